Context: an optimization exercise on an open-source flow, tuned for small area, a short achievable clock period and few clock cycles. The choices shown serve that exercise and are no tape-out recipe.
At most, simulation tests tie the RTL to the original design; equivalence was not proved.
Runs are listed by start time; runs that overlapped did not see each other's results, and the first one shown may already differ from the original design.
Not every run is shown, and edits may drop behaviour that the tests do not exercise.
Function not checked in runs 2 to 5, 8, 13, 17 to 21, 30, 31 and 39: the RTL went through the layout flow alone.
Power and IR drop assume default switching activity.

$ cat config.mk
export PLATFORM = sky130hd
export DESIGN_NAME = DATAPATH
export DESIGN_NICKNAME = DATAPATH
export VERILOG_FILES = /design/flow/design.v
export SDC_FILE = /design/flow/constraint.sdc
export NUM_CORES = 4
export LEC_CHECK = 0
export CAP_MARGIN = 20
export CORE_MARGIN = 2
export CORE_UTILIZATION = 40
export SLEW_MARGIN = 20
$ cat design.v
`timescale 1ns / 1ps
module ADDER16BIT(data_out,
                  data0,
                  data1);
parameter n=16;    
output[n:0] data_out;
input[n-1:0] data0,
            data1;
assign data_out={1'b0,data0}+{1'b0,data1};                        
endmodule
`timescale 1ns / 1ps
module MUX17BIT2_1(data_out,
                   data0,
                   data1,
                   sel);
parameter n=16;   
output[n:0] data_out;
input[n:0] data0,        
            data1;
input sel;
assign  data_out=sel?data1:data0;                   
endmodule
`timescale 1ns / 1ps
module PIPO16BITS(data_out,
                  clk,
                  data_in,
                  load,
                  rst);
parameter n=16;          
output reg[n-1:0] data_out;
input[n-1:0] data_in;
input load,
      clk,
      rst;
always @(posedge clk)
 begin
  if(rst)
   data_out<=16'b0;
  else if(load)
   data_out<=data_in;
  else
   data_out<=data_out; 
 end                              
endmodule
`timescale 1ns / 1ps
module PISO16BITS(data_out,
                 clk,
                 data_in,
                 shift_in,
                 load,
                 shift,
                 rst);
parameter m=16;          
output reg[m-1:0] data_out;
input[m-1:0] data_in;
input load,
      shift,
      shift_in,
      clk,
      rst;
always @(posedge clk)
 begin
  if(rst)
   data_out<=16'b0;
  else if(load)
   data_out<=data_in;
  else if(shift)
   data_out<={shift_in,data_out[15:1]}; 
  else
   data_out<=data_out;
 end                              
endmodule
`timescale 1ns / 1ps
`timescale 1ns / 1ps
module RPIPO16BITS(data_out,
                   clk,
                   data_in,
                   Rrst,
                   load,
                   rst);
parameter n=16;          
output reg[n-1:0] data_out;
input[n-1:0] data_in;
input load,
      Rrst,
      clk,
      rst;
always @(posedge clk)
 begin
  if(rst)
   data_out<=16'b0;
  else if(Rrst)
   data_out<=16'b0;
  else if(load)
   data_out<=data_in;
  else
   data_out<=data_out;
 end                              
endmodule
`timescale 1ns / 1ps
module COUNTER16(count16done,  
                 count16set,   
                 count16reset,
                 rst,
                 clk);
output  count16done;  
input count16set,
      count16reset,
      rst,
      clk;
reg[4:0] count;
assign count16done=count[4];
always @(posedge clk)
begin
 if(rst)
  count<=5'b00001;
 else if(count16reset) 
  count<=5'b00001;
 else if(count16set)
  count<=count+1;
 else
  count<=count;
end               
endmodule
`timescale 1ns / 1ps
module CONTROLLER(load,
                  loadAC,
                  rstAC,
                  shift,
                  count16set,
                  count16reset,
                  clk,
                  start,
                  rst,
                  count16done);
output reg load,
           loadAC,
           rstAC,
           shift,
           count16set,
           count16reset;
input clk,
      rst,
      start,
      count16done;
parameter S0=2'b00,S1=2'b01,S2=2'b10,S3=2'b11;  
reg[1:0] ps,ns;
always @(posedge clk)
begin
 if(rst)
  ps<=S0;
 else
  ps<=ns;
end    
always @(*)
begin
case(ps)
S0: begin
     rstAC=1'b1;
     loadAC=1'b0;
     load=1'b0;
     shift=1'b0;
     count16set=1'b0;
     count16reset=1'b1;  
     if(start)
      ns=S1;
     else
      ns=S0;
    end
S1: begin
     rstAC=1'b1;
     loadAC=1'b0;
     load=1'b1;
     shift=1'b0;
     count16set=1'b0;
     count16reset=1'b1; 
     ns=S2;
    end 
S2: begin
     rstAC=1'b0;
     loadAC=1'b1;
     load=1'b0;
     shift=1'b1;
     count16set=1'b1;
     count16reset=1'b0; 
     if(count16done)
      ns=S3;
     else
      ns=S2; 
    end   
S3: begin
     rstAC=1'b0;
     loadAC=1'b0;
     load=1'b0;
     shift=1'b0;
     count16set=1'b0;
     count16reset=1'b1;
     if(start)
      ns=S1;
     else
      ns=S3;
    end 
default: begin
          rstAC=1'b1;
          loadAC=1'b0;
          load=1'b0;
          shift=1'b0;
          count16set=1'b0;
          count16reset=1'b1;
          ns=S0;
         end 
endcase                       
end                             
endmodule
`timescale 1ns / 1ps
module DATAPATH(Product,
                done,
                clk,
                multiplicand,
                multiplier,
                start,
                rst);
parameter n=16,     
          m=16 ;   
output[m+n-1:0] Product;
output reg done;
input[n:0] multiplicand;
input[m:0] multiplier;
input clk,
      start,
      rst;
wire cr_load,
     cr_loadAC,
     cr_rstAC,
     cr_shift,
     cr_count16set,
     cr_count16reset,
     cr_clk,
     cr_start,
     cr_rst,
     cr_count16done; 
wire ct_counter16done,
     ct_count16set,
     ct_count16reset,
     ct_rst,
     ct_clk;
wire[n-1:0] md_data_out,
            md_data_in;
wire md_clk,
     md_load,
     md_rst;   
wire[n:0] add_data_out;
wire[n-1:0] add_data0,
            add_data1;  
wire[n:0] mux_data_out,
          mux_data0,
          mux_data1;   
wire[n-1:0] ac_data_out,
          ac_data_in;  
wire ac_clk,
     ac_rstAC,
     ac_loadAC,
     ac_rst;    
wire[m-1:0] mr_data_out,
            mr_data_in;
wire mr_clk,
     mr_shift_in,
     mr_load,
     mr_shift,
     mr_rst;                          
CONTROLLER controller(.load(cr_load),
                  .loadAC(cr_loadAC),
                  .rstAC(cr_rstAC),
                  .shift(cr_shift),
                  .count16set(cr_count16set),
                  .count16reset(cr_count16reset),
                  .clk(cr_clk),
                  .start(cr_start),
                  .rst(cr_rst),
                  .count16done(cr_count16done)); 
assign cr_clk=clk;
assign cr_rst=rst;
assign cr_start=start;
assign cr_count16done=ct_count16done;
COUNTER16 ct(.count16done(ct_count16done),  
                 .count16set(ct_count16set),   
                 .count16reset(ct_count16reset),
                 .rst(ct_rst),
                 .clk(ct_clk));
assign ct_count16set=cr_count16set;
assign ct_count16reset=cr_count16reset;
assign ct_rst=rst;
assign ct_clk=clk;
PIPO16BITS md(.data_out(md_data_out),
                  .clk(md_clk),
                  .data_in(md_data_in),
                  .load(md_load),
                  .rst(md_rst));  
assign md_clk=clk;                    
assign md_data_in=multiplicand;
assign md_load=cr_load;
assign md_rst=rst;
ADDER16BIT adder(.data_out(add_data_out),
                  .data0(add_data0),
                  .data1(add_data1));
assign add_data0=md_data_out;
assign add_data1=ac_data_out;
MUX17BIT2_1 mux(.data_out(mux_data_out),
                   .data0(mux_data0),
                   .data1(mux_data1),
                   .sel(mux_sel));
assign mux_data0={1'b0,ac_data_out};
assign mux_data1=add_data_out;
assign mux_sel=mr_data_out[0]; 
RPIPO16BITS ac(.data_out(ac_data_out),
                   .clk(ac_clk),
                   .data_in(ac_data_in),
                   .Rrst(ac_rstAC),
                   .load(ac_loadAC),
                   .rst(ac_rst)); 
assign ac_clk=clk;
assign ac_data_in=mux_data_out[n:1];
assign ac_rstAC=cr_rstAC;
assign ac_loadAC=cr_loadAC;
assign ac_rst=rst;
PISO16BITS mr(.data_out(mr_data_out),
                 .clk(mr_clk),
                 .data_in(mr_data_in),
                 .shift_in(mr_shift_in),
                 .load(mr_load),
                 .shift(mr_shift),
                 .rst(mr_rst));  
assign mr_clk=clk;
assign mr_data_in=multiplier;
assign mr_shift_in=mux_data_out[0];
assign mr_load=cr_load;
assign mr_shift=cr_shift;
assign mr_rst=rst;   
assign Product={ac_data_out,mr_data_out};
always @(posedge clk)
if(rst)
 done<=1'b0;
else
 done<=ct_count16done & cr_count16set;  
endmodule
$ cat constraint.sdc
create_clock -name core_clock -period 4.0 [get_ports {clk}]
set_input_delay 0.8000 -clock core_clock [delete_from_list [all_inputs] [get_ports {clk}]]
set_output_delay 0.8000 -clock core_clock [all_outputs]
set_load 0.01 [all_outputs]
$ cat run.sh
#!/bin/bash
# synth_recipe.tcl (not shown) runs the flow's synth.tcl, then flattens the netlist and writes it again
# the make line also repeats each setting of config.mk as NAME=value (left out here)
make -C /OpenROAD-flow-scripts/flow DESIGN_CONFIG=/design/flow/config.mk WORK_HOME=/design/flow/orfs CLKGATE_MAP_FILE= SYNTH_SCRIPT=/design/flow/synth_recipe.tcl finish
==> metrics.csv, run 1 <==
stage;metric;value;unit
clock_tree;root buf cell;clkbuf_8;
sta;Slew HR;28.2;%
critical_path;Worst EP arrival;2.53;ns
floorplan;Initial Util;41.2;%
global_route;initial antenna violation count;0;
clock_tree;Post-CTS Repair Setup Buffers;0;
critical_path;Max stage delay on crit path;0.45;ns
critical_path;worst-path cell with the longest stage delay;fa_1;
pwr;Peak VDD IR;0.195;mV
route;drt first pass iters;5;
critical_path;Worst path most repeated cell;nor3_2;
pwr;Comb pwr share;34.8;%
sta;Post-Route Setup TNS;0;ns
critical_path;maximum fanout along the worst path;4;
clock_tree;later-pin clock latency in the skew report;0.31;ns
floorplan;die width;92.9;um
route;Routed Antenna Nets;0;
global_route;largest net degree at the start of global routing;35;
floorplan;die area;8640;sq um
pwr;Reg power frac;45.1;%
sta;Slew Limit Fails;0;
yosys;post-synthesis instance total;350;
pwr;Internal;1000;uW
clock_tree;TritonCTS clock tree;yes;
clock_tree;H-tree Lvls;2;
yosys;Synth area leaders;dfxtp_1 35%, mux2i_1 13%, ha_1 8.7%;
layout;Area Growth Syn to Fin;25.3;%
yosys;Post-Syn Area;3160;sq um
pwr;Power Density;378;nW/um^2
yosys;Synth area leader;dfxtp_1;
placement;DP Wirelength;5.16;mm
layout;post-route cell area;3960;sq um
placement;dpl cells;503;
placement;routability cong.;0.853;
yosys;ys flop type;dfxtp_1;
critical_path;CP Cell Sequence;ha_1 > fa_1 > a211oi_2 > nor3_2 > nor3_2 > o221ai_2 > a41oi_1 > nor2_1;
hold_path;worst min path class;flop to flop;
sta;period utilization;58.4;%
placement;Placed Area;3880;sq um
clock_tree;clock buffer depth;2;
clock_tree;Num CTS Buffers;5;
floorplan;# IOs;70;
route;DRT Wirelength;7.15;mm
run_status;status;timing/DRC/antenna clean;
layout;proportion of layout cells with a drive suffix above 1;6.13;%
clock_tree;clock slew at reported path FFs;0.10;ns
critical_path;Setup crit end kind;flop;
pwr;Clk pwr share;20.1;%
layout;Final nets;468;
route;WL/cell;14.0;um
layout;Layout Cells excl Fill;510;
route;DRT iter0 DRCs;98;
route;DR DRC count;0;
sta;minimum clock period;2.33;ns
global_route;first-pass GRT wire length;11.8;mm
floorplan;height of the die;92.9;um
critical_path;crit start category;flop;
sta;Max Clk Rate;428;MHz
critical_path;worst path required time;4.20;ns
pwr;Net Sw Frac;33.0;%
pwr;P_sw;494;uW
yosys;post-synthesis sequential area ratio;35.4;%
global_route;vias in the first global route;2488;
route;DR vias/cell;5.15;
floorplan;core area;7690;sq um
pwr;LEAKAGE;0.00144;uW
yosys;synth warn;8;
yosys;synth unique cells;48;
run;maxcap violations;0;
yosys;Post-synth EDFFs;0;
global_route;GRT Util Overall;17.0;%
clock_tree;post-CTS sizing;0;
route;vias post-DR;2628;
placement;I/O Buffers;67;
yosys;synthesized flop and latch total;56;
sta;final setup violating endpoints;0;
clock_tree;Sink Count;56;
yosys;post-synth top area share;35.4;%
sta;Worst Tran Pin Value;1.08;ns
critical_path;Crit Path Class;flop to flop;
yosys;Post-synth ARST share;0;%
layout;# diodes;0;
sta;Final Hold Viols;0;
sta;RSZ-0062 raised after global routing;false;
yosys;Avg Cell Area, Syn;9.04;sq um
floorplan;Row Count;32;
global_route;total gr overflow;0;
sta;skew final;0.00780;ns
clock_tree;hold_buf cts;0;
[final timing paths]
path              slack (ns)                      endpoint                        start  cells past startpoint
hold / removal          0.48               done$_SDFF_PP0_     ct.count[4]$_SDFFE_PP0N_                      2
setup reg to reg        1.67  ac.data_out[15]$_SDFFE_PP0N_  ac.data_out[0]$_SDFFE_PP0N_                      8
setup / recovery        1.67  ac.data_out[15]$_SDFFE_PP0N_  ac.data_out[0]$_SDFFE_PP0N_                      8
hold reg to reg         0.48               done$_SDFF_PP0_     ct.count[4]$_SDFFE_PP0N_                      2
[per-stage QoR]
stage	setup slack, ns	total power, uW	utilization (%)	hold slack, ns
global route	1.50	1590	51.6	0.519
detailed placement	1.40	1210	50.5	0.473
floorplan	1.88	1030	-	0.445
CTS	1.65	1520	51.6	0.487
finish	1.67	1500	51.6	0.482
global placement	1.41	1200	50.5	0.467
[sequential cells by signal (all words and copies together) (netlist names)]
register	count
md.data_out	16
done	1
controller.ps	2
mr.data_out	16
ct.count	5
ac.data_out	16
[power groups by stage]
stage / registers, uW / logic [uW] / clock network, uW
2_1_floorplan: 698 / 335 / 0
4_1_cts: 675 / 528 / 312
6_report: 675 / 521 / 301
5_1_grt: 686 / 574 / 332
3_3_place_gp: 686 / 518 / 0
3_5_place_dp: 687 / 526 / 0
[kinds of logic after synthesis]
group | after synthesis | synth area share, %
AO/OA/AOI/OAI | 91 | 18.9
XOR/XNOR | 16 | 4.43
adder cells (fa/ha/maj) | 23 | 9.33
buffers and inverters | 29 | 4.63
flip-flops | 56 | 35.4
multiplexers | 43 | 13.6
AND/OR/NAND/NOR | 92 | 13.7
[cell type report]
type,instances,area [sq um]
Tap cell,102,128
Sequential cell,56,1120
Fill cell,766,3720
Multi-Input combinational cell,265,1900
Timing Repair Buffer,71,701
Clock inverter,2,12.5
Inverter,9,33.8
Clock buffer,5,68.8
[cell usage after synthesis (2+ instances only)]
library cell / instances
a31oi_1: 3
nand4_1: 3
ha_1: 22
nand2_1: 15
inv_1: 9
o21ai_0: 15
and3_4: 2
a21o_1: 6
xnor2_1: 10
o22ai_1: 2
nor2b_1: 2
clkbuf_1: 11
nor2_1: 53
a21oi_1: 28
xor2_1: 6
mux2i_1: 42
o21bai_1: 2
a211oi_2: 3
and2_1: 2
o21ai_1: 2
dfxtp_1: 56
buf_2: 3
nor3_2: 2
buf_6: 4
a41oi_1: 2
a211oi_1: 21
nand2b_1: 3
[cells in the final DEF, fill, tap and decap left out, drive strengths merged, types with 2 or more instances in the layout]
cell type      synthesis  final
nor2b                  2      2
nor2                  53     53
nand3                  2      2
and3                   3      3
mux2i                 42     42
clkdlybuf4s50          0     67
dfxtp                 56     56
a21o                   6      6
and2                   2      2
buf                    9      4
ha                    22     22
xnor2                 10     10
nor3                   3      3
o21bai                 2      2
nand2b                 3      3
o21ai                 17     17
a21oi                 28     28
clkbuf                11      5
a31oi                  3      3
xor2                   6      6
a41oi                  2      2
inv                    9      9
o22ai                  2      2
a211oi                24     24
nand4                  3      3
nand2                 15     15
[routing by layer]
| metal | up-vias | part of all wire, % | GRT usage, % | wire [um] |
|---|---|---|---|---|
| li1 | 1371 | - | - | - |
| met1 | 1207 | 50 | 23.4 | 3590 |
| met2 | 44 | 45 | 26.8 | 3210 |
| met3 | 6 | 3.3 | 3.42 | 238 |
| met4 | 0 | 1.5 | 5.27 | 107 |
| met5 | - | 0 | 0 | 0 |
[worst max-delay path, delay by kind of cell (launching register included)]
| family | cells | cell delay, ns |
|---|---|---|
| AO/OA/AOI/OAI | 3 | 0.74 |
| adder cells (fa/ha/maj) | 2 | 0.68 |
| AND/OR/NAND/NOR | 3 | 0.46 |
| flip-flops | 1 | 0.35 |
Testbench counts, summed over its fixed seeds: cycles 43,200.
==> run 2: changes to the inputs <==
==> design.v (replaced) <==
`timescale 1ns / 1ps
module DATAPATH(Product,
                done,
                clk,
                multiplicand,
                multiplier,
                start,
                rst);
output reg [31:0] Product;
output reg done;
input [16:0] multiplicand;
input [16:0] multiplier;
input clk,
      start,
      rst;
always @(posedge clk)
 if (start)
  Product <= multiplicand[15:0] * multiplier[15:0];
always @(posedge clk)
 if (rst)
  done <= 1'b0;
 else
  done <= start;
endmodule
==> run 2 against run 1 <==
Compared with the run above: now fails the layout checks on setup timing; core utilization increased by 8.7 points; wire length grew to 3.7 times the previous value; non-clock buffer count up 265; sequential share of layout area is 21 points lower; cell area rose to 3.6 times the previous value; first-iteration DRC count rose to 3.5 times the previous value; synthesized area rose to 3.1 times the previous value; cell count grew to 3.3 times the previous value; worst setup slack got worse by 3.6 ns; largest cell class unchanged.
==> metrics.csv, run 2 <==
stage;metric;value;unit;change
critical_path;CP Cell Sequence;buf_8 > buf_8 > buf_6 > and2_4 > fa_1 > fa_1 > fa_1 > fa_1 > fa_1 > inv_2 > fa_1 > inv_2 > ha_4 > a21o_1 > a21oi_2 > o21ai_2 > o21ai_2 > nand3_2 > a311oi_2 > xnor2_1;;was ha_1 > fa_1 > a211oi_2 > nor3_2 > nor3_2 > o221ai_2 > a41oi_1 > nor2_1
global_route;first-pass GRT wire length;43.3;mm;was 11.8 mm
yosys;multiplexer area fraction after synthesis;0.104;%;was 13.6%
route;DRT iter0 DRCs;341;;was 98
route;DR vias/cell;4.85;;was 5.15
yosys;post-synth top area share;40.2;%;was 35.4%
clock_tree;clock buffer depth;2;;unchanged
hold_path;hold_sp;rst;;was ct.count[4]$_SDFFE_PP0N_
yosys;post-synthesis sequential area ratio;10.2;%;was 35.4%
layout;area of the multi-input gates;8690;sq um;was 1900 sq um
sta;period utilization;147;%;was 58.4%
yosys;largest family of logic cells by synthesized area;adder cells;;was compound AO/OA/AOI/OAI gates
layout;proportion of layout cells with a drive suffix above 1;41.0;%;was 6.13%
layout;Area Growth Syn to Fin;47.4;%;was 25.3%
placement;DP Wirelength;20.2;mm;was 5.16 mm
route;DRT Wirelength;26.6;mm;was 7.15 mm
run;maxcap violations;0;;unchanged
clock_tree;TritonCTS clock tree;yes;;unchanged
run_status;violated checks;setup timing;;
layout;commonest non-fill, non-tap cell in the layout;inv_1;;was clkdlybuf4s50_1
sta;Post-Route Setup TNS;-39.73;ns;was 0 ns
clock_tree;root buf cell;clkbuf_16;;was clkbuf_8
sta;Slew HR;71.6;%;was 28.2%
floorplan;die area;25400;sq um;was 8640 sq um
layout;fillers;2014;;was 766
yosys;Avg Cell Area, Syn;9.31;sq um;was 9.04 sq um
yosys;Post-Synth XOR/XNOR Area;2.36;%;was 4.43%
yosys;post-synthesis instance total;1037;;was 350
yosys;Synth area leader;fa_1;;was dfxtp_1
layout;Final nets;1677;;was 468
route;WL/cell;16.0;um;was 14.0 um
floorplan;die width;159;um;was 92.9 um
floorplan;# IOs;70;;unchanged
global_route;vias in the first global route;8872;;was 2488
layout;Largest regs;Product: 32 flops, done: 1 flops;;was ac.data_out: 16 flops, md.data_out: 16 flops, mr.data_out: 16 flops
sta;PnR worst setup slack;-1.90;ns;was 1.67 ns
critical_path;Max stage delay on crit path;0.58;ns;was 0.45 ns
hold_path;Hold Crit Depth;2;;unchanged
critical_path;Setup crit end kind;flop;;unchanged
critical_path;worst path required time;4.03;ns;was 4.20 ns
global_route;total gr overflow;0;;unchanged
layout;Largest Register;Product;;
floorplan;height of the die;159;um;was 92.9 um
sta;minimum clock period;5.90;ns;was 2.33 ns
yosys;synth warn;1;;was 8
sta;Worst Tran Pin Value;0.427;ns;was 1.08 ns
layout;# diodes;0;;unchanged
route;vias post-DR;8067;;was 2628
critical_path;crit start category;input port;;was flop
route;DR DRC count;0;;unchanged
yosys;ys flop type;edfxtp_1;;was dfxtp_1
yosys;Post-synth ARST share;0;%;unchanged
sta;Slew Limit Fails;0;;unchanged
yosys;synth unique cells;51;;was 48
route;Routed Antenna Nets;0;;unchanged
sta;Max Clk Rate;170;MHz;was 428 MHz
route;drt first pass iters;5;;unchanged
layout;commonest cells after routing, fill and taps aside;184 x inv_1, 175 x buf_4, 168 x fa_1, 108 x nand2_1, 80 x buf_6;;was 67 x clkdlybuf4s50_1, 56 x dfxtp_1, 53 x nor2_1, 42 x mux2i_1, 28 x a21oi_1
layout;FF+latch area;981;sq um;was 1120 sq um
critical_path;Worst EP arrival;5.93;ns;was 2.53 ns
global_route;initial antenna violation count;0;;unchanged
run_status;status;finished with violations;;was timing/DRC/antenna clean
yosys;Post-Syn Area;9650;sq um;was 3160 sq um
critical_path;Worst path most repeated cell;fa_1;;was nor3_2
clock_tree;Sink Count;33;;was 56
sta;Final Hold Viols;0;;unchanged
placement;I/O Buffers;67;;unchanged
global_route;largest net degree at the start of global routing;34;;was 35
yosys;Synth area leaders;fa_1 40%, ha_1 13%, edfxtp_1 10%;;was dfxtp_1 35%, mux2i_1 13%, ha_1 8.7%
yosys;post-synthesis compound-gate area fraction;6.69;%;was 18.9%
clock_tree;H-tree Lvls;2;;unchanged
critical_path;Top delay family on crit path;adder cells;;was compound AO/OA/AOI/OAI gates
yosys;top-count cell post-synth;inv_1;;was dfxtp_1
clock_tree;clock slew at reported path FFs;0.06;ns;was 0.10 ns
critical_path;maximum fanout along the worst path;6;;was 4
critical_path;Crit Path Class;input port to flop;;was flop to flop
yosys;post-synthesis adder-cell area fraction;53.7;%;was 9.33%
sta;RSZ-0062 raised after global routing;true;;was false
placement;pre-CTS WS;-2.77;ns;was 1.40 ns
hold_path;worst min path class;input port to flop;;was flop to flop
clock_tree;Num CTS Buffers;5;;unchanged
critical_path;crit path buf inv count;5;;was 0
yosys;simple logic cell fraction of the synthesized area;16.5;%;was 13.7%
yosys;Post-synth EDFFs;32;;was 0
layout;Largest register FFs;32;;
hold_path;hold endpoint;done$_SDFF_PP0_;;unchanged
global_route;GRT Util Overall;21.3;%;was 17.0%
placement;routability cong.;0.849;;was 0.853
yosys;Synth top cells by count;230 x inv_1, 194 x fa_1, 146 x nand2_1;;was 56 x dfxtp_1, 53 x nor2_1, 42 x mux2i_1
floorplan;core area;23600;sq um;was 7690 sq um
floorplan;Row Count;56;;was 32
yosys;synthesized flop and latch total;33;;was 56
sta;final setup violating endpoints;26;;was 0
critical_path;worst-path cell with the longest stage delay;fa_1;;unchanged
floorplan;Initial Util;40.9;%;was 41.2%
[run 2: cell types whose count changed in the layout (fill, tap and decap cells not counted), moves of 41 or more]
cell     delta
fa_1      +167
buf_6      +80
nor2_1     -45
nand2_1    +93
and2_4     +47
inv_2      +46
dfxtp_1    -55
inv_1     +175
mux2i_1    -41
buf_4     +171
and2_1     +76
ha_1       +54
[run 2: worst max-delay path by stage]
stage               depth (start not counted)        startpoint  slack [ns]                    end
global placement                           19    multiplier[10]       -2.73  Product[30]$_DFFE_PP_
detailed placement                         19    multiplier[10]       -2.77  Product[30]$_DFFE_PP_
finish                                     20   multiplicand[6]       -1.90  Product[30]$_DFFE_PP_
CTS                                        21     multiplier[4]       -1.91  Product[31]$_DFFE_PP_
global route                               20   multiplicand[6]       -2.07  Product[30]$_DFFE_PP_
floorplan                                  21  multiplicand[14]       -1.78  Product[31]$_DFFE_PP_
[run 2: repair_timing]
item	CTS	global route
pin swaps	129	132
gates resized for setup	309	143
endpoints found under the setup margin	27	27
hold buffers	0	0
gates cloned	5	0
buffers inserted	78	35
[run 2: kinds of logic after synthesis]
family / after synthesis
and+or+nand+nor: 319
adders and majority gates: 298
buffers and inverters: 268
AOI/OAI and AO/OA: 92
DFF: 33
xor gates and xnor gates: 26
muxes: 1
[run 2: layout make-up]
| class | count | area share (%) |
|---|---|---|
| clock buffer | 5 | 0.879 |
| clock inverter | 3 | 0.290 |
| inverter | 230 | 6.07 |
| multi-input combinational | 736 | 61.0 |
| sequential | 33 | 6.89 |
| tap | 319 | 2.80 |
| timing repair buffer | 336 | 22.0 |
[run 2: per-layer routing]
layer / global-route usage [%] / routed length [um]
met5: 0 / 0
met3: 2.42 / 1070
met2: 38.5 / 14100
met4: 5.37 / 498
met1: 27.2 / 10900
[run 2: stage by stage]
stage	cell area [sq um]	util (%)	std cells	hold WS (ns)
floorplan	10100	-	1037	0.872
global placement	12200	51.8	1555	1.32
detailed placement	12200	51.8	1555	1.34
CTS	13700	57.8	1643	1.03
global route	14200	60.3	1662	1.04
finish	14200	60.3	1662	1.03
Power of run 2 is left out: the tool's default activity adds up to more than one toggle a clock period on the data nets, which glitch-free logic cannot reach.
==> run 3: changes to the inputs <==
==> design.v (replaced) <==
`timescale 1ns / 1ps
module DATAPATH(Product, done, clk, multiplicand, multiplier, start, rst);
output [31:0] Product;
output reg done;
input [16:0] multiplicand;
input [16:0] multiplier;
input clk, start, rst;
wire one1 = multiplier[0] ^ 1'b0;
wire two2 = (multiplier[1] & ~multiplier[0] & ~1'b0) | (~multiplier[1] & multiplier[0] & 1'b0);
wire pp3 = ((one1 & multiplicand[0])) ^ multiplier[1];
wire pp4 = ((one1 & multiplicand[1]) | (two2 & multiplicand[0])) ^ multiplier[1];
wire pp5 = ((one1 & multiplicand[2]) | (two2 & multiplicand[1])) ^ multiplier[1];
wire pp6 = ((one1 & multiplicand[3]) | (two2 & multiplicand[2])) ^ multiplier[1];
wire pp7 = ((one1 & multiplicand[4]) | (two2 & multiplicand[3])) ^ multiplier[1];
wire pp8 = ((one1 & multiplicand[5]) | (two2 & multiplicand[4])) ^ multiplier[1];
wire pp9 = ((one1 & multiplicand[6]) | (two2 & multiplicand[5])) ^ multiplier[1];
wire pp10 = ((one1 & multiplicand[7]) | (two2 & multiplicand[6])) ^ multiplier[1];
wire pp11 = ((one1 & multiplicand[8]) | (two2 & multiplicand[7])) ^ multiplier[1];
wire pp12 = ((one1 & multiplicand[9]) | (two2 & multiplicand[8])) ^ multiplier[1];
wire pp13 = ((one1 & multiplicand[10]) | (two2 & multiplicand[9])) ^ multiplier[1];
wire pp14 = ((one1 & multiplicand[11]) | (two2 & multiplicand[10])) ^ multiplier[1];
wire pp15 = ((one1 & multiplicand[12]) | (two2 & multiplicand[11])) ^ multiplier[1];
wire pp16 = ((one1 & multiplicand[13]) | (two2 & multiplicand[12])) ^ multiplier[1];
wire pp17 = ((one1 & multiplicand[14]) | (two2 & multiplicand[13])) ^ multiplier[1];
wire pp18 = ((one1 & multiplicand[15]) | (two2 & multiplicand[14])) ^ multiplier[1];
wire pp19 = ((two2 & multiplicand[15])) ^ multiplier[1];
wire sn20 = ~multiplier[1];
wire one21 = multiplier[2] ^ multiplier[1];
wire two22 = (multiplier[3] & ~multiplier[2] & ~multiplier[1]) | (~multiplier[3] & multiplier[2] & multiplier[1]);
wire pp23 = ((one21 & multiplicand[0])) ^ multiplier[3];
wire pp24 = ((one21 & multiplicand[1]) | (two22 & multiplicand[0])) ^ multiplier[3];
wire pp25 = ((one21 & multiplicand[2]) | (two22 & multiplicand[1])) ^ multiplier[3];
wire pp26 = ((one21 & multiplicand[3]) | (two22 & multiplicand[2])) ^ multiplier[3];
wire pp27 = ((one21 & multiplicand[4]) | (two22 & multiplicand[3])) ^ multiplier[3];
wire pp28 = ((one21 & multiplicand[5]) | (two22 & multiplicand[4])) ^ multiplier[3];
wire pp29 = ((one21 & multiplicand[6]) | (two22 & multiplicand[5])) ^ multiplier[3];
wire pp30 = ((one21 & multiplicand[7]) | (two22 & multiplicand[6])) ^ multiplier[3];
wire pp31 = ((one21 & multiplicand[8]) | (two22 & multiplicand[7])) ^ multiplier[3];
wire pp32 = ((one21 & multiplicand[9]) | (two22 & multiplicand[8])) ^ multiplier[3];
wire pp33 = ((one21 & multiplicand[10]) | (two22 & multiplicand[9])) ^ multiplier[3];
wire pp34 = ((one21 & multiplicand[11]) | (two22 & multiplicand[10])) ^ multiplier[3];
wire pp35 = ((one21 & multiplicand[12]) | (two22 & multiplicand[11])) ^ multiplier[3];
wire pp36 = ((one21 & multiplicand[13]) | (two22 & multiplicand[12])) ^ multiplier[3];
wire pp37 = ((one21 & multiplicand[14]) | (two22 & multiplicand[13])) ^ multiplier[3];
wire pp38 = ((one21 & multiplicand[15]) | (two22 & multiplicand[14])) ^ multiplier[3];
wire pp39 = ((two22 & multiplicand[15])) ^ multiplier[3];
wire sn40 = ~multiplier[3];
wire one41 = multiplier[4] ^ multiplier[3];
wire two42 = (multiplier[5] & ~multiplier[4] & ~multiplier[3]) | (~multiplier[5] & multiplier[4] & multiplier[3]);
wire pp43 = ((one41 & multiplicand[0])) ^ multiplier[5];
wire pp44 = ((one41 & multiplicand[1]) | (two42 & multiplicand[0])) ^ multiplier[5];
wire pp45 = ((one41 & multiplicand[2]) | (two42 & multiplicand[1])) ^ multiplier[5];
wire pp46 = ((one41 & multiplicand[3]) | (two42 & multiplicand[2])) ^ multiplier[5];
wire pp47 = ((one41 & multiplicand[4]) | (two42 & multiplicand[3])) ^ multiplier[5];
wire pp48 = ((one41 & multiplicand[5]) | (two42 & multiplicand[4])) ^ multiplier[5];
wire pp49 = ((one41 & multiplicand[6]) | (two42 & multiplicand[5])) ^ multiplier[5];
wire pp50 = ((one41 & multiplicand[7]) | (two42 & multiplicand[6])) ^ multiplier[5];
wire pp51 = ((one41 & multiplicand[8]) | (two42 & multiplicand[7])) ^ multiplier[5];
wire pp52 = ((one41 & multiplicand[9]) | (two42 & multiplicand[8])) ^ multiplier[5];
wire pp53 = ((one41 & multiplicand[10]) | (two42 & multiplicand[9])) ^ multiplier[5];
wire pp54 = ((one41 & multiplicand[11]) | (two42 & multiplicand[10])) ^ multiplier[5];
wire pp55 = ((one41 & multiplicand[12]) | (two42 & multiplicand[11])) ^ multiplier[5];
wire pp56 = ((one41 & multiplicand[13]) | (two42 & multiplicand[12])) ^ multiplier[5];
wire pp57 = ((one41 & multiplicand[14]) | (two42 & multiplicand[13])) ^ multiplier[5];
wire pp58 = ((one41 & multiplicand[15]) | (two42 & multiplicand[14])) ^ multiplier[5];
wire pp59 = ((two42 & multiplicand[15])) ^ multiplier[5];
wire sn60 = ~multiplier[5];
wire one61 = multiplier[6] ^ multiplier[5];
wire two62 = (multiplier[7] & ~multiplier[6] & ~multiplier[5]) | (~multiplier[7] & multiplier[6] & multiplier[5]);
wire pp63 = ((one61 & multiplicand[0])) ^ multiplier[7];
wire pp64 = ((one61 & multiplicand[1]) | (two62 & multiplicand[0])) ^ multiplier[7];
wire pp65 = ((one61 & multiplicand[2]) | (two62 & multiplicand[1])) ^ multiplier[7];
wire pp66 = ((one61 & multiplicand[3]) | (two62 & multiplicand[2])) ^ multiplier[7];
wire pp67 = ((one61 & multiplicand[4]) | (two62 & multiplicand[3])) ^ multiplier[7];
wire pp68 = ((one61 & multiplicand[5]) | (two62 & multiplicand[4])) ^ multiplier[7];
wire pp69 = ((one61 & multiplicand[6]) | (two62 & multiplicand[5])) ^ multiplier[7];
wire pp70 = ((one61 & multiplicand[7]) | (two62 & multiplicand[6])) ^ multiplier[7];
wire pp71 = ((one61 & multiplicand[8]) | (two62 & multiplicand[7])) ^ multiplier[7];
wire pp72 = ((one61 & multiplicand[9]) | (two62 & multiplicand[8])) ^ multiplier[7];
wire pp73 = ((one61 & multiplicand[10]) | (two62 & multiplicand[9])) ^ multiplier[7];
wire pp74 = ((one61 & multiplicand[11]) | (two62 & multiplicand[10])) ^ multiplier[7];
wire pp75 = ((one61 & multiplicand[12]) | (two62 & multiplicand[11])) ^ multiplier[7];
wire pp76 = ((one61 & multiplicand[13]) | (two62 & multiplicand[12])) ^ multiplier[7];
wire pp77 = ((one61 & multiplicand[14]) | (two62 & multiplicand[13])) ^ multiplier[7];
wire pp78 = ((one61 & multiplicand[15]) | (two62 & multiplicand[14])) ^ multiplier[7];
wire pp79 = ((two62 & multiplicand[15])) ^ multiplier[7];
wire sn80 = ~multiplier[7];
wire one81 = multiplier[8] ^ multiplier[7];
wire two82 = (multiplier[9] & ~multiplier[8] & ~multiplier[7]) | (~multiplier[9] & multiplier[8] & multiplier[7]);
wire pp83 = ((one81 & multiplicand[0])) ^ multiplier[9];
wire pp84 = ((one81 & multiplicand[1]) | (two82 & multiplicand[0])) ^ multiplier[9];
wire pp85 = ((one81 & multiplicand[2]) | (two82 & multiplicand[1])) ^ multiplier[9];
wire pp86 = ((one81 & multiplicand[3]) | (two82 & multiplicand[2])) ^ multiplier[9];
wire pp87 = ((one81 & multiplicand[4]) | (two82 & multiplicand[3])) ^ multiplier[9];
wire pp88 = ((one81 & multiplicand[5]) | (two82 & multiplicand[4])) ^ multiplier[9];
wire pp89 = ((one81 & multiplicand[6]) | (two82 & multiplicand[5])) ^ multiplier[9];
wire pp90 = ((one81 & multiplicand[7]) | (two82 & multiplicand[6])) ^ multiplier[9];
wire pp91 = ((one81 & multiplicand[8]) | (two82 & multiplicand[7])) ^ multiplier[9];
wire pp92 = ((one81 & multiplicand[9]) | (two82 & multiplicand[8])) ^ multiplier[9];
wire pp93 = ((one81 & multiplicand[10]) | (two82 & multiplicand[9])) ^ multiplier[9];
wire pp94 = ((one81 & multiplicand[11]) | (two82 & multiplicand[10])) ^ multiplier[9];
wire pp95 = ((one81 & multiplicand[12]) | (two82 & multiplicand[11])) ^ multiplier[9];
wire pp96 = ((one81 & multiplicand[13]) | (two82 & multiplicand[12])) ^ multiplier[9];
wire pp97 = ((one81 & multiplicand[14]) | (two82 & multiplicand[13])) ^ multiplier[9];
wire pp98 = ((one81 & multiplicand[15]) | (two82 & multiplicand[14])) ^ multiplier[9];
wire pp99 = ((two82 & multiplicand[15])) ^ multiplier[9];
wire sn100 = ~multiplier[9];
wire one101 = multiplier[10] ^ multiplier[9];
wire two102 = (multiplier[11] & ~multiplier[10] & ~multiplier[9]) | (~multiplier[11] & multiplier[10] & multiplier[9]);
wire pp103 = ((one101 & multiplicand[0])) ^ multiplier[11];
wire pp104 = ((one101 & multiplicand[1]) | (two102 & multiplicand[0])) ^ multiplier[11];
wire pp105 = ((one101 & multiplicand[2]) | (two102 & multiplicand[1])) ^ multiplier[11];
wire pp106 = ((one101 & multiplicand[3]) | (two102 & multiplicand[2])) ^ multiplier[11];
wire pp107 = ((one101 & multiplicand[4]) | (two102 & multiplicand[3])) ^ multiplier[11];
wire pp108 = ((one101 & multiplicand[5]) | (two102 & multiplicand[4])) ^ multiplier[11];
wire pp109 = ((one101 & multiplicand[6]) | (two102 & multiplicand[5])) ^ multiplier[11];
wire pp110 = ((one101 & multiplicand[7]) | (two102 & multiplicand[6])) ^ multiplier[11];
wire pp111 = ((one101 & multiplicand[8]) | (two102 & multiplicand[7])) ^ multiplier[11];
wire pp112 = ((one101 & multiplicand[9]) | (two102 & multiplicand[8])) ^ multiplier[11];
wire pp113 = ((one101 & multiplicand[10]) | (two102 & multiplicand[9])) ^ multiplier[11];
wire pp114 = ((one101 & multiplicand[11]) | (two102 & multiplicand[10])) ^ multiplier[11];
wire pp115 = ((one101 & multiplicand[12]) | (two102 & multiplicand[11])) ^ multiplier[11];
wire pp116 = ((one101 & multiplicand[13]) | (two102 & multiplicand[12])) ^ multiplier[11];
wire pp117 = ((one101 & multiplicand[14]) | (two102 & multiplicand[13])) ^ multiplier[11];
wire pp118 = ((one101 & multiplicand[15]) | (two102 & multiplicand[14])) ^ multiplier[11];
wire pp119 = ((two102 & multiplicand[15])) ^ multiplier[11];
wire sn120 = ~multiplier[11];
wire one121 = multiplier[12] ^ multiplier[11];
wire two122 = (multiplier[13] & ~multiplier[12] & ~multiplier[11]) | (~multiplier[13] & multiplier[12] & multiplier[11]);
wire pp123 = ((one121 & multiplicand[0])) ^ multiplier[13];
wire pp124 = ((one121 & multiplicand[1]) | (two122 & multiplicand[0])) ^ multiplier[13];
wire pp125 = ((one121 & multiplicand[2]) | (two122 & multiplicand[1])) ^ multiplier[13];
wire pp126 = ((one121 & multiplicand[3]) | (two122 & multiplicand[2])) ^ multiplier[13];
wire pp127 = ((one121 & multiplicand[4]) | (two122 & multiplicand[3])) ^ multiplier[13];
wire pp128 = ((one121 & multiplicand[5]) | (two122 & multiplicand[4])) ^ multiplier[13];
wire pp129 = ((one121 & multiplicand[6]) | (two122 & multiplicand[5])) ^ multiplier[13];
wire pp130 = ((one121 & multiplicand[7]) | (two122 & multiplicand[6])) ^ multiplier[13];
wire pp131 = ((one121 & multiplicand[8]) | (two122 & multiplicand[7])) ^ multiplier[13];
wire pp132 = ((one121 & multiplicand[9]) | (two122 & multiplicand[8])) ^ multiplier[13];
wire pp133 = ((one121 & multiplicand[10]) | (two122 & multiplicand[9])) ^ multiplier[13];
wire pp134 = ((one121 & multiplicand[11]) | (two122 & multiplicand[10])) ^ multiplier[13];
wire pp135 = ((one121 & multiplicand[12]) | (two122 & multiplicand[11])) ^ multiplier[13];
wire pp136 = ((one121 & multiplicand[13]) | (two122 & multiplicand[12])) ^ multiplier[13];
wire pp137 = ((one121 & multiplicand[14]) | (two122 & multiplicand[13])) ^ multiplier[13];
wire pp138 = ((one121 & multiplicand[15]) | (two122 & multiplicand[14])) ^ multiplier[13];
wire pp139 = ((two122 & multiplicand[15])) ^ multiplier[13];
wire sn140 = ~multiplier[13];
wire one141 = multiplier[14] ^ multiplier[13];
wire two142 = (multiplier[15] & ~multiplier[14] & ~multiplier[13]) | (~multiplier[15] & multiplier[14] & multiplier[13]);
wire pp143 = ((one141 & multiplicand[0])) ^ multiplier[15];
wire pp144 = ((one141 & multiplicand[1]) | (two142 & multiplicand[0])) ^ multiplier[15];
wire pp145 = ((one141 & multiplicand[2]) | (two142 & multiplicand[1])) ^ multiplier[15];
wire pp146 = ((one141 & multiplicand[3]) | (two142 & multiplicand[2])) ^ multiplier[15];
wire pp147 = ((one141 & multiplicand[4]) | (two142 & multiplicand[3])) ^ multiplier[15];
wire pp148 = ((one141 & multiplicand[5]) | (two142 & multiplicand[4])) ^ multiplier[15];
wire pp149 = ((one141 & multiplicand[6]) | (two142 & multiplicand[5])) ^ multiplier[15];
wire pp150 = ((one141 & multiplicand[7]) | (two142 & multiplicand[6])) ^ multiplier[15];
wire pp151 = ((one141 & multiplicand[8]) | (two142 & multiplicand[7])) ^ multiplier[15];
wire pp152 = ((one141 & multiplicand[9]) | (two142 & multiplicand[8])) ^ multiplier[15];
wire pp153 = ((one141 & multiplicand[10]) | (two142 & multiplicand[9])) ^ multiplier[15];
wire pp154 = ((one141 & multiplicand[11]) | (two142 & multiplicand[10])) ^ multiplier[15];
wire pp155 = ((one141 & multiplicand[12]) | (two142 & multiplicand[11])) ^ multiplier[15];
wire pp156 = ((one141 & multiplicand[13]) | (two142 & multiplicand[12])) ^ multiplier[15];
wire pp157 = ((one141 & multiplicand[14]) | (two142 & multiplicand[13])) ^ multiplier[15];
wire pp158 = ((one141 & multiplicand[15]) | (two142 & multiplicand[14])) ^ multiplier[15];
wire pp159 = ((two142 & multiplicand[15])) ^ multiplier[15];
wire sn160 = ~multiplier[15];
wire pp161 = multiplicand[0] & multiplier[15];
wire pp162 = multiplicand[1] & multiplier[15];
wire pp163 = multiplicand[2] & multiplier[15];
wire pp164 = multiplicand[3] & multiplier[15];
wire pp165 = multiplicand[4] & multiplier[15];
wire pp166 = multiplicand[5] & multiplier[15];
wire pp167 = multiplicand[6] & multiplier[15];
wire pp168 = multiplicand[7] & multiplier[15];
wire pp169 = multiplicand[8] & multiplier[15];
wire pp170 = multiplicand[9] & multiplier[15];
wire pp171 = multiplicand[10] & multiplier[15];
wire pp172 = multiplicand[11] & multiplier[15];
wire pp173 = multiplicand[12] & multiplier[15];
wire pp174 = multiplicand[13] & multiplier[15];
wire pp175 = multiplicand[14] & multiplier[15];
wire pp176 = multiplicand[15] & multiplier[15];
wire s177 = multiplier[3] ^ pp5 ^ pp23;
wire c178 = (multiplier[3] & pp5) | (multiplier[3] & pp23) | (pp5 & pp23);
wire s179 = pp6 ^ pp24;
wire c180 = pp6 & pp24;
wire s181 = multiplier[5] ^ pp7 ^ pp25;
wire c182 = (multiplier[5] & pp7) | (multiplier[5] & pp25) | (pp7 & pp25);
wire s183 = pp43 ^ c180;
wire c184 = pp43 & c180;
wire s185 = pp8 ^ pp26 ^ pp44;
wire c186 = (pp8 & pp26) | (pp8 & pp44) | (pp26 & pp44);
wire s187 = c182 ^ c184;
wire c188 = c182 & c184;
wire s189 = multiplier[7] ^ pp9 ^ pp27;
wire c190 = (multiplier[7] & pp9) | (multiplier[7] & pp27) | (pp9 & pp27);
wire s191 = pp45 ^ pp63 ^ c186;
wire c192 = (pp45 & pp63) | (pp45 & c186) | (pp63 & c186);
wire s193 = s189 ^ c188;
wire c194 = s189 & c188;
wire s195 = pp10 ^ pp28 ^ pp46;
wire c196 = (pp10 & pp28) | (pp10 & pp46) | (pp28 & pp46);
wire s197 = pp64 ^ c190 ^ s195;
wire c198 = (pp64 & c190) | (pp64 & s195) | (c190 & s195);
wire s199 = c192 ^ c194;
wire c200 = c192 & c194;
wire s201 = multiplier[9] ^ pp11 ^ pp29;
wire c202 = (multiplier[9] & pp11) | (multiplier[9] & pp29) | (pp11 & pp29);
wire s203 = pp47 ^ pp65 ^ pp83;
wire c204 = (pp47 & pp65) | (pp47 & pp83) | (pp65 & pp83);
wire s205 = c196 ^ s201 ^ s203;
wire c206 = (c196 & s201) | (c196 & s203) | (s201 & s203);
wire s207 = c198 ^ s205;
wire c208 = c198 & s205;
wire s209 = pp12 ^ pp30 ^ pp48;
wire c210 = (pp12 & pp30) | (pp12 & pp48) | (pp30 & pp48);
wire s211 = pp66 ^ pp84 ^ c202;
wire c212 = (pp66 & pp84) | (pp66 & c202) | (pp84 & c202);
wire s213 = c204 ^ s209 ^ c206;
wire c214 = (c204 & s209) | (c204 & c206) | (s209 & c206);
wire s215 = s211 ^ c208;
wire c216 = s211 & c208;
wire s217 = multiplier[11] ^ pp13 ^ pp31;
wire c218 = (multiplier[11] & pp13) | (multiplier[11] & pp31) | (pp13 & pp31);
wire s219 = pp49 ^ pp67 ^ pp85;
wire c220 = (pp49 & pp67) | (pp49 & pp85) | (pp67 & pp85);
wire s221 = pp103 ^ c210 ^ s217;
wire c222 = (pp103 & c210) | (pp103 & s217) | (c210 & s217);
wire s223 = s219 ^ c212 ^ s221;
wire c224 = (s219 & c212) | (s219 & s221) | (c212 & s221);
wire s225 = c214 ^ c216;
wire c226 = c214 & c216;
wire s227 = pp14 ^ pp32 ^ pp50;
wire c228 = (pp14 & pp32) | (pp14 & pp50) | (pp32 & pp50);
wire s229 = pp68 ^ pp86 ^ pp104;
wire c230 = (pp68 & pp86) | (pp68 & pp104) | (pp86 & pp104);
wire s231 = c218 ^ c220 ^ s227;
wire c232 = (c218 & c220) | (c218 & s227) | (c220 & s227);
wire s233 = s229 ^ c222 ^ s231;
wire c234 = (s229 & c222) | (s229 & s231) | (c222 & s231);
wire s235 = c224 ^ s233;
wire c236 = c224 & s233;
wire s237 = multiplier[13] ^ pp15 ^ pp33;
wire c238 = (multiplier[13] & pp15) | (multiplier[13] & pp33) | (pp15 & pp33);
wire s239 = pp51 ^ pp69 ^ pp87;
wire c240 = (pp51 & pp69) | (pp51 & pp87) | (pp69 & pp87);
wire s241 = pp105 ^ pp123 ^ c228;
wire c242 = (pp105 & pp123) | (pp105 & c228) | (pp123 & c228);
wire s243 = c230 ^ s237 ^ s239;
wire c244 = (c230 & s237) | (c230 & s239) | (s237 & s239);
wire s245 = c232 ^ s241 ^ s243;
wire c246 = (c232 & s241) | (c232 & s243) | (s241 & s243);
wire s247 = c234 ^ s245;
wire c248 = c234 & s245;
wire s249 = pp16 ^ pp34 ^ pp52;
wire c250 = (pp16 & pp34) | (pp16 & pp52) | (pp34 & pp52);
wire s251 = pp70 ^ pp88 ^ pp106;
wire c252 = (pp70 & pp88) | (pp70 & pp106) | (pp88 & pp106);
wire s253 = pp124 ^ c238 ^ c240;
wire c254 = (pp124 & c238) | (pp124 & c240) | (c238 & c240);
wire s255 = s249 ^ s251 ^ c242;
wire c256 = (s249 & s251) | (s249 & c242) | (s251 & c242);
wire s257 = c244 ^ s253 ^ s255;
wire c258 = (c244 & s253) | (c244 & s255) | (s253 & s255);
wire s259 = c246 ^ c248;
wire c260 = c246 & c248;
wire s261 = multiplier[15] ^ pp17 ^ pp35;
wire c262 = (multiplier[15] & pp17) | (multiplier[15] & pp35) | (pp17 & pp35);
wire s263 = pp53 ^ pp71 ^ pp89;
wire c264 = (pp53 & pp71) | (pp53 & pp89) | (pp71 & pp89);
wire s265 = pp107 ^ pp125 ^ pp143;
wire c266 = (pp107 & pp125) | (pp107 & pp143) | (pp125 & pp143);
wire s267 = c250 ^ c252 ^ s261;
wire c268 = (c250 & c252) | (c250 & s261) | (c252 & s261);
wire s269 = s263 ^ s265 ^ c254;
wire c270 = (s263 & s265) | (s263 & c254) | (s265 & c254);
wire s271 = s267 ^ c256 ^ s269;
wire c272 = (s267 & c256) | (s267 & s269) | (c256 & s269);
wire s273 = c258 ^ s271;
wire c274 = c258 & s271;
wire s275 = pp18 ^ pp36 ^ pp54;
wire c276 = (pp18 & pp36) | (pp18 & pp54) | (pp36 & pp54);
wire s277 = pp72 ^ pp90 ^ pp108;
wire c278 = (pp72 & pp90) | (pp72 & pp108) | (pp90 & pp108);
wire s279 = pp126 ^ pp144 ^ c262;
wire c280 = (pp126 & pp144) | (pp126 & c262) | (pp144 & c262);
wire s281 = c264 ^ c266 ^ s275;
wire c282 = (c264 & c266) | (c264 & s275) | (c266 & s275);
wire s283 = s277 ^ c268 ^ s279;
wire c284 = (s277 & c268) | (s277 & s279) | (c268 & s279);
wire s285 = s281 ^ c270 ^ s283;
wire c286 = (s281 & c270) | (s281 & s283) | (c270 & s283);
wire s287 = c272 ^ s285;
wire c288 = c272 & s285;
wire s289 = pp161 ^ pp19 ^ pp37;
wire c290 = (pp161 & pp19) | (pp161 & pp37) | (pp19 & pp37);
wire s291 = pp55 ^ pp73 ^ pp91;
wire c292 = (pp55 & pp73) | (pp55 & pp91) | (pp73 & pp91);
wire s293 = pp109 ^ pp127 ^ pp145;
wire c294 = (pp109 & pp127) | (pp109 & pp145) | (pp127 & pp145);
wire s295 = c276 ^ c278 ^ s289;
wire c296 = (c276 & c278) | (c276 & s289) | (c278 & s289);
wire s297 = s291 ^ s293 ^ c280;
wire c298 = (s291 & s293) | (s291 & c280) | (s293 & c280);
wire s299 = c282 ^ s295 ^ s297;
wire c300 = (c282 & s295) | (c282 & s297) | (s295 & s297);
wire s301 = c284 ^ s299 ^ c286;
wire c302 = (c284 & s299) | (c284 & c286) | (s299 & c286);
wire s303 = 1'b1 ^ sn20 ^ pp162;
wire c304 = (1'b1 & sn20) | (1'b1 & pp162) | (sn20 & pp162);
wire s305 = pp38 ^ pp56 ^ pp74;
wire c306 = (pp38 & pp56) | (pp38 & pp74) | (pp56 & pp74);
wire s307 = pp92 ^ pp110 ^ pp128;
wire c308 = (pp92 & pp110) | (pp92 & pp128) | (pp110 & pp128);
wire s309 = pp146 ^ s303 ^ c290;
wire c310 = (pp146 & s303) | (pp146 & c290) | (s303 & c290);
wire s311 = c292 ^ c294 ^ s305;
wire c312 = (c292 & c294) | (c292 & s305) | (c294 & s305);
wire s313 = s307 ^ c296 ^ s309;
wire c314 = (s307 & c296) | (s307 & s309) | (c296 & s309);
wire s315 = s311 ^ c298 ^ s313;
wire c316 = (s311 & c298) | (s311 & s313) | (c298 & s313);
wire s317 = c300 ^ s315;
wire c318 = c300 & s315;
wire s319 = 1'b1 ^ pp163 ^ pp39;
wire c320 = (1'b1 & pp163) | (1'b1 & pp39) | (pp163 & pp39);
wire s321 = pp57 ^ pp75 ^ pp93;
wire c322 = (pp57 & pp75) | (pp57 & pp93) | (pp75 & pp93);
wire s323 = pp111 ^ pp129 ^ pp147;
wire c324 = (pp111 & pp129) | (pp111 & pp147) | (pp129 & pp147);
wire s325 = c304 ^ c306 ^ c308;
wire c326 = (c304 & c306) | (c304 & c308) | (c306 & c308);
wire s327 = s319 ^ s321 ^ s323;
wire c328 = (s319 & s321) | (s319 & s323) | (s321 & s323);
wire s329 = c310 ^ c312 ^ s325;
wire c330 = (c310 & c312) | (c310 & s325) | (c312 & s325);
wire s331 = s327 ^ c314 ^ s329;
wire c332 = (s327 & c314) | (s327 & s329) | (c314 & s329);
wire s333 = c316 ^ s331;
wire c334 = c316 & s331;
wire s335 = sn40 ^ pp164 ^ pp58;
wire c336 = (sn40 & pp164) | (sn40 & pp58) | (pp164 & pp58);
wire s337 = pp76 ^ pp94 ^ pp112;
wire c338 = (pp76 & pp94) | (pp76 & pp112) | (pp94 & pp112);
wire s339 = pp130 ^ pp148 ^ c320;
wire c340 = (pp130 & pp148) | (pp130 & c320) | (pp148 & c320);
wire s341 = c322 ^ c324 ^ s335;
wire c342 = (c322 & c324) | (c322 & s335) | (c324 & s335);
wire s343 = s337 ^ c326 ^ c328;
wire c344 = (s337 & c326) | (s337 & c328) | (c326 & c328);
wire s345 = s339 ^ s341 ^ c330;
wire c346 = (s339 & s341) | (s339 & c330) | (s341 & c330);
wire s347 = s343 ^ c332 ^ s345;
wire c348 = (s343 & c332) | (s343 & s345) | (c332 & s345);
wire s349 = 1'b1 ^ pp165 ^ pp59;
wire c350 = (1'b1 & pp165) | (1'b1 & pp59) | (pp165 & pp59);
wire s351 = pp77 ^ pp95 ^ pp113;
wire c352 = (pp77 & pp95) | (pp77 & pp113) | (pp95 & pp113);
wire s353 = pp131 ^ pp149 ^ c336;
wire c354 = (pp131 & pp149) | (pp131 & c336) | (pp149 & c336);
wire s355 = c338 ^ s349 ^ s351;
wire c356 = (c338 & s349) | (c338 & s351) | (s349 & s351);
wire s357 = c340 ^ c342 ^ s353;
wire c358 = (c340 & c342) | (c340 & s353) | (c342 & s353);
wire s359 = s355 ^ c344 ^ s357;
wire c360 = (s355 & c344) | (s355 & s357) | (c344 & s357);
wire s361 = c346 ^ s359;
wire c362 = c346 & s359;
wire s363 = sn60 ^ pp166 ^ pp78;
wire c364 = (sn60 & pp166) | (sn60 & pp78) | (pp166 & pp78);
wire s365 = pp96 ^ pp114 ^ pp132;
wire c366 = (pp96 & pp114) | (pp96 & pp132) | (pp114 & pp132);
wire s367 = pp150 ^ c350 ^ c352;
wire c368 = (pp150 & c350) | (pp150 & c352) | (c350 & c352);
wire s369 = s363 ^ s365 ^ c354;
wire c370 = (s363 & s365) | (s363 & c354) | (s365 & c354);
wire s371 = c356 ^ s367 ^ s369;
wire c372 = (c356 & s367) | (c356 & s369) | (s367 & s369);
wire s373 = c358 ^ s371 ^ c360;
wire c374 = (c358 & s371) | (c358 & c360) | (s371 & c360);
wire s375 = 1'b1 ^ pp167 ^ pp79;
wire c376 = (1'b1 & pp167) | (1'b1 & pp79) | (pp167 & pp79);
wire s377 = pp97 ^ pp115 ^ pp133;
wire c378 = (pp97 & pp115) | (pp97 & pp133) | (pp115 & pp133);
wire s379 = pp151 ^ c364 ^ c366;
wire c380 = (pp151 & c364) | (pp151 & c366) | (c364 & c366);
wire s381 = s375 ^ s377 ^ c368;
wire c382 = (s375 & s377) | (s375 & c368) | (s377 & c368);
wire s383 = s379 ^ c370 ^ s381;
wire c384 = (s379 & c370) | (s379 & s381) | (c370 & s381);
wire s385 = c372 ^ s383;
wire c386 = c372 & s383;
wire s387 = sn80 ^ pp168 ^ pp98;
wire c388 = (sn80 & pp168) | (sn80 & pp98) | (pp168 & pp98);
wire s389 = pp116 ^ pp134 ^ pp152;
wire c390 = (pp116 & pp134) | (pp116 & pp152) | (pp134 & pp152);
wire s391 = c376 ^ c378 ^ s387;
wire c392 = (c376 & c378) | (c376 & s387) | (c378 & s387);
wire s393 = s389 ^ c380 ^ s391;
wire c394 = (s389 & c380) | (s389 & s391) | (c380 & s391);
wire s395 = c382 ^ s393 ^ c384;
wire c396 = (c382 & s393) | (c382 & c384) | (s393 & c384);
wire s397 = 1'b1 ^ pp169 ^ pp99;
wire c398 = (1'b1 & pp169) | (1'b1 & pp99) | (pp169 & pp99);
wire s399 = pp117 ^ pp135 ^ pp153;
wire c400 = (pp117 & pp135) | (pp117 & pp153) | (pp135 & pp153);
wire s401 = c388 ^ c390 ^ s397;
wire c402 = (c388 & c390) | (c388 & s397) | (c390 & s397);
wire s403 = s399 ^ c392 ^ s401;
wire c404 = (s399 & c392) | (s399 & s401) | (c392 & s401);
wire s405 = c394 ^ s403;
wire c406 = c394 & s403;
wire s407 = sn100 ^ pp170 ^ pp118;
wire c408 = (sn100 & pp170) | (sn100 & pp118) | (pp170 & pp118);
wire s409 = pp136 ^ pp154 ^ c398;
wire c410 = (pp136 & pp154) | (pp136 & c398) | (pp154 & c398);
wire s411 = c400 ^ s407 ^ c402;
wire c412 = (c400 & s407) | (c400 & c402) | (s407 & c402);
wire s413 = s409 ^ c404 ^ s411;
wire c414 = (s409 & c404) | (s409 & s411) | (c404 & s411);
wire s415 = 1'b1 ^ pp171 ^ pp119;
wire c416 = (1'b1 & pp171) | (1'b1 & pp119) | (pp171 & pp119);
wire s417 = pp137 ^ pp155 ^ c408;
wire c418 = (pp137 & pp155) | (pp137 & c408) | (pp155 & c408);
wire s419 = s415 ^ c410 ^ s417;
wire c420 = (s415 & c410) | (s415 & s417) | (c410 & s417);
wire s421 = c412 ^ s419;
wire c422 = c412 & s419;
wire s423 = sn120 ^ pp172 ^ pp138;
wire c424 = (sn120 & pp172) | (sn120 & pp138) | (pp172 & pp138);
wire s425 = pp156 ^ c416 ^ s423;
wire c426 = (pp156 & c416) | (pp156 & s423) | (c416 & s423);
wire s427 = c418 ^ s425 ^ c420;
wire c428 = (c418 & s425) | (c418 & c420) | (s425 & c420);
wire s429 = 1'b1 ^ pp173 ^ pp139;
wire c430 = (1'b1 & pp173) | (1'b1 & pp139) | (pp173 & pp139);
wire s431 = pp157 ^ c424 ^ s429;
wire c432 = (pp157 & c424) | (pp157 & s429) | (c424 & s429);
wire s433 = c426 ^ s431;
wire c434 = c426 & s431;
wire s435 = sn140 ^ pp174 ^ pp158;
wire c436 = (sn140 & pp174) | (sn140 & pp158) | (pp174 & pp158);
wire s437 = c430 ^ s435 ^ c432;
wire c438 = (c430 & s435) | (c430 & c432) | (s435 & c432);
wire s439 = 1'b1 ^ pp175 ^ pp159;
wire c440 = (1'b1 & pp175) | (1'b1 & pp159) | (pp175 & pp159);
wire s441 = c436 ^ s439;
wire c442 = c436 & s439;
wire s443 = sn160 ^ pp176 ^ c440;
wire [31:0] row_s = {c442, s441, c434, s433, c422, s421, c406, s405, c386, s385, c362, s361, c334, c318, s317, c288, c274, c260, s257, c236, c226, s223, s213, c200, s197, s191, s185, s181, s179, s177, pp4, multiplier[1]};
wire [31:0] row_c = {s443, c438, s437, c428, s427, c414, s413, c396, s395, c374, s373, c348, s347, s333, c302, s301, s287, s273, s259, s247, s235, s225, s215, s207, s199, s193, s187, s183, c178, 1'b0, 1'b0, pp3};
reg [31:0] acc_s, acc_c;
always @(posedge clk)
 if (start) begin
  acc_s <= row_s;
  acc_c <= row_c;
 end
assign Product = acc_s + acc_c;
always @(posedge clk)
 if (rst)
  done <= 1'b0;
 else
  done <= start;
endmodule
==> run 3 against run 2 <==
Compared with the run above: worst hold slack got worse by 0.032 ns; critical path type unchanged; the run now finishes clean; non-clock buffer count increased by 1; highest routed layer unchanged; fmax increased by 50%; via count increased by 43%; first-iteration DRC count increased to 3.6 times the previous value; global-route usage increased by 1.5 points.
==> metrics.csv, run 3 <==
stage;metric;value;unit;change
placement;Placed Area;14000;sq um;was 12200 sq um
pwr;Power Density;558;nW/um^2;
layout;Largest register FFs;32;;unchanged
pwr;Clk pwr share;9.3;%;
critical_path;Crit Path Class;input port to flop;;unchanged
global_route;GRT Util Overall;22.8;%;was 21.3%
route;Routed Antenna Nets;0;;unchanged
hold_path;worst min path class;input port to flop;;unchanged
clock_tree;Sink Count;63;;was 33
floorplan;die area;29800;sq um;was 25400 sq um
layout;commonest cells after routing, fill and taps aside;231 x buf_4, 148 x a21oi_1, 132 x nand2_1, 128 x nor2_1, 110 x inv_1;;was 184 x inv_1, 175 x buf_4, 168 x fa_1, 108 x nand2_1, 80 x buf_6
critical_path;maximum fanout along the worst path;5;;was 6
clock_tree;H-tree Lvls;3;;was 2
floorplan;height of the die;173;um;was 159 um
layout;Final nets;1863;;was 1677
route;DRT iter0 DRCs;1232;;was 341
floorplan;die width;173;um;was 159 um
yosys;Post-synth EDFFs;62;;was 32
sta;period utilization;98.2;%;was 147%
pwr;Net Sw Frac;43.2;%;
global_route;vias in the first global route;10595;;was 8872
yosys;synthesized flop and latch total;63;;was 33
layout;# diodes;0;;unchanged
yosys;synth warn;1;;unchanged
clock_tree;Num CTS Buffers;9;;was 5
floorplan;core area;27900;sq um;was 23600 sq um
layout;Largest regs;acc_s: 32 flops, acc_c: 30 flops, done: 1 flops;;was Product: 32 flops, done: 1 flops
global_route;total gr overflow;0;;unchanged
layout;commonest non-fill, non-tap cell in the layout;buf_4;;was inv_1
clock_tree;hold_buf cts;0;;unchanged
layout;Area Growth Syn to Fin;31.2;%;was 47.4%
clock_tree;clock slew at reported path FFs;0.05;ns;was 0.06 ns
sta;Slew Limit Fails;0;;unchanged
pwr;LEAKAGE;0.00628;uW;
floorplan;Initial Util;40.8;%;was 40.9%
clock_tree;root buf cell;clkbuf_16;;unchanged
yosys;Post-synth ARST share;0;%;unchanged
yosys;multiplexer area fraction after synthesis;0.0880;%;was 0.104%
yosys;post-synthesis adder-cell area fraction;27.2;%;was 53.7%
layout;Largest Register;acc_s;;was Product
sta;Slew HR;49.2;%;was 71.6%
route;DR vias/cell;5.65;;was 4.85
floorplan;Row Count;61;;was 56
run_status;status;timing/DRC/antenna clean;;was finished with violations
critical_path;Worst EP arrival;4.00;ns;was 5.93 ns
yosys;Post-Synth XOR/XNOR Area;4.62;%;was 2.36%
pwr;Internal;4730;uW;
global_route;first-pass GRT wire length;55.9;mm;was 43.3 mm
route;DR DRC count;0;;unchanged
yosys;post-synth top area share;18.1;%;was 40.2%
yosys;synth unique cells;64;;was 51
sta;Max Clk Rate;254;MHz;was 170 MHz
pwr;P_sw;3600;uW;
sta;Worst Tran Pin Value;0.762;ns;was 0.427 ns
clock_tree;clock buffer depth;2;;unchanged
floorplan;# IOs;70;;unchanged
route;DRT Wirelength;35.4;mm;was 26.6 mm
layout;Layout Cells excl Fill;2047;;was 1662
placement;I/O Buffers;67;;unchanged
yosys;Avg Cell Area, Syn;7.74;sq um;was 9.31 sq um
placement;DP Wirelength;27.9;mm;was 20.2 mm
yosys;largest family of logic cells by synthesized area;compound AO/OA/AOI/OAI gates;;was adder cells
yosys;post-synthesis compound-gate area fraction;28.0;%;was 6.69%
yosys;simple logic cell fraction of the synthesized area;14.2;%;was 16.5%
placement;dpl cells;2015;;was 1555
layout;post-route cell area;14900;sq um;was 14200 sq um
yosys;Synth top cells by count;151 x a21oi_1, 134 x nand2_1, 133 x nor2_1;;was 230 x inv_1, 194 x fa_1, 146 x nand2_1
sta;minimum clock period;3.93;ns;was 5.90 ns
yosys;top-count cell post-synth;a21oi_1;;was inv_1
global_route;initial antenna violation count;0;;unchanged
critical_path;Setup crit end kind;flop;;unchanged
sta;worst hold slack;1.00;ns;was 1.03 ns
route;vias post-DR;11557;;was 8067
layout;proportion of layout cells with a drive suffix above 1;24.8;%;was 41.0%
yosys;Synth area leader;fa_1;;unchanged
run;maxcap violations;0;;unchanged
critical_path;crit start category;input port;;unchanged
placement;routability cong.;0.933;;was 0.849
route;WL/cell;17.3;um;was 16.0 um
pwr;Reg power frac;15.4;%;
critical_path;worst path required time;4.07;ns;was 4.03 ns
route;drt first pass iters;6;;was 5
sta;Final Hold Viols;0;;unchanged
sta;final setup violating endpoints;0;;was 26
global_route;largest net degree at the start of global routing;64;;was 34
yosys;post-synthesis sequential area ratio;16.5;%;was 10.2%
yosys;ys flop type;edfxtp_1;;unchanged
clock_tree;TritonCTS clock tree;yes;;unchanged
pwr;Peak VDD IR;0.294;mV;
yosys;post-synthesis instance total;1470;;was 1037
yosys;Post-Syn Area;11400;sq um;was 9650 sq um
yosys;Synth area leaders;fa_1 18%, edfxtp_1 16%, a21oi_1 6.6%;;was fa_1 40%, ha_1 13%, edfxtp_1 10%
pwr;Comb pwr share;75.3;%;
run 3: area by class of cell:
type	instances	area, sq um
flip-flops and latches	63	1880
clock inverters	4	53.8
clock buffers	12	256
multi-input cells	1124	8860
repair inverters	1	7.51
repair buffers	337	2900
fillers	2616	12900
inverters	128	485
well taps	378	473
run 3: power by group through the flow:
stage / registers, uW / logic (uW) / clock network, uW
2_1_floorplan: 1260 / 3780 / 0
3_3_place_gp: 1280 / 5960 / 0
3_5_place_dp: 1280 / 6070 / 0
4_1_cts: 1270 / 6150 / 792
5_1_grt: 1310 / 6920 / 824
6_report: 1280 / 6260 / 778
run 3: path summary, 6_finish.rpt:
check	start	depth (start not counted)	slack, ns	endpoint
hold / removal	rst	2	1.00	done$_SDFF_PP0_
setup / recovery	multiplicand[13]	14	0.07	acc_s[17]$_DFFE_PP_
run 3: kinds of logic after synthesis:
kind of cell / Yosys count
xor gates and xnor gates: 60
buffers and inverters: 283
AOI/OAI and AO/OA: 501
and+or+nand+nor: 371
adders and majority gates: 191
muxes: 1
DFF: 63
run 3: per-stage QoR:
stage                     TNS (ns)  setup WS [ns]  total power, uW  util, %
after floorplan             -0.513         -0.145             5040        -
after global placement      -15.48         -0.625             7240     50.3
after detailed placement    -16.65         -0.634             7360     50.3
after CTS                 -0.00211       -0.00211             8220     52.4
after global routing       -0.0297        -0.0161             9050     53.5
final                            0         0.0705             8320     53.5
run 3: per-layer routing:
layer	track usage [%]	vias to the layer above	wire length, um
li1	-	5557	-
met1	33.7	5504	16700
met2	36.3	429	15600
met3	1.32	67	2220
met4	6.20	0	954
met5	0	-	0
run 3: worst max-delay path, cell delays in order:
cell and delay, ns:
dlygate4sd2_1 0.28, buf_4 0.19, buf_4 0.16, o22ai_1 0.15
nor2_1 0.07, nor2_1 0.12, a221oi_2 0.07, fa_2 0.41
fa_1 0.43, inv_1 0.08, fa_1 0.43, fa_1 0.49
inv_1 0.05, ha_1 0.26
run 3: what timing repair did:
action                                  in CTS  in global routing
endpoints found under the hold margin        0                  0
resized for setup                           99                 88
gates cloned                                 2                  2
pin swaps                                   33                 29
setup buffers                                8                  4
endpoints found under the setup margin      33                 29
==> run 4: changes to the inputs <==
--- a/config.mk
+++ b/config.mk
@@ -9,3 +9,4 @@
 export CORE_MARGIN = 2
-export CORE_UTILIZATION = 40
+export CORE_UTILIZATION = 60
+export GPL_TIMING_DRIVEN = 0
 export SLEW_MARGIN = 20
==> run 4 against run 3 <==
Compared with the run above: now fails the layout checks on setup timing; via count increased by 6.5%; fmax decreased by 3.1%; clock power decreased by 13%; cell count decreased by 12%; synthesized area unchanged; cell area decreased by 6.2%; die area decreased by 33%; combinational power increased by 4.0%; core utilization increased by 21 points; sequential share of layout area increased by 0.84 points; non-clock buffer count decreased by 100; critical path depth decreased by 2; critical path type unchanged.
==> metrics.csv, run 4 <==
stage;metric;value;unit;change
yosys;synthesized flop and latch total;63;;unchanged
pwr;Net Sw Frac;45.6;%;was 43.2%
route;Routed Antenna Nets;0;;unchanged
sta;minimum clock period;4.06;ns;was 3.93 ns
run;maxcap violations;0;;unchanged
yosys;multiplexer area fraction after synthesis;0.0880;%;unchanged
critical_path;crit start category;input port;;unchanged
placement;pre-CTS WS;-1.77;ns;was -0.634 ns
placement;Placed Area;12400;sq um;was 14000 sq um
layout;Final nets;1763;;was 1863
hold_path;worst min path class;input port to flop;;unchanged
floorplan;# IOs;70;;unchanged
clock_tree;H-tree Lvls;3;;unchanged
layout;Largest register FFs;32;;unchanged
layout;Area Growth Syn to Fin;23.0;%;was 31.2%
floorplan;height of the die;142;um;was 173 um
floorplan;die area;20100;sq um;was 29800 sq um
clock_tree;Num CTS Buffers;9;;unchanged
yosys;post-synthesis adder-cell area fraction;27.2;%;unchanged
pwr;Comb pwr share;76.7;%;was 75.3%
yosys;post-synth top area share;18.1;%;unchanged
yosys;Post-synth EDFFs;62;;unchanged
critical_path;Worst EP arrival;4.12;ns;was 4.00 ns
route;vias post-DR;12304;;was 11557
layout;proportion of layout cells with a drive suffix above 1;20.4;%;was 24.8%
yosys;largest family of logic cells by synthesized area;compound AO/OA/AOI/OAI gates;;unchanged
yosys;Synth area leaders;fa_1 18%, edfxtp_1 16%, a21oi_1 6.6%;;unchanged
pwr;P_sw;3870;uW;was 3600 uW
global_route;largest net degree at the start of global routing;64;;unchanged
critical_path;Crit Path Class;input port to flop;;unchanged
pwr;Power Density;607;nW/um^2;was 558 nW/um^2
sta;Max Clk Rate;246;MHz;was 254 MHz
sta;Final Hold Viols;0;;unchanged
layout;fillers;1408;;was 2616
sta;worst hold slack;0.773;ns;was 1.00 ns
sta;period utilization;101;%;was 98.2%
yosys;Post-Synth XOR/XNOR Area;4.62;%;unchanged
pwr;Clk pwr share;8.0;%;was 9.3%
placement;I/O Buffers;59;;was 67
pwr;Peak VDD IR;0.323;mV;was 0.294 mV
placement;routability cong.;1.10;;was 0.933
global_route;GRT Util Overall;44.1;%;was 22.8%
yosys;synth warn;1;;unchanged
run_status;violated checks;setup timing;;
route;DR DRC count;0;;unchanged
yosys;ys flop type;edfxtp_1;;unchanged
clock_tree;Sink Count;63;;unchanged
pwr;LEAKAGE;0.00575;uW;was 0.00628 uW
route;DRT Wirelength;44.6;mm;was 35.4 mm
global_route;initial antenna violation count;0;;unchanged
clock_tree;clock slew at reported path FFs;0.05;ns;about the same
yosys;Post-Syn Area;11400;sq um;unchanged
floorplan;Row Count;50;;was 61
sta;Slew Limit Fails;0;;unchanged
yosys;post-synthesis instance total;1470;;unchanged
yosys;post-synthesis compound-gate area fraction;28.0;%;unchanged
sta;Slew HR;50.9;%;was 49.2%
pwr;Reg power frac;15.3;%;was 15.4%
global_route;total gr overflow;0;;unchanged
layout;Largest Register;acc_s;;unchanged
critical_path;Setup crit end kind;flop;;unchanged
sta;RSZ-0062 raised after global routing;true;;
route;drt first pass iters;8;;was 6
route;WL/cell;24.8;um;was 17.3 um
pwr;Internal;4620;uW;was 4730 uW
yosys;Synth area leader;fa_1;;unchanged
critical_path;maximum fanout along the worst path;10;;was 5
layout;Largest regs;acc_s: 32 flops, acc_c: 30 flops, done: 1 flops;;unchanged
critical_path;worst path required time;4.06;ns;was 4.07 ns
placement;dpl cells;1763;;was 2015
route;DR vias/cell;6.83;;was 5.65
run_status;status;finished with violations;;was timing/DRC/antenna clean
layout;post-route cell area;14000;sq um;was 14900 sq um
yosys;synth unique cells;64;;unchanged
layout;Layout Cells excl Fill;1802;;was 2047
clock_tree;clock buffer depth;2;;unchanged
yosys;simple logic cell fraction of the synthesized area;14.2;%;unchanged
floorplan;Initial Util;61.0;%;was 40.8%
yosys;post-synthesis sequential area ratio;16.5;%;unchanged
yosys;Synth top cells by count;151 x a21oi_1, 134 x nand2_1, 133 x nor2_1;;unchanged
clock_tree;root buf cell;clkbuf_16;;unchanged
layout;commonest cells after routing, fill and taps aside;146 x a21oi_1, 131 x nand2_1, 127 x nor2_1, 112 x inv_1, 84 x fa_1;;was 231 x buf_4, 148 x a21oi_1, 132 x nand2_1, 128 x nor2_1, 110 x inv_1
route;DRT iter0 DRCs;1877;;was 1232
placement;DP Wirelength;32.1;mm;was 27.9 mm
layout;# diodes;0;;unchanged
clock_tree;TritonCTS clock tree;yes;;unchanged
sta;PnR worst setup slack;-0.0571;ns;was 0.0705 ns
layout;commonest non-fill, non-tap cell in the layout;a21oi_1;;was buf_4
global_route;first-pass GRT wire length;67.2;mm;was 55.9 mm
pwr;Total Power;8490;uW;was 8320 uW
yosys;Post-synth ARST share;0;%;unchanged
floorplan;core area;18600;sq um;was 27900 sq um
sta;Worst Tran Pin Value;0.737;ns;was 0.762 ns
yosys;Avg Cell Area, Syn;7.74;sq um;unchanged
global_route;vias in the first global route;11521;;was 10595
yosys;top-count cell post-synth;a21oi_1;;unchanged
floorplan;die width;142;um;was 173 um
sta;final setup violating endpoints;2;;was 0
[run 4: cell counts after synthesis]
Identical to the previous run, type by type.
[run 4: final cells by class]
| type | instances | area, sq um | share of cell area [%] |
|---|---|---|---|
| inverter | 128 | 500 | 3.58 |
| clock inverter | 6 | 38.8 | 0.277 |
| sequential | 63 | 1880 | 13.5 |
| multi-input combinational | 1125 | 8930 | 63.8 |
| clock buffer | 9 | 225 | 1.61 |
| tap | 234 | 293 | 2.09 |
| timing repair buffer | 87 | 756 | 5.40 |
| buffer | 150 | 1360 | 9.73 |
[run 4: timing repair]
item,4_1_cts,5_1_grt
cloned,1,1
gates resized for setup,338,175
buffers inserted,21,6
hold buffers,0,0
pin swaps,21,27
endpoints found under the setup margin,48,34
[run 4: logic make-up (layout without fill, tap and decap cells)]
group                    count (synthesis)  after routing
flip-flops                              63             63
adder cells (fa/ha/maj)                191            191
XOR/XNOR                                60             60
AO/OA/AOI/OAI                          501            501
AND/OR/NAND/NOR                        371            372
multiplexers                             1              1
buffers and inverters                  283            380
[run 4: worst paths after layout]
path	cells past startpoint	from	end
min	2	multiplier[1]	acc_s[0]$_DFFE_PP_
max	12	multiplier[7]	acc_c[19]$_DFFE_PP_
[run 4: metrics by stage]
stage	TNS, ns	utilization [%]
floorplan	-0.513	-
global placement	-49.92	66.5
detailed placement	-51.12	66.5
CTS	-0.0836	72.9
global route	-0.135	75.0
finish	-0.0668	75.0
[run 4: critical path, stage by stage]
cell and delay, ns:
buf_4 0.19, clkbuf_4 0.28, buf_4 0.24, o211ai_1 0.10, o21ai_0 0.10, o21ai_2 0.14, fa_2 0.42, fa_1 0.47
fa_2 0.38, fa_1 0.49, inv_1 0.05, fa_1 0.44
[run 4: power groups by stage]
stage / clock network (uW) / logic [uW] / registers [uW]
2_1_floorplan: 0 / 3780 / 1260
3_3_place_gp: 0 / 5670 / 1280
3_5_place_dp: 0 / 5900 / 1290
4_1_cts: 686 / 6240 / 1290
5_1_grt: 710 / 7100 / 1320
6_report: 676 / 6510 / 1300
[run 4: metal layers]
metal	GRT usage, %	vias up	wire, um
li1	-	5369	-
met1	58.0	5690	16300
met2	69.5	982	19300
met3	9.15	263	5710
met4	22.5	0	3310
met5	0	-	0
==> run 5: too many edits to list; what changed since run 4 <==
design.v: 465 -> 478 lines; modules unchanged: 0
  DATAPATH: edited, 464 -> 465 lines, shown in part
  FA3: new, 6 lines
  HA2: new, 6 lines
==> module DATAPATH as of run 5, first 15 of 465 lines <==
module DATAPATH(Product, done, clk, multiplicand, multiplier, start, rst);
output [31:0] Product;
output reg done;
input [16:0] multiplicand;
input [16:0] multiplier;
input clk, start, rst;
wire one1 = multiplier[0] ^ 1'b0;
wire two2 = (multiplier[1] & ~multiplier[0] & ~1'b0) | (~multiplier[1] & multiplier[0] & 1'b0);
wire pp3 = ((one1 & multiplicand[0])) ^ multiplier[1];
wire pp4 = ((one1 & multiplicand[1]) | (two2 & multiplicand[0])) ^ multiplier[1];
wire pp5 = ((one1 & multiplicand[2]) | (two2 & multiplicand[1])) ^ multiplier[1];
wire pp6 = ((one1 & multiplicand[3]) | (two2 & multiplicand[2])) ^ multiplier[1];
wire pp7 = ((one1 & multiplicand[4]) | (two2 & multiplicand[3])) ^ multiplier[1];
wire pp8 = ((one1 & multiplicand[5]) | (two2 & multiplicand[4])) ^ multiplier[1];
wire pp9 = ((one1 & multiplicand[6]) | (two2 & multiplicand[5])) ^ multiplier[1];
==> module FA3 as of run 5 <==
module FA3(a, b, c, s, co);
input a, b, c;
output s, co;
assign s = a ^ b ^ c;
assign co = (a & b) | (a & c) | (b & c);
endmodule
==> module HA2 as of run 5 <==
module HA2(a, b, s, co);
input a, b;
output s, co;
assign s = a ^ b;
assign co = a & b;
endmodule
--- a/config.mk
+++ b/config.mk
@@ -7,2 +7,3 @@
 export LEC_CHECK = 0
+export ABC_AREA = 1
 export CAP_MARGIN = 20
@@ -10,3 +11,4 @@
 export CORE_UTILIZATION = 60
-export GPL_TIMING_DRIVEN = 0
 export SLEW_MARGIN = 20
+export SYNTH_HIERARCHICAL = 1
+export SYNTH_MINIMUM_KEEP_SIZE = 0
==> run 5 against run 4 <==
Compared with the run above: now clean on timing, DRC and antenna; global-route usage down 15 points; cell area down 14%; synthesized cell count down 25%; via count down 35%; worst hold slack better by 0.22 ns; non-clock buffer count down 49; sequential share of layout area up 2.2 points; flip-flop and latch count unchanged; total power down 2.1%; count of clock-buffer cells in the layout up 1.
==> metrics.csv, run 5 <==
stage;metric;value;unit;change
route;WL/cell;17.0;um;was 24.8 um
yosys;post-synthesis instance total;1103;;was 1470
critical_path;Max stage delay on crit path;0.55;ns;was 0.49 ns
global_route;first-pass GRT wire length;39.8;mm;was 67.2 mm
yosys;ys flop type;edfxtp_1;;unchanged
floorplan;Initial Util;61.6;%;was 61.0%
sta;Slew Limit Fails;0;;unchanged
placement;DP Wirelength;20.4;mm;was 32.1 mm
critical_path;Worst EP arrival;4.00;ns;was 4.12 ns
route;DRT iter0 DRCs;530;;was 1877
route;DR vias/cell;5.41;;was 6.83
run;maxcap violations;0;;unchanged
global_route;GR Util met2;46.8;%;was 69.5%
critical_path;CP Cell Sequence;clkdlybuf4s50_1 > inv_2 > o22ai_2 > xor2_2 > fa_2 > fa_1 > fa_2 > fa_2 > fa_1;;was buf_4 > clkbuf_4 > buf_4 > o211ai_1 > o21ai_0 > o21ai_2 > fa_2 > fa_1 > fa_2 > fa_1 > inv_1 > fa_1
global_route;GRT Util Overall;29.0;%;was 44.1%
yosys;synth unique cells;33;;was 64
global_route;total gr overflow;0;;unchanged
pwr;P_sw;3770;uW;was 3870 uW
critical_path;Setup crit end kind;flop;;unchanged
clock_tree;H-tree Lvls;3;;unchanged
yosys;synthesized flop and latch total;63;;unchanged
sta;Worst Tran Pin Value;0.889;ns;was 0.737 ns
layout;Largest regs;acc_s: 32 flops, acc_c: 30 flops, done: 1 flops;;unchanged
yosys;Post-synth EDFFs;62;;unchanged
pwr;Net Sw Frac;45.4;%;was 45.6%
run_status;status;timing/DRC/antenna clean;;was finished with violations
critical_path;maximum fanout along the worst path;7;;was 10
hold_path;worst min path class;input port to flop;;unchanged
pwr;Clk pwr share;8.9;%;was 8.0%
sta;period utilization;98.4;%;was 101%
layout;fillers;1283;;was 1408
clock_tree;root buf cell;clkbuf_16;;unchanged
clock_tree;Sink Count;63;;unchanged
critical_path;crit start category;input port;;unchanged
hold_path;hold endpoint;acc_c[0]$_DFFE_PP_;;was acc_s[0]$_DFFE_PP_
route;DRT Wirelength;25.0;mm;was 44.6 mm
critical_path;Worst path most repeated cell;fa_2;;was fa_1
yosys;Post-Syn Area;9860;sq um;was 11400 sq um
layout;Final Util;75.2;%;was 75.0%
pwr;Power Density;691;nW/um^2;was 607 nW/um^2
floorplan;# IOs;70;;unchanged
route;drt first pass iters;5;;was 8
pwr;Internal;4540;uW;was 4620 uW
global_route;gr busiest metal;met2;;unchanged
sta;minimum clock period;3.94;ns;was 4.06 ns
sta;Slew HR;40.7;%;was 50.9%
layout;commonest cells after routing, fill and taps aside;247 x nand2_1, 146 x inv_1, 137 x xor2_1, 106 x buf_4;;was 146 x a21oi_1, 131 x nand2_1, 127 x nor2_1, 112 x inv_1, 84 x fa_1
clock_tree;TritonCTS clock tree;yes;;unchanged
floorplan;Row Count;46;;was 50
critical_path;Crit Path Class;input port to flop;;unchanged
layout;Area Growth Syn to Fin;22.0;%;was 23.0%
yosys;post-synth top area share;21.3;%;was 18.1%
floorplan;core area;16000;sq um;was 18600 sq um
yosys;Avg Cell Area, Syn;8.94;sq um;was 7.74 sq um
yosys;top-count cell post-synth;nand2_1;;was a21oi_1
critical_path;worst path required time;4.07;ns;was 4.06 ns
pwr;Reg power frac;16.3;%;was 15.3%
yosys;Synth top cells by count;251 x nand2_1, 156 x inv_1, 144 x xor2_1;;was 151 x a21oi_1, 134 x nand2_1, 133 x nor2_1
sta;Final Hold Viols;0;;unchanged
layout;proportion of layout cells with a drive suffix above 1;24.6;%;was 20.4%
floorplan;height of the die;132;um;was 142 um
hold_path;hold_sp;multiplier[0];;was multiplier[1]
global_route;vias in the first global route;7785;;was 11521
route;vias post-DR;7961;;was 12304
global_route;grt met3 use;3.19;%;was 9.15%
yosys;Synth area leaders;fa_1 21%, edfxtp_1 19%, xor2_1 13%;;was fa_1 18%, edfxtp_1 16%, a21oi_1 6.6%
critical_path;worst-path cell with the longest stage delay;fa_1;;unchanged
layout;Final nets;1452;;was 1763
placement;routability cong.;0.930;;was 1.10
clock_tree;clock slew at reported path FFs;0.05;ns;about the same
layout;Largest Register;acc_s;;unchanged
yosys;Synth area leader;fa_1;;unchanged
clock_tree;clock buffer depth;2;;unchanged
floorplan;die width;132;um;was 142 um
placement;dpl cells;1440;;was 1763
clock_tree;hold_buf cts;0;;unchanged
floorplan;die area;17500;sq um;was 20100 sq um
yosys;post-synthesis sequential area ratio;19.1;%;was 16.5%
yosys;Post-synth ARST share;0;%;unchanged
layout;Largest register FFs;32;;unchanged
global_route;initial antenna violation count;0;;unchanged
layout;commonest non-fill, non-tap cell in the layout;nand2_1;;was a21oi_1
layout;# diodes;0;;unchanged
sta;final setup violating endpoints;0;;was 2
layout;Layout Cells excl Fill;1472;;was 1802
placement;I/O Buffers;67;;was 59
route;DR DRC count;0;;unchanged
route;Routed Antenna Nets;0;;unchanged
yosys;synth warn;7;;was 1
pwr;Peak VDD IR;0.609;mV;was 0.323 mV
pwr;LEAKAGE;0.00569;uW;was 0.00575 uW
hold_path;Hold Crit Depth;3;;was 2
sta;RSZ-0062 raised after global routing;true;;unchanged
clock_tree;Num CTS Buffers;9;;unchanged
sta;Max Clk Rate;254;MHz;was 246 MHz
pwr;Comb pwr share;74.8;%;was 76.7%
pwr;Total Power;8310;uW;was 8490 uW
global_route;met1 Usage GRT;41.5;%;was 58.0%
global_route;largest net degree at the start of global routing;44;;was 64
-- run 5: how the worst max path moves through the flow --
stage	startpoint	to	slack [ns]	cells past startpoint
after detailed placement	multiplier[3]	acc_c[16]$_DFFE_PP_	-0.72	12
after floorplan	multiplier[13]	acc_c[19]$_DFFE_PP_	0.001	10
after CTS	multiplicand[7]	acc_c[14]$_DFFE_PP_	-0.03	10
after global placement	multiplier[3]	acc_c[16]$_DFFE_PP_	-0.68	12
after global routing	multiplier[4]	acc_c[19]$_DFFE_PP_	-0.04	11
final	multiplicand[10]	acc_c[19]$_DFFE_PP_	0.06	9
-- run 5: repair_timing --
item                       in CTS  in global routing
gates resized for setup        46                 70
setup endpoints to repair      26                 17
buffers inserted                8                  8
pin swaps                      17                 21
-- run 5: cells by family after synthesis --
kind of cell | count (synthesis) | synth area share (%)
flops | 63 | 19.1
fa+ha+maj | 164 | 28.8
compound gates | 161 | 14.9
simple gates | 356 | 14.7
xor+xnor | 145 | 12.9
buf+inv | 214 | 9.58
-- run 5: stage by stage --
step	worst slack [ns]	hold slack, ns	cell area [sq um]	setup TNS, ns
3_5_place_dp	-0.718	1.35	11300	-16.82
3_3_place_gp	-0.678	1.32	11300	-15.32
4_1_cts	-0.0279	1.00	11800	-0.0597
5_1_grt	-0.0411	1.00	12000	-0.0504
6_report	0.0641	0.994	12000	0
2_1_floorplan	0.00132	0.871	9860	0
-- run 5: routing by layer --
| metal | up-vias | part of all wire, % |
|---|---|---|
| met3 | 31 | 5.8 |
| met5 | - | 0 |
| met4 | 0 | 1.7 |
| li1 | 3853 | - |
| met2 | 263 | 47 |
| met1 | 3814 | 46 |
-- run 5: worst max-delay path: cells and delay by family --
family | cells | cell delay, ns
AO/OA/AOI/OAI | 1 | 0.13
buffers and inverters | 2 | 0.69
XOR/XNOR | 1 | 0.16
adder cells (fa/ha/maj) | 5 | 2.23
-- run 5: area by class of cell --
class	count	area, sq um	share of cell area (%)
Multi-Input combinational cell	826	7290	60.6
Sequential cell	63	1880	15.6
Timing Repair Buffer	188	1670	13.9
Inverter	163	627	5.21
Tap cell	216	270	2.25
Clock buffer	10	229	1.90
Clock inverter	6	61.3	0.510
-- run 5: power by group through the flow --
stage / sequential [uW] / clock [uW] / combinational, uW
2_1_floorplan: 1330 / 0 / 3870
3_3_place_gp: 1360 / 0 / 5870
3_5_place_dp: 1360 / 0 / 6070
4_1_cts: 1360 / 756 / 6160
5_1_grt: 1380 / 780 / 7050
6_report: 1350 / 743 / 6220
-- run 5: per-module statistics from Yosys, one instance, submodules excluded --
| module | flops+latches | cell area [sq um] |
|---|---|---|
| DATAPATH | 63 | 7490 |
| FA3 | 0 | 20.0 |
| HA2 | 0 | 12.5 |
==> run 6: changes to the inputs <==
--- a/design.v
+++ b/design.v
@@ -184,271 +184,283 @@
 wire s177, c178;
-FA3 u_s177 (.a(multiplier[3]), .b(pp5), .c(pp23), .s(s177), .co(c178));
+HA2 u_s177 (.a(multiplier[11]), .b(pp13), .s(s177), .co(c178));
 wire s179, c180;
-HA2 u_s179 (.a(pp6), .b(pp24), .s(s179), .co(c180));
+HA2 u_s179 (.a(pp14), .b(pp32), .s(s179), .co(c180));
 wire s181, c182;
-FA3 u_s181 (.a(multiplier[5]), .b(pp7), .c(pp25), .s(s181), .co(c182));
+FA3 u_s181 (.a(multiplier[13]), .b(pp15), .c(pp33), .s(s181), .co(c182));
 wire s183, c184;
-HA2 u_s183 (.a(pp43), .b(c180), .s(s183), .co(c184));
+FA3 u_s183 (.a(pp16), .b(pp34), .c(pp52), .s(s183), .co(c184));
 wire s185, c186;
-FA3 u_s185 (.a(pp8), .b(pp26), .c(pp44), .s(s185), .co(c186));
+FA3 u_s185 (.a(multiplier[15]), .b(pp17), .c(pp35), .s(s185), .co(c186));
 wire s187, c188;
-HA2 u_s187 (.a(c182), .b(c184), .s(s187), .co(c188));
+HA2 u_s187 (.a(pp53), .b(pp71), .s(s187), .co(c188));
 wire s189, c190;
-FA3 u_s189 (.a(multiplier[7]), .b(pp9), .c(pp27), .s(s189), .co(c190));
+FA3 u_s189 (.a(pp18), .b(pp36), .c(pp54), .s(s189), .co(c190));
 wire s191, c192;
-FA3 u_s191 (.a(pp45), .b(pp63), .c(c186), .s(s191), .co(c192));
+HA2 u_s191 (.a(pp72), .b(pp90), .s(s191), .co(c192));
 wire s193, c194;
-HA2 u_s193 (.a(s189), .b(c188), .s(s193), .co(c194));
+FA3 u_s193 (.a(pp161), .b(pp19), .c(pp37), .s(s193), .co(c194));
 wire s195, c196;
-FA3 u_s195 (.a(pp10), .b(pp28), .c(pp46), .s(s195), .co(c196));
+FA3 u_s195 (.a(pp55), .b(pp73), .c(pp91), .s(s195), .co(c196));
 wire s197, c198;
-FA3 u_s197 (.a(pp64), .b(c190), .c(s195), .s(s197), .co(c198));
+FA3 u_s197 (.a(multiplier[1]), .b(pp162), .c(pp38), .s(s197), .co(c198));
 wire s199, c200;
-HA2 u_s199 (.a(c192), .b(c194), .s(s199), .co(c200));
+FA3 u_s199 (.a(pp56), .b(pp74), .c(pp92), .s(s199), .co(c200));
 wire s201, c202;
-FA3 u_s201 (.a(multiplier[9]), .b(pp11), .c(pp29), .s(s201), .co(c202));
+FA3 u_s201 (.a(multiplier[1]), .b(pp163), .c(pp39), .s(s201), .co(c202));
 wire s203, c204;
-FA3 u_s203 (.a(pp47), .b(pp65), .c(pp83), .s(s203), .co(c204));
+FA3 u_s203 (.a(pp57), .b(pp75), .c(pp93), .s(s203), .co(c204));
 wire s205, c206;
-FA3 u_s205 (.a(c196), .b(s201), .c(s203), .s(s205), .co(c206));
+FA3 u_s205 (.a(sn20), .b(sn40), .c(pp164), .s(s205), .co(c206));
 wire s207, c208;
-HA2 u_s207 (.a(c198), .b(s205), .s(s207), .co(c208));
-wire s209, c210;
-FA3 u_s209 (.a(pp12), .b(pp30), .c(pp48), .s(s209), .co(c210));
+FA3 u_s207 (.a(pp58), .b(pp76), .c(pp94), .s(s207), .co(c208));
+wire s209 = ~(pp165 ^ pp59);
+wire c210 = pp165 | pp59;
 wire s211, c212;
-FA3 u_s211 (.a(pp66), .b(pp84), .c(c202), .s(s211), .co(c212));
+HA2 u_s211 (.a(pp77), .b(pp95), .s(s211), .co(c212));
 wire s213, c214;
-FA3 u_s213 (.a(c204), .b(s209), .c(c206), .s(s213), .co(c214));
-wire s215, c216;
-HA2 u_s215 (.a(s211), .b(c208), .s(s215), .co(c216));
+FA3 u_s213 (.a(sn60), .b(pp166), .c(pp78), .s(s213), .co(c214));
+wire s215 = ~(pp167 ^ pp79);
+wire c216 = pp167 | pp79;
 wire s217, c218;
-FA3 u_s217 (.a(multiplier[11]), .b(pp13), .c(pp31), .s(s217), .co(c218));
+HA2 u_s217 (.a(sn80), .b(pp168), .s(s217), .co(c218));
 wire s219, c220;
-FA3 u_s219 (.a(pp49), .b(pp67), .c(pp85), .s(s219), .co(c220));
+HA2 u_s219 (.a(1'b1), .b(pp169), .s(s219), .co(c220));
 wire s221, c222;
-FA3 u_s221 (.a(pp103), .b(c210), .c(s217), .s(s221), .co(c222));
+HA2 u_s221 (.a(multiplier[7]), .b(pp9), .s(s221), .co(c222));
 wire s223, c224;
-FA3 u_s223 (.a(s219), .b(c212), .c(s221), .s(s223), .co(c224));
+HA2 u_s223 (.a(pp10), .b(pp28), .s(s223), .co(c224));
 wire s225, c226;
-HA2 u_s225 (.a(c214), .b(c216), .s(s225), .co(c226));
+FA3 u_s225 (.a(multiplier[9]), .b(pp11), .c(pp29), .s(s225), .co(c226));
 wire s227, c228;
-FA3 u_s227 (.a(pp14), .b(pp32), .c(pp50), .s(s227), .co(c228));
+FA3 u_s227 (.a(pp12), .b(pp30), .c(pp48), .s(s227), .co(c228));
 wire s229, c230;
-FA3 u_s229 (.a(pp68), .b(pp86), .c(pp104), .s(s229), .co(c230));
+FA3 u_s229 (.a(pp31), .b(pp49), .c(pp67), .s(s229), .co(c230));
 wire s231, c232;
-FA3 u_s231 (.a(c218), .b(c220), .c(s227), .s(s231), .co(c232));
+FA3 u_s231 (.a(pp50), .b(pp68), .c(pp86), .s(s231), .co(c232));
 wire s233, c234;
-FA3 u_s233 (.a(s229), .b(c222), .c(s231), .s(s233), .co(c234));
+FA3 u_s233 (.a(pp51), .b(pp69), .c(pp87), .s(s233), .co(c234));
 wire s235, c236;
-HA2 u_s235 (.a(c224), .b(s233), .s(s235), .co(c236));
+HA2 u_s235 (.a(pp105), .b(pp123), .s(s235), .co(c236));
 wire s237, c238;
-FA3 u_s237 (.a(multiplier[13]), .b(pp15), .c(pp33), .s(s237), .co(c238));
+FA3 u_s237 (.a(pp70), .b(pp88), .c(pp106), .s(s237), .co(c238));
 wire s239, c240;
-FA3 u_s239 (.a(pp51), .b(pp69), .c(pp87), .s(s239), .co(c240));
+HA2 u_s239 (.a(pp124), .b(c182), .s(s239), .co(c240));
 wire s241, c242;
-FA3 u_s241 (.a(pp105), .b(pp123), .c(c228), .s(s241), .co(c242));
+FA3 u_s241 (.a(pp89), .b(pp107), .c(pp125), .s(s241), .co(c242));
 wire s243, c244;
-FA3 u_s243 (.a(c230), .b(s237), .c(s239), .s(s243), .co(c244));
+FA3 u_s243 (.a(pp143), .b(s187), .c(c184), .s(s243), .co(c244));
 wire s245, c246;
-FA3 u_s245 (.a(c232), .b(s241), .c(s243), .s(s245), .co(c246));
+FA3 u_s245 (.a(pp108), .b(pp126), .c(pp144), .s(s245), .co(c246));
 wire s247, c248;
-HA2 u_s247 (.a(c234), .b(s245), .s(s247), .co(c248));
+FA3 u_s247 (.a(c188), .b(s191), .c(c186), .s(s247), .co(c248));
 wire s249, c250;
-FA3 u_s249 (.a(pp16), .b(pp34), .c(pp52), .s(s249), .co(c250));
+FA3 u_s249 (.a(pp109), .b(pp127), .c(pp145), .s(s249), .co(c250));
 wire s251, c252;
-FA3 u_s251 (.a(pp70), .b(pp88), .c(pp106), .s(s251), .co(c252));
+FA3 u_s251 (.a(c192), .b(c190), .c(s193), .s(s251), .co(c252));
 wire s253, c254;
-FA3 u_s253 (.a(pp124), .b(c238), .c(c240), .s(s253), .co(c254));
+FA3 u_s253 (.a(pp110), .b(pp128), .c(pp146), .s(s253), .co(c254));
 wire s255, c256;
-FA3 u_s255 (.a(s249), .b(s251), .c(c242), .s(s255), .co(c256));
+FA3 u_s255 (.a(c194), .b(c196), .c(s197), .s(s255), .co(c256));
 wire s257, c258;
-FA3 u_s257 (.a(c244), .b(s253), .c(s255), .s(s257), .co(c258));
+FA3 u_s257 (.a(pp111), .b(pp129), .c(pp147), .s(s257), .co(c258));
 wire s259, c260;
-HA2 u_s259 (.a(c246), .b(c248), .s(s259), .co(c260));
+FA3 u_s259 (.a(c198), .b(c200), .c(s201), .s(s259), .co(c260));
 wire s261, c262;
-FA3 u_s261 (.a(multiplier[15]), .b(pp17), .c(pp35), .s(s261), .co(c262));
+FA3 u_s261 (.a(pp112), .b(pp130), .c(pp148), .s(s261), .co(c262));
 wire s263, c264;
-FA3 u_s263 (.a(pp53), .b(pp71), .c(pp89), .s(s263), .co(c264));
+FA3 u_s263 (.a(s205), .b(c202), .c(c204), .s(s263), .co(c264));
 wire s265, c266;
-FA3 u_s265 (.a(pp107), .b(pp125), .c(pp143), .s(s265), .co(c266));
+FA3 u_s265 (.a(pp113), .b(pp131), .c(pp149), .s(s265), .co(c266));
 wire s267, c268;
-FA3 u_s267 (.a(c250), .b(c252), .c(s261), .s(s267), .co(c268));
+FA3 u_s267 (.a(c206), .b(s211), .c(c208), .s(s267), .co(c268));
 wire s269, c270;
-FA3 u_s269 (.a(s263), .b(s265), .c(c254), .s(s269), .co(c270));
+FA3 u_s269 (.a(pp96), .b(pp114), .c(pp132), .s(s269), .co(c270));
 wire s271, c272;
-FA3 u_s271 (.a(s267), .b(c256), .c(s269), .s(s271), .co(c272));
+FA3 u_s271 (.a(pp150), .b(c212), .c(c210), .s(s271), .co(c272));
 wire s273, c274;
-HA2 u_s273 (.a(c258), .b(s271), .s(s273), .co(c274));
+FA3 u_s273 (.a(pp97), .b(pp115), .c(pp133), .s(s273), .co(c274));
 wire s275, c276;
-FA3 u_s275 (.a(pp18), .b(pp36), .c(pp54), .s(s275), .co(c276));
+HA2 u_s275 (.a(pp151), .b(c214), .s(s275), .co(c276));
 wire s277, c278;
-FA3 u_s277 (.a(pp72), .b(pp90), .c(pp108), .s(s277), .co(c278));
+FA3 u_s277 (.a(s217), .b(pp98), .c(pp116), .s(s277), .co(c278));
 wire s279, c280;
-FA3 u_s279 (.a(pp126), .b(pp144), .c(c262), .s(s279), .co(c280));
+HA2 u_s279 (.a(pp134), .b(pp152), .s(s279), .co(c280));
 wire s281, c282;
-FA3 u_s281 (.a(c264), .b(c266), .c(s275), .s(s281), .co(c282));
+FA3 u_s281 (.a(c218), .b(s219), .c(pp99), .s(s281), .co(c282));
 wire s283, c284;
-FA3 u_s283 (.a(s277), .b(c268), .c(s279), .s(s283), .co(c284));
+HA2 u_s283 (.a(pp117), .b(pp135), .s(s283), .co(c284));
 wire s285, c286;
-FA3 u_s285 (.a(s281), .b(c270), .c(s283), .s(s285), .co(c286));
+FA3 u_s285 (.a(sn100), .b(pp170), .c(c220), .s(s285), .co(c286));
 wire s287, c288;
-HA2 u_s287 (.a(c272), .b(s285), .s(s287), .co(c288));
-wire s289, c290;
-FA3 u_s289 (.a(pp161), .b(pp19), .c(pp37), .s(s289), .co(c290));
+HA2 u_s287 (.a(pp118), .b(pp136), .s(s287), .co(c288));
+wire s289 = ~(pp171 ^ pp119);
+wire c290 = pp171 | pp119;
 wire s291, c292;
-FA3 u_s291 (.a(pp55), .b(pp73), .c(pp91), .s(s291), .co(c292));
+HA2 u_s291 (.a(sn120), .b(pp172), .s(s291), .co(c292));
 wire s293, c294;
-FA3 u_s293 (.a(pp109), .b(pp127), .c(pp145), .s(s293), .co(c294));
+HA2 u_s293 (.a(1'b1), .b(pp173), .s(s293), .co(c294));
 wire s295, c296;
-FA3 u_s295 (.a(c276), .b(c278), .c(s289), .s(s295), .co(c296));
+HA2 u_s295 (.a(multiplier[5]), .b(pp7), .s(s295), .co(c296));
 wire s297, c298;
-FA3 u_s297 (.a(s291), .b(s293), .c(c280), .s(s297), .co(c298));
+HA2 u_s297 (.a(pp8), .b(pp26), .s(s297), .co(c298));
 wire s299, c300;
-FA3 u_s299 (.a(c282), .b(s295), .c(s297), .s(s299), .co(c300));
+FA3 u_s299 (.a(pp27), .b(pp45), .c(pp63), .s(s299), .co(c300));
 wire s301, c302;
-FA3 u_s301 (.a(c284), .b(s299), .c(c286), .s(s301), .co(c302));
-wire s303 = ~(sn20 ^ pp162);
-wire c304 = sn20 | pp162;
+FA3 u_s301 (.a(pp46), .b(pp64), .c(c222), .s(s301), .co(c302));
+wire s303, c304;
+FA3 u_s303 (.a(pp47), .b(pp65), .c(pp83), .s(s303), .co(c304));
 wire s305, c306;
-FA3 u_s305 (.a(pp38), .b(pp56), .c(pp74), .s(s305), .co(c306));
+FA3 u_s305 (.a(pp66), .b(pp84), .c(c226), .s(s305), .co(c306));
 wire s307, c308;
-FA3 u_s307 (.a(pp92), .b(pp110), .c(pp128), .s(s307), .co(c308));
+FA3 u_s307 (.a(pp85), .b(pp103), .c(s177), .s(s307), .co(c308));
 wire s309, c310;
-FA3 u_s309 (.a(pp146), .b(s303), .c(c290), .s(s309), .co(c310));
+FA3 u_s309 (.a(pp104), .b(c178), .c(s179), .s(s309), .co(c310));
 wire s311, c312;
-FA3 u_s311 (.a(c292), .b(c294), .c(s305), .s(s311), .co(c312));
+FA3 u_s311 (.a(c180), .b(s235), .c(c232), .s(s311), .co(c312));
 wire s313, c314;
-FA3 u_s313 (.a(s307), .b(c296), .c(s309), .s(s313), .co(c314));
+FA3 u_s313 (.a(c236), .b(c234), .c(s237), .s(s313), .co(c314));
 wire s315, c316;
-FA3 u_s315 (.a(s311), .b(c298), .c(s313), .s(s315), .co(c316));
+FA3 u_s315 (.a(c238), .b(s241), .c(s185), .s(s315), .co(c316));
 wire s317, c318;
-HA2 u_s317 (.a(c300), .b(s315), .s(s317), .co(c318));
-wire s319 = ~(pp163 ^ pp39);
-wire c320 = pp163 | pp39;
+FA3 u_s317 (.a(c242), .b(s245), .c(s189), .s(s317), .co(c318));
+wire s319, c320;
+FA3 u_s319 (.a(c246), .b(s249), .c(s195), .s(s319), .co(c320));
 wire s321, c322;
-FA3 u_s321 (.a(pp57), .b(pp75), .c(pp93), .s(s321), .co(c322));
+FA3 u_s321 (.a(c250), .b(s253), .c(s199), .s(s321), .co(c322));
 wire s323, c324;
-FA3 u_s323 (.a(pp111), .b(pp129), .c(pp147), .s(s323), .co(c324));
+FA3 u_s323 (.a(c254), .b(s257), .c(s203), .s(s323), .co(c324));
 wire s325, c326;
-FA3 u_s325 (.a(c304), .b(c306), .c(c308), .s(s325), .co(c326));
+FA3 u_s325 (.a(c258), .b(s261), .c(s207), .s(s325), .co(c326));
 wire s327, c328;
-FA3 u_s327 (.a(s319), .b(s321), .c(s323), .s(s327), .co(c328));
+FA3 u_s327 (.a(c262), .b(s265), .c(s209), .s(s327), .co(c328));
 wire s329, c330;
-FA3 u_s329 (.a(c310), .b(c312), .c(s325), .s(s329), .co(c330));
+FA3 u_s329 (.a(c266), .b(s269), .c(s213), .s(s329), .co(c330));
 wire s331, c332;
-FA3 u_s331 (.a(s327), .b(c314), .c(s329), .s(s331), .co(c332));
+FA3 u_s331 (.a(c270), .b(s273), .c(s215), .s(s331), .co(c332));
 wire s333, c334;
-HA2 u_s333 (.a(c316), .b(s331), .s(s333), .co(c334));
+FA3 u_s333 (.a(s279), .b(c216), .c(c274), .s(s333), .co(c334));
 wire s335, c336;
-FA3 u_s335 (.a(sn40), .b(pp164), .c(pp58), .s(s335), .co(c336));
+FA3 u_s335 (.a(pp153), .b(c280), .c(s283), .s(s335), .co(c336));
 wire s337, c338;
-FA3 u_s337 (.a(pp76), .b(pp94), .c(pp112), .s(s337), .co(c338));
+FA3 u_s337 (.a(pp154), .b(c284), .c(s287), .s(s337), .co(c338));
 wire s339, c340;
-FA3 u_s339 (.a(pp130), .b(pp148), .c(c320), .s(s339), .co(c340));
+FA3 u_s339 (.a(pp137), .b(pp155), .c(c288), .s(s339), .co(c340));
 wire s341, c342;
-FA3 u_s341 (.a(c322), .b(c324), .c(s335), .s(s341), .co(c342));
+FA3 u_s341 (.a(s291), .b(pp138), .c(pp156), .s(s341), .co(c342));
 wire s343, c344;
-FA3 u_s343 (.a(s337), .b(c326), .c(c328), .s(s343), .co(c344));
+FA3 u_s343 (.a(c292), .b(s293), .c(pp139), .s(s343), .co(c344));
 wire s345, c346;
-FA3 u_s345 (.a(s339), .b(s341), .c(c330), .s(s345), .co(c346));
+FA3 u_s345 (.a(sn140), .b(pp174), .c(c294), .s(s345), .co(c346));
 wire s347, c348;
-FA3 u_s347 (.a(s343), .b(c332), .c(s345), .s(s347), .co(c348));
-wire s349 = ~(pp165 ^ pp59);
-wire c350 = pp165 | pp59;
+HA2 u_s347 (.a(1'b1), .b(pp175), .s(s347), .co(c348));
+wire s349, c350;
+HA2 u_s349 (.a(multiplier[3]), .b(pp5), .s(s349), .co(c350));
 wire s351, c352;
-FA3 u_s351 (.a(pp77), .b(pp95), .c(pp113), .s(s351), .co(c352));
+HA2 u_s351 (.a(pp6), .b(pp24), .s(s351), .co(c352));
 wire s353, c354;
-FA3 u_s353 (.a(pp131), .b(pp149), .c(c336), .s(s353), .co(c354));
+FA3 u_s353 (.a(pp25), .b(pp43), .c(s295), .s(s353), .co(c354));
 wire s355, c356;
-FA3 u_s355 (.a(c338), .b(s349), .c(s351), .s(s355), .co(c356));
+FA3 u_s355 (.a(pp44), .b(c296), .c(s297), .s(s355), .co(c356));
 wire s357, c358;
-FA3 u_s357 (.a(c340), .b(c342), .c(s353), .s(s357), .co(c358));
+FA3 u_s357 (.a(c298), .b(s221), .c(s299), .s(s357), .co(c358));
 wire s359, c360;
-FA3 u_s359 (.a(s355), .b(c344), .c(s357), .s(s359), .co(c360));
+FA3 u_s359 (.a(s223), .b(c300), .c(s301), .s(s359), .co(c360));
 wire s361, c362;
-HA2 u_s361 (.a(c346), .b(s359), .s(s361), .co(c362));
+FA3 u_s361 (.a(c224), .b(s303), .c(s225), .s(s361), .co(c362));
 wire s363, c364;
-FA3 u_s363 (.a(sn60), .b(pp166), .c(pp78), .s(s363), .co(c364));
+FA3 u_s363 (.a(c304), .b(s227), .c(s305), .s(s363), .co(c364));
 wire s365, c366;
-FA3 u_s365 (.a(pp96), .b(pp114), .c(pp132), .s(s365), .co(c366));
+FA3 u_s365 (.a(c228), .b(s229), .c(s307), .s(s365), .co(c366));
 wire s367, c368;
-FA3 u_s367 (.a(pp150), .b(c350), .c(c352), .s(s367), .co(c368));
+FA3 u_s367 (.a(c230), .b(s231), .c(c308), .s(s367), .co(c368));
 wire s369, c370;
-FA3 u_s369 (.a(s363), .b(s365), .c(c354), .s(s369), .co(c370));
+FA3 u_s369 (.a(s233), .b(s181), .c(c310), .s(s369), .co(c370));
 wire s371, c372;
-FA3 u_s371 (.a(c356), .b(s367), .c(s369), .s(s371), .co(c372));
+FA3 u_s371 (.a(s183), .b(s239), .c(c312), .s(s371), .co(c372));
 wire s373, c374;
-FA3 u_s373 (.a(c358), .b(s371), .c(c360), .s(s373), .co(c374));
-wire s375 = ~(pp167 ^ pp79);
-wire c376 = pp167 | pp79;
+FA3 u_s373 (.a(c240), .b(c314), .c(s243), .s(s373), .co(c374));
+wire s375, c376;
+FA3 u_s375 (.a(c244), .b(c316), .c(s247), .s(s375), .co(c376));
 wire s377, c378;
-FA3 u_s377 (.a(pp97), .b(pp115), .c(pp133), .s(s377), .co(c378));
+FA3 u_s377 (.a(c248), .b(c318), .c(s319), .s(s377), .co(c378));
 wire s379, c380;
-FA3 u_s379 (.a(pp151), .b(c364), .c(c366), .s(s379), .co(c380));
+FA3 u_s379 (.a(c252), .b(c320), .c(s321), .s(s379), .co(c380));
 wire s381, c382;
-FA3 u_s381 (.a(s375), .b(s377), .c(c368), .s(s381), .co(c382));
+FA3 u_s381 (.a(c256), .b(c322), .c(s323), .s(s381), .co(c382));
 wire s383, c384;
-FA3 u_s383 (.a(s379), .b(c370), .c(s381), .s(s383), .co(c384));
+FA3 u_s383 (.a(c260), .b(c324), .c(s263), .s(s383), .co(c384));
 wire s385, c386;
-HA2 u_s385 (.a(c372), .b(s383), .s(s385), .co(c386));
+FA3 u_s385 (.a(c264), .b(c326), .c(s267), .s(s385), .co(c386));
 wire s387, c388;
-FA3 u_s387 (.a(sn80), .b(pp168), .c(pp98), .s(s387), .co(c388));
+FA3 u_s387 (.a(c268), .b(c328), .c(s271), .s(s387), .co(c388));
 wire s389, c390;
-FA3 u_s389 (.a(pp116), .b(pp134), .c(pp152), .s(s389), .co(c390));
+FA3 u_s389 (.a(s275), .b(c272), .c(c330), .s(s389), .co(c390));
 wire s391, c392;
-FA3 u_s391 (.a(c376), .b(c378), .c(s387), .s(s391), .co(c392));
+FA3 u_s391 (.a(s277), .b(c276), .c(c332), .s(s391), .co(c392));
 wire s393, c394;
-FA3 u_s393 (.a(s389), .b(c380), .c(s391), .s(s393), .co(c394));
+FA3 u_s393 (.a(c278), .b(s281), .c(s335), .s(s393), .co(c394));
 wire s395, c396;
-FA3 u_s395 (.a(c382), .b(s393), .c(c384), .s(s395), .co(c396));
-wire s397 = ~(pp169 ^ pp99);
-wire c398 = pp169 | pp99;
+FA3 u_s395 (.a(s285), .b(c282), .c(c336), .s(s395), .co(c396));
+wire s397, c398;
+FA3 u_s397 (.a(c286), .b(s289), .c(c338), .s(s397), .co(c398));
 wire s399, c400;
-FA3 u_s399 (.a(pp117), .b(pp135), .c(pp153), .s(s399), .co(c400));
+FA3 u_s399 (.a(c290), .b(s341), .c(c340), .s(s399), .co(c400));
 wire s401, c402;
-FA3 u_s401 (.a(c388), .b(c390), .c(s397), .s(s401), .co(c402));
+FA3 u_s401 (.a(pp157), .b(c342), .c(s343), .s(s401), .co(c402));
 wire s403, c404;
-FA3 u_s403 (.a(s399), .b(c392), .c(s401), .s(s403), .co(c404));
+FA3 u_s403 (.a(pp158), .b(s345), .c(c344), .s(s403), .co(c404));
 wire s405, c406;
-HA2 u_s405 (.a(c394), .b(s403), .s(s405), .co(c406));
+FA3 u_s405 (.a(s347), .b(pp159), .c(c346), .s(s405), .co(c406));
 wire s407, c408;
-FA3 u_s407 (.a(sn100), .b(pp170), .c(pp118), .s(s407), .co(c408));
+FA3 u_s407 (.a(sn160), .b(pp176), .c(c348), .s(s407), .co(c408));
 wire s409, c410;
-FA3 u_s409 (.a(pp136), .b(pp154), .c(c398), .s(s409), .co(c410));
+HA2 u_s409 (.a(c302), .b(s361), .s(s409), .co(c410));
 wire s411, c412;
-FA3 u_s411 (.a(c400), .b(s407), .c(c402), .s(s411), .co(c412));
+HA2 u_s411 (.a(c362), .b(c410), .s(s411), .co(c412));
 wire s413, c414;
-FA3 u_s413 (.a(s409), .b(c404), .c(s411), .s(s413), .co(c414));
-wire s415 = ~(pp171 ^ pp119);
-wire c416 = pp171 | pp119;
+FA3 u_s413 (.a(c306), .b(s365), .c(c364), .s(s413), .co(c414));
+wire s415, c416;
+FA3 u_s415 (.a(s309), .b(s367), .c(c366), .s(s415), .co(c416));
 wire s417, c418;
-FA3 u_s417 (.a(pp137), .b(pp155), .c(c408), .s(s417), .co(c418));
+FA3 u_s417 (.a(s311), .b(c368), .c(s369), .s(s417), .co(c418));
 wire s419, c420;
-FA3 u_s419 (.a(s415), .b(c410), .c(s417), .s(s419), .co(c420));
+FA3 u_s419 (.a(s313), .b(c370), .c(s371), .s(s419), .co(c420));
 wire s421, c422;
-HA2 u_s421 (.a(c412), .b(s419), .s(s421), .co(c422));
+FA3 u_s421 (.a(s315), .b(c372), .c(s373), .s(s421), .co(c422));
 wire s423, c424;
-FA3 u_s423 (.a(sn120), .b(pp172), .c(pp138), .s(s423), .co(c424));
+FA3 u_s423 (.a(s317), .b(c374), .c(s375), .s(s423), .co(c424));
 wire s425, c426;
-FA3 u_s425 (.a(pp156), .b(c416), .c(s423), .s(s425), .co(c426));
+FA3 u_s425 (.a(s251), .b(c376), .c(s377), .s(s425), .co(c426));
 wire s427, c428;
-FA3 u_s427 (.a(c418), .b(s425), .c(c420), .s(s427), .co(c428));
-wire s429 = ~(pp173 ^ pp139);
-wire c430 = pp173 | pp139;
+FA3 u_s427 (.a(s255), .b(c378), .c(s379), .s(s427), .co(c428));
+wire s429, c430;
+FA3 u_s429 (.a(s259), .b(c380), .c(s381), .s(s429), .co(c430));
 wire s431, c432;
-FA3 u_s431 (.a(pp157), .b(c424), .c(s429), .s(s431), .co(c432));
+FA3 u_s431 (.a(s325), .b(c382), .c(s383), .s(s431), .co(c432));
 wire s433, c434;
-HA2 u_s433 (.a(c426), .b(s431), .s(s433), .co(c434));
+FA3 u_s433 (.a(s327), .b(c384), .c(s385), .s(s433), .co(c434));
 wire s435, c436;
-FA3 u_s435 (.a(sn140), .b(pp174), .c(pp158), .s(s435), .co(c436));
+FA3 u_s435 (.a(s329), .b(c386), .c(s387), .s(s435), .co(c436));
 wire s437, c438;
-FA3 u_s437 (.a(c430), .b(s435), .c(c432), .s(s437), .co(c438));
-wire s439 = ~(pp175 ^ pp159);
-wire c440 = pp175 | pp159;
+FA3 u_s437 (.a(s331), .b(c388), .c(s389), .s(s437), .co(c438));
+wire s439, c440;
+FA3 u_s439 (.a(s333), .b(c390), .c(s391), .s(s439), .co(c440));
 wire s441, c442;
-HA2 u_s441 (.a(c436), .b(s439), .s(s441), .co(c442));
+FA3 u_s441 (.a(c334), .b(s393), .c(c392), .s(s441), .co(c442));
 wire s443, c444;
-FA3 u_s443 (.a(sn160), .b(pp176), .c(c440), .s(s443), .co(c444));
-wire [31:0] row_s = {c442, s441, c434, s433, c422, s421, c406, s405, c386, s385, c362, s361, c334, c318, s317, c288, c274, c260, s257, c236, c226, s223, s213, c200, s197, s191, s185, s181, s179, s177, pp4, multiplier[1]};
-wire [31:0] row_c = {s443, c438, s437, c428, s427, c414, s413, c396, s395, c374, s373, c348, s347, s333, c302, s301, s287, s273, s259, s247, s235, s225, s215, s207, s199, s193, s187, s183, c178, 1'b0, 1'b0, pp3};
+FA3 u_s443 (.a(s337), .b(s395), .c(c394), .s(s443), .co(c444));
+wire s445, c446;
+FA3 u_s445 (.a(s339), .b(c396), .c(s397), .s(s445), .co(c446));
+wire s447, c448;
+HA2 u_s447 (.a(c398), .b(s399), .s(s447), .co(c448));
+wire s449, c450;
+HA2 u_s449 (.a(s401), .b(c400), .s(s449), .co(c450));
+wire s451, c452;
+HA2 u_s451 (.a(c402), .b(s403), .s(s451), .co(c452));
+wire s453, c454;
+HA2 u_s453 (.a(s405), .b(c404), .s(s453), .co(c454));
+wire s455, c456;
+HA2 u_s455 (.a(s407), .b(c406), .s(s455), .co(c456));
+wire [31:0] row_s = {s455, s453, s451, s449, s447, c444, s443, s441, c438, c436, c434, c432, c430, c428, c426, c424, c422, c420, c418, c416, s415, c412, s363, c360, c358, c356, c354, c352, c350, pp23, pp4, multiplier[1]};
+wire [31:0] row_c = {c454, c452, c450, c448, c446, s445, c442, c440, s439, s437, s435, s433, s431, s429, s427, s425, s423, s421, s419, s417, c414, s413, s411, s409, s359, s357, s355, s353, s351, s349, 1'b0, pp3};
 reg [31:0] acc_s, acc_c;
==> run 6 against run 5 <==
Compared with the run above: still clean; clock power is about 20% higher; via count grew 3.8%; flip-flop and latch count is 1 higher; first-iteration DRC count down 11%; sequential share of layout area is 0.19 points lower; total power increased by 3.9%; critical path depth rose by 1; synthesized area grew 1.6%; worst setup slack lost 0.012 ns; critical path type unchanged; critical endpoint is now acc_c[18]$_DFFE_PP_; largest power group unchanged.
==> metrics.csv, run 6 <==
stage;metric;value;unit;change
yosys;Synth area leader;fa_1;;unchanged
yosys;Avg Cell Area, Syn;8.92;sq um;was 8.94 sq um
yosys;Synth area leaders;fa_1 22%, edfxtp_1 19%, xor2_1 13%;;was fa_1 21%, edfxtp_1 19%, xor2_1 13%
yosys;post-synthesis sequential area ratio;19.1;%;about the same
layout;Largest regs;acc_s: 32 flops, acc_c: 31 flops, done: 1 flops;;was acc_s: 32 flops, acc_c: 30 flops, done: 1 flops
run;maxcap violations;0;;unchanged
critical_path;CP Cell Sequence;clkdlybuf4s50_1 > nand2_1 > nor2_2 > a21oi_4 > o22ai_1 > xor2_1 > fa_1 > fa_1 > fa_1 > fa_1;;was clkdlybuf4s50_1 > inv_2 > o22ai_2 > xor2_2 > fa_2 > fa_1 > fa_2 > fa_2 > fa_1
placement;DP Wirelength;20.8;mm;was 20.4 mm
yosys;Post-synth EDFFs;63;;was 62
sta;RSZ-0062 raised after global routing;true;;unchanged
floorplan;core area;16500;sq um;was 16000 sq um
critical_path;worst path required time;4.04;ns;was 4.07 ns
yosys;post-synth top area share;21.6;%;was 21.3%
placement;dpl cells;1480;;was 1440
placement;I/O Buffers;67;;unchanged
floorplan;height of the die;133;um;was 132 um
layout;# diodes;0;;unchanged
clock_tree;Sink Count;64;;was 63
route;DRT iter0 DRCs;472;;was 530
route;WL/cell;17.4;um;was 17.0 um
pwr;Power Density;698;nW/um^2;was 691 nW/um^2
route;DR DRC count;0;;unchanged
layout;Area Growth Syn to Fin;23.5;%;was 22.0%
layout;proportion of layout cells with a drive suffix above 1;21.7;%;was 24.6%
layout;commonest non-fill, non-tap cell in the layout;nand2_1;;unchanged
critical_path;Max stage delay on crit path;0.58;ns;was 0.55 ns
clock_tree;clock slew at reported path FFs;0.05;ns;about the same
floorplan;Row Count;47;;was 46
global_route;total gr overflow;0;;unchanged
yosys;top-count cell post-synth;nand2_1;;unchanged
yosys;Synth top cells by count;264 x nand2_1, 155 x inv_1, 143 x xor2_1;;was 251 x nand2_1, 156 x inv_1, 144 x xor2_1
critical_path;crit start category;input port;;unchanged
floorplan;Initial Util;60.8;%;was 61.6%
placement;routability cong.;0.933;;was 0.930
clock_tree;hold_buf cts;0;;unchanged
layout;commonest cells after routing, fill and taps aside;259 x nand2_1, 151 x inv_1, 136 x xor2_1, 120 x buf_4, 103 x fa_1;;was 247 x nand2_1, 146 x inv_1, 137 x xor2_1, 106 x buf_4
critical_path;maximum fanout along the worst path;6;;was 7
layout;fillers;1264;;was 1283
pwr;LEAKAGE;0.00600;uW;was 0.00569 uW
route;DR vias/cell;5.46;;was 5.41
floorplan;# IOs;70;;unchanged
yosys;post-synthesis instance total;1123;;was 1103
clock_tree;TritonCTS clock tree;yes;;unchanged
sta;minimum clock period;3.95;ns;was 3.94 ns
route;drt first pass iters;5;;unchanged
clock_tree;root buf cell;clkbuf_16;;unchanged
sta;final setup violating endpoints;0;;unchanged
layout;Largest Register;acc_s;;unchanged
clock_tree;Num CTS Buffers;9;;unchanged
global_route;GRT Util Overall;30.3;%;was 29.0%
yosys;synth warn;7;;unchanged
global_route;largest net degree at the start of global routing;30;;was 44
clock_tree;H-tree Lvls;3;;unchanged
route;DRT Wirelength;26.4;mm;was 25.0 mm
critical_path;Setup crit end kind;flop;;unchanged
yosys;synth unique cells;32;;was 33
yosys;Post-Syn Area;10000;sq um;was 9860 sq um
critical_path;crit path buf inv count;1;;was 2
layout;Layout Cells excl Fill;1513;;was 1472
floorplan;die width;133;um;was 132 um
global_route;first-pass GRT wire length;41.8;mm;was 39.8 mm
global_route;initial antenna violation count;0;;unchanged
sta;Worst Tran Pin Value;0.597;ns;was 0.889 ns
pwr;Peak VDD IR;0.655;mV;was 0.609 mV
yosys;Post-synth ARST share;0;%;unchanged
critical_path;Worst path most repeated cell;fa_1;;was fa_2
sta;Max Clk Rate;253;MHz;was 254 MHz
route;Routed Antenna Nets;0;;unchanged
critical_path;Worst EP arrival;3.99;ns;was 4.00 ns
sta;Slew HR;60.2;%;was 40.7%
layout;Final Util;75.1;%;was 75.2%
yosys;synthesized flop and latch total;64;;was 63
sta;Final Hold Viols;0;;unchanged
global_route;vias in the first global route;8266;;was 7785
layout;Final nets;1496;;was 1452
sta;period utilization;98.7;%;was 98.4%
hold_path;worst min path class;input port to flop;;unchanged
critical_path;Crit Path Class;input port to flop;;unchanged
critical_path;Top delay family on crit path;adder cells;;unchanged
clock_tree;clock buffer depth;2;;unchanged
run_status;status;timing/DRC/antenna clean;;unchanged
layout;Largest register FFs;32;;unchanged
critical_path;worst-path cell with the longest stage delay;fa_1;;unchanged
yosys;ys flop type;edfxtp_1;;unchanged
sta;Slew Limit Fails;0;;unchanged
route;vias post-DR;8266;;was 7961
floorplan;die area;17700;sq um;was 17500 sq um
==> run 6: final timing paths <==
kind	from	end	cells after the start
max	multiplier[2]	acc_c[18]$_DFFE_PP_	10
min	rst	done$_SDFF_PP0_	2
==> run 6: through the flow <==
stage               hold slack, ns  worst slack [ns]  instance area, sq um  total power, uW  TNS [ns]
CTS                           1.00           0.00965                 12000             8550         0
global route                  1.03           -0.0332                 12400             9420   -0.0654
floorplan                    0.871             0.258                 10000             5190         0
detailed placement            1.34            -0.426                 11600             7560     -9.84
finish                        1.01            0.0526                 12400             8640         0
global placement              1.32            -0.396                 11600             7380     -8.37
==> run 6: area by class of cell <==
type | instances | area (sq um) | area share [%]
clock inverter | 5 | 104 | 0.839
clock buffer | 11 | 243 | 1.96
inverter | 162 | 623 | 5.04
tap | 220 | 275 | 2.23
timing repair buffer | 203 | 1850 | 15.0
sequential | 64 | 1910 | 15.5
multi-input combinational | 848 | 7360 | 59.5
==> run 6: cell families (layout without fill, tap and decap cells) <==
logic type | Yosys count | count (layout) | share of synthesized area [%]
xor+xnor | 144 | 144 | 12.6
simple gates | 372 | 372 | 15.0
flops | 64 | 64 | 19.1
buf+inv | 213 | 381 | 9.33
compound gates | 158 | 158 | 14.4
fa+ha+maj | 171 | 171 | 29.5
other cells | 1 | 3 | 0.0374
==> run 6: report_power, final <==
part | switching [uW] | total (uW) | leakage [uW] | internal (uW)
Clock | 268 | 892 | 0.000170 | 625
Combinational | 3560 | 6410 | 0.00521 | 2850
Sequential | 92.4 | 1340 | 0.000623 | 1250
Total | 3920 | 8640 | 0.00600 | 4720
==> run 6: layer usage <==
metal | vias up | part of all wire [%] | global-route usage [%]
met5 | - | 0 | 0
met4 | 0 | 3.3 | 12.6
met3 | 59 | 5.2 | 4.07
met2 | 277 | 49 | 50.6
met1 | 3983 | 43 | 40.1
li1 | 3947 | - | -
==> run 6: Yosys stat by module, one instance, submodules excluded <==
module / copies in the design / cells inside / area [sq um] / flip-flops and latches
FA3: 108 / 1 / 20.0 / 0
HA2: 29 / 1 / 12.5 / 0
DATAPATH: 1 / 986 / 7490 / 64
==> run 6: timing repair <==
item | in CTS | in global routing
pin swaps | 1 | 22
endpoints found under the setup margin | 10 | 24
buffers inserted | 0 | 17
resized for setup | 4 | 57
Testbench counts for the RTL of run 6, summed over its fixed seeds: cycles 2,400.
==> run 7: changes to the inputs <==
==> flow/run.sh (new file) <==
#!/bin/bash
# Standard layout, with plain buffers (instead of delay buffers) on the ports.
set -euo pipefail
export BUFFER_PORTS_ARGS="-buffer_cell sky130_fd_sc_hd__buf_2"
bash standard.sh > standard.log 2>&1
==> standard.sh (new file) <==
#!/bin/bash
# synth_recipe.tcl (not shown) runs the flow's synth.tcl, then flattens the netlist and writes it again
# the make line also repeats each setting of config.mk as NAME=value (left out here)
make -C /OpenROAD-flow-scripts/flow DESIGN_CONFIG=/design/flow/config.mk WORK_HOME=/design/flow/orfs CLKGATE_MAP_FILE= SYNTH_SCRIPT=/design/flow/synth_recipe.tcl "${@:-finish}"
removed: run.sh
==> run 7 against run 6 <==
Compared with the run above: cell area shrank 9.3%; die area is the same; worst setup slack gained 0.15 ns; wire length shrank 6.1%; global-route usage shrank 1.3 points; combinational power shrank 12%; critical path depth grew 1; synthesized area is the same; sequential power is essentially flat; cell count shrank 4.6%; critical path type unchanged; largest power group unchanged.
==> metrics.csv, run 7 <==
stage;metric;value;unit;change
pwr;LEAKAGE;0.00553;uW;was 0.00600 uW
pwr;Total Power;7670;uW;was 8640 uW
route;DR DRC count;0;;unchanged
pwr;Clk pwr share;9.1;%;was 10.3%
sta;Slew HR;50.1;%;was 60.2%
yosys;Post-synth ARST share;0;%;unchanged
yosys;Post-Syn Area;10000;sq um;unchanged
pwr;Internal;3920;uW;was 4720 uW
yosys;synth unique cells;32;;unchanged
clock_tree;clock buffer depth;2;;unchanged
layout;Area Growth Syn to Fin;12.1;%;was 23.5%
route;DRT iter0 DRCs;520;;was 472
sta;RSZ-0062 raised after global routing;false;;was true
global_route;initial antenna violation count;0;;unchanged
yosys;Synth area leader;fa_1;;unchanged
placement;routability cong.;0.882;;was 0.933
hold_path;worst min path class;input port to flop;;unchanged
sta;minimum clock period;3.80;ns;was 3.95 ns
route;drt first pass iters;5;;unchanged
layout;Layout Cells excl Fill;1443;;was 1513
yosys;post-synth top area share;21.6;%;unchanged
layout;commonest cells after routing, fill and taps aside;264 x nand2_1, 155 x inv_1, 143 x xor2_1, 108 x fa_1, 70 x o22ai_2;;was 259 x nand2_1, 151 x inv_1, 136 x xor2_1, 120 x buf_4, 103 x fa_1
critical_path;worst-path cell with the longest stage delay;fa_1;;unchanged
placement;dpl cells;1427;;was 1480
critical_path;Top delay family on crit path;adder cells;;unchanged
yosys;largest family of logic cells by synthesized area;adder cells;;unchanged
clock_tree;root buf cell;clkbuf_16;;unchanged
yosys;ys flop type;edfxtp_1;;unchanged
layout;# diodes;0;;unchanged
yosys;post-synthesis instance total;1123;;unchanged
global_route;vias in the first global route;7588;;was 8266
critical_path;Max stage delay on crit path;0.57;ns;was 0.58 ns
route;vias post-DR;7879;;was 8266
pwr;Peak VDD IR;0.607;mV;was 0.655 mV
run;maxcap violations;0;;unchanged
layout;Largest Register;acc_s;;unchanged
yosys;simple logic cell fraction of the synthesized area;15.0;%;unchanged
pwr;Net Sw Frac;48.9;%;was 45.3%
layout;Largest regs;acc_s: 32 flops, acc_c: 31 flops, done: 1 flops;;unchanged
global_route;total gr overflow;0;;unchanged
yosys;multiplexer area fraction after synthesis;0;%;unchanged
critical_path;worst path required time;4.06;ns;was 4.04 ns
global_route;largest net degree at the start of global routing;36;;was 30
floorplan;core area;16500;sq um;unchanged
critical_path;crit start category;input port;;unchanged
sta;Worst Tran Pin Value;0.749;ns;was 0.597 ns
pwr;Reg power frac;17.4;%;was 15.5%
layout;Largest register FFs;32;;unchanged
critical_path;Worst EP arrival;3.85;ns;was 3.99 ns
critical_path;crit path buf inv count;3;;was 1
yosys;Post-Synth XOR/XNOR Area;12.6;%;unchanged
run_status;status;timing/DRC/antenna clean;;unchanged
pwr;Power Density;683;nW/um^2;was 698 nW/um^2
pwr;P_sw;3750;uW;was 3920 uW
yosys;Avg Cell Area, Syn;8.92;sq um;unchanged
clock_tree;Num CTS Buffers;9;;unchanged
sta;final setup violating endpoints;0;;unchanged
route;WL/cell;17.2;um;was 17.4 um
yosys;synthesized flop and latch total;64;;unchanged
clock_tree;TritonCTS clock tree;yes;;unchanged
floorplan;die width;133;um;unchanged
yosys;post-synthesis sequential area ratio;19.1;%;unchanged
critical_path;CP Cell Sequence;buf_2 > buf_4 > nor2_2 > a21oi_4 > buf_12 > o22ai_2 > xor2_1 > fa_1 > fa_1 > fa_1 > fa_1;;was clkdlybuf4s50_1 > nand2_1 > nor2_2 > a21oi_4 > o22ai_1 > xor2_1 > fa_1 > fa_1 > fa_1 > fa_1
critical_path;Crit Path Class;input port to flop;;unchanged
global_route;first-pass GRT wire length;40.4;mm;was 41.8 mm
floorplan;# IOs;70;;unchanged
yosys;post-synthesis compound-gate area fraction;14.4;%;unchanged
sta;Slew Limit Fails;0;;unchanged
floorplan;Row Count;47;;unchanged
layout;Final nets;1426;;was 1496
sta;period utilization;94.9;%;was 98.7%
yosys;Synth area leaders;fa_1 22%, edfxtp_1 19%, xor2_1 13%;;unchanged
clock_tree;Sink Count;64;;unchanged
yosys;post-synthesis adder-cell area fraction;29.5;%;unchanged
yosys;top-count cell post-synth;nand2_1;;unchanged
placement;I/O Buffers;67;;unchanged
critical_path;Setup crit end kind;flop;;unchanged
sta;Max Clk Rate;263;MHz;was 253 MHz
critical_path;maximum fanout along the worst path;17;;was 6
clock_tree;Post-CTS Repair Setup Buffers;0;;unchanged
critical_path;Worst path most repeated cell;fa_1;;unchanged
layout;proportion of layout cells with a drive suffix above 1;20.4;%;was 21.7%
floorplan;height of the die;133;um;unchanged
clock_tree;clock slew at reported path FFs;0.05;ns;about the same
yosys;Synth top cells by count;264 x nand2_1, 155 x inv_1, 143 x xor2_1;;unchanged
route;DR vias/cell;5.46;;about the same
route;DRT Wirelength;24.8;mm;was 26.4 mm
yosys;synth warn;7;;unchanged
yosys;Post-synth EDFFs;63;;unchanged
clock_tree;H-tree Lvls;3;;unchanged
floorplan;die area;17700;sq um;unchanged
layout;commonest non-fill, non-tap cell in the layout;nand2_1;;unchanged
route;Routed Antenna Nets;0;;unchanged
layout;fillers;1370;;was 1264
placement;DP Wirelength;19.9;mm;was 20.8 mm
pwr;Comb pwr share;73.4;%;was 74.2%
sta;Final Hold Viols;0;;unchanged
layout;FF+latch area;1910;sq um;unchanged
global_route;GRT Util Overall;29.0;%;was 30.3%
floorplan;Initial Util;60.8;%;unchanged
layout;area of the multi-input gates;7180;sq um;was 7360 sq um
run 7: path summary, 6_finish.rpt:
kind	start	end	slack [ns]	cells past startpoint
hold / removal	rst	done$_SDFF_PP0_	0.62	2
setup / recovery	multiplier[11]	acc_c[16]$_DFFE_PP_	0.20	11
run 7: cells by family (layout without fill, tap and decap cells):
family          after synthesis  in the layout
buf+inv                     213            311
fa+ha+maj                   171            171
xor+xnor                    144            144
simple gates                372            372
flops                        64             64
compound gates              158            158
other cells                   1              3
run 7: per-stage QoR:
step | TNS (ns) | setup WS, ns | utilization, % | hold WS, ns | area, sq um
finish | 0 | 0.204 | 68.2 | 0.624 | 11200
global route | 0 | 0.117 | 68.2 | 0.627 | 11200
CTS | 0 | 0.0793 | 68.1 | 0.616 | 11200
detailed placement | -3.69 | -0.246 | 66.4 | 0.960 | 10900
global placement | -2.66 | -0.187 | 66.4 | 0.955 | 10900
floorplan | 0 | 0.258 | - | 0.871 | 10000
run 7: per-module statistics from Yosys (local to each module, per instance):
module | times used | cell area [sq um] | cells inside | flip-flops and latches
FA3 | 108 | 20.0 | 1 | 0
DATAPATH | 1 | 7490 | 986 | 64
HA2 | 29 | 12.5 | 1 | 0
run 7: power groups by stage:
stage / Sequential (uW) / Combinational (uW) / Clock, uW
floorplan: 1310 / 3870 / 0
global placement: 1340 / 5450 / 0
detailed placement: 1350 / 5590 / 0
CTS: 1340 / 5620 / 715
global route: 1370 / 6410 / 741
finish: 1340 / 5630 / 701
run 7: final cells by class:
class                           count  area share (%)
Clock inverter                      5           0.301
Clock buffer                       11            2.16
Sequential cell                    64            17.0
Timing Repair Buffer              133            8.63
Tap cell                          220            2.45
Multi-Input combinational cell    848            64.0
Inverter                          162            5.42
run 7: timing repair:
action                                 CTS  global route
hold buffers                             0             0
endpoints found under the hold margin    0             0
gates resized for setup                  0             1
setup endpoints to repair                0             4
run 7: metal layers:
layer  share of wire (%)  GRT usage (%)
met3                 6.1           4.03
met4                 1.3           5.79
met5                   0              0
met2                  45           46.0
met1                  48           43.0
==> run 8: changes to the inputs <==
==> design.v: back to that of run 5 <==
==> run 8 against run 7 <==
Compared with the run above: still clean; count of clock-buffer cells in the layout rose by 1; flip-flop and latch count fell by 1; synthesized cell count fell by 1.8%; non-clock buffer count rose by 33; cell area rose by 0.97%; critical endpoint is now acc_c[19]$_DFFE_PP_.
==> metrics.csv, run 8 <==
stage;metric;value;unit;change
clock_tree;Num CTS Buffers;9;;unchanged
critical_path;crit start category;input port;;unchanged
pwr;Power Density;682;nW/um^2;was 683 nW/um^2
global_route;GRT Util Overall;28.2;%;was 29.0%
clock_tree;clock slew at reported path FFs;0.05;ns;about the same
critical_path;worst path required time;4.06;ns;about the same
layout;Final Util;70.8;%;was 68.2%
layout;post-route cell area;11300;sq um;was 11200 sq um
sta;Max Clk Rate;255;MHz;was 263 MHz
critical_path;crit path buf inv count;2;;was 3
yosys;ys flop type;edfxtp_1;;unchanged
pwr;Total Power;7730;uW;was 7670 uW
sta;Slew HR;61.2;%;was 50.1%
layout;FF+latch area;1880;sq um;was 1910 sq um
route;DRT iter0 DRCs;581;;was 520
yosys;post-synth top area share;21.3;%;was 21.6%
sta;RSZ-0062 raised after global routing;true;;was false
floorplan;height of the die;132;um;was 133 um
floorplan;die width;132;um;was 133 um
sta;period utilization;97.9;%;was 94.9%
yosys;Post-Synth XOR/XNOR Area;12.9;%;was 12.6%
yosys;largest family of logic cells by synthesized area;adder cells;;unchanged
layout;area of the multi-input gates;7060;sq um;was 7180 sq um
route;DR DRC count;0;;unchanged
layout;Largest regs;acc_s: 32 flops, acc_c: 30 flops, done: 1 flops;;was acc_s: 32 flops, acc_c: 31 flops, done: 1 flops
yosys;synthesized flop and latch total;63;;was 64
route;DRT Wirelength;23.8;mm;was 24.8 mm
placement;DP Wirelength;19.9;mm;about the same
critical_path;Top delay family on crit path;adder cells;;unchanged
yosys;Synth area leader;fa_1;;unchanged
sta;Final Hold Viols;0;;unchanged
hold_path;Hold Crit Depth;2;;unchanged
clock_tree;TritonCTS clock tree;yes;;unchanged
layout;commonest cells after routing, fill and taps aside;251 x nand2_1, 156 x inv_1, 144 x xor2_1, 99 x fa_1, 88 x buf_4;;was 264 x nand2_1, 155 x inv_1, 143 x xor2_1, 108 x fa_1, 70 x o22ai_2
sta;Slew Limit Fails;0;;unchanged
floorplan;core area;16000;sq um;was 16500 sq um
placement;pre-CTS WS;-0.276;ns;was -0.246 ns
route;drt first pass iters;5;;unchanged
floorplan;Initial Util;61.6;%;was 60.8%
floorplan;Row Count;46;;was 47
critical_path;Worst path most repeated cell;fa_1;;unchanged
global_route;total gr overflow;0;;unchanged
placement;I/O Buffers;67;;unchanged
layout;Area Growth Syn to Fin;14.9;%;was 12.1%
route;DR vias/cell;5.39;;was 5.46
route;vias post-DR;7809;;was 7879
global_route;initial antenna violation count;0;;unchanged
layout;Largest Register;acc_s;;unchanged
global_route;first-pass GRT wire length;39.1;mm;was 40.4 mm
sta;Worst Tran Pin Value;0.583;ns;was 0.749 ns
global_route;vias in the first global route;7569;;was 7588
yosys;Post-synth ARST share;0;%;unchanged
yosys;Synth top cells by count;251 x nand2_1, 156 x inv_1, 144 x xor2_1;;was 264 x nand2_1, 155 x inv_1, 143 x xor2_1
yosys;Post-Syn Area;9860;sq um;was 10000 sq um
yosys;post-synthesis adder-cell area fraction;28.8;%;was 29.5%
floorplan;# IOs;70;;unchanged
sta;final setup violating endpoints;0;;unchanged
yosys;synth warn;7;;unchanged
route;Routed Antenna Nets;0;;unchanged
yosys;post-synthesis instance total;1103;;was 1123
hold_path;worst min path class;input port to flop;;unchanged
floorplan;die area;17500;sq um;was 17700 sq um
sta;minimum clock period;3.91;ns;was 3.80 ns
yosys;Synth area leaders;fa_1 21%, edfxtp_1 19%, xor2_1 13%;;was fa_1 22%, edfxtp_1 19%, xor2_1 13%
sta;PnR worst setup slack;0.0850;ns;was 0.204 ns
placement;Placed Area;11000;sq um;was 10900 sq um
critical_path;Worst EP arrival;3.97;ns;was 3.85 ns
clock_tree;clock buffer depth;2;;unchanged
critical_path;Setup crit end kind;flop;;unchanged
layout;# diodes;0;;unchanged
yosys;multiplexer area fraction after synthesis;0;%;unchanged
layout;Final nets;1430;;was 1426
run_status;status;timing/DRC/antenna clean;;unchanged
layout;Largest register FFs;32;;unchanged
hold_path;hold endpoint;done$_SDFF_PP0_;;unchanged
sta;worst hold slack;0.624;ns;about the same
yosys;post-synthesis compound-gate area fraction;14.9;%;was 14.4%
route;WL/cell;16.4;um;was 17.2 um
critical_path;Max stage delay on crit path;0.52;ns;was 0.57 ns
yosys;top-count cell post-synth;nand2_1;;unchanged
critical_path;Crit Path Class;input port to flop;;unchanged
layout;commonest non-fill, non-tap cell in the layout;nand2_1;;unchanged
placement;routability cong.;0.947;;was 0.882
clock_tree;hold_buf cts;0;;unchanged
critical_path;worst-path cell with the longest stage delay;fa_1;;unchanged
pwr;LEAKAGE;0.00554;uW;was 0.00553 uW
yosys;post-synthesis sequential area ratio;19.1;%;about the same
clock_tree;Sink Count;63;;was 64
global_route;largest net degree at the start of global routing;37;;was 36
yosys;simple logic cell fraction of the synthesized area;14.7;%;was 15.0%
yosys;Avg Cell Area, Syn;8.94;sq um;was 8.92 sq um
critical_path;CP Cell Sequence;buf_2 > buf_4 > nor2_2 > a21oi_4 > o22ai_1 > xor2_1 > fa_2 > fa_2 > fa_1 > fa_1 > fa_1;;was buf_2 > buf_4 > nor2_2 > a21oi_4 > buf_12 > o22ai_2 > xor2_1 > fa_1 > fa_1 > fa_1 > fa_1
yosys;synth unique cells;33;;was 32
layout;proportion of layout cells with a drive suffix above 1;23.8;%;was 20.4%
yosys;Post-synth EDFFs;62;;was 63
pwr;Peak VDD IR;0.626;mV;was 0.607 mV
run;maxcap violations;0;;unchanged
clock_tree;root buf cell;clkbuf_16;;unchanged
layout;fillers;1353;;was 1370
hold_path;hold_sp;rst;;unchanged
clock_tree;H-tree Lvls;3;;unchanged
critical_path;maximum fanout along the worst path;6;;was 17
run 8: cell types whose count changed after synthesis, sizes merged:
cell | before | now
a21oi | 27 | 28
and2 | 0 | 1
conb | 1 | 0
edfxtp | 63 | 62
fa | 108 | 105
ha | 63 | 59
inv | 161 | 162
nand2 | 272 | 260
nand3 | 28 | 24
nor2 | 62 | 63
nor3 | 4 | 1
nor4 | 0 | 1
o21ai | 8 | 10
xor2 | 143 | 144
run 8: per-module statistics from Yosys (local to each module, per instance):
module | flops+latches | area [sq um]
DATAPATH | 63 | 7490
FA3 | 0 | 20.0
HA2 | 0 | 12.5
run 8: worst max-delay path by stage:
stage                                      to            from  slack [ns]  cells past startpoint
after floorplan           acc_c[19]$_DFFE_PP_  multiplier[13]       0.001                     10
after global placement    acc_c[16]$_DFFE_PP_   multiplier[3]       -0.25                     12
after detailed placement  acc_c[19]$_DFFE_PP_   multiplier[3]       -0.28                     11
after CTS                 acc_c[19]$_DFFE_PP_   multiplier[3]        0.07                     11
after global routing      acc_c[19]$_DFFE_PP_   multiplier[3]       -0.02                     11
final                     acc_c[19]$_DFFE_PP_   multiplier[3]        0.09                     11
run 8: layout make-up:
cell class	count	area share [%]
inverters	163	5.40
clock buffers	12	2.26
clock inverters	4	0.475
multi-input cells	826	62.3
well taps	216	2.38
repair buffers	166	10.6
flip-flops and latches	63	16.6
run 8: cells by family after synthesis:
logic type,Yosys count
AND/OR/NAND/NOR,356
buffers and inverters,214
XOR/XNOR,145
adder cells (fa/ha/maj),164
AO/OA/AOI/OAI,161
flip-flops,63
run 8: metrics by stage:
stage | TNS (ns) | instances
floorplan | 0 | 1103
global placement | -2.66 | 1434
detailed placement | -2.97 | 1434
CTS | 0 | 1450
global route | -0.0211 | 1450
finish | 0 | 1450
run 8: metal layers:
layer  up-vias  global-route usage (%)  wire length, um
met1      3698                    41.0            11100
met5         -                       0                0
li1       3818                       -                -
met3        29                    3.54             1380
met2       264                    45.1            10900
met4         0                    7.23              438
run 8: power breakdown:
| part | switching (uW) | internal, uW | leakage, uW |
|---|---|---|---|
| Sequential | 88.9 | 1260 | 0.000613 |
| Clock | 259 | 516 | 0.000145 |
| Combinational | 3340 | 2270 | 0.00478 |
| Total | 3680 | 4050 | 0.00554 |
run 8: what timing repair did:
| action | 4_1_cts | 5_1_grt |
|---|---|---|
| buffers inserted | 0 | 0 |
| setup endpoints to repair | 0 | 5 |
| gates resized for setup | 0 | 10 |
==> run 9: too many edits to list; what changed since run 8 <==
design.v: 478 -> 707 lines; modules unchanged: 2
  DATAPATH: edited, 465 -> 684 lines, shown in part
  BSEL: new, 5 lines
  AO21: new, 5 lines
==> module DATAPATH, changes in run 9, first 24 of 643 lines <==
@@ -183,271 +183,283 @@
 wire s177, c178;
-FA3 u_s177 (.a(multiplier[3]), .b(pp5), .c(pp23), .s(s177), .co(c178));
+HA2 u_s177 (.a(multiplier[11]), .b(pp13), .s(s177), .co(c178));
 wire s179, c180;
-HA2 u_s179 (.a(pp6), .b(pp24), .s(s179), .co(c180));
+HA2 u_s179 (.a(pp14), .b(pp32), .s(s179), .co(c180));
 wire s181, c182;
-FA3 u_s181 (.a(multiplier[5]), .b(pp7), .c(pp25), .s(s181), .co(c182));
+FA3 u_s181 (.a(multiplier[13]), .b(pp15), .c(pp33), .s(s181), .co(c182));
 wire s183, c184;
-HA2 u_s183 (.a(pp43), .b(c180), .s(s183), .co(c184));
+FA3 u_s183 (.a(pp16), .b(pp34), .c(pp52), .s(s183), .co(c184));
 wire s185, c186;
-FA3 u_s185 (.a(pp8), .b(pp26), .c(pp44), .s(s185), .co(c186));
+FA3 u_s185 (.a(multiplier[15]), .b(pp17), .c(pp35), .s(s185), .co(c186));
 wire s187, c188;
-HA2 u_s187 (.a(c182), .b(c184), .s(s187), .co(c188));
+HA2 u_s187 (.a(pp53), .b(pp71), .s(s187), .co(c188));
 wire s189, c190;
-FA3 u_s189 (.a(multiplier[7]), .b(pp9), .c(pp27), .s(s189), .co(c190));
+FA3 u_s189 (.a(pp18), .b(pp36), .c(pp54), .s(s189), .co(c190));
 wire s191, c192;
-FA3 u_s191 (.a(pp45), .b(pp63), .c(c186), .s(s191), .co(c192));
==> module BSEL as of run 9 <==
module BSEL(one, two, neg, a0, a1, pp);
input one, two, neg, a0, a1;
output pp;
assign pp = ((one & a0) | (two & a1)) ^ neg;
endmodule
==> module AO21 as of run 9 <==
module AO21(a, b, c, y);
input a, b, c;
output y;
assign y = (a & b) | c;
endmodule
==> run 9 against run 8 <==
Compared with the run above: flip-flop and latch count is 1 higher; worst hold slack lost 0.015 ns; clock power is 5.9% lower; worst setup slack improved by 0.12 ns; sequential power about the same; global-route usage is 0.38 points lower; first-iteration DRC count is 3.1% lower; via count is 19% lower; die area is 11% lower; highest routed layer unchanged.
==> metrics.csv, run 9 <==
stage;metric;value;unit;change
pwr;Comb pwr share;67.2;%;was 72.5%
pwr;Clk pwr share;11.6;%;was 10.0%
critical_path;Worst EP arrival;3.88;ns;was 3.97 ns
yosys;post-synthesis sequential area ratio;21.9;%;was 19.1%
clock_tree;H-tree Lvls;3;;unchanged
critical_path;crit start category;input port;;unchanged
yosys;top-count cell post-synth;xor2_1;;was nand2_1
placement;routability cong.;0.935;;was 0.947
route;DR DRC count;0;;unchanged
critical_path;worst path required time;4.08;ns;was 4.06 ns
critical_path;Setup crit end kind;flop;;unchanged
global_route;initial antenna violation count;0;;unchanged
layout;Area Growth Syn to Fin;9.05;%;was 14.9%
yosys;post-synth top area share;24.8;%;was 21.3%
yosys;largest family of logic cells by synthesized area;adder cells;;unchanged
clock_tree;clock slew at reported path FFs;0.06;ns;was 0.05 ns
yosys;Post-Syn Area;8730;sq um;was 9860 sq um
sta;period utilization;95.0;%;was 97.9%
yosys;synthesized flop and latch total;64;;was 63
yosys;post-synthesis instance total;838;;was 1103
sta;Final Hold Viols;0;;unchanged
layout;# diodes;0;;unchanged
floorplan;Initial Util;60.8;%;was 61.6%
yosys;Post-synth EDFFs;63;;was 62
yosys;simple logic cell fraction of the synthesized area;6.62;%;was 14.7%
yosys;synth warn;7;;unchanged
sta;RSZ-0062 raised after global routing;false;;was true
clock_tree;root buf cell;clkbuf_16;;unchanged
clock_tree;clock buffer depth;2;;unchanged
global_route;first-pass GRT wire length;34.0;mm;was 39.1 mm
sta;Slew Limit Fails;0;;unchanged
hold_path;worst min path class;input port to flop;;unchanged
pwr;Power Density;657;nW/um^2;was 682 nW/um^2
global_route;gr busiest metal;met2;;unchanged
yosys;synth unique cells;36;;was 33
global_route;GRT Util Overall;27.8;%;was 28.2%
clock_tree;TritonCTS clock tree;yes;;unchanged
global_route;grt met3 use;4.42;%;was 3.54%
clock_tree;Num CTS Buffers;9;;unchanged
sta;minimum clock period;3.80;ns;was 3.91 ns
clock_tree;Sink Count;64;;was 63
layout;commonest cells after routing, fill and taps aside;129 x xor2_1, 116 x o22ai_1, 108 x fa_1, 79 x ha_1, 70 x nand2_1;;was 251 x nand2_1, 156 x inv_1, 144 x xor2_1, 99 x fa_1, 88 x buf_4
clock_tree;hold_buf cts;0;;unchanged
yosys;Synth area leaders;fa_1 25%, edfxtp_1 22%, xor2_1 13%;;was fa_1 21%, edfxtp_1 19%, xor2_1 13%
clock_tree;post-CTS sizing;0;;unchanged
sta;Worst Tran Pin Value;0.632;ns;was 0.583 ns
route;DRT Wirelength;20.6;mm;was 23.8 mm
yosys;Avg Cell Area, Syn;10.4;sq um;was 8.94 sq um
layout;Final Util;66.3;%;was 70.8%
route;DRT iter0 DRCs;563;;was 581
layout;Largest register FFs;32;;unchanged
pwr;Total Power;6260;uW;was 7730 uW
sta;final setup violating endpoints;0;;unchanged
global_route;vias in the first global route;6725;;was 7569
yosys;multiplexer area fraction after synthesis;0;%;unchanged
route;WL/cell;19.0;um;was 16.4 um
layout;Largest Register;acc_s;;unchanged
sta;Post-Route Setup TNS;0;ns;unchanged
route;vias post-DR;6287;;was 7809
floorplan;core area;14400;sq um;was 16000 sq um
pwr;Reg power frac;21.2;%;was 17.4%
route;drt first pass iters;6;;was 5
floorplan;height of the die;125;um;was 132 um
yosys;Post-synth ARST share;0;%;unchanged
layout;commonest non-fill, non-tap cell in the layout;xor2_1;;was nand2_1
run_status;status;timing/DRC/antenna clean;;unchanged
layout;proportion of layout cells with a drive suffix above 1;19.7;%;was 23.8%
global_route;total gr overflow;0;;unchanged
critical_path;maximum fanout along the worst path;13;;was 6
run;maxcap violations;0;;unchanged
sta;Max Clk Rate;263;MHz;was 255 MHz
yosys;post-synthesis compound-gate area fraction;11.6;%;was 14.9%
floorplan;die width;125;um;was 132 um
yosys;Synth top cells by count;129 x xor2_1, 116 x o22ai_1, 108 x fa_1;;was 251 x nand2_1, 156 x inv_1, 144 x xor2_1
pwr;P_sw;2710;uW;was 3680 uW
yosys;ys flop type;edfxtp_1;;unchanged
yosys;post-synthesis adder-cell area fraction;36.1;%;was 28.8%
pwr;Internal;3550;uW;was 4050 uW
pwr;Peak VDD IR;0.497;mV;was 0.626 mV
layout;Largest regs;acc_s: 32 flops, acc_c: 31 flops, done: 1 flops;;was acc_s: 32 flops, acc_c: 30 flops, done: 1 flops
route;Routed Antenna Nets;0;;unchanged
pwr;Net Sw Frac;43.3;%;was 47.7%
global_route;met1 Usage GRT;36.9;%;was 41.0%
sta;Slew HR;57.8;%;was 61.2%
layout;Final nets;1119;;was 1430
clock_tree;Post-CTS Repair Setup Buffers;0;;unchanged
global_route;largest net degree at the start of global routing;40;;was 37
floorplan;# IOs;70;;unchanged
pwr;LEAKAGE;0.00434;uW;was 0.00554 uW
floorplan;Row Count;44;;was 46
route;DR vias/cell;5.80;;was 5.39
global_route;GR Util met2;47.0;%;was 45.1%
placement;DP Wirelength;16.4;mm;was 19.9 mm
yosys;Post-Synth XOR/XNOR Area;14.3;%;was 12.9%
placement;I/O Buffers;67;;unchanged
yosys;Synth area leader;fa_1;;unchanged
floorplan;die area;15500;sq um;was 17500 sq um
critical_path;Crit Path Class;input port to flop;;unchanged
run 9: cell types whose count changed after synthesis, sizes merged, moves of 15 or more:
cell   before  now
ha         59   79
buf        48   70
nand2     260   77
xor2      144  129
inv       162   73
nor2       63   40
run 9: cells by family after synthesis:
group / count (synthesis)
AOI/OAI and AO/OA: 154
xor gates and xnor gates: 143
adders and majority gates: 187
buffers and inverters: 158
DFF: 64
other: 1
and+or+nand+nor: 131
run 9: modules after synthesis, one instance, submodules excluded:
module / cells / area [sq um]
FA3: 1 / 20.0
HA2: 1 / 12.5
DATAPATH: 670 / 5820
run 9: per-layer routing:
metal / vias to the layer above / share of wire (%) / wire length, um
li1: 2920 / - / -
met1: 3116 / 43 / 8820
met2: 206 / 49 / 10200
met3: 45 / 5.1 / 1040
met4: 0 / 2.6 / 541
met5: - / 0 / 0
run 9: power groups by stage:
stage	Sequential, uW	Combinational [uW]	Clock [uW]
6_report	1330	4200	729
5_1_grt	1360	4810	767
4_1_cts	1330	4260	742
3_5_place_dp	1340	4230	0
3_3_place_gp	1330	4090	0
2_1_floorplan	1310	3650	0
run 9: final timing paths:
kind,start,to,cells after the start
hold / removal,rst,done$_SDFF_PP0_,2
setup / recovery,multiplier[9],acc_c[17]$_DFFE_PP_,11
run 9: area by class of cell:
class / count / area [sq um]
multi-input cells: 618 / 6000
clock buffers: 9 / 225
fillers: 1141 / 4840
well taps: 184 / 230
clock inverters: 7 / 47.5
repair buffers: 127 / 823
flip-flops and latches: 64 / 1910
inverters: 75 / 282
run 9: worst max-delay path: stages:
cell and delay (ns):
buf_2 0.13, nor2_1 0.15, nand2_1 0.08, o21ai_1 0.07
inv_1 0.22, o22ai_1 0.23, xor2_1 0.31, fa_1 0.49
fa_1 0.49, fa_1 0.51, fa_1 0.40
run 9: stage by stage:
stage	hold WS, ns	cell area, sq um	worst slack [ns]	cells
floorplan	0.871	8740	0.222	840
global placement	0.957	9250	-0.00909	1068
detailed placement	0.964	9250	-0.0629	1068
CTS	0.602	9520	0.225	1084
global route	0.608	9520	0.0134	1084
finish	0.608	9520	0.201	1084
Testbench counts for the RTL of run 9, summed over its fixed seeds: cycles 2,400.
==> run 10: changes to the inputs <==
--- a/config.mk
+++ b/config.mk
@@ -10,3 +10,3 @@
 export CORE_MARGIN = 2
-export CORE_UTILIZATION = 60
+export CORE_UTILIZATION = 70
 export SLEW_MARGIN = 20
==> run 10 against run 9 <==
Compared with the run above: fmax decreased by 0.25%; still clean on timing, DRC and antenna; die area decreased by 14%; wire length is 4.2% higher; via count up 0.86%; global-route usage increased by 5.9 points; largest power group unchanged.
==> metrics.csv, run 10 <==
stage;metric;value;unit;change
yosys;Synth area leader;fa_1;;unchanged
floorplan;die width;116;um;was 125 um
yosys;top-count cell post-synth;xor2_1;;unchanged
pwr;Power Density;678;nW/um^2;was 657 nW/um^2
layout;Largest regs;acc_s: 32 flops, acc_c: 31 flops, done: 1 flops;;unchanged
layout;commonest cells after routing, fill and taps aside;129 x xor2_1, 116 x o22ai_1, 108 x fa_1, 79 x ha_1, 70 x nand2_1;;unchanged
placement;I/O Buffers;67;;unchanged
floorplan;Initial Util;72.1;%;was 60.8%
sta;Slew Limit Fails;0;;unchanged
clock_tree;Post-CTS Repair Setup Buffers;0;;unchanged
floorplan;# IOs;70;;unchanged
route;DR DRC count;0;;unchanged
yosys;ys flop type;edfxtp_1;;unchanged
run_status;status;timing/DRC/antenna clean;;unchanged
sta;period utilization;95.2;%;was 95.0%
critical_path;worst path required time;4.08;ns;about the same
sta;Final Hold Viols;0;;unchanged
global_route;GRT Util Overall;33.7;%;was 27.8%
clock_tree;clock slew at reported path FFs;0.05;ns;was 0.06 ns
hold_path;worst min path class;input port to flop;;unchanged
clock_tree;TritonCTS clock tree;yes;;unchanged
floorplan;Row Count;40;;was 44
critical_path;Top delay family on crit path;adder cells;;unchanged
clock_tree;clock buffer depth;2;;unchanged
global_route;largest net degree at the start of global routing;34;;was 40
route;drt first pass iters;5;;was 6
critical_path;worst-path cell with the longest stage delay;fa_1;;unchanged
floorplan;height of the die;116;um;was 125 um
sta;Worst Tran Pin Value;0.713;ns;was 0.632 ns
route;Routed Antenna Nets;0;;unchanged
yosys;Avg Cell Area, Syn;10.4;sq um;unchanged
yosys;synth warn;7;;unchanged
layout;Largest register FFs;32;;unchanged
pwr;Peak VDD IR;0.490;mV;was 0.497 mV
layout;# diodes;0;;unchanged
global_route;vias in the first global route;6648;;was 6725
route;DR vias/cell;5.95;;was 5.80
layout;Layout Cells excl Fill;1066;;was 1084
clock_tree;H-tree Lvls;3;;unchanged
critical_path;maximum fanout along the worst path;13;;unchanged
global_route;total gr overflow;0;;unchanged
critical_path;crit start category;input port;;unchanged
layout;commonest non-fill, non-tap cell in the layout;xor2_1;;unchanged
yosys;Post-synth ARST share;0;%;unchanged
floorplan;die area;13400;sq um;was 15500 sq um
yosys;synth unique cells;36;;unchanged
yosys;post-synthesis sequential area ratio;21.9;%;unchanged
yosys;Synth top cells by count;129 x xor2_1, 116 x o22ai_1, 108 x fa_1;;unchanged
sta;RSZ-0062 raised after global routing;false;;unchanged
clock_tree;Sink Count;64;;unchanged
pwr;LEAKAGE;0.00438;uW;was 0.00434 uW
route;WL/cell;20.1;um;was 19.0 um
critical_path;CP Cell Sequence;buf_2 > nor2_1 > nand2_1 > o21ai_1 > inv_1 > buf_4 > o22ai_1 > xor2_1 > fa_1 > fa_1 > fa_1 > fa_1;;was buf_2 > nor2_1 > nand2_1 > o21ai_1 > inv_1 > o22ai_1 > xor2_1 > fa_1 > fa_1 > fa_1 > fa_1
placement;dpl cells;1050;;was 1068
clock_tree;Num CTS Buffers;9;;unchanged
layout;Final nets;1117;;was 1119
layout;Area Growth Syn to Fin;9.68;%;was 9.05%
route;DRT iter0 DRCs;570;;was 563
placement;DP Wirelength;16.7;mm;was 16.4 mm
sta;final setup violating endpoints;0;;unchanged
clock_tree;root buf cell;clkbuf_16;;unchanged
layout;fillers;832;;was 1141
critical_path;Setup crit end kind;flop;;unchanged
sta;minimum clock period;3.81;ns;was 3.80 ns
layout;proportion of layout cells with a drive suffix above 1;19.4;%;was 19.7%
critical_path;Worst path most repeated cell;fa_1;;unchanged
sta;Max Clk Rate;263;MHz;about the same
critical_path;Worst EP arrival;3.89;ns;was 3.88 ns
yosys;Synth area leaders;fa_1 25%, edfxtp_1 22%, xor2_1 13%;;unchanged
run;maxcap violations;0;;unchanged
critical_path;Crit Path Class;input port to flop;;unchanged
global_route;first-pass GRT wire length;34.0;mm;about the same
route;DRT Wirelength;21.5;mm;was 20.6 mm
yosys;synthesized flop and latch total;64;;unchanged
sta;Slew HR;52.4;%;was 57.8%
yosys;Post-synth EDFFs;63;;unchanged
clock_tree;hold_buf cts;0;;unchanged
floorplan;core area;12100;sq um;was 14400 sq um
global_route;initial antenna violation count;0;;unchanged
route;vias post-DR;6341;;was 6287
placement;Placed Area;9270;sq um;was 9250 sq um
yosys;Post-Syn Area;8730;sq um;unchanged
critical_path;crit path buf inv count;3;;was 2
clock_tree;post-CTS sizing;0;;unchanged
yosys;post-synth top area share;24.8;%;unchanged
critical_path;Max stage delay on crit path;0.54;ns;was 0.51 ns
layout;Largest Register;acc_s;;unchanged
yosys;post-synthesis instance total;838;;unchanged
placement;routability cong.;0.969;;was 0.935
layout;post-route cell area;9580;sq um;was 9520 sq um
## run 10: cell type report
cell class	count	area [sq um]	share of cell area (%)
sequential	64	1910	20.0
inverter	75	282	2.94
clock inverter	6	83.8	0.875
tap	168	210	2.19
multi-input combinational	618	6000	62.7
timing repair buffer	125	858	8.96
clock buffer	10	229	2.39
## run 10: final timing paths
kind / from / end / slack [ns] / depth (start not counted)
worst max-delay path: multiplier[9] / acc_c[14]$_DFFE_PP_ / 0.19 / 12
worst min-delay path: rst / done$_SDFF_PP0_ / 0.61 / 2
## run 10: cell families after synthesis
kind of cell             after synthesis  share of synthesized area (%)
flip-flops                            64                           21.9
AO/OA/AOI/OAI                        154                           11.6
adder cells (fa/ha/maj)              187                           36.1
other                                  1                         0.0429
XOR/XNOR                             143                           14.3
buffers and inverters                158                           9.44
AND/OR/NAND/NOR                      131                           6.62
## run 10: where the power goes
part | switching, uW | internal, uW | total, uW
combinational | 2400 | 1920 | 4320
sequential | 92.0 | 1240 | 1340
clock | 297 | 542 | 839
## run 10: per-stage QoR
step                      util, %  worst slack, ns  hold slack [ns]   TNS, ns  total power [uW]
after floorplan                 -            0.222            0.871         0              4960
after global placement       76.5         -0.00303            0.957  -0.00303              5340
after detailed placement     76.5          -0.0758            0.961    -0.417              5660
after CTS                    79.1            0.241            0.606         0              6530
after global routing         79.1           0.0654            0.605         0              7120
final                        79.1            0.191            0.609         0              6500
## run 10: metal layers
metal	GRT usage, %	vias up	wire, um
met5	0	-	0
met2	57.8	274	10700
met1	43.8	3111	8780
li1	-	2918	-
met4	12.0	0	516
met3	5.54	38	1480
## run 10: Yosys stat by module (local to each module, per instance)
| module | cell area (sq um) | flip-flops and latches | cells inside | times used |
|---|---|---|---|---|
| HA2 | 12.5 | 0 | 1 | 60 |
| DATAPATH | 5820 | 64 | 670 | 1 |
| FA3 | 20.0 | 0 | 1 | 108 |
==> run 11: changes to the inputs <==
--- a/config.mk
+++ b/config.mk
@@ -10,3 +10,4 @@
 export CORE_MARGIN = 2
-export CORE_UTILIZATION = 70
+export CORE_UTILIZATION = 60
+export SETUP_SLACK_MARGIN = 0.3
 export SLEW_MARGIN = 20
==> run 11 against run 10 <==
Compared with the run above: die area is 16% higher; flip-flop and latch count stayed put; worst setup slack better by 0.11 ns; highest routed layer unchanged; still clean; non-clock buffer count is 8 higher; combinational power hardly changed; largest power group unchanged.
==> metrics.csv, run 11 <==
stage;metric;value;unit;change
run_status;status;timing/DRC/antenna clean;;unchanged
sta;Max Clk Rate;271;MHz;was 263 MHz
critical_path;Worst EP arrival;3.78;ns;was 3.89 ns
global_route;first-pass GRT wire length;34.9;mm;was 34.0 mm
layout;area of the multi-input gates;6230;sq um;was 6000 sq um
floorplan;Row Count;44;;was 40
layout;FF+latch area;1910;sq um;unchanged
critical_path;Crit Path Class;input port to flop;;unchanged
layout;Largest regs;acc_s: 32 flops, acc_c: 31 flops, done: 1 flops;;unchanged
yosys;Avg Cell Area, Syn;10.4;sq um;unchanged
run;maxcap violations;0;;unchanged
hold_path;worst min path class;input port to flop;;unchanged
yosys;Post-synth ARST share;0;%;unchanged
sta;RSZ-0062 raised after global routing;true;;was false
yosys;post-synth top area share;24.8;%;unchanged
route;WL/cell;19.8;um;was 20.1 um
floorplan;Initial Util;60.8;%;was 72.1%
yosys;Synth area leaders;fa_1 25%, edfxtp_1 22%, xor2_1 13%;;unchanged
layout;Area Growth Syn to Fin;13.5;%;was 9.68%
sta;Final Hold Viols;0;;unchanged
layout;Largest Register;acc_s;;unchanged
pwr;Internal;3690;uW;was 3710 uW
clock_tree;H-tree Lvls;3;;unchanged
pwr;Power Density;653;nW/um^2;was 678 nW/um^2
sta;final setup violating endpoints;0;;unchanged
layout;Largest register FFs;32;;unchanged
floorplan;core area;14400;sq um;was 12100 sq um
layout;post-route cell area;9910;sq um;was 9580 sq um
layout;Final Util;69.0;%;was 79.1%
clock_tree;clock slew at reported path FFs;0.06;ns;was 0.05 ns
critical_path;Setup crit end kind;flop;;unchanged
clock_tree;TritonCTS clock tree;yes;;unchanged
pwr;Total Power;6470;uW;was 6500 uW
clock_tree;root buf cell;clkbuf_16;;unchanged
pwr;Peak VDD IR;0.527;mV;was 0.490 mV
sta;Slew HR;46.4;%;was 52.4%
placement;dpl cells;1068;;was 1050
route;vias post-DR;6365;;was 6341
route;DR vias/cell;5.83;;was 5.95
placement;DP Wirelength;16.9;mm;was 16.7 mm
yosys;synth warn;7;;unchanged
yosys;synth unique cells;36;;unchanged
route;DRT Wirelength;21.6;mm;was 21.5 mm
yosys;post-synthesis instance total;838;;unchanged
pwr;Clk pwr share;12.2;%;was 12.9%
sta;period utilization;92.4;%;was 95.2%
pwr;P_sw;2780;uW;was 2790 uW
sta;minimum clock period;3.69;ns;was 3.81 ns
floorplan;die width;125;um;was 116 um
global_route;total gr overflow;0;;unchanged
yosys;post-synthesis sequential area ratio;21.9;%;unchanged
critical_path;crit start category;input port;;unchanged
global_route;largest net degree at the start of global routing;34;;unchanged
clock_tree;Sink Count;64;;unchanged
yosys;Synth top cells by count;129 x xor2_1, 116 x o22ai_1, 108 x fa_1;;unchanged
yosys;Post-synth EDFFs;63;;unchanged
clock_tree;Num CTS Buffers;9;;unchanged
route;DRT iter0 DRCs;457;;was 570
yosys;Synth area leader;fa_1;;unchanged
layout;Final nets;1126;;was 1117
floorplan;height of the die;125;um;was 116 um
critical_path;worst path required time;4.08;ns;about the same
pwr;LEAKAGE;0.00446;uW;was 0.00438 uW
sta;Worst Tran Pin Value;0.804;ns;was 0.713 ns
pwr;Net Sw Frac;43.0;%;was 42.9%
sta;Post-Route Setup TNS;0;ns;unchanged
layout;commonest non-fill, non-tap cell in the layout;xor2_1;;unchanged
floorplan;# IOs;70;;unchanged
route;drt first pass iters;5;;unchanged
route;DR DRC count;0;;unchanged
layout;# diodes;0;;unchanged
sta;Slew Limit Fails;0;;unchanged
pwr;Reg power frac;20.6;%;about the same
layout;fillers;1128;;was 832
yosys;synthesized flop and latch total;64;;unchanged
clock_tree;clock buffer depth;2;;unchanged
placement;routability cong.;0.939;;was 0.969
yosys;ys flop type;edfxtp_1;;unchanged
layout;proportion of layout cells with a drive suffix above 1;24.7;%;was 19.4%
placement;Placed Area;9330;sq um;was 9270 sq um
route;Routed Antenna Nets;0;;unchanged
global_route;GRT Util Overall;28.8;%;was 33.7%
floorplan;die area;15500;sq um;was 13400 sq um
global_route;initial antenna violation count;0;;unchanged
global_route;vias in the first global route;6877;;was 6648
pwr;Comb pwr share;67.2;%;was 66.5%
placement;I/O Buffers;67;;unchanged
critical_path;maximum fanout along the worst path;10;;was 13
layout;commonest cells after routing, fill and taps aside;125 x xor2_1, 105 x fa_1, 103 x o22ai_1, 79 x ha_1, 65 x inv_1;;was 129 x xor2_1, 116 x o22ai_1, 108 x fa_1, 79 x ha_1, 70 x nand2_1
layout;Layout Cells excl Fill;1091;;was 1066
yosys;top-count cell post-synth;xor2_1;;unchanged
yosys;Post-Syn Area;8730;sq um;unchanged
-- run 11: changes by cell type in the layout (fill, tap and decap cells not counted), moves of 6 or more --
| cell | change |
|---|---|
| buf_4 | +10 |
| o22ai_1 | -13 |
| nor2_1 | -7 |
| nand2_1 | -7 |
| o22ai_2 | +11 |
| nor2_4 | +6 |
-- run 11: kinds of logic after synthesis --
| group | count (synthesis) | share of synthesized area [%] |
|---|---|---|
| fa+ha+maj | 187 | 36.1 |
| compound gates | 154 | 11.6 |
| buf+inv | 158 | 9.44 |
| simple gates | 131 | 6.62 |
| other cells | 1 | 0.0429 |
| xor+xnor | 143 | 14.3 |
| flops | 64 | 21.9 |
-- run 11: worst paths after layout --
| path | start | end | slack, ns | cells past startpoint |
|---|---|---|---|---|
| setup / recovery | multiplier[7] | acc_c[17]$_DFFE_PP_ | 0.31 | 11 |
| hold / removal | rst | done$_SDFF_PP0_ | 0.60 | 2 |
-- run 11: what timing repair did --
action | CTS | global route
setup endpoints to repair | 4 | 20
buffers inserted | 0 | 6
pin swaps | 0 | 17
hold buffers | 0 | 0
gates cloned | 0 | 1
gates resized for setup | 3 | 53
-- run 11: modules after synthesis, one instance, submodules excluded --
| module | cells inside | copies in the design | cell area [sq um] | flops+latches |
|---|---|---|---|---|
| DATAPATH | 670 | 1 | 5820 | 64 |
| FA3 | 1 | 108 | 20.0 | 0 |
| HA2 | 1 | 60 | 12.5 | 0 |
-- run 11: per-layer routing --
layer | GRT usage (%) | part of all wire, % | up-vias
met4 | 10.9 | 2.7 | 0
met2 | 48.0 | 50 | 210
met5 | 0 | 0 | -
li1 | - | - | 2933
met1 | 38.8 | 43 | 3186
met3 | 3.69 | 4.9 | 36
-- run 11: worst max-delay path, stage by stage --
cell,delay [ns]
clkbuf_4,0.17
nand2_2,0.11
inv_1,0.07
nor2_4,0.13
inv_4,0.09
o22ai_1,0.23
xor2_1,0.27
fa_1,0.49
fa_1,0.48
fa_1,0.51
fa_1,0.41
-- run 11: through the flow --
step / hold slack (ns) / setup slack, ns
after global routing: 0.600 / 0.224
after CTS: 0.593 / 0.301
after detailed placement: 0.961 / -0.0944
after floorplan: 0.871 / 0.285
after global placement: 0.956 / -0.00441
final: 0.602 / 0.306
-- run 11: final cells by class --
| class | instances | area share (%) |
|---|---|---|
| inverter | 75 | 3.08 |
| sequential | 64 | 19.3 |
| multi-input combinational | 618 | 62.9 |
| timing repair inverter | 1 | 0.0757 |
| clock inverter | 7 | 0.720 |
| tap | 184 | 2.32 |
| timing repair buffer | 133 | 9.34 |
| clock buffer | 9 | 2.27 |
-- run 11: power by group through the flow --
stage               Clock (uW)  Combinational, uW  Sequential (uW)
finish                     792               4350             1330
global route               836               4970             1360
CTS                        808               4300             1340
detailed placement           0               4280             1350
global placement             0               4080             1330
floorplan                    0               3650             1310
--- run 12: outline of the changes from run 11 ---
design.v: 707 -> 691 lines; modules unchanged: 4
  DATAPATH: edited, 684 -> 668 lines, not shown
--- a/config.mk
+++ b/config.mk
@@ -11,3 +11,2 @@
 export CORE_UTILIZATION = 60
-export SETUP_SLACK_MARGIN = 0.3
 export SLEW_MARGIN = 20
==> run 12 against run 11 <==
Compared with the run above: flip-flop and latch count unchanged; combinational power fell by 6.2%; count of clock-buffer cells in the layout is 3 higher; total power down 5.4%; synthesized area fell by 1.0%; first-iteration DRC count is 14% lower; clock power shrank 9.1%; non-clock buffer count shrank 12; via count shrank 3.0%; critical endpoint unchanged; largest power group unchanged; highest routed layer unchanged.
==> metrics.csv, run 12 <==
stage;metric;value;unit;change
global_route;total gr overflow;0;;unchanged
yosys;Avg Cell Area, Syn;10.4;sq um;about the same
critical_path;crit start category;input port;;unchanged
sta;final setup violating endpoints;0;;unchanged
sta;RSZ-0062 raised after global routing;false;;was true
pwr;Comb pwr share;66.8;%;was 67.2%
yosys;post-synthesis adder-cell area fraction;35.4;%;was 36.1%
critical_path;Worst path most repeated cell;fa_1;;unchanged
yosys;Post-Syn Area;8640;sq um;was 8730 sq um
sta;worst hold slack;0.607;ns;was 0.602 ns
pwr;LEAKAGE;0.00426;uW;was 0.00446 uW
critical_path;Worst EP arrival;3.86;ns;was 3.78 ns
sta;Slew Limit Fails;0;;unchanged
layout;Final Util;67.1;%;was 69.0%
pwr;Power Density;652;nW/um^2;was 653 nW/um^2
placement;I/O Buffers;67;;unchanged
run;maxcap violations;0;;unchanged
layout;commonest cells after routing, fill and taps aside;129 x xor2_1, 116 x o22ai_1, 109 x fa_1, 70 x nand2_1, 70 x ha_1;;was 125 x xor2_1, 105 x fa_1, 103 x o22ai_1, 79 x ha_1, 65 x inv_1
yosys;synth warn;7;;unchanged
hold_path;worst min path class;input port to flop;;unchanged
global_route;grt met3 use;5.22;%;was 3.69%
global_route;GR Util met2;45.2;%;was 48.0%
critical_path;maximum fanout along the worst path;9;;was 10
yosys;largest family of logic cells by synthesized area;adder cells;;unchanged
yosys;Post-Synth XOR/XNOR Area;14.5;%;was 14.3%
sta;minimum clock period;3.78;ns;was 3.69 ns
layout;Largest register FFs;32;;unchanged
sta;Worst Tran Pin Value;0.977;ns;was 0.804 ns
route;vias post-DR;6175;;was 6365
layout;commonest non-fill, non-tap cell in the layout;xor2_1;;unchanged
placement;DP Wirelength;16.1;mm;was 16.9 mm
route;DRT iter0 DRCs;395;;was 457
yosys;multiplexer area fraction after synthesis;0;%;unchanged
layout;Largest Register;acc_s;;unchanged
sta;Max Clk Rate;264;MHz;was 271 MHz
yosys;Post-synth ARST share;0;%;unchanged
run_status;status;timing/DRC/antenna clean;;unchanged
placement;routability cong.;0.951;;was 0.939
route;WL/cell;19.0;um;was 19.8 um
clock_tree;post-CTS sizing;0;;was 3
pwr;Clk pwr share;11.8;%;was 12.2%
floorplan;core area;14000;sq um;was 14400 sq um
yosys;Post-synth EDFFs;63;;unchanged
layout;proportion of layout cells with a drive suffix above 1;19.2;%;was 24.7%
layout;Area Growth Syn to Fin;8.58;%;was 13.5%
global_route;GRT Util Overall;28.6;%;was 28.8%
pwr;P_sw;2630;uW;was 2780 uW
floorplan;height of the die;124;um;was 125 um
yosys;simple logic cell fraction of the synthesized area;6.69;%;was 6.62%
route;DR vias/cell;5.79;;was 5.83
critical_path;Setup crit end kind;flop;;unchanged
critical_path;worst-path cell with the longest stage delay;fa_1;;unchanged
critical_path;worst path required time;4.08;ns;about the same
yosys;top-count cell post-synth;xor2_1;;unchanged
critical_path;Crit Path Class;input port to flop;;unchanged
yosys;post-synthesis sequential area ratio;22.1;%;was 21.9%
global_route;vias in the first global route;6168;;was 6877
floorplan;# IOs;70;;unchanged
route;Routed Antenna Nets;0;;unchanged
floorplan;die area;15400;sq um;was 15500 sq um
pwr;Reg power frac;21.4;%;was 20.6%
clock_tree;Post-CTS Repair Setup Buffers;0;;unchanged
yosys;ys flop type;edfxtp_1;;unchanged
clock_tree;Sink Count;64;;unchanged
critical_path;Max stage delay on crit path;0.54;ns;was 0.51 ns
yosys;post-synth top area share;25.2;%;was 24.8%
route;DRT Wirelength;20.3;mm;was 21.6 mm
yosys;Synth area leader;fa_1;;unchanged
yosys;post-synthesis compound-gate area fraction;11.7;%;was 11.6%
floorplan;Initial Util;61.8;%;was 60.8%
layout;Layout Cells excl Fill;1066;;was 1091
placement;dpl cells;1050;;was 1068
route;DR DRC count;0;;unchanged
layout;post-route cell area;9390;sq um;was 9910 sq um
clock_tree;hold_buf cts;0;;unchanged
clock_tree;TritonCTS clock tree;yes;;unchanged
yosys;synthesized flop and latch total;64;;unchanged
yosys;Synth area leaders;fa_1 25%, edfxtp_1 22%, xor2_1 13%;;unchanged
layout;Final nets;1097;;was 1126
clock_tree;clock buffer depth;2;;unchanged
pwr;Peak VDD IR;0.359;mV;was 0.527 mV
global_route;first-pass GRT wire length;33.0;mm;was 34.9 mm
layout;area of the multi-input gates;5920;sq um;was 6230 sq um
pwr;Internal;3490;uW;was 3690 uW
pwr;Net Sw Frac;43.0;%;about the same
global_route;gr busiest metal;met2;;unchanged
placement;Placed Area;9110;sq um;was 9330 sq um
sta;Final Hold Viols;0;;unchanged
sta;Post-Route Setup TNS;0;ns;unchanged
sta;Slew HR;34.9;%;was 46.4%
global_route;met1 Usage GRT;41.2;%;was 38.8%
layout;FF+latch area;1910;sq um;unchanged
global_route;largest net degree at the start of global routing;45;;was 34
yosys;synth unique cells;36;;unchanged
clock_tree;clock slew at reported path FFs;0.05;ns;was 0.06 ns
clock_tree;root buf cell;clkbuf_16;;unchanged
layout;# diodes;0;;unchanged
clock_tree;H-tree Lvls;3;;unchanged
layout;Largest regs;acc_s: 32 flops, acc_c: 31 flops, done: 1 flops;;unchanged
global_route;initial antenna violation count;0;;unchanged
critical_path;CP Cell Sequence;buf_2 > nor2_1 > inv_1 > nand2_1 > o22ai_1 > xor2_1 > fa_1 > fa_1 > fa_1 > fa_1;;was clkbuf_4 > nand2_2 > inv_1 > nor2_4 > inv_4 > o22ai_1 > xor2_1 > fa_1 > fa_1 > fa_1 > fa_1
sta;period utilization;94.5;%;was 92.4%
route;drt first pass iters;7;;was 5
layout;fillers;1101;;was 1128
clock_tree;Num CTS Buffers;9;;unchanged
yosys;post-synthesis instance total;830;;was 838
floorplan;Row Count;43;;was 44
yosys;Synth top cells by count;129 x xor2_1, 116 x o22ai_1, 109 x fa_1;;was 129 x xor2_1, 116 x o22ai_1, 108 x fa_1
floorplan;die width;124;um;was 125 um
-- run 12: cell types whose count changed after synthesis, sizes merged --
cell | before | now
fa | 108 | 109
ha | 79 | 70
-- run 12: cells by family after synthesis --
group | Yosys count
AO/OA/AOI/OAI | 154
XOR/XNOR | 143
adder cells (fa/ha/maj) | 179
buffers and inverters | 158
flip-flops | 64
other | 1
AND/OR/NAND/NOR | 131
-- run 12: stage by stage --
stage | power [uW] | setup slack, ns
2_1_floorplan | 4830 | 0.288
3_3_place_gp | 5230 | -0.187
3_5_place_dp | 5440 | -0.271
4_1_cts | 6200 | 0.112
5_1_grt | 6830 | 0.0326
6_report | 6120 | 0.219
-- run 12: path summary, 6_finish.rpt --
| check | startpoint | endpoint | slack, ns | depth (start not counted) |
|---|---|---|---|---|
| worst max-delay path | multiplier[3] | acc_c[17]$_DFFE_PP_ | 0.22 | 10 |
| worst min-delay path | rst | done$_SDFF_PP0_ | 0.61 | 2 |
-- run 12: power by group through the flow --
stage	Combinational (uW)	Sequential (uW)	Clock, uW
6_report	4080	1310	720
4_1_cts	4140	1320	736
3_5_place_dp	4110	1330	0
3_3_place_gp	3910	1320	0
5_1_grt	4730	1340	763
2_1_floorplan	3540	1290	0
-- run 12: final cells by class --
type	instances	share of cell area [%]
multi-input combinational	610	63.1
sequential	64	20.4
timing repair buffer	121	8.29
inverter	75	3.00
clock buffer	12	2.63
tap	180	2.40
clock inverter	4	0.240
-- run 12: per-module statistics from Yosys (local to each module, per instance) --
module	copies in the design	cells	flops+latches	area (sq um)
DATAPATH	1	670	64	5820
FA3	109	1	0	20.0
HA2	51	1	0	12.5
-- run 12: worst max-delay path: cells and delay by family --
| family | cells | cell delay [ns] |
|---|---|---|
| AOI/OAI and AO/OA | 1 | 0.14 |
| buffers and inverters | 2 | 0.22 |
| xor gates and xnor gates | 1 | 0.30 |
| and+or+nand+nor | 2 | 0.54 |
| adders and majority gates | 4 | 1.85 |
-- run 12: metal layers --
metal / wire (um) / share of wire, % / vias to the layer above
met5: 0 / 0 / -
met4: 315 / 1.6 / 0
met3: 1350 / 6.7 / 37
met2: 9410 / 46 / 247
met1: 9190 / 45 / 3017
li1: - / - / 2874
Testbench counts for the RTL of run 12, summed over its fixed seeds: cycles 2,400.
==> run 13: changes to the inputs <==
--- a/design.v
+++ b/design.v
@@ -387,134 +387,132 @@
 HA2 u_s379 (.a(1'b1), .b(pp175), .s(s379), .co(c380));
+reg [91:0] acc_r;
+always @(posedge clk)
+ if (start)
+  acc_r <= {c380, pp176, sn160, c378, pp159, s379, c376, pp158, s377, c374, c324, s375, c372, s323, s373, c370, s319, s371, c368, c314, s369, c366, s313, s367, c364, s309, s365, c362, s305, s363, c360, s301, s361, c358, s297, s359, c356, s293, s357, c354, s289, s355, c352, s285, s353, c350, s281, s351, c348, s277, s349, c346, s273, s347, c344, s269, s345, c342, s265, s343, c340, s261, s341, c338, s257, s339, c336, s251, s337, c334, s247, s335, c332, s245, s333, c330, s243, s331, c328, pp44, s329, pp43, pp25, s327, pp24, pp6, pp23, pp5, multiplier[3], pp4, pp3, multiplier[1]};
 wire s381, c382;
-HA2 u_s381 (.a(multiplier[3]), .b(pp5), .s(s381), .co(c382));
+HA2 u_s381 (.a(acc_r[3]), .b(acc_r[4]), .s(s381), .co(c382));
 wire s383, c384;
-HA2 u_s383 (.a(pp6), .b(pp24), .s(s383), .co(c384));
+HA2 u_s383 (.a(acc_r[6]), .b(acc_r[7]), .s(s383), .co(c384));
 wire s385, c386;
-FA3 u_s385 (.a(pp25), .b(pp43), .c(s327), .s(s385), .co(c386));
+FA3 u_s385 (.a(acc_r[8]), .b(acc_r[9]), .c(acc_r[10]), .s(s385), .co(c386));
 wire s387, c388;
-FA3 u_s387 (.a(pp44), .b(c328), .c(s329), .s(s387), .co(c388));
+FA3 u_s387 (.a(acc_r[11]), .b(acc_r[12]), .c(acc_r[13]), .s(s387), .co(c388));
 wire s389, c390;
-FA3 u_s389 (.a(c330), .b(s243), .c(s331), .s(s389), .co(c390));
+FA3 u_s389 (.a(acc_r[14]), .b(acc_r[15]), .c(acc_r[16]), .s(s389), .co(c390));
 wire s391, c392;
-FA3 u_s391 (.a(s245), .b(c332), .c(s333), .s(s391), .co(c392));
+FA3 u_s391 (.a(acc_r[17]), .b(acc_r[18]), .c(acc_r[19]), .s(s391), .co(c392));
 wire s393, c394;
-FA3 u_s393 (.a(s247), .b(c334), .c(s335), .s(s393), .co(c394));
+FA3 u_s393 (.a(acc_r[20]), .b(acc_r[21]), .c(acc_r[22]), .s(s393), .co(c394));
 wire s395, c396;
-FA3 u_s395 (.a(s251), .b(c336), .c(s337), .s(s395), .co(c396));
+FA3 u_s395 (.a(acc_r[23]), .b(acc_r[24]), .c(acc_r[25]), .s(s395), .co(c396));
 wire s397, c398;
-FA3 u_s397 (.a(s257), .b(c338), .c(s339), .s(s397), .co(c398));
+FA3 u_s397 (.a(acc_r[26]), .b(acc_r[27]), .c(acc_r[28]), .s(s397), .co(c398));
 wire s399, c400;
-FA3 u_s399 (.a(s261), .b(c340), .c(s341), .s(s399), .co(c400));
+FA3 u_s399 (.a(acc_r[29]), .b(acc_r[30]), .c(acc_r[31]), .s(s399), .co(c400));
 wire s401, c402;
-FA3 u_s401 (.a(s265), .b(c342), .c(s343), .s(s401), .co(c402));
+FA3 u_s401 (.a(acc_r[32]), .b(acc_r[33]), .c(acc_r[34]), .s(s401), .co(c402));
 wire s403, c404;
-FA3 u_s403 (.a(s269), .b(c344), .c(s345), .s(s403), .co(c404));
+FA3 u_s403 (.a(acc_r[35]), .b(acc_r[36]), .c(acc_r[37]), .s(s403), .co(c404));
 wire s405, c406;
-FA3 u_s405 (.a(s273), .b(c346), .c(s347), .s(s405), .co(c406));
+FA3 u_s405 (.a(acc_r[38]), .b(acc_r[39]), .c(acc_r[40]), .s(s405), .co(c406));
 wire s407, c408;
-FA3 u_s407 (.a(s277), .b(c348), .c(s349), .s(s407), .co(c408));
+FA3 u_s407 (.a(acc_r[41]), .b(acc_r[42]), .c(acc_r[43]), .s(s407), .co(c408));
 wire s409, c410;
-FA3 u_s409 (.a(s281), .b(c350), .c(s351), .s(s409), .co(c410));
+FA3 u_s409 (.a(acc_r[44]), .b(acc_r[45]), .c(acc_r[46]), .s(s409), .co(c410));
 wire s411, c412;
-FA3 u_s411 (.a(s285), .b(c352), .c(s353), .s(s411), .co(c412));
+FA3 u_s411 (.a(acc_r[47]), .b(acc_r[48]), .c(acc_r[49]), .s(s411), .co(c412));
 wire s413, c414;
-FA3 u_s413 (.a(s289), .b(c354), .c(s355), .s(s413), .co(c414));
+FA3 u_s413 (.a(acc_r[50]), .b(acc_r[51]), .c(acc_r[52]), .s(s413), .co(c414));
 wire s415, c416;
-FA3 u_s415 (.a(s293), .b(c356), .c(s357), .s(s415), .co(c416));
+FA3 u_s415 (.a(acc_r[53]), .b(acc_r[54]), .c(acc_r[55]), .s(s415), .co(c416));
 wire s417, c418;
-FA3 u_s417 (.a(s297), .b(c358), .c(s359), .s(s417), .co(c418));
+FA3 u_s417 (.a(acc_r[56]), .b(acc_r[57]), .c(acc_r[58]), .s(s417), .co(c418));
 wire s419, c420;
-FA3 u_s419 (.a(s301), .b(c360), .c(s361), .s(s419), .co(c420));
+FA3 u_s419 (.a(acc_r[59]), .b(acc_r[60]), .c(acc_r[61]), .s(s419), .co(c420));
 wire s421, c422;
-FA3 u_s421 (.a(s305), .b(c362), .c(s363), .s(s421), .co(c422));
+FA3 u_s421 (.a(acc_r[62]), .b(acc_r[63]), .c(acc_r[64]), .s(s421), .co(c422));
 wire s423, c424;
-FA3 u_s423 (.a(s309), .b(c364), .c(s365), .s(s423), .co(c424));
+FA3 u_s423 (.a(acc_r[65]), .b(acc_r[66]), .c(acc_r[67]), .s(s423), .co(c424));
 wire s425, c426;
-FA3 u_s425 (.a(s313), .b(c366), .c(s367), .s(s425), .co(c426));
+FA3 u_s425 (.a(acc_r[68]), .b(acc_r[69]), .c(acc_r[70]), .s(s425), .co(c426));
 wire s427, c428;
-FA3 u_s427 (.a(c314), .b(s369), .c(c368), .s(s427), .co(c428));
+FA3 u_s427 (.a(acc_r[71]), .b(acc_r[72]), .c(acc_r[73]), .s(s427), .co(c428));
 wire s429, c430;
-FA3 u_s429 (.a(s319), .b(c370), .c(s371), .s(s429), .co(c430));
+FA3 u_s429 (.a(acc_r[74]), .b(acc_r[75]), .c(acc_r[76]), .s(s429), .co(c430));
 wire s431, c432;
-FA3 u_s431 (.a(s323), .b(c372), .c(s373), .s(s431), .co(c432));
+FA3 u_s431 (.a(acc_r[77]), .b(acc_r[78]), .c(acc_r[79]), .s(s431), .co(c432));
 wire s433, c434;
-FA3 u_s433 (.a(c324), .b(s375), .c(c374), .s(s433), .co(c434));
+FA3 u_s433 (.a(acc_r[80]), .b(acc_r[81]), .c(acc_r[82]), .s(s433), .co(c434));
 wire s435, c436;
-FA3 u_s435 (.a(pp158), .b(s377), .c(c376), .s(s435), .co(c436));
+FA3 u_s435 (.a(acc_r[83]), .b(acc_r[84]), .c(acc_r[85]), .s(s435), .co(c436));
 wire s437, c438;
-FA3 u_s437 (.a(s379), .b(pp159), .c(c378), .s(s437), .co(c438));
+FA3 u_s437 (.a(acc_r[86]), .b(acc_r[87]), .c(acc_r[88]), .s(s437), .co(c438));
 wire s439, c440;
-FA3 u_s439 (.a(sn160), .b(pp176), .c(c380), .s(s439), .co(c440));
-wire [31:0] row_s = {s439, s437, s435, s433, c430, s429, s427, c424, c422, c420, c418, c416, c414, c412, c410, c408, c406, c404, c402, c400, c398, c396, c394, c392, c390, c388, c386, c384, c382, pp23, pp4, multiplier[1]};
-wire [31:0] row_c = {c438, c436, c434, c432, s431, c428, c426, s425, s423, s421, s419, s417, s415, s413, s411, s409, s407, s405, s403, s401, s399, s397, s395, s393, s391, s389, s387, s385, s383, s381, 1'b0, pp3};
-reg [31:0] acc_s, acc_c;
-always @(posedge clk)
- if (start) begin
-  acc_s <= row_s;
-  acc_c <= row_c;
- end
+FA3 u_s439 (.a(acc_r[89]), .b(acc_r[90]), .c(acc_r[91]), .s(s439), .co(c440));
+wire [31:0] acc_s = {c438, c436, c434, c432, c430, c428, c426, c424, c422, c420, c418, c416, c414, c412, c410, c408, c406, c404, c402, c400, c398, c396, c394, c392, c390, c388, c386, c384, c382, acc_r[5], acc_r[2], acc_r[0]};
+wire [31:0] acc_c = {s439, s437, s435, s433, s431, s429, s427, s425, s423, s421, s419, s417, s415, s413, s411, s409, s407, s405, s403, s401, s399, s397, s395, s393, s391, s389, s387, s385, s383, s381, 1'b0, acc_r[1]};
 wire g441, p442;
-HA2 u_g441 (.a(acc_s[0]), .b(acc_c[0]), .s(p442), .co(g441));
+HA2 u_g441 (.a(acc_r[0]), .b(acc_r[1]), .s(p442), .co(g441));
 wire g443, p444;
-HA2 u_g443 (.a(acc_s[2]), .b(acc_c[2]), .s(p444), .co(g443));
+HA2 u_g443 (.a(acc_r[5]), .b(s381), .s(p444), .co(g443));
 wire g445, p446;
-HA2 u_g445 (.a(acc_s[3]), .b(acc_c[3]), .s(p446), .co(g445));
+HA2 u_g445 (.a(c382), .b(s383), .s(p446), .co(g445));
 wire g447, p448;
-HA2 u_g447 (.a(acc_s[4]), .b(acc_c[4]), .s(p448), .co(g447));
+HA2 u_g447 (.a(c384), .b(s385), .s(p448), .co(g447));
 wire g449, p450;
-HA2 u_g449 (.a(acc_s[5]), .b(acc_c[5]), .s(p450), .co(g449));
+HA2 u_g449 (.a(c386), .b(s387), .s(p450), .co(g449));
 wire g451, p452;
-HA2 u_g451 (.a(acc_s[6]), .b(acc_c[6]), .s(p452), .co(g451));
+HA2 u_g451 (.a(c388), .b(s389), .s(p452), .co(g451));
 wire g453, p454;
-HA2 u_g453 (.a(acc_s[7]), .b(acc_c[7]), .s(p454), .co(g453));
+HA2 u_g453 (.a(c390), .b(s391), .s(p454), .co(g453));
 wire g455, p456;
-HA2 u_g455 (.a(acc_s[8]), .b(acc_c[8]), .s(p456), .co(g455));
+HA2 u_g455 (.a(c392), .b(s393), .s(p456), .co(g455));
 wire g457, p458;
-HA2 u_g457 (.a(acc_s[9]), .b(acc_c[9]), .s(p458), .co(g457));
+HA2 u_g457 (.a(c394), .b(s395), .s(p458), .co(g457));
 wire g459, p460;
-HA2 u_g459 (.a(acc_s[10]), .b(acc_c[10]), .s(p460), .co(g459));
+HA2 u_g459 (.a(c396), .b(s397), .s(p460), .co(g459));
 wire g461, p462;
-HA2 u_g461 (.a(acc_s[11]), .b(acc_c[11]), .s(p462), .co(g461));
+HA2 u_g461 (.a(c398), .b(s399), .s(p462), .co(g461));
 wire g463, p464;
-HA2 u_g463 (.a(acc_s[12]), .b(acc_c[12]), .s(p464), .co(g463));
+HA2 u_g463 (.a(c400), .b(s401), .s(p464), .co(g463));
 wire g465, p466;
-HA2 u_g465 (.a(acc_s[13]), .b(acc_c[13]), .s(p466), .co(g465));
+HA2 u_g465 (.a(c402), .b(s403), .s(p466), .co(g465));
 wire g467, p468;
-HA2 u_g467 (.a(acc_s[14]), .b(acc_c[14]), .s(p468), .co(g467));
+HA2 u_g467 (.a(c404), .b(s405), .s(p468), .co(g467));
 wire g469, p470;
-HA2 u_g469 (.a(acc_s[15]), .b(acc_c[15]), .s(p470), .co(g469));
+HA2 u_g469 (.a(c406), .b(s407), .s(p470), .co(g469));
 wire g471, p472;
-HA2 u_g471 (.a(acc_s[16]), .b(acc_c[16]), .s(p472), .co(g471));
+HA2 u_g471 (.a(c408), .b(s409), .s(p472), .co(g471));
 wire g473, p474;
-HA2 u_g473 (.a(acc_s[17]), .b(acc_c[17]), .s(p474), .co(g473));
+HA2 u_g473 (.a(c410), .b(s411), .s(p474), .co(g473));
 wire g475, p476;
-HA2 u_g475 (.a(acc_s[18]), .b(acc_c[18]), .s(p476), .co(g475));
+HA2 u_g475 (.a(c412), .b(s413), .s(p476), .co(g475));
 wire g477, p478;
-HA2 u_g477 (.a(acc_s[19]), .b(acc_c[19]), .s(p478), .co(g477));
+HA2 u_g477 (.a(c414), .b(s415), .s(p478), .co(g477));
 wire g479, p480;
-HA2 u_g479 (.a(acc_s[20]), .b(acc_c[20]), .s(p480), .co(g479));
+HA2 u_g479 (.a(c416), .b(s417), .s(p480), .co(g479));
 wire g481, p482;
-HA2 u_g481 (.a(acc_s[21]), .b(acc_c[21]), .s(p482), .co(g481));
+HA2 u_g481 (.a(c418), .b(s419), .s(p482), .co(g481));
 wire g483, p484;
-HA2 u_g483 (.a(acc_s[22]), .b(acc_c[22]), .s(p484), .co(g483));
+HA2 u_g483 (.a(c420), .b(s421), .s(p484), .co(g483));
 wire g485, p486;
-HA2 u_g485 (.a(acc_s[23]), .b(acc_c[23]), .s(p486), .co(g485));
+HA2 u_g485 (.a(c422), .b(s423), .s(p486), .co(g485));
 wire g487, p488;
-HA2 u_g487 (.a(acc_s[24]), .b(acc_c[24]), .s(p488), .co(g487));
+HA2 u_g487 (.a(c424), .b(s425), .s(p488), .co(g487));
 wire g489, p490;
-HA2 u_g489 (.a(acc_s[25]), .b(acc_c[25]), .s(p490), .co(g489));
+HA2 u_g489 (.a(c426), .b(s427), .s(p490), .co(g489));
 wire g491, p492;
-HA2 u_g491 (.a(acc_s[26]), .b(acc_c[26]), .s(p492), .co(g491));
+HA2 u_g491 (.a(c428), .b(s429), .s(p492), .co(g491));
 wire g493, p494;
-HA2 u_g493 (.a(acc_s[27]), .b(acc_c[27]), .s(p494), .co(g493));
+HA2 u_g493 (.a(c430), .b(s431), .s(p494), .co(g493));
 wire g495, p496;
-HA2 u_g495 (.a(acc_s[28]), .b(acc_c[28]), .s(p496), .co(g495));
+HA2 u_g495 (.a(c432), .b(s433), .s(p496), .co(g495));
 wire g497, p498;
-HA2 u_g497 (.a(acc_s[29]), .b(acc_c[29]), .s(p498), .co(g497));
+HA2 u_g497 (.a(c434), .b(s435), .s(p498), .co(g497));
 wire g499, p500;
-HA2 u_g499 (.a(acc_s[30]), .b(acc_c[30]), .s(p500), .co(g499));
+HA2 u_g499 (.a(c436), .b(s437), .s(p500), .co(g499));
 wire g501, p502;
-HA2 u_g501 (.a(acc_s[31]), .b(acc_c[31]), .s(p502), .co(g501));
-wire q503 = acc_s[1] & g441;
-wire q504 = acc_s[1] & p442;
+HA2 u_g501 (.a(c438), .b(s439), .s(p502), .co(g501));
+wire q503 = acc_r[2] & g441;
+wire q504 = acc_r[2] & p442;
 wire q505 = (p446 & g443) | g445;
@@ -631,3 +629,3 @@
 wire q616 = p500 & q586;
-wire q617 = acc_s[1] ^ g441;
+wire q617 = acc_r[2] ^ g441;
 wire q618 = p444 ^ q503;
==> run 13 against run 12 <==
Compared with the run above: now fails the layout checks on setup timing; clock power up 27%; largest power group unchanged; largest cell class unchanged; flip-flop and latch count up 29; wire length up 4.9%; cell count up 4.2%; total power up 31%; critical path type is now flop to output pin.
==> metrics.csv, run 13 <==
stage;metric;value;unit;change
run_status;status;finished with violations;;was timing/DRC/antenna clean
run_status;violated checks;setup timing;;
floorplan;Initial Util;60.6;%;was 61.8%
clock_tree;H-tree Lvls;3;;unchanged
yosys;Post-synth ARST share;0;%;unchanged
layout;# diodes;0;;unchanged
yosys;Synth top cells by count;129 x xor2_1, 116 x o22ai_1, 109 x fa_1;;unchanged
yosys;Post-Syn Area;9510;sq um;was 8640 sq um
sta;Final Hold Viols;0;;unchanged
run;maxcap violations;0;;unchanged
layout;Layout Cells excl Fill;1111;;was 1066
clock_tree;root buf cell;clkbuf_16;;unchanged
clock_tree;clock buffer depth;2;;unchanged
global_route;vias in the first global route;6452;;was 6168
yosys;synthesized flop and latch total;93;;was 64
critical_path;crit start category;flop;;was input port
critical_path;worst path required time;3.20;ns;was 4.08 ns
route;Routed Antenna Nets;0;;unchanged
global_route;initial antenna violation count;1;;was 0
placement;DP Wirelength;16.3;mm;was 16.1 mm
pwr;P_sw;3490;uW;was 2630 uW
pwr;LEAKAGE;0.00446;uW;was 0.00426 uW
sta;minimum clock period;4.02;ns;was 3.78 ns
clock_tree;clock slew at reported path FFs;0.07;ns;was 0.05 ns
pwr;Comb pwr share;67.9;%;was 66.8%
layout;Final Util;65.3;%;was 67.1%
layout;Area Growth Syn to Fin;7.89;%;was 8.58%
sta;Post-Route Setup TNS;-0.0184;ns;was 0 ns
yosys;post-synthesis compound-gate area fraction;10.6;%;was 11.7%
hold_path;hold endpoint;done$_SDFF_PP0_;;unchanged
placement;I/O Buffers;67;;unchanged
sta;final setup violating endpoints;1;;was 0
yosys;Post-Synth XOR/XNOR Area;13.2;%;was 14.5%
critical_path;Worst EP arrival;3.22;ns;was 3.86 ns
yosys;post-synthesis instance total;859;;was 830
critical_path;Crit Path Class;flop to output pin;;was input port to flop
yosys;post-synth top area share;29.0;%;was 25.2%
global_route;total gr overflow;0;;unchanged
layout;Largest regs;acc_r: 92 flops, done: 1 flops;;was acc_s: 32 flops, acc_c: 31 flops, done: 1 flops
clock_tree;Num CTS Buffers;9;;unchanged
clock_tree;Sink Count;93;;was 64
route;WL/cell;19.1;um;was 19.0 um
layout;Largest register FFs;92;;was 32
pwr;Reg power frac;20.7;%;was 21.4%
hold_path;worst min path class;input port to flop;;unchanged
layout;commonest cells after routing, fill and taps aside;129 x xor2_1, 116 x o22ai_1, 108 x fa_1, 92 x edfxtp_1, 68 x inv_1;;was 129 x xor2_1, 116 x o22ai_1, 109 x fa_1, 70 x nand2_1, 70 x ha_1
layout;proportion of layout cells with a drive suffix above 1;18.8;%;was 19.2%
yosys;synth warn;7;;unchanged
yosys;Synth area leaders;edfxtp_1 29%, fa_1 23%, xor2_1 12%;;was fa_1 25%, edfxtp_1 22%, xor2_1 13%
yosys;synth unique cells;36;;unchanged
yosys;multiplexer area fraction after synthesis;0;%;unchanged
critical_path;Setup crit end kind;output pin;;was flop
layout;commonest non-fill, non-tap cell in the layout;xor2_1;;unchanged
yosys;Synth area leader;edfxtp_1;;was fa_1
sta;PnR worst setup slack;-0.0184;ns;was 0.219 ns
critical_path;maximum fanout along the worst path;4;;was 9
layout;fillers;1269;;was 1101
sta;period utilization;100;%;was 94.5%
pwr;Clk pwr share;11.4;%;was 11.8%
sta;Max Clk Rate;249;MHz;was 264 MHz
pwr;Internal;4500;uW;was 3490 uW
floorplan;height of the die;130;um;was 124 um
yosys;Avg Cell Area, Syn;11.1;sq um;was 10.4 sq um
sta;RSZ-0062 raised after global routing;true;;was false
pwr;Peak VDD IR;0.885;mV;was 0.359 mV
global_route;GRT Util Overall;26.6;%;was 28.6%
sta;Worst Tran Pin Value;0.825;ns;was 0.977 ns
placement;routability cong.;0.912;;was 0.951
floorplan;die width;130;um;was 124 um
sta;Slew HR;45.0;%;was 34.9%
route;vias post-DR;6407;;was 6175
floorplan;die area;16900;sq um;was 15400 sq um
floorplan;# IOs;70;;unchanged
route;DR vias/cell;5.77;;was 5.79
pwr;Power Density;778;nW/um^2;was 652 nW/um^2
route;drt first pass iters;5;;was 7
sta;Slew Limit Fails;0;;unchanged
yosys;top-count cell post-synth;xor2_1;;unchanged
global_route;first-pass GRT wire length;33.8;mm;was 33.0 mm
route;DRT iter0 DRCs;574;;was 395
hold_path;Hold Crit Depth;2;;unchanged
layout;Largest Register;acc_r;;was acc_s
layout;Final nets;1106;;was 1097
route;DRT Wirelength;21.3;mm;was 20.3 mm
yosys;largest family of logic cells by synthesized area;adder cells;;unchanged
clock_tree;hold_buf cts;0;;unchanged
floorplan;core area;15700;sq um;was 14000 sq um
clock_tree;TritonCTS clock tree;yes;;unchanged
global_route;largest net degree at the start of global routing;94;;was 45
yosys;ys flop type;edfxtp_1;;unchanged
floorplan;Row Count;46;;was 43
yosys;post-synthesis adder-cell area fraction;32.1;%;was 35.4%
route;DR DRC count;0;;unchanged
hold_path;hold_sp;rst;;unchanged
yosys;Post-synth EDFFs;92;;was 63
placement;dpl cells;1089;;was 1050
pwr;Net Sw Frac;43.7;%;was 43.0%
yosys;simple logic cell fraction of the synthesized area;6.08;%;was 6.69%
yosys;post-synthesis sequential area ratio;29.2;%;was 22.1%
run 13: metrics by stage:
stage	area [sq um]	hold slack [ns]	setup slack (ns)	total power (uW)
floorplan	9520	0.871	0.681	6260
global placement	9790	0.957	0.202	6640
detailed placement	9790	0.958	0.151	6810
CTS	10200	0.579	0.00912	7890
global route	10300	0.580	-0.176	8750
finish	10300	0.590	-0.0184	7990
run 13: area by class of cell:
cell class	instances	area [sq um]	share of cell area, %
clock buffer	9	225	2.19
clock inverter	7	90.1	0.878
timing repair buffer	101	597	5.81
sequential	93	2780	27.1
multi-input combinational	610	6020	58.6
inverter	75	282	2.74
tap	216	270	2.63
run 13: per-module statistics from Yosys, one instance, submodules excluded:
module / cell area (sq um) / cells inside
HA2: 12.5 / 1
FA3: 20.0 / 1
DATAPATH: 6690 / 699
run 13: power groups by stage:
stage | sequential (uW) | combinational [uW] | clock, uW
floorplan | 1650 | 4610 | 0
global placement | 1670 | 4970 | 0
detailed placement | 1690 | 5120 | 0
CTS | 1670 | 5300 | 930
global route | 1700 | 6090 | 966
finish | 1660 | 5420 | 911
run 13: cells by family after synthesis:
family	after synthesis
other cells	1
fa+ha+maj	179
flops	93
compound gates	154
buf+inv	158
xor+xnor	143
simple gates	131
run 13: what timing repair did:
action                                  CTS  global route
cloned                                    0             0
setup buffers                             2             4
gates resized for setup                  10            11
pin swaps                                 5            12
endpoints found under the setup margin    6             8
run 13: worst max-delay path: stages, from the launching register on:
cell and delay, ns:
edfxtp_1 0.41, fa_2 0.62, ha_4 0.22, nand2_2 0.08, inv_2 0.05, a21oi_4 0.21, nand2_2 0.10, nand2_2 0.08
nand2_4 0.08, nand2_4 0.07, nand2_4 0.08, nand2_2 0.07, nand2_2 0.06, nand2_1 0.07, nand2_1 0.08, ha_2 0.19
nor2_2 0.12, xnor2_1 0.12, buf_2 0.15
run 13: worst max-delay path by stage:
stage,startpoint,slack [ns],endpoint,cells after the start
after floorplan,acc_r[11]$_DFFE_PP_,0.68,Product[31],18
after global placement,acc_r[11]$_DFFE_PP_,0.20,Product[31],18
after detailed placement,acc_r[17]$_DFFE_PP_,0.15,Product[31],18
after CTS,acc_r[19]$_DFFE_PP_,0.009,Product[31],18
after global routing,acc_r[16]$_DFFE_PP_,-0.18,Product[31],18
final,acc_r[17]$_DFFE_PP_,-0.02,Product[31],18
run 13: layer usage:
metal	track usage, %	wire [um]	up-vias
met5	0	7	-
met1	38.3	9350	3132
met4	8.79	503	2
met2	40.0	9720	268
li1	-	-	2957
met3	6.31	1680	48
==> run 14: changes to the inputs <==
==> design.v: back to that of run 9 <==
--- a/config.mk
+++ b/config.mk
@@ -7,3 +7,3 @@
 export LEC_CHECK = 0
-export ABC_AREA = 1
+export ABC_AREA = 0
 export CAP_MARGIN = 20
==> run 14 against run 13 <==
Compared with the run above: the run now finishes clean; wire length up 43%; flip-flop and latch count down 29; cell area up 20%; core utilization up 4.0 points; highest routed layer is now met4; largest cell class unchanged; critical endpoint is now acc_c[20]$_DFFE_PP_; critical path depth down 8; sequential share of layout area down 12 points.
==> metrics.csv, run 14 <==
stage;metric;value;unit;change
run_status;status;timing/DRC/antenna clean;;was finished with violations
clock_tree;Post-CTS Repair Setup Buffers;0;;was 2
layout;Largest regs;acc_s: 32 flops, acc_c: 31 flops, done: 1 flops;;was acc_r: 92 flops, done: 1 flops
global_route;total gr overflow;0;;unchanged
clock_tree;clock slew at reported path FFs;0.05;ns;was 0.07 ns
yosys;post-synthesis sequential area ratio;17.7;%;was 29.2%
global_route;GRT Util Overall;31.6;%;was 26.6%
critical_path;maximum fanout along the worst path;10;;was 4
pwr;Total Power;6510;uW;was 7990 uW
placement;routability cong.;0.994;;was 0.912
critical_path;Worst EP arrival;3.98;ns;was 3.22 ns
sta;Slew Limit Fails;0;;unchanged
pwr;Peak VDD IR;0.718;mV;was 0.885 mV
clock_tree;H-tree Lvls;3;;unchanged
yosys;Post-Syn Area;10800;sq um;was 9510 sq um
hold_path;hold_sp;rst;;unchanged
clock_tree;Num CTS Buffers;9;;unchanged
yosys;Post-synth ARST share;0;%;unchanged
pwr;LEAKAGE;0.00515;uW;was 0.00446 uW
route;WL/cell;19.0;um;was 19.1 um
yosys;synth unique cells;51;;was 36
clock_tree;Sink Count;64;;was 93
floorplan;core area;17800;sq um;was 15700 sq um
layout;Area Growth Syn to Fin;14.3;%;was 7.89%
sta;Max Clk Rate;256;MHz;was 249 MHz
yosys;post-synth top area share;20.0;%;was 29.0%
placement;Placed Area;12000;sq um;was 9790 sq um
global_route;initial antenna violation count;0;;was 1
critical_path;Setup crit end kind;flop;;was output pin
critical_path;Crit Path Class;input port to flop;;was flop to output pin
sta;minimum clock period;3.91;ns;was 4.02 ns
global_route;first-pass GRT wire length;48.1;mm;was 33.8 mm
clock_tree;root buf cell;clkbuf_16;;unchanged
placement;dpl cells;1583;;was 1089
placement;I/O Buffers;67;;unchanged
route;Routed Antenna Nets;0;;unchanged
layout;Final nets;1589;;was 1106
layout;# diodes;0;;unchanged
sta;Final Hold Viols;0;;unchanged
yosys;Avg Cell Area, Syn;8.43;sq um;was 11.1 sq um
route;drt first pass iters;7;;was 5
global_route;largest net degree at the start of global routing;66;;was 94
sta;period utilization;97.8;%;was 100%
sta;PnR worst setup slack;0.0890;ns;was -0.0184 ns
critical_path;crit start category;input port;;was flop
floorplan;Row Count;49;;was 46
placement;pre-CTS WS;-0.330;ns;was 0.151 ns
layout;commonest non-fill, non-tap cell in the layout;nand2_1;;was xor2_1
yosys;Synth area leader;fa_1;;was edfxtp_1
floorplan;die width;138;um;was 130 um
floorplan;# IOs;70;;unchanged
sta;Worst Tran Pin Value;0.937;ns;was 0.825 ns
clock_tree;hold_buf cts;0;;unchanged
sta;Slew HR;37.5;%;was 45.0%
yosys;ys flop type;edfxtp_1;;unchanged
route;DRT Wirelength;30.4;mm;was 21.3 mm
sta;final setup violating endpoints;0;;was 1
yosys;post-synthesis instance total;1280;;was 859
yosys;Synth area leaders;fa_1 20%, edfxtp_1 18%, ha_1 9.2%;;was edfxtp_1 29%, fa_1 23%, xor2_1 12%
placement;DP Wirelength;23.9;mm;was 16.3 mm
route;DRT iter0 DRCs;899;;was 574
yosys;Post-synth EDFFs;63;;was 92
floorplan;Initial Util;60.7;%;was 60.6%
run;maxcap violations;0;;unchanged
critical_path;worst path required time;4.07;ns;was 3.20 ns
layout;commonest cells after routing, fill and taps aside;198 x nand2_1, 172 x buf_4, 157 x a21oi_1, 108 x fa_1, 105 x nor2_1;;was 129 x xor2_1, 116 x o22ai_1, 108 x fa_1, 92 x edfxtp_1, 68 x inv_1
floorplan;die area;19100;sq um;was 16900 sq um
clock_tree;post-CTS sizing;0;;was 10
layout;Largest Register;acc_s;;was acc_r
yosys;synth warn;7;;unchanged
floorplan;height of the die;138;um;was 130 um
layout;proportion of layout cells with a drive suffix above 1;20.5;%;was 18.8%
route;DR DRC count;0;;unchanged
layout;Layout Cells excl Fill;1599;;was 1111
sta;worst hold slack;0.623;ns;was 0.590 ns
yosys;Synth top cells by count;198 x nand2_1, 157 x a21oi_1, 108 x fa_1;;was 129 x xor2_1, 116 x o22ai_1, 109 x fa_1
global_route;vias in the first global route;8741;;was 6452
sta;RSZ-0062 raised after global routing;false;;was true
yosys;synthesized flop and latch total;64;;was 93
layout;post-route cell area;12300;sq um;was 10300 sq um
route;vias post-DR;9639;;was 6407
pwr;Power Density;528;nW/um^2;was 778 nW/um^2
critical_path;Critical path origin;multiplier[5];;was acc_r[17]$_DFFE_PP_
route;DR vias/cell;6.03;;was 5.77
clock_tree;clock buffer depth;2;;unchanged
layout;Largest register FFs;32;;was 92
hold_path;worst min path class;input port to flop;;unchanged
clock_tree;TritonCTS clock tree;yes;;unchanged
yosys;top-count cell post-synth;nand2_1;;was xor2_1
run 14: critical path, cell delays in order:
cell and delay [ns]:
buf_2 0.12, buf_4 0.15, xor2_1 0.16, and2_1 0.30, a221oi_1 0.39, buf_4 0.18, fa_1 0.44, fa_1 0.40
fa_1 0.59, fa_1 0.43
run 14: stage by stage:
step	setup TNS (ns)	utilization (%)
4_1_cts	0	69.2
5_1_grt	0	69.3
3_5_place_dp	-4.69	67.4
2_1_floorplan	0	-
3_3_place_gp	-3.44	67.4
6_report	0	69.3
run 14: kinds of logic after synthesis:
group	count (synthesis)	synth area share, %
and+or+nand+nor	392	15.6
AOI/OAI and AO/OA	362	21.8
adders and majority gates	226	32.8
buffers and inverters	193	8.50
DFF	64	17.7
xor gates and xnor gates	30	2.44
muxes	12	1.11
other	1	0.0348
run 14: layout make-up:
type | instances | area [sq um]
timing repair buffer | 245 | 1750
tap | 229 | 287
multi-input combinational | 1025 | 7990
sequential | 64 | 1910
fill | 1477 | 5450
inverter | 20 | 75.1
clock inverter | 5 | 80.1
clock buffer | 11 | 243
run 14: worst paths after layout:
path                             endpoint  slack [ns]  cells past startpoint
worst min-delay path      done$_SDFF_PP0_        0.62                      2
worst max-delay path  acc_c[20]$_DFFE_PP_        0.09                     10
run 14: layer usage:
metal / part of all wire [%] / vias up / track usage [%]
met5: 0 / - / 0
met4: 1.7 / 0 / 6.77
met3: 8.6 / 40 / 3.81
met2: 43 / 416 / 47.6
met1: 46 / 4547 / 49.5
li1: - / 4636 / -
run 14: report_power, final:
group	leakage, uW	total, uW	switching [uW]	internal, uW
combinational	0.00437	4410	2420	1990
clock	0.000152	835	274	561
sequential	0.000623	1270	85.6	1180
total	0.00515	6510	2780	3730
run 14: per-module statistics from Yosys, one instance, submodules excluded:
module	cell area (sq um)	cells inside
DATAPATH	7880	1112
HA2	12.5	1
FA3	20.0	1
Testbench counts for the RTL of run 14, summed over its fixed seeds: cycles 2,400.
==> run 15: changes to the inputs <==
==> design.v: back to that of run 12 <==
--- a/config.mk
+++ b/config.mk
@@ -7,7 +7,7 @@
 export LEC_CHECK = 0
-export ABC_AREA = 0
-export CAP_MARGIN = 20
+export ABC_AREA = 1
+export CAP_MARGIN = 0
 export CORE_MARGIN = 2
 export CORE_UTILIZATION = 60
-export SLEW_MARGIN = 20
+export SLEW_MARGIN = 0
 export SYNTH_HIERARCHICAL = 1
==> run 15 against run 14 <==
Compared with the run above: sequential power increased by 3%; core utilization decreased by 2.2 points; cell count decreased by 33%; global-route usage decreased by 3.0 points; synthesized cell count decreased by 35%; first-iteration DRC count decreased by 56%; non-clock buffer count decreased by 124; critical path depth unchanged; wire length decreased by 33%; cell area decreased by 24%; critical path type unchanged.
==> metrics.csv, run 15 <==
stage;metric;value;unit;change
clock_tree;TritonCTS clock tree;yes;;unchanged
hold_path;hold_sp;rst;;unchanged
placement;Placed Area;9110;sq um;was 12000 sq um
sta;Post-Route Setup TNS;0;ns;unchanged
hold_path;Hold Crit Depth;2;;unchanged
pwr;Clk pwr share;11.8;%;was 12.8%
global_route;first-pass GRT wire length;33.0;mm;was 48.1 mm
critical_path;Critical path origin;multiplier[3];;was multiplier[5]
sta;final setup violating endpoints;0;;unchanged
pwr;P_sw;2630;uW;was 2780 uW
yosys;top-count cell post-synth;xor2_1;;was nand2_1
critical_path;maximum fanout along the worst path;9;;was 10
sta;RSZ-0062 raised after global routing;false;;unchanged
clock_tree;hold_buf cts;0;;unchanged
route;WL/cell;19.0;um;about the same
route;M1 wire length;9.19;mm;was 14.1 mm
placement;DP Wirelength;16.1;mm;was 23.9 mm
layout;Largest Register;acc_s;;unchanged
route;DR vias/cell;5.79;;was 6.03
layout;Largest regs;acc_s: 32 flops, acc_c: 31 flops, done: 1 flops;;unchanged
floorplan;Initial Util;61.8;%;was 60.7%
yosys;synth unique cells;36;;was 51
floorplan;die area;15400;sq um;was 19100 sq um
yosys;post-synth top area share;25.2;%;was 20.0%
critical_path;Crit Path Class;input port to flop;;unchanged
route;vias post-DR;6175;;was 9639
global_route;initial antenna violation count;0;;unchanged
pwr;Internal;3490;uW;was 3730 uW
placement;routability cong.;0.951;;was 0.994
layout;commonest non-fill, non-tap cell in the layout;xor2_1;;was nand2_1
yosys;post-synthesis instance total;830;;was 1280
clock_tree;Num CTS Buffers;9;;unchanged
route;DR DRC count;0;;unchanged
global_route;largest net degree at the start of global routing;45;;was 66
yosys;Avg Cell Area, Syn;10.4;sq um;was 8.43 sq um
hold_path;hold endpoint;done$_SDFF_PP0_;;unchanged
route;Routed Antenna Nets;0;;unchanged
pwr;Comb pwr share;66.8;%;was 67.7%
global_route;total gr overflow;0;;unchanged
sta;Max Clk Rate;264;MHz;was 256 MHz
clock_tree;H-tree Lvls;3;;unchanged
hold_path;worst min path class;input port to flop;;unchanged
layout;# diodes;0;;unchanged
yosys;synth warn;7;;unchanged
layout;proportion of layout cells with a drive suffix above 1;19.2;%;was 20.5%
layout;Largest register FFs;32;;unchanged
sta;minimum clock period;3.78;ns;was 3.91 ns
pwr;Power Density;652;nW/um^2;was 528 nW/um^2
layout;post-route cell area;9390;sq um;was 12300 sq um
yosys;synthesized flop and latch total;64;;unchanged
placement;dpl cells;1050;;was 1583
route;Top Metal Used;met4;;unchanged
placement;I/O Buffers;67;;unchanged
critical_path;Setup crit end kind;flop;;unchanged
floorplan;height of the die;124;um;was 138 um
clock_tree;clock slew at reported path FFs;0.05;ns;about the same
clock_tree;root buf cell;clkbuf_16;;unchanged
route;DRT iter0 DRCs;395;;was 899
clock_tree;clock buffer depth;2;;unchanged
critical_path;crit start category;input port;;unchanged
yosys;Post-Syn Area;8640;sq um;was 10800 sq um
sta;period utilization;94.5;%;was 97.8%
yosys;Post-synth EDFFs;63;;unchanged
floorplan;Row Count;43;;was 49
yosys;ys flop type;edfxtp_1;;unchanged
yosys;Synth top cells by count;129 x xor2_1, 116 x o22ai_1, 109 x fa_1;;was 198 x nand2_1, 157 x a21oi_1, 108 x fa_1
layout;Area Growth Syn to Fin;8.58;%;was 14.3%
global_route;GRT Util Overall;28.6;%;was 31.6%
clock_tree;post-CTS sizing;0;;unchanged
route;DRT Wirelength;20.3;mm;was 30.4 mm
sta;Worst Tran Pin Value;0.977;ns;was 0.937 ns
layout;fillers;1101;;was 1477
pwr;Reg power frac;21.4;%;was 19.5%
run_status;status;timing/DRC/antenna clean;;unchanged
clock_tree;Post-CTS Repair Setup Buffers;0;;unchanged
route;drt first pass iters;7;;unchanged
pwr;LEAKAGE;0.00426;uW;was 0.00515 uW
pwr;Net Sw Frac;43.0;%;was 42.7%
critical_path;worst path required time;4.08;ns;was 4.07 ns
layout;Final nets;1097;;was 1589
floorplan;die width;124;um;was 138 um
route;met2 routed WL;9.41;mm;was 13.2 mm
sta;Final Hold Viols;0;;unchanged
floorplan;# IOs;70;;unchanged
layout;Layout Cells excl Fill;1066;;was 1599
critical_path;Worst EP arrival;3.86;ns;was 3.98 ns
sta;Slew Limit Fails;0;;unchanged
sta;Slew HR;34.9;%;was 37.5%
layout;commonest cells after routing, fill and taps aside;129 x xor2_1, 116 x o22ai_1, 109 x fa_1, 70 x nand2_1, 70 x ha_1;;was 198 x nand2_1, 172 x buf_4, 157 x a21oi_1, 108 x fa_1, 105 x nor2_1
run;maxcap violations;0;;unchanged
yosys;Synth area leaders;fa_1 25%, edfxtp_1 22%, xor2_1 13%;;was fa_1 20%, edfxtp_1 18%, ha_1 9.2%
floorplan;core area;14000;sq um;was 17800 sq um
yosys;Synth area leader;fa_1;;unchanged
clock_tree;Sink Count;64;;unchanged
yosys;post-synthesis sequential area ratio;22.1;%;was 17.7%
global_route;vias in the first global route;6168;;was 8741
route;DR WL met3;1.35;mm;was 2.63 mm
pwr;Peak VDD IR;0.359;mV;was 0.718 mV
yosys;Post-synth ARST share;0;%;unchanged
## run 15: changes by cell type in the layout (fill, tap and decap cells not counted), sizes merged, moves of 43 or more
cell    change
a21oi     -140
buf       -124
xor2      +122
nand2     -121
o22ai      +75
nor2       -68
a221oi     -67
inv        +54
nor2b      -43
## run 15: metal layers
layer  track usage (%)  up-vias
li1                  -     2874
met1              41.2     3017
met2              45.2      247
met3              5.22       37
met4              6.95        0
met5                 0        -
## run 15: cells by family (layout without fill, tap and decap cells)
logic type                 after synthesis  after routing  synth area share [%]
buffers and inverters                  158            212                  9.57
other                                    1              3                0.0434
xor gates and xnor gates               143            143                  14.5
DFF                                     64             64                  22.1
adders and majority gates              179            179                  35.4
AOI/OAI and AO/OA                      154            154                  11.7
and+or+nand+nor                        131            131                  6.69
## run 15: stage by stage
stage               hold WS, ns  total power (uW)  util (%)  setup slack [ns]
floorplan                 0.871              4830         -             0.288
global placement          0.956              5230      65.1            -0.187
detailed placement        0.960              5440      65.1            -0.271
CTS                       0.601              6200      67.0             0.112
global route              0.607              6830      67.1            0.0326
finish                    0.607              6120      67.1             0.219
## run 15: Yosys stat by module, one instance, submodules excluded
module | flops+latches | cells
DATAPATH | 64 | 670
FA3 | 0 | 1
HA2 | 0 | 1
## run 15: power groups by stage
stage / clock network, uW / registers (uW) / logic, uW
floorplan: 0 / 1290 / 3540
global placement: 0 / 1320 / 3910
detailed placement: 0 / 1330 / 4110
CTS: 736 / 1320 / 4140
global route: 763 / 1340 / 4730
finish: 720 / 1310 / 4080
## run 15: worst max-delay path by stage
stage                               end  cells past startpoint
floorplan           acc_c[17]$_DFFE_PP_                     11
global placement    acc_c[20]$_DFFE_PP_                     10
detailed placement  acc_c[17]$_DFFE_PP_                     10
CTS                 acc_c[17]$_DFFE_PP_                     10
global route        acc_c[17]$_DFFE_PP_                     10
finish              acc_c[17]$_DFFE_PP_                     10
## run 15: area by class of cell
cell class	count	area, sq um	share of cell area (%)
Timing Repair Buffer	121	778	8.29
Clock inverter	4	22.5	0.240
Clock buffer	12	246	2.63
Inverter	75	282	3.00
Sequential cell	64	1910	20.4
Tap cell	180	225	2.40
Multi-Input combinational cell	610	5920	63.1
## run 15: worst max-delay path: stages
cell	delay, ns
buf_2	0.13
nor2_1	0.25
inv_1	0.09
nand2_1	0.29
o22ai_1	0.14
xor2_1	0.30
fa_1	0.47
fa_1	0.43
fa_1	0.54
fa_1	0.41
Testbench counts for the RTL of run 15, summed over its fixed seeds: cycles 2,400.
==> run 16: changes to the inputs <==
--- a/config.mk
+++ b/config.mk
@@ -8,7 +8,8 @@
 export ABC_AREA = 1
-export CAP_MARGIN = 0
+export CAP_MARGIN = 20
 export CORE_MARGIN = 2
 export CORE_UTILIZATION = 60
-export SLEW_MARGIN = 0
+export SLEW_MARGIN = 20
 export SYNTH_HIERARCHICAL = 1
 export SYNTH_MINIMUM_KEEP_SIZE = 0
+export TNS_END_PERCENT = 0
==> run 16 against run 15 <==
Compared with the run above: still clean on timing, DRC and antenna; die area stayed put; non-clock buffer count stayed put; total power stayed put; highest routed layer unchanged.
==> metrics.csv, run 16 <==
stage;metric;value;unit;change
critical_path;Worst EP arrival;3.86;ns;about the same
sta;Slew Limit Fails;0;;unchanged
yosys;synth warn;7;;unchanged
layout;post-route cell area;9390;sq um;unchanged
floorplan;height of the die;124;um;unchanged
placement;pre-CTS WS;-0.271;ns;unchanged
global_route;first-pass GRT wire length;33.0;mm;unchanged
global_route;gr busiest metal;met2;;unchanged
critical_path;maximum fanout along the worst path;9;;unchanged
yosys;Post-synth EDFFs;63;;unchanged
global_route;total gr overflow;0;;unchanged
global_route;largest net degree at the start of global routing;45;;unchanged
sta;PnR worst setup slack;0.219;ns;unchanged
sta;Max Clk Rate;264;MHz;unchanged
hold_path;worst min path class;input port to flop;;unchanged
clock_tree;Sink Count;64;;unchanged
critical_path;Worst path most repeated cell;fa_1;;unchanged
sta;final setup violating endpoints;0;;unchanged
critical_path;worst-path cell with the longest stage delay;fa_1;;unchanged
pwr;Reg power frac;21.4;%;about the same
floorplan;die area;15400;sq um;unchanged
clock_tree;hold_buf cts;0;;unchanged
placement;DP Wirelength;16.1;mm;unchanged
route;WL/cell;19.0;um;unchanged
yosys;Post-Syn Area;8640;sq um;unchanged
floorplan;# IOs;70;;unchanged
route;DRT iter0 DRCs;395;;unchanged
critical_path;Setup crit end kind;flop;;unchanged
yosys;ys flop type;edfxtp_1;;unchanged
global_route;grt met3 use;5.22;%;unchanged
clock_tree;Num CTS Buffers;9;;unchanged
global_route;initial antenna violation count;0;;unchanged
placement;I/O Buffers;67;;unchanged
layout;proportion of layout cells with a drive suffix above 1;19.2;%;unchanged
route;DR vias/cell;5.79;;unchanged
sta;RSZ-0062 raised after global routing;false;;unchanged
layout;commonest non-fill, non-tap cell in the layout;xor2_1;;unchanged
placement;dpl cells;1050;;unchanged
global_route;GR Util met2;45.2;%;unchanged
layout;Largest regs;acc_s: 32 flops, acc_c: 31 flops, done: 1 flops;;unchanged
floorplan;Row Count;43;;unchanged
route;DR DRC count;0;;unchanged
critical_path;worst path required time;4.08;ns;about the same
critical_path;crit start category;input port;;unchanged
critical_path;Max stage delay on crit path;0.54;ns;about the same
yosys;post-synthesis sequential area ratio;22.1;%;unchanged
yosys;synth unique cells;36;;unchanged
yosys;top-count cell post-synth;xor2_1;;unchanged
pwr;P_sw;2630;uW;unchanged
critical_path;CP Cell Sequence;buf_2 > nor2_1 > inv_1 > nand2_1 > o22ai_1 > xor2_1 > fa_1 > fa_1 > fa_1 > fa_1;;unchanged
pwr;Internal;3490;uW;unchanged
clock_tree;H-tree Lvls;3;;unchanged
route;vias post-DR;6175;;unchanged
pwr;Net Sw Frac;43.0;%;unchanged
floorplan;Initial Util;61.8;%;unchanged
layout;fillers;1101;;unchanged
clock_tree;TritonCTS clock tree;yes;;unchanged
layout;commonest cells after routing, fill and taps aside;129 x xor2_1, 116 x o22ai_1, 109 x fa_1, 70 x nand2_1, 70 x ha_1;;unchanged
yosys;Synth top cells by count;129 x xor2_1, 116 x o22ai_1, 109 x fa_1;;unchanged
critical_path;Crit Path Class;input port to flop;;unchanged
placement;routability cong.;0.951;;unchanged
clock_tree;clock buffer depth;2;;unchanged
sta;worst hold slack;0.607;ns;unchanged
run_status;status;timing/DRC/antenna clean;;unchanged
floorplan;core area;14000;sq um;unchanged
critical_path;crit path buf inv count;2;;unchanged
route;DRT Wirelength;20.3;mm;unchanged
pwr;Comb pwr share;66.8;%;about the same
global_route;GRT Util Overall;28.6;%;unchanged
sta;period utilization;94.5;%;unchanged
sta;Final Hold Viols;0;;unchanged
pwr;Peak VDD IR;0.359;mV;unchanged
layout;Area Growth Syn to Fin;8.58;%;unchanged
layout;Largest Register;acc_s;;unchanged
pwr;LEAKAGE;0.00426;uW;unchanged
clock_tree;clock slew at reported path FFs;0.05;ns;about the same
sta;Worst Tran Pin Value;0.977;ns;unchanged
yosys;Avg Cell Area, Syn;10.4;sq um;unchanged
critical_path;Top delay family on crit path;adder cells;;unchanged
pwr;Power Density;652;nW/um^2;unchanged
route;drt first pass iters;7;;unchanged
yosys;post-synth top area share;25.2;%;unchanged
pwr;Total Power;6120;uW;unchanged
layout;Largest register FFs;32;;unchanged
sta;Slew HR;34.9;%;unchanged
yosys;synthesized flop and latch total;64;;unchanged
clock_tree;root buf cell;clkbuf_16;;unchanged
layout;Final nets;1097;;unchanged
placement;Placed Area;9110;sq um;unchanged
layout;Layout Cells excl Fill;1066;;unchanged
yosys;Synth area leader;fa_1;;unchanged
yosys;post-synthesis instance total;830;;unchanged
floorplan;die width;124;um;unchanged
global_route;met1 Usage GRT;41.2;%;unchanged
pwr;Clk pwr share;11.8;%;about the same
global_route;vias in the first global route;6168;;unchanged
yosys;Synth area leaders;fa_1 25%, edfxtp_1 22%, xor2_1 13%;;unchanged
route;Routed Antenna Nets;0;;unchanged
sta;minimum clock period;3.78;ns;unchanged
yosys;Post-synth ARST share;0;%;unchanged
run;maxcap violations;0;;unchanged
layout;# diodes;0;;unchanged
-- run 16: worst paths after layout --
check	cells after the start	to	startpoint	slack, ns
hold / removal	2	done$_SDFF_PP0_	rst	0.61
setup / recovery	10	acc_c[17]$_DFFE_PP_	multiplier[3]	0.22
-- run 16: Yosys stat by module, one instance, submodules excluded --
module / area [sq um] / copies in the design / flip-flops and latches
DATAPATH: 5820 / 1 / 64
FA3: 20.0 / 109 / 0
HA2: 12.5 / 51 / 0
-- run 16: final cells by class --
cell class / instances / area (sq um) / area share [%]
Multi-Input combinational cell: 610 / 5920 / 63.1
Sequential cell: 64 / 1910 / 20.4
Timing Repair Buffer: 121 / 778 / 8.29
Inverter: 75 / 282 / 3.00
Clock buffer: 12 / 246 / 2.63
Tap cell: 180 / 225 / 2.40
Clock inverter: 4 / 22.5 / 0.240
-- run 16: repair_timing --
item                       CTS  global route
buffers inserted             0             0
setup endpoints to repair    0             6
resized for setup            0             1
-- run 16: logic make-up (layout without fill, tap and decap cells) --
kind of cell               after synthesis  after routing  synth area share (%)
adders and majority gates              179            179                  35.4
buffers and inverters                  158            212                  9.57
AOI/OAI and AO/OA                      154            154                  11.7
xor gates and xnor gates               143            143                  14.5
and+or+nand+nor                        131            131                  6.69
DFF                                     64             64                  22.1
other                                    1              3                0.0434
-- run 16: stage by stage --
step                TNS, ns  util (%)
floorplan                 0         -
global placement      -1.79      65.1
detailed placement    -3.19      65.1
CTS                       0      67.0
global route              0      67.1
finish                    0      67.1
-- run 16: power groups by stage --
stage | Combinational [uW] | Sequential, uW | Clock (uW)
after floorplan | 3540 | 1290 | 0
after global placement | 3910 | 1320 | 0
after detailed placement | 4110 | 1330 | 0
after CTS | 4140 | 1320 | 736
after global routing | 4730 | 1340 | 763
final | 4080 | 1310 | 720
-- run 16: layer usage --
metal / wire (um) / part of all wire, % / up-vias
li1: - / - / 2874
met1: 9190 / 45 / 3017
met2: 9410 / 46 / 247
met3: 1350 / 6.7 / 37
met4: 315 / 1.6 / 0
met5: 0 / 0 / -
==> run 17: changes to the inputs <==
--- a/design.v
+++ b/design.v
@@ -447,4 +447,17 @@
 FA3 u_s439 (.a(sn160), .b(pp176), .c(c380), .s(s439), .co(c440));
-wire [31:0] row_s = {s439, s437, s435, s433, c430, s429, s427, c424, c422, c420, c418, c416, c414, c412, c410, c408, c406, c404, c402, c400, c398, c396, c394, c392, c390, c388, c386, c384, c382, pp23, pp4, multiplier[1]};
-wire [31:0] row_c = {c438, c436, c434, c432, s431, c428, c426, s425, s423, s421, s419, s417, s415, s413, s411, s409, s407, s405, s403, s401, s399, s397, s395, s393, s391, s389, s387, s385, s383, s381, 1'b0, pp3};
+wire s441, c442;
+HA2 u_s441 (.a(multiplier[1]), .b(pp3), .s(s441), .co(c442));
+wire s443, c444;
+HA2 u_s443 (.a(pp4), .b(c442), .s(s443), .co(c444));
+wire s445, c446;
+FA3 u_s445 (.a(pp23), .b(s381), .c(c444), .s(s445), .co(c446));
+wire s447, c448;
+FA3 u_s447 (.a(c382), .b(s383), .c(c446), .s(s447), .co(c448));
+wire s449, c450;
+FA3 u_s449 (.a(c384), .b(s385), .c(c448), .s(s449), .co(c450));
+wire s451, c452;
+HA2 u_s451 (.a(s437), .b(c436), .s(s451), .co(c452));
+wire s453 = s439 ^ c438 ^ c452;
+wire [31:0] row_s = {s453, s451, s435, s433, c430, s429, s427, c424, c422, c420, c418, c416, c414, c412, c410, c408, c406, c404, c402, c400, c398, c396, c394, c392, c390, c388, c386, 1'b0, 1'b0, 1'b0, 1'b0, 1'b0};
+wire [31:0] row_c = {1'b0, 1'b0, c434, c432, s431, c428, c426, s425, s423, s421, s419, s417, s415, s413, s411, s409, s407, s405, s403, s401, s399, s397, s395, s393, s391, s389, s387, 1'b0, 1'b0, 1'b0, 1'b0, 1'b0};
 reg [31:0] acc_s, acc_c;
@@ -455,210 +468,159 @@
  end
-wire g441, p442;
-HA2 u_g441 (.a(acc_s[0]), .b(acc_c[0]), .s(p442), .co(g441));
-wire g443, p444;
-HA2 u_g443 (.a(acc_s[2]), .b(acc_c[2]), .s(p444), .co(g443));
-wire g445, p446;
-HA2 u_g445 (.a(acc_s[3]), .b(acc_c[3]), .s(p446), .co(g445));
-wire g447, p448;
-HA2 u_g447 (.a(acc_s[4]), .b(acc_c[4]), .s(p448), .co(g447));
-wire g449, p450;
-HA2 u_g449 (.a(acc_s[5]), .b(acc_c[5]), .s(p450), .co(g449));
-wire g451, p452;
-HA2 u_g451 (.a(acc_s[6]), .b(acc_c[6]), .s(p452), .co(g451));
-wire g453, p454;
-HA2 u_g453 (.a(acc_s[7]), .b(acc_c[7]), .s(p454), .co(g453));
-wire g455, p456;
-HA2 u_g455 (.a(acc_s[8]), .b(acc_c[8]), .s(p456), .co(g455));
-wire g457, p458;
-HA2 u_g457 (.a(acc_s[9]), .b(acc_c[9]), .s(p458), .co(g457));
-wire g459, p460;
-HA2 u_g459 (.a(acc_s[10]), .b(acc_c[10]), .s(p460), .co(g459));
-wire g461, p462;
-HA2 u_g461 (.a(acc_s[11]), .b(acc_c[11]), .s(p462), .co(g461));
-wire g463, p464;
-HA2 u_g463 (.a(acc_s[12]), .b(acc_c[12]), .s(p464), .co(g463));
-wire g465, p466;
-HA2 u_g465 (.a(acc_s[13]), .b(acc_c[13]), .s(p466), .co(g465));
-wire g467, p468;
-HA2 u_g467 (.a(acc_s[14]), .b(acc_c[14]), .s(p468), .co(g467));
-wire g469, p470;
-HA2 u_g469 (.a(acc_s[15]), .b(acc_c[15]), .s(p470), .co(g469));
-wire g471, p472;
-HA2 u_g471 (.a(acc_s[16]), .b(acc_c[16]), .s(p472), .co(g471));
-wire g473, p474;
-HA2 u_g473 (.a(acc_s[17]), .b(acc_c[17]), .s(p474), .co(g473));
-wire g475, p476;
-HA2 u_g475 (.a(acc_s[18]), .b(acc_c[18]), .s(p476), .co(g475));
-wire g477, p478;
-HA2 u_g477 (.a(acc_s[19]), .b(acc_c[19]), .s(p478), .co(g477));
-wire g479, p480;
-HA2 u_g479 (.a(acc_s[20]), .b(acc_c[20]), .s(p480), .co(g479));
-wire g481, p482;
-HA2 u_g481 (.a(acc_s[21]), .b(acc_c[21]), .s(p482), .co(g481));
-wire g483, p484;
-HA2 u_g483 (.a(acc_s[22]), .b(acc_c[22]), .s(p484), .co(g483));
-wire g485, p486;
-HA2 u_g485 (.a(acc_s[23]), .b(acc_c[23]), .s(p486), .co(g485));
-wire g487, p488;
-HA2 u_g487 (.a(acc_s[24]), .b(acc_c[24]), .s(p488), .co(g487));
-wire g489, p490;
-HA2 u_g489 (.a(acc_s[25]), .b(acc_c[25]), .s(p490), .co(g489));
-wire g491, p492;
-HA2 u_g491 (.a(acc_s[26]), .b(acc_c[26]), .s(p492), .co(g491));
-wire g493, p494;
-HA2 u_g493 (.a(acc_s[27]), .b(acc_c[27]), .s(p494), .co(g493));
-wire g495, p496;
-HA2 u_g495 (.a(acc_s[28]), .b(acc_c[28]), .s(p496), .co(g495));
-wire g497, p498;
-HA2 u_g497 (.a(acc_s[29]), .b(acc_c[29]), .s(p498), .co(g497));
-wire g499, p500;
-HA2 u_g499 (.a(acc_s[30]), .b(acc_c[30]), .s(p500), .co(g499));
-wire g501, p502;
-HA2 u_g501 (.a(acc_s[31]), .b(acc_c[31]), .s(p502), .co(g501));
-wire q503 = acc_s[1] & g441;
-wire q504 = acc_s[1] & p442;
-wire q505 = (p446 & g443) | g445;
-wire q506 = p446 & p444;
-wire q507 = (p450 & g447) | g449;
-wire q508 = p450 & p448;
-wire q509 = (p454 & g451) | g453;
-wire q510 = p454 & p452;
-wire q511 = (p458 & g455) | g457;
-wire q512 = p458 & p456;
-wire q513 = (p462 & g459) | g461;
-wire q514 = p462 & p460;
-wire q515 = (p466 & g463) | g465;
-wire q516 = p466 & p464;
-wire q517 = (p470 & g467) | g469;
-wire q518 = p470 & p468;
-wire q519 = (p474 & g471) | g473;
-wire q520 = p474 & p472;
-wire q521 = (p478 & g475) | g477;
-wire q522 = p478 & p476;
-wire q523 = (p482 & g479) | g481;
-wire q524 = p482 & p480;
-wire q525 = (p486 & g483) | g485;
-wire q526 = p486 & p484;
-wire q527 = (p490 & g487) | g489;
-wire q528 = p490 & p488;
-wire q529 = (p494 & g491) | g493;
-wire q530 = p494 & p492;
-wire q531 = (p498 & g495) | g497;
-wire q532 = p498 & p496;
-wire q533 = (p502 & g499) | g501;
-wire q534 = p502 & p500;
-wire q535 = (q506 & q503) | q505;
-wire q536 = q506 & q504;
-wire q537 = (q510 & q507) | q509;
-wire q538 = q510 & q508;
-wire q539 = (q514 & q511) | q513;
-wire q540 = q514 & q512;
-wire q541 = (q518 & q515) | q517;
-wire q542 = q518 & q516;
-wire q543 = (q522 & q519) | q521;
-wire q544 = q522 & q520;
-wire q545 = (q526 & q523) | q525;
-wire q546 = q526 & q524;
-wire q547 = (q530 & q527) | q529;
-wire q548 = q530 & q528;
-wire q549 = (q534 & q531) | q533;
-wire q550 = q534 & q532;
-wire q551 = (q538 & q535) | q537;
-wire q552 = q538 & q536;
-wire q553 = (q542 & q539) | q541;
-wire q554 = q542 & q540;
-wire q555 = (q546 & q543) | q545;
-wire q556 = q546 & q544;
-wire q557 = (q550 & q547) | q549;
-wire q558 = q550 & q548;
-wire q559 = (q554 & q551) | q553;
-wire q560 = q554 & q552;
-wire q561 = (q558 & q555) | q557;
-wire q562 = q558 & q556;
-wire q563 = (q562 & q559) | q561;
-wire q564 = q562 & q560;
-wire q565 = (q556 & q559) | q555;
-wire q566 = q556 & q560;
-wire q567 = (q540 & q551) | q539;
-wire q568 = q540 & q552;
-wire q569 = (q544 & q559) | q543;
-wire q570 = q544 & q560;
-wire q571 = (q548 & q565) | q547;
-wire q572 = q548 & q566;
-wire q573 = (q508 & q535) | q507;
-wire q574 = q508 & q536;
-wire q575 = (q512 & q551) | q511;
-wire q576 = q512 & q552;
-wire q577 = (q516 & q567) | q515;
-wire q578 = q516 & q568;
-wire q579 = (q520 & q559) | q519;
-wire q580 = q520 & q560;
-wire q581 = (q524 & q569) | q523;
-wire q582 = q524 & q570;
-wire q583 = (q528 & q565) | q527;
-wire q584 = q528 & q566;
-wire q585 = (q532 & q571) | q531;
-wire q586 = q532 & q572;
-wire q587 = (p444 & q503) | g443;
-wire q588 = p444 & q504;
-wire q589 = (p448 & q535) | g447;
-wire q590 = p448 & q536;
-wire q591 = (p452 & q573) | g451;
-wire q592 = p452 & q574;
-wire q593 = (p456 & q551) | g455;
-wire q594 = p456 & q552;
-wire q595 = (p460 & q575) | g459;
-wire q596 = p460 & q576;
-wire q597 = (p464 & q567) | g463;
-wire q598 = p464 & q568;
-wire q599 = (p468 & q577) | g467;
-wire q600 = p468 & q578;
-wire q601 = (p472 & q559) | g471;
-wire q602 = p472 & q560;
-wire q603 = (p476 & q579) | g475;
-wire q604 = p476 & q580;
-wire q605 = (p480 & q569) | g479;
-wire q606 = p480 & q570;
-wire q607 = (p484 & q581) | g483;
-wire q608 = p484 & q582;
-wire q609 = (p488 & q565) | g487;
-wire q610 = p488 & q566;
-wire q611 = (p492 & q583) | g491;
-wire q612 = p492 & q584;
-wire q613 = (p496 & q571) | g495;
-wire q614 = p496 & q572;
-wire q615 = (p500 & q585) | g499;
-wire q616 = p500 & q586;
-wire q617 = acc_s[1] ^ g441;
-wire q618 = p444 ^ q503;
-wire q619 = p446 ^ q587;
-wire q620 = p448 ^ q535;
-wire q621 = p450 ^ q589;
-wire q622 = p452 ^ q573;
-wire q623 = p454 ^ q591;
-wire q624 = p456 ^ q551;
-wire q625 = p458 ^ q593;
-wire q626 = p460 ^ q575;
-wire q627 = p462 ^ q595;
-wire q628 = p464 ^ q567;
-wire q629 = p466 ^ q597;
-wire q630 = p468 ^ q577;
-wire q631 = p470 ^ q599;
-wire q632 = p472 ^ q559;
-wire q633 = p474 ^ q601;
-wire q634 = p476 ^ q579;
-wire q635 = p478 ^ q603;
-wire q636 = p480 ^ q569;
-wire q637 = p482 ^ q605;
-wire q638 = p484 ^ q581;
-wire q639 = p486 ^ q607;
-wire q640 = p488 ^ q565;
-wire q641 = p490 ^ q609;
-wire q642 = p492 ^ q583;
-wire q643 = p494 ^ q611;
-wire q644 = p496 ^ q571;
-wire q645 = p498 ^ q613;
-wire q646 = p500 ^ q585;
-wire q647 = p502 ^ q615;
-assign Product = {q647, q646, q645, q644, q643, q642, q641, q640, q639, q638, q637, q636, q635, q634, q633, q632, q631, q630, q629, q628, q627, q626, q625, q624, q623, q622, q621, q620, q619, q618, q617, p442};
+reg [4:0] lo_r;
+reg cin_r;
+always @(posedge clk)
+ if (start) begin
+  lo_r <= {s449, s447, s445, s443, s441};
+  cin_r <= c450;
+ end
+wire g454, p455;
+HA2 u_g454 (.a(acc_s[5]), .b(acc_c[5]), .s(p455), .co(g454));
+wire g456, p457;
+HA2 u_g456 (.a(acc_s[6]), .b(acc_c[6]), .s(p457), .co(g456));
+wire g458, p459;
+HA2 u_g458 (.a(acc_s[7]), .b(acc_c[7]), .s(p459), .co(g458));
+wire g460, p461;
+HA2 u_g460 (.a(acc_s[8]), .b(acc_c[8]), .s(p461), .co(g460));
+wire g462, p463;
+HA2 u_g462 (.a(acc_s[9]), .b(acc_c[9]), .s(p463), .co(g462));
+wire g464, p465;
+HA2 u_g464 (.a(acc_s[10]), .b(acc_c[10]), .s(p465), .co(g464));
+wire g466, p467;
+HA2 u_g466 (.a(acc_s[11]), .b(acc_c[11]), .s(p467), .co(g466));
+wire g468, p469;
+HA2 u_g468 (.a(acc_s[12]), .b(acc_c[12]), .s(p469), .co(g468));
+wire g470, p471;
+HA2 u_g470 (.a(acc_s[13]), .b(acc_c[13]), .s(p471), .co(g470));
+wire g472, p473;
+HA2 u_g472 (.a(acc_s[14]), .b(acc_c[14]), .s(p473), .co(g472));
+wire g474, p475;
+HA2 u_g474 (.a(acc_s[15]), .b(acc_c[15]), .s(p475), .co(g474));
+wire g476, p477;
+HA2 u_g476 (.a(acc_s[16]), .b(acc_c[16]), .s(p477), .co(g476));
+wire g478, p479;
+HA2 u_g478 (.a(acc_s[17]), .b(acc_c[17]), .s(p479), .co(g478));
+wire g480, p481;
+HA2 u_g480 (.a(acc_s[18]), .b(acc_c[18]), .s(p481), .co(g480));
+wire g482, p483;
+HA2 u_g482 (.a(acc_s[19]), .b(acc_c[19]), .s(p483), .co(g482));
+wire g484, p485;
+HA2 u_g484 (.a(acc_s[20]), .b(acc_c[20]), .s(p485), .co(g484));
+wire g486, p487;
+HA2 u_g486 (.a(acc_s[21]), .b(acc_c[21]), .s(p487), .co(g486));
+wire g488, p489;
+HA2 u_g488 (.a(acc_s[22]), .b(acc_c[22]), .s(p489), .co(g488));
+wire g490, p491;
+HA2 u_g490 (.a(acc_s[23]), .b(acc_c[23]), .s(p491), .co(g490));
+wire g492, p493;
+HA2 u_g492 (.a(acc_s[24]), .b(acc_c[24]), .s(p493), .co(g492));
+wire g494, p495;
+HA2 u_g494 (.a(acc_s[25]), .b(acc_c[25]), .s(p495), .co(g494));
+wire g496, p497;
+HA2 u_g496 (.a(acc_s[26]), .b(acc_c[26]), .s(p497), .co(g496));
+wire g498, p499;
+HA2 u_g498 (.a(acc_s[27]), .b(acc_c[27]), .s(p499), .co(g498));
+wire g500, p501;
+HA2 u_g500 (.a(acc_s[28]), .b(acc_c[28]), .s(p501), .co(g500));
+wire g502, p503;
+HA2 u_g502 (.a(acc_s[29]), .b(acc_c[29]), .s(p503), .co(g502));
+wire q504 = (p455 & cin_r) | g454;
+wire q505 = (p459 & g456) | g458;
+wire q506 = p459 & p457;
+wire q507 = (p463 & g460) | g462;
+wire q508 = p463 & p461;
+wire q509 = (p467 & g464) | g466;
+wire q510 = p467 & p465;
+wire q511 = (p471 & g468) | g470;
+wire q512 = p471 & p469;
+wire q513 = (p475 & g472) | g474;
+wire q514 = p475 & p473;
+wire q515 = (p479 & g476) | g478;
+wire q516 = p479 & p477;
+wire q517 = (p483 & g480) | g482;
+wire q518 = p483 & p481;
+wire q519 = (p487 & g484) | g486;
+wire q520 = p487 & p485;
+wire q521 = (p491 & g488) | g490;
+wire q522 = p491 & p489;
+wire q523 = (p495 & g492) | g494;
+wire q524 = p495 & p493;
+wire q525 = (p499 & g496) | g498;
+wire q526 = p499 & p497;
+wire q527 = (p503 & g500) | g502;
+wire q528 = p503 & p501;
+wire q529 = acc_s[31] & acc_s[30];
+wire q530 = (q506 & q504) | q505;
+wire q531 = (q510 & q507) | q509;
+wire q532 = q510 & q508;
+wire q533 = (q514 & q511) | q513;
+wire q534 = q514 & q512;
+wire q535 = (q518 & q515) | q517;
+wire q536 = q518 & q516;
+wire q537 = (q522 & q519) | q521;
+wire q538 = q522 & q520;
+wire q539 = (q526 & q523) | q525;
+wire q540 = q526 & q524;
+wire q541 = q529 & q527;
+wire q542 = q529 & q528;
+wire q543 = (q534 & q531) | q533;
+wire q544 = q534 & q532;
+wire q545 = (q538 & q535) | q537;
+wire q546 = q538 & q536;
+wire q547 = (q542 & q539) | q541;
+wire q548 = q542 & q540;
+wire q549 = (q544 & q530) | q543;
+wire q550 = (q548 & q545) | q547;
+wire q551 = q548 & q546;
+wire q552 = (q551 & q549) | q550;
+wire q553 = (q546 & q549) | q545;
+wire q554 = (q532 & q530) | q531;
+wire q555 = (q536 & q549) | q535;
+wire q556 = (q540 & q553) | q539;
+wire q557 = (q508 & q530) | q507;
+wire q558 = (q512 & q554) | q511;
+wire q559 = (q516 & q549) | q515;
+wire q560 = (q520 & q555) | q519;
+wire q561 = (q524 & q553) | q523;
+wire q562 = (q528 & q556) | q527;
+wire q563 = (p457 & q504) | g456;
+wire q564 = (p461 & q530) | g460;
+wire q565 = (p465 & q557) | g464;
+wire q566 = (p469 & q554) | g468;
+wire q567 = (p473 & q558) | g472;
+wire q568 = (p477 & q549) | g476;
+wire q569 = (p481 & q559) | g480;
+wire q570 = (p485 & q555) | g484;
+wire q571 = (p489 & q560) | g488;
+wire q572 = (p493 & q553) | g492;
+wire q573 = (p497 & q561) | g496;
+wire q574 = (p501 & q556) | g500;
+wire q575 = acc_s[30] & q562;
+wire q576 = p455 ^ cin_r;
+wire q577 = p457 ^ q504;
+wire q578 = p459 ^ q563;
+wire q579 = p461 ^ q530;
+wire q580 = p463 ^ q564;
+wire q581 = p465 ^ q557;
+wire q582 = p467 ^ q565;
+wire q583 = p469 ^ q554;
+wire q584 = p471 ^ q566;
+wire q585 = p473 ^ q558;
+wire q586 = p475 ^ q567;
+wire q587 = p477 ^ q549;
+wire q588 = p479 ^ q568;
+wire q589 = p481 ^ q559;
+wire q590 = p483 ^ q569;
+wire q591 = p485 ^ q555;
+wire q592 = p487 ^ q570;
+wire q593 = p489 ^ q560;
+wire q594 = p491 ^ q571;
+wire q595 = p493 ^ q553;
+wire q596 = p495 ^ q572;
+wire q597 = p497 ^ q561;
+wire q598 = p499 ^ q573;
+wire q599 = p501 ^ q556;
+wire q600 = p503 ^ q574;
+wire q601 = acc_s[30] ^ q562;
+wire q602 = acc_s[31] ^ q575;
+assign Product = {q602, q601, q600, q599, q598, q597, q596, q595, q594, q593, q592, q591, q590, q589, q588, q587, q586, q585, q584, q583, q582, q581, q580, q579, q578, q577, q576, lo_r[4], lo_r[3], lo_r[2], lo_r[1], lo_r[0]};
 always @(posedge clk)
--- a/config.mk
+++ b/config.mk
@@ -14,2 +14 @@
 export SYNTH_MINIMUM_KEEP_SIZE = 0
-export TNS_END_PERCENT = 0
==> run 17 against run 16 <==
Compared with the run above: worst setup slack worse by 0.017 ns; non-clock buffer count grew 4; cell count decreased by 0.75%; flip-flop and latch count is 5 lower; clock power grew 5.7%; cell area decreased by 0.91%; still clean on timing, DRC and antenna; die area is 2.7% lower; fmax fell by 0.44%; worst hold slack better by 0.010 ns; count of clock-buffer cells in the layout is 1 lower; synthesized cell count is 2.0% lower.
==> metrics.csv, run 17 <==
stage;metric;value;unit;change
pwr;Power Density;652;nW/um^2;about the same
yosys;Post-Syn Area;8400;sq um;was 8640 sq um
critical_path;Crit Path Class;input port to flop;;unchanged
layout;Area Growth Syn to Fin;10.7;%;was 8.58%
global_route;largest net degree at the start of global routing;38;;was 45
yosys;post-synth top area share;26.7;%;was 25.2%
layout;Final Util;67.5;%;was 67.1%
sta;Worst Tran Pin Value;0.863;ns;was 0.977 ns
layout;Final nets;1087;;was 1097
layout;commonest cells after routing, fill and taps aside;130 x xor2_1, 112 x fa_1, 109 x o22ai_1, 82 x nand2_1, 68 x inv_1;;was 129 x xor2_1, 116 x o22ai_1, 109 x fa_1, 70 x nand2_1, 70 x ha_1
floorplan;die width;122;um;was 124 um
placement;I/O Buffers;67;;unchanged
sta;final setup violating endpoints;0;;unchanged
layout;Largest Register;acc_s;;unchanged
clock_tree;post-CTS sizing;0;;unchanged
yosys;Post-synth EDFFs;58;;was 63
floorplan;Row Count;43;;unchanged
yosys;synthesized flop and latch total;59;;was 64
critical_path;Setup crit end kind;flop;;unchanged
floorplan;# IOs;70;;unchanged
global_route;GRT Util Overall;29.0;%;was 28.6%
yosys;Avg Cell Area, Syn;10.3;sq um;was 10.4 sq um
clock_tree;TritonCTS clock tree;yes;;unchanged
clock_tree;H-tree Lvls;3;;unchanged
sta;Slew HR;42.4;%;was 34.9%
route;DR vias/cell;5.66;;was 5.79
route;DRT Wirelength;20.0;mm;was 20.3 mm
yosys;top-count cell post-synth;xor2_1;;unchanged
sta;RSZ-0062 raised after global routing;false;;unchanged
critical_path;worst path required time;4.08;ns;about the same
route;WL/cell;18.9;um;was 19.0 um
global_route;GR Util met2;47.3;%;was 45.2%
placement;routability cong.;0.964;;was 0.951
global_route;vias in the first global route;6173;;was 6168
clock_tree;clock slew at reported path FFs;0.05;ns;about the same
critical_path;crit start category;input port;;unchanged
floorplan;core area;13800;sq um;was 14000 sq um
critical_path;Worst EP arrival;3.88;ns;was 3.86 ns
run_status;status;timing/DRC/antenna clean;;unchanged
clock_tree;hold_buf cts;0;;unchanged
sta;worst hold slack;0.617;ns;was 0.607 ns
yosys;Synth top cells by count;130 x xor2_1, 112 x fa_1, 109 x o22ai_1;;was 129 x xor2_1, 116 x o22ai_1, 109 x fa_1
route;vias post-DR;5991;;was 6175
yosys;ys flop type;edfxtp_1;;unchanged
floorplan;height of the die;122;um;was 124 um
clock_tree;Post-CTS Repair Setup Buffers;0;;unchanged
layout;commonest non-fill, non-tap cell in the layout;xor2_1;;unchanged
sta;period utilization;94.9;%;was 94.5%
yosys;post-synthesis sequential area ratio;21.0;%;was 22.1%
yosys;post-synthesis instance total;813;;was 830
global_route;first-pass GRT wire length;32.5;mm;was 33.0 mm
yosys;Synth area leader;fa_1;;unchanged
route;DRT iter0 DRCs;364;;was 395
layout;Largest regs;acc_s: 27 flops, acc_c: 25 flops, lo_r: 5 flops;;was acc_s: 32 flops, acc_c: 31 flops, done: 1 flops
sta;Slew Limit Fails;0;;unchanged
route;DR DRC count;0;;unchanged
route;drt first pass iters;5;;was 7
global_route;gr busiest metal;met2;;unchanged
placement;DP Wirelength;16.0;mm;was 16.1 mm
run;maxcap violations;0;;unchanged
hold_path;worst min path class;input port to flop;;unchanged
clock_tree;Sink Count;59;;was 64
clock_tree;root buf cell;clkbuf_16;;unchanged
clock_tree;Num CTS Buffers;9;;unchanged
sta;minimum clock period;3.80;ns;was 3.78 ns
layout;# diodes;0;;unchanged
yosys;synth warn;7;;unchanged
layout;proportion of layout cells with a drive suffix above 1;20.2;%;was 19.2%
floorplan;Initial Util;61.0;%;was 61.8%
layout;Largest register FFs;27;;was 32
global_route;initial antenna violation count;0;;unchanged
clock_tree;clock buffer depth;2;;unchanged
yosys;Post-synth ARST share;0;%;unchanged
global_route;total gr overflow;0;;unchanged
yosys;synth unique cells;33;;was 36
floorplan;die area;15000;sq um;was 15400 sq um
pwr;LEAKAGE;0.00426;uW;about the same
global_route;grt met3 use;4.41;%;was 5.22%
global_route;met1 Usage GRT;40.4;%;was 41.2%
route;Routed Antenna Nets;0;;unchanged
sta;Max Clk Rate;263;MHz;was 264 MHz
critical_path;maximum fanout along the worst path;14;;was 9
sta;Final Hold Viols;0;;unchanged
yosys;Synth area leaders;fa_1 27%, edfxtp_1 21%, xor2_1 14%;;was fa_1 25%, edfxtp_1 22%, xor2_1 13%
pwr;Peak VDD IR;0.423;mV;was 0.359 mV
==> run 17: cell types whose count changed in the layout (fill, tap and decap cells not counted), moves of 5 or more <==
cell | previous run | this run
edfxtp_1 | 63 | 58
ha_1 | 70 | 65
nand2_1 | 70 | 82
nand2_2 | 7 | 2
nor2_1 | 31 | 22
nor2_2 | 5 | 11
o22ai_1 | 116 | 109
o22ai_2 | 4 | 11
==> run 17: routing by layer <==
| metal | wire [um] | vias up |
|---|---|---|
| li1 | - | 2830 |
| met1 | 9160 | 2951 |
| met2 | 9480 | 188 |
| met3 | 1050 | 22 |
| met4 | 313 | 0 |
| met5 | 0 | - |
==> run 17: cell type report <==
class,instances,area (sq um)
multi-input combinational,603,5900
fill,1107,4470
sequential,59,1760
timing repair buffer,125,846
inverter,75,282
clock buffer,11,233
tap,180,225
clock inverter,5,53.8
==> run 17: report_power, final <==
part | leakage [uW] | internal [uW] | total [uW] | switching (uW)
logic | 0.00355 | 1810 | 4040 | 2230
clock network | 0.000133 | 478 | 761 | 283
registers | 0.000575 | 1180 | 1260 | 87.6
total | 0.00426 | 3460 | 6060 | 2600
==> run 17: worst paths after layout <==
check / from / cells after the start / end / slack (ns)
max: multiplier[11] / 10 / acc_c[20]$_DFFE_PP_ / 0.20
min: rst / 2 / done$_SDFF_PP0_ / 0.62
==> run 17: kinds of logic after synthesis <==
family          count (synthesis)  synth area share, %
compound gates                149                 12.0
xor+xnor                      143                 14.9
fa+ha+maj                     177                 36.4
buf+inv                       153                 9.08
flops                          59                 21.0
other cells                     1               0.0446
simple gates                  131                 6.60
==> run 17: per-stage QoR <==
stage               instance area, sq um  cells  total power [uW]  setup TNS [ns]  worst slack [ns]
floorplan                           8410    815              4710               0             0.150
global placement                    9000   1042              5150           -1.43            -0.126
detailed placement                  9000   1042              5320           -2.68            -0.195
finish                              9300   1058              6060               0             0.202
CTS                                 9290   1058              6120               0             0.154
global route                        9300   1058              6690               0          0.000648
==> run 17: critical path, cell delays in order <==
cell,delay (ns)
buf_2,0.14
nand2_1,0.10
nor2_2,0.05
a21oi_2,0.53
o22ai_1,0.19
xor2_1,0.26
fa_1,0.47
fa_1,0.40
fa_1,0.53
fa_1,0.40
==> run 17: modules after synthesis (local to each module, per instance) <==
module | cells inside | copies in the design | cell area, sq um
FA3 | 1 | 112 | 20.0
DATAPATH | 653 | 1 | 5560
HA2 | 1 | 48 | 12.5
==> run 18: changes to the inputs <==
--- a/config.mk
+++ b/config.mk
@@ -11,2 +11,4 @@
 export CORE_UTILIZATION = 60
+export CTS_BUF_LIST = sky130_fd_sc_hd__clkbuf_4 sky130_fd_sc_hd__clkbuf_8
+export CTS_CLUSTER_SIZE = 30
 export SLEW_MARGIN = 20
==> run 18 against run 17 <==
Compared with the run above: sequential share of layout area grew 0.21 points; highest routed layer unchanged; cell count unchanged; flip-flop and latch count is the same; largest power group unchanged; still clean; via count is 0.30% lower; critical path type unchanged; die area stayed put; worst setup slack worse by 0.047 ns.
==> metrics.csv, run 18 <==
stage;metric;value;unit;change
clock_tree;Post-CTS Repair Setup Buffers;0;;unchanged
placement;pre-CTS WS;-0.195;ns;unchanged
layout;Largest register FFs;27;;unchanged
route;Routed Antenna Nets;0;;unchanged
pwr;Internal;3270;uW;was 3460 uW
yosys;Synth area leaders;fa_1 27%, edfxtp_1 21%, xor2_1 14%;;unchanged
sta;minimum clock period;3.85;ns;was 3.80 ns
yosys;post-synthesis adder-cell area fraction;36.4;%;unchanged
floorplan;Row Count;43;;unchanged
yosys;Avg Cell Area, Syn;10.3;sq um;unchanged
floorplan;die area;15000;sq um;unchanged
layout;area of the multi-input gates;5890;sq um;was 5900 sq um
global_route;initial antenna violation count;0;;unchanged
yosys;post-synth top area share;26.7;%;unchanged
yosys;synthesized flop and latch total;59;;unchanged
layout;proportion of layout cells with a drive suffix above 1;20.5;%;was 20.2%
yosys;post-synthesis compound-gate area fraction;12.0;%;unchanged
pwr;Net Sw Frac;44.0;%;was 42.9%
yosys;Post-Syn Area;8400;sq um;unchanged
pwr;LEAKAGE;0.00422;uW;was 0.00426 uW
clock_tree;clock buffer depth;2;;unchanged
global_route;GRT Util Overall;28.9;%;was 29.0%
route;vias post-DR;5973;;was 5991
layout;Final nets;1087;;unchanged
sta;RSZ-0062 raised after global routing;false;;unchanged
clock_tree;root buf cell;clkbuf_8;;was clkbuf_16
global_route;first-pass GRT wire length;32.3;mm;was 32.5 mm
route;drt first pass iters;5;;unchanged
critical_path;Crit Path Class;input port to flop;;unchanged
layout;Final Util;66.8;%;was 67.5%
route;DR vias/cell;5.65;;was 5.66
critical_path;Critical path origin;multiplier[9];;was multiplier[11]
floorplan;height of the die;122;um;unchanged
critical_path;Worst EP arrival;3.96;ns;was 3.88 ns
critical_path;CP Cell Sequence;buf_2 > or2_1 > nor2_2 > a21oi_2 > o22ai_1 > xor2_1 > fa_1 > fa_1 > fa_1 > fa_1;;was buf_2 > nand2_1 > nor2_2 > a21oi_2 > o22ai_1 > xor2_1 > fa_1 > fa_1 > fa_1 > fa_1
yosys;synth warn;7;;unchanged
yosys;top-count cell post-synth;xor2_1;;unchanged
layout;Layout Cells excl Fill;1058;;unchanged
sta;period utilization;96.1;%;was 94.9%
yosys;Synth top cells by count;130 x xor2_1, 112 x fa_1, 109 x o22ai_1;;unchanged
placement;I/O Buffers;67;;unchanged
route;DRT Wirelength;19.9;mm;was 20.0 mm
critical_path;maximum fanout along the worst path;15;;was 14
sta;worst hold slack;0.578;ns;was 0.617 ns
layout;# diodes;0;;unchanged
clock_tree;clock slew at reported path FFs;0.07;ns;was 0.05 ns
pwr;Comb pwr share;68.8;%;was 66.6%
floorplan;# IOs;70;;unchanged
pwr;Total Power;5850;uW;was 6060 uW
pwr;Power Density;636;nW/um^2;was 652 nW/um^2
sta;final setup violating endpoints;0;;unchanged
critical_path;Critical Path End;acc_c[21]$_DFFE_PP_;;was acc_c[20]$_DFFE_PP_
sta;Slew Limit Fails;0;;unchanged
clock_tree;H-tree Lvls;3;;unchanged
critical_path;Max stage delay on crit path;0.58;ns;was 0.53 ns
floorplan;die width;122;um;unchanged
yosys;Post-Synth XOR/XNOR Area;14.9;%;unchanged
global_route;largest net degree at the start of global routing;38;;unchanged
placement;routability cong.;0.964;;unchanged
layout;FF+latch area;1760;sq um;unchanged
sta;Max Clk Rate;260;MHz;was 263 MHz
layout;Largest regs;acc_s: 27 flops, acc_c: 25 flops, lo_r: 5 flops;;unchanged
layout;commonest cells after routing, fill and taps aside;130 x xor2_1, 112 x fa_1, 109 x o22ai_1, 82 x nand2_1, 68 x inv_1;;unchanged
pwr;Clk pwr share;9.6;%;was 12.6%
sta;Worst Tran Pin Value;0.857;ns;was 0.863 ns
run;maxcap violations;0;;unchanged
pwr;Reg power frac;21.6;%;was 20.9%
yosys;ys flop type;edfxtp_1;;unchanged
clock_tree;TritonCTS clock tree;yes;;unchanged
yosys;simple logic cell fraction of the synthesized area;6.60;%;unchanged
critical_path;worst-path cell with the longest stage delay;a21oi_2;;unchanged
yosys;Post-synth EDFFs;58;;unchanged
sta;Slew HR;42.9;%;was 42.4%
yosys;largest family of logic cells by synthesized area;adder cells;;unchanged
yosys;Post-synth ARST share;0;%;unchanged
layout;Largest Register;acc_s;;unchanged
placement;DP Wirelength;16.0;mm;unchanged
critical_path;worst path required time;4.12;ns;was 4.08 ns
floorplan;core area;13800;sq um;unchanged
sta;Final Hold Viols;0;;unchanged
clock_tree;Num CTS Buffers;9;;unchanged
global_route;total gr overflow;0;;unchanged
sta;PnR worst setup slack;0.155;ns;was 0.202 ns
pwr;Peak VDD IR;0.424;mV;was 0.423 mV
floorplan;Initial Util;61.0;%;unchanged
yosys;Synth area leader;fa_1;;unchanged
global_route;vias in the first global route;6158;;was 6173
yosys;post-synthesis instance total;813;;unchanged
layout;commonest non-fill, non-tap cell in the layout;xor2_1;;unchanged
layout;Area Growth Syn to Fin;9.46;%;was 10.7%
yosys;post-synthesis sequential area ratio;21.0;%;unchanged
route;WL/cell;18.8;um;was 18.9 um
clock_tree;Sink Count;59;;unchanged
yosys;multiplexer area fraction after synthesis;0;%;unchanged
critical_path;Worst path most repeated cell;fa_1;;unchanged
critical_path;crit start category;input port;;unchanged
pwr;P_sw;2570;uW;was 2600 uW
route;DRT iter0 DRCs;420;;was 364
route;DR DRC count;0;;unchanged
critical_path;Setup crit end kind;flop;;unchanged
layout;fillers;1121;;was 1107
yosys;synth unique cells;33;;unchanged
run_status;status;timing/DRC/antenna clean;;unchanged
hold_path;worst min path class;input port to flop;;unchanged
placement;dpl cells;1042;;unchanged
## run 18: worst min path at each step
stage          start              end  depth (start not counted)
6_report         rst  done$_SDFF_PP0_                          2
3_3_place_gp     rst  done$_SDFF_PP0_                          2
5_1_grt          rst  done$_SDFF_PP0_                          2
3_5_place_dp     rst  done$_SDFF_PP0_                          2
4_1_cts          rst  done$_SDFF_PP0_                          2
2_1_floorplan    rst  done$_SDFF_PP0_                          1
## run 18: stage by stage
stage                     instance area (sq um)  setup TNS, ns
after floorplan                            8410              0
after global placement                     9000          -1.43
after detailed placement                   9000          -2.68
after CTS                                  9190              0
after global routing                       9200              0
final                                      9200              0
## run 18: power groups by stage
stage / clock network, uW / registers, uW / logic [uW]
floorplan: 0 / 1250 / 3450
global placement: 0 / 1270 / 3880
detailed placement: 0 / 1280 / 4040
CTS: 573 / 1270 / 4070
global route: 595 / 1290 / 4610
finish: 560 / 1260 / 4020
## run 18: modules after synthesis, one instance, submodules excluded
module	times used	cell area (sq um)	cells inside
DATAPATH	1	5560	653
HA2	48	12.5	1
FA3	112	20.0	1
## run 18: layer usage
| layer | GRT usage, % | routed length (um) | vias up |
|---|---|---|---|
| li1 | - | - | 2824 |
| met4 | 8.41 | 312 | 0 |
| met2 | 46.4 | 9360 | 185 |
| met1 | 40.5 | 9070 | 2940 |
| met3 | 5.30 | 1160 | 24 |
| met5 | 0 | 0 | - |
## run 18: critical path, delay by kind of cell
kind	cells	cell delay, ns
xor+xnor	1	0.21
buf+inv	1	0.13
fa+ha+maj	4	1.86
compound gates	2	0.77
simple gates	2	0.19
## run 18: logic make-up after synthesis
kind of cell | after synthesis
flip-flops | 59
adder cells (fa/ha/maj) | 177
AO/OA/AOI/OAI | 149
buffers and inverters | 153
other | 1
XOR/XNOR | 143
AND/OR/NAND/NOR | 131
## run 18: area by class of cell
class / instances / area share [%]
clock buffers: 11 / 1.51
repair buffers: 125 / 9.20
clock inverters: 5 / 0.585
well taps: 180 / 2.45
inverters: 75 / 3.06
multi-input cells: 603 / 64.0
flip-flops and latches: 59 / 19.2
## run 18: timing repair
action | CTS | global route
hold buffers | 0 | 0
resized for setup | 0 | 1
endpoints found under the setup margin | 0 | 2
==> run 19: changes to the inputs <==
--- a/config.mk
+++ b/config.mk
@@ -10,3 +10,3 @@
 export CORE_MARGIN = 2
-export CORE_UTILIZATION = 60
+export CORE_UTILIZATION = 50
 export CTS_BUF_LIST = sky130_fd_sc_hd__clkbuf_4 sky130_fd_sc_hd__clkbuf_8
==> run 19 against run 18 <==
Compared with the run above: global-route usage decreased by 5.3 points; core utilization decreased by 11 points; clock power decreased by 4%; sequential power about the same; cell count increased by 4.1%; non-clock buffer count increased by 3; still clean on timing, DRC and antenna; total power decreased by 0.30%; synthesized area unchanged; cell area increased by 0.22%.
==> metrics.csv, run 19 <==
stage;metric;value;unit;change
floorplan;die area;17900;sq um;was 15000 sq um
route;WL/cell;18.2;um;was 18.8 um
pwr;LEAKAGE;0.00421;uW;was 0.00422 uW
critical_path;Worst path most repeated cell;fa_1;;unchanged
yosys;post-synthesis instance total;813;;unchanged
floorplan;Row Count;47;;was 43
hold_path;worst min path class;input port to flop;;unchanged
global_route;first-pass GRT wire length;32.9;mm;was 32.3 mm
critical_path;Crit Path Class;input port to flop;;unchanged
layout;Largest regs;acc_s: 27 flops, acc_c: 25 flops, lo_r: 5 flops;;unchanged
layout;Largest Register;acc_s;;unchanged
yosys;Synth area leader;fa_1;;unchanged
floorplan;die width;134;um;was 122 um
yosys;ys flop type;edfxtp_1;;unchanged
yosys;Avg Cell Area, Syn;10.3;sq um;unchanged
sta;final setup violating endpoints;0;;unchanged
layout;fillers;1437;;was 1121
floorplan;Initial Util;50.8;%;was 61.0%
placement;dpl cells;1085;;was 1042
global_route;GRT Util Overall;23.6;%;was 28.9%
route;Routed Antenna Nets;0;;unchanged
yosys;Post-Syn Area;8400;sq um;unchanged
sta;RSZ-0062 raised after global routing;false;;unchanged
layout;Area Growth Syn to Fin;9.69;%;was 9.46%
route;DR vias/cell;5.47;;was 5.65
yosys;top-count cell post-synth;xor2_1;;unchanged
clock_tree;H-tree Lvls;3;;unchanged
route;DR DRC count;0;;unchanged
global_route;met1 Usage GRT;32.6;%;was 40.5%
clock_tree;clock slew at reported path FFs;0.07;ns;about the same
layout;# diodes;0;;unchanged
critical_path;worst-path cell with the longest stage delay;fa_1;;was a21oi_2
critical_path;worst path required time;4.10;ns;was 4.12 ns
sta;Slew Limit Fails;0;;unchanged
critical_path;crit start category;input port;;unchanged
placement;DP Wirelength;16.1;mm;was 16.0 mm
sta;Max Clk Rate;261;MHz;was 260 MHz
global_route;GR Util met2;38.6;%;was 46.4%
critical_path;Top delay family on crit path;adder cells;;unchanged
yosys;synth unique cells;33;;unchanged
run;maxcap violations;0;;unchanged
placement;routability cong.;0.931;;was 0.964
critical_path;Worst EP arrival;3.94;ns;was 3.96 ns
yosys;Post-synth EDFFs;58;;unchanged
critical_path;Max stage delay on crit path;0.54;ns;was 0.58 ns
yosys;synth warn;7;;unchanged
pwr;Power Density;632;nW/um^2;was 636 nW/um^2
yosys;Post-synth ARST share;0;%;unchanged
clock_tree;TritonCTS clock tree;yes;;unchanged
sta;Final Hold Viols;0;;unchanged
yosys;post-synthesis sequential area ratio;21.0;%;unchanged
route;vias post-DR;6018;;was 5973
sta;Post-Route Setup TNS;0;ns;unchanged
floorplan;height of the die;134;um;was 122 um
layout;Largest register FFs;27;;unchanged
critical_path;Setup crit end kind;flop;;unchanged
global_route;gr busiest metal;met2;;unchanged
route;DRT Wirelength;20.0;mm;was 19.9 mm
global_route;total gr overflow;0;;unchanged
global_route;initial antenna violation count;0;;unchanged
route;DRT iter0 DRCs;409;;was 420
sta;period utilization;95.9;%;was 96.1%
placement;I/O Buffers;67;;unchanged
yosys;Synth area leaders;fa_1 27%, edfxtp_1 21%, xor2_1 14%;;unchanged
layout;proportion of layout cells with a drive suffix above 1;20.5;%;about the same
critical_path;maximum fanout along the worst path;10;;was 15
yosys;post-synth top area share;26.7;%;unchanged
layout;commonest cells after routing, fill and taps aside;130 x xor2_1, 112 x fa_1, 109 x o22ai_1, 82 x nand2_1, 68 x inv_1;;unchanged
critical_path;crit path buf inv count;3;;was 1
global_route;grt met3 use;3.73;%;was 5.30%
global_route;largest net degree at the start of global routing;36;;was 38
layout;Layout Cells excl Fill;1101;;was 1058
run_status;status;timing/DRC/antenna clean;;unchanged
clock_tree;root buf cell;clkbuf_8;;unchanged
sta;Slew HR;43.1;%;was 42.9%
floorplan;# IOs;70;;unchanged
route;drt first pass iters;5;;unchanged
sta;minimum clock period;3.84;ns;was 3.85 ns
sta;worst hold slack;0.583;ns;was 0.578 ns
layout;Final nets;1090;;was 1087
clock_tree;clock buffer depth;2;;unchanged
yosys;synthesized flop and latch total;59;;unchanged
critical_path;CP Cell Sequence;buf_2 > nand2_1 > nor2_2 > a21oi_2 > buf_4 > buf_4 > o22ai_1 > xor2_1 > ha_1 > fa_1 > fa_1 > fa_1;;was buf_2 > or2_1 > nor2_2 > a21oi_2 > o22ai_1 > xor2_1 > fa_1 > fa_1 > fa_1 > fa_1
floorplan;core area;16500;sq um;was 13800 sq um
pwr;Peak VDD IR;0.348;mV;was 0.424 mV
clock_tree;Sink Count;59;;unchanged
sta;Worst Tran Pin Value;0.853;ns;was 0.857 ns
yosys;Synth top cells by count;130 x xor2_1, 112 x fa_1, 109 x o22ai_1;;unchanged
layout;commonest non-fill, non-tap cell in the layout;xor2_1;;unchanged
global_route;vias in the first global route;6348;;was 6158
clock_tree;Num CTS Buffers;9;;unchanged
run 19: cell counts after synthesis:
No cell type changed its count.
run 19: repair_timing:
action | CTS | global route
hold buffers | 0 | 0
setup buffers | 0 | 0
resized for setup | 0 | 2
setup endpoints to repair | 0 | 7
run 19: final cells by class:
type | count | area, sq um | share of cell area, %
clock buffers | 9 | 124 | 1.34
clock inverters | 7 | 58.8 | 0.638
multi-input cells | 603 | 5900 | 64.0
flip-flops and latches | 59 | 1760 | 19.1
repair buffers | 128 | 818 | 8.88
inverters | 75 | 282 | 3.05
well taps | 220 | 275 | 2.99
run 19: logic make-up after synthesis:
logic type | count (synthesis) | share of synthesized area (%)
adders and majority gates | 177 | 36.4
xor gates and xnor gates | 143 | 14.9
buffers and inverters | 153 | 9.08
AOI/OAI and AO/OA | 149 | 12.0
DFF | 59 | 21.0
other | 1 | 0.0446
and+or+nand+nor | 131 | 6.60
run 19: per-layer routing:
metal  part of all wire (%)  up-vias
met4                    1.7        0
met5                      0        -
li1                       -     2828
met1                     45     2989
met3                    5.7       18
met2                     47      183
run 19: modules after synthesis, one instance, submodules excluded:
module | flops+latches | copies in the design | cells | cell area (sq um)
FA3 | 0 | 112 | 1 | 20.0
DATAPATH | 59 | 1 | 653 | 5560
HA2 | 0 | 48 | 1 | 12.5
run 19: report_power, final:
part           total, uW  internal (uW)  leakage (uW)  switching, uW
Clock                540            279     0.0000915            262
Sequential          1250           1170      0.000575           79.7
Combinational       4040           1790       0.00355           2240
run 19: final timing paths:
path / from / to / slack (ns) / cells past startpoint
setup / recovery: multiplier[11] / acc_c[14]$_DFFE_PP_ / 0.16 / 12
hold / removal: rst / done$_SDFF_PP0_ / 0.58 / 2
run 19: through the flow:
step                utilization, %  setup WS (ns)  area [sq um]  power, uW
CTS                           55.7         0.0963          9200       5900
finish                        55.8          0.163          9220       5830
detailed placement            54.6         -0.289          9020       5320
global placement              54.6         -0.197          9020       5180
global route                  55.8        0.00466          9220       6500
floorplan                        -          0.150          8410       4710
==> run 20: changes to the inputs <==
--- a/flow/run.sh
+++ b/flow/run.sh
@@ -4,2 +4,3 @@
 export BUFFER_PORTS_ARGS="-buffer_cell sky130_fd_sc_hd__buf_2"
+export RECOVER_POWER=100
 bash standard.sh > standard.log 2>&1
--- a/config.mk
+++ b/config.mk
@@ -10,3 +10,3 @@
 export CORE_MARGIN = 2
-export CORE_UTILIZATION = 50
+export CORE_UTILIZATION = 60
 export CTS_BUF_LIST = sky130_fd_sc_hd__clkbuf_4 sky130_fd_sc_hd__clkbuf_8
==> run 20 against run 19 <==
Compared with the run above: now fails the layout checks on capacitance limit, slew limit; count of clock-buffer cells in the layout is 2 higher; non-clock buffer count is 3 lower; core utilization is 11 points higher; cell count is 3.9% lower; clock power is 3.9% higher; synthesized area stayed put; synthesized cell count stayed put; flip-flop and latch count stayed put; die area is 16% lower; sequential share of layout area is 0.18 points higher; worst setup slack worse by 0.0010 ns; fmax hardly changed; critical endpoint is now acc_c[21]$_DFFE_PP_.
==> metrics.csv, run 20 <==
stage;metric;value;unit;change
clock_tree;clock slew at reported path FFs;0.07;ns;about the same
layout;commonest non-fill, non-tap cell in the layout;xor2_1;;unchanged
yosys;Post-synth ARST share;0;%;unchanged
floorplan;die area;15000;sq um;was 17900 sq um
yosys;post-synth top area share;26.7;%;unchanged
pwr;P_sw;2590;uW;was 2580 uW
pwr;Net Sw Frac;45.1;%;was 44.3%
clock_tree;Num CTS Buffers;9;;unchanged
hold_path;hold endpoint;done$_SDFF_PP0_;;unchanged
run_status;violated checks;capacitance limit, slew limit;;
global_route;largest net degree at the start of global routing;38;;was 36
sta;Slew Limit Fails;38;;was 0
pwr;Comb pwr share;68.2;%;was 69.2%
yosys;Synth area leader;fa_1;;unchanged
yosys;Avg Cell Area, Syn;10.3;sq um;unchanged
pwr;Clk pwr share;9.8;%;was 9.3%
hold_path;worst min path class;input port to flop;;unchanged
global_route;vias in the first global route;6158;;was 6348
clock_tree;Post-CTS Repair Setup Buffers;0;;unchanged
floorplan;Row Count;43;;was 47
yosys;Post-synth EDFFs;58;;unchanged
critical_path;crit start category;input port;;unchanged
layout;Largest register FFs;27;;unchanged
yosys;post-synthesis sequential area ratio;21.0;%;unchanged
critical_path;Crit Path Class;input port to flop;;unchanged
sta;Worst Tran Pin Value;2.05;ns;was 0.853 ns
floorplan;# IOs;70;;unchanged
pwr;Reg power frac;22.0;%;was 21.5%
global_route;GRT Util Overall;28.9;%;was 23.6%
yosys;post-synthesis instance total;813;;unchanged
floorplan;Initial Util;61.0;%;was 50.8%
clock_tree;TritonCTS clock tree;yes;;unchanged
pwr;LEAKAGE;0.00411;uW;was 0.00421 uW
route;drt first pass iters;5;;unchanged
yosys;top-count cell post-synth;xor2_1;;unchanged
global_route;first-pass GRT wire length;32.3;mm;was 32.9 mm
route;WL/cell;18.8;um;was 18.2 um
placement;I/O Buffers;67;;unchanged
run;maxcap violations;1;;was 0
layout;Final nets;1087;;was 1090
layout;commonest cells after routing, fill and taps aside;130 x xor2_1, 112 x fa_1, 109 x o22ai_1, 82 x nand2_1, 69 x inv_1;;was 130 x xor2_1, 112 x fa_1, 109 x o22ai_1, 82 x nand2_1, 68 x inv_1
clock_tree;H-tree Lvls;3;;unchanged
floorplan;die width;122;um;was 134 um
run_status;status;finished with violations;;was timing/DRC/antenna clean
yosys;synth unique cells;33;;unchanged
layout;Area Growth Syn to Fin;8.67;%;was 9.69%
clock_tree;clock buffer depth;2;;unchanged
floorplan;height of the die;122;um;was 134 um
critical_path;Worst EP arrival;3.96;ns;was 3.94 ns
route;DR DRC count;0;;unchanged
sta;RSZ-0062 raised after global routing;false;;unchanged
global_route;initial antenna violation count;0;;unchanged
sta;final setup violating endpoints;0;;unchanged
sta;Final Hold Viols;0;;unchanged
placement;Placed Area;9000;sq um;was 9020 sq um
placement;routability cong.;0.964;;was 0.931
critical_path;Setup crit end kind;flop;;unchanged
placement;DP Wirelength;16.0;mm;was 16.1 mm
layout;proportion of layout cells with a drive suffix above 1;15.7;%;was 20.5%
floorplan;core area;13800;sq um;was 16500 sq um
clock_tree;root buf cell;clkbuf_8;;unchanged
route;DR vias/cell;5.68;;was 5.47
pwr;Internal;3150;uW;was 3250 uW
pwr;Total Power;5740;uW;was 5830 uW
route;DRT iter0 DRCs;398;;was 409
route;vias post-DR;6008;;was 6018
layout;Largest Register;acc_s;;unchanged
sta;Max Clk Rate;261;MHz;about the same
yosys;ys flop type;edfxtp_1;;unchanged
layout;post-route cell area;9130;sq um;was 9220 sq um
layout;# diodes;0;;unchanged
yosys;Post-Syn Area;8400;sq um;unchanged
critical_path;maximum fanout along the worst path;15;;was 10
route;DRT Wirelength;19.9;mm;was 20.0 mm
layout;Largest regs;acc_s: 27 flops, acc_c: 25 flops, lo_r: 5 flops;;unchanged
clock_tree;Sink Count;59;;unchanged
yosys;synth warn;7;;unchanged
yosys;Synth top cells by count;130 x xor2_1, 112 x fa_1, 109 x o22ai_1;;unchanged
global_route;total gr overflow;0;;unchanged
route;Routed Antenna Nets;0;;unchanged
yosys;Synth area leaders;fa_1 27%, edfxtp_1 21%, xor2_1 14%;;unchanged
pwr;Power Density;628;nW/um^2;was 632 nW/um^2
pwr;Peak VDD IR;0.407;mV;was 0.348 mV
hold_path;Hold Crit Depth;2;;unchanged
yosys;synthesized flop and latch total;59;;unchanged
sta;period utilization;95.9;%;about the same
sta;minimum clock period;3.84;ns;about the same
hold_path;hold_sp;rst;;unchanged
critical_path;worst path required time;4.12;ns;was 4.10 ns
sta;Slew HR;-36.8;%;was 43.1%
-- run 20: power by group through the flow --
stage | Clock (uW) | Sequential [uW] | Combinational (uW)
after global routing | 595 | 1290 | 4470
final | 561 | 1260 | 3910
after global placement | 0 | 1270 | 3880
after floorplan | 0 | 1250 | 3450
after CTS | 573 | 1270 | 4070
after detailed placement | 0 | 1280 | 4040
-- run 20: how the worst max path moves through the flow --
stage | start | endpoint | cells after the start
6_report | multiplier[9] | acc_c[21]$_DFFE_PP_ | 10
3_3_place_gp | multiplier[9] | acc_c[21]$_DFFE_PP_ | 9
4_1_cts | acc_s[5]$_DFFE_PP_ | Product[31] | 17
3_5_place_dp | multiplier[9] | acc_c[16]$_DFFE_PP_ | 9
5_1_grt | multiplier[9] | acc_c[17]$_DFFE_PP_ | 10
2_1_floorplan | multiplier[5] | acc_c[17]$_DFFE_PP_ | 11
-- run 20: cell families after synthesis --
| group | after synthesis | synth area share, % |
|---|---|---|
| other cells | 1 | 0.0446 |
| fa+ha+maj | 177 | 36.4 |
| xor+xnor | 143 | 14.9 |
| simple gates | 131 | 6.60 |
| compound gates | 149 | 12.0 |
| buf+inv | 153 | 9.08 |
| flops | 59 | 21.0 |
-- run 20: cell type report --
cell class / instances / area [sq um]
multi-input combinational: 603 / 5880
fill: 1150 / 4640
sequential: 59 / 1760
timing repair buffer: 125 / 785
inverter: 75 / 282
tap: 180 / 225
clock buffer: 11 / 139
clock inverter: 5 / 53.8
-- run 20: layer usage --
layer / share of wire, % / vias up / global-route usage (%)
met5: 0 / - / 0
met3: 5.7 / 30 / 5.30
li1: - / 2823 / -
met4: 1.6 / 0 / 8.41
met2: 47 / 185 / 46.4
met1: 46 / 2970 / 40.5
-- run 20: repair_timing --
| action | CTS | global route |
|---|---|---|
| hold buffers | 0 | 0 |
| resized for setup | 0 | 1 |
| setup endpoints to repair | 0 | 2 |
-- run 20: per-stage QoR --
step	hold WS [ns]	TNS, ns	worst slack (ns)	std cells	util, %
global placement	0.956	-1.43	-0.126	1042	65.3
CTS	0.567	0	0.152	1058	66.7
floorplan	0.871	0	0.150	815	-
detailed placement	0.974	-2.68	-0.195	1042	65.3
global route	0.574	0	0.0203	1058	66.3
finish	0.580	0	0.162	1058	66.3
-- run 20: worst max-delay path, stage by stage --
cell and delay, ns:
buf_2 0.12, or2_1 0.13, nor2_1 0.06, a21oi_2 0.58
o22ai_1 0.19, xor2_1 0.21, fa_1 0.46, fa_1 0.46
fa_1 0.53, fa_1 0.41
-- run 20: Yosys stat by module, one instance, submodules excluded --
module / copies in the design / cells inside / flops+latches / area [sq um]
HA2: 48 / 1 / 0 / 12.5
DATAPATH: 1 / 653 / 59 / 5560
FA3: 112 / 1 / 0 / 20.0
==> run 21: changes to the inputs <==
--- a/flow/run.sh
+++ b/flow/run.sh
@@ -4,3 +4,3 @@
 export BUFFER_PORTS_ARGS="-buffer_cell sky130_fd_sc_hd__buf_2"
-export RECOVER_POWER=100
+export MATCH_CELL_FOOTPRINT=0
 bash standard.sh > standard.log 2>&1
==> run 21 against run 20 <==
Compared with the run above: the run now finishes clean; synthesized cell count unchanged; worst hold slack got worse by 0.0017 ns; die area unchanged; total power increased by 1.9%; synthesized area unchanged; cell count unchanged; sequential share of layout area decreased by 0.14 points; largest cell class unchanged; largest power group unchanged; highest routed layer unchanged.
==> metrics.csv, run 21 <==
stage;metric;value;unit;change
global_route;total gr overflow;0;;unchanged
pwr;P_sw;2570;uW;was 2590 uW
floorplan;Row Count;43;;unchanged
clock_tree;post-CTS sizing;0;;unchanged
yosys;synth unique cells;33;;unchanged
layout;proportion of layout cells with a drive suffix above 1;20.5;%;was 15.7%
global_route;GRT Util Overall;28.9;%;unchanged
layout;Largest regs;acc_s: 27 flops, acc_c: 25 flops, lo_r: 5 flops;;unchanged
pwr;Comb pwr share;68.8;%;was 68.2%
yosys;top-count cell post-synth;xor2_1;;unchanged
layout;fillers;1121;;was 1150
yosys;post-synthesis instance total;813;;unchanged
critical_path;worst path required time;4.12;ns;about the same
route;Routed Antenna Nets;0;;unchanged
run;maxcap violations;0;;was 1
layout;Area Growth Syn to Fin;9.46;%;was 8.67%
clock_tree;Num CTS Buffers;9;;unchanged
clock_tree;root buf cell;clkbuf_8;;unchanged
clock_tree;clock buffer depth;2;;unchanged
route;WL/cell;18.8;um;about the same
yosys;Avg Cell Area, Syn;10.3;sq um;unchanged
route;DRT Wirelength;19.9;mm;about the same
clock_tree;Post-CTS Repair Setup Buffers;0;;unchanged
critical_path;crit start category;input port;;unchanged
placement;I/O Buffers;67;;unchanged
route;DR DRC count;0;;unchanged
pwr;Reg power frac;21.6;%;was 22.0%
layout;Final nets;1087;;unchanged
pwr;Total Power;5850;uW;was 5740 uW
critical_path;Worst EP arrival;3.96;ns;about the same
global_route;initial antenna violation count;0;;unchanged
yosys;Synth area leaders;fa_1 27%, edfxtp_1 21%, xor2_1 14%;;unchanged
clock_tree;hold_buf cts;0;;unchanged
critical_path;Max stage delay on crit path;0.58;ns;about the same
route;vias post-DR;5973;;was 6008
clock_tree;TritonCTS clock tree;yes;;unchanged
sta;Max Clk Rate;260;MHz;was 261 MHz
global_route;vias in the first global route;6158;;unchanged
clock_tree;Sink Count;59;;unchanged
critical_path;Setup crit end kind;flop;;unchanged
yosys;Post-Syn Area;8400;sq um;unchanged
run_status;status;timing/DRC/antenna clean;;was finished with violations
layout;Largest register FFs;27;;unchanged
pwr;Power Density;636;nW/um^2;was 628 nW/um^2
yosys;synth warn;7;;unchanged
yosys;Post-synth ARST share;0;%;unchanged
layout;# diodes;0;;unchanged
pwr;Clk pwr share;9.6;%;was 9.8%
yosys;Synth top cells by count;130 x xor2_1, 112 x fa_1, 109 x o22ai_1;;unchanged
critical_path;worst-path cell with the longest stage delay;a21oi_2;;unchanged
layout;post-route cell area;9200;sq um;was 9130 sq um
floorplan;# IOs;70;;unchanged
sta;RSZ-0062 raised after global routing;false;;unchanged
critical_path;crit path buf inv count;1;;unchanged
layout;Largest Register;acc_s;;unchanged
sta;Worst Tran Pin Value;0.857;ns;was 2.05 ns
floorplan;core area;13800;sq um;unchanged
pwr;Internal;3270;uW;was 3150 uW
yosys;post-synthesis sequential area ratio;21.0;%;unchanged
yosys;ys flop type;edfxtp_1;;unchanged
route;DRT iter0 DRCs;420;;was 398
sta;worst hold slack;0.578;ns;was 0.580 ns
sta;Final Hold Viols;0;;unchanged
sta;Slew Limit Fails;0;;was 38
global_route;largest net degree at the start of global routing;38;;unchanged
placement;Placed Area;9000;sq um;unchanged
hold_path;worst min path class;input port to flop;;unchanged
floorplan;Initial Util;61.0;%;unchanged
layout;commonest cells after routing, fill and taps aside;130 x xor2_1, 112 x fa_1, 109 x o22ai_1, 82 x nand2_1, 68 x inv_1;;was 130 x xor2_1, 112 x fa_1, 109 x o22ai_1, 82 x nand2_1, 69 x inv_1
floorplan;die width;122;um;unchanged
critical_path;CP Cell Sequence;buf_2 > or2_1 > nor2_2 > a21oi_2 > o22ai_1 > xor2_1 > fa_1 > fa_1 > fa_1 > fa_1;;was buf_2 > or2_1 > nor2_1 > a21oi_2 > o22ai_1 > xor2_1 > fa_1 > fa_1 > fa_1 > fa_1
critical_path;maximum fanout along the worst path;15;;unchanged
clock_tree;clock slew at reported path FFs;0.07;ns;about the same
critical_path;Crit Path Class;input port to flop;;unchanged
yosys;synthesized flop and latch total;59;;unchanged
pwr;Net Sw Frac;44.0;%;was 45.1%
pwr;Peak VDD IR;0.424;mV;was 0.407 mV
yosys;Synth area leader;fa_1;;unchanged
critical_path;Top delay family on crit path;adder cells;;unchanged
sta;minimum clock period;3.85;ns;was 3.84 ns
global_route;first-pass GRT wire length;32.3;mm;unchanged
yosys;Post-synth EDFFs;58;;unchanged
sta;period utilization;96.1;%;was 95.9%
layout;commonest non-fill, non-tap cell in the layout;xor2_1;;unchanged
pwr;LEAKAGE;0.00422;uW;was 0.00411 uW
sta;PnR worst setup slack;0.155;ns;was 0.162 ns
sta;Slew HR;42.9;%;was -36.8%
placement;pre-CTS WS;-0.195;ns;unchanged
critical_path;Worst path most repeated cell;fa_1;;unchanged
clock_tree;H-tree Lvls;3;;unchanged
sta;final setup violating endpoints;0;;unchanged
floorplan;die area;15000;sq um;unchanged
placement;routability cong.;0.964;;unchanged
route;drt first pass iters;5;;unchanged
yosys;post-synth top area share;26.7;%;unchanged
placement;DP Wirelength;16.0;mm;unchanged
sta;Post-Route Setup TNS;0;ns;unchanged
floorplan;height of the die;122;um;unchanged
route;DR vias/cell;5.65;;was 5.68
## run 21: cell counts after synthesis
No cell type changed its count.
## run 21: through the flow
stage,util [%],cells
4_1_cts,66.7,1058
6_report,66.8,1058
5_1_grt,66.8,1058
3_5_place_dp,65.3,1042
2_1_floorplan,-,815
3_3_place_gp,65.3,1042
## run 21: Yosys stat by module (local to each module, per instance)
module	flip-flops and latches	copies in the design	cells
FA3	0	112	1
DATAPATH	59	1	653
HA2	0	48	1
## run 21: cells by family after synthesis
| group | synth area share, % |
|---|---|
| xor+xnor | 14.9 |
| other cells | 0.0446 |
| simple gates | 6.60 |
| flops | 21.0 |
| fa+ha+maj | 36.4 |
| buf+inv | 9.08 |
| compound gates | 12.0 |
## run 21: layout make-up
cell class                 instances  area (sq um)  area share (%)
sequential                        59          1760            19.2
multi-input combinational        603          5890            64.0
clock inverter                     5          53.8           0.585
tap                              180           225            2.45
inverter                          75           282            3.06
clock buffer                      11           139            1.51
timing repair buffer             125           846            9.20
## run 21: path summary, 6_finish.rpt
kind                     startpoint                   to  cells after the start  slack [ns]
worst max-delay path  multiplier[9]  acc_c[21]$_DFFE_PP_                     10        0.15
worst min-delay path            rst      done$_SDFF_PP0_                      2        0.58
## run 21: power by group through the flow
stage / clock (uW) / sequential (uW) / combinational [uW]
after detailed placement: 0 / 1280 / 4040
after global routing: 595 / 1290 / 4610
after floorplan: 0 / 1250 / 3450
after global placement: 0 / 1270 / 3880
final: 560 / 1260 / 4020
after CTS: 573 / 1270 / 4070
## run 21: layer usage
metal,GRT usage [%],share of wire (%)
met5,0,0
met4,8.41,1.6
met3,5.30,5.8
met2,46.4,47
met1,40.5,46
==> run 22: changes to the inputs <==
==> design.v: back to that of run 12 <==
--- a/flow/run.sh
+++ b/flow/run.sh
@@ -4,3 +4,2 @@
 export BUFFER_PORTS_ARGS="-buffer_cell sky130_fd_sc_hd__buf_2"
-export MATCH_CELL_FOOTPRINT=0
 bash standard.sh > standard.log 2>&1
==> run 22 against run 21 <==
Compared with the run above: core utilization down 0.35 points; sequential share of layout area up 1.4 points; combinational power up 1%; die area up 2.8%; cell area up 1.0%; count of clock-buffer cells in the layout up 1; fmax up 2.0%; via count up 2.3%; critical path type unchanged; largest cell class unchanged; largest power group unchanged.
==> metrics.csv, run 22 <==
stage;metric;value;unit;change
run_status;status;timing/DRC/antenna clean;;unchanged
sta;Post-Route Setup TNS;0;ns;unchanged
critical_path;worst-path cell with the longest stage delay;fa_1;;was a21oi_2
critical_path;Setup crit end kind;flop;;unchanged
sta;minimum clock period;3.77;ns;was 3.85 ns
sta;Final Hold Viols;0;;unchanged
route;Routed Antenna Nets;0;;unchanged
pwr;Peak VDD IR;0.359;mV;was 0.424 mV
sta;final setup violating endpoints;0;;unchanged
pwr;Comb pwr share;69.0;%;was 68.8%
pwr;Net Sw Frac;44.0;%;about the same
sta;Slew HR;35.1;%;was 42.9%
critical_path;Worst EP arrival;3.88;ns;was 3.96 ns
critical_path;Crit Path Class;input port to flop;;unchanged
clock_tree;Sink Count;64;;was 59
yosys;Synth area leaders;fa_1 25%, edfxtp_1 22%, xor2_1 13%;;was fa_1 27%, edfxtp_1 21%, xor2_1 14%
yosys;Avg Cell Area, Syn;10.4;sq um;was 10.3 sq um
layout;Largest register FFs;32;;was 27
yosys;Post-synth ARST share;0;%;unchanged
yosys;Synth area leader;fa_1;;unchanged
sta;Max Clk Rate;265;MHz;was 260 MHz
critical_path;CP Cell Sequence;buf_2 > nor2_1 > inv_1 > nand2_1 > o22ai_1 > xor2_1 > fa_1 > fa_1 > fa_1 > fa_1;;was buf_2 > or2_1 > nor2_2 > a21oi_2 > o22ai_1 > xor2_1 > fa_1 > fa_1 > fa_1 > fa_1
clock_tree;H-tree Lvls;3;;unchanged
global_route;largest net degree at the start of global routing;45;;was 38
pwr;Reg power frac;22.2;%;was 21.6%
floorplan;die width;124;um;was 122 um
yosys;ys flop type;edfxtp_1;;unchanged
clock_tree;clock slew at reported path FFs;0.07;ns;about the same
layout;Largest regs;acc_s: 32 flops, acc_c: 31 flops, done: 1 flops;;was acc_s: 27 flops, acc_c: 25 flops, lo_r: 5 flops
global_route;initial antenna violation count;0;;unchanged
layout;Largest Register;acc_s;;unchanged
clock_tree;Num CTS Buffers;9;;unchanged
layout;Area Growth Syn to Fin;7.50;%;was 9.46%
layout;commonest non-fill, non-tap cell in the layout;xor2_1;;unchanged
pwr;Total Power;5900;uW;was 5850 uW
layout;# diodes;0;;unchanged
yosys;post-synthesis instance total;830;;was 813
hold_path;worst min path class;input port to flop;;unchanged
route;DR vias/cell;5.73;;was 5.65
yosys;synthesized flop and latch total;64;;was 59
global_route;vias in the first global route;6201;;was 6158
layout;commonest cells after routing, fill and taps aside;129 x xor2_1, 116 x o22ai_1, 109 x fa_1, 70 x nand2_1, 70 x ha_1;;was 130 x xor2_1, 112 x fa_1, 109 x o22ai_1, 82 x nand2_1, 68 x inv_1
placement;dpl cells;1050;;was 1042
global_route;total gr overflow;0;;unchanged
route;WL/cell;18.9;um;was 18.8 um
sta;PnR worst setup slack;0.231;ns;was 0.155 ns
clock_tree;TritonCTS clock tree;yes;;unchanged
pwr;LEAKAGE;0.00422;uW;about the same
placement;pre-CTS WS;-0.271;ns;was -0.195 ns
global_route;GRT Util Overall;28.5;%;was 28.9%
route;drt first pass iters;5;;unchanged
clock_tree;root buf cell;clkbuf_8;;unchanged
yosys;Post-synth EDFFs;63;;was 58
critical_path;Worst path most repeated cell;fa_1;;unchanged
layout;Final nets;1097;;was 1087
critical_path;crit start category;input port;;unchanged
floorplan;Initial Util;61.8;%;was 61.0%
sta;Worst Tran Pin Value;0.973;ns;was 0.857 ns
yosys;Post-Syn Area;8640;sq um;was 8400 sq um
critical_path;maximum fanout along the worst path;9;;was 15
placement;routability cong.;0.951;;was 0.964
route;DRT Wirelength;20.1;mm;was 19.9 mm
floorplan;height of the die;124;um;was 122 um
placement;DP Wirelength;16.1;mm;was 16.0 mm
critical_path;Max stage delay on crit path;0.54;ns;was 0.58 ns
route;DRT iter0 DRCs;387;;was 420
yosys;post-synth top area share;25.2;%;was 26.7%
yosys;Synth top cells by count;129 x xor2_1, 116 x o22ai_1, 109 x fa_1;;was 130 x xor2_1, 112 x fa_1, 109 x o22ai_1
clock_tree;hold_buf cts;0;;unchanged
yosys;top-count cell post-synth;xor2_1;;unchanged
route;vias post-DR;6109;;was 5973
pwr;Power Density;635;nW/um^2;was 636 nW/um^2
sta;period utilization;94.2;%;was 96.1%
pwr;Clk pwr share;8.7;%;was 9.6%
layout;Layout Cells excl Fill;1066;;was 1058
floorplan;core area;14000;sq um;was 13800 sq um
floorplan;# IOs;70;;unchanged
critical_path;worst path required time;4.11;ns;was 4.12 ns
floorplan;Row Count;43;;unchanged
sta;RSZ-0062 raised after global routing;false;;unchanged
critical_path;crit path buf inv count;2;;was 1
layout;proportion of layout cells with a drive suffix above 1;19.4;%;was 20.5%
global_route;first-pass GRT wire length;32.8;mm;was 32.3 mm
critical_path;Top delay family on crit path;adder cells;;unchanged
hold_path;Hold Crit Depth;2;;unchanged
route;DR DRC count;0;;unchanged
yosys;post-synthesis sequential area ratio;22.1;%;was 21.0%
placement;I/O Buffers;67;;unchanged
run;maxcap violations;0;;unchanged
pwr;P_sw;2600;uW;was 2570 uW
clock_tree;clock buffer depth;2;;unchanged
critical_path;Crit path depth;10;;unchanged
pwr;Internal;3300;uW;was 3270 uW
yosys;synth unique cells;36;;was 33
floorplan;die area;15400;sq um;was 15000 sq um
yosys;synth warn;7;;unchanged
sta;Slew Limit Fails;0;;unchanged
==> run 22: cell types whose count changed after synthesis, moves of 6 or more <==
cell	before	now
nor2_2	11	5
o22ai_1	109	116
nor2_1	22	31
buf_6	2	8
o22ai_2	11	4
nand2_1	82	70
==> run 22: path summary, 6_finish.rpt <==
check     startpoint                  end  slack (ns)
max    multiplier[3]  acc_c[17]$_DFFE_PP_        0.23
min              rst      done$_SDFF_PP0_        0.57
==> run 22: layer usage <==
| layer | GRT usage, % | vias up | wire length [um] |
|---|---|---|---|
| li1 | - | 2883 | - |
| met1 | 40.4 | 2988 | 9200 |
| met2 | 44.9 | 205 | 9380 |
| met3 | 5.68 | 33 | 1170 |
| met4 | 8.01 | 0 | 360 |
| met5 | 0 | - | 0 |
==> run 22: layout make-up <==
type,instances,area (sq um)
multi-input cells,610,5920
fillers,1124,4700
flip-flops and latches,64,1910
repair buffers,121,778
inverters,75,282
well taps,180,225
clock buffers,12,153
clock inverters,4,22.5
==> run 22: per-stage QoR <==
stage               area [sq um]  util (%)  hold WS [ns]
floorplan                   8650         -         0.871
global placement            9110      65.1         0.956
detailed placement          9110      65.1         0.960
CTS                         9280      66.4         0.553
global route                9290      66.4         0.560
finish                      9290      66.4         0.573
==> run 22: power groups by stage <==
stage	Combinational [uW]	Clock, uW	Sequential [uW]
floorplan	3540	0	1290
global placement	3910	0	1320
detailed placement	4110	0	1330
CTS	4130	536	1310
global route	4710	561	1340
finish	4070	516	1310
==> run 22: kinds of logic (layout without fill, tap and decap cells) <==
family                   count (synthesis)  count (layout)  share of synthesized area, %
flip-flops                              64              64                          22.1
XOR/XNOR                               143             143                          14.5
other                                    1               3                        0.0434
AO/OA/AOI/OAI                          154             154                          11.7
adder cells (fa/ha/maj)                179             179                          35.4
AND/OR/NAND/NOR                        131             131                          6.69
buffers and inverters                  158             212                          9.57
==> run 22: per-module statistics from Yosys (local to each module, per instance) <==
module	area (sq um)	times used	cells	flops+latches
FA3	20.0	109	1	0
DATAPATH	5820	1	670	64
HA2	12.5	51	1	0
==> run 22: what timing repair did <==
action                     4_1_cts  5_1_grt
gates resized for setup          0        1
setup endpoints to repair        0        2
buffers inserted                 0        0
Testbench counts for the RTL of run 22, summed over its fixed seeds: cycles 2,400.
==> run 23: changes to the inputs <==
--- a/config.mk
+++ b/config.mk
@@ -10,3 +10,3 @@
 export CORE_MARGIN = 2
-export CORE_UTILIZATION = 60
+export CORE_UTILIZATION = 50
 export CTS_BUF_LIST = sky130_fd_sc_hd__clkbuf_4 sky130_fd_sc_hd__clkbuf_8
==> run 23 against run 22 <==
Compared with the run above: synthesized area is the same; die area grew 19%; critical path depth grew 7; cell area grew 0.88%; sequential power is essentially flat; fmax grew 2.7%; wire length grew 2.0%; critical endpoint is now Product[31]; highest routed layer unchanged.
==> metrics.csv, run 23 <==
stage;metric;value;unit;change
sta;Max Clk Rate;273;MHz;was 265 MHz
floorplan;# IOs;70;;unchanged
critical_path;crit path buf inv count;1;;was 2
yosys;Synth top cells by count;129 x xor2_1, 116 x o22ai_1, 109 x fa_1;;unchanged
critical_path;Crit Path Class;flop to output pin;;was input port to flop
yosys;Post-synth EDFFs;63;;unchanged
floorplan;height of the die;135;um;was 124 um
sta;minimum clock period;3.67;ns;was 3.77 ns
floorplan;Initial Util;50.5;%;was 61.8%
sta;Slew HR;52.7;%;was 35.1%
critical_path;CP Cell Sequence;ha_1 > nand2_1 > nand2_1 > a21oi_2 > nand2_2 > nand2_1 > nand2_2 > nand2_2 > nand2_2 > nand2_2 > nand2_2 > nand2_1 > nand2_1 > ha_1 > nor2_1 > xnor2_1 > buf_2;;was buf_2 > nor2_1 > inv_1 > nand2_1 > o22ai_1 > xor2_1 > fa_1 > fa_1 > fa_1 > fa_1
clock_tree;TritonCTS clock tree;yes;;unchanged
yosys;synth unique cells;36;;unchanged
run;maxcap violations;0;;unchanged
route;DRT iter0 DRCs;349;;was 387
layout;Final nets;1103;;was 1097
layout;commonest non-fill, non-tap cell in the layout;xor2_1;;unchanged
global_route;initial antenna violation count;0;;unchanged
pwr;LEAKAGE;0.00424;uW;was 0.00422 uW
hold_path;worst min path class;input port to flop;;unchanged
yosys;Avg Cell Area, Syn;10.4;sq um;unchanged
critical_path;Worst EP arrival;2.87;ns;was 3.88 ns
floorplan;core area;17100;sq um;was 14000 sq um
placement;Placed Area;9200;sq um;was 9110 sq um
sta;final setup violating endpoints;0;;unchanged
sta;RSZ-0062 raised after global routing;false;;unchanged
global_route;first-pass GRT wire length;33.3;mm;was 32.8 mm
sta;Slew Limit Fails;0;;unchanged
critical_path;worst path required time;3.20;ns;was 4.11 ns
floorplan;die area;18400;sq um;was 15400 sq um
floorplan;die width;135;um;was 124 um
placement;routability cong.;0.940;;was 0.951
yosys;synthesized flop and latch total;64;;unchanged
global_route;largest net degree at the start of global routing;35;;was 45
sta;period utilization;91.7;%;was 94.2%
layout;Area Growth Syn to Fin;8.44;%;was 7.50%
clock_tree;post-CTS sizing;0;;unchanged
critical_path;Worst path most repeated cell;nand2_2;;was fa_1
layout;proportion of layout cells with a drive suffix above 1;19.5;%;was 19.4%
clock_tree;root buf cell;clkbuf_8;;unchanged
layout;Largest register FFs;32;;unchanged
global_route;total gr overflow;0;;unchanged
clock_tree;H-tree Lvls;3;;unchanged
clock_tree;Num CTS Buffers;9;;unchanged
pwr;Power Density;630;nW/um^2;was 635 nW/um^2
global_route;GRT Util Overall;23.7;%;was 28.5%
floorplan;Row Count;48;;was 43
route;DR DRC count;0;;unchanged
yosys;Post-Syn Area;8640;sq um;unchanged
yosys;Synth area leaders;fa_1 25%, edfxtp_1 22%, xor2_1 13%;;unchanged
placement;I/O Buffers;67;;unchanged
route;DR vias/cell;5.49;;was 5.73
yosys;Post-synth ARST share;0;%;unchanged
layout;commonest cells after routing, fill and taps aside;129 x xor2_1, 116 x o22ai_1, 109 x fa_1, 70 x nand2_1, 70 x ha_1;;unchanged
global_route;vias in the first global route;6362;;was 6201
route;Routed Antenna Nets;0;;unchanged
yosys;ys flop type;edfxtp_1;;unchanged
clock_tree;Post-CTS Repair Setup Buffers;0;;unchanged
yosys;synth warn;7;;unchanged
critical_path;Setup crit end kind;output pin;;was flop
yosys;top-count cell post-synth;xor2_1;;unchanged
clock_tree;hold_buf cts;0;;unchanged
critical_path;crit start category;flop;;was input port
critical_path;worst-path cell with the longest stage delay;edfxtp_1;;was fa_1
yosys;post-synthesis sequential area ratio;22.1;%;unchanged
pwr;Peak VDD IR;0.432;mV;was 0.359 mV
route;drt first pass iters;5;;unchanged
sta;Post-Route Setup TNS;0;ns;unchanged
layout;Largest Register;acc_s;;unchanged
route;DRT Wirelength;20.5;mm;was 20.1 mm
pwr;Total Power;5910;uW;was 5900 uW
clock_tree;Sink Count;64;;unchanged
run_status;status;timing/DRC/antenna clean;;unchanged
placement;DP Wirelength;16.7;mm;was 16.1 mm
critical_path;Max stage delay on crit path;0.38;ns;was 0.54 ns
clock_tree;clock buffer depth;2;;unchanged
sta;Worst Tran Pin Value;0.710;ns;was 0.973 ns
layout;Final Util;54.8;%;was 66.4%
route;vias post-DR;6129;;was 6109
layout;# diodes;0;;unchanged
route;WL/cell;18.4;um;was 18.9 um
layout;post-route cell area;9370;sq um;was 9290 sq um
critical_path;maximum fanout along the worst path;4;;was 9
clock_tree;clock slew at reported path FFs;0.08;ns;was 0.07 ns
layout;Largest regs;acc_s: 32 flops, acc_c: 31 flops, done: 1 flops;;unchanged
critical_path;Top delay family on crit path;simple AND/OR/NAND/NOR gates;;was adder cells
sta;Final Hold Viols;0;;unchanged
yosys;Synth area leader;fa_1;;unchanged
yosys;post-synth top area share;25.2;%;unchanged
yosys;post-synthesis instance total;830;;unchanged
## run 23: cell counts after synthesis
No cell type changed its count.
## run 23: stage by stage
stage | hold slack [ns] | std cells | setup WS [ns]
6_report | 0.586 | 1116 | 0.331
4_1_cts | 0.572 | 1116 | 0.272
3_5_place_dp | 0.960 | 1101 | -0.0333
3_3_place_gp | 0.959 | 1101 | -0.0115
2_1_floorplan | 0.871 | 832 | 0.288
5_1_grt | 0.577 | 1116 | 0.106
## run 23: worst paths after layout
check	from	end	slack (ns)	cells past startpoint
min	rst	done$_SDFF_PP0_	0.59	2
max	acc_s[5]$_DFFE_PP_	Product[31]	0.33	17
## run 23: report_power, final
part,switching [uW],internal (uW)
Clock,263,276
Combinational,2240,1820
Sequential,80.8,1220
## run 23: final cells by class
cell class / instances / area (sq um)
tap: 225 / 282
fill: 1518 / 7740
timing repair buffer: 127 / 811
clock inverter: 6 / 51.3
multi-input combinational: 610 / 5910
inverter: 75 / 282
clock buffer: 9 / 124
sequential: 64 / 1910
## run 23: layer usage
layer	share of wire, %	wire, um	GRT usage (%)	vias to the layer above
met5	0	0	0	-
met4	1.8	379	7.00	0
met1	44	9000	32.2	3032
met2	48	9880	38.5	182
met3	6.1	1250	4.94	27
li1	-	-	-	2888
## run 23: logic make-up after synthesis
logic type / share of synthesized area, %
DFF: 22.1
adders and majority gates: 35.4
buffers and inverters: 9.57
other: 0.0434
xor gates and xnor gates: 14.5
and+or+nand+nor: 6.69
AOI/OAI and AO/OA: 11.7
## run 23: Yosys stat by module, one instance, submodules excluded
module | copies in the design | area, sq um
HA2 | 51 | 12.5
DATAPATH | 1 | 5820
FA3 | 109 | 20.0
==> run 24: changes to the inputs <==
--- a/config.mk
+++ b/config.mk
@@ -10,5 +10,6 @@
 export CORE_MARGIN = 2
-export CORE_UTILIZATION = 50
+export CORE_UTILIZATION = 60
 export CTS_BUF_LIST = sky130_fd_sc_hd__clkbuf_4 sky130_fd_sc_hd__clkbuf_8
 export CTS_CLUSTER_SIZE = 30
+export PLACE_DENSITY = 0.75
 export SLEW_MARGIN = 20
==> run 24 against run 23 <==
Compared with the run above: first-iteration DRC count increased by 9.7%; fmax decreased by 1.7%; via count increased by 2.4%; combinational power increased by 1%; total power increased by 2.8%; core utilization increased by 12 points.
==> metrics.csv, run 24 <==
stage;metric;value;unit;change
run_status;status;timing/DRC/antenna clean;;unchanged
pwr;Net Sw Frac;43.5;%;was 43.8%
clock_tree;Num CTS Buffers;9;;unchanged
layout;# diodes;0;;unchanged
hold_path;Hold Crit Depth;2;;unchanged
yosys;synth unique cells;36;;unchanged
floorplan;die width;124;um;was 135 um
yosys;Post-synth ARST share;0;%;unchanged
layout;commonest non-fill, non-tap cell in the layout;xor2_1;;unchanged
pwr;Internal;3430;uW;was 3320 uW
run;maxcap violations;0;;unchanged
sta;period utilization;93.3;%;was 91.7%
route;WL/cell;19.8;um;was 18.4 um
global_route;vias in the first global route;6498;;was 6362
sta;Post-Route Setup TNS;0;ns;unchanged
yosys;Synth area leaders;fa_1 25%, edfxtp_1 22%, xor2_1 13%;;unchanged
layout;proportion of layout cells with a drive suffix above 1;19.3;%;was 19.5%
route;drt first pass iters;5;;unchanged
critical_path;Setup crit end kind;flop;;was output pin
pwr;Clk pwr share;10.6;%;was 9.1%
clock_tree;H-tree Lvls;3;;unchanged
route;DR DRC count;0;;unchanged
hold_path;worst min path class;input port to flop;;unchanged
global_route;first-pass GRT wire length;33.4;mm;was 33.3 mm
pwr;Peak VDD IR;0.405;mV;was 0.432 mV
layout;Largest Register;acc_s;;unchanged
layout;Final nets;1096;;was 1103
sta;Max Clk Rate;268;MHz;was 273 MHz
route;Routed Antenna Nets;0;;unchanged
clock_tree;hold_buf cts;0;;unchanged
floorplan;# IOs;70;;unchanged
layout;commonest cells after routing, fill and taps aside;129 x xor2_1, 116 x o22ai_1, 109 x fa_1, 70 x nand2_1, 70 x ha_1;;unchanged
global_route;initial antenna violation count;0;;unchanged
placement;I/O Buffers;67;;unchanged
layout;Largest regs;acc_s: 32 flops, acc_c: 31 flops, done: 1 flops;;unchanged
clock_tree;Post-CTS Repair Setup Buffers;0;;unchanged
pwr;Comb pwr share;67.8;%;was 68.8%
yosys;Avg Cell Area, Syn;10.4;sq um;unchanged
yosys;synth warn;7;;unchanged
placement;dpl cells;1049;;was 1101
layout;post-route cell area;9400;sq um;was 9370 sq um
pwr;Total Power;6070;uW;was 5910 uW
pwr;P_sw;2650;uW;was 2590 uW
global_route;total gr overflow;0;;unchanged
sta;Slew Limit Fails;0;;unchanged
route;DR vias/cell;5.89;;was 5.49
yosys;Post-Syn Area;8640;sq um;unchanged
floorplan;die area;15400;sq um;was 18400 sq um
layout;fillers;1095;;was 1518
sta;Worst Tran Pin Value;0.717;ns;was 0.710 ns
sta;PnR worst setup slack;0.267;ns;was 0.331 ns
yosys;Synth area leader;fa_1;;unchanged
pwr;Reg power frac;21.5;%;was 22.1%
layout;Largest register FFs;32;;unchanged
sta;RSZ-0062 raised after global routing;false;;unchanged
yosys;post-synthesis instance total;830;;unchanged
yosys;Post-synth EDFFs;63;;unchanged
clock_tree;root buf cell;clkbuf_8;;unchanged
layout;Layout Cells excl Fill;1065;;was 1116
sta;Slew HR;52.2;%;was 52.7%
placement;routability cong.;0.960;;was 0.940
pwr;LEAKAGE;0.00426;uW;was 0.00424 uW
floorplan;Row Count;43;;was 48
clock_tree;post-CTS sizing;0;;unchanged
floorplan;core area;14000;sq um;was 17100 sq um
yosys;synthesized flop and latch total;64;;unchanged
yosys;post-synthesis sequential area ratio;22.1;%;unchanged
critical_path;maximum fanout along the worst path;12;;was 4
global_route;largest net degree at the start of global routing;35;;unchanged
clock_tree;clock buffer depth;2;;unchanged
clock_tree;TritonCTS clock tree;yes;;unchanged
sta;minimum clock period;3.73;ns;was 3.67 ns
sta;final setup violating endpoints;0;;unchanged
critical_path;Critical path origin;multiplier[9];;was acc_s[5]$_DFFE_PP_
floorplan;height of the die;124;um;was 135 um
route;DRT Wirelength;21.1;mm;was 20.5 mm
route;DRT iter0 DRCs;383;;was 349
yosys;post-synth top area share;25.2;%;unchanged
placement;Placed Area;9180;sq um;was 9200 sq um
floorplan;Initial Util;61.8;%;was 50.5%
critical_path;Crit Path Class;input port to flop;;was flop to output pin
placement;pre-CTS WS;-0.0175;ns;was -0.0333 ns
sta;Final Hold Viols;0;;unchanged
critical_path;Worst EP arrival;3.84;ns;was 2.87 ns
critical_path;worst path required time;4.11;ns;was 3.20 ns
yosys;Synth top cells by count;129 x xor2_1, 116 x o22ai_1, 109 x fa_1;;unchanged
hold_path;hold_sp;rst;;unchanged
yosys;top-count cell post-synth;xor2_1;;unchanged
clock_tree;clock slew at reported path FFs;0.08;ns;about the same
placement;DP Wirelength;16.8;mm;was 16.7 mm
global_route;GRT Util Overall;29.3;%;was 23.7%
pwr;Power Density;646;nW/um^2;was 630 nW/um^2
route;vias post-DR;6274;;was 6129
clock_tree;Sink Count;64;;unchanged
yosys;ys flop type;edfxtp_1;;unchanged
layout;Area Growth Syn to Fin;8.71;%;was 8.44%
critical_path;crit start category;input port;;was flop
==> run 24: cell counts after synthesis <==
No cell type changed its count.
==> run 24: through the flow <==
stage | utilization, % | hold slack (ns)
after detailed placement | 65.6 | 0.963
after global routing | 67.2 | 0.575
after floorplan | - | 0.871
after CTS | 67.2 | 0.553
after global placement | 65.6 | 0.956
final | 67.2 | 0.569
==> run 24: logic make-up after synthesis <==
| logic type | Yosys count | synth area share, % |
|---|---|---|
| adders and majority gates | 179 | 35.4 |
| buffers and inverters | 158 | 9.57 |
| AOI/OAI and AO/OA | 154 | 11.7 |
| DFF | 64 | 22.1 |
| and+or+nand+nor | 131 | 6.69 |
| other | 1 | 0.0434 |
| xor gates and xnor gates | 143 | 14.5 |
==> run 24: routing by layer <==
metal,global-route usage (%),wire [um]
met4,11.2,518
met1,39.1,8740
met3,3.66,1450
met5,0,0
met2,49.2,10400
==> run 24: worst max-delay path, cell delays in order <==
cell and delay [ns]:
buf_2 0.14, nor2_1 0.15, nand2_1 0.08, o21ai_1 0.08, inv_1 0.23, o22ai_1 0.29, xor2_1 0.28, fa_1 0.45
fa_1 0.40, fa_1 0.54, fa_1 0.40
==> run 24: path summary, 6_finish.rpt <==
kind,slack [ns],endpoint
min,0.57,done$_SDFF_PP0_
max,0.27,acc_c[19]$_DFFE_PP_
==> run 24: modules after synthesis (local to each module, per instance) <==
module	copies in the design	cell area (sq um)	flip-flops and latches
DATAPATH	1	5820	64
FA3	109	20.0	0
HA2	51	12.5	0
==> run 24: power by group through the flow <==
stage / clock [uW] / sequential [uW] / combinational, uW
2_1_floorplan: 0 / 1290 / 3540
3_3_place_gp: 0 / 1310 / 3930
3_5_place_dp: 0 / 1330 / 4130
4_1_cts: 660 / 1310 / 4160
5_1_grt: 678 / 1330 / 4690
6_report: 647 / 1310 / 4120
==> run 24: final cells by class <==
class / instances / area [sq um] / area share, %
repair buffers: 120 / 846 / 9.00
flip-flops and latches: 64 / 1910 / 20.3
inverters: 75 / 282 / 3.00
clock buffers: 11 / 139 / 1.48
multi-input cells: 610 / 5910 / 62.9
well taps: 180 / 225 / 2.40
clock inverters: 5 / 81.3 / 0.866
==> run 25: changes to the inputs <==
--- a/config.mk
+++ b/config.mk
@@ -10,6 +10,5 @@
 export CORE_MARGIN = 2
-export CORE_UTILIZATION = 60
+export CORE_UTILIZATION = 40
 export CTS_BUF_LIST = sky130_fd_sc_hd__clkbuf_4 sky130_fd_sc_hd__clkbuf_8
 export CTS_CLUSTER_SIZE = 30
-export PLACE_DENSITY = 0.75
 export SLEW_MARGIN = 20
==> run 25 against run 24 <==
Compared with the run above: critical path depth up 7; first-iteration DRC count up 3.4%; critical endpoint is now Product[31]; wire length shrank 4.1%; still clean on timing, DRC and antenna; flip-flop and latch count unchanged.
==> metrics.csv, run 25 <==
stage;metric;value;unit;change
route;drt first pass iters;5;;unchanged
clock_tree;Sink Count;64;;unchanged
placement;DP Wirelength;16.4;mm;was 16.8 mm
placement;routability cong.;0.916;;was 0.960
run_status;status;timing/DRC/antenna clean;;unchanged
floorplan;core area;21100;sq um;was 14000 sq um
yosys;Post-synth ARST share;0;%;unchanged
layout;Largest register FFs;32;;unchanged
yosys;post-synthesis instance total;830;;unchanged
floorplan;# IOs;70;;unchanged
hold_path;worst min path class;input port to flop;;unchanged
route;DR vias/cell;5.18;;was 5.89
layout;commonest cells after routing, fill and taps aside;129 x xor2_1, 116 x o22ai_1, 109 x fa_1, 70 x nand2_1, 70 x ha_1;;unchanged
clock_tree;H-tree Lvls;3;;unchanged
layout;proportion of layout cells with a drive suffix above 1;19.7;%;was 19.3%
yosys;post-synth top area share;25.2;%;unchanged
sta;Slew Limit Fails;0;;unchanged
global_route;vias in the first global route;6382;;was 6498
critical_path;Crit Path Class;flop to output pin;;was input port to flop
route;DR DRC count;0;;unchanged
yosys;Synth area leader;fa_1;;unchanged
sta;Slew HR;54.8;%;was 52.2%
yosys;post-synthesis sequential area ratio;22.1;%;unchanged
yosys;Synth area leaders;fa_1 25%, edfxtp_1 22%, xor2_1 13%;;unchanged
yosys;Post-synth EDFFs;63;;unchanged
yosys;top-count cell post-synth;xor2_1;;unchanged
layout;# diodes;0;;unchanged
clock_tree;clock buffer depth;2;;unchanged
sta;minimum clock period;3.65;ns;was 3.73 ns
pwr;P_sw;2590;uW;was 2650 uW
sta;Max Clk Rate;274;MHz;was 268 MHz
critical_path;Setup crit end kind;output pin;;was flop
pwr;Net Sw Frac;43.3;%;was 43.5%
route;DRT Wirelength;20.2;mm;was 21.1 mm
pwr;Reg power frac;21.8;%;was 21.5%
yosys;Post-Syn Area;8640;sq um;unchanged
pwr;Internal;3390;uW;was 3430 uW
clock_tree;clock slew at reported path FFs;0.07;ns;was 0.08 ns
floorplan;Initial Util;41.0;%;was 61.8%
layout;Largest Register;acc_s;;unchanged
pwr;Power Density;631;nW/um^2;was 646 nW/um^2
sta;worst hold slack;0.579;ns;was 0.569 ns
pwr;LEAKAGE;0.00425;uW;was 0.00426 uW
run;maxcap violations;0;;unchanged
clock_tree;Num CTS Buffers;9;;unchanged
yosys;ys flop type;edfxtp_1;;unchanged
yosys;synth unique cells;36;;unchanged
floorplan;die width;151;um;was 124 um
pwr;Peak VDD IR;0.410;mV;was 0.405 mV
sta;Final Hold Viols;0;;unchanged
yosys;synth warn;7;;unchanged
global_route;initial antenna violation count;0;;unchanged
route;vias post-DR;6030;;was 6274
placement;I/O Buffers;67;;unchanged
global_route;GRT Util Overall;19.3;%;was 29.3%
critical_path;maximum fanout along the worst path;4;;was 12
critical_path;Critical Path End;Product[31];;was acc_c[19]$_DFFE_PP_
route;Routed Antenna Nets;0;;unchanged
clock_tree;TritonCTS clock tree;yes;;unchanged
critical_path;Max stage delay on crit path;0.37;ns;was 0.54 ns
sta;final setup violating endpoints;0;;unchanged
layout;commonest non-fill, non-tap cell in the layout;xor2_1;;unchanged
global_route;total gr overflow;0;;unchanged
yosys;synthesized flop and latch total;64;;unchanged
floorplan;height of the die;151;um;was 124 um
critical_path;Critical path origin;acc_s[0]$_DFFE_PP_;;was multiplier[9]
sta;Worst Tran Pin Value;0.678;ns;was 0.717 ns
pwr;Total Power;5970;uW;was 6070 uW
layout;Final Util;44.9;%;was 67.2%
critical_path;crit start category;flop;;was input port
critical_path;CP Cell Sequence;ha_1 > ha_1 > nand3_1 > nand3_2 > nand2_1 > nand2_2 > nand2_1 > nand2_2 > nand2_2 > nand2_2 > nand2_2 > nand2_2 > nand2_1 > nand2_1 > ha_1 > nor2_1 > xnor2_1 > buf_2;;was buf_2 > nor2_1 > nand2_1 > o21ai_1 > inv_1 > o22ai_1 > xor2_1 > fa_1 > fa_1 > fa_1 > fa_1
floorplan;die area;22800;sq um;was 15400 sq um
clock_tree;root buf cell;clkbuf_8;;unchanged
clock_tree;Post-CTS Repair Setup Buffers;0;;unchanged
layout;Final nets;1101;;was 1096
pwr;Comb pwr share;67.9;%;was 67.8%
layout;Area Growth Syn to Fin;9.54;%;was 8.71%
critical_path;worst path required time;3.20;ns;was 4.11 ns
sta;period utilization;91.3;%;was 93.3%
route;DRT iter0 DRCs;396;;was 383
yosys;Synth top cells by count;129 x xor2_1, 116 x o22ai_1, 109 x fa_1;;unchanged
yosys;Avg Cell Area, Syn;10.4;sq um;unchanged
critical_path;Worst EP arrival;2.85;ns;was 3.84 ns
critical_path;Worst path most repeated cell;nand2_2;;was fa_1
pwr;Clk pwr share;10.3;%;was 10.6%
layout;Largest regs;acc_s: 32 flops, acc_c: 31 flops, done: 1 flops;;unchanged
sta;RSZ-0062 raised after global routing;false;;unchanged
clock_tree;hold_buf cts;0;;unchanged
critical_path;worst-path cell with the longest stage delay;edfxtp_1;;was fa_1
clock_tree;post-CTS sizing;0;;unchanged
route;WL/cell;17.4;um;was 19.8 um
hold_path;hold_sp;rst;;unchanged
global_route;first-pass GRT wire length;33.6;mm;was 33.4 mm
global_route;largest net degree at the start of global routing;38;;was 35
floorplan;Row Count;53;;was 43
run 25: cell counts after synthesis:
No cell type changed its count.
run 25: cells by family after synthesis:
logic type | share of synthesized area, %
other | 0.0434
DFF | 22.1
and+or+nand+nor | 6.69
xor gates and xnor gates | 14.5
AOI/OAI and AO/OA | 11.7
adders and majority gates | 35.4
buffers and inverters | 9.57
run 25: modules after synthesis, one instance, submodules excluded:
module / flops+latches / cells / area (sq um)
FA3: 0 / 1 / 20.0
DATAPATH: 64 / 670 / 5820
HA2: 0 / 1 / 12.5
run 25: per-stage QoR:
stage / cells / area, sq um / TNS [ns] / worst slack, ns
after floorplan: 832 / 8650 / 0 / 0.288
after global placement: 1149 / 9260 / 0 / 0.0115
after detailed placement: 1149 / 9260 / -0.00729 / -0.00729
after CTS: 1165 / 9470 / 0 / 0.279
after global routing: 1165 / 9470 / 0 / 0.0981
final: 1165 / 9470 / 0 / 0.346
run 25: worst max-delay path, delay by kind of cell (launching register included):
family | cells | cell delay, ns
xor gates and xnor gates | 1 | 0.13
adders and majority gates | 3 | 0.58
buffers and inverters | 1 | 0.15
DFF | 1 | 0.37
and+or+nand+nor | 13 | 1.24
run 25: layer usage:
layer | part of all wire (%) | routed length [um] | global-route usage (%)
met5 | 0 | 0 | 0
met4 | 2.1 | 415 | 6.59
met3 | 5.7 | 1140 | 2.62
met2 | 49 | 9840 | 32.3
met1 | 44 | 8820 | 26.0
run 25: how the worst min path moves through the flow:
stage / to / cells after the start
finish: done$_SDFF_PP0_ / 2
global route: done$_SDFF_PP0_ / 2
CTS: done$_SDFF_PP0_ / 2
detailed placement: done$_SDFF_PP0_ / 2
global placement: done$_SDFF_PP0_ / 2
floorplan: done$_SDFF_PP0_ / 1
run 25: cell type report:
cell class | count | area (sq um)
Fill cell | 2068 | 11600
Multi-Input combinational cell | 610 | 5910
Sequential cell | 64 | 1910
Timing Repair Buffer | 125 | 808
Tap cell | 275 | 344
Inverter | 75 | 282
Clock buffer | 9 | 124
Clock inverter | 7 | 86.3
run 25: power groups by stage:
| stage | clock network, uW | registers, uW | logic [uW] |
|---|---|---|---|
| 2_1_floorplan | 0 | 1290 | 3540 |
| 3_3_place_gp | 0 | 1310 | 4060 |
| 3_5_place_dp | 0 | 1320 | 4160 |
| 4_1_cts | 639 | 1300 | 4180 |
| 5_1_grt | 668 | 1330 | 4710 |
| 6_report | 616 | 1300 | 4060 |
==> run 26: changes to the inputs <==
--- a/config.mk
+++ b/config.mk
@@ -10,3 +10,3 @@
 export CORE_MARGIN = 2
-export CORE_UTILIZATION = 40
+export CORE_UTILIZATION = 30
 export CTS_BUF_LIST = sky130_fd_sc_hd__clkbuf_4 sky130_fd_sc_hd__clkbuf_8
==> run 26 against run 25 <==
Compared with the run above: worst setup slack improved by 0.013 ns; core utilization decreased by 11 points; synthesized cell count did not move; highest routed layer is now met5; die area up 32%; non-clock buffer count is 2 lower.
==> metrics.csv, run 26 <==
stage;metric;value;unit;change
run_status;status;timing/DRC/antenna clean;;unchanged
yosys;multiplexer area fraction after synthesis;0;%;unchanged
layout;proportion of layout cells with a drive suffix above 1;19.6;%;was 19.7%
sta;Worst Tran Pin Value;0.535;ns;was 0.678 ns
yosys;synth unique cells;36;;unchanged
yosys;top-count cell post-synth;xor2_1;;unchanged
clock_tree;clock slew at reported path FFs;0.08;ns;was 0.07 ns
yosys;synth warn;7;;unchanged
yosys;post-synthesis instance total;830;;unchanged
yosys;Post-synth ARST share;0;%;unchanged
critical_path;Max stage delay on crit path;0.54;ns;was 0.37 ns
floorplan;Row Count;62;;was 53
yosys;ys flop type;edfxtp_1;;unchanged
route;DR vias/cell;4.79;;was 5.18
route;Routed Antenna Nets;0;;unchanged
yosys;post-synthesis adder-cell area fraction;35.4;%;unchanged
layout;Layout Cells excl Fill;1272;;was 1165
layout;commonest non-fill, non-tap cell in the layout;xor2_1;;unchanged
layout;Final nets;1099;;was 1101
critical_path;CP Cell Sequence;buf_2 > nand2_1 > nor2_2 > a21oi_4 > o22ai_1 > xor2_1 > fa_1 > fa_1 > fa_1 > fa_1;;was ha_1 > ha_1 > nand3_1 > nand3_2 > nand2_1 > nand2_2 > nand2_1 > nand2_2 > nand2_2 > nand2_2 > nand2_2 > nand2_2 > nand2_1 > nand2_1 > ha_1 > nor2_1 > xnor2_1 > buf_2
run;maxcap violations;0;;unchanged
clock_tree;root buf cell;clkbuf_8;;unchanged
sta;worst hold slack;0.575;ns;was 0.579 ns
route;WL/cell;16.2;um;was 17.4 um
placement;routability cong.;0.910;;was 0.916
yosys;Synth area leader;fa_1;;unchanged
route;DR DRC count;0;;unchanged
critical_path;Worst EP arrival;3.76;ns;was 2.85 ns
floorplan;core area;28500;sq um;was 21100 sq um
clock_tree;TritonCTS clock tree;yes;;unchanged
yosys;largest family of logic cells by synthesized area;adder cells;;unchanged
hold_path;worst min path class;input port to flop;;unchanged
clock_tree;post-CTS sizing;0;;unchanged
yosys;Post-Synth XOR/XNOR Area;14.5;%;unchanged
sta;final setup violating endpoints;0;;unchanged
critical_path;maximum fanout along the worst path;15;;was 4
placement;I/O Buffers;67;;unchanged
yosys;simple logic cell fraction of the synthesized area;6.69;%;unchanged
layout;Area Growth Syn to Fin;10.9;%;was 9.54%
critical_path;worst-path cell with the longest stage delay;fa_1;;was edfxtp_1
critical_path;Crit Path Class;input port to flop;;was flop to output pin
yosys;post-synthesis sequential area ratio;22.1;%;unchanged
route;drt first pass iters;5;;unchanged
sta;Slew Limit Fails;0;;unchanged
global_route;total gr overflow;0;;unchanged
layout;FF+latch area;1910;sq um;unchanged
layout;Largest regs;acc_s: 32 flops, acc_c: 31 flops, done: 1 flops;;unchanged
sta;minimum clock period;3.64;ns;was 3.65 ns
pwr;LEAKAGE;0.00424;uW;was 0.00425 uW
global_route;vias in the first global route;6202;;was 6382
sta;Final Hold Viols;0;;unchanged
sta;Slew HR;64.3;%;was 54.8%
route;DRT Wirelength;20.6;mm;was 20.2 mm
clock_tree;Post-CTS Repair Setup Buffers;0;;unchanged
global_route;GRT Util Overall;14.2;%;was 19.3%
sta;Max Clk Rate;275;MHz;was 274 MHz
layout;Final Util;33.6;%;was 44.9%
layout;post-route cell area;9590;sq um;was 9470 sq um
clock_tree;clock buffer depth;2;;unchanged
floorplan;Initial Util;30.3;%;was 41.0%
placement;Placed Area;9370;sq um;was 9260 sq um
global_route;largest net degree at the start of global routing;31;;was 38
yosys;Post-synth EDFFs;63;;unchanged
yosys;Post-Syn Area;8640;sq um;unchanged
clock_tree;Sink Count;64;;unchanged
sta;RSZ-0062 raised after global routing;false;;unchanged
yosys;Synth top cells by count;129 x xor2_1, 116 x o22ai_1, 109 x fa_1;;unchanged
layout;# diodes;0;;unchanged
layout;Largest Register;acc_s;;unchanged
floorplan;# IOs;70;;unchanged
floorplan;height of the die;174;um;was 151 um
sta;period utilization;91.0;%;was 91.3%
critical_path;crit start category;input port;;was flop
yosys;post-synth top area share;25.2;%;unchanged
floorplan;die area;30200;sq um;was 22800 sq um
critical_path;Setup crit end kind;flop;;was output pin
clock_tree;H-tree Lvls;3;;unchanged
layout;area of the multi-input gates;5910;sq um;unchanged
layout;fillers;2991;;was 2068
critical_path;worst path required time;4.12;ns;was 3.20 ns
layout;commonest cells after routing, fill and taps aside;129 x xor2_1, 116 x o22ai_1, 109 x fa_1, 70 x nand2_1, 70 x ha_1;;unchanged
yosys;post-synthesis compound-gate area fraction;11.7;%;unchanged
yosys;Avg Cell Area, Syn;10.4;sq um;unchanged
placement;DP Wirelength;16.9;mm;was 16.4 mm
critical_path;Worst path most repeated cell;fa_1;;was nand2_2
pwr;Peak VDD IR;0.399;mV;was 0.410 mV
yosys;Synth area leaders;fa_1 25%, edfxtp_1 22%, xor2_1 13%;;unchanged
route;DRT iter0 DRCs;441;;was 396
pwr;Power Density;631;nW/um^2;about the same
global_route;first-pass GRT wire length;33.5;mm;was 33.6 mm
clock_tree;hold_buf cts;0;;unchanged
route;vias post-DR;6092;;was 6030
clock_tree;Num CTS Buffers;9;;unchanged
floorplan;die width;174;um;was 151 um
placement;dpl cells;1256;;was 1149
layout;Largest register FFs;32;;unchanged
global_route;initial antenna violation count;2;;was 0
yosys;synthesized flop and latch total;64;;unchanged
-- run 26: cell type report --
type | instances | area share [%]
clock buffers | 9 | 1.29
clock inverters | 7 | 1.00
inverters | 75 | 2.94
multi-input cells | 610 | 61.7
flip-flops and latches | 64 | 19.9
well taps | 384 | 5.01
repair buffers | 123 | 8.14
-- run 26: logic make-up after synthesis --
group	after synthesis
xor gates and xnor gates	143
and+or+nand+nor	131
other	1
DFF	64
buffers and inverters	158
adders and majority gates	179
AOI/OAI and AO/OA	154
-- run 26: layer usage --
metal	track usage, %	share of wire [%]	wire length [um]	up-vias
met5	0	0.063	13	-
met4	4.66	2.3	473	2
met3	2.37	4.9	1010	36
met2	23.0	48	9860	181
met1	19.3	45	9270	2980
li1	-	-	-	2893
-- run 26: modules after synthesis (local to each module, per instance) --
module | flops+latches | cells inside | area, sq um
HA2 | 0 | 1 | 12.5
FA3 | 0 | 1 | 20.0
DATAPATH | 64 | 670 | 5820
-- run 26: metrics by stage --
stage | total power, uW | worst slack [ns] | setup TNS [ns]
global route | 6790 | 0.114 | 0
global placement | 5450 | 0.0143 | 0
floorplan | 4830 | 0.288 | 0
CTS | 6200 | 0.293 | 0
detailed placement | 5530 | -0.00860 | -0.0123
finish | 6050 | 0.359 | 0
-- run 26: worst paths after layout --
| path | depth (start not counted) | slack (ns) | start | endpoint |
|---|---|---|---|---|
| worst max-delay path | 10 | 0.36 | multiplier[11] | acc_c[18]$_DFFE_PP_ |
| worst min-delay path | 2 | 0.57 | rst | done$_SDFF_PP0_ |
-- run 26: critical path, delay by kind of cell --
| kind | cells | cell delay [ns] |
|---|---|---|
| compound gates | 2 | 0.54 |
| xor+xnor | 1 | 0.24 |
| fa+ha+maj | 4 | 1.81 |
| buf+inv | 1 | 0.18 |
| simple gates | 2 | 0.18 |
-- run 26: power breakdown --
part           leakage [uW]  switching, uW  internal [uW]  total [uW]
clock              0.000113            286            351         637
sequential         0.000624           76.6           1220        1300
combinational       0.00350           2300           1820        4110
total               0.00424           2660           3390        6050
==> run 27: changes to the inputs <==
--- a/config.mk
+++ b/config.mk
@@ -10,5 +10,6 @@
 export CORE_MARGIN = 2
-export CORE_UTILIZATION = 30
+export CORE_UTILIZATION = 40
 export CTS_BUF_LIST = sky130_fd_sc_hd__clkbuf_4 sky130_fd_sc_hd__clkbuf_8
 export CTS_CLUSTER_SIZE = 30
+export PLACE_DENSITY = 0.45
 export SLEW_MARGIN = 20
==> run 27 against run 26 <==
Compared with the run above: cell area decreased by 0.10%; synthesized area unchanged; die area decreased by 24%; wire length increased by 5.6%; cell count decreased by 8.3%; clock power increased by 11%; critical path depth unchanged; sequential power about the same; sequential share of layout area about the same; highest routed layer is now met4.
==> metrics.csv, run 27 <==
stage;metric;value;unit;change
pwr;Clk pwr share;11.7;%;was 10.5%
global_route;largest net degree at the start of global routing;65;;was 31
layout;Final nets;1103;;was 1099
clock_tree;H-tree Lvls;3;;unchanged
floorplan;height of the die;151;um;was 174 um
layout;Area Growth Syn to Fin;10.8;%;was 10.9%
pwr;Power Density;636;nW/um^2;was 631 nW/um^2
floorplan;Initial Util;41.0;%;was 30.3%
yosys;top-count cell post-synth;xor2_1;;unchanged
pwr;Peak VDD IR;0.390;mV;was 0.399 mV
clock_tree;clock slew at reported path FFs;0.09;ns;was 0.08 ns
yosys;post-synthesis sequential area ratio;22.1;%;unchanged
layout;commonest cells after routing, fill and taps aside;129 x xor2_1, 116 x o22ai_1, 109 x fa_1, 70 x ha_1;;was 129 x xor2_1, 116 x o22ai_1, 109 x fa_1, 70 x nand2_1, 70 x ha_1
placement;dpl cells;1151;;was 1256
critical_path;worst path required time;4.12;ns;about the same
yosys;Post-synth ARST share;0;%;unchanged
pwr;Reg power frac;21.4;%;was 21.5%
pwr;P_sw;2630;uW;was 2660 uW
sta;worst hold slack;0.558;ns;was 0.575 ns
critical_path;maximum fanout along the worst path;15;;unchanged
clock_tree;Num CTS Buffers;9;;unchanged
global_route;vias in the first global route;6342;;was 6202
hold_path;worst min path class;input port to flop;;unchanged
yosys;Synth top cells by count;129 x xor2_1, 116 x o22ai_1, 109 x fa_1;;unchanged
floorplan;core area;21100;sq um;was 28500 sq um
layout;proportion of layout cells with a drive suffix above 1;20.0;%;was 19.6%
placement;routability cong.;0.890;;was 0.910
sta;period utilization;97.7;%;was 91.0%
sta;Post-Route Setup TNS;0;ns;unchanged
route;DRT Wirelength;21.8;mm;was 20.6 mm
yosys;synth unique cells;36;;unchanged
pwr;Internal;3460;uW;was 3390 uW
critical_path;worst-path cell with the longest stage delay;a21oi_2;;was fa_1
layout;Largest register FFs;32;;unchanged
critical_path;crit start category;input port;;unchanged
floorplan;Row Count;53;;was 62
yosys;ys flop type;edfxtp_1;;unchanged
route;drt first pass iters;5;;unchanged
route;vias post-DR;6064;;was 6092
floorplan;# IOs;70;;unchanged
route;DRT iter0 DRCs;380;;was 441
sta;Worst Tran Pin Value;0.872;ns;was 0.535 ns
layout;Final Util;45.4;%;was 33.6%
global_route;first-pass GRT wire length;35.4;mm;was 33.5 mm
layout;Largest Register;acc_s;;unchanged
global_route;total gr overflow;0;;unchanged
placement;DP Wirelength;17.4;mm;was 16.9 mm
run_status;status;timing/DRC/antenna clean;;unchanged
yosys;synth warn;7;;unchanged
run;maxcap violations;0;;unchanged
pwr;LEAKAGE;0.00430;uW;was 0.00424 uW
route;Routed Antenna Nets;0;;unchanged
sta;minimum clock period;3.91;ns;was 3.64 ns
sta;Slew HR;41.9;%;was 64.3%
critical_path;crit path buf inv count;1;;unchanged
pwr;Net Sw Frac;43.1;%;was 44.0%
clock_tree;root buf cell;clkbuf_8;;unchanged
global_route;GRT Util Overall;20.6;%;was 14.2%
yosys;Avg Cell Area, Syn;10.4;sq um;unchanged
yosys;post-synth top area share;25.2;%;unchanged
yosys;synthesized flop and latch total;64;;unchanged
sta;RSZ-0062 raised after global routing;false;;unchanged
global_route;initial antenna violation count;0;;was 2
sta;Slew Limit Fails;0;;unchanged
critical_path;CP Cell Sequence;buf_2 > nand2_1 > nor2_1 > a21oi_2 > o22ai_1 > xor2_1 > fa_1 > fa_1 > fa_1 > fa_1;;was buf_2 > nand2_1 > nor2_2 > a21oi_4 > o22ai_1 > xor2_1 > fa_1 > fa_1 > fa_1 > fa_1
pwr;Comb pwr share;66.9;%;was 68.0%
critical_path;Max stage delay on crit path;0.64;ns;was 0.54 ns
sta;Max Clk Rate;256;MHz;was 275 MHz
floorplan;die area;22800;sq um;was 30200 sq um
critical_path;Setup crit end kind;flop;;unchanged
sta;final setup violating endpoints;0;;unchanged
yosys;Post-synth EDFFs;63;;unchanged
clock_tree;clock buffer depth;2;;unchanged
layout;commonest non-fill, non-tap cell in the layout;xor2_1;;unchanged
layout;Layout Cells excl Fill;1167;;was 1272
route;WL/cell;18.7;um;was 16.2 um
critical_path;Worst EP arrival;4.03;ns;was 3.76 ns
route;DR DRC count;0;;unchanged
critical_path;Top delay family on crit path;adder cells;;unchanged
yosys;post-synthesis instance total;830;;unchanged
yosys;Post-Syn Area;8640;sq um;unchanged
yosys;Synth area leaders;fa_1 25%, edfxtp_1 22%, xor2_1 13%;;unchanged
yosys;Synth area leader;fa_1;;unchanged
layout;# diodes;0;;unchanged
floorplan;die width;151;um;was 174 um
route;DR vias/cell;5.20;;was 4.79
layout;Largest regs;acc_s: 32 flops, acc_c: 31 flops, done: 1 flops;;unchanged
clock_tree;Sink Count;64;;unchanged
sta;Final Hold Viols;0;;unchanged
placement;I/O Buffers;67;;unchanged
critical_path;Crit Path Class;input port to flop;;unchanged
critical_path;Worst path most repeated cell;fa_1;;unchanged
clock_tree;TritonCTS clock tree;yes;;unchanged
[run 27: cell counts after synthesis]
No cell type changed its count.
[run 27: modules after synthesis, one instance, submodules excluded]
module,copies in the design,flip-flops and latches,area (sq um),cells
DATAPATH,1,64,5820,670
FA3,109,0,20.0,1
HA2,51,0,12.5,1
[run 27: kinds of logic after synthesis]
group / after synthesis / share of synthesized area (%)
xor+xnor: 143 / 14.5
compound gates: 154 / 11.7
flops: 64 / 22.1
buf+inv: 158 / 9.57
other cells: 1 / 0.0434
fa+ha+maj: 179 / 35.4
simple gates: 131 / 6.69
[run 27: routing by layer]
metal	global-route usage, %	share of wire [%]	wire (um)
met3	3.46	5.3	1150
met2	31.8	45	9770
met1	29.4	48	10400
met5	0	0	0
met4	6.82	1.9	409
[run 27: final cells by class]
class | instances | area, sq um
Sequential cell | 64 | 1910
Tap cell | 275 | 344
Fill cell | 2028 | 11500
Timing Repair Buffer | 127 | 886
Inverter | 75 | 282
Multi-Input combinational cell | 610 | 5910
Clock buffer | 10 | 131
Clock inverter | 6 | 108
[run 27: stage by stage]
stage / setup WS [ns] / total power [uW] / cell area, sq um
after floorplan: 0.288 / 4830 / 8650
after global placement: -0.247 / 5380 / 9340
after detailed placement: -0.271 / 5470 / 9340
after CTS: 0.138 / 6220 / 9570
after global routing: 0.0341 / 6830 / 9580
final: 0.0918 / 6090 / 9580
[run 27: power groups by stage]
stage	clock, uW	combinational [uW]	sequential [uW]
2_1_floorplan	0	3540	1290
5_1_grt	765	4730	1330
4_1_cts	738	4170	1310
3_5_place_dp	0	4150	1320
6_report	710	4070	1300
3_3_place_gp	0	4060	1320
[run 27: final timing paths]
| check | startpoint | endpoint | slack (ns) | cells after the start |
|---|---|---|---|---|
| setup / recovery | multiplier[3] | acc_c[17]$_DFFE_PP_ | 0.09 | 10 |
| hold / removal | rst | done$_SDFF_PP0_ | 0.56 | 2 |
[run 27: what timing repair did]
item / 4_1_cts / 5_1_grt
setup endpoints to repair: 0 / 1
resized for setup: 0 / 1
endpoints found under the hold margin: 0 / 0
hold buffers: 0 / 0
setup buffers: 0 / 0
==> run 28: changes to the inputs <==
--- a/config.mk
+++ b/config.mk
@@ -13,3 +13,3 @@
 export CTS_CLUSTER_SIZE = 30
-export PLACE_DENSITY = 0.45
+export GPL_ROUTABILITY_DRIVEN = 0
 export SLEW_MARGIN = 20
==> run 28 against run 27 <==
Compared with the run above: worst hold slack better by 0.021 ns; count of clock-buffer cells in the layout fell by 1; flip-flop and latch count unchanged; fmax grew 7.0%; first-iteration DRC count up 4.2%; critical endpoint is now Product[31].
==> metrics.csv, run 28 <==
stage;metric;value;unit;change
yosys;Post-synth ARST share;0;%;unchanged
route;vias post-DR;6030;;was 6064
layout;Final nets;1101;;was 1103
pwr;LEAKAGE;0.00425;uW;was 0.00430 uW
yosys;post-synth top area share;25.2;%;unchanged
yosys;Avg Cell Area, Syn;10.4;sq um;unchanged
layout;Largest register FFs;32;;unchanged
critical_path;worst path required time;3.20;ns;was 4.12 ns
pwr;Power Density;631;nW/um^2;was 636 nW/um^2
placement;dpl cells;1149;;was 1151
layout;commonest non-fill, non-tap cell in the layout;xor2_1;;unchanged
layout;commonest cells after routing, fill and taps aside;129 x xor2_1, 116 x o22ai_1, 109 x fa_1, 70 x nand2_1, 70 x ha_1;;was 129 x xor2_1, 116 x o22ai_1, 109 x fa_1, 70 x ha_1
clock_tree;hold_buf cts;0;;unchanged
run;maxcap violations;0;;unchanged
global_route;total gr overflow;0;;unchanged
clock_tree;Post-CTS Repair Setup Buffers;0;;unchanged
yosys;ys flop type;edfxtp_1;;unchanged
layout;Largest regs;acc_s: 32 flops, acc_c: 31 flops, done: 1 flops;;unchanged
route;DR DRC count;0;;unchanged
clock_tree;TritonCTS clock tree;yes;;unchanged
critical_path;Setup crit end kind;output pin;;was flop
clock_tree;clock buffer depth;2;;unchanged
sta;period utilization;91.3;%;was 97.7%
route;DRT iter0 DRCs;396;;was 380
critical_path;Crit Path Class;flop to output pin;;was input port to flop
critical_path;crit start category;flop;;was input port
yosys;top-count cell post-synth;xor2_1;;unchanged
hold_path;worst min path class;input port to flop;;unchanged
layout;proportion of layout cells with a drive suffix above 1;19.7;%;was 20.0%
floorplan;# IOs;70;;unchanged
clock_tree;Num CTS Buffers;9;;unchanged
route;Routed Antenna Nets;0;;unchanged
yosys;post-synthesis sequential area ratio;22.1;%;unchanged
layout;area of the multi-input gates;5910;sq um;about the same
layout;Largest Register;acc_s;;unchanged
sta;RSZ-0062 raised after global routing;false;;unchanged
yosys;post-synthesis instance total;830;;unchanged
global_route;vias in the first global route;6382;;was 6342
layout;fillers;2068;;was 2028
sta;Worst Tran Pin Value;0.678;ns;was 0.872 ns
global_route;GRT Util Overall;19.3;%;was 20.6%
yosys;Synth area leaders;fa_1 25%, edfxtp_1 22%, xor2_1 13%;;unchanged
layout;FF+latch area;1910;sq um;unchanged
sta;Slew Limit Fails;0;;unchanged
clock_tree;H-tree Lvls;3;;unchanged
sta;Final Hold Viols;0;;unchanged
yosys;Post-synth EDFFs;63;;unchanged
yosys;Post-Syn Area;8640;sq um;unchanged
layout;# diodes;0;;unchanged
yosys;Synth area leader;fa_1;;unchanged
clock_tree;clock slew at reported path FFs;0.07;ns;was 0.09 ns
yosys;synth unique cells;36;;unchanged
yosys;Synth top cells by count;129 x xor2_1, 116 x o22ai_1, 109 x fa_1;;unchanged
sta;minimum clock period;3.65;ns;was 3.91 ns
yosys;synthesized flop and latch total;64;;unchanged
layout;Layout Cells excl Fill;1165;;was 1167
sta;Post-Route Setup TNS;0;ns;unchanged
critical_path;maximum fanout along the worst path;4;;was 15
route;WL/cell;17.4;um;was 18.7 um
sta;Slew HR;54.8;%;was 41.9%
sta;Max Clk Rate;274;MHz;was 256 MHz
clock_tree;root buf cell;clkbuf_8;;unchanged
floorplan;Initial Util;41.0;%;unchanged
route;DR vias/cell;5.18;;was 5.20
route;DRT Wirelength;20.2;mm;was 21.8 mm
layout;Area Growth Syn to Fin;9.54;%;was 10.8%
run_status;status;timing/DRC/antenna clean;;unchanged
global_route;largest net degree at the start of global routing;38;;was 65
floorplan;die width;151;um;unchanged
global_route;initial antenna violation count;0;;unchanged
critical_path;Worst EP arrival;2.85;ns;was 4.03 ns
route;drt first pass iters;5;;unchanged
placement;DP Wirelength;16.4;mm;was 17.4 mm
floorplan;die area;22800;sq um;unchanged
yosys;synth warn;7;;unchanged
floorplan;height of the die;151;um;unchanged
sta;final setup violating endpoints;0;;unchanged
placement;I/O Buffers;67;;unchanged
clock_tree;Sink Count;64;;unchanged
clock_tree;post-CTS sizing;0;;unchanged
floorplan;Row Count;53;;unchanged
floorplan;core area;21100;sq um;unchanged
pwr;Peak VDD IR;0.410;mV;was 0.390 mV
global_route;first-pass GRT wire length;33.6;mm;was 35.4 mm
[run 28: changes by cell type in the layout (fill, tap and decap cells not counted)]
cell and delta:
nand2_2 -1, clkbuf_4 -1, clkinv_4 -1, buf_4 +3
clkinv_2 +2, clkinvlp_4 +1, bufinv_16 -1, nand2_1 +1
buf_12 -5
[run 28: worst paths after layout]
kind / from / endpoint / slack, ns / cells past startpoint
worst max-delay path: acc_s[0]$_DFFE_PP_ / Product[31] / 0.35 / 18
worst min-delay path: rst / done$_SDFF_PP0_ / 0.58 / 2
[run 28: kinds of logic after synthesis]
| logic type | after synthesis | synth area share, % |
|---|---|---|
| flops | 64 | 22.1 |
| other cells | 1 | 0.0434 |
| buf+inv | 158 | 9.57 |
| compound gates | 154 | 11.7 |
| fa+ha+maj | 179 | 35.4 |
| xor+xnor | 143 | 14.5 |
| simple gates | 131 | 6.69 |
[run 28: metal layers]
metal / routed length [um] / up-vias / GRT usage, %
met5: 0 / - / 0
met1: 8820 / 2955 / 26.0
met3: 1140 / 21 / 2.62
met4: 415 / 0 / 6.59
li1: - / 2884 / -
met2: 9840 / 170 / 32.3
[run 28: final cells by class]
type / count / share of cell area [%]
clock buffer: 9 / 1.31
clock inverter: 7 / 0.912
inverter: 75 / 2.97
multi-input combinational: 610 / 62.4
sequential: 64 / 20.2
tap: 275 / 3.63
timing repair buffer: 125 / 8.54
[run 28: report_power, final]
group | total (uW) | switching (uW) | internal (uW)
logic | 4060 | 2240 | 1820
registers | 1300 | 76.0 | 1220
clock network | 616 | 271 | 345
[run 28: worst max-delay path, cell delays in order (launching register included)]
cell and delay (ns):
edfxtp_1 0.37, ha_1 0.21, ha_1 0.19, nand3_1 0.09, nand3_2 0.11, nand2_1 0.16, nand2_2 0.09, nand2_1 0.09
nand2_2 0.11, nand2_2 0.08, nand2_2 0.10, nand2_2 0.09, nand2_2 0.06, nand2_1 0.07, nand2_1 0.06, ha_1 0.18
nor2_1 0.13, xnor2_1 0.13, buf_2 0.15
[run 28: per-stage QoR]
step	setup WS, ns	utilization (%)	area [sq um]	power, uW	hold slack [ns]
floorplan	0.288	-	8650	4830	0.871
global placement	0.0115	43.9	9260	5380	0.971
detailed placement	-0.00729	43.9	9260	5480	0.969
CTS	0.279	44.9	9470	6120	0.562
global route	0.0981	44.9	9470	6710	0.568
finish	0.346	44.9	9470	5970	0.579
[run 28: modules after synthesis (local to each module, per instance)]
module    times used  cells inside
DATAPATH           1           670
FA3              109             1
HA2               51             1
==> run 29: changes to the inputs <==
--- a/config.mk
+++ b/config.mk
@@ -13,3 +13,3 @@
 export CTS_CLUSTER_SIZE = 30
-export GPL_ROUTABILITY_DRIVEN = 0
+export PLACE_DENSITY = 0.9
 export SLEW_MARGIN = 20
==> run 29 against run 28 <==
Compared with the run above: critical endpoint is now acc_c[16]$_DFFE_PP_; count of clock-buffer cells in the layout is 1 higher; highest routed layer unchanged; worst hold slack lost 0.011 ns; synthesized area stayed put; global-route usage is 0.40 points lower.
==> metrics.csv, run 29 <==
stage;metric;value;unit;change
clock_tree;H-tree Lvls;3;;unchanged
yosys;Post-Syn Area;8640;sq um;unchanged
critical_path;Top delay family on crit path;adder cells;;was simple AND/OR/NAND/NOR gates
clock_tree;TritonCTS clock tree;yes;;unchanged
pwr;LEAKAGE;0.00420;uW;was 0.00425 uW
layout;Layout Cells excl Fill;1157;;was 1165
pwr;Comb pwr share;68.9;%;was 67.9%
critical_path;worst path required time;4.12;ns;was 3.20 ns
run;maxcap violations;0;;unchanged
global_route;vias in the first global route;6488;;was 6382
placement;DP Wirelength;16.4;mm;about the same
route;drt first pass iters;5;;unchanged
route;DR DRC count;0;;unchanged
layout;Largest register FFs;32;;unchanged
critical_path;Max stage delay on crit path;0.53;ns;was 0.37 ns
pwr;P_sw;2670;uW;was 2590 uW
critical_path;Crit Path Class;input port to flop;;was flop to output pin
placement;routability cong.;1.02;;
sta;Final Hold Viols;0;;unchanged
placement;dpl cells;1141;;was 1149
critical_path;Worst path most repeated cell;fa_1;;was nand2_2
clock_tree;Post-CTS Repair Setup Buffers;0;;unchanged
placement;pre-CTS WS;-0.0646;ns;was -0.00729 ns
global_route;largest net degree at the start of global routing;51;;was 38
route;DRT Wirelength;20.5;mm;was 20.2 mm
clock_tree;clock slew at reported path FFs;0.07;ns;about the same
yosys;ys flop type;edfxtp_1;;unchanged
global_route;total gr overflow;0;;unchanged
pwr;Clk pwr share;9.4;%;was 10.3%
yosys;post-synth top area share;25.2;%;unchanged
pwr;Power Density;641;nW/um^2;was 631 nW/um^2
yosys;Post-synth ARST share;0;%;unchanged
layout;# diodes;0;;unchanged
clock_tree;Sink Count;64;;unchanged
floorplan;Row Count;53;;unchanged
layout;commonest non-fill, non-tap cell in the layout;xor2_1;;unchanged
sta;period utilization;93.4;%;was 91.3%
clock_tree;post-CTS sizing;0;;unchanged
clock_tree;root buf cell;clkbuf_8;;unchanged
sta;Worst Tran Pin Value;0.679;ns;was 0.678 ns
global_route;initial antenna violation count;0;;unchanged
floorplan;die area;22800;sq um;unchanged
yosys;top-count cell post-synth;xor2_1;;unchanged
pwr;Reg power frac;21.7;%;was 21.8%
clock_tree;clock buffer depth;2;;unchanged
yosys;synth unique cells;36;;unchanged
yosys;post-synthesis sequential area ratio;22.1;%;unchanged
layout;Area Growth Syn to Fin;8.66;%;was 9.54%
yosys;post-synthesis instance total;830;;unchanged
critical_path;worst-path cell with the longest stage delay;fa_1;;was edfxtp_1
floorplan;core area;21100;sq um;unchanged
clock_tree;Num CTS Buffers;9;;unchanged
yosys;Synth top cells by count;129 x xor2_1, 116 x o22ai_1, 109 x fa_1;;unchanged
floorplan;die width;151;um;unchanged
sta;Max Clk Rate;268;MHz;was 274 MHz
pwr;Peak VDD IR;0.371;mV;was 0.410 mV
sta;RSZ-0062 raised after global routing;false;;unchanged
layout;Largest Register;acc_s;;unchanged
sta;final setup violating endpoints;0;;unchanged
yosys;synth warn;7;;unchanged
hold_path;worst min path class;input port to flop;;unchanged
global_route;first-pass GRT wire length;33.3;mm;was 33.6 mm
floorplan;Initial Util;41.0;%;unchanged
yosys;Avg Cell Area, Syn;10.4;sq um;unchanged
placement;I/O Buffers;67;;unchanged
critical_path;crit path buf inv count;2;;was 1
pwr;Net Sw Frac;44.3;%;was 43.3%
pwr;Internal;3350;uW;was 3390 uW
global_route;GRT Util Overall;18.9;%;was 19.3%
route;Routed Antenna Nets;0;;unchanged
layout;Final Util;44.5;%;was 44.9%
sta;minimum clock period;3.74;ns;was 3.65 ns
sta;worst hold slack;0.568;ns;was 0.579 ns
route;DR vias/cell;5.47;;was 5.18
route;WL/cell;17.7;um;was 17.4 um
layout;Final nets;1093;;was 1101
run_status;status;timing/DRC/antenna clean;;unchanged
critical_path;Setup crit end kind;flop;;was output pin
critical_path;crit start category;input port;;was flop
route;vias post-DR;6330;;was 6030
critical_path;maximum fanout along the worst path;15;;was 4
pwr;Total Power;6020;uW;was 5970 uW
critical_path;CP Cell Sequence;buf_2 > nor2_1 > nand2_1 > o21ai_1 > inv_1 > o22ai_1 > xor2_1 > fa_1 > fa_1 > fa_1 > fa_1;;was ha_1 > ha_1 > nand3_1 > nand3_2 > nand2_1 > nand2_2 > nand2_1 > nand2_2 > nand2_2 > nand2_2 > nand2_2 > nand2_2 > nand2_1 > nand2_1 > ha_1 > nor2_1 > xnor2_1 > buf_2
sta;PnR worst setup slack;0.262;ns;was 0.346 ns
yosys;Synth area leaders;fa_1 25%, edfxtp_1 22%, xor2_1 13%;;unchanged
yosys;Post-synth EDFFs;63;;unchanged
yosys;synthesized flop and latch total;64;;unchanged
floorplan;# IOs;70;;unchanged
layout;Largest regs;acc_s: 32 flops, acc_c: 31 flops, done: 1 flops;;unchanged
sta;Slew Limit Fails;0;;unchanged
yosys;Synth area leader;fa_1;;unchanged
critical_path;Worst EP arrival;3.86;ns;was 2.85 ns
layout;proportion of layout cells with a drive suffix above 1;19.0;%;was 19.7%
route;DRT iter0 DRCs;494;;was 396
clock_tree;hold_buf cts;0;;unchanged
floorplan;height of the die;151;um;unchanged
layout;commonest cells after routing, fill and taps aside;129 x xor2_1, 116 x o22ai_1, 109 x fa_1, 70 x nand2_1, 70 x ha_1;;unchanged
sta;Slew HR;54.7;%;was 54.8%
[run 29: Yosys stat by module (local to each module, per instance)]
module    area, sq um  copies in the design
DATAPATH         5820                     1
FA3              20.0                   109
HA2              12.5                    51
[run 29: final timing paths]
check          start                  end  slack (ns)  depth (start not counted)
min              rst      done$_SDFF_PP0_        0.57                          2
max    multiplier[9]  acc_c[16]$_DFFE_PP_        0.26                         11
[run 29: area by class of cell]
| class | instances | area (sq um) |
|---|---|---|
| sequential | 64 | 1910 |
| inverter | 75 | 282 |
| clock buffer | 10 | 131 |
| timing repair buffer | 117 | 751 |
| tap | 275 | 344 |
| clock inverter | 6 | 60.1 |
| multi-input combinational | 610 | 5910 |
| fill | 1961 | 11700 |
[run 29: logic make-up after synthesis]
logic type	synth area share [%]
compound gates	11.7
xor+xnor	14.5
fa+ha+maj	35.4
buf+inv	9.57
flops	22.1
other cells	0.0434
simple gates	6.69
[run 29: metrics by stage]
step                      setup TNS, ns  area [sq um]
after floorplan                       0          8650
after global placement                0          9200
after detailed placement         -0.250          9200
after CTS                             0          9390
after global routing                  0          9390
final                                 0          9390
[run 29: power groups by stage]
stage          Clock [uW]  Combinational (uW)  Sequential [uW]
2_1_floorplan           0                3540             1290
3_3_place_gp            0                3980             1310
3_5_place_dp            0                4200             1330
4_1_cts               584                4230             1310
5_1_grt               614                4730             1340
6_report              565                4150             1310
[run 29: layer usage]
metal / share of wire, % / vias to the layer above / wire length (um) / GRT usage, %
li1: - / 2866 / - / -
met1: 40 / 3116 / 8280 / 24.1
met2: 49 / 301 / 10100 / 32.2
met3: 7.7 / 47 / 1570 / 3.89
met4: 2.8 / 0 / 563 / 6.64
met5: 0 / - / 0 / 0
## Run 30: large edit since run 29, in outline
design.v: 691 -> 832 lines; modules unchanged: 4
  DATAPATH: edited, 668 -> 809 lines, shown in part
==> module DATAPATH, changes in run 30, first 18 of 633 lines <==
@@ -386,278 +386,419 @@
 HA2 u_s379 (.a(1'b1), .b(pp175), .s(s379), .co(c380));
+reg [91:0] acc_r;
+always @(posedge clk)
+ if (start)
+  acc_r <= {c380, pp176, sn160, c378, pp159, s379, c376, pp158, s377, c374, c324, s375, c372, s323, s373, c370, s319, s371, c368, c314, s369, c366, s313, s367, c364, s309, s365, c362, s305, s363, c360, s301, s361, c358, s297, s359, c356, s293, s357, c354, s289, s355, c352, s285, s353, c350, s281, s351, c348, s277, s349, c346, s273, s347, c344, s269, s345, c342, s265, s343, c340, s261, s341, c338, s257, s339, c336, s251, s337, c334, s247, s335, c332, s245, s333, c330, s243, s331, c328, pp44, s329, pp43, pp25, s327, pp24, pp6, pp23, pp5, multiplier[3], pp4, pp3, multiplier[1]};
 wire s381, c382;
-HA2 u_s381 (.a(multiplier[3]), .b(pp5), .s(s381), .co(c382));
+HA2 u_s381 (.a(acc_r[3]), .b(acc_r[4]), .s(s381), .co(c382));
 wire s383, c384;
-HA2 u_s383 (.a(pp6), .b(pp24), .s(s383), .co(c384));
+HA2 u_s383 (.a(acc_r[6]), .b(acc_r[7]), .s(s383), .co(c384));
 wire s385, c386;
-FA3 u_s385 (.a(pp25), .b(pp43), .c(s327), .s(s385), .co(c386));
+FA3 u_s385 (.a(acc_r[8]), .b(acc_r[9]), .c(acc_r[10]), .s(s385), .co(c386));
 wire s387, c388;
-FA3 u_s387 (.a(pp44), .b(c328), .c(s329), .s(s387), .co(c388));
+FA3 u_s387 (.a(acc_r[11]), .b(acc_r[12]), .c(acc_r[13]), .s(s387), .co(c388));
--- a/config.mk
+++ b/config.mk
@@ -13,3 +13,3 @@
 export CTS_CLUSTER_SIZE = 30
-export PLACE_DENSITY = 0.9
+export PLACE_DENSITY = 0.75
 export SLEW_MARGIN = 20
==> run 30 against run 29 <==
Compared with the run above: count of clock-buffer cells in the layout shrank 1; critical endpoint is now acc_r[44]$_DFFE_PP_; non-clock buffer count shrank 10; worst setup slack gained 0.12 ns; highest routed layer is now met5; synthesized cell count grew 41%; still clean.
==> metrics.csv, run 30 <==
stage;metric;value;unit;change
floorplan;height of the die;167;um;was 151 um
sta;Max Clk Rate;276;MHz;was 268 MHz
critical_path;Setup crit end kind;flop;;unchanged
yosys;Post-Syn Area;10600;sq um;was 8640 sq um
global_route;GRT Util Overall;18.8;%;was 18.9%
yosys;synth unique cells;32;;was 36
placement;DP Wirelength;21.3;mm;was 16.4 mm
run_status;status;timing/DRC/antenna clean;;unchanged
run;maxcap violations;0;;unchanged
layout;Final nets;1410;;was 1093
yosys;ys flop type;edfxtp_1;;unchanged
hold_path;Hold Crit Depth;2;;unchanged
critical_path;Crit Path Class;input port to flop;;unchanged
clock_tree;hold_buf cts;0;;unchanged
sta;worst hold slack;0.584;ns;was 0.568 ns
global_route;first-pass GRT wire length;41.9;mm;was 33.3 mm
global_route;largest net degree at the start of global routing;94;;was 51
floorplan;# IOs;70;;unchanged
yosys;Post-synth EDFFs;92;;was 63
layout;fillers;2470;;was 1961
floorplan;die width;167;um;was 151 um
floorplan;Initial Util;40.7;%;was 41.0%
sta;minimum clock period;3.62;ns;was 3.74 ns
sta;Slew HR;23.0;%;was 54.7%
floorplan;core area;26100;sq um;was 21100 sq um
layout;post-route cell area;11400;sq um;was 9390 sq um
layout;proportion of layout cells with a drive suffix above 1;13.3;%;was 19.0%
critical_path;Worst EP arrival;3.71;ns;was 3.86 ns
route;DRT iter0 DRCs;740;;was 494
yosys;synthesized flop and latch total;93;;was 64
hold_path;hold_sp;rst;;unchanged
placement;routability cong.;0.942;;was 1.02
sta;final setup violating endpoints;0;;unchanged
yosys;top-count cell post-synth;nand2_1;;was xor2_1
hold_path;worst min path class;input port to flop;;unchanged
critical_path;maximum fanout along the worst path;15;;unchanged
route;DRT Wirelength;26.4;mm;was 20.5 mm
layout;FF+latch area;2780;sq um;was 1910 sq um
route;DR vias/cell;5.23;;was 5.47
sta;Post-Route Setup TNS;0;ns;unchanged
sta;Worst Tran Pin Value;1.15;ns;was 0.679 ns
sta;RSZ-0062 raised after global routing;false;;unchanged
placement;Placed Area;11200;sq um;was 9200 sq um
layout;Largest regs;acc_r: 92 flops, done: 1 flops;;was acc_s: 32 flops, acc_c: 31 flops, done: 1 flops
yosys;post-synth top area share;26.0;%;was 25.2%
yosys;Post-synth ARST share;0;%;unchanged
global_route;total gr overflow;0;;unchanged
clock_tree;Num CTS Buffers;9;;unchanged
sta;period utilization;90.5;%;was 93.4%
clock_tree;post-CTS sizing;0;;unchanged
yosys;Synth area leaders;edfxtp_1 26%, fa_1 21%, xor2_1 12%;;was fa_1 25%, edfxtp_1 22%, xor2_1 13%
global_route;initial antenna violation count;4;;was 0
clock_tree;H-tree Lvls;3;;unchanged
floorplan;Row Count;59;;was 53
sta;Slew Limit Fails;0;;unchanged
global_route;vias in the first global route;7837;;was 6488
yosys;Avg Cell Area, Syn;9.06;sq um;was 10.4 sq um
yosys;post-synthesis instance total;1172;;was 830
sta;PnR worst setup slack;0.381;ns;was 0.262 ns
layout;Largest Register;acc_r;;was acc_s
route;DR DRC count;0;;unchanged
route;WL/cell;17.0;um;was 17.7 um
yosys;Synth top cells by count;267 x nand2_1, 155 x inv_1, 143 x xor2_1;;was 129 x xor2_1, 116 x o22ai_1, 109 x fa_1
clock_tree;clock buffer depth;2;;unchanged
layout;area of the multi-input gates;6730;sq um;was 5910 sq um
critical_path;crit start category;input port;;unchanged
sta;Final Hold Viols;0;;unchanged
placement;I/O Buffers;67;;unchanged
layout;Area Growth Syn to Fin;7.38;%;was 8.66%
yosys;Synth area leader;edfxtp_1;;was fa_1
yosys;synth warn;7;;unchanged
route;drt first pass iters;5;;unchanged
layout;commonest cells after routing, fill and taps aside;267 x nand2_1, 155 x inv_1, 143 x xor2_1, 109 x fa_1, 99 x o22ai_1;;was 129 x xor2_1, 116 x o22ai_1, 109 x fa_1, 70 x nand2_1, 70 x ha_1
yosys;post-synthesis sequential area ratio;26.2;%;was 22.1%
critical_path;worst path required time;4.09;ns;was 4.12 ns
clock_tree;clock slew at reported path FFs;0.09;ns;was 0.07 ns
clock_tree;Post-CTS Repair Setup Buffers;0;;unchanged
clock_tree;Sink Count;93;;was 64
route;Routed Antenna Nets;0;;unchanged
layout;commonest non-fill, non-tap cell in the layout;nand2_1;;was xor2_1
layout;Largest register FFs;92;;was 32
hold_path;hold endpoint;done$_SDFF_PP0_;;unchanged
placement;pre-CTS WS;0.0607;ns;was -0.0646 ns
clock_tree;root buf cell;clkbuf_8;;unchanged
clock_tree;TritonCTS clock tree;yes;;unchanged
route;vias post-DR;8115;;was 6330
floorplan;die area;27900;sq um;was 22800 sq um
run 30: cell types whose count changed after synthesis, moves of 7 or more:
| cell | previous run | this run |
|---|---|---|
| xor2_1 | 129 | 143 |
| ha_1 | 70 | 55 |
| buf_1 | 3 | 10 |
| inv_1 | 69 | 155 |
| nand3_1 | 9 | 29 |
| o22ai_1 | 116 | 99 |
| nor2_1 | 31 | 54 |
| edfxtp_1 | 63 | 92 |
| o22ai_2 | 4 | 21 |
| nand2_1 | 70 | 267 |
| a21oi_1 | 11 | 21 |
| xnor2_1 | 14 | 0 |
run 30: cells by family (layout without fill, tap and decap cells):
family / Yosys count / count (layout) / synth area share [%]
simple gates: 372 / 372 / 14.0
buf+inv: 241 / 281 / 10.5
fa+ha+maj: 164 / 164 / 27.0
compound gates: 158 / 158 / 10.4
xor+xnor: 143 / 143 / 11.8
flops: 93 / 93 / 26.2
other cells: 1 / 6 / 0.0353
run 30: area by class of cell:
type                       instances  share of cell area, %
inverter                         158                   5.20
clock buffer                       9                   1.09
tap                              335                   3.68
clock inverter                     7                  0.801
antenna                            3                 0.0659
sequential                        93                   24.4
timing repair buffer             107                   5.71
multi-input combinational        840                   59.0
run 30: per-module statistics from Yosys (local to each module, per instance):
| module | flops+latches | copies in the design |
|---|---|---|
| FA3 | 0 | 109 |
| HA2 | 0 | 51 |
| DATAPATH | 93 | 1 |
run 30: metal layers:
metal	wire, um	share of wire (%)	up-vias	GRT usage (%)
met5	11	0.042	-	0
li1	-	-	3864	-
met1	11200	42	3852	25.8
met3	2450	9.3	34	3.80
met4	641	2.4	2	6.45
met2	12200	46	363	29.9
run 30: worst max path at each step:
| stage | startpoint | end | slack (ns) | cells past startpoint |
|---|---|---|---|---|
| 3_5_place_dp | multiplier[11] | acc_r[44]$_DFFE_PP_ | 0.06 | 9 |
| 4_1_cts | acc_r[17]$_DFFE_PP_ | Product[28] | 0.38 | 13 |
| 2_1_floorplan | multiplier[5] | acc_r[47]$_DFFE_PP_ | 0.62 | 10 |
| 6_report | multiplier[11] | acc_r[44]$_DFFE_PP_ | 0.38 | 9 |
| 5_1_grt | acc_r[17]$_DFFE_PP_ | Product[20] | 0.19 | 13 |
| 3_3_place_gp | multiplier[11] | acc_r[56]$_DFFE_PP_ | 0.12 | 9 |
run 30: worst max-delay path: stages:
cell     delay, ns
buf_2         0.13
inv_2         0.10
nor2_1        0.08
a21oi_2       0.83
o22ai_2       0.15
xor2_1        0.24
fa_1          0.46
fa_1          0.40
fa_1          0.51
run 30: through the flow:
step	cells	utilization, %
finish	1552	43.7
global route	1552	43.7
CTS	1549	43.7
detailed placement	1533	42.9
global placement	1533	42.9
floorplan	1174	-
Power of run 30 is not shown: the default activity estimate is doubtful for this run.
==> run 31: changes to the inputs <==
==> design.v: back to that of run 17 <==
==> run 31 against run 30 <==
Compared with the run above: wire length decreased by 27%; first-iteration DRC count is 37% lower; non-clock buffer count rose by 15; die area down 20%; global-route usage down 1.0 points; count of clock-buffer cells in the layout grew 1; sequential share of layout area decreased by 5.5 points; worst setup slack lost 0.22 ns; cell count fell by 26%; worst hold slack better by 0.0050 ns; cell area decreased by 18%; critical path type unchanged.
==> metrics.csv, run 31 <==
stage;metric;value;unit;change
layout;Area Growth Syn to Fin;10.9;%;was 7.38%
critical_path;CP Cell Sequence;buf_2 > or2_1 > nor2_2 > a21oi_2 > o22ai_1 > xor2_1 > fa_1 > fa_1 > fa_1 > fa_1;;was buf_2 > inv_2 > nor2_1 > a21oi_2 > o22ai_2 > xor2_1 > fa_1 > fa_1 > fa_1
global_route;total gr overflow;0;;unchanged
clock_tree;clock slew at reported path FFs;0.06;ns;was 0.09 ns
critical_path;Worst EP arrival;3.94;ns;was 3.71 ns
critical_path;maximum fanout along the worst path;15;;unchanged
clock_tree;clock buffer depth;2;;unchanged
route;DR vias/cell;5.22;;was 5.23
floorplan;die area;22200;sq um;was 27900 sq um
sta;Slew HR;35.7;%;was 23.0%
run;maxcap violations;0;;unchanged
layout;Largest Register;acc_s;;was acc_r
critical_path;crit start category;input port;;unchanged
layout;Final Util;44.8;%;was 43.7%
yosys;Synth top cells by count;130 x xor2_1, 112 x fa_1, 109 x o22ai_1;;was 267 x nand2_1, 155 x inv_1, 143 x xor2_1
sta;RSZ-0062 raised after global routing;false;;unchanged
sta;Worst Tran Pin Value;0.964;ns;was 1.15 ns
yosys;Avg Cell Area, Syn;10.3;sq um;was 9.06 sq um
yosys;top-count cell post-synth;xor2_1;;was nand2_1
hold_path;Hold Crit Depth;2;;unchanged
global_route;vias in the first global route;6159;;was 7837
route;DRT iter0 DRCs;468;;was 740
floorplan;Row Count;53;;was 59
floorplan;# IOs;70;;unchanged
critical_path;Crit Path Class;input port to flop;;unchanged
global_route;largest net degree at the start of global routing;44;;was 94
critical_path;worst-path cell with the longest stage delay;fa_1;;was a21oi_2
floorplan;Initial Util;40.3;%;was 40.7%
yosys;Synth area leader;fa_1;;was edfxtp_1
critical_path;worst path required time;4.10;ns;was 4.09 ns
route;WL/cell;16.8;um;was 17.0 um
placement;DP Wirelength;15.6;mm;was 21.3 mm
yosys;Synth area leaders;fa_1 27%, edfxtp_1 21%, xor2_1 14%;;was edfxtp_1 26%, fa_1 21%, xor2_1 12%
floorplan;die width;149;um;was 167 um
sta;final setup violating endpoints;0;;unchanged
sta;Max Clk Rate;260;MHz;was 276 MHz
clock_tree;H-tree Lvls;3;;unchanged
sta;period utilization;96.0;%;was 90.5%
route;DR DRC count;0;;unchanged
clock_tree;hold_buf cts;0;;unchanged
critical_path;Setup crit end kind;flop;;unchanged
sta;worst hold slack;0.589;ns;was 0.584 ns
yosys;Post-Syn Area;8400;sq um;was 10600 sq um
layout;Final nets;1084;;was 1410
sta;minimum clock period;3.84;ns;was 3.62 ns
placement;Placed Area;9110;sq um;was 11200 sq um
clock_tree;Post-CTS Repair Setup Buffers;0;;unchanged
critical_path;Critical Path End;acc_c[20]$_DFFE_PP_;;was acc_r[44]$_DFFE_PP_
yosys;post-synthesis sequential area ratio;21.0;%;was 26.2%
placement;routability cong.;0.981;;was 0.942
sta;Final Hold Viols;0;;unchanged
placement;I/O Buffers;67;;unchanged
pwr;Power Density;634;nW/um^2;
yosys;synthesized flop and latch total;59;;was 93
layout;# diodes;0;;was 3
yosys;synth unique cells;33;;was 32
run_status;status;timing/DRC/antenna clean;;unchanged
global_route;first-pass GRT wire length;30.9;mm;was 41.9 mm
global_route;initial antenna violation count;1;;was 4
pwr;LEAKAGE;0.00422;uW;
yosys;post-synthesis instance total;813;;was 1172
clock_tree;post-CTS sizing;0;;unchanged
layout;Largest regs;acc_s: 27 flops, acc_c: 25 flops, lo_r: 5 flops;;was acc_r: 92 flops, done: 1 flops
critical_path;Max stage delay on crit path;0.55;ns;was 0.83 ns
route;DRT Wirelength;19.3;mm;was 26.4 mm
layout;Largest register FFs;27;;was 92
floorplan;height of the die;149;um;was 167 um
yosys;Post-synth EDFFs;58;;was 92
layout;fillers;1972;;was 2470
route;Routed Antenna Nets;0;;unchanged
layout;commonest non-fill, non-tap cell in the layout;xor2_1;;was nand2_1
yosys;ys flop type;edfxtp_1;;unchanged
global_route;GRT Util Overall;17.8;%;was 18.8%
sta;Post-Route Setup TNS;0;ns;unchanged
floorplan;core area;20800;sq um;was 26100 sq um
clock_tree;Sink Count;59;;was 93
yosys;post-synth top area share;26.7;%;was 26.0%
hold_path;worst min path class;input port to flop;;unchanged
route;drt first pass iters;5;;unchanged
critical_path;Worst path most repeated cell;fa_1;;unchanged
layout;proportion of layout cells with a drive suffix above 1;20.0;%;was 13.3%
clock_tree;TritonCTS clock tree;yes;;unchanged
yosys;synth warn;7;;unchanged
sta;Slew Limit Fails;0;;unchanged
pwr;Peak VDD IR;0.267;mV;
layout;post-route cell area;9320;sq um;was 11400 sq um
clock_tree;root buf cell;clkbuf_8;;unchanged
critical_path;Critical path origin;multiplier[9];;was multiplier[11]
route;vias post-DR;6001;;was 8115
layout;commonest cells after routing, fill and taps aside;130 x xor2_1, 112 x fa_1, 109 x o22ai_1, 82 x nand2_1, 68 x inv_1;;was 267 x nand2_1, 155 x inv_1, 143 x xor2_1, 109 x fa_1, 99 x o22ai_1
yosys;Post-synth ARST share;0;%;unchanged
clock_tree;Num CTS Buffers;9;;unchanged
## run 31: changes by cell type in the layout (fill, tap and decap cells not counted), sizes merged, moves of 13 or more
cell / before / now
buf: 107 / 122
nand2: 270 / 84
xor2: 143 / 130
inv: 160 / 74
edfxtp: 92 / 58
xnor2: 0 / 13
nor2: 59 / 34
nand3: 29 / 8
## run 31: metrics by stage
| stage | total power [uW] | setup slack (ns) | instances |
|---|---|---|---|
| after floorplan | 4710 | 0.150 | 815 |
| after global placement | 5210 | -0.107 | 1134 |
| after detailed placement | 5380 | -0.177 | 1134 |
| after CTS | 6030 | 0.192 | 1150 |
| after global routing | 6590 | 0.0307 | 1150 |
| final | 5910 | 0.159 | 1150 |
## run 31: kinds of logic after synthesis
kind of cell	synth area share (%)
fa+ha+maj	36.4
buf+inv	9.08
compound gates	12.0
xor+xnor	14.9
simple gates	6.60
flops	21.0
other cells	0.0446
## run 31: critical path, delay by kind of cell
family / cells / cell delay [ns]
AO/OA/AOI/OAI: 2 / 0.70
XOR/XNOR: 1 / 0.21
adder cells (fa/ha/maj): 4 / 1.90
buffers and inverters: 1 / 0.13
AND/OR/NAND/NOR: 2 / 0.19
## run 31: per-layer routing
metal  track usage (%)  share of wire [%]
met2              29.6                 48
met5                 0              0.036
met1              22.5                 42
met3              4.86                7.7
met4              6.14                2.5
## run 31: layout make-up
class	instances	area, sq um	area share, %
sequential	59	1760	18.9
inverter	75	282	3.02
multi-input combinational	603	5880	63.1
timing repair buffer	122	836	8.97
tap	275	344	3.69
clock inverter	6	80.1	0.859
clock buffer	10	131	1.41
## run 31: how the worst min path moves through the flow
stage                     startpoint  slack (ns)         endpoint
final                            rst        0.59  done$_SDFF_PP0_
after global routing             rst        0.59  done$_SDFF_PP0_
after global placement           rst        0.96  done$_SDFF_PP0_
after CTS                        rst        0.57  done$_SDFF_PP0_
after detailed placement         rst        0.97  done$_SDFF_PP0_
after floorplan                  rst        0.87  done$_SDFF_PP0_
## run 31: per-module statistics from Yosys, one instance, submodules excluded
module | copies in the design | cells inside
HA2 | 48 | 1
DATAPATH | 1 | 653
FA3 | 112 | 1
## run 31: power breakdown
group          switching, uW  internal [uW]
Clock                    254            352
Combinational           2250           1800
Sequential              78.5           1170
==> run 32: changes to the inputs <==
==> design.v: back to that of run 12 <==
--- a/config.mk
+++ b/config.mk
@@ -13,3 +13,3 @@
 export CTS_CLUSTER_SIZE = 30
-export PLACE_DENSITY = 0.75
+export PLACE_DENSITY = 0.7
 export SLEW_MARGIN = 20
==> run 32 against run 31 <==
Compared with the run above: highest routed layer is now met4; worst hold slack got worse by 0.020 ns; critical path type is now flop to output pin; sequential share of layout area increased by 1.5 points; wire length increased by 3.5%; synthesized cell count increased by 2.1%.
==> metrics.csv, run 32 <==
stage;metric;value;unit;change
run_status;status;timing/DRC/antenna clean;;unchanged
critical_path;Worst path most repeated cell;nand2_2;;was fa_1
yosys;Synth top cells by count;129 x xor2_1, 116 x o22ai_1, 109 x fa_1;;was 130 x xor2_1, 112 x fa_1, 109 x o22ai_1
pwr;LEAKAGE;0.00420;uW;was 0.00422 uW
critical_path;Max stage delay on crit path;0.39;ns;was 0.55 ns
clock_tree;H-tree Lvls;3;;unchanged
clock_tree;Sink Count;64;;was 59
yosys;Post-synth EDFFs;63;;was 58
sta;worst hold slack;0.569;ns;was 0.589 ns
sta;Post-Route Setup TNS;0;ns;unchanged
pwr;Reg power frac;22.0;%;was 21.2%
placement;Placed Area;9220;sq um;was 9110 sq um
yosys;Synth area leaders;fa_1 25%, edfxtp_1 22%, xor2_1 13%;;was fa_1 27%, edfxtp_1 21%, xor2_1 14%
floorplan;Initial Util;41.0;%;was 40.3%
sta;period utilization;91.8;%;was 96.0%
critical_path;Crit Path Class;flop to output pin;;was input port to flop
clock_tree;Num CTS Buffers;9;;unchanged
critical_path;worst-path cell with the longest stage delay;edfxtp_1;;was fa_1
floorplan;height of the die;151;um;was 149 um
layout;post-route cell area;9390;sq um;was 9320 sq um
route;DRT Wirelength;20.0;mm;was 19.3 mm
pwr;Comb pwr share;69.5;%;was 68.5%
placement;pre-CTS WS;-0.0278;ns;was -0.177 ns
critical_path;crit start category;flop;;was input port
pwr;Clk pwr share;8.5;%;was 10.3%
global_route;initial antenna violation count;1;;unchanged
global_route;vias in the first global route;6224;;was 6159
layout;commonest cells after routing, fill and taps aside;129 x xor2_1, 116 x o22ai_1, 109 x fa_1, 70 x nand2_1, 70 x ha_1;;was 130 x xor2_1, 112 x fa_1, 109 x o22ai_1, 82 x nand2_1, 68 x inv_1
clock_tree;clock slew at reported path FFs;0.08;ns;was 0.06 ns
critical_path;Setup crit end kind;output pin;;was flop
placement;routability cong.;0.943;;was 0.981
global_route;first-pass GRT wire length;32.4;mm;was 30.9 mm
critical_path;maximum fanout along the worst path;4;;was 15
route;DR vias/cell;5.25;;was 5.22
global_route;GRT Util Overall;18.6;%;was 17.8%
critical_path;Worst EP arrival;2.87;ns;was 3.94 ns
route;vias post-DR;6101;;was 6001
critical_path;crit path buf inv count;1;;unchanged
clock_tree;post-CTS sizing;0;;unchanged
global_route;total gr overflow;0;;unchanged
pwr;Internal;3280;uW;was 3320 uW
placement;DP Wirelength;16.2;mm;was 15.6 mm
clock_tree;hold_buf cts;0;;unchanged
global_route;largest net degree at the start of global routing;34;;was 44
route;DR DRC count;0;;unchanged
yosys;Avg Cell Area, Syn;10.4;sq um;was 10.3 sq um
yosys;post-synthesis sequential area ratio;22.1;%;was 21.0%
yosys;ys flop type;edfxtp_1;;unchanged
yosys;synth warn;7;;unchanged
critical_path;CP Cell Sequence;ha_1 > ha_1 > nand3_1 > nand3_2 > nand2_1 > nand2_2 > nand2_1 > nand2_2 > nand2_2 > nand2_2 > nand2_2 > nand2_2 > nand2_1 > nand2_1 > ha_1 > nor2_1 > xnor2_1 > buf_2;;was buf_2 > or2_1 > nor2_2 > a21oi_2 > o22ai_1 > xor2_1 > fa_1 > fa_1 > fa_1 > fa_1
sta;RSZ-0062 raised after global routing;false;;unchanged
layout;FF+latch area;1910;sq um;was 1760 sq um
clock_tree;TritonCTS clock tree;yes;;unchanged
sta;minimum clock period;3.67;ns;was 3.84 ns
floorplan;Row Count;53;;unchanged
layout;proportion of layout cells with a drive suffix above 1;19.3;%;was 20.0%
pwr;Net Sw Frac;44.6;%;was 43.8%
floorplan;die area;22800;sq um;was 22200 sq um
yosys;Synth area leader;fa_1;;unchanged
critical_path;worst path required time;3.20;ns;was 4.10 ns
critical_path;Top delay family on crit path;simple AND/OR/NAND/NOR gates;;was adder cells
yosys;post-synthesis instance total;830;;was 813
pwr;P_sw;2640;uW;was 2580 uW
clock_tree;Post-CTS Repair Setup Buffers;0;;unchanged
clock_tree;root buf cell;clkbuf_8;;unchanged
sta;Max Clk Rate;272;MHz;was 260 MHz
yosys;Post-Syn Area;8640;sq um;was 8400 sq um
clock_tree;clock buffer depth;2;;unchanged
sta;final setup violating endpoints;0;;unchanged
layout;Largest regs;acc_s: 32 flops, acc_c: 31 flops, done: 1 flops;;was acc_s: 27 flops, acc_c: 25 flops, lo_r: 5 flops
floorplan;core area;21100;sq um;was 20800 sq um
yosys;top-count cell post-synth;xor2_1;;unchanged
route;Routed Antenna Nets;0;;unchanged
yosys;post-synth top area share;25.2;%;was 26.7%
hold_path;worst min path class;input port to flop;;unchanged
floorplan;# IOs;70;;unchanged
layout;Final Util;44.5;%;was 44.8%
yosys;synthesized flop and latch total;64;;was 59
pwr;Power Density;631;nW/um^2;was 634 nW/um^2
sta;Slew Limit Fails;0;;unchanged
layout;Area Growth Syn to Fin;8.58;%;was 10.9%
sta;PnR worst setup slack;0.326;ns;was 0.159 ns
layout;area of the multi-input gates;5910;sq um;was 5880 sq um
sta;Final Hold Viols;0;;unchanged
run;maxcap violations;0;;unchanged
yosys;Post-synth ARST share;0;%;unchanged
layout;Largest register FFs;32;;was 27
yosys;synth unique cells;36;;was 33
placement;I/O Buffers;67;;unchanged
layout;Final nets;1097;;was 1084
route;drt first pass iters;4;;was 5
pwr;Peak VDD IR;0.598;mV;was 0.267 mV
route;DRT iter0 DRCs;386;;was 468
route;WL/cell;17.2;um;was 16.8 um
layout;Largest Register;acc_s;;unchanged
floorplan;die width;151;um;was 149 um
layout;fillers;2032;;was 1972
layout;commonest non-fill, non-tap cell in the layout;xor2_1;;unchanged
[run 32: cell count changes in the layout (fill, tap and decap cells not counted), sizes merged, moves of 3 or more]
cell	before	now
edfxtp	58	63
o21ai	7	10
fa	112	109
a31o	0	3
nor2	34	40
ha	65	70
nand2	84	77
[run 32: logic make-up (layout without fill, tap and decap cells)]
family,Yosys count,in the layout,share of synthesized area [%]
AO/OA/AOI/OAI,154,154,11.7
XOR/XNOR,143,143,14.5
adder cells (fa/ha/maj),179,179,35.4
buffers and inverters,158,212,9.57
flip-flops,64,64,22.1
other,1,4,0.0434
AND/OR/NAND/NOR,131,131,6.69
[run 32: per-layer routing]
metal  vias up  wire length [um]  GRT usage [%]
li1       2877                 -              -
met2       214              9770           30.7
met1      2979              8280           24.5
met5         -                 0              0
met4         0               497           6.45
met3        31              1420           3.49
[run 32: modules after synthesis (local to each module, per instance)]
module    cells  area, sq um  copies in the design
DATAPATH    670         5820                     1
FA3           1         20.0                   109
HA2           1         12.5                    51
[run 32: worst paths after layout]
path	startpoint	to	slack, ns	cells after the start
hold / removal	rst	done$_SDFF_PP0_	0.57	2
setup / recovery	acc_s[0]$_DFFE_PP_	Product[31]	0.33	18
[run 32: area by class of cell]
cell class	instances	area share, %
multi-input cells	610	63.0
clock buffers	10	1.40
diodes	1	0.0267
well taps	275	3.67
repair buffers	121	8.16
clock inverters	6	0.387
flip-flops and latches	64	20.4
inverters	75	3.00
[run 32: power by group through the flow]
stage | Combinational (uW) | Sequential [uW] | Clock, uW
after floorplan | 3540 | 1290 | 0
after global placement | 4030 | 1310 | 0
after detailed placement | 4190 | 1320 | 0
after CTS | 4220 | 1310 | 526
after global routing | 4750 | 1330 | 550
final | 4120 | 1300 | 504
[run 32: metrics by stage]
step,power (uW),std cells
6_report,5920,1162
5_1_grt,6630,1161
4_1_cts,6050,1161
3_5_place_dp,5510,1145
3_3_place_gp,5340,1145
2_1_floorplan,4830,832
Testbench counts for the RTL of run 32, summed over its fixed seeds: cycles 2,400.
==> run 33: changes to the inputs <==
--- a/config.mk
+++ b/config.mk
@@ -13,3 +13,3 @@
 export CTS_CLUSTER_SIZE = 30
-export PLACE_DENSITY = 0.7
+export PLACE_DENSITY = 0.75
 export SLEW_MARGIN = 20
==> run 33 against run 32 <==
Compared with the run above: combinational power about the same; cell area rose by 0.20%; die area unchanged; via count rose by 0.48%; wire length is 0.89% lower; cell count down 0.43%; flip-flop and latch count unchanged; first-iteration DRC count grew 19%; sequential share of layout area barely moved; critical path type is now input port to flop; largest cell class unchanged; critical endpoint is now acc_c[24]$_DFFE_PP_; critical path depth down 7; worst hold slack improved by 0.0075 ns.
==> metrics.csv, run 33 <==
stage;metric;value;unit;change
run_status;status;timing/DRC/antenna clean;;unchanged
yosys;Synth area leaders;fa_1 25%, edfxtp_1 22%, xor2_1 13%;;unchanged
clock_tree;root buf cell;clkbuf_8;;unchanged
route;vias post-DR;6130;;was 6101
route;DRT iter0 DRCs;459;;was 386
clock_tree;Sink Count;64;;unchanged
floorplan;die area;22800;sq um;unchanged
yosys;largest family of logic cells by synthesized area;adder cells;;unchanged
critical_path;CP Cell Sequence;buf_2 > nand2_1 > inv_1 > nor2_4 > inv_2 > o22ai_2 > xor2_1 > fa_1 > fa_1 > fa_1 > fa_1;;was ha_1 > ha_1 > nand3_1 > nand3_2 > nand2_1 > nand2_2 > nand2_1 > nand2_2 > nand2_2 > nand2_2 > nand2_2 > nand2_2 > nand2_1 > nand2_1 > ha_1 > nor2_1 > xnor2_1 > buf_2
route;DR WL met3;1.52;mm;was 1.42 mm
critical_path;Crit Path Class;input port to flop;;was flop to output pin
sta;Final Hold Viols;0;;unchanged
placement;routability cong.;0.937;;was 0.943
route;WL/cell;17.1;um;was 17.2 um
route;Routed Antenna Nets;0;;unchanged
floorplan;Row Count;53;;unchanged
yosys;post-synthesis adder-cell area fraction;35.4;%;unchanged
floorplan;core area;21100;sq um;unchanged
sta;Max Clk Rate;276;MHz;was 272 MHz
sta;Post-Route Setup TNS;0;ns;unchanged
sta;Slew Limit Fails;0;;unchanged
yosys;Post-Syn Area;8640;sq um;unchanged
yosys;synth warn;7;;unchanged
yosys;post-synth top area share;25.2;%;unchanged
clock_tree;Post-CTS Repair Setup Buffers;0;;unchanged
yosys;Post-synth EDFFs;63;;unchanged
sta;Slew HR;60.2;%;
layout;commonest cells after routing, fill and taps aside;129 x xor2_1, 116 x o22ai_1, 109 x fa_1, 70 x nand2_1, 70 x ha_1;;unchanged
layout;proportion of layout cells with a drive suffix above 1;18.7;%;was 19.3%
pwr;Power Density;639;nW/um^2;was 631 nW/um^2
yosys;multiplexer area fraction after synthesis;0;%;unchanged
placement;I/O Buffers;67;;unchanged
yosys;Synth area leader;fa_1;;unchanged
placement;dpl cells;1141;;was 1145
pwr;Peak VDD IR;0.507;mV;was 0.598 mV
global_route;initial antenna violation count;0;;was 1
hold_path;Hold Crit Depth;2;;unchanged
critical_path;maximum fanout along the worst path;15;;was 4
sta;minimum clock period;3.63;ns;was 3.67 ns
yosys;Post-Synth XOR/XNOR Area;14.5;%;unchanged
sta;final setup violating endpoints;0;;unchanged
route;DRT Wirelength;19.8;mm;was 20.0 mm
clock_tree;Num CTS Buffers;9;;unchanged
global_route;vias in the first global route;6358;;was 6224
critical_path;crit path buf inv count;3;;was 1
layout;Largest regs;acc_s: 32 flops, acc_c: 31 flops, done: 1 flops;;unchanged
clock_tree;clock slew at reported path FFs;0.07;ns;was 0.08 ns
floorplan;# IOs;70;;unchanged
layout;Final nets;1093;;was 1097
pwr;LEAKAGE;0.00421;uW;was 0.00420 uW
yosys;post-synthesis sequential area ratio;22.1;%;unchanged
route;DR vias/cell;5.30;;was 5.25
sta;PnR worst setup slack;0.373;ns;was 0.326 ns
hold_path;hold endpoint;done$_SDFF_PP0_;;unchanged
floorplan;height of the die;151;um;unchanged
placement;DP Wirelength;15.9;mm;was 16.2 mm
route;M1 wire length;8.26;mm;was 8.28 mm
critical_path;Max stage delay on crit path;0.51;ns;was 0.39 ns
yosys;ys flop type;edfxtp_1;;unchanged
sta;Worst Tran Pin Value;0.597;ns;
critical_path;worst-path cell with the longest stage delay;fa_1;;was edfxtp_1
yosys;synth unique cells;36;;unchanged
yosys;post-synthesis compound-gate area fraction;11.7;%;unchanged
clock_tree;TritonCTS clock tree;yes;;unchanged
yosys;synthesized flop and latch total;64;;unchanged
route;Top Metal Used;met4;;unchanged
run;maxcap violations;0;;unchanged
clock_tree;H-tree Lvls;3;;unchanged
hold_path;worst min path class;input port to flop;;unchanged
layout;Largest Register;acc_s;;unchanged
sta;period utilization;90.7;%;was 91.8%
critical_path;Worst path most repeated cell;fa_1;;was nand2_2
global_route;largest net degree at the start of global routing;48;;was 34
layout;Largest register FFs;32;;unchanged
yosys;simple logic cell fraction of the synthesized area;6.69;%;unchanged
yosys;Post-synth ARST share;0;%;unchanged
yosys;top-count cell post-synth;xor2_1;;unchanged
critical_path;crit start category;input port;;was flop
clock_tree;hold_buf cts;0;;unchanged
sta;RSZ-0062 raised after global routing;false;;unchanged
clock_tree;clock buffer depth;2;;unchanged
sta;worst hold slack;0.576;ns;was 0.569 ns
route;drt first pass iters;5;;was 4
critical_path;Worst EP arrival;3.74;ns;was 2.87 ns
floorplan;die width;151;um;unchanged
critical_path;Setup crit end kind;flop;;was output pin
yosys;post-synthesis instance total;830;;unchanged
yosys;Synth top cells by count;129 x xor2_1, 116 x o22ai_1, 109 x fa_1;;unchanged
global_route;first-pass GRT wire length;32.3;mm;was 32.4 mm
route;met2 routed WL;9.55;mm;was 9.77 mm
global_route;total gr overflow;0;;unchanged
placement;pre-CTS WS;0.0102;ns;was -0.0278 ns
floorplan;Initial Util;41.0;%;unchanged
critical_path;worst path required time;4.11;ns;was 3.20 ns
layout;Layout Cells excl Fill;1157;;was 1162
global_route;GRT Util Overall;18.4;%;was 18.6%
layout;Area Growth Syn to Fin;8.80;%;was 8.58%
yosys;Avg Cell Area, Syn;10.4;sq um;unchanged
clock_tree;post-CTS sizing;0;;unchanged
critical_path;Top delay family on crit path;adder cells;;was simple AND/OR/NAND/NOR gates
layout;commonest non-fill, non-tap cell in the layout;xor2_1;;unchanged
route;DR DRC count;0;;unchanged
hold_path;hold_sp;rst;;unchanged
run 33: cell types whose count changed in the layout (fill, tap and decap cells not counted):
cell	previous run	this run
buf_12	2	3
clkinv_1	3	4
clkinv_2	2	1
bufinv_16	0	2
buf_4	52	47
clkinvlp_4	3	0
run 33: final cells by class:
| type | instances | area [sq um] |
|---|---|---|
| Inverter | 75 | 282 |
| Timing Repair Buffer | 117 | 748 |
| Multi-Input combinational cell | 610 | 5910 |
| Sequential cell | 64 | 1910 |
| Fill cell | 2007 | 11700 |
| Tap cell | 275 | 344 |
| Antenna cell | 1 | 2.50 |
| Clock buffer | 10 | 131 |
| Clock inverter | 5 | 72.6 |
run 33: how the worst max path moves through the flow:
stage,start,end,slack (ns),cells past startpoint
after CTS,acc_c[0]$_DFFE_PP_,Product[31],0.32,18
after floorplan,multiplier[6],acc_c[17]$_DFFE_PP_,0.29,11
after global routing,acc_s[5]$_DFFE_PP_,Product[31],0.13,17
after detailed placement,multiplier[9],acc_c[19]$_DFFE_PP_,0.01,11
after global placement,multiplier[7],acc_c[20]$_DFFE_PP_,0.06,11
final,multiplier[7],acc_c[24]$_DFFE_PP_,0.37,11
run 33: logic make-up (layout without fill, tap and decap cells):
| group | after synthesis | count (layout) |
|---|---|---|
| flops | 64 | 64 |
| compound gates | 154 | 154 |
| fa+ha+maj | 179 | 179 |
| simple gates | 131 | 131 |
| other cells | 1 | 4 |
| xor+xnor | 143 | 143 |
| buf+inv | 158 | 207 |
run 33: stage by stage:
stage,util [%],cell area [sq um],power (uW)
final,44.6,9400,6010
after detailed placement,43.6,9200,5500
after global placement,43.6,9200,5330
after CTS,44.6,9400,6140
after floorplan,-,8650,4830
after global routing,44.6,9400,6700
run 33: power by group:
group	total, uW	switching [uW]	internal (uW)	leakage, uW
clock network	615	266	349	0.000105
registers	1300	76.9	1220	0.000624
logic	4090	2270	1820	0.00348
run 33: modules after synthesis (local to each module, per instance):
module | area, sq um | cells | times used | flip-flops and latches
DATAPATH | 5820 | 670 | 1 | 64
FA3 | 20.0 | 1 | 109 | 0
HA2 | 12.5 | 1 | 51 | 0
run 33: routing by layer:
metal,up-vias,track usage [%]
met5,-,0
met4,0,7.48
met3,36,3.70
met2,211,30.0
met1,3008,24.1
li1,2875,-
==> run 34: changes to the inputs <==
--- a/config.mk
+++ b/config.mk
@@ -12,3 +12,4 @@
 export CTS_BUF_LIST = sky130_fd_sc_hd__clkbuf_4 sky130_fd_sc_hd__clkbuf_8
-export CTS_CLUSTER_SIZE = 30
+export CTS_CLUSTER_DIAMETER = 60
+export CTS_CLUSTER_SIZE = 50
 export PLACE_DENSITY = 0.75
==> run 34 against run 33 <==
Compared with the run above: critical path depth did not move; core utilization did not move; cell area did not move; worst hold slack did not move; via count did not move; cell count did not move; critical path type unchanged; largest cell class unchanged; largest power group unchanged; highest routed layer unchanged.
==> metrics.csv, run 34 <==
stage;metric;value;unit;change
yosys;top-count cell post-synth;xor2_1;;unchanged
critical_path;Crit Path Class;input port to flop;;unchanged
sta;Slew Limit Fails;0;;unchanged
critical_path;Worst EP arrival;3.74;ns;about the same
global_route;vias in the first global route;6358;;unchanged
yosys;Avg Cell Area, Syn;10.4;sq um;unchanged
clock_tree;clock slew at reported path FFs;0.07;ns;about the same
yosys;Post-Syn Area;8640;sq um;unchanged
clock_tree;hold_buf cts;0;;unchanged
yosys;post-synthesis sequential area ratio;22.1;%;unchanged
route;DR DRC count;0;;unchanged
global_route;GRT Util Overall;18.4;%;unchanged
sta;Final Hold Viols;0;;unchanged
pwr;Clk pwr share;10.2;%;about the same
route;DR vias/cell;5.30;;unchanged
layout;Largest Register;acc_s;;unchanged
placement;DP Wirelength;15.9;mm;unchanged
clock_tree;Num CTS Buffers;9;;unchanged
critical_path;worst path required time;4.11;ns;about the same
global_route;first-pass GRT wire length;32.3;mm;unchanged
floorplan;Initial Util;41.0;%;unchanged
layout;proportion of layout cells with a drive suffix above 1;18.7;%;unchanged
pwr;Comb pwr share;68.1;%;about the same
route;WL/cell;17.1;um;unchanged
yosys;ys flop type;edfxtp_1;;unchanged
clock_tree;Post-CTS Repair Setup Buffers;0;;unchanged
clock_tree;H-tree Lvls;3;;unchanged
sta;Worst Tran Pin Value;0.597;ns;unchanged
floorplan;Row Count;53;;unchanged
pwr;Reg power frac;21.6;%;about the same
sta;Post-Route Setup TNS;0;ns;unchanged
pwr;Net Sw Frac;43.5;%;unchanged
floorplan;die area;22800;sq um;unchanged
pwr;P_sw;2610;uW;unchanged
yosys;Synth top cells by count;129 x xor2_1, 116 x o22ai_1, 109 x fa_1;;unchanged
floorplan;height of the die;151;um;unchanged
yosys;synth warn;7;;unchanged
sta;Max Clk Rate;276;MHz;unchanged
critical_path;Setup crit end kind;flop;;unchanged
yosys;Synth area leaders;fa_1 25%, edfxtp_1 22%, xor2_1 13%;;unchanged
route;Routed Antenna Nets;0;;unchanged
hold_path;hold endpoint;done$_SDFF_PP0_;;unchanged
layout;Largest register FFs;32;;unchanged
yosys;Post-synth ARST share;0;%;unchanged
yosys;post-synth top area share;25.2;%;unchanged
run_status;status;timing/DRC/antenna clean;;unchanged
sta;minimum clock period;3.63;ns;unchanged
yosys;Synth area leader;fa_1;;unchanged
sta;RSZ-0062 raised after global routing;false;;unchanged
placement;I/O Buffers;67;;unchanged
route;vias post-DR;6130;;unchanged
sta;Slew HR;60.2;%;unchanged
global_route;grt met3 use;3.70;%;unchanged
yosys;post-synthesis instance total;830;;unchanged
hold_path;Hold Crit Depth;2;;unchanged
global_route;met1 Usage GRT;24.1;%;unchanged
floorplan;# IOs;70;;unchanged
route;DRT Wirelength;19.8;mm;unchanged
global_route;total gr overflow;0;;unchanged
sta;final setup violating endpoints;0;;unchanged
critical_path;maximum fanout along the worst path;15;;unchanged
layout;commonest non-fill, non-tap cell in the layout;xor2_1;;unchanged
floorplan;core area;21100;sq um;unchanged
yosys;Post-synth EDFFs;63;;unchanged
placement;Placed Area;9200;sq um;unchanged
clock_tree;TritonCTS clock tree;yes;;unchanged
sta;period utilization;90.7;%;unchanged
hold_path;hold_sp;rst;;unchanged
pwr;Peak VDD IR;0.507;mV;unchanged
clock_tree;Sink Count;64;;unchanged
layout;Largest regs;acc_s: 32 flops, acc_c: 31 flops, done: 1 flops;;unchanged
global_route;largest net degree at the start of global routing;48;;unchanged
global_route;initial antenna violation count;0;;unchanged
pwr;Power Density;639;nW/um^2;unchanged
clock_tree;clock buffer depth;2;;unchanged
pwr;LEAKAGE;0.00421;uW;unchanged
clock_tree;post-CTS sizing;0;;unchanged
layout;Final nets;1093;;unchanged
global_route;gr busiest metal;met2;;unchanged
placement;dpl cells;1141;;unchanged
yosys;synth unique cells;36;;unchanged
route;drt first pass iters;5;;unchanged
layout;commonest cells after routing, fill and taps aside;129 x xor2_1, 116 x o22ai_1, 109 x fa_1, 70 x nand2_1, 70 x ha_1;;unchanged
floorplan;die width;151;um;unchanged
clock_tree;root buf cell;clkbuf_8;;unchanged
layout;post-route cell area;9400;sq um;unchanged
layout;Area Growth Syn to Fin;8.80;%;unchanged
hold_path;worst min path class;input port to flop;;unchanged
route;DRT iter0 DRCs;459;;unchanged
placement;routability cong.;0.937;;unchanged
pwr;Internal;3400;uW;unchanged
layout;Layout Cells excl Fill;1157;;unchanged
run;maxcap violations;0;;unchanged
global_route;GR Util met2;30.0;%;unchanged
yosys;synthesized flop and latch total;64;;unchanged
critical_path;crit start category;input port;;unchanged
run 34: routing by layer:
layer	share of wire, %	up-vias
met2	48	211
met3	7.7	36
met1	42	3008
met5	0	-
met4	2.4	0
li1	-	2875
run 34: how the worst max path moves through the flow:
stage	from	to	slack, ns	depth (start not counted)
2_1_floorplan	multiplier[6]	acc_c[17]$_DFFE_PP_	0.29	11
3_3_place_gp	multiplier[7]	acc_c[20]$_DFFE_PP_	0.06	11
3_5_place_dp	multiplier[9]	acc_c[19]$_DFFE_PP_	0.01	11
4_1_cts	acc_c[0]$_DFFE_PP_	Product[31]	0.32	18
5_1_grt	acc_s[5]$_DFFE_PP_	Product[31]	0.13	17
6_report	multiplier[7]	acc_c[24]$_DFFE_PP_	0.37	11
run 34: power groups by stage:
| stage | clock network (uW) | registers, uW | logic, uW |
|---|---|---|---|
| 2_1_floorplan | 0 | 1290 | 3540 |
| 3_3_place_gp | 0 | 1310 | 4020 |
| 3_5_place_dp | 0 | 1320 | 4180 |
| 4_1_cts | 631 | 1310 | 4200 |
| 5_1_grt | 656 | 1330 | 4720 |
| 6_report | 615 | 1300 | 4090 |
run 34: cell families (layout without fill, tap and decap cells):
kind of cell | after synthesis | in the layout | synth area share [%]
other | 1 | 4 | 0.0434
adder cells (fa/ha/maj) | 179 | 179 | 35.4
AO/OA/AOI/OAI | 154 | 154 | 11.7
XOR/XNOR | 143 | 143 | 14.5
flip-flops | 64 | 64 | 22.1
AND/OR/NAND/NOR | 131 | 131 | 6.69
buffers and inverters | 158 | 207 | 9.57
run 34: modules after synthesis, one instance, submodules excluded:
module    cells  times used  flops+latches
HA2           1          51              0
DATAPATH    670           1             64
FA3           1         109              0
run 34: layout make-up:
type,count,area (sq um)
fill,2007,11700
multi-input combinational,610,5910
clock buffer,10,131
antenna,1,2.50
inverter,75,282
clock inverter,5,72.6
sequential,64,1910
timing repair buffer,117,748
tap,275,344
run 34: critical path, stage by stage:
cell and delay, ns:
buf_2 0.20, nand2_1 0.11, inv_1 0.11, nor2_4 0.04, inv_2 0.24, o22ai_2 0.12, xor2_1 0.28, fa_1 0.50
fa_1 0.40, fa_1 0.51, fa_1 0.42
run 34: stage by stage:
step                setup slack, ns  utilization [%]  hold slack (ns)  total power, uW
floorplan                     0.288                -            0.871             4830
global placement             0.0629             43.6            0.975             5330
detailed placement           0.0102             43.6            0.974             5500
CTS                           0.322             44.6            0.568             6140
global route                  0.132             44.6            0.568             6700
finish                        0.373             44.6            0.576             6010
==> run 35: changes to the inputs <==
--- a/config.mk
+++ b/config.mk
@@ -9,2 +9,3 @@
 export CAP_MARGIN = 20
+export CORE_ASPECT_RATIO = 0.5
 export CORE_MARGIN = 2
@@ -12,4 +13,3 @@
 export CTS_BUF_LIST = sky130_fd_sc_hd__clkbuf_4 sky130_fd_sc_hd__clkbuf_8
-export CTS_CLUSTER_DIAMETER = 60
-export CTS_CLUSTER_SIZE = 50
+export CTS_CLUSTER_SIZE = 30
 export PLACE_DENSITY = 0.75
==> run 35 against run 34 <==
Compared with the run above: first-iteration DRC count shrank 13%; clock power shrank 17%; worst hold slack gained 0.0048 ns; critical endpoint is now acc_c[20]$_DFFE_PP_; cell count grew 1.5%; sequential power is essentially flat; fmax shrank 1.7%; non-clock buffer count is the same; synthesized area is the same; sequential share of layout area grew 0.054 points; cell area shrank 0.27%; via count grew 1.1%.
==> metrics.csv, run 35 <==
stage;metric;value;unit;change
run_status;status;timing/DRC/antenna clean;;unchanged
route;DRT Wirelength;19.9;mm;was 19.8 mm
critical_path;Top delay family on crit path;adder cells;;unchanged
critical_path;Worst EP arrival;3.79;ns;was 3.74 ns
sta;Post-Route Setup TNS;0;ns;unchanged
clock_tree;H-tree Lvls;3;;unchanged
global_route;largest net degree at the start of global routing;37;;was 48
route;WL/cell;17.0;um;was 17.1 um
yosys;Post-Syn Area;8640;sq um;unchanged
layout;Largest regs;acc_s: 32 flops, acc_c: 31 flops, done: 1 flops;;unchanged
floorplan;core area;20900;sq um;was 21100 sq um
floorplan;height of the die;108;um;was 151 um
pwr;Total Power;5950;uW;was 6010 uW
clock_tree;clock slew at reported path FFs;0.07;ns;about the same
sta;Worst Tran Pin Value;0.668;ns;was 0.597 ns
yosys;post-synthesis instance total;830;;unchanged
clock_tree;root buf cell;clkbuf_8;;unchanged
critical_path;maximum fanout along the worst path;9;;was 15
clock_tree;Num CTS Buffers;9;;unchanged
global_route;vias in the first global route;6463;;was 6358
yosys;Synth area leaders;fa_1 25%, edfxtp_1 22%, xor2_1 13%;;unchanged
critical_path;crit path buf inv count;2;;was 3
sta;Final Hold Viols;0;;unchanged
placement;Placed Area;9210;sq um;was 9200 sq um
pwr;Peak VDD IR;0.326;mV;was 0.507 mV
clock_tree;TritonCTS clock tree;yes;;unchanged
critical_path;Max stage delay on crit path;0.54;ns;was 0.51 ns
yosys;Avg Cell Area, Syn;10.4;sq um;unchanged
yosys;Synth top cells by count;129 x xor2_1, 116 x o22ai_1, 109 x fa_1;;unchanged
critical_path;crit start category;input port;;unchanged
placement;routability cong.;0.935;;was 0.937
global_route;total gr overflow;0;;unchanged
global_route;GRT Util Overall;18.9;%;was 18.4%
layout;Area Growth Syn to Fin;8.51;%;was 8.80%
yosys;Synth area leader;fa_1;;unchanged
placement;pre-CTS WS;-0.0336;ns;was 0.0102 ns
yosys;synth unique cells;36;;unchanged
layout;commonest non-fill, non-tap cell in the layout;xor2_1;;unchanged
yosys;post-synth top area share;25.2;%;unchanged
route;Routed Antenna Nets;0;;unchanged
sta;period utilization;92.2;%;was 90.7%
layout;# diodes;0;;was 1
clock_tree;Sink Count;64;;unchanged
global_route;first-pass GRT wire length;33.4;mm;was 32.3 mm
pwr;LEAKAGE;0.00418;uW;was 0.00421 uW
critical_path;Critical path origin;multiplier[5];;was multiplier[7]
layout;fillers;1930;;was 2007
yosys;synth warn;7;;unchanged
yosys;synthesized flop and latch total;64;;unchanged
yosys;top-count cell post-synth;xor2_1;;unchanged
sta;PnR worst setup slack;0.311;ns;was 0.373 ns
route;drt first pass iters;5;;unchanged
critical_path;Worst path most repeated cell;fa_1;;unchanged
layout;proportion of layout cells with a drive suffix above 1;19.0;%;was 18.7%
clock_tree;hold_buf cts;0;;unchanged
floorplan;die width;212;um;was 151 um
route;DR vias/cell;5.28;;was 5.30
layout;Largest register FFs;32;;unchanged
layout;Final nets;1093;;unchanged
critical_path;CP Cell Sequence;buf_2 > nor2_1 > nand2_1 > o21ai_1 > inv_1 > o22ai_1 > xor2_1 > fa_1 > fa_1 > fa_1 > fa_1;;was buf_2 > nand2_1 > inv_1 > nor2_4 > inv_2 > o22ai_2 > xor2_1 > fa_1 > fa_1 > fa_1 > fa_1
critical_path;Crit path depth;11;;unchanged
sta;Slew Limit Fails;0;;unchanged
sta;minimum clock period;3.69;ns;was 3.63 ns
route;vias post-DR;6197;;was 6130
sta;Slew HR;55.5;%;was 60.2%
run;maxcap violations;0;;unchanged
yosys;ys flop type;edfxtp_1;;unchanged
critical_path;worst path required time;4.10;ns;was 4.11 ns
global_route;initial antenna violation count;2;;was 0
critical_path;Crit Path Class;input port to flop;;unchanged
sta;Max Clk Rate;271;MHz;was 276 MHz
critical_path;worst-path cell with the longest stage delay;fa_1;;unchanged
layout;Final Util;44.9;%;was 44.6%
sta;RSZ-0062 raised after global routing;false;;unchanged
floorplan;# IOs;70;;unchanged
floorplan;die area;22900;sq um;was 22800 sq um
clock_tree;Post-CTS Repair Setup Buffers;0;;unchanged
yosys;post-synthesis sequential area ratio;22.1;%;unchanged
pwr;Power Density;635;nW/um^2;was 639 nW/um^2
hold_path;worst min path class;input port to flop;;unchanged
route;DR DRC count;0;;unchanged
placement;I/O Buffers;67;;unchanged
clock_tree;clock buffer depth;2;;unchanged
layout;Largest Register;acc_s;;unchanged
clock_tree;post-CTS sizing;0;;unchanged
floorplan;Initial Util;41.4;%;was 41.0%
critical_path;Setup crit end kind;flop;;unchanged
floorplan;Row Count;37;;was 53
layout;commonest cells after routing, fill and taps aside;129 x xor2_1, 116 x o22ai_1, 109 x fa_1, 70 x nand2_1, 70 x ha_1;;unchanged
placement;DP Wirelength;16.1;mm;was 15.9 mm
sta;final setup violating endpoints;0;;unchanged
critical_path;Critical Path End;acc_c[20]$_DFFE_PP_;;was acc_c[24]$_DFFE_PP_
layout;post-route cell area;9380;sq um;was 9400 sq um
yosys;Post-synth ARST share;0;%;unchanged
yosys;Post-synth EDFFs;63;;unchanged
route;DRT iter0 DRCs;398;;was 459
==> run 35: cell counts after synthesis <==
Identical to the previous run, type by type.
==> run 35: per-module statistics from Yosys, one instance, submodules excluded <==
module / cell area [sq um] / cells
DATAPATH: 5820 / 670
HA2: 12.5 / 1
FA3: 20.0 / 1
==> run 35: how the worst min path moves through the flow <==
stage               from              end  slack (ns)  cells after the start
detailed placement   rst  done$_SDFF_PP0_        0.96                      2
finish               rst  done$_SDFF_PP0_        0.58                      2
CTS                  rst  done$_SDFF_PP0_        0.56                      2
floorplan            rst  done$_SDFF_PP0_        0.87                      1
global placement     rst  done$_SDFF_PP0_        0.96                      2
global route         rst  done$_SDFF_PP0_        0.56                      2
==> run 35: cells by family after synthesis <==
| group | synth area share [%] |
|---|---|
| xor gates and xnor gates | 14.5 |
| buffers and inverters | 9.57 |
| other | 0.0434 |
| AOI/OAI and AO/OA | 11.7 |
| DFF | 22.1 |
| and+or+nand+nor | 6.69 |
| adders and majority gates | 35.4 |
==> run 35: routing by layer <==
metal	up-vias	part of all wire, %	global-route usage, %
met4	4	2.6	6.39
li1	2870	-	-
met2	195	50	32.8
met1	3090	43	24.1
met5	-	0.14	0
met3	38	4.9	3.25
==> run 35: through the flow <==
step	hold slack [ns]	instances
final	0.581	1174
after global routing	0.560	1174
after CTS	0.562	1174
after detailed placement	0.963	1158
after global placement	0.960	1158
after floorplan	0.871	832
==> run 35: final cells by class <==
cell class / count / area, sq um / area share (%)
inverter: 75 / 282 / 3.00
sequential: 64 / 1910 / 20.4
multi-input combinational: 610 / 5910 / 63.0
clock buffer: 9 / 124 / 1.32
clock inverter: 7 / 48.8 / 0.520
timing repair buffer: 117 / 736 / 7.84
tap: 292 / 365 / 3.90
==> run 35: power by group <==
part,internal [uW],switching [uW],total (uW)
logic,1840,2290,4130
clock network,223,289,512
registers,1220,84.8,1310
==> run 36: changes to the inputs <==
==> flow/run.sh (replaced) <==
#!/bin/bash
# Standard layout, with plain buffers (instead of delay buffers) on the ports.
set -euo pipefail
export BUFFER_PORTS_ARGS="-buffer_cell sky130_fd_sc_hd__buf_1"
bash standard.sh > standard.log 2>&1
--- a/config.mk
+++ b/config.mk
@@ -9,3 +9,2 @@
 export CAP_MARGIN = 20
-export CORE_ASPECT_RATIO = 0.5
 export CORE_MARGIN = 2
==> run 36 against run 35 <==
Compared with the run above: largest cell class unchanged; core utilization shrank 0.11 points; sequential share of layout area shrank 0.15 points; worst setup slack lost 0.030 ns; critical path type unchanged; combinational power shrank 3%; total power grew 0.83%; clock power grew 35%; count of clock-buffer cells in the layout grew 2.
==> metrics.csv, run 36 <==
stage;metric;value;unit;change
clock_tree;H-tree Lvls;3;;unchanged
route;vias post-DR;6194;;was 6197
clock_tree;Num CTS Buffers;9;;unchanged
yosys;Synth area leader;fa_1;;unchanged
clock_tree;Sink Count;64;;unchanged
placement;DP Wirelength;16.1;mm;about the same
yosys;post-synthesis instance total;830;;unchanged
layout;Final Util;44.8;%;was 44.9%
global_route;vias in the first global route;6495;;was 6463
clock_tree;post-CTS sizing;0;;unchanged
sta;Max Clk Rate;269;MHz;was 271 MHz
route;WL/cell;17.2;um;was 17.0 um
hold_path;Hold Crit Depth;2;;unchanged
sta;final setup violating endpoints;0;;unchanged
run;maxcap violations;0;;unchanged
layout;commonest cells after routing, fill and taps aside;129 x xor2_1, 116 x o22ai_1, 109 x fa_1, 70 x nand2_1, 70 x ha_1;;unchanged
yosys;ys flop type;edfxtp_1;;unchanged
clock_tree;Post-CTS Repair Setup Buffers;0;;unchanged
clock_tree;clock buffer depth;2;;unchanged
yosys;synthesized flop and latch total;64;;unchanged
yosys;Post-Syn Area;8640;sq um;unchanged
yosys;post-synthesis sequential area ratio;22.1;%;unchanged
critical_path;crit start category;input port;;unchanged
layout;commonest non-fill, non-tap cell in the layout;xor2_1;;unchanged
global_route;total gr overflow;0;;unchanged
layout;post-route cell area;9450;sq um;was 9380 sq um
layout;Largest Register;acc_s;;unchanged
yosys;post-synth top area share;25.2;%;unchanged
route;drt first pass iters;5;;unchanged
yosys;synth unique cells;36;;unchanged
sta;Final Hold Viols;0;;unchanged
pwr;LEAKAGE;0.00411;uW;was 0.00418 uW
clock_tree;hold_buf cts;0;;unchanged
clock_tree;clock slew at reported path FFs;0.07;ns;about the same
pwr;Peak VDD IR;0.382;mV;was 0.326 mV
layout;Largest register FFs;32;;unchanged
clock_tree;TritonCTS clock tree;yes;;unchanged
placement;routability cong.;0.927;;was 0.935
layout;Final nets;1106;;was 1093
layout;Largest regs;acc_s: 32 flops, acc_c: 31 flops, done: 1 flops;;unchanged
yosys;Synth top cells by count;129 x xor2_1, 116 x o22ai_1, 109 x fa_1;;unchanged
global_route;initial antenna violation count;1;;was 2
sta;PnR worst setup slack;0.281;ns;was 0.311 ns
floorplan;die area;22800;sq um;was 22900 sq um
route;DR vias/cell;5.29;;was 5.28
clock_tree;root buf cell;clkbuf_8;;unchanged
placement;dpl cells;1154;;was 1158
floorplan;height of the die;151;um;was 108 um
floorplan;die width;151;um;was 212 um
sta;Slew HR;60.0;%;was 55.5%
critical_path;Crit Path Class;input port to flop;;unchanged
critical_path;worst path required time;4.12;ns;was 4.10 ns
route;Routed Antenna Nets;0;;unchanged
placement;I/O Buffers;67;;unchanged
critical_path;maximum fanout along the worst path;7;;was 9
yosys;top-count cell post-synth;xor2_1;;unchanged
placement;Placed Area;9210;sq um;about the same
critical_path;Worst EP arrival;3.83;ns;was 3.79 ns
floorplan;# IOs;70;;unchanged
sta;Worst Tran Pin Value;0.601;ns;was 0.668 ns
run_status;status;timing/DRC/antenna clean;;unchanged
floorplan;Row Count;53;;was 37
floorplan;Initial Util;41.0;%;was 41.4%
layout;Area Growth Syn to Fin;9.32;%;was 8.51%
critical_path;Setup crit end kind;flop;;unchanged
yosys;Post-synth EDFFs;63;;unchanged
global_route;first-pass GRT wire length;33.0;mm;was 33.4 mm
yosys;synth warn;7;;unchanged
yosys;Post-synth ARST share;0;%;unchanged
sta;Post-Route Setup TNS;0;ns;unchanged
sta;RSZ-0062 raised after global routing;false;;unchanged
sta;period utilization;93.0;%;was 92.2%
route;DRT iter0 DRCs;385;;was 398
yosys;Avg Cell Area, Syn;10.4;sq um;unchanged
route;DR DRC count;0;;unchanged
sta;minimum clock period;3.72;ns;was 3.69 ns
layout;proportion of layout cells with a drive suffix above 1;12.8;%;was 19.0%
hold_path;hold_sp;rst;;unchanged
floorplan;core area;21100;sq um;was 20900 sq um
global_route;GRT Util Overall;18.9;%;about the same
sta;Slew Limit Fails;0;;unchanged
hold_path;worst min path class;input port to flop;;unchanged
global_route;largest net degree at the start of global routing;48;;was 37
layout;Layout Cells excl Fill;1170;;was 1174
pwr;Power Density;635;nW/um^2;about the same
hold_path;hold endpoint;done$_SDFF_PP0_;;unchanged
yosys;Synth area leaders;fa_1 25%, edfxtp_1 22%, xor2_1 13%;;unchanged
placement;pre-CTS WS;-0.0777;ns;was -0.0336 ns
route;DRT Wirelength;20.1;mm;was 19.9 mm
run 36: cell counts after synthesis:
Identical to the previous run, type by type.
run 36: area by class of cell:
type,count,area [sq um]
inverters,75,282
clock inverters,4,93.8
repair buffers,130,764
flip-flops and latches,64,1910
fillers,1998,11600
multi-input cells,610,5910
clock buffers,11,139
well taps,275,344
diodes,1,2.50
run 36: cell families (layout without fill, tap and decap cells):
family | after synthesis | in the layout | synth area share [%]
fa+ha+maj | 179 | 179 | 35.4
flops | 64 | 64 | 22.1
simple gates | 131 | 131 | 6.69
xor+xnor | 143 | 143 | 14.5
compound gates | 154 | 154 | 11.7
other cells | 1 | 4 | 0.0434
buf+inv | 158 | 220 | 9.57
run 36: modules after synthesis (local to each module, per instance):
module    copies in the design  cell area [sq um]  flops+latches  cells
HA2                         51               12.5              0      1
FA3                        109               20.0              0      1
DATAPATH                     1               5820             64    670
run 36: critical path: stages:
cell and delay, ns:
buf_1 0.19, buf_4 0.18, nor2_2 0.06, a21oi_4 0.21
o22ai_1 0.11, xor2_1 0.38, fa_1 0.52, fa_1 0.45
fa_1 0.53, fa_1 0.41
run 36: worst max-delay path by stage:
stage	startpoint	slack, ns	to
3_3_place_gp	multiplier[7]	-0.03	acc_c[21]$_DFFE_PP_
5_1_grt	multiplier[9]	0.13	acc_c[19]$_DFFE_PP_
2_1_floorplan	multiplier[6]	0.29	acc_c[17]$_DFFE_PP_
3_5_place_dp	multiplier[7]	-0.08	acc_c[19]$_DFFE_PP_
6_report	multiplier[3]	0.28	acc_c[18]$_DFFE_PP_
4_1_cts	acc_c[0]$_DFFE_PP_	0.29	Product[31]
run 36: layer usage:
layer	wire length [um]	GRT usage, %	vias to the layer above
met2	9610	31.1	200
met4	557	6.96	0
met5	0	0	-
met3	1480	4.10	33
li1	-	-	2894
met1	8430	24.6	3067
run 36: stage by stage:
stage | hold WS [ns] | power (uW)
3_3_place_gp | 0.989 | 5230
5_1_grt | 0.591 | 6670
6_report | 0.582 | 6000
4_1_cts | 0.582 | 6100
2_1_floorplan | 0.871 | 4830
3_5_place_dp | 0.983 | 5380
run 36: power by group:
part           internal (uW)  switching [uW]
Sequential              1220            78.9
Clock                    423             267
Combinational           1700            2310
==> run 37: changes to the inputs <==
==> flow/run.sh (replaced) <==
#!/bin/bash
# Standard layout, with plain buffers (instead of delay buffers) on the ports.
set -euo pipefail
export BUFFER_PORTS_ARGS="-buffer_cell sky130_fd_sc_hd__buf_2"
bash standard.sh > standard.log 2>&1
--- a/config.mk
+++ b/config.mk
@@ -14,2 +14,3 @@
 export PLACE_DENSITY = 0.75
+export SETUP_SLACK_MARGIN = -0.3
 export SLEW_MARGIN = 20
==> run 37 against run 36 <==
Compared with the run above: cell count is 1.1% lower; first-iteration DRC count is 19% higher; via count is 1.0% lower; worst hold slack worse by 0.0056 ns; global-route usage is 0.48 points lower; total power is 0.13% higher; sequential share of layout area is 0.097 points higher; sequential power hardly changed; count of clock-buffer cells in the layout is 1 lower; fmax is 2.5% higher; die area stayed put; critical endpoint is now acc_c[24]$_DFFE_PP_.
==> metrics.csv, run 37 <==
stage;metric;value;unit;change
run_status;status;timing/DRC/antenna clean;;unchanged
clock_tree;TritonCTS clock tree;yes;;unchanged
critical_path;Worst path most repeated cell;fa_1;;unchanged
yosys;Synth area leaders;fa_1 25%, edfxtp_1 22%, xor2_1 13%;;unchanged
critical_path;worst-path cell with the longest stage delay;fa_1;;unchanged
yosys;simple logic cell fraction of the synthesized area;6.69;%;unchanged
yosys;post-synthesis sequential area ratio;22.1;%;unchanged
critical_path;CP Cell Sequence;buf_2 > nand2_1 > inv_1 > nor2_4 > inv_2 > o22ai_2 > xor2_1 > fa_1 > fa_1 > fa_1 > fa_1;;was buf_1 > buf_4 > nor2_2 > a21oi_4 > o22ai_1 > xor2_1 > fa_1 > fa_1 > fa_1 > fa_1
route;drt first pass iters;5;;unchanged
yosys;post-synthesis adder-cell area fraction;35.4;%;unchanged
sta;Max Clk Rate;276;MHz;was 269 MHz
clock_tree;root buf cell;clkbuf_8;;unchanged
yosys;Post-synth ARST share;0;%;unchanged
critical_path;Worst EP arrival;3.74;ns;was 3.83 ns
route;WL/cell;17.1;um;was 17.2 um
yosys;Post-synth EDFFs;63;;unchanged
clock_tree;clock slew at reported path FFs;0.07;ns;about the same
yosys;Synth area leader;fa_1;;unchanged
global_route;largest net degree at the start of global routing;48;;unchanged
route;DRT Wirelength;19.8;mm;was 20.1 mm
yosys;ys flop type;edfxtp_1;;unchanged
layout;Largest regs;acc_s: 32 flops, acc_c: 31 flops, done: 1 flops;;unchanged
critical_path;Setup crit end kind;flop;;unchanged
yosys;post-synthesis compound-gate area fraction;11.7;%;unchanged
global_route;met1 Usage GRT;24.1;%;was 24.6%
layout;Largest register FFs;32;;unchanged
yosys;multiplexer area fraction after synthesis;0;%;unchanged
critical_path;Crit path depth;11;;was 10
run;maxcap violations;0;;unchanged
critical_path;maximum fanout along the worst path;15;;was 7
layout;Largest Register;acc_s;;unchanged
yosys;top-count cell post-synth;xor2_1;;unchanged
placement;I/O Buffers;67;;unchanged
clock_tree;post-CTS sizing;0;;unchanged
hold_path;Hold Crit Depth;2;;unchanged
placement;routability cong.;0.937;;was 0.927
global_route;initial antenna violation count;0;;was 1
layout;commonest cells after routing, fill and taps aside;129 x xor2_1, 116 x o22ai_1, 109 x fa_1, 70 x nand2_1, 70 x ha_1;;unchanged
global_route;vias in the first global route;6358;;was 6495
critical_path;Top delay family on crit path;adder cells;;unchanged
yosys;synth warn;7;;unchanged
yosys;largest family of logic cells by synthesized area;adder cells;;unchanged
sta;period utilization;90.7;%;was 93.0%
global_route;first-pass GRT wire length;32.3;mm;was 33.0 mm
route;DRT iter0 DRCs;459;;was 385
layout;Area Growth Syn to Fin;8.80;%;was 9.32%
yosys;Synth top cells by count;129 x xor2_1, 116 x o22ai_1, 109 x fa_1;;unchanged
critical_path;Critical path origin;multiplier[7];;was multiplier[3]
sta;RSZ-0062 raised after global routing;false;;unchanged
sta;Slew HR;60.2;%;was 60.0%
clock_tree;Sink Count;64;;unchanged
clock_tree;Post-CTS Repair Setup Buffers;0;;unchanged
pwr;Power Density;639;nW/um^2;was 635 nW/um^2
route;DR vias/cell;5.30;;was 5.29
clock_tree;H-tree Lvls;3;;unchanged
pwr;LEAKAGE;0.00421;uW;was 0.00411 uW
sta;minimum clock period;3.63;ns;was 3.72 ns
critical_path;Crit Path Class;input port to flop;;unchanged
global_route;total gr overflow;0;;unchanged
yosys;Avg Cell Area, Syn;10.4;sq um;unchanged
route;vias post-DR;6130;;was 6194
floorplan;height of the die;151;um;unchanged
layout;proportion of layout cells with a drive suffix above 1;18.7;%;was 12.8%
floorplan;core area;21100;sq um;unchanged
yosys;Post-Synth XOR/XNOR Area;14.5;%;unchanged
placement;Placed Area;9200;sq um;was 9210 sq um
floorplan;Initial Util;41.0;%;unchanged
layout;commonest non-fill, non-tap cell in the layout;xor2_1;;unchanged
sta;Worst Tran Pin Value;0.597;ns;was 0.601 ns
yosys;synth unique cells;36;;unchanged
yosys;post-synthesis instance total;830;;unchanged
global_route;GR Util met2;30.0;%;was 31.1%
global_route;gr busiest metal;met2;;unchanged
critical_path;Max stage delay on crit path;0.51;ns;was 0.53 ns
sta;final setup violating endpoints;0;;unchanged
global_route;grt met3 use;3.70;%;was 4.10%
yosys;post-synth top area share;25.2;%;unchanged
floorplan;# IOs;70;;unchanged
global_route;GRT Util Overall;18.4;%;was 18.9%
yosys;synthesized flop and latch total;64;;unchanged
hold_path;worst min path class;input port to flop;;unchanged
clock_tree;clock buffer depth;2;;unchanged
layout;Final nets;1093;;was 1106
sta;Slew Limit Fails;0;;unchanged
sta;Post-Route Setup TNS;0;ns;unchanged
floorplan;die area;22800;sq um;unchanged
clock_tree;Num CTS Buffers;9;;unchanged
critical_path;crit path buf inv count;3;;was 2
floorplan;die width;151;um;unchanged
clock_tree;hold_buf cts;0;;unchanged
critical_path;crit start category;input port;;unchanged
pwr;Peak VDD IR;0.507;mV;was 0.382 mV
pwr;Total Power;6010;uW;was 6000 uW
route;DR DRC count;0;;unchanged
placement;DP Wirelength;15.9;mm;was 16.1 mm
hold_path;hold_sp;rst;;unchanged
yosys;Post-Syn Area;8640;sq um;unchanged
critical_path;worst path required time;4.11;ns;was 4.12 ns
layout;post-route cell area;9400;sq um;was 9450 sq um
floorplan;Row Count;53;;unchanged
sta;Final Hold Viols;0;;unchanged
route;Routed Antenna Nets;0;;unchanged
-- run 37: cell count changes in the layout (fill, tap and decap cells not counted), sizes merged --
cell / change
buf: -11
clkbuf: -3
clkinv: +2
bufinv: -1
-- run 37: path summary, 6_finish.rpt --
kind	slack [ns]	endpoint
max	0.37	acc_c[24]$_DFFE_PP_
min	0.58	done$_SDFF_PP0_
-- run 37: cell type report --
class	instances	area (sq um)
Clock inverter	5	72.6
Timing Repair Buffer	117	748
Fill cell	2007	11700
Sequential cell	64	1910
Inverter	75	282
Clock buffer	10	131
Multi-Input combinational cell	610	5910
Antenna cell	1	2.50
Tap cell	275	344
-- run 37: cell families (layout without fill, tap and decap cells) --
logic type,Yosys count,after routing
xor gates and xnor gates,143,143
and+or+nand+nor,131,131
AOI/OAI and AO/OA,154,154
buffers and inverters,158,207
adders and majority gates,179,179
other,1,4
DFF,64,64
-- run 37: report_power, final --
group | internal (uW) | switching, uW | leakage (uW)
sequential | 1220 | 76.9 | 0.000624
clock | 349 | 266 | 0.000105
combinational | 1820 | 2270 | 0.00348
total | 3400 | 2610 | 0.00421
-- run 37: Yosys stat by module (local to each module, per instance) --
| module | cells | times used | cell area, sq um |
|---|---|---|---|
| DATAPATH | 670 | 1 | 5820 |
| FA3 | 1 | 109 | 20.0 |
| HA2 | 1 | 51 | 12.5 |
-- run 37: through the flow --
stage | hold slack (ns) | util [%] | worst slack (ns) | std cells
after floorplan | 0.871 | - | 0.288 | 832
after global placement | 0.975 | 43.6 | 0.0629 | 1141
after detailed placement | 0.974 | 43.6 | 0.0102 | 1141
after CTS | 0.568 | 44.6 | 0.322 | 1156
after global routing | 0.568 | 44.6 | 0.132 | 1156
final | 0.576 | 44.6 | 0.373 | 1157
-- run 37: metal layers --
layer | vias to the layer above | part of all wire (%)
li1 | 2875 | -
met1 | 3008 | 42
met2 | 211 | 48
met3 | 36 | 7.7
met4 | 0 | 2.4
met5 | - | 0
==> run 38: changes to the inputs <==
--- a/config.mk
+++ b/config.mk
@@ -14,3 +14,3 @@
 export PLACE_DENSITY = 0.75
-export SETUP_SLACK_MARGIN = -0.3
+export SETUP_SLACK_MARGIN = 0.5
 export SLEW_MARGIN = 20
==> run 38 against run 37 <==
Compared with the run above: still clean; worst hold slack got worse by 0.0036 ns; sequential power increased by 4%; via count increased by 2.6%; die area unchanged; first-iteration DRC count increased by 8.5%; synthesized area unchanged; non-clock buffer count increased by 16; core utilization increased by 4.4 points; fmax increased by 3.7%; global-route usage increased by 0.72 points; clock power increased by 1%; largest cell class unchanged.
==> metrics.csv, run 38 <==
stage;metric;value;unit;change
yosys;Post-Syn Area;8640;sq um;unchanged
clock_tree;clock buffer depth;2;;unchanged
floorplan;die area;22800;sq um;unchanged
route;Routed Antenna Nets;0;;unchanged
layout;Layout Cells excl Fill;1174;;was 1157
floorplan;# IOs;70;;unchanged
clock_tree;Num CTS Buffers;9;;unchanged
route;DRT Wirelength;21.6;mm;was 19.8 mm
sta;Slew HR;47.6;%;was 60.2%
layout;Final Util;48.9;%;was 44.6%
global_route;GRT Util Overall;19.1;%;was 18.4%
critical_path;Worst EP arrival;3.62;ns;was 3.74 ns
yosys;Post-synth EDFFs;63;;unchanged
floorplan;core area;21100;sq um;unchanged
critical_path;worst path required time;4.12;ns;was 4.11 ns
placement;Placed Area;9370;sq um;was 9200 sq um
critical_path;worst-path cell with the longest stage delay;fa_1;;unchanged
placement;I/O Buffers;67;;unchanged
layout;# diodes;0;;was 1
global_route;first-pass GRT wire length;33.2;mm;was 32.3 mm
critical_path;CP Cell Sequence;clkbuf_4 > nor2_4 > buf_4 > nor2_4 > inv_6 > o22ai_2 > xor2_1 > fa_1 > fa_2 > fa_1 > fa_1;;was buf_2 > nand2_1 > inv_1 > nor2_4 > inv_2 > o22ai_2 > xor2_1 > fa_1 > fa_1 > fa_1 > fa_1
layout;post-route cell area;10300;sq um;was 9400 sq um
yosys;post-synthesis sequential area ratio;22.1;%;unchanged
route;DRT iter0 DRCs;498;;was 459
floorplan;Initial Util;41.0;%;unchanged
route;DR DRC count;0;;unchanged
clock_tree;Sink Count;64;;unchanged
yosys;synthesized flop and latch total;64;;unchanged
critical_path;crit path buf inv count;3;;unchanged
sta;final setup violating endpoints;0;;unchanged
yosys;synth unique cells;36;;unchanged
critical_path;maximum fanout along the worst path;15;;unchanged
critical_path;Top delay family on crit path;adder cells;;unchanged
pwr;Power Density;629;nW/um^2;was 639 nW/um^2
floorplan;die width;151;um;unchanged
hold_path;hold_sp;rst;;unchanged
global_route;initial antenna violation count;0;;unchanged
layout;Largest regs;acc_s: 32 flops, acc_c: 31 flops, done: 1 flops;;unchanged
clock_tree;root buf cell;clkbuf_8;;unchanged
critical_path;Crit Path Class;input port to flop;;unchanged
route;DR vias/cell;5.36;;was 5.30
sta;minimum clock period;3.50;ns;was 3.63 ns
placement;routability cong.;0.924;;was 0.937
yosys;top-count cell post-synth;xor2_1;;unchanged
clock_tree;H-tree Lvls;3;;unchanged
run_status;status;timing/DRC/antenna clean;;unchanged
layout;commonest non-fill, non-tap cell in the layout;xor2_1;;unchanged
sta;Max Clk Rate;286;MHz;was 276 MHz
hold_path;worst min path class;input port to flop;;unchanged
layout;Largest register FFs;32;;unchanged
placement;dpl cells;1139;;was 1141
layout;Final nets;1110;;was 1093
clock_tree;clock slew at reported path FFs;0.08;ns;was 0.07 ns
yosys;Synth area leader;fa_1;;unchanged
global_route;total gr overflow;0;;unchanged
pwr;Peak VDD IR;0.453;mV;was 0.507 mV
floorplan;Row Count;53;;unchanged
layout;Largest Register;acc_s;;unchanged
critical_path;crit start category;input port;;unchanged
yosys;Synth top cells by count;129 x xor2_1, 116 x o22ai_1, 109 x fa_1;;unchanged
placement;DP Wirelength;16.2;mm;was 15.9 mm
hold_path;hold endpoint;done$_SDFF_PP0_;;unchanged
global_route;largest net degree at the start of global routing;37;;was 48
yosys;ys flop type;edfxtp_1;;unchanged
yosys;post-synth top area share;25.2;%;unchanged
floorplan;height of the die;151;um;unchanged
yosys;synth warn;7;;unchanged
layout;proportion of layout cells with a drive suffix above 1;33.5;%;was 18.7%
yosys;post-synthesis instance total;830;;unchanged
run;maxcap violations;0;;unchanged
route;drt first pass iters;7;;was 5
sta;Final Hold Viols;0;;unchanged
hold_path;Hold Crit Depth;2;;unchanged
pwr;LEAKAGE;0.00440;uW;was 0.00421 uW
route;vias post-DR;6288;;was 6130
clock_tree;TritonCTS clock tree;yes;;unchanged
sta;period utilization;87.4;%;was 90.7%
pwr;Total Power;6490;uW;was 6010 uW
yosys;Post-synth ARST share;0;%;unchanged
sta;RSZ-0062 raised after global routing;true;;was false
critical_path;Worst path most repeated cell;fa_1;;unchanged
sta;worst hold slack;0.573;ns;was 0.576 ns
critical_path;Max stage delay on crit path;0.54;ns;was 0.51 ns
sta;Worst Tran Pin Value;0.786;ns;was 0.597 ns
layout;commonest cells after routing, fill and taps aside;119 x xor2_1, 87 x o22ai_1, 83 x fa_1, 63 x inv_1, 63 x edfxtp_1;;was 129 x xor2_1, 116 x o22ai_1, 109 x fa_1, 70 x nand2_1, 70 x ha_1
critical_path;Setup crit end kind;flop;;unchanged
layout;Area Growth Syn to Fin;19.4;%;was 8.80%
route;WL/cell;18.4;um;was 17.1 um
yosys;Synth area leaders;fa_1 25%, edfxtp_1 22%, xor2_1 13%;;unchanged
yosys;Avg Cell Area, Syn;10.4;sq um;unchanged
global_route;vias in the first global route;6375;;was 6358
sta;Slew Limit Fails;0;;unchanged
run 38: metal layers:
layer  vias up  global-route usage (%)  part of all wire [%]
met5         -                       0                     0
met4         0                    5.75                   2.5
met3        36                    4.13                   7.7
met2       221                    31.8                    49
met1      3135                    25.2                    41
li1       2896                       -                     -
run 38: layout make-up:
class | count | area, sq um
fill | 1883 | 10800
clock inverter | 7 | 86.3
sequential | 64 | 1910
clock buffer | 9 | 124
timing repair inverter | 1 | 7.51
inverter | 75 | 302
tap | 275 | 344
timing repair buffer | 133 | 930
multi-input combinational | 610 | 6620
run 38: worst max-delay path by stage:
stage                               end  cells past startpoint          startpoint  slack, ns
finish              acc_c[19]$_DFFE_PP_                     11       multiplier[9]       0.50
global route        acc_c[17]$_DFFE_PP_                     12       multiplier[9]       0.41
CTS                         Product[31]                     18  acc_c[0]$_DFFE_PP_       0.49
detailed placement  acc_c[18]$_DFFE_PP_                      9      multiplier[13]     -0.009
global placement    acc_c[18]$_DFFE_PP_                      9      multiplier[13]       0.06
floorplan           acc_c[18]$_DFFE_PP_                     10      multiplier[15]       0.39
run 38: kinds of logic after synthesis:
| family | count (synthesis) | share of synthesized area, % |
|---|---|---|
| xor+xnor | 143 | 14.5 |
| fa+ha+maj | 179 | 35.4 |
| buf+inv | 158 | 9.57 |
| other cells | 1 | 0.0434 |
| compound gates | 154 | 11.7 |
| simple gates | 131 | 6.69 |
| flops | 64 | 22.1 |
run 38: repair_timing:
item                                    CTS  global route
cloned                                    0             1
buffers inserted                          4            14
hold buffers                              0             0
pin swaps                                 8            35
endpoints found under the setup margin   14            27
resized for setup                        16            96
run 38: metrics by stage:
| stage | setup slack, ns | setup TNS (ns) |
|---|---|---|
| final | 0.503 | 0 |
| after detailed placement | -0.00885 | -0.00885 |
| after global routing | 0.410 | 0 |
| after floorplan | 0.386 | 0 |
| after global placement | 0.0633 | 0 |
| after CTS | 0.493 | 0 |
run 38: per-module statistics from Yosys (local to each module, per instance):
module	cells	copies in the design	flip-flops and latches	cell area, sq um
DATAPATH	670	1	64	5820
FA3	1	109	0	20.0
HA2	1	51	0	12.5
run 38: power by group:
part | switching [uW] | internal (uW) | leakage, uW
Sequential | 125 | 1230 | 0.000624
Clock | 279 | 345 | 0.000106
Combinational | 2430 | 2090 | 0.00367
==> run 39: changes to the inputs <==
--- a/design.v
+++ b/design.v
@@ -392,59 +392,115 @@
 wire s385, c386;
-FA3 u_s385 (.a(pp25), .b(pp43), .c(s327), .s(s385), .co(c386));
-wire s387, c388;
-FA3 u_s387 (.a(pp44), .b(c328), .c(s329), .s(s387), .co(c388));
+HA2 u_s385 (.a(pp25), .b(pp43), .s(s385), .co(c386));
+wire s387 = s385 ^ s327;
+wire c388 = c386 | (s385 & s327);
 wire s389, c390;
-FA3 u_s389 (.a(c330), .b(s243), .c(s331), .s(s389), .co(c390));
-wire s391, c392;
-FA3 u_s391 (.a(s245), .b(c332), .c(s333), .s(s391), .co(c392));
+HA2 u_s389 (.a(pp44), .b(c328), .s(s389), .co(c390));
+wire s391 = s389 ^ s329;
+wire c392 = c390 | (s389 & s329);
 wire s393, c394;
-FA3 u_s393 (.a(s247), .b(c334), .c(s335), .s(s393), .co(c394));
-wire s395, c396;
-FA3 u_s395 (.a(s251), .b(c336), .c(s337), .s(s395), .co(c396));
+HA2 u_s393 (.a(c330), .b(s243), .s(s393), .co(c394));
+wire s395 = s393 ^ s331;
+wire c396 = c394 | (s393 & s331);
 wire s397, c398;
-FA3 u_s397 (.a(s257), .b(c338), .c(s339), .s(s397), .co(c398));
-wire s399, c400;
-FA3 u_s399 (.a(s261), .b(c340), .c(s341), .s(s399), .co(c400));
+HA2 u_s397 (.a(s245), .b(c332), .s(s397), .co(c398));
+wire s399 = s397 ^ s333;
+wire c400 = c398 | (s397 & s333);
 wire s401, c402;
-FA3 u_s401 (.a(s265), .b(c342), .c(s343), .s(s401), .co(c402));
-wire s403, c404;
-FA3 u_s403 (.a(s269), .b(c344), .c(s345), .s(s403), .co(c404));
+HA2 u_s401 (.a(s247), .b(c334), .s(s401), .co(c402));
+wire s403 = s401 ^ s335;
+wire c404 = c402 | (s401 & s335);
 wire s405, c406;
-FA3 u_s405 (.a(s273), .b(c346), .c(s347), .s(s405), .co(c406));
-wire s407, c408;
-FA3 u_s407 (.a(s277), .b(c348), .c(s349), .s(s407), .co(c408));
+HA2 u_s405 (.a(s251), .b(c336), .s(s405), .co(c406));
+wire s407 = s405 ^ s337;
+wire c408 = c406 | (s405 & s337);
 wire s409, c410;
-FA3 u_s409 (.a(s281), .b(c350), .c(s351), .s(s409), .co(c410));
-wire s411, c412;
-FA3 u_s411 (.a(s285), .b(c352), .c(s353), .s(s411), .co(c412));
+HA2 u_s409 (.a(s257), .b(c338), .s(s409), .co(c410));
+wire s411 = s409 ^ s339;
+wire c412 = c410 | (s409 & s339);
 wire s413, c414;
-FA3 u_s413 (.a(s289), .b(c354), .c(s355), .s(s413), .co(c414));
-wire s415, c416;
-FA3 u_s415 (.a(s293), .b(c356), .c(s357), .s(s415), .co(c416));
+HA2 u_s413 (.a(s261), .b(c340), .s(s413), .co(c414));
+wire s415 = s413 ^ s341;
+wire c416 = c414 | (s413 & s341);
 wire s417, c418;
-FA3 u_s417 (.a(s297), .b(c358), .c(s359), .s(s417), .co(c418));
-wire s419, c420;
-FA3 u_s419 (.a(s301), .b(c360), .c(s361), .s(s419), .co(c420));
+HA2 u_s417 (.a(s265), .b(c342), .s(s417), .co(c418));
+wire s419 = s417 ^ s343;
+wire c420 = c418 | (s417 & s343);
 wire s421, c422;
-FA3 u_s421 (.a(s305), .b(c362), .c(s363), .s(s421), .co(c422));
-wire s423, c424;
-FA3 u_s423 (.a(s309), .b(c364), .c(s365), .s(s423), .co(c424));
+HA2 u_s421 (.a(s269), .b(c344), .s(s421), .co(c422));
+wire s423 = s421 ^ s345;
+wire c424 = c422 | (s421 & s345);
 wire s425, c426;
-FA3 u_s425 (.a(s313), .b(c366), .c(s367), .s(s425), .co(c426));
-wire s427, c428;
-FA3 u_s427 (.a(c314), .b(s369), .c(c368), .s(s427), .co(c428));
+HA2 u_s425 (.a(s273), .b(c346), .s(s425), .co(c426));
+wire s427 = s425 ^ s347;
+wire c428 = c426 | (s425 & s347);
 wire s429, c430;
-FA3 u_s429 (.a(s319), .b(c370), .c(s371), .s(s429), .co(c430));
-wire s431, c432;
-FA3 u_s431 (.a(s323), .b(c372), .c(s373), .s(s431), .co(c432));
+HA2 u_s429 (.a(s277), .b(c348), .s(s429), .co(c430));
+wire s431 = s429 ^ s349;
+wire c432 = c430 | (s429 & s349);
 wire s433, c434;
-FA3 u_s433 (.a(c324), .b(s375), .c(c374), .s(s433), .co(c434));
-wire s435, c436;
-FA3 u_s435 (.a(pp158), .b(s377), .c(c376), .s(s435), .co(c436));
+HA2 u_s433 (.a(s281), .b(c350), .s(s433), .co(c434));
+wire s435 = s433 ^ s351;
+wire c436 = c434 | (s433 & s351);
 wire s437, c438;
-FA3 u_s437 (.a(s379), .b(pp159), .c(c378), .s(s437), .co(c438));
-wire s439, c440;
-FA3 u_s439 (.a(sn160), .b(pp176), .c(c380), .s(s439), .co(c440));
-wire [31:0] row_s = {s439, s437, s435, s433, c430, s429, s427, c424, c422, c420, c418, c416, c414, c412, c410, c408, c406, c404, c402, c400, c398, c396, c394, c392, c390, c388, c386, c384, c382, pp23, pp4, multiplier[1]};
-wire [31:0] row_c = {c438, c436, c434, c432, s431, c428, c426, s425, s423, s421, s419, s417, s415, s413, s411, s409, s407, s405, s403, s401, s399, s397, s395, s393, s391, s389, s387, s385, s383, s381, 1'b0, pp3};
+HA2 u_s437 (.a(s285), .b(c352), .s(s437), .co(c438));
+wire s439 = s437 ^ s353;
+wire c440 = c438 | (s437 & s353);
+wire s441, c442;
+HA2 u_s441 (.a(s289), .b(c354), .s(s441), .co(c442));
+wire s443 = s441 ^ s355;
+wire c444 = c442 | (s441 & s355);
+wire s445, c446;
+HA2 u_s445 (.a(s293), .b(c356), .s(s445), .co(c446));
+wire s447 = s445 ^ s357;
+wire c448 = c446 | (s445 & s357);
+wire s449, c450;
+HA2 u_s449 (.a(s297), .b(c358), .s(s449), .co(c450));
+wire s451 = s449 ^ s359;
+wire c452 = c450 | (s449 & s359);
+wire s453, c454;
+HA2 u_s453 (.a(s301), .b(c360), .s(s453), .co(c454));
+wire s455 = s453 ^ s361;
+wire c456 = c454 | (s453 & s361);
+wire s457, c458;
+HA2 u_s457 (.a(s305), .b(c362), .s(s457), .co(c458));
+wire s459 = s457 ^ s363;
+wire c460 = c458 | (s457 & s363);
+wire s461, c462;
+HA2 u_s461 (.a(s309), .b(c364), .s(s461), .co(c462));
+wire s463 = s461 ^ s365;
+wire c464 = c462 | (s461 & s365);
+wire s465, c466;
+HA2 u_s465 (.a(s313), .b(c366), .s(s465), .co(c466));
+wire s467 = s465 ^ s367;
+wire c468 = c466 | (s465 & s367);
+wire s469, c470;
+HA2 u_s469 (.a(c314), .b(s369), .s(s469), .co(c470));
+wire s471 = s469 ^ c368;
+wire c472 = c470 | (s469 & c368);
+wire s473, c474;
+HA2 u_s473 (.a(s319), .b(c370), .s(s473), .co(c474));
+wire s475 = s473 ^ s371;
+wire c476 = c474 | (s473 & s371);
+wire s477, c478;
+HA2 u_s477 (.a(s323), .b(c372), .s(s477), .co(c478));
+wire s479 = s477 ^ s373;
+wire c480 = c478 | (s477 & s373);
+wire s481, c482;
+HA2 u_s481 (.a(c324), .b(s375), .s(s481), .co(c482));
+wire s483 = s481 ^ c374;
+wire c484 = c482 | (s481 & c374);
+wire s485, c486;
+HA2 u_s485 (.a(pp158), .b(s377), .s(s485), .co(c486));
+wire s487 = s485 ^ c376;
+wire c488 = c486 | (s485 & c376);
+wire s489, c490;
+HA2 u_s489 (.a(s379), .b(pp159), .s(s489), .co(c490));
+wire s491 = s489 ^ c378;
+wire c492 = c490 | (s489 & c378);
+wire s493, c494;
+HA2 u_s493 (.a(sn160), .b(pp176), .s(s493), .co(c494));
+wire s495 = s493 ^ c380;
+wire c496 = c494 | (s493 & c380);
+wire [31:0] row_s = {s495, s491, s487, s483, s479, s475, s471, c464, c460, c456, c452, c448, c444, c440, c436, c432, c428, c424, c420, c416, c412, c408, c404, c400, c396, c392, c388, c384, c382, pp23, pp4, multiplier[1]};
+wire [31:0] row_c = {c492, c488, c484, c480, c476, c472, c468, s467, s463, s459, s455, s451, s447, s443, s439, s435, s431, s427, s423, s419, s415, s411, s407, s403, s399, s395, s391, s387, s383, s381, 1'b0, pp3};
 reg [31:0] acc_s, acc_c;
@@ -455,210 +511,210 @@
  end
-wire g441, p442;
-HA2 u_g441 (.a(acc_s[0]), .b(acc_c[0]), .s(p442), .co(g441));
-wire g443, p444;
-HA2 u_g443 (.a(acc_s[2]), .b(acc_c[2]), .s(p444), .co(g443));
-wire g445, p446;
-HA2 u_g445 (.a(acc_s[3]), .b(acc_c[3]), .s(p446), .co(g445));
-wire g447, p448;
-HA2 u_g447 (.a(acc_s[4]), .b(acc_c[4]), .s(p448), .co(g447));
-wire g449, p450;
-HA2 u_g449 (.a(acc_s[5]), .b(acc_c[5]), .s(p450), .co(g449));
-wire g451, p452;
-HA2 u_g451 (.a(acc_s[6]), .b(acc_c[6]), .s(p452), .co(g451));
-wire g453, p454;
-HA2 u_g453 (.a(acc_s[7]), .b(acc_c[7]), .s(p454), .co(g453));
-wire g455, p456;
-HA2 u_g455 (.a(acc_s[8]), .b(acc_c[8]), .s(p456), .co(g455));
-wire g457, p458;
-HA2 u_g457 (.a(acc_s[9]), .b(acc_c[9]), .s(p458), .co(g457));
-wire g459, p460;
-HA2 u_g459 (.a(acc_s[10]), .b(acc_c[10]), .s(p460), .co(g459));
-wire g461, p462;
-HA2 u_g461 (.a(acc_s[11]), .b(acc_c[11]), .s(p462), .co(g461));
-wire g463, p464;
-HA2 u_g463 (.a(acc_s[12]), .b(acc_c[12]), .s(p464), .co(g463));
-wire g465, p466;
-HA2 u_g465 (.a(acc_s[13]), .b(acc_c[13]), .s(p466), .co(g465));
-wire g467, p468;
-HA2 u_g467 (.a(acc_s[14]), .b(acc_c[14]), .s(p468), .co(g467));
-wire g469, p470;
-HA2 u_g469 (.a(acc_s[15]), .b(acc_c[15]), .s(p470), .co(g469));
-wire g471, p472;
-HA2 u_g471 (.a(acc_s[16]), .b(acc_c[16]), .s(p472), .co(g471));
-wire g473, p474;
-HA2 u_g473 (.a(acc_s[17]), .b(acc_c[17]), .s(p474), .co(g473));
-wire g475, p476;
-HA2 u_g475 (.a(acc_s[18]), .b(acc_c[18]), .s(p476), .co(g475));
-wire g477, p478;
-HA2 u_g477 (.a(acc_s[19]), .b(acc_c[19]), .s(p478), .co(g477));
-wire g479, p480;
-HA2 u_g479 (.a(acc_s[20]), .b(acc_c[20]), .s(p480), .co(g479));
-wire g481, p482;
-HA2 u_g481 (.a(acc_s[21]), .b(acc_c[21]), .s(p482), .co(g481));
-wire g483, p484;
-HA2 u_g483 (.a(acc_s[22]), .b(acc_c[22]), .s(p484), .co(g483));
-wire g485, p486;
-HA2 u_g485 (.a(acc_s[23]), .b(acc_c[23]), .s(p486), .co(g485));
-wire g487, p488;
-HA2 u_g487 (.a(acc_s[24]), .b(acc_c[24]), .s(p488), .co(g487));
-wire g489, p490;
-HA2 u_g489 (.a(acc_s[25]), .b(acc_c[25]), .s(p490), .co(g489));
-wire g491, p492;
-HA2 u_g491 (.a(acc_s[26]), .b(acc_c[26]), .s(p492), .co(g491));
-wire g493, p494;
-HA2 u_g493 (.a(acc_s[27]), .b(acc_c[27]), .s(p494), .co(g493));
-wire g495, p496;
-HA2 u_g495 (.a(acc_s[28]), .b(acc_c[28]), .s(p496), .co(g495));
 wire g497, p498;
-HA2 u_g497 (.a(acc_s[29]), .b(acc_c[29]), .s(p498), .co(g497));
+HA2 u_g497 (.a(acc_s[0]), .b(acc_c[0]), .s(p498), .co(g497));
 wire g499, p500;
-HA2 u_g499 (.a(acc_s[30]), .b(acc_c[30]), .s(p500), .co(g499));
+HA2 u_g499 (.a(acc_s[2]), .b(acc_c[2]), .s(p500), .co(g499));
 wire g501, p502;
-HA2 u_g501 (.a(acc_s[31]), .b(acc_c[31]), .s(p502), .co(g501));
-wire q503 = acc_s[1] & g441;
-wire q504 = acc_s[1] & p442;
-wire q505 = (p446 & g443) | g445;
-wire q506 = p446 & p444;
-wire q507 = (p450 & g447) | g449;
-wire q508 = p450 & p448;
-wire q509 = (p454 & g451) | g453;
-wire q510 = p454 & p452;
-wire q511 = (p458 & g455) | g457;
-wire q512 = p458 & p456;
-wire q513 = (p462 & g459) | g461;
-wire q514 = p462 & p460;
-wire q515 = (p466 & g463) | g465;
-wire q516 = p466 & p464;
-wire q517 = (p470 & g467) | g469;
-wire q518 = p470 & p468;
-wire q519 = (p474 & g471) | g473;
-wire q520 = p474 & p472;
-wire q521 = (p478 & g475) | g477;
-wire q522 = p478 & p476;
-wire q523 = (p482 & g479) | g481;
-wire q524 = p482 & p480;
-wire q525 = (p486 & g483) | g485;
-wire q526 = p486 & p484;
-wire q527 = (p490 & g487) | g489;
-wire q528 = p490 & p488;
-wire q529 = (p494 & g491) | g493;
-wire q530 = p494 & p492;
-wire q531 = (p498 & g495) | g497;
-wire q532 = p498 & p496;
-wire q533 = (p502 & g499) | g501;
-wire q534 = p502 & p500;
-wire q535 = (q506 & q503) | q505;
-wire q536 = q506 & q504;
-wire q537 = (q510 & q507) | q509;
-wire q538 = q510 & q508;
-wire q539 = (q514 & q511) | q513;
-wire q540 = q514 & q512;
-wire q541 = (q518 & q515) | q517;
-wire q542 = q518 & q516;
-wire q543 = (q522 & q519) | q521;
-wire q544 = q522 & q520;
-wire q545 = (q526 & q523) | q525;
-wire q546 = q526 & q524;
-wire q547 = (q530 & q527) | q529;
-wire q548 = q530 & q528;
-wire q549 = (q534 & q531) | q533;
-wire q550 = q534 & q532;
-wire q551 = (q538 & q535) | q537;
-wire q552 = q538 & q536;
-wire q553 = (q542 & q539) | q541;
-wire q554 = q542 & q540;
-wire q555 = (q546 & q543) | q545;
-wire q556 = q546 & q544;
-wire q557 = (q550 & q547) | q549;
-wire q558 = q550 & q548;
-wire q559 = (q554 & q551) | q553;
-wire q560 = q554 & q552;
-wire q561 = (q558 & q555) | q557;
-wire q562 = q558 & q556;
-wire q563 = (q562 & q559) | q561;
-wire q564 = q562 & q560;
-wire q565 = (q556 & q559) | q555;
-wire q566 = q556 & q560;
-wire q567 = (q540 & q551) | q539;
-wire q568 = q540 & q552;
-wire q569 = (q544 & q559) | q543;
-wire q570 = q544 & q560;
-wire q571 = (q548 & q565) | q547;
-wire q572 = q548 & q566;
-wire q573 = (q508 & q535) | q507;
-wire q574 = q508 & q536;
-wire q575 = (q512 & q551) | q511;
-wire q576 = q512 & q552;
-wire q577 = (q516 & q567) | q515;
-wire q578 = q516 & q568;
-wire q579 = (q520 & q559) | q519;
-wire q580 = q520 & q560;
-wire q581 = (q524 & q569) | q523;
-wire q582 = q524 & q570;
-wire q583 = (q528 & q565) | q527;
-wire q584 = q528 & q566;
-wire q585 = (q532 & q571) | q531;
-wire q586 = q532 & q572;
-wire q587 = (p444 & q503) | g443;
-wire q588 = p444 & q504;
-wire q589 = (p448 & q535) | g447;
-wire q590 = p448 & q536;
-wire q591 = (p452 & q573) | g451;
-wire q592 = p452 & q574;
-wire q593 = (p456 & q551) | g455;
-wire q594 = p456 & q552;
-wire q595 = (p460 & q575) | g459;
-wire q596 = p460 & q576;
-wire q597 = (p464 & q567) | g463;
-wire q598 = p464 & q568;
-wire q599 = (p468 & q577) | g467;
-wire q600 = p468 & q578;
-wire q601 = (p472 & q559) | g471;
-wire q602 = p472 & q560;
-wire q603 = (p476 & q579) | g475;
-wire q604 = p476 & q580;
-wire q605 = (p480 & q569) | g479;
-wire q606 = p480 & q570;
-wire q607 = (p484 & q581) | g483;
-wire q608 = p484 & q582;
-wire q609 = (p488 & q565) | g487;
-wire q610 = p488 & q566;
-wire q611 = (p492 & q583) | g491;
-wire q612 = p492 & q584;
-wire q613 = (p496 & q571) | g495;
-wire q614 = p496 & q572;
-wire q615 = (p500 & q585) | g499;
-wire q616 = p500 & q586;
-wire q617 = acc_s[1] ^ g441;
-wire q618 = p444 ^ q503;
-wire q619 = p446 ^ q587;
-wire q620 = p448 ^ q535;
-wire q621 = p450 ^ q589;
-wire q622 = p452 ^ q573;
-wire q623 = p454 ^ q591;
-wire q624 = p456 ^ q551;
-wire q625 = p458 ^ q593;
-wire q626 = p460 ^ q575;
-wire q627 = p462 ^ q595;
-wire q628 = p464 ^ q567;
-wire q629 = p466 ^ q597;
-wire q630 = p468 ^ q577;
-wire q631 = p470 ^ q599;
-wire q632 = p472 ^ q559;
-wire q633 = p474 ^ q601;
-wire q634 = p476 ^ q579;
-wire q635 = p478 ^ q603;
-wire q636 = p480 ^ q569;
-wire q637 = p482 ^ q605;
-wire q638 = p484 ^ q581;
-wire q639 = p486 ^ q607;
-wire q640 = p488 ^ q565;
-wire q641 = p490 ^ q609;
-wire q642 = p492 ^ q583;
-wire q643 = p494 ^ q611;
-wire q644 = p496 ^ q571;
-wire q645 = p498 ^ q613;
-wire q646 = p500 ^ q585;
-wire q647 = p502 ^ q615;
-assign Product = {q647, q646, q645, q644, q643, q642, q641, q640, q639, q638, q637, q636, q635, q634, q633, q632, q631, q630, q629, q628, q627, q626, q625, q624, q623, q622, q621, q620, q619, q618, q617, p442};
+HA2 u_g501 (.a(acc_s[3]), .b(acc_c[3]), .s(p502), .co(g501));
+wire g503, p504;
+HA2 u_g503 (.a(acc_s[4]), .b(acc_c[4]), .s(p504), .co(g503));
+wire g505, p506;
+HA2 u_g505 (.a(acc_s[5]), .b(acc_c[5]), .s(p506), .co(g505));
+wire g507, p508;
+HA2 u_g507 (.a(acc_s[6]), .b(acc_c[6]), .s(p508), .co(g507));
+wire g509, p510;
+HA2 u_g509 (.a(acc_s[7]), .b(acc_c[7]), .s(p510), .co(g509));
+wire g511, p512;
+HA2 u_g511 (.a(acc_s[8]), .b(acc_c[8]), .s(p512), .co(g511));
+wire g513, p514;
+HA2 u_g513 (.a(acc_s[9]), .b(acc_c[9]), .s(p514), .co(g513));
+wire g515, p516;
+HA2 u_g515 (.a(acc_s[10]), .b(acc_c[10]), .s(p516), .co(g515));
+wire g517, p518;
+HA2 u_g517 (.a(acc_s[11]), .b(acc_c[11]), .s(p518), .co(g517));
+wire g519, p520;
+HA2 u_g519 (.a(acc_s[12]), .b(acc_c[12]), .s(p520), .co(g519));
+wire g521, p522;
+HA2 u_g521 (.a(acc_s[13]), .b(acc_c[13]), .s(p522), .co(g521));
+wire g523, p524;
+HA2 u_g523 (.a(acc_s[14]), .b(acc_c[14]), .s(p524), .co(g523));
+wire g525, p526;
+HA2 u_g525 (.a(acc_s[15]), .b(acc_c[15]), .s(p526), .co(g525));
+wire g527, p528;
+HA2 u_g527 (.a(acc_s[16]), .b(acc_c[16]), .s(p528), .co(g527));
+wire g529, p530;
+HA2 u_g529 (.a(acc_s[17]), .b(acc_c[17]), .s(p530), .co(g529));
+wire g531, p532;
+HA2 u_g531 (.a(acc_s[18]), .b(acc_c[18]), .s(p532), .co(g531));
+wire g533, p534;
+HA2 u_g533 (.a(acc_s[19]), .b(acc_c[19]), .s(p534), .co(g533));
+wire g535, p536;
+HA2 u_g535 (.a(acc_s[20]), .b(acc_c[20]), .s(p536), .co(g535));
+wire g537, p538;
+HA2 u_g537 (.a(acc_s[21]), .b(acc_c[21]), .s(p538), .co(g537));
+wire g539, p540;
+HA2 u_g539 (.a(acc_s[22]), .b(acc_c[22]), .s(p540), .co(g539));
+wire g541, p542;
+HA2 u_g541 (.a(acc_s[23]), .b(acc_c[23]), .s(p542), .co(g541));
+wire g543, p544;
+HA2 u_g543 (.a(acc_s[24]), .b(acc_c[24]), .s(p544), .co(g543));
+wire g545, p546;
+HA2 u_g545 (.a(acc_s[25]), .b(acc_c[25]), .s(p546), .co(g545));
+wire g547, p548;
+HA2 u_g547 (.a(acc_s[26]), .b(acc_c[26]), .s(p548), .co(g547));
+wire g549, p550;
+HA2 u_g549 (.a(acc_s[27]), .b(acc_c[27]), .s(p550), .co(g549));
+wire g551, p552;
+HA2 u_g551 (.a(acc_s[28]), .b(acc_c[28]), .s(p552), .co(g551));
+wire g553, p554;
+HA2 u_g553 (.a(acc_s[29]), .b(acc_c[29]), .s(p554), .co(g553));
+wire g555, p556;
+HA2 u_g555 (.a(acc_s[30]), .b(acc_c[30]), .s(p556), .co(g555));
+wire g557, p558;
+HA2 u_g557 (.a(acc_s[31]), .b(acc_c[31]), .s(p558), .co(g557));
+wire q559 = acc_s[1] & g497;
+wire q560 = acc_s[1] & p498;
+wire q561 = (p502 & g499) | g501;
+wire q562 = p502 & p500;
+wire q563 = (p506 & g503) | g505;
+wire q564 = p506 & p504;
+wire q565 = (p510 & g507) | g509;
+wire q566 = p510 & p508;
+wire q567 = (p514 & g511) | g513;
+wire q568 = p514 & p512;
+wire q569 = (p518 & g515) | g517;
+wire q570 = p518 & p516;
+wire q571 = (p522 & g519) | g521;
+wire q572 = p522 & p520;
+wire q573 = (p526 & g523) | g525;
+wire q574 = p526 & p524;
+wire q575 = (p530 & g527) | g529;
+wire q576 = p530 & p528;
+wire q577 = (p534 & g531) | g533;
+wire q578 = p534 & p532;
+wire q579 = (p538 & g535) | g537;
+wire q580 = p538 & p536;
+wire q581 = (p542 & g539) | g541;
+wire q582 = p542 & p540;
+wire q583 = (p546 & g543) | g545;
+wire q584 = p546 & p544;
+wire q585 = (p550 & g547) | g549;
+wire q586 = p550 & p548;
+wire q587 = (p554 & g551) | g553;
+wire q588 = p554 & p552;
+wire q589 = (p558 & g555) | g557;
+wire q590 = p558 & p556;
+wire q591 = (q562 & q559) | q561;
+wire q592 = q562 & q560;
+wire q593 = (q566 & q563) | q565;
+wire q594 = q566 & q564;
+wire q595 = (q570 & q567) | q569;
+wire q596 = q570 & q568;
+wire q597 = (q574 & q571) | q573;
+wire q598 = q574 & q572;
+wire q599 = (q578 & q575) | q577;
+wire q600 = q578 & q576;
+wire q601 = (q582 & q579) | q581;
+wire q602 = q582 & q580;
+wire q603 = (q586 & q583) | q585;
+wire q604 = q586 & q584;
+wire q605 = (q590 & q587) | q589;
+wire q606 = q590 & q588;
+wire q607 = (q594 & q591) | q593;
+wire q608 = q594 & q592;
+wire q609 = (q598 & q595) | q597;
+wire q610 = q598 & q596;
+wire q611 = (q602 & q599) | q601;
+wire q612 = q602 & q600;
+wire q613 = (q606 & q603) | q605;
+wire q614 = q606 & q604;
+wire q615 = (q610 & q607) | q609;
+wire q616 = q610 & q608;
+wire q617 = (q614 & q611) | q613;
+wire q618 = q614 & q612;
+wire q619 = (q618 & q615) | q617;
+wire q620 = q618 & q616;
+wire q621 = (q612 & q615) | q611;
+wire q622 = q612 & q616;
+wire q623 = (q596 & q607) | q595;
+wire q624 = q596 & q608;
+wire q625 = (q600 & q615) | q599;
+wire q626 = q600 & q616;
+wire q627 = (q604 & q621) | q603;
+wire q628 = q604 & q622;
+wire q629 = (q564 & q591) | q563;
+wire q630 = q564 & q592;
+wire q631 = (q568 & q607) | q567;
+wire q632 = q568 & q608;
+wire q633 = (q572 & q623) | q571;
+wire q634 = q572 & q624;
+wire q635 = (q576 & q615) | q575;
+wire q636 = q576 & q616;
+wire q637 = (q580 & q625) | q579;
+wire q638 = q580 & q626;
+wire q639 = (q584 & q621) | q583;
+wire q640 = q584 & q622;
+wire q641 = (q588 & q627) | q587;
+wire q642 = q588 & q628;
+wire q643 = (p500 & q559) | g499;
+wire q644 = p500 & q560;
+wire q645 = (p504 & q591) | g503;
+wire q646 = p504 & q592;
+wire q647 = (p508 & q629) | g507;
+wire q648 = p508 & q630;
+wire q649 = (p512 & q607) | g511;
+wire q650 = p512 & q608;
+wire q651 = (p516 & q631) | g515;
+wire q652 = p516 & q632;
+wire q653 = (p520 & q623) | g519;
+wire q654 = p520 & q624;
+wire q655 = (p524 & q633) | g523;
+wire q656 = p524 & q634;
+wire q657 = (p528 & q615) | g527;
+wire q658 = p528 & q616;
+wire q659 = (p532 & q635) | g531;
+wire q660 = p532 & q636;
+wire q661 = (p536 & q625) | g535;
+wire q662 = p536 & q626;
+wire q663 = (p540 & q637) | g539;
+wire q664 = p540 & q638;
+wire q665 = (p544 & q621) | g543;
+wire q666 = p544 & q622;
+wire q667 = (p548 & q639) | g547;
+wire q668 = p548 & q640;
+wire q669 = (p552 & q627) | g551;
+wire q670 = p552 & q628;
+wire q671 = (p556 & q641) | g555;
+wire q672 = p556 & q642;
+wire q673 = acc_s[1] ^ g497;
+wire q674 = p500 ^ q559;
+wire q675 = p502 ^ q643;
+wire q676 = p504 ^ q591;
+wire q677 = p506 ^ q645;
+wire q678 = p508 ^ q629;
+wire q679 = p510 ^ q647;
+wire q680 = p512 ^ q607;
+wire q681 = p514 ^ q649;
+wire q682 = p516 ^ q631;
+wire q683 = p518 ^ q651;
+wire q684 = p520 ^ q623;
+wire q685 = p522 ^ q653;
+wire q686 = p524 ^ q633;
+wire q687 = p526 ^ q655;
+wire q688 = p528 ^ q615;
+wire q689 = p530 ^ q657;
+wire q690 = p532 ^ q635;
+wire q691 = p534 ^ q659;
+wire q692 = p536 ^ q625;
+wire q693 = p538 ^ q661;
+wire q694 = p540 ^ q637;
+wire q695 = p542 ^ q663;
+wire q696 = p544 ^ q621;
+wire q697 = p546 ^ q665;
+wire q698 = p548 ^ q639;
+wire q699 = p550 ^ q667;
+wire q700 = p552 ^ q627;
+wire q701 = p554 ^ q669;
+wire q702 = p556 ^ q641;
+wire q703 = p558 ^ q671;
+assign Product = {q703, q702, q701, q700, q699, q698, q697, q696, q695, q694, q693, q692, q691, q690, q689, q688, q687, q686, q685, q684, q683, q682, q681, q680, q679, q678, q677, q676, q675, q674, q673, p498};
 always @(posedge clk)
--- a/config.mk
+++ b/config.mk
@@ -14,3 +14,2 @@
 export PLACE_DENSITY = 0.75
-export SETUP_SLACK_MARGIN = 0.5
 export SLEW_MARGIN = 20
==> run 39 against run 38 <==
Compared with the run above: largest power group unchanged; critical path type unchanged; cell count up 5.8%; highest routed layer unchanged; combinational power about the same; worst setup slack worse by 0.38 ns; still clean on timing, DRC and antenna; global-route usage down 1.5 points; largest cell class unchanged.
==> metrics.csv, run 39 <==
stage;metric;value;unit;change
run_status;status;timing/DRC/antenna clean;;unchanged
yosys;synth warn;7;;unchanged
route;DRT iter0 DRCs;529;;was 498
clock_tree;clock buffer depth;2;;unchanged
global_route;first-pass GRT wire length;33.9;mm;was 33.2 mm
clock_tree;Sink Count;64;;unchanged
yosys;post-synthesis adder-cell area fraction;34.8;%;was 35.4%
yosys;synth unique cells;35;;was 36
clock_tree;TritonCTS clock tree;yes;;unchanged
yosys;Post-Synth XOR/XNOR Area;13.8;%;was 14.5%
yosys;Avg Cell Area, Syn;10.3;sq um;was 10.4 sq um
layout;area of the multi-input gates;6440;sq um;was 6620 sq um
yosys;synthesized flop and latch total;64;;unchanged
clock_tree;clock slew at reported path FFs;0.07;ns;was 0.08 ns
run;maxcap violations;0;;unchanged
pwr;Power Density;635;nW/um^2;was 629 nW/um^2
pwr;LEAKAGE;0.00473;uW;was 0.00440 uW
clock_tree;root buf cell;clkbuf_8;;unchanged
yosys;multiplexer area fraction after synthesis;0;%;unchanged
clock_tree;H-tree Lvls;3;;unchanged
global_route;vias in the first global route;6714;;was 6375
placement;dpl cells;1224;;was 1139
layout;Final nets;1193;;was 1110
yosys;Synth area leader;edfxtp_1;;was fa_1
hold_path;worst min path class;input port to flop;;unchanged
global_route;GRT Util Overall;17.7;%;was 19.1%
route;DR vias/cell;5.26;;was 5.36
clock_tree;hold_buf cts;0;;unchanged
critical_path;Worst EP arrival;4.00;ns;was 3.62 ns
critical_path;crit start category;input port;;unchanged
yosys;Synth top cells by count;130 x xor2_1, 125 x ha_1, 81 x fa_1;;was 129 x xor2_1, 116 x o22ai_1, 109 x fa_1
layout;commonest cells after routing, fill and taps aside;130 x xor2_1, 125 x ha_1, 81 x fa_1, 80 x o22ai_1, 70 x nand2_1;;was 119 x xor2_1, 87 x o22ai_1, 83 x fa_1, 63 x inv_1, 63 x edfxtp_1
floorplan;die area;24100;sq um;was 22800 sq um
layout;Largest Register;acc_s;;unchanged
floorplan;die width;155;um;was 151 um
yosys;post-synthesis instance total;886;;was 830
route;DRT Wirelength;20.9;mm;was 21.6 mm
sta;period utilization;97.0;%;was 87.4%
placement;I/O Buffers;67;;unchanged
layout;fillers;2097;;was 1883
global_route;grt met3 use;3.37;%;was 4.13%
critical_path;Setup crit end kind;flop;;unchanged
floorplan;Initial Util;40.6;%;was 41.0%
route;DR DRC count;0;;unchanged
global_route;met1 Usage GRT;23.9;%;was 25.2%
sta;Final Hold Viols;0;;unchanged
critical_path;maximum fanout along the worst path;12;;was 15
critical_path;worst path required time;4.11;ns;was 4.12 ns
sta;RSZ-0062 raised after global routing;false;;was true
yosys;Post-synth EDFFs;63;;unchanged
sta;final setup violating endpoints;0;;unchanged
yosys;simple logic cell fraction of the synthesized area;8.03;%;was 6.69%
global_route;gr busiest metal;met2;;unchanged
global_route;GR Util met2;28.4;%;was 31.8%
critical_path;Crit Path Class;input port to flop;;unchanged
yosys;largest family of logic cells by synthesized area;adder cells;;unchanged
yosys;post-synthesis compound-gate area fraction;13.5;%;was 11.7%
route;WL/cell;16.8;um;was 18.4 um
layout;Area Growth Syn to Fin;10.4;%;was 19.4%
floorplan;Row Count;55;;was 53
layout;FF+latch area;1910;sq um;unchanged
floorplan;# IOs;70;;unchanged
layout;commonest non-fill, non-tap cell in the layout;xor2_1;;unchanged
yosys;ys flop type;edfxtp_1;;unchanged
clock_tree;Post-CTS Repair Setup Buffers;0;;was 4
sta;Worst Tran Pin Value;0.610;ns;was 0.786 ns
yosys;top-count cell post-synth;xor2_1;;unchanged
route;drt first pass iters;5;;was 7
global_route;largest net degree at the start of global routing;43;;was 37
layout;Largest regs;acc_s: 32 flops, acc_c: 31 flops, done: 1 flops;;unchanged
route;Routed Antenna Nets;0;;unchanged
placement;routability cong.;0.930;;was 0.924
global_route;initial antenna violation count;2;;was 0
route;vias post-DR;6528;;was 6288
yosys;Synth area leaders;edfxtp_1 21%, fa_1 18%, ha_1 17%;;was fa_1 25%, edfxtp_1 22%, xor2_1 13%
layout;Largest register FFs;32;;unchanged
placement;DP Wirelength;16.8;mm;was 16.2 mm
sta;minimum clock period;3.88;ns;was 3.50 ns
floorplan;height of the die;155;um;was 151 um
sta;Slew Limit Fails;0;;unchanged
layout;Final Util;44.8;%;was 48.9%
pwr;Peak VDD IR;0.221;mV;was 0.453 mV
yosys;post-synth top area share;20.7;%;was 25.2%
yosys;Post-synth ARST share;0;%;unchanged
layout;proportion of layout cells with a drive suffix above 1;26.5;%;was 33.5%
floorplan;core area;22600;sq um;was 21100 sq um
sta;Max Clk Rate;258;MHz;was 286 MHz
clock_tree;post-CTS sizing;0;;was 16
yosys;Post-Syn Area;9160;sq um;was 8640 sq um
sta;Slew HR;59.4;%;was 47.6%
clock_tree;Num CTS Buffers;9;;unchanged
yosys;post-synthesis sequential area ratio;20.9;%;was 22.1%
layout;Layout Cells excl Fill;1242;;was 1174
sta;worst hold slack;0.579;ns;was 0.573 ns
global_route;total gr overflow;0;;unchanged
==> run 39: changes by cell type after synthesis, moves of 3 or more <==
cell,previous run,this run
o22ai_2,4,40
ha_1,70,125
buf_1,3,0
or2_2,1,27
buf_4,40,43
o22ai_1,116,80
buf_6,8,5
clkbuf_1,13,8
inv_2,4,12
inv_1,69,63
fa_1,109,81
buf_2,19,27
==> run 39: metrics by stage <==
| step | setup WS (ns) | TNS, ns | power [uW] | cell area, sq um |
|---|---|---|---|---|
| 3_3_place_gp | -0.236 | -2.46 | 5730 | 9920 |
| 3_5_place_dp | -0.324 | -3.78 | 5940 | 9920 |
| 2_1_floorplan | 0.0832 | 0 | 5110 | 9170 |
| 6_report | 0.119 | 0 | 6420 | 10100 |
| 4_1_cts | 0.0820 | 0 | 6520 | 10100 |
| 5_1_grt | 0.0130 | 0 | 7180 | 10100 |
==> run 39: logic make-up after synthesis <==
family	count (synthesis)
adder cells (fa/ha/maj)	206
buffers and inverters	158
AND/OR/NAND/NOR	158
AO/OA/AOI/OAI	155
XOR/XNOR	144
flip-flops	64
other	1
==> run 39: where the power goes <==
group	internal, uW	switching, uW	leakage [uW]
Sequential	1240	83.2	0.000623
Clock	295	255	0.0000990
Combinational	2090	2450	0.00401
==> run 39: modules after synthesis (local to each module, per instance) <==
module / area, sq um / cells inside / flip-flops and latches / copies in the design
FA3: 20.0 / 1 / 0 / 81
DATAPATH: 6550 / 726 / 64 / 1
HA2: 12.5 / 1 / 0 / 79
==> run 39: worst paths after layout <==
path	to	from	depth (start not counted)	slack (ns)
max	acc_s[18]$_DFFE_PP_	multiplier[8]	12	0.12
min	done$_SDFF_PP0_	rst	2	0.58
==> run 39: worst max-delay path, cell delays in order <==
cell     delay, ns
buf_2         0.13
nand2_1       0.10
nor2_2        0.06
a21oi_4       0.43
o22ai_1       0.15
xor2_1        0.22
fa_1          0.46
fa_1          0.44
fa_1          0.43
ha_1          0.29
ha_1          0.18
or2_2         0.28
==> run 39: metal layers <==
metal / vias up / part of all wire [%]
met1: 3151 / 45
met4: 0 / 2.5
met2: 214 / 46
met3: 39 / 6.5
met5: - / 0
li1: 3124 / -
==> run 39: final cells by class <==
cell class                      count  share of cell area [%]
Clock inverter                      5                   0.470
Sequential cell                    64                    18.9
Multi-Input combinational cell    666                    63.6
Timing Repair Buffer              134                    9.27
Antenna cell                        2                  0.0495
Clock buffer                       11                    1.37
Tap cell                          285                    3.52
Inverter                           75                    2.78
==> run 40: changes to the inputs <==
==> design.v: back to that of run 12 <==
==> run.sh (new file) <==
#!/bin/bash
# synth_recipe.tcl (not shown) runs the flow's synth.tcl, then flattens the netlist and writes it again
# the make line also repeats each setting of config.mk as NAME=value (left out here)
make -C /OpenROAD-flow-scripts/flow DESIGN_CONFIG=/design/flow/config.mk WORK_HOME=/design/flow/orfs CLKGATE_MAP_FILE= SYNTH_SCRIPT=/design/flow/synth_recipe.tcl finish
--- a/config.mk
+++ b/config.mk
@@ -10,6 +10,5 @@
 export CORE_MARGIN = 2
-export CORE_UTILIZATION = 40
+export CORE_UTILIZATION = 60
 export CTS_BUF_LIST = sky130_fd_sc_hd__clkbuf_4 sky130_fd_sc_hd__clkbuf_8
 export CTS_CLUSTER_SIZE = 30
-export PLACE_DENSITY = 0.75
 export SLEW_MARGIN = 20
removed: flow/run.sh
removed: standard.sh
==> run 40 against run 39 <==
Compared with the run above: first-iteration DRC count decreased by 25%; core utilization increased by 28 points; total power is 4.2% higher; die area is 36% lower; via count is 1.9% lower; cell count shrank 11%; worst setup slack worse by 0.064 ns; wire length rose by 1.5%; synthesized cell count decreased by 6.3%; global-route usage increased by 11 points; non-clock buffer count rose by 30; critical path type unchanged; critical endpoint is now acc_c[20]$_DFFE_PP_.
==> metrics.csv, run 40 <==
stage;metric;value;unit;change
run_status;status;timing/DRC/antenna clean;;unchanged
yosys;synthesized flop and latch total;64;;unchanged
global_route;GRT Util Overall;29.1;%;was 17.7%
critical_path;Crit Path Class;input port to flop;;unchanged
floorplan;Row Count;43;;was 55
route;DRT iter0 DRCs;397;;was 529
yosys;Post-synth EDFFs;63;;unchanged
layout;post-route cell area;10100;sq um;about the same
floorplan;Initial Util;61.8;%;was 40.6%
sta;Worst Tran Pin Value;0.526;ns;was 0.610 ns
clock_tree;TritonCTS clock tree;yes;;unchanged
layout;Area Growth Syn to Fin;17.3;%;was 10.4%
route;DR DRC count;0;;unchanged
layout;Largest Register;acc_s;;unchanged
yosys;synth warn;7;;unchanged
floorplan;height of the die;124;um;was 155 um
sta;final setup violating endpoints;0;;unchanged
clock_tree;Sink Count;64;;unchanged
critical_path;maximum fanout along the worst path;8;;was 12
yosys;Synth area leader;fa_1;;was edfxtp_1
yosys;synth unique cells;36;;was 35
pwr;Net Sw Frac;40.2;%;was 43.5%
sta;Final Hold Viols;0;;unchanged
layout;proportion of layout cells with a drive suffix above 1;18.5;%;was 26.5%
floorplan;die width;124;um;was 155 um
yosys;post-synthesis sequential area ratio;22.1;%;was 20.9%
global_route;total gr overflow;0;;unchanged
route;drt first pass iters;5;;unchanged
critical_path;Setup crit end kind;flop;;unchanged
yosys;ys flop type;edfxtp_1;;unchanged
global_route;initial antenna violation count;0;;was 2
critical_path;crit start category;input port;;unchanged
layout;# diodes;0;;was 2
pwr;Clk pwr share;9.2;%;was 8.6%
pwr;Total Power;6690;uW;was 6420 uW
floorplan;die area;15400;sq um;was 24100 sq um
clock_tree;root buf cell;clkbuf_8;;unchanged
yosys;Avg Cell Area, Syn;10.4;sq um;was 10.3 sq um
route;Routed Antenna Nets;0;;unchanged
yosys;Synth area leaders;fa_1 25%, edfxtp_1 22%, xor2_1 13%;;was edfxtp_1 21%, fa_1 18%, ha_1 17%
layout;Largest register FFs;32;;unchanged
yosys;Post-Syn Area;8640;sq um;was 9160 sq um
pwr;Power Density;660;nW/um^2;was 635 nW/um^2
hold_path;Hold Crit Depth;1;;was 2
route;vias post-DR;6406;;was 6528
route;DR vias/cell;5.78;;was 5.26
placement;DP Wirelength;17.0;mm;was 16.8 mm
layout;commonest cells after routing, fill and taps aside;127 x xor2_1, 111 x o22ai_1, 106 x fa_1, 93 x buf_4, 69 x ha_1;;was 130 x xor2_1, 125 x ha_1, 81 x fa_1, 80 x o22ai_1, 70 x nand2_1
sta;PnR worst setup slack;0.0547;ns;was 0.119 ns
pwr;Reg power frac;19.6;%;was 20.7%
yosys;top-count cell post-synth;xor2_1;;unchanged
layout;Final nets;1140;;was 1193
hold_path;worst min path class;input port to flop;;unchanged
sta;Slew HR;64.9;%;was 59.4%
global_route;largest net degree at the start of global routing;42;;was 43
sta;Slew Limit Fails;0;;unchanged
sta;period utilization;98.6;%;was 97.0%
yosys;post-synth top area share;25.2;%;was 20.7%
sta;Max Clk Rate;253;MHz;was 258 MHz
pwr;Comb pwr share;71.2;%;was 70.8%
floorplan;core area;14000;sq um;was 22600 sq um
critical_path;worst path required time;4.10;ns;was 4.11 ns
global_route;first-pass GRT wire length;33.2;mm;was 33.9 mm
yosys;post-synthesis instance total;830;;was 886
clock_tree;Num CTS Buffers;9;;unchanged
placement;I/O Buffers;67;;unchanged
run;maxcap violations;0;;unchanged
pwr;P_sw;2690;uW;was 2790 uW
critical_path;Worst EP arrival;4.05;ns;was 4.00 ns
yosys;Synth top cells by count;129 x xor2_1, 116 x o22ai_1, 109 x fa_1;;was 130 x xor2_1, 125 x ha_1, 81 x fa_1
pwr;Peak VDD IR;0.436;mV;was 0.221 mV
pwr;Internal;4000;uW;was 3630 uW
clock_tree;H-tree Lvls;3;;unchanged
pwr;LEAKAGE;0.00459;uW;was 0.00473 uW
global_route;vias in the first global route;6467;;was 6714
placement;routability cong.;0.937;;was 0.930
route;WL/cell;19.1;um;was 16.8 um
sta;minimum clock period;3.95;ns;was 3.88 ns
clock_tree;hold_buf cts;0;;unchanged
clock_tree;clock buffer depth;2;;unchanged
layout;commonest non-fill, non-tap cell in the layout;xor2_1;;unchanged
placement;Placed Area;9720;sq um;was 9920 sq um
placement;pre-CTS WS;-0.474;ns;was -0.324 ns
route;DRT Wirelength;21.2;mm;was 20.9 mm
yosys;Post-synth ARST share;0;%;unchanged
floorplan;# IOs;70;;unchanged
clock_tree;clock slew at reported path FFs;0.07;ns;about the same
layout;Largest regs;acc_s: 32 flops, acc_c: 31 flops, done: 1 flops;;unchanged
## run 40: changes by cell type after synthesis, sizes merged, moves of 3 or more
cell,delta
clkbuf,+5
buf,-5
ha,-55
or2,-27
fa,+28
nand3,+3
## run 40: critical path, cell delays in order
cell,delay (ns)
clkdlybuf4s50_1,0.51
nand2_1,0.11
nor2_2,0.14
a21oi_2,0.04
buf_4,0.16
o22ai_1,0.18
xor2_1,0.21
fa_1,0.50
fa_1,0.44
fa_1,0.53
fa_1,0.41
## run 40: per-layer routing
layer	track usage [%]	share of wire (%)	vias up
met5	0	0	-
met4	7.44	1.6	0
met3	5.82	6.4	36
met2	48.1	48	229
met1	39.5	44	3178
li1	-	-	2963
## run 40: cell type report
| cell class | instances | area (sq um) |
|---|---|---|
| clock buffers | 14 | 186 |
| clock inverters | 2 | 35.0 |
| fillers | 1028 | 3850 |
| inverters | 75 | 287 |
| multi-input cells | 610 | 6030 |
| flip-flops and latches | 64 | 1910 |
| well taps | 180 | 225 |
| repair buffers | 164 | 1470 |
## run 40: power groups by stage
stage | Combinational (uW) | Sequential (uW) | Clock [uW]
6_report | 4760 | 1310 | 616
5_1_grt | 5350 | 1340 | 655
4_1_cts | 4790 | 1310 | 630
3_5_place_dp | 4740 | 1330 | 0
3_3_place_gp | 4520 | 1310 | 0
2_1_floorplan | 3540 | 1290 | 0
## run 40: what timing repair did
action                                  in CTS  in global routing
cloned                                       0                  0
endpoints found under the hold margin        0                  0
endpoints found under the setup margin      11                 29
setup buffers                                3                  2
gates resized for setup                     10                 38
pin swaps                                    2                 10
## run 40: cells by family after synthesis
logic type	share of synthesized area, %
buf+inv	9.57
compound gates	11.7
flops	22.1
other cells	0.0434
xor+xnor	14.5
fa+ha+maj	35.4
simple gates	6.69
## run 40: final timing paths
| kind | to | from |
|---|---|---|
| min | acc_c[28]$_DFFE_PP_ | start |
| max | acc_c[20]$_DFFE_PP_ | multiplier[4] |
## run 40: modules after synthesis (local to each module, per instance)
| module | times used | cell area (sq um) | cells |
|---|---|---|---|
| DATAPATH | 1 | 5820 | 670 |
| FA3 | 109 | 20.0 | 1 |
| HA2 | 51 | 12.5 | 1 |
## run 40: through the flow
step / utilization (%) / instances / setup TNS, ns / hold slack, ns
floorplan: - / 832 / 0 / 0.871
global placement: 69.5 / 1088 / -7.80 / 1.32
detailed placement: 69.5 / 1088 / -9.54 / 1.33
CTS: 71.5 / 1107 / 0 / 0.934
global route: 72.5 / 1109 / -0.0340 / 0.965
finish: 72.5 / 1109 / 0 / 0.942
Testbench counts for the RTL of run 40, summed over its fixed seeds: cycles 2,400.
==> run 41: changes to the inputs <==
--- a/config.mk
+++ b/config.mk
@@ -10,5 +10,7 @@
 export CORE_MARGIN = 2
-export CORE_UTILIZATION = 60
+export CORE_UTILIZATION = 40
 export CTS_BUF_LIST = sky130_fd_sc_hd__clkbuf_4 sky130_fd_sc_hd__clkbuf_8
 export CTS_CLUSTER_SIZE = 30
+export PLACE_DENSITY = 0.75
+export SETUP_SLACK_MARGIN = 0.1
 export SLEW_MARGIN = 20
==> run 41 against run 40 <==
Compared with the run above: total power down 0.95%; synthesized area unchanged; clock power down 1%; non-clock buffer count up 4; cell area up 2.8%; combinational power down 1%; count of clock-buffer cells in the layout down 4; critical path type unchanged; critical endpoint is now acc_c[13]$_DFFE_PP_; largest cell class unchanged; highest routed layer unchanged.
==> metrics.csv, run 41 <==
stage;metric;value;unit;change
layout;Final nets;1146;;was 1140
route;DR vias/cell;5.30;;was 5.78
placement;I/O Buffers;67;;unchanged
yosys;Synth top cells by count;129 x xor2_1, 116 x o22ai_1, 109 x fa_1;;unchanged
yosys;synth warn;7;;unchanged
critical_path;Crit Path Class;input port to flop;;unchanged
layout;post-route cell area;10400;sq um;was 10100 sq um
yosys;Post-synth EDFFs;63;;unchanged
global_route;largest net degree at the start of global routing;40;;was 42
yosys;Synth area leaders;fa_1 25%, edfxtp_1 22%, xor2_1 13%;;unchanged
critical_path;Setup crit end kind;flop;;unchanged
layout;Area Growth Syn to Fin;20.6;%;was 17.3%
floorplan;die width;151;um;was 124 um
yosys;post-synth top area share;25.2;%;unchanged
clock_tree;TritonCTS clock tree;yes;;unchanged
sta;minimum clock period;3.90;ns;was 3.95 ns
sta;period utilization;97.4;%;was 98.6%
pwr;Net Sw Frac;40.4;%;was 40.2%
placement;dpl cells;1183;;was 1088
route;drt first pass iters;5;;unchanged
floorplan;die area;22800;sq um;was 15400 sq um
floorplan;core area;21100;sq um;was 14000 sq um
hold_path;hold_sp;rst;;was start
floorplan;Initial Util;41.0;%;was 61.8%
global_route;GRT Util Overall;19.1;%;was 29.1%
route;WL/cell;17.5;um;was 19.1 um
layout;commonest cells after routing, fill and taps aside;125 x xor2_1, 103 x o22ai_1, 94 x fa_1, 94 x buf_4, 69 x ha_1;;was 127 x xor2_1, 111 x o22ai_1, 106 x fa_1, 93 x buf_4, 69 x ha_1
route;Routed Antenna Nets;0;;unchanged
yosys;top-count cell post-synth;xor2_1;;unchanged
critical_path;crit start category;input port;;unchanged
route;vias post-DR;6403;;was 6406
critical_path;maximum fanout along the worst path;8;;unchanged
layout;proportion of layout cells with a drive suffix above 1;21.9;%;was 18.5%
floorplan;Row Count;53;;was 43
pwr;Internal;3950;uW;was 4000 uW
sta;final setup violating endpoints;0;;unchanged
sta;Worst Tran Pin Value;0.601;ns;was 0.526 ns
yosys;post-synthesis instance total;830;;unchanged
hold_path;worst min path class;input port to flop;;unchanged
global_route;vias in the first global route;6702;;was 6467
layout;commonest non-fill, non-tap cell in the layout;xor2_1;;unchanged
clock_tree;Sink Count;64;;unchanged
clock_tree;hold_buf cts;0;;unchanged
yosys;Post-synth ARST share;0;%;unchanged
yosys;Synth area leader;fa_1;;unchanged
sta;RSZ-0062 raised after global routing;true;;
pwr;Clk pwr share;9.2;%;about the same
placement;DP Wirelength;16.4;mm;was 17.0 mm
pwr;LEAKAGE;0.00461;uW;was 0.00459 uW
layout;Largest register FFs;32;;unchanged
yosys;Post-Syn Area;8640;sq um;unchanged
clock_tree;H-tree Lvls;3;;unchanged
layout;Layout Cells excl Fill;1208;;was 1109
floorplan;height of the die;151;um;was 124 um
yosys;synth unique cells;36;;unchanged
yosys;post-synthesis sequential area ratio;22.1;%;unchanged
layout;FF+latch area;1910;sq um;unchanged
pwr;Comb pwr share;71.1;%;was 71.2%
global_route;total gr overflow;0;;unchanged
hold_path;hold endpoint;done$_SDFF_PP0_;;was acc_c[28]$_DFFE_PP_
pwr;P_sw;2680;uW;was 2690 uW
layout;Largest Register;acc_s;;unchanged
route;DR DRC count;0;;unchanged
layout;area of the multi-input gates;6150;sq um;was 6030 sq um
clock_tree;root buf cell;clkbuf_8;;unchanged
floorplan;# IOs;70;;unchanged
yosys;Avg Cell Area, Syn;10.4;sq um;unchanged
critical_path;Worst EP arrival;4.00;ns;was 4.05 ns
run_status;status;timing/DRC/antenna clean;;unchanged
pwr;Power Density;636;nW/um^2;was 660 nW/um^2
pwr;Peak VDD IR;0.498;mV;was 0.436 mV
sta;worst hold slack;0.950;ns;was 0.942 ns
pwr;Reg power frac;19.7;%;was 19.6%
global_route;first-pass GRT wire length;33.5;mm;was 33.2 mm
global_route;initial antenna violation count;0;;unchanged
clock_tree;Num CTS Buffers;9;;unchanged
placement;pre-CTS WS;-0.420;ns;was -0.474 ns
layout;# diodes;0;;unchanged
sta;Max Clk Rate;257;MHz;was 253 MHz
yosys;ys flop type;edfxtp_1;;unchanged
layout;Largest regs;acc_s: 32 flops, acc_c: 31 flops, done: 1 flops;;unchanged
run;maxcap violations;0;;unchanged
yosys;synthesized flop and latch total;64;;unchanged
clock_tree;clock buffer depth;2;;unchanged
placement;routability cong.;0.912;;was 0.937
sta;Final Hold Viols;0;;unchanged
sta;Slew HR;60.0;%;was 64.9%
hold_path;Hold Crit Depth;2;;was 1
sta;Slew Limit Fails;0;;unchanged
placement;Placed Area;9830;sq um;was 9720 sq um
route;DRT Wirelength;21.2;mm;about the same
sta;PnR worst setup slack;0.103;ns;was 0.0547 ns
route;DRT iter0 DRCs;528;;was 397
layout;fillers;1859;;was 1028
critical_path;worst path required time;4.11;ns;was 4.10 ns
clock_tree;clock slew at reported path FFs;0.07;ns;about the same
==> run 41: cell counts after synthesis <==
No cell type changed its count.
==> run 41: worst max-delay path by stage <==
stage | from | end | slack (ns) | cells past startpoint
after floorplan | multiplier[6] | acc_c[17]$_DFFE_PP_ | 0.29 | 11
after global placement | multiplier[7] | acc_c[17]$_DFFE_PP_ | -0.42 | 11
after detailed placement | multiplier[7] | acc_c[18]$_DFFE_PP_ | -0.42 | 11
after CTS | multiplier[8] | acc_c[18]$_DFFE_PP_ | 0.11 | 12
after global routing | multiplicand[9] | acc_c[13]$_DFFE_PP_ | 0.03 | 9
final | multiplier[4] | acc_c[13]$_DFFE_PP_ | 0.10 | 12
==> run 41: cell type report <==
class / count / area share [%]
clock buffer: 10 / 1.26
tap: 275 / 3.30
inverter: 75 / 2.79
clock inverter: 4 / 0.684
sequential: 64 / 18.3
multi-input combinational: 610 / 59.0
timing repair inverter: 2 / 0.132
timing repair buffer: 168 / 14.5
==> run 41: critical path, stage by stage <==
cell and delay (ns):
clkdlybuf4s50_1 0.52, nand2_2 0.10, nor2_4 0.13, a21oi_2 0.03
buf_4 0.17, buf_4 0.17, o22ai_1 0.17, xor2_1 0.22
ha_1 0.28, fa_1 0.45, fa_2 0.55, fa_1 0.40
==> run 41: power groups by stage <==
| stage | clock network [uW] | logic, uW | registers, uW |
|---|---|---|---|
| floorplan | 0 | 3540 | 1290 |
| global placement | 0 | 4600 | 1310 |
| detailed placement | 0 | 4750 | 1320 |
| CTS | 623 | 4750 | 1310 |
| global route | 653 | 5320 | 1340 |
| finish | 610 | 4710 | 1310 |
==> run 41: Yosys stat by module (local to each module, per instance) <==
module	cells inside	area (sq um)
HA2	1	12.5
FA3	1	20.0
DATAPATH	670	5820
==> run 41: timing repair <==
item | CTS | global route
gates resized for setup | 27 | 62
pin swaps | 12 | 34
setup endpoints to repair | 21 | 30
cloned | 0 | 2
buffers inserted | 2 | 7
==> run 41: logic make-up (layout without fill, tap and decap cells) <==
family                   count (synthesis)  count (layout)  share of synthesized area (%)
AND/OR/NAND/NOR                        131             131                           6.69
AO/OA/AOI/OAI                          154             154                           11.7
other                                    1               3                         0.0434
buffers and inverters                  158             259                           9.57
XOR/XNOR                               143             143                           14.5
adder cells (fa/ha/maj)                179             179                           35.4
flip-flops                              64              64                           22.1
==> run 41: routing by layer <==
layer  wire length (um)  share of wire, %  global-route usage [%]  vias up
met5                  0                 0                       0        -
met4                527               2.5                    6.21        0
met3               1500               7.1                    3.80       40
met2              10200                48                    31.7      266
met1               8950                42                    25.2     3133
li1                   -                 -                       -     2964
==> run 41: metrics by stage <==
step	utilization (%)	power [uW]	setup TNS [ns]
2_1_floorplan	-	4830	0
3_3_place_gp	46.6	5910	-8.87
3_5_place_dp	46.6	6070	-8.86
4_1_cts	47.9	6690	0
5_1_grt	49.4	7310	0
6_report	49.4	6630	0
==> run 42: changes to the inputs <==
==> flow/run.sh (new file) <==
#!/bin/bash
# Standard layout, with plain buffers (instead of delay buffers) on the ports.
set -euo pipefail
export BUFFER_PORTS_ARGS="-buffer_cell sky130_fd_sc_hd__buf_4"
bash standard.sh > standard.log 2>&1
==> standard.sh (new file) <==
#!/bin/bash
# synth_recipe.tcl (not shown) runs the flow's synth.tcl, then flattens the netlist and writes it again
# the make line also repeats each setting of config.mk as NAME=value (left out here)
make -C /OpenROAD-flow-scripts/flow DESIGN_CONFIG=/design/flow/config.mk WORK_HOME=/design/flow/orfs CLKGATE_MAP_FILE= SYNTH_SCRIPT=/design/flow/synth_recipe.tcl "${@:-finish}"
--- a/config.mk
+++ b/config.mk
@@ -14,3 +14,2 @@
 export PLACE_DENSITY = 0.75
-export SETUP_SLACK_MARGIN = 0.1
 export SLEW_MARGIN = 20
removed: run.sh
==> run 42 against run 41 <==
Compared with the run above: worst setup slack better by 0.25 ns; clock power down 9.3%; combinational power down 5.9%; fmax up 7.0%; critical path type unchanged; die area unchanged; wire length down 7.4%; critical endpoint is now acc_c[21]$_DFFE_PP_; count of clock-buffer cells in the layout up 1; critical path depth down 1; flip-flop and latch count unchanged; still clean on timing, DRC and antenna; synthesized cell count unchanged; global-route usage down 0.94 points.
==> metrics.csv, run 42 <==
stage;metric;value;unit;change
run_status;status;timing/DRC/antenna clean;;unchanged
yosys;Synth top cells by count;129 x xor2_1, 116 x o22ai_1, 109 x fa_1;;unchanged
route;DR DRC count;0;;unchanged
yosys;Synth area leader;fa_1;;unchanged
pwr;Clk pwr share;8.8;%;was 9.2%
clock_tree;Num CTS Buffers;9;;unchanged
run;maxcap violations;0;;unchanged
yosys;synth unique cells;36;;unchanged
sta;Slew Limit Fails;0;;unchanged
pwr;Reg power frac;20.8;%;was 19.7%
route;DRT Wirelength;19.6;mm;was 21.2 mm
global_route;largest net degree at the start of global routing;65;;was 40
clock_tree;hold_buf cts;0;;unchanged
floorplan;core area;21100;sq um;unchanged
route;vias post-DR;6092;;was 6403
sta;Final Hold Viols;0;;unchanged
clock_tree;H-tree Lvls;3;;unchanged
layout;Largest register FFs;32;;unchanged
critical_path;Crit Path Class;input port to flop;;unchanged
critical_path;maximum fanout along the worst path;12;;was 8
yosys;top-count cell post-synth;xor2_1;;unchanged
yosys;post-synthesis instance total;830;;unchanged
layout;commonest non-fill, non-tap cell in the layout;xor2_1;;unchanged
critical_path;worst path required time;4.11;ns;about the same
critical_path;crit start category;input port;;unchanged
yosys;post-synth top area share;25.2;%;unchanged
yosys;Avg Cell Area, Syn;10.4;sq um;unchanged
clock_tree;clock buffer depth;2;;unchanged
yosys;synth warn;7;;unchanged
clock_tree;root buf cell;clkbuf_8;;unchanged
floorplan;Row Count;53;;unchanged
pwr;Net Sw Frac;42.1;%;was 40.4%
layout;Largest regs;acc_s: 32 flops, acc_c: 31 flops, done: 1 flops;;unchanged
global_route;vias in the first global route;6250;;was 6702
hold_path;hold_sp;rst;;unchanged
global_route;initial antenna violation count;0;;unchanged
hold_path;worst min path class;input port to flop;;unchanged
placement;routability cong.;0.978;;was 0.912
sta;Slew HR;43.2;%;was 60.0%
hold_path;hold endpoint;done$_SDFF_PP0_;;unchanged
sta;Post-Route Setup TNS;0;ns;unchanged
yosys;post-synthesis sequential area ratio;22.1;%;unchanged
clock_tree;TritonCTS clock tree;yes;;unchanged
sta;minimum clock period;3.64;ns;was 3.90 ns
global_route;first-pass GRT wire length;31.9;mm;was 33.5 mm
pwr;Peak VDD IR;0.592;mV;was 0.498 mV
sta;RSZ-0062 raised after global routing;false;;was true
layout;Final Util;45.1;%;was 49.4%
route;DR vias/cell;5.27;;was 5.30
critical_path;Max stage delay on crit path;0.54;ns;was 0.55 ns
critical_path;crit path buf inv count;3;;unchanged
route;WL/cell;17.0;um;was 17.5 um
hold_path;Hold Crit Depth;2;;unchanged
floorplan;height of the die;151;um;unchanged
critical_path;Worst path most repeated cell;fa_1;;
layout;commonest cells after routing, fill and taps aside;129 x xor2_1, 117 x buf_4, 116 x o22ai_1, 109 x fa_1;;was 125 x xor2_1, 103 x o22ai_1, 94 x fa_1, 94 x buf_4, 69 x ha_1
placement;I/O Buffers;67;;unchanged
layout;Largest Register;acc_s;;unchanged
global_route;total gr overflow;0;;unchanged
clock_tree;post-CTS sizing;0;;was 27
floorplan;Initial Util;41.0;%;unchanged
clock_tree;clock slew at reported path FFs;0.07;ns;about the same
pwr;P_sw;2650;uW;was 2680 uW
pwr;Comb pwr share;70.4;%;was 71.1%
placement;dpl cells;1141;;was 1183
layout;Final nets;1093;;was 1146
global_route;GRT Util Overall;18.2;%;was 19.1%
yosys;Post-synth EDFFs;63;;unchanged
layout;Area Growth Syn to Fin;10.1;%;was 20.6%
critical_path;Setup crit end kind;flop;;unchanged
sta;Worst Tran Pin Value;0.852;ns;was 0.601 ns
critical_path;CP Cell Sequence;buf_4 > nand2_1 > inv_1 > nor2_1 > inv_1 > o22ai_1 > xor2_1 > fa_1 > fa_1 > fa_1 > fa_1;;was clkdlybuf4s50_1 > nand2_2 > nor2_4 > a21oi_2 > buf_4 > buf_4 > o22ai_1 > xor2_1 > ha_1 > fa_1 > fa_2 > fa_1
layout;fillers;1959;;was 1859
clock_tree;Sink Count;64;;unchanged
layout;Layout Cells excl Fill;1156;;was 1208
yosys;Post-synth ARST share;0;%;unchanged
clock_tree;Post-CTS Repair Setup Buffers;0;;was 2
floorplan;die area;22800;sq um;unchanged
yosys;Synth area leaders;fa_1 25%, edfxtp_1 22%, xor2_1 13%;;unchanged
route;DRT iter0 DRCs;417;;was 528
critical_path;Top delay family on crit path;adder cells;;unchanged
placement;DP Wirelength;15.8;mm;was 16.4 mm
route;Routed Antenna Nets;0;;unchanged
yosys;ys flop type;edfxtp_1;;unchanged
sta;Max Clk Rate;274;MHz;was 257 MHz
critical_path;worst-path cell with the longest stage delay;fa_1;;was fa_2
sta;period utilization;91.1;%;was 97.4%
pwr;Power Density;661;nW/um^2;was 636 nW/um^2
route;drt first pass iters;5;;unchanged
layout;# diodes;0;;unchanged
pwr;LEAKAGE;0.00424;uW;was 0.00461 uW
layout;proportion of layout cells with a drive suffix above 1;18.8;%;was 21.9%
floorplan;die width;151;um;unchanged
pwr;Internal;3640;uW;was 3950 uW
sta;final setup violating endpoints;0;;unchanged
critical_path;Worst EP arrival;3.76;ns;was 4.00 ns
floorplan;# IOs;70;;unchanged
yosys;synthesized flop and latch total;64;;unchanged
yosys;Post-Syn Area;8640;sq um;unchanged
==> run 42: final cells by class <==
type                    count  area, sq um  area share (%)
clock inverters             4         46.3           0.487
clock buffers              11          139            1.46
flip-flops and latches     64         1910            20.1
inverters                  75          282            2.96
repair buffers            117          878            9.23
well taps                 275          344            3.62
multi-input cells         610         5910            62.1
==> run 42: through the flow <==
step	area, sq um	setup WS (ns)	hold WS [ns]	total power (uW)
global route	9510	0.169	0.581	6970
floorplan	8650	0.288	0.871	4830
detailed placement	9330	0.0338	0.968	5840
CTS	9510	0.336	0.570	6410
finish	9510	0.357	0.582	6290
global placement	9330	0.0792	0.968	5660
==> run 42: modules after synthesis (local to each module, per instance) <==
| module | cells | area (sq um) |
|---|---|---|
| DATAPATH | 670 | 5820 |
| FA3 | 1 | 20.0 |
| HA2 | 1 | 12.5 |
==> run 42: metal layers <==
layer	track usage (%)	up-vias	share of wire, %
li1	-	2867	-
met4	6.12	0	2.5
met1	24.1	2934	43
met5	0	-	0
met2	30.1	255	48
met3	3.31	36	6.8
==> run 42: worst max path at each step <==
stage                  startpoint                   to  slack [ns]  depth (start not counted)
6_report            multiplier[9]  acc_c[21]$_DFFE_PP_        0.36                         11
5_1_grt             multiplier[9]  acc_c[20]$_DFFE_PP_        0.17                         11
4_1_cts        acc_c[0]$_DFFE_PP_          Product[31]        0.34                         18
2_1_floorplan       multiplier[6]  acc_c[17]$_DFFE_PP_        0.29                         11
3_3_place_gp        multiplier[5]  acc_c[20]$_DFFE_PP_        0.08                         11
3_5_place_dp        multiplier[9]  acc_c[17]$_DFFE_PP_        0.03                         11
==> run 42: power by group through the flow <==
| stage | sequential [uW] | clock [uW] | combinational (uW) |
|---|---|---|---|
| after global routing | 1340 | 591 | 5040 |
| final | 1310 | 553 | 4430 |
| after detailed placement | 1330 | 0 | 4510 |
| after CTS | 1310 | 568 | 4530 |
| after global placement | 1310 | 0 | 4350 |
| after floorplan | 1290 | 0 | 3540 |
==> run 42: cell families after synthesis <==
family	Yosys count	synth area share (%)
flip-flops	64	22.1
buffers and inverters	158	9.57
other	1	0.0434
XOR/XNOR	143	14.5
AND/OR/NAND/NOR	131	6.69
AO/OA/AOI/OAI	154	11.7
adder cells (fa/ha/maj)	179	35.4

==> what the ideal ports hide <==
How much do the figures lean on ideal ports? The routed layouts below were timed once more, with nothing changed but the port constraints.
Step 1, drivers: a clkbuf_16 drives clk and a buf_2 each remaining input, both assumed.
Step 2 also shifts input and output timing later by t, the mid clock arrival at the registers, as if the neighbouring blocks saw the same clock.
Three values: ideal, step 1, step 2; two values: the first two.
| run | t (ns) | setup WS [ns] | clock arrival spread, ns | slew at the worst register clock pin (ns) |
|---|---|---|---|---|
| run 1 | 0.335 | 1.666 / 1.666 / 1.452 | 0.008 / 0.008 | 0.10 / 0.10 |
| run 2 | 0.327 | -1.900 / -1.897 / -2.224 | 0.010 / 0.011 | 0.06 / 0.06 |
| run 3 | 0.358 | 0.071 / 0.091 / -0.267 | 0.010 / 0.010 | 0.06 / 0.06 |
| run 4 | 0.360 | -0.057 / -0.050 / -0.410 | 0.006 / 0.006 | 0.05 / 0.05 |
| run 5 | 0.362 | 0.064 / 0.078 / -0.284 | 0.006 / 0.006 | 0.05 / 0.05 |
| run 6 | 0.363 | 0.053 / 0.052 / -0.311 | 0.008 / 0.008 | 0.05 / 0.05 |
| run 7 | 0.358 | 0.204 / 0.217 / -0.142 | 0.005 / 0.005 | 0.05 / 0.05 |
| run 8 | 0.358 | 0.085 / 0.103 / -0.256 | 0.007 / 0.007 | 0.05 / 0.05 |
| run 9 | 0.382 | 0.201 / 0.223 / -0.159 | 0.008 / 0.008 | 0.06 / 0.06 |
| run 10 | 0.381 | 0.191 / 0.210 / -0.171 | 0.008 / 0.008 | 0.06 / 0.06 |
| run 11 | 0.385 | 0.306 / 0.313 / -0.072 | 0.010 / 0.011 | 0.06 / 0.06 |
| run 12 | 0.381 | 0.219 / 0.243 / -0.138 | 0.010 / 0.010 | 0.06 / 0.06 |
| run 13 | 0.396 | -0.018 / -0.061 / 0.260 | 0.011 / 0.011 | 0.07 / 0.07 |
| run 14 | 0.355 | 0.089 / 0.086 / -0.269 | 0.005 / 0.004 | 0.05 / 0.05 |
| run 15 | 0.381 | 0.219 / 0.243 / -0.138 | 0.010 / 0.010 | 0.06 / 0.06 |
| run 16 | 0.381 | 0.219 / 0.243 / -0.138 | 0.010 / 0.010 | 0.06 / 0.06 |
| run 17 | 0.381 | 0.202 / 0.202 / -0.179 | 0.006 / 0.005 | 0.05 / 0.05 |
| run 18 | 0.415 | 0.155 / 0.130 / -0.286 | 0.010 / 0.009 | 0.07 / 0.07 |
| run 19 | 0.405 | 0.163 / 0.176 / -0.229 | 0.012 / 0.012 | 0.08 / 0.08 |
| run 20 | 0.414 | 0.162 / 0.136 / -0.278 | 0.010 / 0.010 | 0.07 / 0.07 |
| run 21 | 0.415 | 0.155 / 0.130 / -0.286 | 0.010 / 0.009 | 0.07 / 0.07 |
| run 22 | 0.407 | 0.231 / 0.226 / -0.158 | 0.013 / 0.013 | 0.08 / 0.08 |
| run 23 | 0.398 | 0.331 / 0.292 / -0.013 | 0.013 / 0.013 | 0.08 / 0.08 |
| run 24 | 0.406 | 0.267 / 0.253 / -0.127 | 0.016 / 0.016 | 0.08 / 0.08 |
| run 25 | 0.405 | 0.346 / 0.307 / -0.003 | 0.010 / 0.010 | 0.07 / 0.07 |
| run 26 | 0.408 | 0.359 / 0.338 / -0.036 | 0.008 / 0.008 | 0.08 / 0.08 |
| run 27 | 0.414 | 0.092 / 0.104 / -0.310 | 0.013 / 0.013 | 0.09 / 0.09 |
| run 28 | 0.405 | 0.346 / 0.307 / -0.003 | 0.010 / 0.010 | 0.07 / 0.07 |
| run 29 | 0.414 | 0.262 / 0.262 / -0.152 | 0.009 / 0.009 | 0.08 / 0.08 |
| run 30 | 0.394 | 0.381 / 0.333 / -0.061 | 0.016 / 0.016 | 0.10 / 0.10 |
| run 31 | 0.394 | 0.159 / 0.172 / -0.222 | 0.014 / 0.013 | 0.07 / 0.07 |
| run 32 | 0.407 | 0.326 / 0.291 / -0.050 | 0.009 / 0.009 | 0.08 / 0.08 |
| run 33 | 0.410 | 0.373 / 0.346 / -0.018 | 0.009 / 0.010 | 0.07 / 0.07 |
| run 34 | 0.410 | 0.373 / 0.346 / -0.018 | 0.009 / 0.010 | 0.07 / 0.07 |
| run 35 | 0.406 | 0.311 / 0.303 / -0.079 | 0.011 / 0.012 | 0.08 / 0.08 |
| run 36 | 0.404 | 0.281 / 0.296 / -0.109 | 0.013 / 0.013 | 0.08 / 0.08 |
| run 37 | 0.410 | 0.373 / 0.346 / -0.018 | 0.009 / 0.010 | 0.07 / 0.07 |
| run 38 | 0.411 | 0.503 / 0.503 / 0.092 | 0.011 / 0.011 | 0.08 / 0.08 |
| run 39 | 0.403 | 0.119 / 0.118 / -0.285 | 0.007 / 0.007 | 0.07 / 0.07 |
| run 40 | 0.398 | 0.055 / 0.069 / -0.329 | 0.008 / 0.008 | 0.07 / 0.07 |
| run 41 | 0.408 | 0.103 / 0.120 / -0.288 | 0.009 / 0.010 | 0.07 / 0.07 |
| run 42 | 0.402 | 0.357 / 0.372 / -0.030 | 0.009 / 0.009 | 0.07 / 0.07 |
For run 30, which loses most, drivers alone change the setup slack by -0.048 ns; drivers and shift together by -0.442 ns.
